From an optimization exercise on the open Yosys and OpenROAD flow, aimed at small area, a short achievable clock period and few clock cycles per item; shortcuts taken in it are not production practice.
Where RTL was checked, it was by simulation tests only, not by an equivalence proof against the original.
The runs stand in the order in which they began. Some may have run side by side, so a run need not build on the results above it, and the first need not be the original design.
The series may have gaps, and a smaller design here may also do less where the tests do not look.
The RTL of runs 2 to 4, 7 to 12, 15 to 23, 26 and 31 was laid out without a check of its function.
Power is estimated from default activity; no workload was simulated.

==> flow/config.mk <==
export PLATFORM = sky130hd
export DESIGN_NAME = huffman
export DESIGN_NICKNAME = huffman
export VERILOG_FILES = /design/flow/design.v
export SDC_FILE = /design/flow/constraint.sdc
export NUM_CORES = 4
export LEC_CHECK = 0
export CAP_MARGIN = 20
export CORE_MARGIN = 2
export CORE_UTILIZATION = 40
export SLEW_MARGIN = 20
==> flow/constraint.sdc <==
create_clock -name core_clock -period 6.0 [get_ports {clk}]
set_input_delay 1.2000 -clock core_clock [delete_from_list [all_inputs] [get_ports {clk}]]
set_output_delay 1.2000 -clock core_clock [all_outputs]
set_load 0.01 [all_outputs]
==> flow/design.v <==
module huffman(clk, reset, gray_data, gray_valid, CNT_valid, CNT1, CNT2, CNT3, CNT4, CNT5, CNT6,
    code_valid, HC1, HC2, HC3, HC4, HC5, HC6, M1, M2, M3, M4, M5, M6);
input clk;
input reset;
input gray_valid;
input [7:0] gray_data;
output reg CNT_valid;
output [7:0] CNT1, CNT2, CNT3, CNT4, CNT5, CNT6;
output reg code_valid;
output [7:0] HC1, HC2, HC3, HC4, HC5, HC6;
output [7:0] M1, M2, M3, M4, M5, M6;
reg [7:0] cnt[0:5];
reg [6:0] pix_cnt;
reg [7:0] HC[0:5];
reg [7:0] M[0:5];
reg [7:0] weight[0:5];
reg [5:0] member[0:5];    
reg [2:0] len;            
reg [2:0] pos;            
reg [2:0] sort_cnt;
reg [2:0] state;
parameter IDLE    = 0;
parameter INPUT   = 1;
parameter LOAD    = 2;
parameter SORT    = 3;
parameter COMBINE = 4;
parameter REORDER = 5;
parameter OUT     = 6;
integer i;
wire [7:0] sum_w = weight[len - 2] + weight[len - 1];
wire [5:0] up_set = member[len - 2];
wire [5:0] lo_set = member[len - 1];
always @(posedge clk or posedge reset) begin
	if (reset) begin
		state <= IDLE;
	end
	else begin
		case(state)
			IDLE: if (gray_valid) state <= INPUT;
			INPUT: if (gray_valid && pix_cnt == 99) state <= LOAD;
			LOAD: state <= SORT;
			SORT: if (sort_cnt == 5) state <= COMBINE;
			COMBINE: state <= (len == 2) ? OUT : REORDER;
			REORDER: if (pos == 0 || weight[pos - 1] >= weight[pos]) state <= COMBINE;
			OUT: state <= IDLE;
			default: state <= IDLE;
		endcase
	end
end
always @(posedge clk or posedge reset) begin
	if (reset) begin
		pix_cnt <= 0;
		for(i = 0; i < 6; i = i + 1) begin
			cnt[i] <= 0;
		end
	end
	else begin
		case(state)
			IDLE, INPUT: begin
				if (gray_valid) begin
					pix_cnt <= pix_cnt + 1;
					case(gray_data)
						1: cnt[0] <= cnt[0] + 1;
						2: cnt[1] <= cnt[1] + 1;
						3: cnt[2] <= cnt[2] + 1;
						4: cnt[3] <= cnt[3] + 1;
						5: cnt[4] <= cnt[4] + 1;
						6: cnt[5] <= cnt[5] + 1;
						default: ;
					endcase
				end
			end
			OUT: begin
				pix_cnt <= 0;
				for(i = 0; i < 6; i = i + 1) begin
					cnt[i] <= 0;
				end
			end
			default: ;
		endcase
	end
end
always @(posedge clk or posedge reset) begin
	if (reset) begin
		CNT_valid <= 0;
	end
	else begin
		CNT_valid <= (state == IDLE || state == INPUT) && gray_valid && pix_cnt == 99;
	end
end
assign CNT1 = cnt[0];
assign CNT2 = cnt[1];
assign CNT3 = cnt[2];
assign CNT4 = cnt[3];
assign CNT5 = cnt[4];
assign CNT6 = cnt[5];
always @(posedge clk or posedge reset) begin
	if (reset) begin
		sort_cnt <= 0;
	end
	else begin
		case(state)
			SORT: sort_cnt <= (sort_cnt == 5) ? 0 : (sort_cnt + 1);
			default: sort_cnt <= 0;
		endcase
	end
end
always @(posedge clk or posedge reset) begin
	if (reset) begin
		len <= 0;
		pos <= 0;
		for(i = 0; i < 6; i = i + 1) begin
			weight[i] <= 0;
			member[i] <= 0;
		end
	end
	else begin
		case(state)
			LOAD: begin
				len <= 6;
				for(i = 0; i < 6; i = i + 1) begin
					weight[i] <= cnt[i];
					member[i] <= 6'b000001 << i;
				end
			end
			SORT: begin
				for(i = 0; i < 5; i = i + 1) begin
					if (i[0] == sort_cnt[0] && weight[i] < weight[i + 1]) begin
						weight[i] <= weight[i + 1];
						weight[i + 1] <= weight[i];
						member[i] <= member[i + 1];
						member[i + 1] <= member[i];
					end
				end
			end
			COMBINE: begin
				weight[len - 2] <= sum_w;
				member[len - 2] <= up_set | lo_set;
				weight[len - 1] <= 0;
				member[len - 1] <= 0;
				len <= len - 1;
				pos <= len - 2;
			end
			REORDER: begin
				if (pos != 0 && weight[pos - 1] < weight[pos]) begin
					weight[pos - 1] <= weight[pos];
					weight[pos] <= weight[pos - 1];
					member[pos - 1] <= member[pos];
					member[pos] <= member[pos - 1];
					pos <= pos - 1;
				end
			end
			default: ;
		endcase
	end
end
always @(posedge clk or posedge reset) begin
	if (reset) begin
		for(i = 0; i < 6; i = i + 1) begin
			HC[i] <= 0;
			M[i] <= 0;
		end
	end
	else begin
		case(state)
			LOAD: begin
				for(i = 0; i < 6; i = i + 1) begin
					HC[i] <= 0;
					M[i] <= 0;
				end
			end
			COMBINE: begin
				for(i = 0; i < 6; i = i + 1) begin
					if (lo_set[i]) begin
						HC[i] <= HC[i] | (M[i] + 1);
						M[i] <= (M[i] << 1) + 1;
					end
					else if (up_set[i]) begin
						M[i] <= (M[i] << 1) + 1;
					end
				end
			end
			default: ;
		endcase
	end
end
assign HC1 = HC[0];
assign HC2 = HC[1];
assign HC3 = HC[2];
assign HC4 = HC[3];
assign HC5 = HC[4];
assign HC6 = HC[5];
assign M1 = M[0];
assign M2 = M[1];
assign M3 = M[2];
assign M4 = M[3];
assign M5 = M[4];
assign M6 = M[5];
always @(posedge clk or posedge reset) begin
	if (reset) begin
		code_valid <= 0;
	end
	else begin
		code_valid <= (state == COMBINE && len == 2);
	end
end
endmodule
==> flow/run.sh <==
#!/bin/bash
# synth_recipe.tcl (not shown) runs the flow's synth.tcl, then flattens the netlist and writes it again
# the make line also repeats each setting of config.mk as NAME=value (left out here)
make -C /OpenROAD-flow-scripts/flow DESIGN_CONFIG=/design/flow/config.mk WORK_HOME=/design/flow/orfs CLKGATE_MAP_FILE= SYNTH_SCRIPT=/design/flow/synth_recipe.tcl finish
==> results of run 1 <==
## power by group
| group | internal, mW | switching (mW) |
|---|---|---|
| logic | 2.70 | 5.34 |
| clock network | 1.22 | 0.788 |
| registers | 2.01 | 0.791 |
| total | 5.94 | 6.92 |
## kinds of logic after synthesis
logic type	count (synthesis)	synth area share, %
flip-flops	249	35.5
XOR/XNOR	86	4.48
AO/OA/AOI/OAI	692	27.2
AND/OR/NAND/NOR	665	16.4
buffers and inverters	222	5.04
adder cells (fa/ha/maj)	74	5.32
multiplexers	102	6.09
## layout by cell type, fill, tap and decap left out, types with 46 or more instances in the layout
| cell type | instances |
|---|---|
| clkdlybuf4s50_1 | 156 |
| a21oi_1 | 174 |
| nor2_1 | 227 |
| nand3_1 | 51 |
| ha_1 | 73 |
| buf_4 | 68 |
| xor2_1 | 53 |
| a221oi_1 | 46 |
| nand2_1 | 272 |
| dfrtp_1 | 249 |
| inv_1 | 61 |
| o21ai_0 | 144 |
| a222oi_1 | 54 |
| mux2i_1 | 63 |
## worst max-delay path: stages, from the launching register on
cell and delay [ns]:
dfrtp_1 0.43, inv_1 0.15, ha_1 0.48, nor2_1 0.10
mux2_2 0.41, and2_1 0.35, a21oi_1 0.43, inv_1 0.12
ha_1 0.32, and4b_1 0.21, a211oi_1 0.23, o2111ai_1 0.30
nand2_1 0.40, o311a_1 0.54, buf_4 0.36, o21ai_0 0.13
o22a_1 0.19
## sequential cells by signal, indices dropped and copies added (netlist names), 7 cells and up
signal   count
weight      48
member      36
M           48
pix_cnt      7
cnt         48
HC          48
## stage by stage
stage               cell area (µm²)  util [%]
floorplan                     17600         -
global placement              19800      45.9
detailed placement            19800      45.9
CTS                           20900      48.4
global route                  20900      48.4
finish                        20900      48.4
## final cells by class
type	count	share of cell area, %
clock buffers	40	4.11
clock inverters	16	1.10
inverters	62	1.13
multi-input cells	1619	50.3
flip-flops and latches	249	29.8
well taps	585	3.50
repair buffers	226	10.1
## metal layers
layer | GRT usage, % | part of all wire [%] | vias to the layer above
met1 | 43.4 | 40 | 8614
met3 | 5.81 | 10 | 258
met2 | 48.3 | 43 | 1113
met5 | 0 | 0 | -
met4 | 17.5 | 6.6 | 0
li1 | - | - | 7963
## path summary, 6_finish.rpt
check	start	to
worst max-delay path	pos[0]	weight[2][1]
worst min-delay path	HC[4][3]	HC[4][3]
worst max register to register	pos[0]	weight[2][1]
worst min register to register	HC[4][3]	HC[4][3]
max in group asynchronous	reset	weight[0][2]
min in group asynchronous	reset	len[2]
==> impl_metrics.tcl, run 1 <==
set metrics [dict create \
    status "no timing/DRC/antenna violations" \
    fmax_mhz 189 \
    cts_max_path_buffers 3 \
    setup_slack_ns 0.714 \
    start_util_pct 40.7 \
    first_iter_violations 2640 \
    grt_pass1_vias 17029 \
    cts.clk_slew.worst_paths_ns 0.06 \
    synth_warnings 6 \
    synth_edf_count 0 \
    antenna_cells 0 \
    htree_levels 1 \
    p_leak_nw 8.72 \
    drc 0 \
    yosysTopAreaCell "dfrtp_1" \
    min_path_cells 2 \
    synth_most_common_cell "nand2_1" \
    worstRegToRegCells 16 \
    cp.required_ns 6.46 \
    ios 157 \
    grt_antenna_before_repair 0 \
    drive_above_1_share_pct 8.82 \
    dp_hpwl_um 51000 \
    clock_latency_ns 0.58 \
    multiInputGateArea_um2 10500 \
    hp-class "register to register" \
    min_period_over_period_pct 88.1 \
    ant_nets 0 \
    dieArea_um2 45600 \
    grt_pass1_wl_um 110000 \
    ys_types 80 \
    fin_total_pwr_mw 12.9 \
    wl_per_cell_um 26.2 \
    portBuffers 156 \
    grt.total_usage_pct 32.0 \
    final_cell_count_no_fill 2797 \
    die_x_um 214 \
    n_fill_cell 4229 \
    dpl.cell_count 2741 \
    grt_max_degree 158 \
    synth_common_cells "nand2_1 (272), dfrtp_1 (249), nor2_1 (228), a21oi_1 (174), o21ai_0 (144)" \
    yosys-top-cells-area "dfrtp_1 (35%), nand2_1 (5.8%), ha_1 (5.2%), a21oi_1 (5.0%), nor2_1 (4.9%)" \
    worst_clock_skew_ns 0.0140 \
    r2r_slack_ns 0.71 \
    drtPass1Iterations 9 \
    regArea_um2 6230 \
    yosysTopAreaCellShare_pct 35.5 \
    fin_hold_ws_ns 0.493 \
    synth_seq_cells 249 \
    finalSetupViolations 0 \
    endpoint_kind "register" \
    synth-main-ff-cell "dfrtp_1" \
    row_count 76 \
    die_y_um 214 \
    peakVddDrop_mv 0.342 \
    avgSynthCellArea_um2 8.40 \
    cts_made_buffers 30 \
    synth-seq-area-share_pct 35.5 \
    cts_tree "built" \
    post_cts_buffers 0 \
    synth_area_um2 17600 \
    postCtsHoldBufs 0 \
    cts_sinks 249 \
    num_vias 17948 \
    final.min_clock_period_ns 5.29 \
    vias_per_cell 6.42 \
    totalWireLength_um 73200 \
    fin_tns_setup_ns 0 \
    cts_root_buf "clkbuf_16" \
    fin_nets 2273 \
    grt_overflow 0 \
    area_delta_synth_final_pct 19.1 \
    rsz0062_at_grt "false" \
    crit_type "register to register" \
    place_ws_ns 0.963 \
    synthCells 2090 \
    cp_max_fo 18 \
    final-max-slew-violation-count 0 \
    tightest_slew_ns 0.996 \
    cts_resized 0 \
    core_um2 43200 \
    cp-start-kind "register" \
    arrival_ns 5.75 \
    cap_violations 0 \
    power.density_nw_per_um2 615 \
    timing.final.hold_violations 0 \
    slew_headroom_pct 33.4 \
    place_congestion 0.991 \
    async_flop_share_pct 100 \
]
Testbench counts, summed over its fixed seeds: cycles 23,527, frames 192.
==> run 2: changes to the inputs <==
==> flow/design.v (replaced) <==
module huffman(clk, reset, gray_data, gray_valid, CNT_valid, CNT1, CNT2, CNT3, CNT4, CNT5, CNT6,
    code_valid, HC1, HC2, HC3, HC4, HC5, HC6, M1, M2, M3, M4, M5, M6);
input clk;
input reset;
input gray_valid;
input [7:0] gray_data;
output reg CNT_valid;
output [7:0] CNT1, CNT2, CNT3, CNT4, CNT5, CNT6;
output reg code_valid;
output [7:0] HC1, HC2, HC3, HC4, HC5, HC6;
output [7:0] M1, M2, M3, M4, M5, M6;
reg [1:0] st;
reg in_v;
reg [2:0] in_d;
reg [6:0] w[0:5];
reg [2:0] pos[0:5];
reg [4:0] hc[0:5];
reg [4:0] m[0:5];
reg par;         
reg merged;      
reg [2:0] ncomb;
integer i;
wire idle     = (st == 2'd0);
wire counting = (st == 2'd1);
wire build    = (st == 2'd2);
reg [5:0] sel;
reg [6:0] cur;
always @* begin
	cur = 7'd0;
	for (i = 0; i < 6; i = i + 1) begin
		sel[i] = in_v && (in_d == i + 1);
		cur = cur | ({7{sel[i]}} & w[i]);
	end
end
wire [6:0] inc = cur + 7'd1;
reg [4:0] lt, swap;
always @* begin
	for (i = 0; i < 5; i = i + 1) begin
		lt[i] = (w[i] < w[i + 1]);
		swap[i] = build && lt[i] && (merged || (i[0] == par));
	end
end
wire in_order = ~|lt;
wire comb = build && in_order;
wire last = comb && (ncomb == 3'd4);
wire [6:0] sum = w[4] + w[5];
reg [2:0] np[0:5];
always @* begin
	for (i = 0; i < 6; i = i + 1) begin
		if (comb)
			np[i] = (i >= 4) ? 3'd5 : i + 1;
		else if (i < 5 && swap[i])
			np[i] = i + 1;
		else if (i > 0 && swap[i - 1])
			np[i] = i - 1;
		else
			np[i] = i;
	end
end
always @(posedge clk or posedge reset) begin
	if (reset) begin
		st <= 2'd0;
		in_v <= 1'b0;
		CNT_valid <= 1'b0;
		code_valid <= 1'b0;
	end
	else begin
		if (idle)
			st <= gray_valid ? 2'd1 : 2'd0;
		else if (counting)
			st <= gray_valid ? 2'd1 : 2'd2;
		else if (last)
			st <= 2'd0;
		in_v <= gray_valid;
		CNT_valid <= counting && !gray_valid;
		code_valid <= last;
	end
end
always @(posedge clk) begin
	in_d <= gray_data[2:0];
	if (!build) begin
		par <= 1'b0;
		merged <= 1'b0;
		ncomb <= 3'd0;
	end
	else begin
		par <= ~par;
		if (comb) begin
			merged <= 1'b1;
			ncomb <= ncomb + 3'd1;
		end
	end
end
always @(posedge clk) begin
	for (i = 0; i < 6; i = i + 1) begin
		if (idle)
			w[i] <= 7'd0;
		else if (counting) begin
			if (sel[i])
				w[i] <= inc;
		end
		else if (i > 0 && (comb ? i < 5 : swap[i - 1]))
			w[i] <= w[i - 1];
		else if (i < 5 && swap[i])
			w[i] <= w[i + 1];
		else if (comb)
			w[i] <= (i == 0) ? 7'd127 : sum;
	end
end
always @(posedge clk) begin
	for (i = 0; i < 6; i = i + 1) begin
		if (!build) begin
			pos[i] <= i;
			hc[i] <= 5'd0;
			m[i] <= 5'd0;
		end
		else begin
			pos[i] <= np[pos[i]];
			if (comb && pos[i][2]) begin
				m[i] <= {m[i][3:0], 1'b1};
				if (pos[i][0])
					hc[i] <= hc[i] | ({m[i][3:0], 1'b1} & ~m[i]);
			end
		end
	end
end
assign CNT1 = {1'b0, w[0]};
assign CNT2 = {1'b0, w[1]};
assign CNT3 = {1'b0, w[2]};
assign CNT4 = {1'b0, w[3]};
assign CNT5 = {1'b0, w[4]};
assign CNT6 = {1'b0, w[5]};
assign HC1 = {3'b0, hc[0]};
assign HC2 = {3'b0, hc[1]};
assign HC3 = {3'b0, hc[2]};
assign HC4 = {3'b0, hc[3]};
assign HC5 = {3'b0, hc[4]};
assign HC6 = {3'b0, hc[5]};
assign M1 = {3'b0, m[0]};
assign M2 = {3'b0, m[1]};
assign M3 = {3'b0, m[2]};
assign M4 = {3'b0, m[3]};
assign M5 = {3'b0, m[4]};
assign M6 = {3'b0, m[5]};
endmodule
==> impl_metrics.tcl, run 2 <==
set metrics [dict create \
    num_vias 7943 \
    synth_seq_cells 133 \
    synth_warnings 10 \
    yosysTopAreaCellShare_pct 31.5 \
    portBuffers 109 \
    grt_max_degree 69 \
    drtPass1Iterations 5 \
    wl_per_cell_um 17.8 \
    n_fill_cell 1996 \
    power.density_nw_per_um2 548 \
    timing.final.hold_violations 0 \
    fmax_mhz 256 \
    vias_per_cell 5.66 \
    fin_tns_setup_ns 0 \
    final_util_pct 48.9 \
    htree_levels 4 \
    layout_common_cells "dfxtp_1 (128), clkdlybuf4s50_1 (109), nor2_1 (108)" \
    ys_types 79 \
    core_um2 20100 \
    start_util_pct 40.5 \
    place_congestion 0.954 \
    cts.clk_slew.worst_paths_ns 0.06 \
    yosys-top-cells-area "dfxtp_1 (31%), ha_1 (6.1%), a21oi_1 (5.2%), nor2_1 (5.0%), nand2_1 (4.5%)" \
    tightest_slew_ns 0.992 \
    min_period_over_period_pct 65.1 \
    avgSynthCellArea_um2 7.79 \
    cts_max_path_buffers 2 \
    cts_made_buffers 17 \
    grt_pass1_wl_um 39500 \
    synth_area_um2 8140 \
    ant_nets 0 \
    synth_common_cells "dfxtp_1 (128), nor2_1 (108), nand2_1 (97), a21oi_1 (85), inv_1 (67)" \
    hp-class "register to register" \
    ios 157 \
    endpoint_kind "register" \
    cp_max_fo 52 \
    arrival_ns 4.20 \
    final-max-slew-violation-count 0 \
    p_leak_nw 3.93 \
    grt_overflow 0 \
    cap_violations 0 \
    dp_hpwl_um 17900 \
    top_regs "w: 42 flops, hc: 30 flops, m: 30 flops" \
    die_x_um 147 \
    cts_root_buf "clkbuf_16" \
    die_y_um 147 \
    worstRegToRegCells 11 \
    grt.total_usage_pct 22.9 \
    cp.required_ns 6.30 \
    finalSetupViolations 0 \
    synthCells 1045 \
    post_cts_buffers 0 \
    synth-main-ff-cell "dfxtp_1" \
    drive_above_1_share_pct 6.44 \
    totalWireLength_um 25000 \
    cp-start-kind "register" \
    largest_reg_flops 42 \
    dieArea_um2 21500 \
    grt_pass1_vias 7131 \
    rsz0062_at_grt "false" \
    async_flop_share_pct 3.76 \
    fin_nets 1172 \
    grt_antenna_before_repair 0 \
    clock_latency_ns 0.43 \
    first_iter_violations 671 \
    cts_sinks 133 \
    synth-seq-area-share_pct 33.0 \
    synth_most_common_cell "dfxtp_1" \
    cts_tree "built" \
    row_count 52 \
    crit_type "register to register" \
    area_delta_synth_final_pct 20.6 \
    worst_clock_skew_ns 0.0134 \
    postCtsHoldBufs 0 \
    status "no timing/DRC/antenna violations" \
    min_path_cells 1 \
    top_register "w" \
    antenna_cells 0 \
    cts_resized 0 \
    yosysTopAreaCell "dfxtp_1" \
    final_common_cell "dfxtp_1" \
    final.min_clock_period_ns 3.90 \
    peakVddDrop_mv 0.274 \
    slew_headroom_pct 33.9 \
    drc 0 \
    synth_edf_count 0 \
]
[run 2: worst paths after layout]
kind,startpoint,slack [ns],end
worst min-delay path,par,0.46,par
worst min register to register,par,0.46,par
min in group asynchronous,reset,0.97,code_valid
worst max-delay path,w[5][2],2.10,w[2][4]
max in group asynchronous,reset,4.86,in_v
worst max register to register,w[5][2],2.10,w[2][4]
[run 2: critical path, cell delays in order, from the launching register on]
cell and delay (ns):
dfxtp_1 0.51, inv_1 0.11, ha_1 0.40, a21oi_1 0.09, a21oi_1 0.20, o22ai_1 0.26, nor4_4 0.56, and2_2 0.90
nor3_1 0.17, buf_4 0.23, o21ai_0 0.19, a32oi_1 0.13
[run 2: metrics by stage]
stage | worst slack, ns | std cells | total power, mW | area (µm²) | hold WS, ns
after floorplan | 3.22 | 1086 | 3.36 | 8300 | 0.422
after global placement | 2.00 | 1371 | 4.27 | 9250 | 0.437
after detailed placement | 2.00 | 1371 | 4.30 | 9250 | 0.444
after CTS | 1.94 | 1403 | 5.33 | 9820 | 0.458
after global routing | 1.76 | 1403 | 5.79 | 9820 | 0.489
final | 2.10 | 1403 | 5.39 | 9820 | 0.462
[run 2: power breakdown]
part	switching, mW	internal (mW)	total [mW]
combinational	1.68	1.23	2.91
sequential	0.386	1.07	1.46
clock	0.457	0.559	1.02
[run 2: cell type report]
type | count | area [µm²] | area share, %
Clock buffer | 18 | 439 | 4.47
Clock inverter | 14 | 130 | 1.32
Inverter | 69 | 259 | 2.64
Multi-Input combinational cell | 775 | 4770 | 48.5
Sequential cell | 133 | 2690 | 27.4
Tap cell | 270 | 338 | 3.44
Timing Repair Buffer | 124 | 1200 | 12.3
[run 2: cell families (layout without fill, tap and decap cells)]
logic type | after synthesis | count (layout) | synth area share, %
XOR/XNOR | 8 | 8 | 0.860
other | 1 | 42 | 0.0460
flip-flops | 133 | 133 | 33.0
multiplexers | 23 | 23 | 3.09
AO/OA/AOI/OAI | 321 | 321 | 26.2
buffers and inverters | 178 | 225 | 10.5
adder cells (fa/ha/maj) | 41 | 41 | 6.39
AND/OR/NAND/NOR | 340 | 340 | 19.9
[run 2: layer usage]
layer / vias to the layer above / GRT usage, % / share of wire (%) / wire, µm
met2: 363 / 35.2 / 44 / 11000
met4: 0 / 5.97 / 1.6 / 392
met5: - / 0 / 0 / 0
li1: 3828 / - / - / -
met1: 3719 / 32.5 / 46 / 11400
met3: 33 / 5.00 / 8.7 / 2190
==> run 3: changes to the inputs <==
--- a/flow/config.mk
+++ b/flow/config.mk
@@ -7,2 +7,3 @@
 export LEC_CHECK = 0
+export ABC_CLOCK_PERIOD_IN_PS = 2500
 export CAP_MARGIN = 20
@@ -10,2 +11,3 @@
 export CORE_UTILIZATION = 40
+export SETUP_SLACK_MARGIN = 3.5
 export SLEW_MARGIN = 20
==> impl_metrics.tcl, run 3 <==
set metrics [dict create \
    status "no timing/DRC/antenna violations" \
    area_delta_synth_final_pct 59.5 \
    first_iter_violations 1103 \
    arrival_ns 3.33 \
    cpPeakStageDelay_ns 0.47 \
    ys_types 79 \
    n_fill_cell 1583 \
    largest_reg_flops 42 \
    timing.final.hold_violations 0 \
    grt.total_usage_pct 26.6 \
    portBuffers 109 \
    cp-start-kind "register" \
    grt_antenna_before_repair 0 \
    cp.required_ns 6.36 \
    cap_violations 0 \
    yosysTopAreaCell "dfxtp_1" \
    vias_per_cell 5.97 \
    hp-class "register to register" \
    tightest_slew_ns 0.974 \
    yosys-top-cells-area "dfxtp_1 (31%), ha_1 (6.1%), a21oi_1 (5.2%), nor2_1 (5.0%), nand2_1 (4.5%)" \
    dp_hpwl_um 17600 \
    synth_area_um2 8140 \
    drc 0 \
    htree_levels 4 \
    grt_pass1_wl_um 45800 \
    min_period_over_period_pct 49.5 \
    cts_made_buffers 17 \
    cts_tree "built" \
    row_count 52 \
    layout_common_cells "dlygate4sd2_1 (96), nor2_1 (89), buf_4 (88)" \
    antenna_cells 0 \
    top_register "w" \
    cp_max_fo 6 \
    totalWireLength_um 31400 \
    synthCells 1045 \
    synth_warnings 10 \
    rsz0062_at_grt "true" \
    avgSynthCellArea_um2 7.79 \
    async_flop_share_pct 3.76 \
    final_util_pct 64.6 \
    dieArea_um2 21500 \
    fin_tns_setup_ns 0 \
    cts_sinks 133 \
    synth_seq_cells 133 \
    cp_cell_sequence "buf_4 -> ha_4 -> and3_4 -> nand2_1 -> o21a_2 -> nor3_4 -> and2_4 -> buf_6 -> buf_8 -> buf_12 -> nor2_1 -> mux4_2 -> a21oi_2" \
    synth-seq-area-share_pct 33.0 \
    yosysTopAreaCellShare_pct 31.5 \
    peakVddDrop_mv 0.328 \
    core_um2 20100 \
    drtPass1Iterations 6 \
    final.min_clock_period_ns 2.97 \
    ios 157 \
    crit_type "register to register" \
    fin_nets 1312 \
    crit_family "simple AND/OR/NAND/NOR gates" \
    wl_per_cell_um 20.3 \
    final-max-slew-violation-count 0 \
    fmax_mhz 336 \
    synth_most_common_cell "dfxtp_1" \
    start_util_pct 40.5 \
    power.density_nw_per_um2 577 \
    crit_buf_inv 4 \
    place_congestion 0.931 \
    ant_nets 0 \
    endpoint_kind "register" \
    synth-main-ff-cell "dfxtp_1" \
    clock_latency_ns 0.43 \
    finalSetupViolations 0 \
    drive_above_1_share_pct 39.0 \
    die_x_um 147 \
    synth_common_cells "dfxtp_1 (128), nor2_1 (108), nand2_1 (97), a21oi_1 (85), inv_1 (67)" \
    synth_edf_count 0 \
    slowest_stage "mux4_2" \
    top_regs "w: 42 flops, hc: 30 flops, m: 30 flops" \
    grt_pass1_vias 8405 \
    worst_clock_skew_ns 0.00871 \
    slew_headroom_pct 35.0 \
    grt_max_degree 43 \
    p_leak_nw 5.45 \
    cts_max_path_buffers 2 \
    cts.clk_slew.worst_paths_ns 0.07 \
    grt_overflow 0 \
    final_common_cell "dlygate4sd2_1" \
    die_y_um 147 \
    num_vias 9213 \
    cts_root_buf "clkbuf_16" \
]
run 3: what timing repair did:
item / 4_1_cts / 5_1_grt
gates cloned: 7 / 3
gates resized for setup: 416 / 145
hold buffers: 0 / 0
endpoints found under the setup margin: 222 / 133
pin swaps: 133 / 70
setup buffers: 111 / 21
run 3: cell type report:
| type | count | area, µm² | share of cell area (%) |
|---|---|---|---|
| multi-input combinational | 779 | 6410 | 49.4 |
| timing repair buffer | 260 | 2530 | 19.5 |
| inverter | 69 | 264 | 2.03 |
| tap | 270 | 338 | 2.60 |
| clock inverter | 15 | 159 | 1.22 |
| clock buffer | 17 | 425 | 3.28 |
| sequential | 133 | 2850 | 22.0 |
run 3: logic make-up (layout without fill, tap and decap cells):
family	count (synthesis)	in the layout	share of synthesized area, %
muxes	23	23	3.09
and+or+nand+nor	340	343	19.9
AOI/OAI and AO/OA	321	322	26.2
buffers and inverters	178	361	10.5
adders and majority gates	41	41	6.39
DFF	133	133	33.0
other	1	42	0.0460
xor gates and xnor gates	8	8	0.860
run 3: final timing paths:
| kind | cells after the start | end | slack, ns | start |
|---|---|---|---|---|
| max | 13 | pos[1][0] | 3.03 | w[1][6] |
| min | 1 | hc[5][3] | 0.46 | hc[5][3] |
| max reg2reg | 13 | pos[1][0] | 3.03 | w[1][6] |
| min reg2reg | 1 | hc[5][3] | 0.46 | hc[5][3] |
| max in group asynchronous | 2 | in_v | 4.86 | reset |
| min in group asynchronous | 2 | code_valid | 0.96 | reset |
run 3: where the power goes:
group          switching, mW  leakage (nW)  internal [mW]
Sequential             0.408          1.12           1.14
Combinational           2.58          4.05           2.31
Clock                  0.464         0.279          0.589
run 3: routing by layer:
metal,GRT usage [%],wire (µm),vias to the layer above
met5,0,0,-
met4,9.03,1130,0
met3,4.84,3180,111
met2,41.3,14100,573
met1,37.2,12900,4407
li1,-,-,4122
run 3: per-stage QoR:
step | hold WS, ns | area, µm² | power, mW | setup WS [ns] | instances
after floorplan | 0.422 | 8490 | 3.53 | 3.47 | 1086
after global placement | 0.438 | 9390 | 4.39 | 2.34 | 1369
after detailed placement | 0.450 | 9400 | 4.44 | 2.43 | 1369
after CTS | 0.461 | 12100 | 6.81 | 3.19 | 1519
after global routing | 0.474 | 13000 | 7.88 | 3.00 | 1543
final | 0.455 | 13000 | 7.49 | 3.03 | 1543
==> run 4: changes to the inputs <==
--- a/flow/config.mk
+++ b/flow/config.mk
@@ -7,3 +7,3 @@
 export LEC_CHECK = 0
-export ABC_CLOCK_PERIOD_IN_PS = 2500
+export ABC_CLOCK_PERIOD_IN_PS = 2000
 export CAP_MARGIN = 20
@@ -11,3 +11,3 @@
 export CORE_UTILIZATION = 40
-export SETUP_SLACK_MARGIN = 3.5
+export SETUP_SLACK_MARGIN = 4.0
 export SLEW_MARGIN = 20
==> impl_metrics.tcl, run 4 <==
set metrics [dict create \
    htree_levels 4 \
    first_iter_violations 1133 \
    drtPass1Iterations 7 \
    worstRegToRegCells 12 \
    synthCells 1045 \
    top_regs "w: 42 flops, hc: 30 flops, m: 30 flops" \
    vias_per_cell 5.96 \
    grt_use_met2_pct 44.3 \
    async_flop_share_pct 3.76 \
    cp.required_ns 6.31 \
    p_leak_nw 5.91 \
    antenna_cells 0 \
    core_um2 20100 \
    worst_clock_skew_ns 0.0105 \
    peakVddDrop_mv 0.483 \
    cts_tree "built" \
    yosysTopAreaCellShare_pct 31.5 \
    synth-seq-area-share_pct 33.0 \
    cts_sinks 133 \
    r2r_start "w[1][6]" \
    cts_max_path_buffers 2 \
    grt_max_degree 57 \
    hp-class "register to register" \
    totalWireLength_um 34200 \
    ant_nets 0 \
    cts_made_buffers 17 \
    crit_type "register to register" \
    row_count 52 \
    dp_hpwl_um 17900 \
    final_cell_area_um2 14300 \
    grt_overflow 0 \
    clock_latency_ns 0.44 \
    avgSynthCellArea_um2 7.79 \
    n_fill_cell 1437 \
    cp_max_fo 7 \
    layout_common_cells "buf_6 (174), buf_4 (143), nor2_1 (83)" \
    status "no timing/DRC/antenna violations" \
    num_vias 9807 \
    yosysTopAreaCell "dfxtp_1" \
    dieArea_um2 21500 \
    synth-main-ff-cell "dfxtp_1" \
    reg2reg_to "w[3][0]" \
    met3_usage_pct 6.61 \
    arrival_ns 3.23 \
    grt_pass1_vias 8700 \
    synth_most_common_cell "dfxtp_1" \
    synth_edf_count 0 \
    die_y_um 147 \
    start_util_pct 40.5 \
    final_common_cell "buf_6" \
    busiest_layer "met2" \
    top_register "w" \
    min_period_over_period_pct 48.7 \
    cp-start-kind "register" \
    finalSetupViolations 0 \
    tightest_slew_ns 0.664 \
    r2r_slack_ns 3.08 \
    timing.final.hold_violations 0 \
    cap_violations 0 \
    synth_area_um2 8140 \
    grt.total_usage_pct 27.9 \
    min-delay-start "hc[3][0]" \
    min_path_cells 1 \
    postCtsHoldBufs 0 \
    wl_per_cell_um 20.8 \
    endpoint_kind "register" \
    fin_tns_setup_ns 0 \
    ys_types 79 \
    ios 157 \
    placed_area_um2 9650 \
    portBuffers 109 \
    place_congestion 0.934 \
    drc 0 \
    synth_warnings 10 \
    grt_util_met1_pct 36.7 \
    cts_root_buf "clkbuf_16" \
    grt_pass1_wl_um 47800 \
    final-max-slew-violation-count 0 \
    synth_common_cells "dfxtp_1 (128), nor2_1 (108), nand2_1 (97), a21oi_1 (85), inv_1 (67)" \
    area_delta_synth_final_pct 75.6 \
    cts.clk_slew.worst_paths_ns 0.07 \
    fmax_mhz 342 \
    largest_reg_flops 42 \
    synth_seq_cells 133 \
    yosys-top-cells-area "dfxtp_1 (31%), ha_1 (6.1%), a21oi_1 (5.2%), nor2_1 (5.0%), nand2_1 (4.5%)" \
    hold_end "hc[3][0]" \
    power.density_nw_per_um2 589 \
    final.min_clock_period_ns 2.92 \
    rsz0062_at_grt "true" \
    drive_above_1_share_pct 54.5 \
    grt_antenna_before_repair 0 \
    die_x_um 147 \
    fin_nets 1414 \
    slew_headroom_pct 55.6 \
]
-- run 4: worst max path at each step --
stage | start | to | slack, ns | cells after the start
after detailed placement | w[1][3] | w[1][4] | 2.35 | 10
after CTS | w[1][6] | w[3][1] | 3.22 | 12
after global routing | w[1][6] | w[3][6] | 3.02 | 13
after floorplan | w[1][6] | w[3][2] | 3.48 | 11
final | w[1][6] | w[3][0] | 3.08 | 12
after global placement | w[1][3] | w[1][0] | 2.40 | 10
-- run 4: worst max-delay path, stage by stage, from the launching register on --
cell and delay [ns]:
dfxtp_4 0.38, inv_4 0.05, ha_4 0.20, o21a_1 0.19, a221o_1 0.36, a41oi_4 0.21, buf_12 0.16, nor4_4 0.05
buf_4 0.16, a211oi_4 0.27, and2b_4 0.28, o21ai_1 0.10, a2111oi_1 0.38
-- run 4: kinds of logic after synthesis --
group / share of synthesized area [%]
simple gates: 19.9
compound gates: 26.2
buf+inv: 10.5
flops: 33.0
fa+ha+maj: 6.39
mux: 3.09
xor+xnor: 0.860
other cells: 0.0460
-- run 4: report_power, final --
group          internal [mW]  total (mW)  switching, mW
registers               1.14        1.49          0.345
clock network          0.574        1.05          0.477
logic                   2.92        5.88           2.96
-- run 4: through the flow --
step	hold WS [ns]	power (mW)	instances	setup slack, ns	util (%)
finish	0.471	8.42	1645	3.08	71.1
global placement	0.437	4.55	1369	2.40	48.0
global route	0.484	8.76	1645	3.02	71.1
floorplan	0.422	3.70	1086	3.48	-
CTS	0.469	7.32	1582	3.22	64.9
detailed placement	0.444	4.58	1369	2.35	48.0
-- run 4: area by class of cell --
cell class | count | area [µm²] | area share (%)
repair buffers | 358 | 3680 | 25.8
well taps | 270 | 338 | 2.36
clock inverters | 14 | 131 | 0.919
clock buffers | 18 | 450 | 3.15
multi-input cells | 783 | 6460 | 45.2
flip-flops and latches | 133 | 2960 | 20.7
inverters | 69 | 272 | 1.90
-- run 4: routing by layer --
layer | up-vias | share of wire, %
met3 | 172 | 9.2
li1 | 4352 | -
met4 | 0 | 4.6
met1 | 4647 | 40
met5 | - | 0
met2 | 636 | 46
-- run 4: repair_timing --
action | CTS | global route
gates cloned | 11 | 3
pin swaps | 89 | 94
gates resized for setup | 854 | 163
setup endpoints to repair | 230 | 230
setup buffers | 170 | 60
==> run 5: changes to the inputs <==
--- a/flow/design.v
+++ b/flow/design.v
@@ -21,2 +21,4 @@
 reg [2:0] ncomb;
+reg srt;         
+reg [4:1] pend;  
 integer i;
@@ -39,3 +41,6 @@
 		lt[i] = (w[i] < w[i + 1]);
-		swap[i] = build && lt[i] && (merged || (i[0] == par));
+		if (merged)
+			swap[i] = build && (i > 0) && pend[i] && (i == 4 || !pend[i + 1]);
+		else
+			swap[i] = build && lt[i] && (i[0] == par);
 	end
@@ -43,3 +48,3 @@
 wire in_order = ~|lt;
-wire comb = build && in_order;
+wire comb = build && (merged ? ~|pend : srt);
 wire last = comb && (ncomb == 3'd4);
@@ -84,2 +89,3 @@
 		ncomb <= 3'd0;
+		srt <= 1'b0;
 	end
@@ -87,2 +93,8 @@
 		par <= ~par;
+		srt <= in_order;
+		if (comb)
+			for (i = 1; i < 5; i = i + 1)
+				pend[i] <= (w[i - 1] < sum);
+		else
+			pend <= pend & ~swap[4:1];
 		if (comb) begin
--- a/flow/config.mk
+++ b/flow/config.mk
@@ -7,3 +7,2 @@
 export LEC_CHECK = 0
-export ABC_CLOCK_PERIOD_IN_PS = 2000
 export CAP_MARGIN = 20
@@ -11,3 +10,2 @@
 export CORE_UTILIZATION = 40
-export SETUP_SLACK_MARGIN = 4.0
 export SLEW_MARGIN = 20
==> impl_metrics.tcl, run 5 <==
set metrics [dict create \
    slew_headroom_pct 32.7 \
    wl_per_cell_um 17.9 \
    grt_pass1_wl_um 42300 \
    top_regs "w: 42 flops, hc: 30 flops, m: 30 flops" \
    worst_clock_skew_ns 0.0138 \
    drive_above_1_share_pct 5.29 \
    yosysTopAreaCellShare_pct 29.5 \
    ant_nets 0 \
    synth_seq_cells 138 \
    peakVddDrop_mv 0.431 \
    worstSetupEndpoint "w[4][6]" \
    cts_tree "built" \
    status "no timing/DRC/antenna violations" \
    endpoint_kind "register" \
    grt_antenna_before_repair 0 \
    synth-seq-area-share_pct 32.3 \
    synth-main-ff-cell "dfxtp_1" \
    cts_max_path_buffers 2 \
    regArea_um2 2830 \
    dieArea_um2 23100 \
    r2r_slack_ns 1.97 \
    top_register "w" \
    cts_sinks 138 \
    num_vias 8394 \
    grt_pass1_vias 7526 \
    fin_nets 1272 \
    die_y_um 152 \
    cp-start-kind "register" \
    cts.clk_slew.worst_paths_ns 0.06 \
    drtPass1Iterations 6 \
    cap_violations 0 \
    synth_common_cells "dfxtp_1 (129), a21oi_1 (117), nor2_1 (112), nand2_1 (88), inv_1 (82)" \
    portBuffers 109 \
    crit_type "register to register" \
    synthCells 1123 \
    area_delta_synth_final_pct 19.0 \
    largest_reg_flops 42 \
    fin_tns_setup_ns 0 \
    min-delay-start "hc[2][4]" \
    first_iter_violations 811 \
    dp_hpwl_um 19100 \
    totalWireLength_um 26600 \
    final_cell_count_no_fill 1489 \
    tightest_slew_ns 1.00 \
    row_count 54 \
    cp.required_ns 6.32 \
    postCtsHoldBufs 0 \
    ios 157 \
    synth_area_um2 8760 \
    crit_start "in_d[0]" \
    fmax_mhz 248 \
    cp_max_fo 22 \
    power.density_nw_per_um2 566 \
    start_util_pct 40.4 \
    final_common_cell "dfxtp_1" \
    antenna_cells 0 \
    dpl.cell_count 1457 \
    htree_levels 4 \
    n_fill_cell 2133 \
    p_leak_nw 4.23 \
    vias_per_cell 5.64 \
    worstRegToRegCells 10 \
    cts_made_buffers 17 \
    grt.total_usage_pct 22.7 \
    core_um2 21700 \
    reg2reg_to "w[4][6]" \
    post_cts_buffers 0 \
    arrival_ns 4.35 \
    grt_max_degree 41 \
    place_congestion 0.896 \
    yosysTopAreaCell "dfxtp_1" \
    cts_resized 0 \
    final-max-slew-violation-count 0 \
    fin_hold_ws_ns 0.467 \
    grt_overflow 0 \
    timing.final.hold_violations 0 \
    finalSetupViolations 0 \
    synth_edf_count 4 \
    final.min_clock_period_ns 4.03 \
    cts_root_buf "clkbuf_16" \
    clock_latency_ns 0.43 \
    synth_most_common_cell "dfxtp_1" \
    synth_warnings 12 \
    rsz0062_at_grt "false" \
    drc 0 \
    yosys-top-cells-area "dfxtp_1 (29%), ha_1 (9.1%), a21oi_1 (6.7%), nor2_1 (4.8%), buf_4 (3.9%)" \
    r2r_start "in_d[0]" \
    layout_common_cells "dfxtp_1 (129), a21oi_1 (117), nor2_1 (111)" \
    ys_types 75 \
    multiInputGateArea_um2 5170 \
    die_x_um 152 \
    avgSynthCellArea_um2 7.80 \
    hp-class "register to register" \
    min_period_over_period_pct 67.2 \
    async_flop_share_pct 3.62 \
]
run 5: changes by cell type after synthesis, sizes merged, moves of 9 or more:
cell / previous run / this run
inv: 68 / 83
nand3b: 6 / 15
a211oi: 17 / 27
nand2: 97 / 88
nand2b: 11 / 27
ha: 40 / 64
a21oi: 85 / 119
a31oi: 23 / 41
run 5: cells by family after synthesis:
family | share of synthesized area (%)
AO/OA/AOI/OAI | 25.2
AND/OR/NAND/NOR | 19.6
buffers and inverters | 10.5
flip-flops | 32.3
adder cells (fa/ha/maj) | 9.37
multiplexers | 1.97
XOR/XNOR | 1.00
other | 0.0428
run 5: area by class of cell:
cell class,count,share of cell area [%]
Multi-Input combinational cell,835,49.6
Sequential cell,138,27.1
Timing Repair Buffer,121,11.3
Clock buffer,17,4.08
Tap cell,280,3.36
Inverter,83,2.99
Clock inverter,15,1.52
run 5: worst max-delay path: stages, from the launching register on:
cell	delay, ns
dfxtp_1	0.90
nor3b_1	0.51
a32o_1	0.26
or2_2	0.20
ha_1	0.18
o21ai_0	0.17
nor4b_1	0.41
mux2i_1	0.85
nand2_1	0.16
a211oi_1	0.21
nor2_1	0.07
run 5: through the flow:
stage / area [µm²] / util [%] / power, mW / setup slack, ns
floorplan: 8910 / - / 3.68 / 3.39
global placement: 9840 / 45.4 / 4.74 / 2.18
detailed placement: 9840 / 45.4 / 4.81 / 2.18
CTS: 10400 / 48.0 / 5.89 / 2.16
global route: 10400 / 48.1 / 6.42 / 1.68
finish: 10400 / 48.1 / 5.90 / 1.97
run 5: layer usage:
metal / track usage [%] / wire length (µm) / vias up
met5: 0 / 0 / -
met4: 7.88 / 648 / 0
met3: 4.73 / 1940 / 44
met2: 34.1 / 11600 / 333
met1: 32.2 / 12400 / 3939
li1: - / - / 4078
run 5: worst min-delay path by stage:
stage / endpoint / slack, ns / cells after the start
2_1_floorplan: par / 0.45 / 1
3_3_place_gp: hc[1][2] / 0.45 / 2
3_5_place_dp: hc[3][4] / 0.46 / 2
4_1_cts: hc[3][4] / 0.47 / 2
5_1_grt: m[0][4] / 0.49 / 2
6_report: hc[2][4] / 0.47 / 2
run 5: report_power, final:
| part | leakage, nW | switching (mW) | internal, mW |
|---|---|---|---|
| Clock | 0.282 | 0.473 | 0.587 |
| Sequential | 1.16 | 0.453 | 1.12 |
| Combinational | 2.79 | 1.87 | 1.40 |
Testbench counts for the RTL of run 5, summed over its fixed seeds: cycles 22,627, frames 192.
==> run 6: changes to the inputs <==
--- a/flow/config.mk
+++ b/flow/config.mk
@@ -10,2 +10,4 @@
 export CORE_UTILIZATION = 40
+export SETUP_SLACK_MARGIN = 3.4
 export SLEW_MARGIN = 20
+export TNS_END_PERCENT = 10
==> impl_metrics.tcl, run 6 <==
set metrics [dict create \
    fin_total_pwr_mw 6.96 \
    grt_overflow 0 \
    grt_max_degree 41 \
    grt_pass1_vias 7856 \
    synth_warnings 12 \
    hp-class "register to register" \
    drc 0 \
    slowest_stage "clkdlybuf4s50_1" \
    yosysTopAreaCell "dfxtp_1" \
    dp_hpwl_um 19300 \
    cts_made_buffers 17 \
    power.density_nw_per_um2 603 \
    final_common_cell "clkdlybuf4s50_1" \
    peakVddDrop_mv 0.641 \
    antenna_cells 0 \
    synth_common_cells "dfxtp_1 (129), a21oi_1 (117), nor2_1 (112), nand2_1 (88), inv_1 (82)" \
    cp-start-kind "register" \
    ant_nets 0 \
    ios 157 \
    final-max-slew-violation-count 0 \
    p_leak_nw 4.66 \
    portBuffers 109 \
    top_regs "w: 42 flops, hc: 30 flops, m: 30 flops" \
    num_vias 8793 \
    htree_levels 4 \
    fin_tns_setup_ns 0 \
    drtPass1Iterations 5 \
    core_um2 21700 \
    top_register "w" \
    rsz0062_at_grt "true" \
    worst_clock_skew_ns 0.0119 \
    vias_per_cell 5.68 \
    start_util_pct 40.4 \
    layout_common_cells "clkdlybuf4s50_1 (109), a21oi_1 (106), nor2_1 (105)" \
    cp.required_ns 4.80 \
    synth-main-ff-cell "dfxtp_1" \
    slew_headroom_pct 53.4 \
    cp_cell_sequence "clkdlybuf4s50_1" \
    arrival_ns 1.49 \
    die_y_um 152 \
    cts_max_path_buffers 2 \
    avgSynthCellArea_um2 7.80 \
    row_count 54 \
    grt_antenna_before_repair 0 \
    cts_root_buf "clkbuf_16" \
    grt.total_usage_pct 23.9 \
    min_period_over_period_pct 44.8 \
    cp_max_fo 8 \
    synth_area_um2 8760 \
    crit_type "register to output pin" \
    synthCells 1123 \
    wl_per_cell_um 18.6 \
    largest_reg_flops 42 \
    place_ws_ns 2.10 \
    multiInputGateArea_um2 5660 \
    cts_tree "built" \
    tightest_slew_ns 0.699 \
    cap_violations 0 \
    endpoint_kind "output pin" \
    crit_family "buffers and inverters" \
    place_congestion 0.887 \
    n_fill_cell 2059 \
    cpPeakStageDelay_ns 0.59 \
    fin_nets 1332 \
    totalWireLength_um 28800 \
    clock_latency_ns 0.42 \
    first_iter_violations 775 \
    cts_sinks 138 \
    dieArea_um2 23100 \
    die_x_um 152 \
    cts.clk_slew.worst_paths_ns 0.07 \
    status "no timing/DRC/antenna violations" \
    drive_above_1_share_pct 19.0 \
    grt_pass1_wl_um 44400 \
    ys_types 75 \
    finalSetupViolations 0 \
    fmax_mhz 372 \
    regArea_um2 2920 \
    crit_buf_inv 1 \
    timing.final.hold_violations 0 \
    yosys-top-cells-area "dfxtp_1 (29%), ha_1 (9.1%), a21oi_1 (6.7%), nor2_1 (4.8%), buf_4 (3.9%)" \
    final.min_clock_period_ns 2.69 \
    setup_slack_ns 3.31 \
    synth_most_common_cell "dfxtp_1" \
    yosysTopAreaCellShare_pct 29.5 \
    synth_edf_count 4 \
    async_flop_share_pct 3.62 \
    synth_seq_cells 138 \
    synth-seq-area-share_pct 32.3 \
    area_delta_synth_final_pct 31.8 \
]
[run 6: cell types whose count changed in the layout (fill, tap and decap cells not counted), sizes merged]
cell / before / now
inv: 90 / 91
clkinv: 5 / 3
clkinvlp: 2 / 3
nand2b: 27 / 28
buf: 12 / 70
mux2: 2 / 3
[run 6: path summary, 6_finish.rpt]
kind | slack (ns) | start | cells after the start | to
max | 3.31 | w[1][3] | 1 | CNT2[3]
min | 0.47 | hc[1][3] | 2 | hc[1][3]
max reg2reg | 3.33 | w[4][1] | 11 | pos[4][1]
min reg2reg | 0.47 | hc[1][3] | 2 | hc[1][3]
max in group asynchronous | 4.84 | reset | 2 | in_v
min in group asynchronous | 0.97 | reset | 2 | code_valid
[run 6: through the flow]
step	hold WS (ns)	std cells	cell area [µm²]	utilization, %
floorplan	0.450	1164	8910	-
global placement	0.447	1458	9840	45.4
detailed placement	0.455	1458	9840	45.4
CTS	0.475	1520	11100	51.0
global route	0.486	1549	11500	53.2
finish	0.469	1549	11500	53.2
[run 6: cell type report]
| type | instances | share of cell area [%] |
|---|---|---|
| clock inverters | 15 | 1.33 |
| flip-flops and latches | 138 | 25.3 |
| repair buffers | 179 | 14.9 |
| inverters | 83 | 2.73 |
| multi-input cells | 837 | 49.0 |
| well taps | 280 | 3.04 |
| clock buffers | 17 | 3.69 |
[run 6: kinds of logic (layout without fill, tap and decap cells)]
kind of cell	Yosys count	in the layout	share of synthesized area [%]
compound gates	351	351	25.2
fa+ha+maj	65	65	9.37
xor+xnor	10	10	1.00
buf+inv	191	294	10.5
flops	138	138	32.3
other cells	1	42	0.0428
mux	17	18	1.97
simple gates	350	351	19.6
[run 6: power breakdown]
group          switching, mW  total (mW)  internal [mW]
clock                  0.470        1.06          0.588
sequential             0.467        1.63           1.16
combinational           2.23        4.27           2.04
[run 6: repair_timing]
item,4_1_cts,5_1_grt
gates resized for setup,118,66
cloned,2,0
pin swaps,14,20
endpoints found under the setup margin,115,117
buffers inserted,28,29
hold buffers,0,0
hold endpoints to repair,0,0
[run 6: layer usage]
layer	GRT usage (%)	wire length (µm)	vias to the layer above
met5	0	0	-
met3	5.68	2370	53
met4	8.23	702	0
met1	33.4	13000	4164
met2	36.0	12800	376
li1	-	-	4200
==> run 7: changes to the inputs <==
--- a/flow/design.v
+++ b/flow/design.v
@@ -150,8 +150,8 @@
 assign HC6 = {3'b0, hc[5]};
-assign M1 = {3'b0, m[0]};
-assign M2 = {3'b0, m[1]};
-assign M3 = {3'b0, m[2]};
-assign M4 = {3'b0, m[3]};
-assign M5 = {3'b0, m[4]};
-assign M6 = {3'b0, m[5]};
+assign M1 = {3'b0, m[0][4:1], 1'b1};
+assign M2 = {3'b0, m[1][4:1], 1'b1};
+assign M3 = {3'b0, m[2][4:1], 1'b1};
+assign M4 = {3'b0, m[3][4:1], 1'b1};
+assign M5 = {3'b0, m[4][4:1], 1'b1};
+assign M6 = {3'b0, m[5][4:1], 1'b1};
 endmodule
==> flow/flow/run.sh (new file) <==
#!/bin/bash
# Standard layout, with plain buffers (instead of the delay buffers buffer_ports picks by
# default) on the input and output ports.
set -euo pipefail
export BUFFER_PORTS_ARGS="-buffer_cell sky130_fd_sc_hd__buf_2"
bash standard.sh > standard_flow.log 2>&1
==> flow/standard.sh (new file) <==
#!/bin/bash
# synth_recipe.tcl (not shown) runs the flow's synth.tcl, then flattens the netlist and writes it again
# the make line also repeats each setting of config.mk as NAME=value (left out here)
make -C /OpenROAD-flow-scripts/flow DESIGN_CONFIG=/design/flow/config.mk WORK_HOME=/design/flow/orfs CLKGATE_MAP_FILE= SYNTH_SCRIPT=/design/flow/synth_recipe.tcl "${@:-finish}"
--- a/flow/config.mk
+++ b/flow/config.mk
@@ -10,3 +10,3 @@
 export CORE_UTILIZATION = 40
-export SETUP_SLACK_MARGIN = 3.4
+export SETUP_SLACK_MARGIN = 3.6
 export SLEW_MARGIN = 20
removed: flow/run.sh
==> impl_metrics.tcl, run 7 <==
set metrics [dict create \
    finalSetupViolations 0 \
    cts_max_path_buffers 2 \
    cp_max_fo 5 \
    yosysTopAreaCell "dfxtp_1" \
    min-delay-start "hc[3][4]" \
    min_period_over_period_pct 44.3 \
    tightest_slew_ns 0.700 \
    grt_pass1_vias 8194 \
    p_seq_share_pct 21.4 \
    synth_common_cells "dfxtp_1 (129), a21oi_1 (117), nor2_1 (112), nand2_1 (88), inv_1 (82)" \
    first_iter_violations 1048 \
    vias_per_cell 5.83 \
    drive_above_1_share_pct 31.0 \
    ant_nets 0 \
    largest_reg_flops 42 \
    cts_root_buf "clkbuf_16" \
    cap_violations 0 \
    p_sw_mw 3.52 \
    cts_sinks 138 \
    fmax_mhz 376 \
    die_y_um 154 \
    htree_levels 4 \
    top_register "w" \
    core_um2 22000 \
    synth_most_common_cell "dfxtp_1" \
    drtPass1Iterations 5 \
    synth_edf_count 4 \
    highest_layer "met4" \
    rsz0062_at_grt "true" \
    grt_antenna_before_repair 1 \
    async_flop_share_pct 3.62 \
    power.internal_mw 4.07 \
    avgSynthCellArea_um2 7.79 \
    yosys-top-cells-area "dfxtp_1 (29%), ha_1 (8.9%), a21oi_1 (6.5%), buf_4 (6.3%), nor2_1 (4.7%)" \
    cp.required_ns 6.30 \
    crit_start "in_d[1]" \
    peakVddDrop_mv 0.661 \
    synth-main-ff-cell "dfxtp_1" \
    fin_total_pwr_mw 7.59 \
    portBuffers 103 \
    status "no timing/DRC/antenna violations" \
    cts.clk_slew.worst_paths_ns 0.07 \
    synth_warnings 12 \
    crit_type "register to register" \
    comb_power_share_pct 64.6 \
    p_leak_nw 5.06 \
    die_x_um 154 \
    hp-class "register to register" \
    ios 157 \
    place_congestion 0.931 \
    arrival_ns 2.96 \
    top_regs "w: 42 flops, hc: 30 flops, m: 30 flops" \
    pwr-share-clk_pct 14.0 \
    yosysTopAreaCellShare_pct 28.7 \
    wl_met3_um 3120 \
    synth_area_um2 8990 \
    met1_length_um 13000 \
    grt_pass1_wl_um 46800 \
    worstRegToRegCells 11 \
    num_vias 9270 \
    totalWireLength_um 31300 \
    worst_clock_skew_ns 0.0190 \
    area_delta_synth_final_pct 30.7 \
    p_sw_share_pct 46.4 \
    power.density_nw_per_um2 646 \
    cp-start-kind "register" \
    grt_max_degree 36 \
    timing.final.hold_violations 0 \
    route.met2.wl_um 13900 \
    slew_headroom_pct 53.2 \
    synth_seq_cells 138 \
    min_path_cells 2 \
    cts_tree "built" \
    cts_made_buffers 17 \
    final_cell_area_um2 11700 \
    final_common_cell "nor2_1" \
    dp_hpwl_um 19000 \
    dieArea_um2 23700 \
    row_count 54 \
    wl_per_cell_um 19.7 \
    fin_tns_setup_ns 0 \
    synth-seq-area-share_pct 31.5 \
    start_util_pct 40.9 \
    placed_area_um2 9340 \
    fin_nets 1371 \
    clock_latency_ns 0.43 \
    ys_types 75 \
    r2r_start "in_d[1]" \
    grt_overflow 0 \
    layout_common_cells "nor2_1 (105), buf_2 (103), a21oi_1 (101)" \
    endpoint_kind "register" \
    r2r_slack_ns 3.34 \
    final.min_clock_period_ns 2.66 \
    grt.total_usage_pct 25.1 \
    final-max-slew-violation-count 0 \
    synthCells 1154 \
    drc 0 \
]
-- run 7: layer usage --
layer | vias up | track usage, %
met5 | - | 0
li1 | 4283 | -
met4 | 0 | 9.17
met1 | 4324 | 33.8
met3 | 100 | 5.36
met2 | 563 | 39.9
-- run 7: timing repair --
action                                  in CTS  in global routing
hold buffers                                 0                  0
gates resized for setup                    150                 82
pin swaps                                   33                 34
cloned                                       3                  2
setup buffers                               59                 36
endpoints found under the setup margin     111                 70
-- run 7: worst paths after layout --
kind                                  to
worst min register to register  hc[3][4]
min in group asynchronous           in_v
max in group asynchronous          st[1]
worst max register to register   w[2][6]
worst min-delay path            hc[3][4]
worst max-delay path             w[2][6]
-- run 7: power groups by stage --
| stage | logic, mW | registers (mW) | clock network (mW) |
|---|---|---|---|
| 5_1_grt | 5.31 | 1.63 | 1.12 |
| 3_5_place_dp | 3.13 | 1.61 | 0 |
| 6_report | 4.90 | 1.63 | 1.06 |
| 2_1_floorplan | 2.31 | 1.42 | 0 |
| 3_3_place_gp | 3.06 | 1.61 | 0 |
| 4_1_cts | 4.04 | 1.58 | 1.07 |
-- run 7: final cells by class --
cell class	count	area, µm²
fill	1980	10200
multi-input combinational	842	5930
sequential	138	2940
timing repair buffer	213	1630
clock buffer	17	425
tap	280	350
inverter	83	319
clock inverter	15	156
antenna	1	2.50
-- run 7: worst max-delay path: stages, from the launching register on --
cell and delay, ns:
dfxtp_4 0.37, buf_4 0.15, nor2b_1 0.19, a32oi_1 0.12, o211ai_1 0.25, ha_2 0.23
o21ai_2 0.10, nor4b_4 0.33, mux2i_4 0.43, buf_12 0.15, and3_1 0.14, a21oi_1 0.06
-- run 7: cell families after synthesis --
| logic type | after synthesis | synth area share, % |
|---|---|---|
| other | 2 | 0.0836 |
| multiplexers | 17 | 1.92 |
| buffers and inverters | 221 | 12.8 |
| flip-flops | 138 | 31.5 |
| AND/OR/NAND/NOR | 350 | 19.1 |
| adder cells (fa/ha/maj) | 65 | 9.13 |
| XOR/XNOR | 10 | 0.975 |
| AO/OA/AOI/OAI | 351 | 24.5 |
-- run 7: per-stage QoR --
| stage | util, % | worst slack (ns) | instances | hold slack, ns |
|---|---|---|---|---|
| CTS | 50.4 | 3.29 | 1550 | 0.465 |
| floorplan | - | 3.53 | 1200 | 0.450 |
| detailed placement | 42.5 | 2.30 | 1456 | 0.450 |
| finish | 53.5 | 3.34 | 1589 | 0.459 |
| global placement | 42.5 | 2.42 | 1456 | 0.441 |
| global route | 53.5 | 3.28 | 1589 | 0.486 |
==> run 8: changes to the inputs <==
--- a/flow/design.v
+++ b/flow/design.v
@@ -12,4 +12,3 @@
 reg [1:0] st;
-reg in_v;
-reg [2:0] in_d;
+reg [5:0] sel;
 reg [6:0] w[0:5];
@@ -20,6 +19,33 @@
 reg merged;      
+reg srt;         
+reg chk;         
+reg [3:1] pend;  
 reg [2:0] ncomb;
-reg srt;         
-reg [4:1] pend;  
 integer i;
+function lt7(input [6:0] x, input [6:0] z);
+	integer j;
+	reg r;
+	begin
+		r = 1'b0;
+		for (j = 0; j < 7; j = j + 1)
+			r = (~x[j] & z[j]) | (~(x[j] & ~z[j]) & r);
+		lt7 = r;
+	end
+endfunction
+function [6:0] add7(input [6:0] x, input [6:0] z);
+	integer j, k;
+	reg [6:0] g, p, c;
+	reg gg;
+	begin
+		g = x & z;
+		p = x ^ z;
+		for (j = 0; j < 7; j = j + 1) begin
+			gg = 1'b0;
+			for (k = 0; k < j; k = k + 1)
+				gg = g[k] | (p[k] & gg);
+			c[j] = gg;
+		end
+		add7 = p ^ c;
+	end
+endfunction
 wire idle     = (st == 2'd0);
@@ -27,26 +53,32 @@
 wire build    = (st == 2'd2);
-reg [5:0] sel;
-reg [6:0] cur;
+reg [6:0] cur, inc;
 always @* begin
 	cur = 7'd0;
-	for (i = 0; i < 6; i = i + 1) begin
-		sel[i] = in_v && (in_d == i + 1);
+	for (i = 0; i < 6; i = i + 1)
 		cur = cur | ({7{sel[i]}} & w[i]);
+	for (i = 0; i < 7; i = i + 1)
+		inc[i] = cur[i] ^ (&(cur | ~((7'd1 << i) - 7'd1)));
+end
+reg [4:0] lt;
+always @* begin
+	for (i = 0; i < 5; i = i + 1)
+		lt[i] = lt7(w[i], w[i + 1]);
+end
+wire in_order = ~|lt;
+wire comb = build && (merged ? (!chk && pend == 3'd0) : srt);
+wire last = comb && (ncomb == 3'd4);
+wire [6:0] sum = add7(w[4], w[5]);
+reg [4:0] swap;
+always @* begin
+	for (i = 0; i < 5; i = i + 1) begin
+		if (!build)
+			swap[i] = 1'b0;
+		else if (!merged)
+			swap[i] = lt[i] && (i[0] == par);
+		else if (chk)
+			swap[i] = (i == 4) && lt[4];
+		else
+			swap[i] = (i >= 1 && i <= 3) && pend[i] && (i == 3 || !pend[i + 1]);
 	end
 end
-wire [6:0] inc = cur + 7'd1;
-reg [4:0] lt, swap;
-always @* begin
-	for (i = 0; i < 5; i = i + 1) begin
-		lt[i] = (w[i] < w[i + 1]);
-		if (merged)
-			swap[i] = build && (i > 0) && pend[i] && (i == 4 || !pend[i + 1]);
-		else
-			swap[i] = build && lt[i] && (i[0] == par);
-	end
-end
-wire in_order = ~|lt;
-wire comb = build && (merged ? ~|pend : srt);
-wire last = comb && (ncomb == 3'd4);
-wire [6:0] sum = w[4] + w[5];
 reg [2:0] np[0:5];
@@ -67,3 +99,3 @@
 		st <= 2'd0;
-		in_v <= 1'b0;
+		sel <= 6'd0;
 		CNT_valid <= 1'b0;
@@ -78,3 +110,4 @@
 			st <= 2'd0;
-		in_v <= gray_valid;
+		for (i = 0; i < 6; i = i + 1)
+			sel[i] <= gray_valid && (gray_data[2:0] == i + 1);
 		CNT_valid <= counting && !gray_valid;
@@ -84,3 +117,2 @@
 always @(posedge clk) begin
-	in_d <= gray_data[2:0];
 	if (!build) begin
@@ -88,4 +120,5 @@
 		merged <= 1'b0;
+		srt <= 1'b0;
+		chk <= 1'b0;
 		ncomb <= 3'd0;
-		srt <= 1'b0;
 	end
@@ -94,7 +127,3 @@
 		srt <= in_order;
-		if (comb)
-			for (i = 1; i < 5; i = i + 1)
-				pend[i] <= (w[i - 1] < sum);
-		else
-			pend <= pend & ~swap[4:1];
+		chk <= comb;
 		if (comb) begin
@@ -104,2 +133,8 @@
 	end
+	if (chk) begin
+		for (i = 1; i < 4; i = i + 1)
+			pend[i] <= lt7(w[i], w[5]);
+	end
+	else
+		pend <= pend & ~swap[3:1];
 end
--- a/flow/config.mk
+++ b/flow/config.mk
@@ -9,4 +9,6 @@
 export CORE_MARGIN = 2
-export CORE_UTILIZATION = 40
-export SETUP_SLACK_MARGIN = 3.6
+export CORE_UTILIZATION = 55
+export CTS_BUF_LIST = sky130_fd_sc_hd__clkbuf_8
+export CTS_CLUSTER_SIZE = 30
+export SETUP_SLACK_MARGIN = 3.7
 export SLEW_MARGIN = 20
==> impl_metrics.tcl, run 8 <==
set metrics [dict create \
    ios 157 \
    slowest_stage "fa_2" \
    slew_headroom_pct 31.9 \
    cts.clk_slew.worst_paths_ns 0.09 \
    antenna_cells 0 \
    p_leak_nw 4.19 \
    place_congestion 0.892 \
    cp.required_ns 6.34 \
    vias_per_cell 6.09 \
    synth_edf_count 0 \
    row_count 45 \
    cp_cell_sequence "ha_4 -> fa_1 -> fa_2 -> inv_2 -> fa_2 -> fa_2 -> fa_2 -> xor2_4 -> nor4_2 -> a41oi_1 -> a32oi_1 -> a31oi_1" \
    grt_overflow 0 \
    layout_common_cells "nor2_1 (124), dfxtp_1 (111), nand2_1 (103), buf_2 (103), a21oi_1 (98)" \
    synth_area_um2 8480 \
    power.density_nw_per_um2 599 \
    portBuffers 103 \
    cpPeakStageDelay_ns 0.43 \
    start_util_pct 56.0 \
    first_iter_violations 993 \
    drtPass1Iterations 8 \
    async_flop_share_pct 7.14 \
    worst_clock_skew_ns 0.0111 \
    cap_violations 0 \
    synthCells 1126 \
    cts_sinks 140 \
    hp-class "register to register" \
    final_cell_area_um2 10000 \
    drc 0 \
    area_delta_synth_final_pct 18.1 \
    grt_pass1_vias 7291 \
    final-max-slew-violation-count 0 \
    dieArea_um2 16400 \
    crit_path_frequent_cell "fa_2" \
    yosysTopAreaCellShare_pct 30.7 \
    yosysTopAreaCell "dfxtp_1" \
    status "no timing/DRC/antenna violations" \
    cp-start-kind "register" \
    die_y_um 128 \
    tightest_slew_ns 1.02 \
    die_x_um 128 \
    synth_common_cells "dfxtp_1 (130), nor2_1 (130), nand2_1 (108), a21oi_1 (100), inv_1 (76)" \
    placed_area_um2 8800 \
    htree_levels 4 \
    synth_seq_cells 140 \
    endpoint_kind "register" \
    synth-seq-area-share_pct 33.6 \
    timing.final.hold_violations 0 \
    largest_reg_flops 42 \
    crit_type "register to register" \
    fin_tns_setup_ns 0 \
    grt.total_usage_pct 31.1 \
    peakVddDrop_mv 0.285 \
    ant_nets 0 \
    num_vias 8619 \
    wl_per_cell_um 18.7 \
    totalWireLength_um 26400 \
    fin_nets 1250 \
    core_um2 15100 \
    ys_types 66 \
    cts_tree "built" \
    arrival_ns 3.37 \
    min_period_over_period_pct 50.6 \
    top_regs "w: 42 flops, hc: 30 flops, m: 30 flops" \
    fin_hold_ws_ns 0.467 \
    clock_latency_ns 0.46 \
    synth-main-ff-cell "dfxtp_1" \
    final_common_cell "nor2_1" \
    cts_made_buffers 17 \
    postCtsHoldBufs 0 \
    finalSetupViolations 0 \
    dp_hpwl_um 17300 \
    r2r_slack_ns 2.97 \
    rsz0062_at_grt "true" \
    cp_max_fo 4 \
    final.min_clock_period_ns 3.03 \
    cts_max_path_buffers 2 \
    grt_pass1_wl_um 40100 \
    grt_antenna_before_repair 0 \
    fmax_mhz 330 \
    grt_max_degree 65 \
    drive_above_1_share_pct 23.6 \
    synth_warnings 14 \
    cts_root_buf "clkbuf_8" \
    avgSynthCellArea_um2 7.53 \
    top_register "w" \
    yosys-top-cells-area "dfxtp_1 (31%), buf_4 (6.4%), a21oi_1 (5.9%), nor2_1 (5.8%), nand2_1 (4.8%)" \
]
run 8: cell count changes in the layout (fill, tap and decap cells not counted), sizes merged, moves of 13 or more:
cell | before | now
o211ai | 9 | 23
nand2 | 88 | 108
nor2b | 10 | 25
maj3 | 0 | 19
a21oi | 119 | 102
nand3b | 15 | 2
o21ai | 66 | 48
buf | 209 | 158
ha | 64 | 19
a22oi | 2 | 26
nor2 | 112 | 132
run 8: stage by stage:
stage               instances  utilization, %  total power, mW  worst slack (ns)
floorplan                1172               -             3.51              3.13
global placement         1339            58.1             4.37              2.20
detailed placement       1339            58.1             4.39              2.21
CTS                      1397            63.7             5.63              2.95
global route             1416            66.1             6.37              2.90
finish                   1416            66.1             6.00              2.97
run 8: per-layer routing:
layer  global-route usage [%]  part of all wire (%)  vias to the layer above
met5                        0                     0                        -
met4                     10.2                   2.6                        0
met3                     7.43                    11                       65
met2                     44.9                    43                      489
met1                     45.6                    44                     4008
li1                         -                     -                     4057
run 8: cell families (layout without fill, tap and decap cells):
| logic type | after synthesis | in the layout | share of synthesized area, % |
|---|---|---|---|
| muxes | 6 | 6 | 0.752 |
| buffers and inverters | 217 | 269 | 12.8 |
| other | 2 | 48 | 0.0885 |
| xor gates and xnor gates | 7 | 7 | 0.723 |
| and+or+nand+nor | 367 | 370 | 19.4 |
| AOI/OAI and AO/OA | 344 | 345 | 26.4 |
| DFF | 140 | 140 | 33.6 |
| adders and majority gates | 43 | 43 | 6.25 |
run 8: what timing repair did:
item | 4_1_cts | 5_1_grt
setup buffers | 25 | 15
gates resized for setup | 64 | 58
setup endpoints to repair | 130 | 133
cloned | 1 | 4
pin swaps | 22 | 13
run 8: final cells by class:
type	count	area, µm²
Tap cell	188	235
Multi-Input combinational cell	819	5130
Sequential cell	140	2900
Clock inverter	15	186
Fill cell	1363	5130
Clock buffer	17	234
Inverter	78	297
Timing Repair Buffer	159	1030
run 8: critical path: cells and delay by family (launching register included):
kind,cells,cell delay [ns]
and+or+nand+nor,1,0.16
buffers and inverters,1,0.05
DFF,1,0.38
AOI/OAI and AO/OA,3,0.40
xor gates and xnor gates,1,0.20
adders and majority gates,6,1.74
run 8: worst paths after layout:
kind / startpoint / cells after the start / to
hold / removal: srt / 2 / merged
setup / recovery: w[4][0] / 12 / w[1][6]
min in group asynchronous: reset / 2 / sel[4]
hold reg to reg: srt / 2 / merged
setup reg to reg: w[4][0] / 12 / w[1][6]
max in group asynchronous: reset / 2 / st[1]
run 8: power by group:
part           leakage, nW  total (mW)  internal, mW  switching, mW
logic                 2.79        3.56          1.53           2.03
registers             1.19        1.60          1.16          0.440
clock network        0.211       0.837         0.419          0.418
total                 4.19        6.00          3.11           2.89
==> run 9: changes to the inputs <==
--- a/flow/config.mk
+++ b/flow/config.mk
@@ -9,5 +9,3 @@
 export CORE_MARGIN = 2
-export CORE_UTILIZATION = 55
-export CTS_BUF_LIST = sky130_fd_sc_hd__clkbuf_8
-export CTS_CLUSTER_SIZE = 30
+export CORE_UTILIZATION = 40
 export SETUP_SLACK_MARGIN = 3.7
==> impl_metrics.tcl, run 9 <==
set metrics [dict create \
    fmax_mhz 334 \
    cts_max_path_buffers 2 \
    cts_tree "built" \
    antenna_cells 0 \
    min-delay-start "srt" \
    power.density_nw_per_um2 596 \
    timing.final.hold_violations 0 \
    dieArea_um2 22400 \
    place_congestion 0.901 \
    core_um2 20900 \
    arrival_ns 3.30 \
    r2r_slack_ns 3.01 \
    crit_type "register to register" \
    finalSetupViolations 0 \
    worst_clock_skew_ns 0.00667 \
    slowest_stage "maj3_2" \
    cts_sinks 140 \
    die_x_um 150 \
    synth_area_um2 8480 \
    comb_power_share_pct 56.4 \
    htree_levels 4 \
    slew_headroom_pct 51.9 \
    peakVddDrop_mv 0.292 \
    largest_reg_flops 42 \
    status "no timing/DRC/antenna violations" \
    place_ws_ns 2.25 \
    synth-seq-area-share_pct 33.6 \
    cts_made_buffers 17 \
    area_delta_synth_final_pct 21.8 \
    r2r_start "w[2][0]" \
    drc 0 \
    setup_slack_ns 3.01 \
    ant_nets 0 \
    synth_compound_area_share_pct 26.4 \
    row_count 53 \
    vias_per_cell 5.63 \
    p_seq_share_pct 26.0 \
    synth_top_family_by_area "compound AO/OA/AOI/OAI gates" \
    cp.required_ns 6.31 \
    synth_mux_area_share_pct 0.752 \
    hp-class "register to register" \
    cap_violations 0 \
    hold_end "merged" \
    drtPass1Iterations 5 \
    final.min_clock_period_ns 2.99 \
    synth_fa_ha_area_share_pct 6.25 \
    synth_common_cells "dfxtp_1 (130), nor2_1 (130), nand2_1 (108), a21oi_1 (100), inv_1 (76)" \
    num_vias 8510 \
    die_y_um 150 \
    grt_pass1_vias 7667 \
    worstRegToRegCells 10 \
    top_register "w" \
    avgSynthCellArea_um2 7.53 \
    p_sw_mw 2.88 \
    totalWireLength_um 27400 \
    pwr-share-clk_pct 17.6 \
    fin_nets 1258 \
    n_fill_cell 2077 \
    tightest_slew_ns 0.719 \
    clock_latency_ns 0.42 \
    synth_warnings 14 \
    ios 157 \
    crit_path_frequent_cell "maj3_2" \
    wl_per_cell_um 18.1 \
    crit_family "compound AO/OA/AOI/OAI gates" \
    first_iter_violations 810 \
    postCtsHoldBufs 0 \
    rsz0062_at_grt "true" \
    final_util_pct 49.4 \
    yosysTopAreaCellShare_pct 30.7 \
    cpPeakStageDelay_ns 0.40 \
    layout_common_cells "nor2_1 (126), dfxtp_1 (108), nand2_1 (104)" \
    dp_hpwl_um 17800 \
    endpoint_kind "register" \
    min_path_cells 2 \
    placed_area_um2 8910 \
    cp-start-kind "register" \
    final_common_cell "nor2_1" \
    final-max-slew-violation-count 0 \
    cts.clk_slew.worst_paths_ns 0.06 \
    reg2reg_to "w[1][2]" \
    synth-main-ff-cell "dfxtp_1" \
    top_regs "w: 42 flops, hc: 30 flops, m: 30 flops" \
    yosys-top-cells-area "dfxtp_1 (31%), buf_4 (6.4%), a21oi_1 (5.9%), nor2_1 (5.8%), nand2_1 (4.8%)" \
    fin_tns_setup_ns 0 \
    drive_above_1_share_pct 25.0 \
    synthSimpleGateAreaFrac_pct 19.4 \
    grt_pass1_wl_um 42000 \
    grt_max_degree 53 \
    p_leak_nw 4.28 \
    grt_antenna_before_repair 0 \
    min_period_over_period_pct 49.9 \
    portBuffers 103 \
    p_sw_share_pct 46.7 \
    async_flop_share_pct 7.14 \
    cts_root_buf "clkbuf_16" \
    power.internal_mw 3.28 \
    start_util_pct 40.6 \
    grt_overflow 0 \
    grt.total_usage_pct 24.0 \
    synthXorXnorAreaFrac_pct 0.723 \
    crit_buf_inv 1 \
    cp_max_fo 6 \
    cp_cell_sequence "nor2b_4 -> maj3_2 -> o311a_1 -> o31a_1 -> maj3_2 -> o21ai_2 -> buf_6 -> mux2_2 -> a221oi_2 -> a21oi_1" \
    yosysTopAreaCell "dfxtp_1" \
    final_cell_area_um2 10300 \
    synth_edf_count 0 \
    ys_types 66 \
    synthCells 1126 \
    synth_seq_cells 140 \
]
## run 9: power by group through the flow
| stage | sequential (mW) | combinational (mW) | clock (mW) |
|---|---|---|---|
| final | 1.60 | 3.47 | 1.08 |
| after global routing | 1.63 | 3.77 | 1.15 |
| after CTS | 1.57 | 3.22 | 1.10 |
| after detailed placement | 1.60 | 2.79 | 0 |
| after global placement | 1.61 | 2.77 | 0 |
| after floorplan | 1.44 | 2.06 | 0 |
## run 9: worst reg2reg max path, stage by stage, from the launching register on
cell and delay (ns):
dfxtp_4 0.34, nor2b_4 0.12, maj3_2 0.32, o311a_1 0.33
o31a_1 0.33, maj3_2 0.40, o21ai_2 0.16, buf_6 0.16
mux2_2 0.36, a221oi_2 0.25, a21oi_1 0.11
## run 9: cell type report
class                      instances  area, µm²  share of cell area (%)
clock buffer                      20        478                    4.63
clock inverter                    12        121                    1.18
inverter                          78        300                    2.91
multi-input combinational        818       5080                    49.2
sequential                       140       2910                    28.2
tap                              275        344                    3.33
timing repair buffer             168       1090                    10.6
## run 9: worst max-delay path by stage
| stage | start | depth (start not counted) | end | slack (ns) |
|---|---|---|---|---|
| 6_report | w[2][0] | 10 | w[1][2] | 3.01 |
| 5_1_grt | w[5][0] | 12 | w[1][6] | 2.93 |
| 4_1_cts | w[5][0] | 12 | w[1][6] | 3.01 |
| 3_5_place_dp | w[4][2] | 11 | w[4][3] | 2.25 |
| 3_3_place_gp | w[4][2] | 11 | w[4][3] | 2.26 |
| 2_1_floorplan | w[2][0] | 10 | w[2][3] | 3.13 |
## run 9: per-stage QoR
stage               power [mW]  cells  hold WS [ns]
detailed placement        4.39   1426         0.453
floorplan                 3.51   1172         0.427
finish                    6.16   1511         0.459
CTS                       5.89   1492         0.459
global placement          4.38   1426         0.439
global route              6.54   1511         0.488
## run 9: logic make-up (layout without fill, tap and decap cells)
family | Yosys count | count (layout)
muxes | 6 | 6
DFF | 140 | 140
and+or+nand+nor | 367 | 370
adders and majority gates | 43 | 43
AOI/OAI and AO/OA | 344 | 344
buffers and inverters | 217 | 278
other | 2 | 48
xor gates and xnor gates | 7 | 7
## run 9: what timing repair did
action	CTS	global route
cloned	2	2
buffers inserted	32	17
setup endpoints to repair	124	117
resized for setup	77	44
pin swaps	17	13
## run 9: layer usage
layer	vias up	wire length [µm]	GRT usage (%)
li1	4066	-	-
met1	3964	12000	33.1
met2	422	12400	37.0
met3	58	2200	4.60
met4	0	774	9.67
met5	-	0	0
==> run 10: changes to the inputs <==
--- a/flow/design.v
+++ b/flow/design.v
@@ -25,9 +25,17 @@
 function lt7(input [6:0] x, input [6:0] z);
-	integer j;
-	reg r;
+	reg [6:0] l, e;
+	reg l65, e65, l43, e43, l21, e21, l6to3, e6to3, l2to0;
 	begin
-		r = 1'b0;
-		for (j = 0; j < 7; j = j + 1)
-			r = (~x[j] & z[j]) | (~(x[j] & ~z[j]) & r);
-		lt7 = r;
+		l = ~x & z;
+		e = ~(x ^ z);
+		l65 = l[6] | (e[6] & l[5]);
+		e65 = e[6] & e[5];
+		l43 = l[4] | (e[4] & l[3]);
+		e43 = e[4] & e[3];
+		l21 = l[2] | (e[2] & l[1]);
+		e21 = e[2] & e[1];
+		l6to3 = l65 | (e65 & l43);
+		e6to3 = e65 & e43;
+		l2to0 = l21 | (e21 & l[0]);
+		lt7 = l6to3 | (e6to3 & l2to0);
 	end
==> impl_metrics.tcl, run 10 <==
set metrics [dict create \
    postCtsHoldBufs 0 \
    async_flop_share_pct 7.14 \
    grt_use_met2_pct 36.7 \
    ant_nets 0 \
    first_iter_violations 1010 \
    layout_common_cells "buf_2 (104), dfxtp_1 (95), nor2_1 (91), a21oi_1 (91), nand2_1 (78)" \
    n_fill_cell 2078 \
    start_util_pct 41.0 \
    avgSynthCellArea_um2 7.95 \
    synth-seq-area-share_pct 33.0 \
    htree_levels 4 \
    area_delta_synth_final_pct 19.9 \
    dp_hpwl_um 18600 \
    yosysTopAreaCell "dfxtp_1" \
    core_um2 21100 \
    synth_seq_cells 140 \
    ios 157 \
    top_regs "w: 42 flops, hc: 30 flops, m: 30 flops" \
    grt_util_met1_pct 34.3 \
    finalSetupViolations 0 \
    synth_edf_count 0 \
    totalWireLength_um 27600 \
    yosysTopAreaCellShare_pct 30.1 \
    final_common_cell "buf_2" \
    final.min_clock_period_ns 2.99 \
    grt_antenna_before_repair 0 \
    cts_tree "built" \
    slew_headroom_pct 41.1 \
    cp-start-kind "register" \
    worstSetupEndpoint "w[4][5]" \
    wl_per_cell_um 18.8 \
    fin_hold_ws_ns 0.444 \
    endpoint_kind "register" \
    grt_pass1_wl_um 42800 \
    largest_reg_flops 42 \
    vias_per_cell 5.74 \
    grt_pass1_vias 7665 \
    fmax_mhz 335 \
    cts_made_buffers 17 \
    row_count 53 \
    cts_max_path_buffers 2 \
    clock_latency_ns 0.44 \
    dieArea_um2 22800 \
    arrival_ns 3.29 \
    synthCells 1087 \
    busiest_layer "met2" \
    worst_clock_skew_ns 0.0147 \
    peakVddDrop_mv 0.315 \
    status "no timing/DRC/antenna violations" \
    synth_most_common_cell "dfxtp_1" \
    die_x_um 151 \
    cp.required_ns 6.31 \
    cap_violations 0 \
    grt_overflow 0 \
    synth_area_um2 8640 \
    synth_warnings 14 \
    crit_start "w[4][0]" \
    synth-main-ff-cell "dfxtp_1" \
    drtPass1Iterations 6 \
    p_leak_nw 4.41 \
    fin_tns_setup_ns 0 \
    num_vias 8433 \
    rsz0062_at_grt "true" \
    crit_type "register to register" \
    place_congestion 0.901 \
    min_period_over_period_pct 49.8 \
    worstRegToRegCells 13 \
    synth_common_cells "dfxtp_1 (130), a21oi_1 (100), nor2_1 (92), inv_1 (84), nand2_1 (83)" \
    antenna_cells 0 \
    top_register "w" \
    power.density_nw_per_um2 629 \
    fin_nets 1251 \
    cts_sinks 140 \
    ys_types 77 \
    portBuffers 103 \
    die_y_um 151 \
    met3_usage_pct 5.45 \
    cp_max_fo 5 \
    cts_root_buf "clkbuf_16" \
    reg2reg_to "w[4][5]" \
    yosys-top-cells-area "dfxtp_1 (30%), ha_1 (8.0%), buf_4 (6.4%), a21oi_1 (5.8%), nor2_1 (4.0%)" \
    tightest_slew_ns 0.859 \
    hp-class "register to register" \
    grt_max_degree 68 \
    r2r_start "w[4][0]" \
    min-delay-start "par" \
    timing.final.hold_violations 0 \
    r2r_slack_ns 3.01 \
    drc 0 \
    cts.clk_slew.worst_paths_ns 0.07 \
    drive_above_1_share_pct 26.3 \
    final-max-slew-violation-count 0 \
    grt.total_usage_pct 24.4 \
]
## run 10: worst min path at each step
stage / to / slack [ns] / depth (start not counted)
after floorplan: par / 0.41 / 1
after global placement: par / 0.42 / 1
after detailed placement: par / 0.44 / 1
after CTS: par / 0.45 / 1
after global routing: hc[5][1] / 0.48 / 2
final: par / 0.44 / 1
## run 10: routing by layer
layer	routed length [µm]	up-vias
met5	0	-
met4	657	0
met3	2400	48
met2	12100	428
met1	12400	3987
li1	-	3970
## run 10: logic make-up (layout without fill, tap and decap cells)
logic type,after synthesis,in the layout,synth area share (%)
compound gates,323,323,24.2
mux,13,14,1.64
flops,140,140,33.0
buf+inv,214,273,12.9
other cells,2,48,0.0869
fa+ha+maj,60,60,9.12
simple gates,328,328,18.3
xor+xnor,7,7,0.709
## run 10: cell type report
class	instances	area, µm²	share of cell area [%]
clock inverter	13	130	1.26
multi-input combinational	780	5210	50.3
sequential	140	2950	28.5
timing repair buffer	157	946	9.13
clock buffer	19	454	4.38
inverter	84	323	3.12
tap	275	344	3.32
## run 10: report_power, final
| part | switching (mW) | internal, mW | total, mW |
|---|---|---|---|
| Clock | 0.457 | 0.605 | 1.06 |
| Combinational | 2.27 | 1.54 | 3.81 |
| Sequential | 0.440 | 1.20 | 1.64 |
| Total | 3.17 | 3.34 | 6.51 |
## run 10: critical path: stages (launching register included)
cell and delay [ns]:
dfxtp_4 0.38, ha_4 0.13, inv_2 0.03, fa_2 0.32, inv_2 0.06, fa_2 0.18, inv_2 0.04, fa_2 0.33
fa_2 0.34, inv_2 0.06, fa_2 0.47, mux2_4 0.28, o21ai_1 0.14, a31oi_1 0.10
## run 10: per-stage QoR
stage	power, mW	cell area, µm²	utilization [%]	worst slack (ns)	instances
floorplan	3.85	8850	-	3.13	1133
global placement	4.76	8970	42.5	2.41	1388
detailed placement	4.80	8970	42.5	2.36	1388
CTS	6.32	10100	48.0	3.04	1451
global route	6.97	10400	49.1	2.97	1468
finish	6.51	10400	49.1	3.01	1468
## run 10: repair_timing
item	in CTS	in global routing
pin swaps	19	4
endpoints found under the setup margin	118	111
cloned	1	1
gates resized for setup	100	30
setup buffers	30	16
==> run 11: changes to the inputs <==
--- a/flow/design.v
+++ b/flow/design.v
@@ -43,5 +43,4 @@
 function [6:0] add7(input [6:0] x, input [6:0] z);
-	integer j, k;
 	reg [6:0] g, p, c;
-	reg gg;
+	reg g10, g32, p32, g54, p54;
 	begin
@@ -49,8 +48,14 @@
 		p = x ^ z;
-		for (j = 0; j < 7; j = j + 1) begin
-			gg = 1'b0;
-			for (k = 0; k < j; k = k + 1)
-				gg = g[k] | (p[k] & gg);
-			c[j] = gg;
-		end
+		g10 = g[1] | (p[1] & g[0]);
+		g32 = g[3] | (p[3] & g[2]);
+		p32 = p[3] & p[2];
+		g54 = g[5] | (p[5] & g[4]);
+		p54 = p[5] & p[4];
+		c[0] = 1'b0;
+		c[1] = g[0];
+		c[2] = g10;
+		c[3] = g[2] | (p[2] & g10);
+		c[4] = g32 | (p32 & g10);
+		c[5] = g[4] | (p[4] & c[4]);
+		c[6] = g54 | (p54 & c[4]);
 		add7 = p ^ c;
--- a/flow/config.mk
+++ b/flow/config.mk
@@ -9,3 +9,5 @@
 export CORE_MARGIN = 2
-export CORE_UTILIZATION = 40
+export CORE_UTILIZATION = 55
+export CTS_BUF_LIST = sky130_fd_sc_hd__clkbuf_8
+export CTS_CLUSTER_SIZE = 30
 export SETUP_SLACK_MARGIN = 3.7
==> impl_metrics.tcl, run 11 <==
set metrics [dict create \
    postCtsHoldBufs 0 \
    top_regs "w: 42 flops, hc: 30 flops, m: 30 flops" \
    cp-start-kind "register" \
    slowest_stage "dfxtp_4" \
    busiest_layer "met1" \
    reg2reg_to "w[1][5]" \
    die_y_um 132 \
    synth_compound_area_share_pct 26.8 \
    largest_reg_flops 42 \
    cts_tree "built" \
    multiInputGateArea_um2 5810 \
    wl_per_cell_um 22.0 \
    synthXorXnorAreaFrac_pct 0.581 \
    place_congestion 0.973 \
    clock_latency_ns 0.48 \
    finalSetupViolations 0 \
    cts_made_buffers 17 \
    worstRegToRegCells 12 \
    yosysTopAreaCellShare_pct 28.8 \
    setup_slack_ns 3.27 \
    slew_headroom_pct 59.9 \
    regArea_um2 2970 \
    rsz0062_at_grt "true" \
    ios 157 \
    min_period_over_period_pct 45.5 \
    cpPeakStageDelay_ns 0.38 \
    met3_usage_pct 10.5 \
    endpoint_kind "register" \
    avgSynthCellArea_um2 7.94 \
    layout_common_cells "buf_2 (103), a21oi_1 (98), dfxtp_1 (94)" \
    cp_cell_sequence "ha_4 -> inv_2 -> fa_2 -> or2_4 -> a21oi_2 -> nor2_2 -> fa_2 -> xor2_4 -> inv_2 -> mux2i_2 -> a31oi_1 -> a31oi_1" \
    n_fill_cell 1314 \
    power.density_nw_per_um2 696 \
    drc 0 \
    grt_overflow 0 \
    peakVddDrop_mv 0.352 \
    status "no timing/DRC/antenna violations" \
    area_delta_synth_final_pct 25.3 \
    async_flop_share_pct 7.14 \
    synth-main-ff-cell "dfxtp_1" \
    cts_max_path_buffers 2 \
    hold_end "par" \
    drive_above_1_share_pct 31.2 \
    ys_types 80 \
    synth_mux_area_share_pct 2.92 \
    synth_warnings 14 \
    fmax_mhz 366 \
    tightest_slew_ns 0.600 \
    synth_most_common_cell "dfxtp_1" \
    antenna_cells 0 \
    cts_sinks 140 \
    fin_tns_setup_ns 0 \
    min-delay-start "par" \
    num_vias 9688 \
    timing.final.hold_violations 0 \
    row_count 46 \
    r2r_slack_ns 3.27 \
    dp_hpwl_um 19900 \
    die_x_um 132 \
    min_path_cells 1 \
    grt_antenna_before_repair 0 \
    portBuffers 103 \
    htree_levels 4 \
    yosysTopAreaCell "dfxtp_1" \
    synth_edf_count 0 \
    grt_use_met2_pct 49.2 \
    crit_type "register to register" \
    yosys-top-cells-area "dfxtp_1 (29%), ha_1 (8.2%), buf_4 (6.1%), a21oi_1 (5.7%), nor2_1 (4.0%)" \
    cp_max_fo 3 \
    vias_per_cell 6.43 \
    place_ws_ns 2.13 \
    grt.total_usage_pct 34.8 \
    core_um2 16000 \
    start_util_pct 56.5 \
    drtPass1Iterations 8 \
    synthSimpleGateAreaFrac_pct 16.4 \
    totalWireLength_um 33100 \
    synth_seq_cells 140 \
    hp-class "register to register" \
    grt_pass1_wl_um 47800 \
    p_leak_nw 4.81 \
    worst_clock_skew_ns 0.0157 \
    synth_area_um2 9050 \
    arrival_ns 3.12 \
    synth_common_cells "dfxtp_1 (130), a21oi_1 (103), nor2_1 (96), inv_1 (87), nand2_1 (76)" \
    cap_violations 0 \
    grt_max_degree 78 \
    synth-seq-area-share_pct 31.5 \
    synth_top_family_by_area "compound AO/OA/AOI/OAI gates" \
    dieArea_um2 17500 \
    fin_nets 1350 \
    first_iter_violations 1217 \
    r2r_start "w[4][0]" \
    synth_fa_ha_area_share_pct 8.82 \
    cp.required_ns 6.39 \
    ant_nets 0 \
    cts_root_buf "clkbuf_8" \
    final_common_cell "buf_2" \
    final-max-slew-violation-count 0 \
    grt_util_met1_pct 49.6 \
    top_register "w" \
    grt_pass1_vias 8281 \
    final.min_clock_period_ns 2.73 \
    synthCells 1139 \
    cts.clk_slew.worst_paths_ns 0.09 \
]
[run 11: logic make-up after synthesis]
kind of cell / count (synthesis)
compound gates: 373
xor+xnor: 6
fa+ha+maj: 62
buf+inv: 225
flops: 140
mux: 22
other cells: 2
simple gates: 309
[run 11: layout make-up]
cell class                      count  area share, %
Clock buffer                       18           2.19
Clock inverter                     14           1.41
Inverter                           89           3.16
Multi-Input combinational cell    823           51.3
Sequential cell                   140           26.2
Tap cell                          216           2.38
Timing Repair Buffer              206           13.4
[run 11: how the worst max path moves through the flow]
stage            start        to  slack [ns]  cells after the start
2_1_floorplan  w[5][0]   w[2][5]        3.48                     12
3_3_place_gp     st[1]  hc[4][1]        2.19                     10
3_5_place_dp     st[1]  hc[2][1]        2.13                     10
4_1_cts        w[2][6]   w[3][0]        3.35                      9
5_1_grt        w[4][0]   w[2][5]        3.22                     12
6_report       w[4][0]   w[1][5]        3.27                     12
[run 11: timing repair]
item	CTS	global route
hold endpoints to repair	0	0
resized for setup	90	104
gates cloned	2	4
pin swaps	8	21
endpoints found under the setup margin	156	138
buffers inserted	27	58
[run 11: power breakdown]
| part | leakage [nW] | switching (mW) | internal (mW) | total [mW] |
|---|---|---|---|---|
| sequential | 1.19 | 0.466 | 1.22 | 1.69 |
| combinational | 3.42 | 3.06 | 2.32 | 5.38 |
| clock | 0.204 | 0.432 | 0.390 | 0.822 |
[run 11: routing by layer]
| layer | share of wire, % | vias up |
|---|---|---|
| met5 | 0 | - |
| met4 | 4.7 | 0 |
| met3 | 14 | 144 |
| met2 | 42 | 734 |
| met1 | 40 | 4494 |
| li1 | - | 4316 |
[run 11: through the flow]
step / utilization [%] / power [mW] / area [µm²] / instances / hold WS (ns)
finish: 70.8 / 7.89 / 11300 / 1506 / 0.451
detailed placement: 58.6 / 5.45 / 9380 / 1383 / 0.427
global route: 70.8 / 8.25 / 11300 / 1506 / 0.470
CTS: 64.4 / 6.76 / 10300 / 1444 / 0.446
floorplan: - / 4.25 / 9310 / 1185 / 0.408
global placement: 58.6 / 5.42 / 9380 / 1383 / 0.422
[run 11: critical path: cells and delay by family (launching register included)]
family,cells,cell delay [ns]
AO/OA/AOI/OAI,3,0.46
multiplexers,1,0.27
XOR/XNOR,1,0.21
flip-flops,1,0.38
buffers and inverters,2,0.13
adder cells (fa/ha/maj),3,0.86
AND/OR/NAND/NOR,2,0.31
==> run 12: changes to the inputs <==
--- a/flow/config.mk
+++ b/flow/config.mk
@@ -9,5 +9,3 @@
 export CORE_MARGIN = 2
-export CORE_UTILIZATION = 55
-export CTS_BUF_LIST = sky130_fd_sc_hd__clkbuf_8
-export CTS_CLUSTER_SIZE = 30
+export CORE_UTILIZATION = 40
 export SETUP_SLACK_MARGIN = 3.7
==> impl_metrics.tcl, run 12 <==
set metrics [dict create \
    cap_violations 0 \
    cts_made_buffers 17 \
    async_flop_share_pct 7.14 \
    p_seq_share_pct 20.9 \
    start_util_pct 40.3 \
    power.internal_mw 4.10 \
    fin_nets 1348 \
    final-max-slew-violation-count 0 \
    portBuffers 103 \
    pwr-share-clk_pct 13.6 \
    ys_types 80 \
    n_fill_cell 2142 \
    layout_common_cells "buf_2 (104), a21oi_1 (95), dfxtp_1 (91)" \
    finalSetupViolations 0 \
    yosysTopAreaCellShare_pct 28.8 \
    synthXorXnorAreaFrac_pct 0.581 \
    synth_common_cells "dfxtp_1 (130), a21oi_1 (103), nor2_1 (96), inv_1 (87), nand2_1 (76)" \
    power.density_nw_per_um2 694 \
    cts_sinks 140 \
    p_leak_nw 4.85 \
    synthCells 1139 \
    synth-main-ff-cell "dfxtp_1" \
    hp-class "register to register" \
    arrival_ns 3.03 \
    area_delta_synth_final_pct 26.5 \
    fmax_mhz 376 \
    cp.required_ns 6.37 \
    synth_fa_ha_area_share_pct 8.82 \
    core_um2 22400 \
    synth_mux_area_share_pct 2.92 \
    dieArea_um2 23800 \
    cp_max_fo 25 \
    top_regs "w: 42 flops, hc: 30 flops, m: 30 flops" \
    synth_seq_cells 140 \
    drive_above_1_share_pct 31.3 \
    synth-seq-area-share_pct 31.5 \
    grt_max_degree 77 \
    postCtsHoldBufs 0 \
    die_y_um 154 \
    synth_top_family_by_area "compound AO/OA/AOI/OAI gates" \
    comb_power_share_pct 65.5 \
    synth_warnings 14 \
    cts.clk_slew.worst_paths_ns 0.07 \
    setup_slack_ns 3.34 \
    num_vias 9525 \
    cts_root_buf "clkbuf_16" \
    timing.final.hold_violations 0 \
    drc 0 \
    wl_per_cell_um 20.8 \
    avgSynthCellArea_um2 7.94 \
    grt.total_usage_pct 26.1 \
    worst_clock_skew_ns 0.00829 \
    cp-start-kind "register" \
    endpoint_kind "register" \
    cts_max_path_buffers 2 \
    first_iter_violations 953 \
    grt_pass1_wl_um 48300 \
    slew_headroom_pct 30.1 \
    dp_hpwl_um 20300 \
    final.min_clock_period_ns 2.66 \
    die_x_um 154 \
    synthSimpleGateAreaFrac_pct 16.4 \
    place_congestion 0.990 \
    status "no timing/DRC/antenna violations" \
    synth_area_um2 9050 \
    synth_most_common_cell "dfxtp_1" \
    synth_edf_count 0 \
    final_common_cell "buf_2" \
    ant_nets 0 \
    rsz0062_at_grt "true" \
    peakVddDrop_mv 0.314 \
    vias_per_cell 6.06 \
    yosysTopAreaCell "dfxtp_1" \
    grt_overflow 0 \
    yosys-top-cells-area "dfxtp_1 (29%), ha_1 (8.2%), buf_4 (6.1%), a21oi_1 (5.7%), nor2_1 (4.0%)" \
    htree_levels 4 \
    cts_tree "built" \
    p_sw_mw 3.84 \
    tightest_slew_ns 1.02 \
    drtPass1Iterations 5 \
    antenna_cells 0 \
    largest_reg_flops 42 \
    place_ws_ns 2.54 \
    grt_antenna_before_repair 1 \
    fin_tns_setup_ns 0 \
    crit_type "register to register" \
    top_register "w" \
    p_sw_share_pct 48.4 \
    clock_latency_ns 0.45 \
    row_count 55 \
    synth_compound_area_share_pct 26.8 \
    ios 157 \
    min_period_over_period_pct 44.3 \
    grt_pass1_vias 8409 \
    totalWireLength_um 32800 \
]
-- run 12: cell counts after synthesis --
Identical to the previous run, type by type.
-- run 12: kinds of logic (layout without fill, tap and decap cells) --
logic type,after synthesis,after routing
other,2,48
buffers and inverters,225,322
flip-flops,140,140
AND/OR/NAND/NOR,309,312
adder cells (fa/ha/maj),62,62
AO/OA/AOI/OAI,373,376
XOR/XNOR,6,6
multiplexers,22,22
-- run 12: cell type report --
cell class / instances / area [µm²] / share of cell area, %
multi-input cells: 826 / 5790 / 50.6
flip-flops and latches: 140 / 2970 / 25.9
repair buffers: 201 / 1390 / 12.2
clock buffers: 20 / 468 / 4.09
well taps: 285 / 357 / 3.12
inverters: 89 / 352 / 3.07
clock inverters: 12 / 123 / 1.07
-- run 12: worst paths after layout --
check | end | start | depth (start not counted) | slack (ns)
max reg2reg | w[3][0] | st[1] | 6 | 3.34
min | par | par | 1 | 0.46
max | w[3][0] | st[1] | 6 | 3.34
max in group asynchronous | sel[2] | reset | 2 | 5.01
min in group asynchronous | sel[3] | reset | 2 | 0.71
min reg2reg | par | par | 1 | 0.46
-- run 12: stage by stage --
step	cell area [µm²]	util (%)	total power [mW]	hold WS, ns	std cells
after detailed placement	9440	42.1	5.41	0.436	1449
after global routing	11400	51.0	8.36	0.484	1573
after CTS	10800	48.2	7.22	0.454	1529
final	11400	51.0	7.94	0.461	1573
after global placement	9440	42.1	5.37	0.428	1449
after floorplan	9310	-	4.25	0.408	1185
-- run 12: worst max-delay path, stage by stage (launching register included) --
cell        delay [ns]
dfrtp_1           0.37
buf_12            0.20
clkinvlp_4        0.50
and3_1            0.42
or4_4             0.58
mux2_4            0.32
a211oi_2          0.19
-- run 12: what timing repair did --
action	in CTS	in global routing
pin swaps	19	23
setup buffers	43	41
endpoints found under the setup margin	146	128
cloned	5	3
gates resized for setup	120	72
-- run 12: power by group through the flow --
stage / combinational [mW] / sequential [mW] / clock, mW
after floorplan: 2.76 / 1.49 / 0
after global placement: 3.71 / 1.66 / 0
after detailed placement: 3.75 / 1.66 / 0
after CTS: 4.49 / 1.64 / 1.09
after global routing: 5.55 / 1.67 / 1.14
final: 5.20 / 1.66 / 1.08
-- run 12: metal layers --
metal / routed length, µm / up-vias / share of wire [%] / track usage (%)
li1: - / 4327 / - / -
met1: 13200 / 4447 / 40 / 32.9
met2: 14600 / 610 / 45 / 41.1
met3: 3160 / 139 / 9.6 / 6.70
met4: 1770 / 2 / 5.4 / 14.4
met5: 11 / - / 0.034 / 0
==> run 13: changes to the inputs <==
--- a/flow/design.v
+++ b/flow/design.v
@@ -11,3 +11,3 @@
 output [7:0] M1, M2, M3, M4, M5, M6;
-reg [1:0] st;
+reg idle, counting, build;    
 reg [5:0] sel;
@@ -19,4 +19,4 @@
 reg merged;      
-reg srt;         
 reg chk;         
+reg comb;        
 reg [3:1] pend;  
@@ -63,5 +63,2 @@
 endfunction
-wire idle     = (st == 2'd0);
-wire counting = (st == 2'd1);
-wire build    = (st == 2'd2);
 reg [6:0] cur, inc;
@@ -80,3 +77,3 @@
 wire in_order = ~|lt;
-wire comb = build && (merged ? (!chk && pend == 3'd0) : srt);
+wire sorting = build && !merged;
 wire last = comb && (ncomb == 3'd4);
@@ -86,5 +83,3 @@
 	for (i = 0; i < 5; i = i + 1) begin
-		if (!build)
-			swap[i] = 1'b0;
-		else if (!merged)
+		if (sorting)
 			swap[i] = lt[i] && (i[0] == par);
@@ -93,4 +88,64 @@
 		else
-			swap[i] = (i >= 1 && i <= 3) && pend[i] && (i == 3 || !pend[i + 1]);
-	end
+			swap[i] = build && (i >= 1 && i <= 3) && pend[i] && (i == 3 || !pend[i + 1]);
+	end
+end
+reg [3:1] pend_nx;
+always @* begin
+	if (chk) begin
+		for (i = 1; i < 4; i = i + 1)
+			pend_nx[i] = lt7(w[i], w[5]);
+	end
+	else
+		pend_nx = pend & ~swap[3:1];
+end
+wire build_nx  = build ? !last : (counting && !gray_valid);
+wire merged_nx = build && (merged || comb);
+wire chk_nx    = build && comb;
+wire comb_nx   = build_nx && (merged_nx ? (!chk_nx && pend_nx == 3'd0) : (build && in_order));
+always @(posedge clk or posedge reset) begin
+	if (reset) begin
+		idle <= 1'b1;
+		counting <= 1'b0;
+		build <= 1'b0;
+		sel <= 6'd0;
+		CNT_valid <= 1'b0;
+		code_valid <= 1'b0;
+	end
+	else begin
+		idle <= idle ? !gray_valid : last;
+		counting <= idle ? gray_valid : (counting && gray_valid);
+		build <= build_nx;
+		for (i = 0; i < 6; i = i + 1)
+			sel[i] <= gray_valid && (gray_data[2:0] == i + 1);
+		CNT_valid <= counting && !gray_valid;
+		code_valid <= last;
+	end
+end
+always @(posedge clk) begin
+	par <= build && !par;
+	merged <= merged_nx;
+	chk <= chk_nx;
+	comb <= comb_nx;
+	pend <= pend_nx;
+	if (!build)
+		ncomb <= 3'd0;
+	else if (comb)
+		ncomb <= ncomb + 3'd1;
+end
+reg dn[0:5], up[0:5], hold[0:5];
+always @* begin
+	for (i = 0; i < 6; i = i + 1) begin
+		dn[i] = (i > 0) && (comb ? (i < 5) : swap[i - 1]);
+		up[i] = (i < 5) && !comb && swap[i];
+		hold[i] = counting ? !sel[i] : (build && !comb && !(i < 5 && swap[i]) && !(i > 0 && swap[i - 1]));
+	end
+end
+always @(posedge clk) begin
+	for (i = 0; i < 6; i = i + 1)
+		w[i] <= ({7{hold[i]}} & w[i])
+		      | ({7{dn[i]}} & w[(i + 5) % 6])
+		      | ({7{up[i]}} & w[(i + 1) % 6])
+		      | ({7{counting && sel[i]}} & inc)
+		      | ({7{comb && i == 5}} & sum)
+		      | {7{comb && i == 0}};
 end
@@ -107,62 +162,2 @@
 			np[i] = i;
-	end
-end
-always @(posedge clk or posedge reset) begin
-	if (reset) begin
-		st <= 2'd0;
-		sel <= 6'd0;
-		CNT_valid <= 1'b0;
-		code_valid <= 1'b0;
-	end
-	else begin
-		if (idle)
-			st <= gray_valid ? 2'd1 : 2'd0;
-		else if (counting)
-			st <= gray_valid ? 2'd1 : 2'd2;
-		else if (last)
-			st <= 2'd0;
-		for (i = 0; i < 6; i = i + 1)
-			sel[i] <= gray_valid && (gray_data[2:0] == i + 1);
-		CNT_valid <= counting && !gray_valid;
-		code_valid <= last;
-	end
-end
-always @(posedge clk) begin
-	if (!build) begin
-		par <= 1'b0;
-		merged <= 1'b0;
-		srt <= 1'b0;
-		chk <= 1'b0;
-		ncomb <= 3'd0;
-	end
-	else begin
-		par <= ~par;
-		srt <= in_order;
-		chk <= comb;
-		if (comb) begin
-			merged <= 1'b1;
-			ncomb <= ncomb + 3'd1;
-		end
-	end
-	if (chk) begin
-		for (i = 1; i < 4; i = i + 1)
-			pend[i] <= lt7(w[i], w[5]);
-	end
-	else
-		pend <= pend & ~swap[3:1];
-end
-always @(posedge clk) begin
-	for (i = 0; i < 6; i = i + 1) begin
-		if (idle)
-			w[i] <= 7'd0;
-		else if (counting) begin
-			if (sel[i])
-				w[i] <= inc;
-		end
-		else if (i > 0 && (comb ? i < 5 : swap[i - 1]))
-			w[i] <= w[i - 1];
-		else if (i < 5 && swap[i])
-			w[i] <= w[i + 1];
-		else if (comb)
-			w[i] <= (i == 0) ? 7'd127 : sum;
 	end
--- a/flow/config.mk
+++ b/flow/config.mk
@@ -9,3 +9,5 @@
 export CORE_MARGIN = 2
-export CORE_UTILIZATION = 40
+export CORE_UTILIZATION = 55
+export CTS_BUF_LIST = sky130_fd_sc_hd__clkbuf_8
+export CTS_CLUSTER_SIZE = 30
 export SETUP_SLACK_MARGIN = 3.7
==> impl_metrics.tcl, run 13 <==
set metrics [dict create \
    status "no timing/DRC/antenna violations" \
    arrival_ns 2.72 \
    drc 0 \
    totalWireLength_um 22200 \
    tightest_slew_ns 0.815 \
    final.min_clock_period_ns 2.39 \
    die_y_um 128 \
    p_sw_mw 2.34 \
    portBuffers 103 \
    synth_seq_cells 141 \
    rsz0062_at_grt "true" \
    start_util_pct 55.8 \
    synth_mux_area_share_pct 2.00 \
    cp-start-kind "register" \
    crit_path_frequent_cell "nand2b_2" \
    finalSetupViolations 0 \
    cts_root_buf "clkbuf_8" \
    die_x_um 128 \
    cp_cell_sequence "inv_1 -> ha_1 -> a21o_1 -> a21oi_4 -> a31oi_4 -> nand2b_2 -> nand2b_2 -> o311ai_1 -> a31oi_1" \
    grt_pass1_vias 6695 \
    yosysTopAreaCellShare_pct 31.0 \
    final-max-slew-violation-count 0 \
    synth_area_um2 8390 \
    cts_max_path_buffers 2 \
    fin_hold_ws_ns 0.470 \
    dieArea_um2 16300 \
    postCtsHoldBufs 0 \
    place_ws_ns 2.74 \
    grt_pass1_wl_um 34900 \
    first_iter_violations 784 \
    cts_tree "built" \
    num_vias 7652 \
    yosys-top-cells-area "dfxtp_1 (31%), ha_1 (8.8%), buf_4 (6.4%), nand2_1 (5.2%), nor2_1 (5.2%)" \
    timing.final.hold_violations 0 \
    synth_edf_count 0 \
    reg2reg_to "pos[2][0]" \
    crit_family "compound AO/OA/AOI/OAI gates" \
    ys_types 75 \
    vias_per_cell 5.83 \
    p_seq_share_pct 32.6 \
    setup_slack_ns 3.61 \
    min-delay-start "hc[0][1]" \
    final_common_cell "nand2_1" \
    top_register "w" \
    synth_most_common_cell "dfxtp_1" \
    dp_hpwl_um 14700 \
    final_cell_count_no_fill 1312 \
    wl_per_cell_um 17.0 \
    worstRegToRegCells 9 \
    synthCells 1025 \
    synth_top_family_by_area "compound AO/OA/AOI/OAI gates" \
    p_sw_share_pct 45.8 \
    fin_tns_setup_ns 0 \
    htree_levels 4 \
    drtPass1Iterations 7 \
    cts_sinks 141 \
    power.internal_mw 2.77 \
    crit_type "register to register" \
    avgSynthCellArea_um2 8.19 \
    ant_nets 0 \
    min_period_over_period_pct 39.9 \
    synth_warnings 19 \
    crit_start "w[4][4]" \
    area_delta_synth_final_pct 17.3 \
    hp-class "register to register" \
    r2r_slack_ns 3.61 \
    async_flop_share_pct 7.80 \
    synthSimpleGateAreaFrac_pct 20.6 \
    layout_common_cells "nand2_1 (115), nor2_1 (112), buf_2 (103)" \
    slowest_stage "dfxtp_4" \
    slew_headroom_pct 45.6 \
    dpl.cell_count 1232 \
    path_depth 9 \
    cpPeakStageDelay_ns 0.41 \
    pwr-share-clk_pct 14.9 \
    antenna_cells 0 \
    power.density_nw_per_um2 519 \
    drive_above_1_share_pct 27.3 \
    clock_latency_ns 0.44 \
    largest_reg_flops 42 \
    place_congestion 0.881 \
    grt_overflow 0 \
    worstSetupEndpoint "pos[2][0]" \
    n_fill_cell 1327 \
    cp.required_ns 6.32 \
    top_regs "w: 42 flops, hc: 30 flops, m: 30 flops" \
    cts_made_buffers 17 \
    grt.total_usage_pct 26.7 \
    synth_compound_area_share_pct 20.7 \
    r2r_start "w[4][4]" \
    cp_max_fo 8 \
    endpoint_kind "register" \
    final_util_pct 65.5 \
    cts.clk_slew.worst_paths_ns 0.08 \
    synthXorXnorAreaFrac_pct 0.939 \
    fin_nets 1184 \
    grt_antenna_before_repair 0 \
    fmax_mhz 418 \
    synth-main-ff-cell "dfxtp_1" \
    row_count 45 \
    worst_clock_skew_ns 0.0102 \
    crit_buf_inv 1 \
    core_um2 15000 \
    ios 157 \
    synth_fa_ha_area_share_pct 9.51 \
    synth_common_cells "dfxtp_1 (130), nand2_1 (116), nor2_1 (116), buf_4 (72), a21oi_1 (62)" \
    yosysTopAreaCell "dfxtp_1" \
    peakVddDrop_mv 0.281 \
    comb_power_share_pct 52.5 \
    grt_max_degree 74 \
    cap_violations 0 \
    p_leak_nw 4.38 \
    synth-seq-area-share_pct 34.3 \
]
[run 13: cell types whose count changed after synthesis, moves of 17 or more]
cell,before,now
a21oi_1,103,62
a221o_1,1,18
a222oi_1,0,17
a31oi_1,53,9
inv_1,87,51
nand2_1,76,116
nor2_1,96,116
nor3b_1,1,25
o21ai_0,70,30
[run 13: cell type report]
| cell class | count | area, µm² | share of cell area [%] |
|---|---|---|---|
| clock buffer | 18 | 248 | 2.52 |
| multi-input combinational | 745 | 5080 | 51.6 |
| clock inverter | 14 | 144 | 1.46 |
| inverter | 53 | 211 | 2.15 |
| tap | 188 | 235 | 2.39 |
| sequential | 141 | 2990 | 30.3 |
| timing repair buffer | 153 | 937 | 9.52 |
[run 13: timing repair]
action / in CTS / in global routing
endpoints found under the setup margin: 93 / 86
hold endpoints to repair: 0 / 0
resized for setup: 82 / 67
pin swaps: 19 / 23
setup buffers: 27 / 19
cloned: 0 / 2
[run 13: cells by family after synthesis]
logic type / count (synthesis)
AOI/OAI and AO/OA: 238
xor gates and xnor gates: 9
and+or+nand+nor: 371
muxes: 15
DFF: 141
buffers and inverters: 187
adders and majority gates: 62
other: 2
[run 13: metal layers]
metal  up-vias  track usage, %  wire [µm]
li1       3706               -          -
met4         0            6.53        342
met1      3599            39.9      10600
met2       316            39.6       9540
met5         -               0          0
met3        31            5.28       1780
[run 13: power by group through the flow]
stage / sequential (mW) / combinational (mW) / clock (mW)
after global routing: 1.72 / 2.95 / 0.817
after CTS: 1.63 / 2.38 / 0.782
after global placement: 1.65 / 2.12 / 0
after floorplan: 1.47 / 1.72 / 0
after detailed placement: 1.65 / 2.14 / 0
final: 1.67 / 2.68 / 0.764
[run 13: how the worst min path moves through the flow]
stage,endpoint,slack [ns],cells past startpoint
after global placement,hc[1][2],0.45,2
final,hc[0][1],0.47,2
after floorplan,par,0.44,1
after global routing,hc[0][2],0.50,2
after detailed placement,hc[1][4],0.46,2
after CTS,m[0][4],0.48,2
[run 13: worst min-delay path: stages (launching register included)]
cell	delay (ns)
dfxtp_1	0.33
nor2_1	0.04
nor2_1	0.07
[run 13: through the flow]
stage / total power [mW] / cell area, µm²
2_1_floorplan: 3.20 / 8570
6_report: 5.11 / 9840
4_1_cts: 4.79 / 9420
3_5_place_dp: 3.79 / 8560
3_3_place_gp: 3.77 / 8560
5_1_grt: 5.48 / 9840
Testbench counts for the RTL of run 13, summed over its fixed seeds: cycles 22,806, frames 192.
==> run 14: changes to the inputs <==
--- a/flow/config.mk
+++ b/flow/config.mk
@@ -9,5 +9,3 @@
 export CORE_MARGIN = 2
-export CORE_UTILIZATION = 55
-export CTS_BUF_LIST = sky130_fd_sc_hd__clkbuf_8
-export CTS_CLUSTER_SIZE = 30
+export CORE_UTILIZATION = 40
 export SETUP_SLACK_MARGIN = 3.7
==> impl_metrics.tcl, run 14 <==
set metrics [dict create \
    final_cell_count_no_fill 1391 \
    synth_common_cells "dfxtp_1 (130), nand2_1 (116), nor2_1 (116), buf_4 (72), a21oi_1 (62)" \
    ant_nets 0 \
    portBuffers 103 \
    place_congestion 0.883 \
    die_y_um 149 \
    rsz0062_at_grt "true" \
    dp_hpwl_um 15400 \
    status "no timing/DRC/antenna violations" \
    final.min_clock_period_ns 2.44 \
    grt_pass1_vias 6872 \
    first_iter_violations 805 \
    dieArea_um2 22200 \
    arrival_ns 2.73 \
    fmax_mhz 409 \
    drtPass1Iterations 5 \
    grt_antenna_before_repair 0 \
    drc 0 \
    endpoint_kind "register" \
    grt.total_usage_pct 20.3 \
    synth-main-ff-cell "dfxtp_1" \
    cp.required_ns 6.29 \
    yosys-top-cells-area "dfxtp_1 (31%), ha_1 (8.8%), buf_4 (6.4%), nand2_1 (5.2%), nor2_1 (5.2%)" \
    yosysTopAreaCellShare_pct 31.0 \
    cts_tree "built" \
    grt_pass1_wl_um 36000 \
    synth_warnings 19 \
    slew_headroom_pct 49.4 \
    worst_clock_skew_ns 0.0115 \
    totalWireLength_um 23400 \
    num_vias 7639 \
    hp-class "register to register" \
    dpl.cell_count 1313 \
    grt_max_degree 76 \
    top_regs "w: 42 flops, hc: 30 flops, m: 30 flops" \
    cap_violations 0 \
    die_x_um 149 \
    ys_types 75 \
    synth_seq_cells 141 \
    largest_reg_flops 42 \
    yosysTopAreaCell "dfxtp_1" \
    min_period_over_period_pct 40.7 \
    postCtsHoldBufs 0 \
    cts_root_buf "clkbuf_16" \
    tightest_slew_ns 0.760 \
    fin_hold_ws_ns 0.461 \
    ios 157 \
    cts.clk_slew.worst_paths_ns 0.06 \
    clock_latency_ns 0.42 \
    avgSynthCellArea_um2 8.19 \
    p_leak_nw 4.44 \
    cp_max_fo 7 \
    final_cell_area_um2 10100 \
    synthCells 1025 \
    fin_nets 1181 \
    finalSetupViolations 0 \
    synth_most_common_cell "dfxtp_1" \
    core_um2 20400 \
    cts_sinks 141 \
    placed_area_um2 8650 \
    peakVddDrop_mv 0.331 \
    vias_per_cell 5.49 \
    grt_overflow 0 \
    wl_per_cell_um 16.8 \
    layout_common_cells "nand2_1 (115), nor2_1 (113), buf_2 (103)" \
    n_fill_cell 2032 \
    regArea_um2 2970 \
    cp-start-kind "register" \
    synth_area_um2 8390 \
    final_common_cell "nand2_1" \
    crit_type "register to register" \
    async_flop_share_pct 7.80 \
    cts_max_path_buffers 2 \
    top_register "w" \
    synth_edf_count 0 \
    cts_made_buffers 17 \
    start_util_pct 41.1 \
    htree_levels 4 \
    power.density_nw_per_um2 536 \
    fin_tns_setup_ns 0 \
    timing.final.hold_violations 0 \
    drive_above_1_share_pct 26.1 \
    multiInputGateArea_um2 5060 \
    antenna_cells 0 \
    row_count 52 \
    synth-seq-area-share_pct 34.3 \
    area_delta_synth_final_pct 20.2 \
    final-max-slew-violation-count 0 \
]
-- run 14: timing repair --
action | CTS | global route
gates resized for setup | 96 | 35
setup endpoints to repair | 84 | 70
cloned | 1 | 2
pin swaps | 21 | 24
setup buffers | 19 | 24
-- run 14: path summary, 6_finish.rpt --
check                         start   endpoint  slack, ns  depth (start not counted)
min                        hc[1][3]   hc[1][3]       0.46                          2
min in group asynchronous     reset      build       0.75                          2
max in group asynchronous     reset       idle       4.92                          2
min reg2reg                hc[1][3]   hc[1][3]       0.46                          2
max                         w[2][6]  pos[0][0]       3.56                          9
max reg2reg                 w[2][6]  pos[0][0]       3.56                          9
-- run 14: worst max-delay path, stage by stage (launching register included) --
cell       delay [ns]
dfxtp_4          0.35
inv_2            0.07
ha_4             0.20
buf_4            0.14
a2111oi_4        0.45
o41ai_4          0.19
buf_4            0.19
or4_4            0.48
o311ai_2         0.10
a41oi_2          0.13
-- run 14: final cells by class --
type	instances	area share (%)
multi-input combinational	745	50.1
sequential	141	29.4
timing repair buffer	149	8.68
clock buffer	19	4.50
tap	270	3.35
inverter	53	2.10
clock inverter	13	1.74
timing repair inverter	1	0.0744
-- run 14: routing by layer --
metal | up-vias | GRT usage [%] | share of wire, %
li1 | 3709 | - | -
met1 | 3582 | 27.6 | 45
met2 | 300 | 32.0 | 45
met3 | 48 | 4.19 | 6.9
met4 | 0 | 7.24 | 2.5
met5 | - | 0 | 0
-- run 14: cells by family (layout without fill, tap and decap cells) --
logic type	after synthesis	count (layout)	synth area share [%]
AOI/OAI and AO/OA	238	238	20.7
xor gates and xnor gates	9	9	0.939
adders and majority gates	62	62	9.51
buffers and inverters	187	235	11.9
DFF	141	141	34.3
muxes	15	15	2.00
other	2	48	0.0895
and+or+nand+nor	371	373	20.6
-- run 14: metrics by stage --
| stage | power (mW) | setup slack, ns | util, % |
|---|---|---|---|
| final | 5.41 | 3.56 | 49.4 |
| after global routing | 5.78 | 3.46 | 49.4 |
| after CTS | 5.22 | 3.53 | 47.7 |
| after detailed placement | 3.82 | 2.75 | 42.3 |
| after global placement | 3.78 | 2.76 | 42.3 |
| after floorplan | 3.20 | 3.64 | - |
-- run 14: report_power, final --
group / internal [mW] / switching [mW]
clock network: 0.689 / 0.441
logic: 1.12 / 1.48
registers: 1.21 / 0.466
==> run 15: changes to the inputs <==
--- a/flow/design.v
+++ b/flow/design.v
@@ -25,17 +25,17 @@
 function lt7(input [6:0] x, input [6:0] z);
-	reg [6:0] l, e;
-	reg l65, e65, l43, e43, l21, e21, l6to3, e6to3, l2to0;
+	reg [6:0] l, g;
+	reg l65, g65, l43, g43, l21, g21, l6to3, g6to3, l2to0;
 	begin
 		l = ~x & z;
-		e = ~(x ^ z);
-		l65 = l[6] | (e[6] & l[5]);
-		e65 = e[6] & e[5];
-		l43 = l[4] | (e[4] & l[3]);
-		e43 = e[4] & e[3];
-		l21 = l[2] | (e[2] & l[1]);
-		e21 = e[2] & e[1];
-		l6to3 = l65 | (e65 & l43);
-		e6to3 = e65 & e43;
-		l2to0 = l21 | (e21 & l[0]);
-		lt7 = l6to3 | (e6to3 & l2to0);
+		g = x & ~z;
+		l65 = l[6] | (~g[6] & l[5]);
+		g65 = g[6] | (~l[6] & g[5]);
+		l43 = l[4] | (~g[4] & l[3]);
+		g43 = g[4] | (~l[4] & g[3]);
+		l21 = l[2] | (~g[2] & l[1]);
+		g21 = g[2] | (~l[2] & g[1]);
+		l6to3 = l65 | (~g65 & l43);
+		g6to3 = g65 | (~l65 & g43);
+		l2to0 = l21 | (~g21 & l[0]);
+		lt7 = l6to3 | (~g6to3 & l2to0);
 	end
--- a/flow/config.mk
+++ b/flow/config.mk
@@ -9,3 +9,5 @@
 export CORE_MARGIN = 2
-export CORE_UTILIZATION = 40
+export CORE_UTILIZATION = 55
+export CTS_BUF_LIST = sky130_fd_sc_hd__clkbuf_8
+export CTS_CLUSTER_SIZE = 30
 export SETUP_SLACK_MARGIN = 3.7
==> impl_metrics.tcl, run 15 <==
set metrics [dict create \
    cts_made_buffers 17 \
    min_path_cells 1 \
    ys_types 75 \
    cts_tree "built" \
    synthCells 1033 \
    avgSynthCellArea_um2 7.92 \
    p_leak_nw 3.86 \
    synth_area_um2 8180 \
    die_y_um 126 \
    die_x_um 126 \
    slowest_stage "or4_4" \
    portBuffers 103 \
    grt_pass1_vias 6549 \
    arrival_ns 3.04 \
    final_util_pct 63.2 \
    status "no timing/DRC/antenna violations" \
    cap_violations 0 \
    row_count 44 \
    peakVddDrop_mv 0.223 \
    vias_per_cell 5.80 \
    synth-main-ff-cell "dfxtp_1" \
    antenna_cells 0 \
    totalWireLength_um 21600 \
    synth_edf_count 0 \
    top_regs "w: 42 flops, hc: 30 flops, m: 30 flops" \
    start_util_pct 56.3 \
    slew_headroom_pct 47.2 \
    cts_max_path_buffers 2 \
    place_congestion 0.864 \
    n_fill_cell 1343 \
    finalSetupViolations 0 \
    crit_path_frequent_cell "maj3_2" \
    cp-start-kind "register" \
    drc 0 \
    dp_hpwl_um 14700 \
    min_period_over_period_pct 44.5 \
    multiInputGateArea_um2 4700 \
    layout_common_cells "nand2_1 (122), nor2_1 (117), dfxtp_1 (107)" \
    grt_overflow 0 \
    timing.final.hold_violations 0 \
    htree_levels 4 \
    worstRegToRegCells 10 \
    postCtsHoldBufs 0 \
    grt_pass1_wl_um 35000 \
    crit_type "register to register" \
    synth_seq_cells 141 \
    final_common_cell "nand2_1" \
    final.min_clock_period_ns 2.67 \
    cp_cell_sequence "nand2b_4 -> maj3_2 -> maj3_2 -> maj3_2 -> a221oi_4 -> buf_6 -> buf_12 -> o32ai_4 -> or4_4 -> o31ai_1" \
    wl_per_cell_um 16.8 \
    synth_warnings 19 \
    synth_most_common_cell "dfxtp_1" \
    grt.total_usage_pct 27.1 \
    cp.required_ns 6.37 \
    power.density_nw_per_um2 458 \
    synth-seq-area-share_pct 35.2 \
    hp-class "register to register" \
    endpoint_kind "register" \
    tightest_slew_ns 0.792 \
    rsz0062_at_grt "true" \
    drive_above_1_share_pct 21.7 \
    cts_sinks 141 \
    grt_antenna_before_repair 0 \
    largest_reg_flops 42 \
    first_iter_violations 785 \
    regArea_um2 2930 \
    top_register "w" \
    cpPeakStageDelay_ns 0.43 \
    drtPass1Iterations 6 \
    ios 157 \
    num_vias 7436 \
    cp_max_fo 5 \
    fin_tns_setup_ns 0 \
    area_delta_synth_final_pct 12.3 \
    fmax_mhz 375 \
    synth_common_cells "dfxtp_1 (130), nand2_1 (123), nor2_1 (121), buf_4 (75)" \
    cts.clk_slew.worst_paths_ns 0.09 \
    fin_nets 1123 \
    async_flop_share_pct 7.80 \
    ant_nets 0 \
    yosysTopAreaCellShare_pct 31.8 \
    worst_clock_skew_ns 0.0113 \
    yosysTopAreaCell "dfxtp_1" \
    clock_latency_ns 0.45 \
    final-max-slew-violation-count 0 \
    cts_root_buf "clkbuf_8" \
    dieArea_um2 15900 \
    grt_max_degree 73 \
    yosys-top-cells-area "dfxtp_1 (32%), buf_4 (6.9%), nand2_1 (5.6%), nor2_1 (5.6%), ha_1 (3.5%)" \
    core_um2 14500 \
]
==> run 15: cell families (layout without fill, tap and decap cells) <==
logic type	Yosys count	in the layout	synth area share, %
and+or+nand+nor	404	404	23.1
AOI/OAI and AO/OA	237	237	21.3
buffers and inverters	192	212	12.4
DFF	141	141	35.2
adders and majority gates	39	39	5.89
xor gates and xnor gates	11	11	1.18
muxes	7	7	0.872
other	2	48	0.0918
==> run 15: routing by layer <==
| layer | share of wire (%) | GRT usage, % | wire [µm] | vias to the layer above |
|---|---|---|---|---|
| met1 | 48 | 42.7 | 10400 | 3420 |
| met2 | 42 | 37.7 | 9020 | 345 |
| met5 | 0 | 0 | 0 | - |
| met3 | 9.0 | 5.27 | 1940 | 18 |
| li1 | - | - | - | 3653 |
| met4 | 1.0 | 7.11 | 216 | 0 |
==> run 15: metrics by stage <==
step                power, mW  cell area, µm²  std cells  setup WS (ns)  hold WS [ns]
floorplan                2.72            8450       1079           3.52         0.406
global placement         3.17            8380       1230           2.85         0.425
detailed placement       3.18            8380       1230           2.83         0.433
CTS                      4.11            9090       1279           3.34         0.451
global route             4.51            9190       1283           3.24         0.487
finish                   4.21            9190       1283           3.33         0.454
==> run 15: report_power, final <==
part | switching [mW] | leakage (nW) | internal, mW | total [mW]
logic | 1.15 | 2.47 | 0.822 | 1.97
clock network | 0.400 | 0.182 | 0.316 | 0.716
registers | 0.379 | 1.21 | 1.14 | 1.52
total | 1.93 | 3.86 | 2.28 | 4.21
==> run 15: final cells by class <==
class	instances	share of cell area, %
repair buffers	130	8.35
inverters	50	2.04
clock inverters	13	1.16
well taps	184	2.51
flip-flops and latches	141	31.9
multi-input cells	746	51.2
clock buffers	19	2.85
==> run 15: worst max-delay path: cells and delay by family, from the launching register on <==
kind	cells	cell delay (ns)
buf+inv	2	0.28
compound gates	3	0.41
simple gates	2	0.56
fa+ha+maj	3	0.98
flops	1	0.36
==> run 15: path summary, 6_finish.rpt <==
check,from,to,slack (ns)
worst max register to register,w[1][0],comb,3.33
worst min-delay path,par,par,0.45
max in group asynchronous,reset,idle,4.97
min in group asynchronous,reset,build,0.71
worst min register to register,par,par,0.45
worst max-delay path,w[1][0],comb,3.33
==> run 15: repair_timing <==
item / CTS / global route
pin swaps: 9 / 10
gates resized for setup: 53 / 23
setup buffers: 16 / 4
setup endpoints to repair: 99 / 100
gates cloned: 1 / 0
==> run 16: changes to the inputs <==
--- a/flow/design.v
+++ b/flow/design.v
@@ -19,5 +19,5 @@
 reg merged;      
-reg chk;         
 reg comb;        
-reg [3:1] pend;  
+reg fin;         
+reg [4:1] pend;  
 reg [2:0] ncomb;
@@ -78,3 +78,2 @@
 wire sorting = build && !merged;
-wire last = comb && (ncomb == 3'd4);
 wire [6:0] sum = add7(w[4], w[5]);
@@ -85,21 +84,19 @@
 			swap[i] = lt[i] && (i[0] == par);
-		else if (chk)
-			swap[i] = (i == 4) && lt[4];
 		else
-			swap[i] = build && (i >= 1 && i <= 3) && pend[i] && (i == 3 || !pend[i + 1]);
+			swap[i] = build && !comb && !fin && (i >= 1) && pend[i] && (i == 4 || !pend[i + 1]);
 	end
 end
-reg [3:1] pend_nx;
+reg [4:1] pend_nx;
 always @* begin
-	if (chk) begin
-		for (i = 1; i < 4; i = i + 1)
-			pend_nx[i] = lt7(w[i], w[5]);
+	if (comb) begin
+		for (i = 1; i < 5; i = i + 1)
+			pend_nx[i] = lt7(w[i - 1], sum);
 	end
 	else
-		pend_nx = pend & ~swap[3:1];
+		pend_nx = pend & ~swap[4:1];
 end
-wire build_nx  = build ? !last : (counting && !gray_valid);
+wire fin_nx    = build && comb && (ncomb == 3'd3);
+wire build_nx  = build ? !fin : (counting && !gray_valid);
 wire merged_nx = build && (merged || comb);
-wire chk_nx    = build && comb;
-wire comb_nx   = build_nx && (merged_nx ? (!chk_nx && pend_nx == 3'd0) : (build && in_order));
+wire comb_nx   = build_nx && !fin_nx && (merged_nx ? (pend_nx == 4'd0) : (build && in_order));
 always @(posedge clk or posedge reset) begin
@@ -114,3 +111,3 @@
 	else begin
-		idle <= idle ? !gray_valid : last;
+		idle <= idle ? !gray_valid : fin;
 		counting <= idle ? gray_valid : (counting && gray_valid);
@@ -120,3 +117,3 @@
 		CNT_valid <= counting && !gray_valid;
-		code_valid <= last;
+		code_valid <= fin;
 	end
@@ -126,4 +123,4 @@
 	merged <= merged_nx;
-	chk <= chk_nx;
 	comb <= comb_nx;
+	fin <= fin_nx;
 	pend <= pend_nx;
@@ -173,5 +170,5 @@
 			pos[i] <= np[pos[i]];
-			if (comb && pos[i][2]) begin
+			if ((comb && pos[i][2]) || fin) begin
 				m[i] <= {m[i][3:0], 1'b1};
-				if (pos[i][0])
+				if (fin ? pos[i][0] ^ pend[4] : pos[i][0])
 					hc[i] <= hc[i] | ({m[i][3:0], 1'b1} & ~m[i]);
--- a/flow/config.mk
+++ b/flow/config.mk
@@ -14,2 +14,2 @@
 export SLEW_MARGIN = 20
-export TNS_END_PERCENT = 10
+export TNS_END_PERCENT = 100
==> impl_metrics.tcl, run 16 <==
set metrics [dict create \
    cp.required_ns 6.41 \
    final_cell_area_um2 11300 \
    placed_area_um2 8910 \
    grt_antenna_before_repair 0 \
    final_cell_count_no_fill 1455 \
    synth_warnings 17 \
    cts_made_buffers 17 \
    endpoint_kind "register" \
    final-max-slew-violation-count 0 \
    timing.final.hold_violations 0 \
    wl_per_cell_um 18.7 \
    dpl.cell_count 1320 \
    cts_sinks 142 \
    drive_above_1_share_pct 34.7 \
    p_leak_nw 4.81 \
    postCtsHoldBufs 0 \
    synth-seq-area-share_pct 33.0 \
    die_x_um 130 \
    yosys-top-cells-area "dfxtp_1 (30%), buf_4 (6.4%), nand2_1 (6.2%), nor2_1 (5.6%), a21oi_1 (3.6%)" \
    crit_start "w[5][1]" \
    largest_reg_flops 42 \
    drc 0 \
    die_y_um 130 \
    drtPass1Iterations 5 \
    top_register "w" \
    r2r_slack_ns 2.74 \
    htree_levels 4 \
    vias_per_cell 5.94 \
    yosysTopAreaCellShare_pct 29.9 \
    fin_nets 1263 \
    ios 157 \
    portBuffers 103 \
    min_period_over_period_pct 54.3 \
    fin_tns_setup_ns 0 \
    crit_family "simple AND/OR/NAND/NOR gates" \
    setup_slack_ns 2.74 \
    worstRegToRegCells 13 \
    ant_nets 0 \
    ys_types 96 \
    grt.total_usage_pct 30.3 \
    layout_common_cells "nand2_1 (140), nor2_1 (125), buf_2 (100)" \
    core_um2 15800 \
    arrival_ns 3.67 \
    final_common_cell "nand2_1" \
    peakVddDrop_mv 0.229 \
    top_regs "w: 42 flops, hc: 30 flops, m: 30 flops" \
    synthCells 1098 \
    totalWireLength_um 27200 \
    fmax_mhz 307 \
    grt_overflow 0 \
    grt_pass1_wl_um 40100 \
    synth_most_common_cell "nand2_1" \
    avgSynthCellArea_um2 8.00 \
    cp_max_fo 6 \
    place_ws_ns 2.06 \
    dp_hpwl_um 16100 \
    area_delta_synth_final_pct 28.7 \
    start_util_pct 55.7 \
    reg2reg_to "comb" \
    synth-main-ff-cell "dfxtp_1" \
    clock_latency_ns 0.46 \
    row_count 46 \
    synth_area_um2 8780 \
    path_depth 13 \
    status "no timing/DRC/antenna violations" \
    tightest_slew_ns 0.699 \
    grt_pass1_vias 7452 \
    first_iter_violations 1090 \
    r2r_start "w[5][1]" \
    place_congestion 0.898 \
    final.min_clock_period_ns 3.26 \
    cts_max_path_buffers 2 \
    cts_tree "built" \
    yosysTopAreaCell "dfxtp_1" \
    cts_root_buf "clkbuf_8" \
    finalSetupViolations 0 \
    rsz0062_at_grt "true" \
    cap_violations 0 \
    power.density_nw_per_um2 590 \
    crit_path_frequent_cell "fa_2" \
    synth_seq_cells 142 \
    cts.clk_slew.worst_paths_ns 0.09 \
    slowest_stage "or3_4" \
    fin_total_pwr_mw 6.67 \
    crit_type "register to register" \
    worst_clock_skew_ns 0.0159 \
    synth_edf_count 0 \
    grt_max_degree 56 \
    dieArea_um2 17000 \
    synth_common_cells "nand2_1 (145), dfxtp_1 (131), nor2_1 (130), buf_4 (75), a21oi_1 (64)" \
    async_flop_share_pct 7.75 \
    worstSetupEndpoint "comb" \
    slew_headroom_pct 53.4 \
    cpPeakStageDelay_ns 0.41 \
    cp-start-kind "register" \
    hp-class "register to register" \
    cp_cell_sequence "inv_1 -> fa_2 -> or2_4 -> a21oi_2 -> nor2_2 -> fa_2 -> xnor2_4 -> or2_2 -> a211oi_1 -> a31o_2 -> or3_4 -> nor4_4 -> o31a_1" \
    num_vias 8641 \
    crit_buf_inv 1 \
]
[run 16: cell count changes in the layout (fill, tap and decap cells not counted), sizes merged, moves of 9 or more]
cell,previous run,this run
nand2,123,147
a221oi,13,2
a21oi,49,67
a21o,1,10
buf,130,205
nor2,121,131
a221o,9,21
nand3,53,20
[run 16: kinds of logic (layout without fill, tap and decap cells)]
group,after synthesis,count (layout),synth area share [%]
AND/OR/NAND/NOR,418,419,22.2
other,2,49,0.0855
XOR/XNOR,15,15,1.50
flip-flops,142,142,33.0
buffers and inverters,198,290,12.6
adder cells (fa/ha/maj),37,37,5.29
multiplexers,7,7,0.812
AO/OA/AOI/OAI,279,280,24.4
[run 16: worst min-delay path by stage]
| stage | startpoint | end | slack [ns] | cells past startpoint |
|---|---|---|---|---|
| finish | hc[5][2] | hc[5][2] | 0.47 | 2 |
| global placement | par | par | 0.44 | 1 |
| CTS | m[4][4] | m[4][4] | 0.47 | 2 |
| detailed placement | par | par | 0.44 | 1 |
| global route | hc[3][0] | hc[3][0] | 0.49 | 2 |
| floorplan | fin | code_valid | 0.34 | 0 |
[run 16: power by group]
group          switching (mW)  total, mW  internal [mW]
Sequential              0.504       1.77           1.27
Clock                   0.414      0.815          0.401
Combinational            2.15       4.08           1.93
[run 16: cell type report]
class                           instances  area [µm²]
Multi-Input combinational cell        806        5680
Fill cell                            1295        4470
Sequential cell                       142        3040
Timing Repair Buffer                  211        1710
Tap cell                              216         270
Clock buffer                           19         262
Inverter                               48         190
Clock inverter                         12         148
Antenna cell                            1        2.50
[run 16: layer usage]
| metal | routed length (µm) | vias up | track usage [%] |
|---|---|---|---|
| li1 | - | 4037 | - |
| met1 | 12100 | 4072 | 44.0 |
| met2 | 11900 | 481 | 44.6 |
| met3 | 2580 | 51 | 6.60 |
| met4 | 626 | 0 | 10.3 |
| met5 | 0 | - | 0 |
[run 16: worst min-delay path, cell delays in order, from the launching register on]
cell and delay [ns]:
dfxtp_1 0.33, nor2_1 0.04, nor2_1 0.07
[run 16: per-stage QoR]
step	util, %	hold slack (ns)
after floorplan	-	0.345
after CTS	66.5	0.473
final	71.7	0.467
after global routing	71.7	0.493
after detailed placement	56.5	0.443
after global placement	56.5	0.439
[run 16: what timing repair did]
item / 4_1_cts / 5_1_grt
setup buffers: 51 / 43
endpoints found under the setup margin: 99 / 76
cloned: 8 / 1
pin swaps: 54 / 72
gates resized for setup: 161 / 99
==> run 17: changes to the inputs <==
--- a/flow/config.mk
+++ b/flow/config.mk
@@ -14,2 +14,2 @@
 export SLEW_MARGIN = 20
-export TNS_END_PERCENT = 100
+export TNS_END_PERCENT = 10
==> impl_metrics.tcl, run 17 <==
set metrics [dict create \
    timing.final.hold_violations 0 \
    status "no timing/DRC/antenna violations" \
    grt_overflow 0 \
    synth-main-ff-cell "dfxtp_1" \
    layout_common_cells "nand2_1 (143), nor2_1 (128), dfxtp_1 (106)" \
    synth_common_cells "nand2_1 (145), dfxtp_1 (131), nor2_1 (130), buf_4 (75), a21oi_1 (64)" \
    cts.clk_slew.worst_paths_ns 0.09 \
    cts_sinks 142 \
    ys_types 96 \
    crit_start "w[4][0]" \
    dp_hpwl_um 16200 \
    vias_per_cell 5.87 \
    final_common_cell "nand2_1" \
    grt_pass1_vias 7034 \
    rsz0062_at_grt "true" \
    postCtsHoldBufs 0 \
    final-max-slew-violation-count 0 \
    r2r_start "w[4][0]" \
    clock_latency_ns 0.46 \
    fin_nets 1208 \
    arrival_ns 3.54 \
    tightest_slew_ns 0.805 \
    peakVddDrop_mv 0.245 \
    grt_max_degree 55 \
    top_register "w" \
    endpoint_kind "register" \
    ios 157 \
    crit_family "adder cells" \
    wl_per_cell_um 17.5 \
    yosysTopAreaCell "dfxtp_1" \
    final_cell_area_um2 10100 \
    final_util_pct 64.2 \
    drc 0 \
    final.min_clock_period_ns 3.18 \
    dieArea_um2 17000 \
    die_x_um 130 \
    synth_warnings 17 \
    ant_nets 0 \
    crit_type "register to register" \
    fin_total_pwr_mw 5.80 \
    top_regs "w: 42 flops, hc: 30 flops, m: 30 flops" \
    grt.total_usage_pct 28.3 \
    grt_antenna_before_repair 0 \
    fmax_mhz 314 \
    yosysTopAreaCellShare_pct 29.9 \
    place_congestion 0.879 \
    drive_above_1_share_pct 25.8 \
    htree_levels 4 \
    p_leak_nw 4.34 \
    totalWireLength_um 24500 \
    slowest_stage "fa_2" \
    placed_area_um2 8890 \
    min-delay-start "hc[5][0]" \
    power.density_nw_per_um2 573 \
    slew_headroom_pct 45.9 \
    cts_made_buffers 17 \
    finalSetupViolations 0 \
    min_period_over_period_pct 53.0 \
    cp.required_ns 6.36 \
    die_y_um 130 \
    cap_violations 0 \
    async_flop_share_pct 7.75 \
    largest_reg_flops 42 \
    fin_tns_setup_ns 0 \
    dpl.cell_count 1320 \
    yosys-top-cells-area "dfxtp_1 (30%), buf_4 (6.4%), nand2_1 (6.2%), nor2_1 (5.6%), a21oi_1 (3.6%)" \
    area_delta_synth_final_pct 15.3 \
    synth_seq_cells 142 \
    synthCells 1098 \
    synth_area_um2 8780 \
    hp-class "register to register" \
    start_util_pct 55.7 \
    drtPass1Iterations 8 \
    synth_most_common_cell "nand2_1" \
    antenna_cells 0 \
    cts_tree "built" \
    synth-seq-area-share_pct 33.0 \
    cp-start-kind "register" \
    num_vias 8215 \
    cts_root_buf "clkbuf_8" \
    row_count 46 \
    cpPeakStageDelay_ns 0.48 \
    portBuffers 103 \
    crit_buf_inv 1 \
    first_iter_violations 850 \
    final_cell_count_no_fill 1400 \
    core_um2 15800 \
    cts_max_path_buffers 2 \
    cp_max_fo 5 \
    avgSynthCellArea_um2 8.00 \
    synth_edf_count 0 \
    grt_pass1_wl_um 37500 \
    cp_cell_sequence "ha_4 -> inv_2 -> fa_2 -> fa_2 -> o221ai_2 -> o211ai_1 -> maj3_2 -> maj3_2 -> a2111oi_2 -> or3_4 -> nor4_2 -> o31a_1" \
    worst_clock_skew_ns 0.0133 \
]
[run 17: cell counts after synthesis]
No cell type changed its count.
[run 17: what timing repair did]
action / CTS / global route
pin swaps: 24 / 21
setup buffers: 30 / 15
gates resized for setup: 77 / 36
cloned: 2 / 1
setup endpoints to repair: 100 / 97
[run 17: per-layer routing]
layer / routed length [µm] / track usage (%)
met1: 11300 / 41.1
met2: 10500 / 41.7
met3: 2220 / 6.52
met4: 486 / 8.76
met5: 0 / 0
[run 17: power breakdown]
part | switching (mW) | internal [mW] | leakage (nW) | total (mW)
clock network | 0.421 | 0.311 | 0.183 | 0.732
logic | 1.84 | 1.49 | 2.93 | 3.34
registers | 0.496 | 1.24 | 1.22 | 1.74
[run 17: cell families (layout without fill, tap and decap cells)]
family / count (synthesis) / in the layout / synth area share, %
other: 2 / 48 / 0.0855
XOR/XNOR: 15 / 15 / 1.50
AND/OR/NAND/NOR: 418 / 418 / 22.2
AO/OA/AOI/OAI: 279 / 280 / 24.4
multiplexers: 7 / 7 / 0.812
adder cells (fa/ha/maj): 37 / 37 / 5.29
flip-flops: 142 / 142 / 33.0
buffers and inverters: 198 / 237 / 12.6
[run 17: final cells by class]
cell class,instances,area (µm²)
Timing Repair Buffer,157,1050
Tap cell,216,270
Clock buffer,18,248
Fill cell,1468,5640
Multi-Input combinational cell,805,5300
Clock inverter,14,120
Inverter,48,185
Sequential cell,142,2960
[run 17: through the flow]
stage | hold slack [ns] | setup WS (ns)
after floorplan | 0.345 | 2.82
after global placement | 0.430 | 2.08
after detailed placement | 0.439 | 2.03
after CTS | 0.472 | 2.78
after global routing | 0.492 | 2.67
final | 0.464 | 2.82
[run 17: worst paths after layout]
check / endpoint / slack [ns] / cells after the start
setup / recovery: comb / 2.82 / 12
hold / removal: hc[5][0] / 0.46 / 2
setup reg to reg: comb / 2.82 / 12
hold reg to reg: hc[5][0] / 0.46 / 2
max in group asynchronous: idle / 4.97 / 2
min in group asynchronous: CNT_valid / 0.71 / 2
[run 17: worst reg2reg max path: cells and delay by family (launching register included)]
kind	cells	cell delay (ns)
AO/OA/AOI/OAI	4	0.87
AND/OR/NAND/NOR	2	0.23
flip-flops	1	0.37
buffers and inverters	1	0.03
adder cells (fa/ha/maj)	5	1.59
==> run 18: changes to the inputs <==
--- a/flow/design.v
+++ b/flow/design.v
@@ -19,5 +19,5 @@
 reg merged;      
+reg chk;         
 reg comb;        
-reg fin;         
-reg [4:1] pend;  
+reg [3:1] pend;  
 reg [2:0] ncomb;
@@ -78,2 +78,3 @@
 wire sorting = build && !merged;
+wire last = chk && (ncomb == 3'd4);    
 wire [6:0] sum = add7(w[4], w[5]);
@@ -84,19 +85,21 @@
 			swap[i] = lt[i] && (i[0] == par);
+		else if (chk)
+			swap[i] = (i == 4) && lt[4];
 		else
-			swap[i] = build && !comb && !fin && (i >= 1) && pend[i] && (i == 4 || !pend[i + 1]);
-	end
-end
-reg [4:1] pend_nx;
-always @* begin
-	if (comb) begin
-		for (i = 1; i < 5; i = i + 1)
-			pend_nx[i] = lt7(w[i - 1], sum);
+			swap[i] = build && (i >= 1 && i <= 3) && pend[i] && (i == 3 || !pend[i + 1]);
+	end
+end
+reg [3:1] pend_nx;
+always @* begin
+	if (chk) begin
+		for (i = 1; i < 4; i = i + 1)
+			pend_nx[i] = lt7(w[i], w[5]);
 	end
 	else
-		pend_nx = pend & ~swap[4:1];
-end
-wire fin_nx    = build && comb && (ncomb == 3'd3);
-wire build_nx  = build ? !fin : (counting && !gray_valid);
+		pend_nx = pend & ~swap[3:1];
+end
+wire build_nx  = build ? !last : (counting && !gray_valid);
 wire merged_nx = build && (merged || comb);
-wire comb_nx   = build_nx && !fin_nx && (merged_nx ? (pend_nx == 4'd0) : (build && in_order));
+wire chk_nx    = build && comb;
+wire comb_nx   = build_nx && (ncomb != 3'd4) && (merged_nx ? (!chk_nx && pend_nx == 3'd0) : (build && in_order));
 always @(posedge clk or posedge reset) begin
@@ -111,3 +114,3 @@
 	else begin
-		idle <= idle ? !gray_valid : fin;
+		idle <= idle ? !gray_valid : last;
 		counting <= idle ? gray_valid : (counting && gray_valid);
@@ -117,3 +120,3 @@
 		CNT_valid <= counting && !gray_valid;
-		code_valid <= fin;
+		code_valid <= last;
 	end
@@ -123,4 +126,4 @@
 	merged <= merged_nx;
+	chk <= chk_nx;
 	comb <= comb_nx;
-	fin <= fin_nx;
 	pend <= pend_nx;
@@ -170,5 +173,5 @@
 			pos[i] <= np[pos[i]];
-			if ((comb && pos[i][2]) || fin) begin
+			if ((comb && pos[i][2]) || last) begin
 				m[i] <= {m[i][3:0], 1'b1};
-				if (fin ? pos[i][0] ^ pend[4] : pos[i][0])
+				if (last ? pos[i][0] ^ lt[4] : pos[i][0])
 					hc[i] <= hc[i] | ({m[i][3:0], 1'b1} & ~m[i]);
==> impl_metrics.tcl, run 18 <==
set metrics [dict create \
    status "no timing/DRC/antenna violations" \
    cts.clk_slew.worst_paths_ns 0.08 \
    fmax_mhz 390 \
    largest_reg_flops 42 \
    cap_violations 0 \
    grt_pass1_wl_um 37200 \
    clock_latency_ns 0.46 \
    top_regs "w: 42 flops, hc: 30 flops, m: 30 flops" \
    cts_root_buf "clkbuf_8" \
    htree_levels 4 \
    synth_top_family_by_area "compound AO/OA/AOI/OAI gates" \
    synth_common_cells "nand2_1 (155), dfxtp_1 (130), nor2_1 (89), inv_1 (76), buf_4 (74)" \
    cts_tree "built" \
    placed_area_um2 8360 \
    die_x_um 126 \
    place_congestion 0.914 \
    slew_headroom_pct 47.9 \
    rsz0062_at_grt "true" \
    p_leak_nw 4.30 \
    final.min_clock_period_ns 2.56 \
    final_util_pct 69.4 \
    portBuffers 103 \
    crit_type "register to register" \
    first_iter_violations 1063 \
    grt_max_degree 75 \
    drtPass1Iterations 10 \
    synth_edf_count 0 \
    async_flop_share_pct 7.80 \
    cp-start-kind "register" \
    dp_hpwl_um 15100 \
    antenna_cells 0 \
    grt_antenna_before_repair 0 \
    place_ws_ns 2.74 \
    final_cell_area_um2 10100 \
    timing.final.hold_violations 0 \
    totalWireLength_um 24500 \
    die_y_um 126 \
    ant_nets 0 \
    area_delta_synth_final_pct 23.1 \
    ios 157 \
    cts_max_path_buffers 2 \
    n_fill_cell 1204 \
    row_count 44 \
    cp_max_fo 7 \
    start_util_pct 56.4 \
    arrival_ns 2.89 \
    cts_sinks 141 \
    wl_per_cell_um 18.2 \
    cts_made_buffers 17 \
    cp.required_ns 6.33 \
    synthSimpleGateAreaFrac_pct 19.0 \
    r2r_slack_ns 3.44 \
    worst_clock_skew_ns 0.00904 \
    drive_above_1_share_pct 31.0 \
    synth_compound_area_share_pct 23.4 \
    vias_per_cell 5.95 \
    power.density_nw_per_um2 547 \
    tightest_slew_ns 0.782 \
    top_register "w" \
    synthXorXnorAreaFrac_pct 1.38 \
    final-max-slew-violation-count 0 \
    synth-seq-area-share_pct 35.0 \
    regArea_um2 2980 \
    setup_slack_ns 3.44 \
    peakVddDrop_mv 0.299 \
    synth_seq_cells 141 \
    finalSetupViolations 0 \
    multiInputGateArea_um2 4960 \
    core_um2 14600 \
    final_common_cell "nand2_1" \
    synth_most_common_cell "nand2_1" \
    dieArea_um2 16000 \
    grt_pass1_vias 6857 \
    avgSynthCellArea_um2 7.88 \
    drc 0 \
    synth_warnings 19 \
    yosysTopAreaCellShare_pct 31.6 \
    synth_fa_ha_area_share_pct 6.80 \
    fin_nets 1186 \
    min_period_over_period_pct 42.7 \
    synth_area_um2 8230 \
    ys_types 75 \
    hp-class "register to register" \
    synth-main-ff-cell "dfxtp_1" \
    yosysTopAreaCell "dfxtp_1" \
    yosys-top-cells-area "dfxtp_1 (32%), nand2_1 (7.1%), buf_4 (6.8%), a21oi_1 (4.1%), a222oi_1 (4.1%)" \
    postCtsHoldBufs 0 \
    num_vias 8010 \
    synth_mux_area_share_pct 0.502 \
    grt.total_usage_pct 29.1 \
    grt_overflow 0 \
    endpoint_kind "register" \
    synthCells 1044 \
    layout_common_cells "nand2_1 (153), buf_2 (103), dfxtp_1 (92)" \
    fin_tns_setup_ns 0 \
]
-- run 18: changes by cell type in the layout (fill, tap and decap cells not counted), moves of 15 or more --
| cell | before | now |
|---|---|---|
| a221o_1 | 21 | 3 |
| a222oi_1 | 19 | 34 |
| a31oi_1 | 5 | 31 |
| buf_4 | 38 | 62 |
| inv_1 | 44 | 65 |
| nor2_1 | 128 | 83 |
| nor3b_1 | 27 | 0 |
-- run 18: metrics by stage --
stage,hold slack [ns],std cells,total power [mW]
after global routing,0.480,1346,5.86
after floorplan,0.413,1090,3.09
after global placement,0.435,1238,3.64
after CTS,0.468,1308,5.06
final,0.465,1346,5.54
after detailed placement,0.445,1238,3.64
-- run 18: timing repair --
action	in CTS	in global routing
gates resized for setup	116	64
gates cloned	2	1
setup endpoints to repair	134	132
setup buffers	36	37
pin swaps	26	42
-- run 18: per-layer routing --
layer | vias to the layer above | wire length [µm] | GRT usage, % | part of all wire [%]
li1 | 3753 | - | - | -
met1 | 3765 | 10900 | 43.8 | 45
met2 | 454 | 10500 | 41.8 | 43
met3 | 38 | 2730 | 7.42 | 11
met4 | 0 | 399 | 6.85 | 1.6
met5 | - | 0 | 0 | 0
-- run 18: worst paths after layout --
path / from / cells past startpoint / endpoint
hold / removal: hc[1][4] / 2 / hc[1][4]
setup reg to reg: w[4][4] / 11 / w[4][6]
setup / recovery: w[4][4] / 11 / w[4][6]
min in group asynchronous: reset / 2 / sel[3]
max in group asynchronous: reset / 2 / idle
hold reg to reg: hc[1][4] / 2 / hc[1][4]
-- run 18: kinds of logic after synthesis --
group | Yosys count
muxes | 4
DFF | 141
xor gates and xnor gates | 13
AOI/OAI and AO/OA | 271
other | 2
and+or+nand+nor | 349
adders and majority gates | 46
buffers and inverters | 218
-- run 18: power by group --
group	leakage, nW	internal, mW	total [mW]	switching, mW
combinational	2.86	1.40	3.07	1.67
sequential	1.22	1.19	1.63	0.447
clock	0.222	0.448	0.840	0.392
total	4.30	3.04	5.54	2.50
-- run 18: area by class of cell --
cell class	count	share of cell area, %
Multi-Input combinational cell	733	49.0
Timing Repair Buffer	179	12.0
Tap cell	184	2.27
Sequential cell	141	29.4
Inverter	77	3.04
Clock inverter	12	1.57
Clock buffer	20	2.72
-- run 18: critical path: stages, from the launching register on --
cell and delay, ns:
dfxtp_4 0.40, inv_4 0.05, ha_4 0.16, nor2b_4 0.12, or4_4 0.41, o211ai_1 0.24, buf_4 0.21, nor2_4 0.08
buf_6 0.17, buf_16 0.13, a222oi_1 0.36, nand2_1 0.10
==> run 19: changes to the inputs <==
--- a/flow/design.v
+++ b/flow/design.v
@@ -25,17 +25,17 @@
 function lt7(input [6:0] x, input [6:0] z);
-	reg [6:0] l, g;
-	reg l65, g65, l43, g43, l21, g21, l6to3, g6to3, l2to0;
+	reg [6:0] l, e;
+	reg l65, e65, l43, e43, l21, e21, l6to3, e6to3, l2to0;
 	begin
 		l = ~x & z;
-		g = x & ~z;
-		l65 = l[6] | (~g[6] & l[5]);
-		g65 = g[6] | (~l[6] & g[5]);
-		l43 = l[4] | (~g[4] & l[3]);
-		g43 = g[4] | (~l[4] & g[3]);
-		l21 = l[2] | (~g[2] & l[1]);
-		g21 = g[2] | (~l[2] & g[1]);
-		l6to3 = l65 | (~g65 & l43);
-		g6to3 = g65 | (~l65 & g43);
-		l2to0 = l21 | (~g21 & l[0]);
-		lt7 = l6to3 | (~g6to3 & l2to0);
+		e = ~(x ^ z);
+		l65 = l[6] | (e[6] & l[5]);
+		e65 = e[6] & e[5];
+		l43 = l[4] | (e[4] & l[3]);
+		e43 = e[4] & e[3];
+		l21 = l[2] | (e[2] & l[1]);
+		e21 = e[2] & e[1];
+		l6to3 = l65 | (e65 & l43);
+		e6to3 = e65 & e43;
+		l2to0 = l21 | (e21 & l[0]);
+		lt7 = l6to3 | (e6to3 & l2to0);
 	end
==> impl_metrics.tcl, run 19 <==
set metrics [dict create \
    p_sw_share_pct 45.2 \
    cts_max_path_buffers 2 \
    place_congestion 0.882 \
    wl_per_cell_um 17.7 \
    antenna_cells 0 \
    cts_sinks 141 \
    first_iter_violations 786 \
    synthCells 1016 \
    busiest_layer "met2" \
    clock_latency_ns 0.46 \
    cts_tree "built" \
    async_flop_share_pct 7.80 \
    area_delta_synth_final_pct 22.1 \
    met3_usage_pct 5.78 \
    min-delay-start "hc[0][3]" \
    fmax_mhz 409 \
    multiInputGateArea_um2 5140 \
    synth_warnings 19 \
    placed_area_um2 8690 \
    final.min_clock_period_ns 2.44 \
    top_regs "w: 42 flops, hc: 30 flops, m: 30 flops" \
    finalSetupViolations 0 \
    drtPass1Iterations 7 \
    pwr-share-clk_pct 15.5 \
    yosysTopAreaCell "dfxtp_1" \
    grt_overflow 0 \
    status "no timing/DRC/antenna violations" \
    grt_pass1_wl_um 36900 \
    comb_power_share_pct 53.9 \
    synth_common_cells "dfxtp_1 (130), nand2_1 (111), nor2_1 (87), inv_1 (85), a21oi_1 (75)" \
    timing.final.hold_violations 0 \
    worst_clock_skew_ns 0.0116 \
    dieArea_um2 16200 \
    drc 0 \
    cts_root_buf "clkbuf_8" \
    final_cell_area_um2 10200 \
    crit_start "w[2][1]" \
    cp.required_ns 6.36 \
    grt_antenna_before_repair 0 \
    p_leak_nw 4.42 \
    htree_levels 4 \
    rsz0062_at_grt "true" \
    num_vias 7813 \
    cap_violations 0 \
    cp_max_fo 7 \
    die_x_um 127 \
    tightest_slew_ns 0.756 \
    totalWireLength_um 23700 \
    synth-main-ff-cell "dfxtp_1" \
    grt_util_met1_pct 41.9 \
    grt_use_met2_pct 42.7 \
    die_y_um 127 \
    synth_most_common_cell "dfxtp_1" \
    p_sw_mw 2.33 \
    largest_reg_flops 42 \
    crit_buf_inv 2 \
    layout_common_cells "nand2_1 (109), buf_2 (107), dfxtp_1 (95)" \
    core_um2 15000 \
    cpPeakStageDelay_ns 0.38 \
    endpoint_kind "register" \
    arrival_ns 2.80 \
    crit_family "compound AO/OA/AOI/OAI gates" \
    ant_nets 0 \
    power.density_nw_per_um2 505 \
    r2r_start "w[2][1]" \
    cts.clk_slew.worst_paths_ns 0.09 \
    yosys-top-cells-area "dfxtp_1 (31%), ha_1 (8.8%), buf_4 (6.5%), nand2_1 (5.0%), a21oi_1 (4.5%)" \
    avgSynthCellArea_um2 8.22 \
    min_period_over_period_pct 40.7 \
    synth_edf_count 0 \
    final_common_cell "nand2_1" \
    top_register "w" \
    synth_area_um2 8350 \
    cts_made_buffers 17 \
    grt_max_degree 74 \
    crit_type "register to register" \
    fin_nets 1206 \
    fin_tns_setup_ns 0 \
    hp-class "register to register" \
    ios 157 \
    slew_headroom_pct 49.6 \
    cp_cell_sequence "inv_1 -> ha_1 -> nand4b_1 -> a21oi_2 -> a2111oi_4 -> buf_4 -> o21a_1 -> nor2_1 -> a32o_1 -> a221o_1" \
    grt.total_usage_pct 28.6 \
    start_util_pct 55.5 \
    dp_hpwl_um 15800 \
    yosysTopAreaCellShare_pct 31.2 \
    row_count 45 \
    p_seq_share_pct 30.6 \
    slowest_stage "dfxtp_4" \
    ys_types 67 \
    portBuffers 103 \
    regArea_um2 3000 \
    synth_seq_cells 141 \
    final-max-slew-violation-count 0 \
    power.internal_mw 2.82 \
    grt_pass1_vias 6937 \
    peakVddDrop_mv 0.250 \
    n_fill_cell 1333 \
    synth-seq-area-share_pct 34.5 \
    cp-start-kind "register" \
    drive_above_1_share_pct 29.8 \
    vias_per_cell 5.86 \
]
-- run 19: changes by cell type after synthesis, moves of 12 or more --
cell / delta
ha_1: +36
nor2b_1: -12
a222oi_1: -27
a221o_1: +29
nand2_1: -44
nand2b_1: -17
-- run 19: what timing repair did --
action | in CTS | in global routing
gates cloned | 0 | 1
buffers inserted | 37 | 28
setup endpoints to repair | 125 | 113
hold buffers | 0 | 0
pin swaps | 28 | 21
resized for setup | 100 | 52
-- run 19: area by class of cell --
class                      count  area share, %
clock buffer                  20           2.70
sequential                   141           29.4
timing repair buffer         174           10.6
inverter                      87           3.25
tap                          188           2.31
clock inverter                11           1.24
multi-input combinational    712           50.5
-- run 19: cell families (layout without fill, tap and decap cells) --
logic type | count (synthesis) | after routing | share of synthesized area [%]
AOI/OAI and AO/OA | 292 | 292 | 24.8
xor gates and xnor gates | 11 | 11 | 1.15
adders and majority gates | 62 | 62 | 9.56
buffers and inverters | 209 | 292 | 12.7
DFF | 141 | 141 | 34.5
muxes | 16 | 16 | 1.98
other | 2 | 48 | 0.0900
and+or+nand+nor | 283 | 283 | 15.2
-- run 19: worst paths after layout --
kind / to / slack [ns] / depth (start not counted)
max in group asynchronous: idle / 4.94 / 2
max reg2reg: w[2][2] / 3.56 / 10
min in group asynchronous: code_valid / 0.72 / 2
max: w[2][2] / 3.56 / 10
min: hc[0][3] / 0.46 / 2
min reg2reg: hc[0][3] / 0.46 / 2
-- run 19: power by group through the flow --
stage	Sequential [mW]	Clock [mW]	Combinational [mW]
after floorplan	1.43	0	1.63
after global placement	1.58	0	2.09
after detailed placement	1.58	0	2.10
after CTS	1.56	0.810	2.56
after global routing	1.61	0.853	3.03
final	1.57	0.800	2.77
-- run 19: metrics by stage --
step	hold slack (ns)	power (mW)	instances	worst slack (ns)	utilization (%)
6_report	0.465	5.15	1333	3.56	67.8
5_1_grt	0.485	5.49	1333	3.47	67.8
4_1_cts	0.454	4.93	1304	3.59	65.0
3_5_place_dp	0.436	3.69	1236	2.60	57.8
3_3_place_gp	0.419	3.67	1236	2.62	57.8
2_1_floorplan	0.401	3.07	1062	3.65	-
-- run 19: metal layers --
metal  routed length [µm]  part of all wire, %  up-vias
li1                     -                    -     3765
met1                11100                   47     3693
met2                10500                   44      328
met3                 1780                  7.5       27
met4                  284                  1.2        0
met5                    0                    0        -
-- run 19: worst reg2reg max path: cells and delay by family (launching register included) --
| kind | cells | cell delay [ns] |
|---|---|---|
| AOI/OAI and AO/OA | 5 | 1.16 |
| DFF | 1 | 0.38 |
| adders and majority gates | 1 | 0.28 |
| and+or+nand+nor | 2 | 0.28 |
| buffers and inverters | 2 | 0.25 |
==> run 20: changes to the inputs <==
--- a/flow/config.mk
+++ b/flow/config.mk
@@ -10,3 +10,3 @@
 export CORE_UTILIZATION = 55
-export CTS_BUF_LIST = sky130_fd_sc_hd__clkbuf_8
+export CTS_BUF_LIST = sky130_fd_sc_hd__clkbuf_4 sky130_fd_sc_hd__clkbuf_8
 export CTS_CLUSTER_SIZE = 30
==> impl_metrics.tcl, run 20 <==
set metrics [dict create \
    status "no timing/DRC/antenna violations" \
    htree_levels 4 \
    ios 157 \
    synth_warnings 19 \
    p_sw_mw 2.33 \
    hold_end "hc[0][3]" \
    cts.clk_slew.worst_paths_ns 0.09 \
    drtPass1Iterations 7 \
    synth_seq_cells 141 \
    clock_latency_ns 0.46 \
    avgSynthCellArea_um2 8.22 \
    core_um2 15000 \
    finalSetupViolations 0 \
    pwr-share-clk_pct 15.5 \
    p_sw_share_pct 45.2 \
    synthCells 1016 \
    comb_power_share_pct 53.9 \
    r2r_slack_ns 3.56 \
    rsz0062_at_grt "true" \
    power.density_nw_per_um2 505 \
    dieArea_um2 16200 \
    synth_area_um2 8350 \
    synth-main-ff-cell "dfxtp_1" \
    synthSimpleGateAreaFrac_pct 15.2 \
    die_y_um 127 \
    start_util_pct 55.5 \
    n_fill_cell 1333 \
    layout_common_cells "nand2_1 (109), buf_2 (107), dfxtp_1 (95)" \
    reg2reg_to "w[2][2]" \
    synth-seq-area-share_pct 34.5 \
    cap_violations 0 \
    first_iter_violations 786 \
    synth_fa_ha_area_share_pct 9.56 \
    drive_above_1_share_pct 29.8 \
    cts_sinks 141 \
    final.min_clock_period_ns 2.44 \
    power.internal_mw 2.82 \
    top_regs "w: 42 flops, hc: 30 flops, m: 30 flops" \
    top_register "w" \
    grt_max_degree 74 \
    totalWireLength_um 23700 \
    portBuffers 103 \
    ys_types 67 \
    place_congestion 0.882 \
    ant_nets 0 \
    grt_pass1_wl_um 36900 \
    cts_max_path_buffers 2 \
    grt_overflow 0 \
    peakVddDrop_mv 0.250 \
    wl_per_cell_um 17.7 \
    fin_tns_setup_ns 0 \
    yosys-top-cells-area "dfxtp_1 (31%), ha_1 (8.8%), buf_4 (6.5%), nand2_1 (5.0%), a21oi_1 (4.5%)" \
    fmax_mhz 409 \
    yosysTopAreaCell "dfxtp_1" \
    grt.total_usage_pct 28.6 \
    async_flop_share_pct 7.80 \
    cts_made_buffers 17 \
    cts_root_buf "clkbuf_8" \
    dp_hpwl_um 15800 \
    worst_clock_skew_ns 0.0116 \
    hp-class "register to register" \
    arrival_ns 2.80 \
    worstRegToRegCells 10 \
    grt_antenna_before_repair 0 \
    timing.final.hold_violations 0 \
    row_count 45 \
    crit_type "register to register" \
    area_delta_synth_final_pct 22.1 \
    final_common_cell "nand2_1" \
    cpPeakStageDelay_ns 0.38 \
    die_x_um 127 \
    final_util_pct 67.8 \
    p_leak_nw 4.42 \
    min_period_over_period_pct 40.7 \
    synth_common_cells "dfxtp_1 (130), nand2_1 (111), nor2_1 (87), inv_1 (85), a21oi_1 (75)" \
    antenna_cells 0 \
    endpoint_kind "register" \
    synth_mux_area_share_pct 1.98 \
    drc 0 \
    min_path_cells 2 \
    synth_compound_area_share_pct 24.8 \
    largest_reg_flops 42 \
    cp_max_fo 7 \
    slew_headroom_pct 49.6 \
    synth_edf_count 0 \
    p_seq_share_pct 30.6 \
    slowest_stage "dfxtp_4" \
    synthXorXnorAreaFrac_pct 1.15 \
    fin_nets 1206 \
    yosysTopAreaCellShare_pct 31.2 \
    num_vias 7813 \
    vias_per_cell 5.86 \
    cp.required_ns 6.36 \
    r2r_start "w[2][1]" \
    min-delay-start "hc[0][3]" \
    cp-start-kind "register" \
    tightest_slew_ns 0.756 \
    synth_top_family_by_area "compound AO/OA/AOI/OAI gates" \
    cts_tree "built" \
    final-max-slew-violation-count 0 \
    grt_pass1_vias 6937 \
    cp_cell_sequence "inv_1 -> ha_1 -> nand4b_1 -> a21oi_2 -> a2111oi_4 -> buf_4 -> o21a_1 -> nor2_1 -> a32o_1 -> a221o_1" \
    synth_most_common_cell "dfxtp_1" \
]
-- run 20: how the worst max path moves through the flow --
stage,cells past startpoint,to,from,slack [ns]
global placement,9,pos[4][0],w[0][2],2.62
floorplan,9,pos[1][0],w[1][4],3.65
detailed placement,9,pos[4][0],w[0][2],2.60
global route,10,w[2][1],w[2][1],3.47
CTS,11,w[2][5],w[2][2],3.59
finish,10,w[2][2],w[2][1],3.56
-- run 20: power by group through the flow --
stage | Combinational [mW] | Sequential (mW) | Clock (mW)
after global routing | 3.03 | 1.61 | 0.853
after CTS | 2.56 | 1.56 | 0.810
after global placement | 2.09 | 1.58 | 0
final | 2.77 | 1.57 | 0.800
after detailed placement | 2.10 | 1.58 | 0
after floorplan | 1.63 | 1.43 | 0
-- run 20: cell families after synthesis --
logic type      Yosys count
xor+xnor                 11
buf+inv                 209
compound gates          292
other cells               2
fa+ha+maj                62
flops                   141
simple gates            283
mux                      16
-- run 20: final cells by class --
class / count / area, µm² / area share [%]
Multi-Input combinational cell: 712 / 5140 / 50.5
Sequential cell: 141 / 3000 / 29.4
Timing Repair Buffer: 174 / 1080 / 10.6
Inverter: 87 / 332 / 3.25
Clock buffer: 20 / 275 / 2.70
Tap cell: 188 / 235 / 2.31
Clock inverter: 11 / 126 / 1.24
-- run 20: per-layer routing --
layer | GRT usage [%] | part of all wire (%) | vias to the layer above
li1 | - | - | 3765
met1 | 41.9 | 47 | 3693
met2 | 42.7 | 44 | 328
met3 | 5.78 | 7.5 | 27
met4 | 7.95 | 1.2 | 0
met5 | 0 | 0 | -
-- run 20: timing repair --
action                                  CTS  global route
setup buffers                            37            28
cloned                                    0             1
pin swaps                                28            21
hold buffers                              0             0
gates resized for setup                 100            52
endpoints found under the setup margin  125           113
-- run 20: through the flow --
stage	power, mW	hold slack, ns	area, µm²	instances	setup slack (ns)
after floorplan	3.07	0.401	8640	1062	3.65
after global placement	3.67	0.419	8690	1236	2.62
after detailed placement	3.69	0.436	8690	1236	2.60
after CTS	4.93	0.454	9770	1304	3.59
after global routing	5.49	0.485	10200	1333	3.47
final	5.15	0.465	10200	1333	3.56
-- run 20: critical path: cells and delay by family, from the launching register on --
family          cells  cell delay [ns]
flops               1             0.38
compound gates      5             1.15
buf+inv             2             0.25
simple gates        2             0.28
fa+ha+maj           1             0.28
==> run 21: changes to the inputs <==
==> flow/flow/run.sh (replaced) <==
#!/bin/bash
# Standard layout, with two changes: plain buffers (instead of the delay buffers
# buffer_ports picks by default) on the input and output ports, and one tie
# cell per constant value shared by all constant outputs (instead of one per port).
set -euo pipefail
export BUFFER_PORTS_ARGS="-buffer_cell sky130_fd_sc_hd__buf_2"
export SKIP_REPAIR_TIE_FANOUT=1
bash standard.sh > standard_flow.log 2>&1
--- a/flow/config.mk
+++ b/flow/config.mk
@@ -10,3 +10,3 @@
 export CORE_UTILIZATION = 55
-export CTS_BUF_LIST = sky130_fd_sc_hd__clkbuf_4 sky130_fd_sc_hd__clkbuf_8
+export CTS_BUF_LIST = sky130_fd_sc_hd__clkbuf_8
 export CTS_CLUSTER_SIZE = 30
==> impl_metrics.tcl, run 21 <==
set metrics [dict create \
    totalWireLength_um 24300 \
    cts_root_buf "clkbuf_8" \
    cts_tree "built" \
    final_common_cell "nand2_1" \
    r2r_slack_ns 3.49 \
    fin_tns_setup_ns 0 \
    top_register "w" \
    yosys-top-cells-area "dfxtp_1 (31%), ha_1 (8.8%), buf_4 (6.5%), nand2_1 (5.0%), a21oi_1 (4.5%)" \
    synth_warnings 19 \
    reg2reg_to "pos[1][0]" \
    layout_common_cells "nand2_1 (110), buf_2 (103), dfxtp_1 (97)" \
    final.min_clock_period_ns 2.51 \
    setup_slack_ns 3.49 \
    die_y_um 127 \
    arrival_ns 2.86 \
    p_seq_share_pct 29.3 \
    ant_nets 0 \
    antenna_cells 0 \
    synth-seq-area-share_pct 34.5 \
    synth_area_um2 8350 \
    fin_hold_ws_ns 0.446 \
    route.met2.wl_um 11000 \
    worst_clock_skew_ns 0.0138 \
    crit_type "register to register" \
    grt_max_degree 74 \
    largest_reg_flops 42 \
    hold_end "par" \
    fin_nets 1157 \
    met1_length_um 11000 \
    place_ws_ns 2.62 \
    synth-main-ff-cell "dfxtp_1" \
    start_util_pct 55.5 \
    endpoint_kind "register" \
    grt_pass1_vias 7325 \
    grt.total_usage_pct 29.7 \
    synth_edf_count 0 \
    comb_power_share_pct 56.4 \
    p_sw_mw 2.40 \
    cp.required_ns 6.34 \
    peakVddDrop_mv 0.264 \
    cts_made_buffers 17 \
    yosysTopAreaCell "dfxtp_1" \
    async_flop_share_pct 7.80 \
    synthCells 1016 \
    synth_common_cells "dfxtp_1 (130), nand2_1 (111), nor2_1 (87), inv_1 (85), a21oi_1 (75)" \
    grt_util_met1_pct 41.9 \
    postCtsHoldBufs 0 \
    grt_use_met2_pct 47.0 \
    grt_pass1_wl_um 38400 \
    htree_levels 4 \
    synth_seq_cells 141 \
    core_um2 15000 \
    clock_latency_ns 0.46 \
    ys_types 67 \
    tightest_slew_ns 1.06 \
    cp_max_fo 4 \
    power.density_nw_per_um2 530 \
    p_leak_nw 4.25 \
    cap_violations 0 \
    final-max-slew-violation-count 0 \
    area_delta_synth_final_pct 19.0 \
    cts_sinks 141 \
    fmax_mhz 398 \
    busiest_layer "met2" \
    wl_per_cell_um 18.9 \
    first_iter_violations 874 \
    grt_overflow 0 \
    place_congestion 0.971 \
    wl_met3_um 1960 \
    synth_most_common_cell "dfxtp_1" \
    avgSynthCellArea_um2 8.22 \
    ios 157 \
    highest_layer "met4" \
    r2r_start "w[3][4]" \
    min_period_over_period_pct 41.9 \
    cts.clk_slew.worst_paths_ns 0.08 \
    num_vias 7805 \
    grt_antenna_before_repair 0 \
    die_x_um 127 \
    worstRegToRegCells 10 \
    row_count 45 \
    drive_above_1_share_pct 30.1 \
    finalSetupViolations 0 \
    dieArea_um2 16200 \
    hp-class "register to register" \
    drtPass1Iterations 7 \
    vias_per_cell 6.07 \
    timing.final.hold_violations 0 \
    top_regs "w: 42 flops, hc: 30 flops, m: 30 flops" \
    cts_max_path_buffers 2 \
    min_path_cells 1 \
    drc 0 \
    yosysTopAreaCellShare_pct 31.2 \
    slew_headroom_pct 29.0 \
    portBuffers 103 \
    dp_hpwl_um 16500 \
    met3_usage_pct 5.15 \
    p_sw_share_pct 45.6 \
    pwr-share-clk_pct 14.3 \
    min-delay-start "par" \
    rsz0062_at_grt "true" \
    status "no timing/DRC/antenna violations" \
    cp-start-kind "register" \
    power.internal_mw 2.86 \
]
==> run 21: cell types whose count changed in the layout (fill, tap and decap cells not counted), sizes merged <==
cell,previous run,this run
clkinv,2,6
clkinvlp,2,1
clkbuf,20,17
bufinv,2,1
conb,48,2
buf,174,171
inv,92,94
==> run 21: final cells by class <==
| type | count | area (µm²) |
|---|---|---|
| clock buffers | 17 | 234 |
| clock inverters | 15 | 149 |
| fillers | 1286 | 5100 |
| inverters | 87 | 332 |
| multi-input cells | 666 | 4900 |
| flip-flops and latches | 141 | 2980 |
| well taps | 188 | 235 |
| repair buffers | 171 | 1100 |
==> run 21: kinds of logic (layout without fill, tap and decap cells) <==
family                     count (synthesis)  in the layout  share of synthesized area (%)
AOI/OAI and AO/OA                        292            292                           24.8
buffers and inverters                    209            290                           12.7
and+or+nand+nor                          283            283                           15.2
other                                      2              2                         0.0900
DFF                                      141            141                           34.5
xor gates and xnor gates                  11             11                           1.15
adders and majority gates                 62             62                           9.56
muxes                                     16             16                           1.98
==> run 21: critical path, stage by stage (launching register included) <==
cell and delay [ns]:
dfxtp_4 0.36, buf_12 0.12, ha_4 0.24, a21oi_4 0.12, nor2_2 0.06, a2111oi_4 0.36, buf_4 0.18, o21ai_4 0.07
or2_4 0.27, or3_1 0.31, a311o_1 0.32
==> run 21: power by group through the flow <==
stage | registers (mW) | logic [mW] | clock network (mW)
after global routing | 1.57 | 3.22 | 0.811
after global placement | 1.57 | 2.06 | 0
after floorplan | 1.43 | 1.63 | 0
after detailed placement | 1.58 | 2.13 | 0
after CTS | 1.54 | 2.70 | 0.770
final | 1.54 | 2.97 | 0.756
==> run 21: through the flow <==
stage | utilization, % | power, mW | std cells | cell area, µm²
floorplan | - | 3.07 | 1016 | 8460
detailed placement | 56.6 | 3.71 | 1189 | 8510
global route | 66.1 | 5.60 | 1285 | 9930
CTS | 64.4 | 5.00 | 1268 | 9680
global placement | 56.6 | 3.63 | 1189 | 8510
finish | 66.1 | 5.27 | 1285 | 9930
==> run 21: worst max path at each step <==
stage / from / cells after the start / slack [ns] / end
after floorplan: w[1][4] / 9 / 3.65 / pos[1][0]
after global placement: w[0][2] / 9 / 2.66 / pos[1][0]
after detailed placement: w[0][2] / 9 / 2.62 / pos[4][0]
after CTS: w[3][4] / 9 / 3.55 / pos[1][0]
after global routing: w[3][4] / 10 / 3.44 / pos[1][0]
final: w[3][4] / 10 / 3.49 / pos[1][0]
==> run 21: what timing repair did <==
| item | in CTS | in global routing |
|---|---|---|
| resized for setup | 110 | 23 |
| pin swaps | 29 | 17 |
| setup buffers | 47 | 17 |
| setup endpoints to repair | 125 | 107 |
==> run 22: changes to the inputs <==
==> flow/flow/run.sh (replaced) <==
#!/bin/bash
# Standard layout, with plain buffers (instead of the delay buffers buffer_ports picks by
# default) on the input and output ports.
set -euo pipefail
export BUFFER_PORTS_ARGS="-buffer_cell sky130_fd_sc_hd__buf_2"
bash standard.sh > standard_flow.log 2>&1
--- a/flow/config.mk
+++ b/flow/config.mk
@@ -12,4 +12,4 @@
 export CTS_CLUSTER_SIZE = 30
-export SETUP_SLACK_MARGIN = 3.7
+export SETUP_SLACK_MARGIN = 3.9
 export SLEW_MARGIN = 20
-export TNS_END_PERCENT = 10
+export TNS_END_PERCENT = 5
==> impl_metrics.tcl, run 22 <==
set metrics [dict create \
    fin_nets 1226 \
    first_iter_violations 896 \
    cap_violations 0 \
    hp-class "register to register" \
    largest_reg_flops 42 \
    endpoint_kind "register" \
    n_fill_cell 1219 \
    core_um2 15000 \
    min_period_over_period_pct 39.6 \
    cp-start-kind "register" \
    crit_family "compound AO/OA/AOI/OAI gates" \
    layout_common_cells "nand2_1 (108), buf_2 (102), dfxtp_1 (89)" \
    placed_area_um2 8710 \
    final.min_clock_period_ns 2.38 \
    synth_most_common_cell "dfxtp_1" \
    slowest_stage "dfxtp_4" \
    timing.final.hold_violations 0 \
    die_x_um 127 \
    cts_max_path_buffers 2 \
    min_path_cells 1 \
    place_congestion 0.881 \
    synth_edf_count 0 \
    top_register "w" \
    final_cell_count_no_fill 1353 \
    cts_tree "built" \
    reg2reg_to "pos[1][0]" \
    area_delta_synth_final_pct 27.7 \
    final_util_pct 70.9 \
    status "no timing/DRC/antenna violations" \
    rsz0062_at_grt "true" \
    grt.total_usage_pct 29.4 \
    crit_path_frequent_cell "a21oi_2" \
    ys_types 67 \
    async_flop_share_pct 7.80 \
    grt_pass1_vias 6975 \
    final_cell_area_um2 10700 \
    worstRegToRegCells 10 \
    antenna_cells 0 \
    min-delay-start "par" \
    vias_per_cell 5.88 \
    power.density_nw_per_um2 521 \
    wl_per_cell_um 17.9 \
    fin_tns_setup_ns 0 \
    avgSynthCellArea_um2 8.22 \
    top_regs "w: 42 flops, hc: 30 flops, m: 30 flops" \
    p_leak_nw 4.58 \
    die_y_um 127 \
    hold_end "par" \
    row_count 45 \
    totalWireLength_um 24200 \
    clock_latency_ns 0.46 \
    cp.required_ns 6.35 \
    synth_common_cells "dfxtp_1 (130), nand2_1 (111), nor2_1 (87), inv_1 (85), a21oi_1 (75)" \
    synth-seq-area-share_pct 34.5 \
    fin_hold_ws_ns 0.449 \
    cts_root_buf "clkbuf_8" \
    portBuffers 103 \
    start_util_pct 55.5 \
    finalSetupViolations 0 \
    grt_antenna_before_repair 0 \
    drc 0 \
    cp_max_fo 3 \
    peakVddDrop_mv 0.287 \
    ios 157 \
    yosysTopAreaCell "dfxtp_1" \
    r2r_slack_ns 3.62 \
    yosysTopAreaCellShare_pct 31.2 \
    htree_levels 4 \
    synthCells 1016 \
    dp_hpwl_um 15600 \
    cp_cell_sequence "buf_6 -> ha_4 -> a21oi_2 -> a21oi_2 -> a2111oi_4 -> buf_4 -> o21ai_4 -> or2_4 -> or3_1 -> a311o_1" \
    crit_buf_inv 2 \
    final-max-slew-violation-count 0 \
    grt_overflow 0 \
    dpl.cell_count 1234 \
    fmax_mhz 421 \
    r2r_start "w[2][2]" \
    worst_clock_skew_ns 0.0116 \
    drtPass1Iterations 6 \
    cts_made_buffers 17 \
    final_common_cell "nand2_1" \
    synth_warnings 19 \
    synth_seq_cells 141 \
    slew_headroom_pct 49.0 \
    grt_pass1_wl_um 37700 \
    num_vias 7950 \
    arrival_ns 2.73 \
    synth_area_um2 8350 \
    synth-main-ff-cell "dfxtp_1" \
    crit_type "register to register" \
    cts.clk_slew.worst_paths_ns 0.08 \
    tightest_slew_ns 0.765 \
    dieArea_um2 16200 \
    cts_sinks 141 \
    ant_nets 0 \
    cpPeakStageDelay_ns 0.35 \
    postCtsHoldBufs 0 \
    yosys-top-cells-area "dfxtp_1 (31%), ha_1 (8.8%), buf_4 (6.5%), nand2_1 (5.0%), a21oi_1 (4.5%)" \
    drive_above_1_share_pct 33.5 \
    grt_max_degree 74 \
]
-- run 22: changes by cell type in the layout (fill, tap and decap cells not counted), sizes merged --
cell | previous run | this run
bufinv | 1 | 4
clkbuf | 17 | 20
inv | 94 | 86
clkinvlp | 1 | 2
conb | 2 | 48
clkinv | 6 | 7
buf | 171 | 193
-- run 22: cells by family (layout without fill, tap and decap cells) --
kind of cell    count (synthesis)  after routing  share of synthesized area (%)
other cells                     2             48                         0.0900
flops                         141            141                           34.5
buf+inv                       209            312                           12.7
fa+ha+maj                      62             62                           9.56
xor+xnor                       11             11                           1.15
simple gates                  283            283                           15.2
compound gates                292            292                           24.8
mux                            16             16                           1.98
-- run 22: worst max path at each step --
| stage | slack (ns) | start | to | depth (start not counted) |
|---|---|---|---|---|
| floorplan | 3.65 | w[1][4] | pos[1][0] | 9 |
| global placement | 2.67 | w[0][2] | pos[4][0] | 9 |
| detailed placement | 2.69 | w[0][2] | pos[4][0] | 9 |
| CTS | 3.62 | w[2][2] | CNT3[2] | 3 |
| global route | 3.54 | w[2][4] | pos[1][0] | 9 |
| finish | 3.62 | w[2][2] | pos[1][0] | 10 |
-- run 22: cell type report --
type,instances,area [µm²],share of cell area [%]
multi-input combinational,712,5300,49.7
tap,188,235,2.21
inverter,87,345,3.24
timing repair buffer,193,1310,12.3
timing repair inverter,1,5.00,0.0470
clock inverter,11,181,1.70
sequential,141,3010,28.2
clock buffer,20,275,2.58
-- run 22: layer usage --
metal | track usage, % | routed length (µm)
met2 | 44.1 | 10800
met5 | 0 | 0
met3 | 5.49 | 1770
met1 | 43.1 | 11300
met4 | 8.60 | 327
-- run 22: what timing repair did --
item | 4_1_cts | 5_1_grt
pin swaps | 43 | 35
resized for setup | 141 | 50
cloned | 1 | 0
setup buffers | 65 | 22
endpoints found under the setup margin | 221 | 200
-- run 22: power by group --
group          total, mW  switching (mW)  leakage [nW]  internal [mW]
sequential          1.58           0.384          1.22           1.19
combinational       3.09            1.65          3.14           1.44
clock              0.893           0.402         0.230          0.490
-- run 22: worst register-to-register path, cell delays in order (launching register included) --
cell       delay [ns]
dfxtp_4          0.35
buf_6            0.12
ha_4             0.23
a21oi_2          0.15
a21oi_2          0.09
a2111oi_4        0.23
buf_4            0.19
o21ai_4          0.05
or2_4            0.24
or3_1            0.30
a311o_1          0.31
-- run 22: metrics by stage --
stage	worst slack [ns]	total power, mW
after floorplan	3.65	3.08
after global placement	2.67	3.67
after detailed placement	2.69	3.69
after CTS	3.62	5.24
after global routing	3.54	5.90
final	3.62	5.56
==> run 23: changes to the inputs <==
--- a/flow/config.mk
+++ b/flow/config.mk
@@ -12,4 +12,4 @@
 export CTS_CLUSTER_SIZE = 30
-export SETUP_SLACK_MARGIN = 3.9
+export SETUP_SLACK_MARGIN = 3.5
 export SLEW_MARGIN = 20
-export TNS_END_PERCENT = 5
+export TNS_END_PERCENT = 10
==> impl_metrics.tcl, run 23 <==
set metrics [dict create \
    place_congestion 0.878 \
    status "no timing/DRC/antenna violations" \
    vias_per_cell 5.88 \
    tightest_slew_ns 0.775 \
    grt_antenna_before_repair 0 \
    endpoint_kind "register" \
    power.density_nw_per_um2 515 \
    dp_hpwl_um 15800 \
    peakVddDrop_mv 0.316 \
    dieArea_um2 16200 \
    cp.required_ns 6.35 \
    avgSynthCellArea_um2 8.22 \
    setup_slack_ns 3.45 \
    cts_tree "built" \
    layout_common_cells "nand2_1 (111), buf_2 (103), dfxtp_1 (99)" \
    r2r_start "sel[2]" \
    die_y_um 127 \
    finalSetupViolations 0 \
    start_util_pct 55.5 \
    crit_buf_inv 0 \
    slowest_stage "dfrtp_2" \
    final.min_clock_period_ns 2.55 \
    min-delay-start "par" \
    grt_pass1_vias 6881 \
    crit_path_frequent_cell "ha_1" \
    drtPass1Iterations 6 \
    min_period_over_period_pct 42.5 \
    timing.final.hold_violations 0 \
    cts_sinks 141 \
    wl_per_cell_um 17.7 \
    ios 157 \
    p_leak_nw 4.26 \
    cts.clk_slew.worst_paths_ns 0.08 \
    worst_clock_skew_ns 0.0105 \
    num_vias 7662 \
    area_delta_synth_final_pct 17.1 \
    portBuffers 103 \
    crit_type "register to register" \
    grt_pass1_wl_um 36600 \
    final_cell_area_um2 9780 \
    async_flop_share_pct 7.80 \
    grt_max_degree 74 \
    top_register "w" \
    synth_area_um2 8350 \
    crit_family "compound AO/OA/AOI/OAI gates" \
    ys_types 67 \
    drc 0 \
    synth_common_cells "dfxtp_1 (130), nand2_1 (111), nor2_1 (87), inv_1 (85), a21oi_1 (75)" \
    slew_headroom_pct 48.3 \
    cap_violations 0 \
    die_x_um 127 \
    core_um2 15000 \
    fin_nets 1177 \
    antenna_cells 0 \
    cts_root_buf "clkbuf_8" \
    cts_max_path_buffers 2 \
    arrival_ns 2.89 \
    htree_levels 4 \
    ant_nets 0 \
    drive_above_1_share_pct 25.5 \
    yosys-top-cells-area "dfxtp_1 (31%), ha_1 (8.8%), buf_4 (6.5%), nand2_1 (5.0%), a21oi_1 (4.5%)" \
    rsz0062_at_grt "true" \
    fmax_mhz 392 \
    synthCells 1016 \
    synth-seq-area-share_pct 34.5 \
    final-max-slew-violation-count 0 \
    cts_made_buffers 17 \
    cp-start-kind "register" \
    first_iter_violations 817 \
    synth_seq_cells 141 \
    top_regs "w: 42 flops, hc: 30 flops, m: 30 flops" \
    yosysTopAreaCellShare_pct 31.2 \
    cpPeakStageDelay_ns 0.52 \
    synth_most_common_cell "dfxtp_1" \
    placed_area_um2 8570 \
    final_common_cell "nand2_1" \
    synth-main-ff-cell "dfxtp_1" \
    cp_max_fo 12 \
    synth_edf_count 0 \
    n_fill_cell 1337 \
    place_ws_ns 2.54 \
    fin_total_pwr_mw 5.04 \
    crit_start "sel[2]" \
    grt.total_usage_pct 28.2 \
    totalWireLength_um 23100 \
    clock_latency_ns 0.46 \
    cp_cell_sequence "a22oi_1 -> nand3_2 -> ha_1 -> and3_1 -> ha_1 -> xnor2_4 -> o21ai_0 -> a221o_1" \
    grt_overflow 0 \
    hp-class "register to register" \
    row_count 45 \
    yosysTopAreaCell "dfxtp_1" \
    synth_warnings 19 \
    fin_tns_setup_ns 0 \
    largest_reg_flops 42 \
]
[run 23: stage by stage]
stage               hold WS, ns  utilization (%)  cells
floorplan                 0.401                -   1062
global placement          0.438             57.0   1234
detailed placement        0.443             57.0   1234
CTS                       0.459             62.7   1286
global route              0.478             65.0   1304
finish                    0.460             65.0   1304
[run 23: cell type report]
cell class              count  area [µm²]  area share [%]
repair inverters            1        5.00          0.0512
clock buffers              19         262            2.67
clock inverters            12         145            1.48
multi-input cells         712        4970            50.8
inverters                  87         337            3.44
repair buffers            144         856            8.75
flip-flops and latches    141        2970            30.4
well taps                 188         235            2.41
[run 23: where the power goes]
part           leakage, nW  total (mW)  internal, mW  switching [mW]
combinational         2.84        2.65          1.16            1.49
clock                0.205       0.804         0.427           0.377
sequential            1.21        1.58          1.18           0.404
[run 23: timing repair]
action / in CTS / in global routing
resized for setup: 77 / 53
gates cloned: 0 / 1
hold buffers: 0 / 0
pin swaps: 13 / 21
endpoints found under the setup margin: 91 / 88
buffers inserted: 21 / 17
[run 23: final timing paths]
check | endpoint | slack [ns] | cells after the start
max in group asynchronous | idle | 4.96 | 2
max reg2reg | w[0][5] | 3.45 | 8
max | w[0][5] | 3.45 | 8
min | par | 0.46 | 1
min reg2reg | par | 0.46 | 1
min in group asynchronous | sel[5] | 0.71 | 2
[run 23: kinds of logic (layout without fill, tap and decap cells)]
| family | Yosys count | in the layout | synth area share, % |
|---|---|---|---|
| buf+inv | 209 | 263 | 12.7 |
| fa+ha+maj | 62 | 62 | 9.56 |
| simple gates | 283 | 283 | 15.2 |
| compound gates | 292 | 292 | 24.8 |
| other cells | 2 | 48 | 0.0900 |
| xor+xnor | 11 | 11 | 1.15 |
| mux | 16 | 16 | 1.98 |
| flops | 141 | 141 | 34.5 |
[run 23: per-layer routing]
layer  track usage, %  vias to the layer above  part of all wire [%]
li1                 -                     3697                     -
met4             7.30                        0                   1.1
met2             42.5                      294                    44
met3             5.57                       25                   6.8
met1             41.5                     3646                    48
met5                0                        -                     0
==> run 24: changes to the inputs <==
--- a/flow/design.v
+++ b/flow/design.v
@@ -19,5 +19,4 @@
 reg merged;      
-reg chk;         
+reg fin;         
 reg comb;        
-reg [3:1] pend;  
 reg [2:0] ncomb;
@@ -77,4 +76,3 @@
 wire in_order = ~|lt;
-wire sorting = build && !merged;
-wire last = chk && (ncomb == 3'd4);    
+wire last = fin;
 wire [6:0] sum = add7(w[4], w[5]);
@@ -83,18 +81,4 @@
 	for (i = 0; i < 5; i = i + 1) begin
-		if (sorting)
-			swap[i] = lt[i] && (i[0] == par);
-		else if (chk)
-			swap[i] = (i == 4) && lt[4];
-		else
-			swap[i] = build && (i >= 1 && i <= 3) && pend[i] && (i == 3 || !pend[i + 1]);
+		swap[i] = build && !comb && lt[i] && (merged || (i[0] == par));
 	end
-end
-reg [3:1] pend_nx;
-always @* begin
-	if (chk) begin
-		for (i = 1; i < 4; i = i + 1)
-			pend_nx[i] = lt7(w[i], w[5]);
-	end
-	else
-		pend_nx = pend & ~swap[3:1];
 end
@@ -102,4 +86,4 @@
 wire merged_nx = build && (merged || comb);
-wire chk_nx    = build && comb;
-wire comb_nx   = build_nx && (ncomb != 3'd4) && (merged_nx ? (!chk_nx && pend_nx == 3'd0) : (build && in_order));
+wire fin_nx    = build && comb && (ncomb == 3'd3);
+wire comb_nx   = build && !comb && !fin && in_order;
 always @(posedge clk or posedge reset) begin
@@ -126,5 +110,4 @@
 	merged <= merged_nx;
-	chk <= chk_nx;
+	fin <= fin_nx;
 	comb <= comb_nx;
-	pend <= pend_nx;
 	if (!build)
==> flow/flow/run.sh (replaced) <==
#!/bin/bash
# Standard layout, with two changes: plain buffers (instead of the delay buffers
# buffer_ports picks by default) on the input and output ports, and one tie
# cell per constant value shared by all constant outputs (instead of one per port).
set -euo pipefail
export BUFFER_PORTS_ARGS="-buffer_cell sky130_fd_sc_hd__buf_2"
export SKIP_REPAIR_TIE_FANOUT=1
bash standard.sh > standard_flow.log 2>&1
==> impl_metrics.tcl, run 24 <==
set metrics [dict create \
    status "no timing/DRC/antenna violations" \
    synth-seq-area-share_pct 36.1 \
    endpoint_kind "register" \
    yosysTopAreaCellShare_pct 32.6 \
    ant_nets 0 \
    cts_root_buf "clkbuf_8" \
    p_seq_share_pct 32.8 \
    first_iter_violations 531 \
    largest_reg_flops 42 \
    r2r_slack_ns 3.35 \
    ios 157 \
    min-delay-start "hc[1][2]" \
    p_sw_mw 2.17 \
    fmax_mhz 377 \
    hp-class "register to register" \
    final.min_clock_period_ns 2.65 \
    p_sw_share_pct 45.2 \
    async_flop_share_pct 7.97 \
    num_vias 6967 \
    antenna_cells 0 \
    crit_path_frequent_cell "a21oi_1" \
    final_common_cell "nand2_1" \
    arrival_ns 3.03 \
    cpPeakStageDelay_ns 0.56 \
    drtPass1Iterations 6 \
    yosysTopAreaCell "dfxtp_1" \
    min_period_over_period_pct 44.2 \
    wl_per_cell_um 18.3 \
    p_leak_nw 3.69 \
    start_util_pct 56.2 \
    grt_overflow 0 \
    slew_headroom_pct 40.6 \
    crit_buf_inv 2 \
    crit_family "compound AO/OA/AOI/OAI gates" \
    crit_type "register to register" \
    totalWireLength_um 20800 \
    cp_max_fo 22 \
    slowest_stage "a2111oi_0" \
    rsz0062_at_grt "true" \
    cts_sinks 138 \
    avgSynthCellArea_um2 8.51 \
    pwr-share-clk_pct 17.5 \
    grt_max_degree 96 \
    portBuffers 103 \
    cp_cell_sequence "inv_1 -> ha_1 -> a21oi_1 -> a21oi_1 -> o32a_1 -> buf_6 -> a2111oi_0 -> a221oi_1 -> nor2_1" \
    fin_tns_setup_ns 0 \
    cts_tree "built" \
    cp-start-kind "register" \
    place_congestion 0.900 \
    drive_above_1_share_pct 24.1 \
    grt_antenna_before_repair 0 \
    placed_area_um2 7860 \
    drc 0 \
    synth_area_um2 7800 \
    area_delta_synth_final_pct 12.0 \
    synth_common_cells "dfxtp_1 (127), nand2_1 (123), buf_4 (72), o21ai_0 (67), inv_1 (47)" \
    top_regs "w: 42 flops, hc: 30 flops, m: 30 flops" \
    cts_max_path_buffers 2 \
    r2r_start "w[3][2]" \
    synth-main-ff-cell "dfxtp_1" \
    grt_pass1_wl_um 32400 \
    power.internal_mw 2.63 \
    layout_common_cells "nand2_1 (122), dfxtp_1 (104), buf_2 (103)" \
    final_cell_area_um2 8740 \
    clock_latency_ns 0.46 \
    cp.required_ns 6.38 \
    yosys-top-cells-area "dfxtp_1 (33%), buf_4 (6.9%), ha_1 (6.6%), nand2_1 (5.9%), a221o_1 (5.0%)" \
    synthCells 917 \
    htree_levels 4 \
    synth_seq_cells 138 \
    dp_hpwl_um 14200 \
    core_um2 13900 \
    top_register "w" \
    tightest_slew_ns 0.891 \
    cap_violations 0 \
    die_x_um 123 \
    die_y_um 123 \
    timing.final.hold_violations 0 \
    comb_power_share_pct 49.6 \
    peakVddDrop_mv 0.342 \
    synth_edf_count 0 \
    crit_start "w[3][2]" \
    finalSetupViolations 0 \
    grt_pass1_vias 6430 \
    vias_per_cell 6.13 \
    row_count 43 \
    fin_hold_ws_ns 0.452 \
    synth_warnings 15 \
    cts.clk_slew.worst_paths_ns 0.08 \
    final-max-slew-violation-count 0 \
    dieArea_um2 15200 \
    power.density_nw_per_um2 549 \
    worst_clock_skew_ns 0.0139 \
    synth_most_common_cell "dfxtp_1" \
    ys_types 68 \
    fin_nets 999 \
    cts_made_buffers 17 \
    grt.total_usage_pct 27.1 \
]
[run 24: cell count changes after synthesis, moves of 8 or more]
cell / change
a32o_1: +14
nand2_1: +12
nor2b_1: +12
a21boi_0: +30
a21oi_1: -43
nand2b_1: +20
mux2i_1: -8
inv_1: -38
nor2_1: -52
a31oi_1: -30
o21ai_0: +31
ha_1: -18
[run 24: worst reg2reg max path: stages, from the launching register on]
cell and delay (ns):
dfxtp_4 0.40, inv_1 0.05, ha_1 0.31, a21oi_1 0.24
a21oi_1 0.17, o32a_1 0.39, buf_6 0.22, a2111oi_0 0.56
a221oi_1 0.11, nor2_1 0.12
[run 24: area by class of cell]
type	count	area, µm²
clock buffers	17	234
fillers	1222	5140
multi-input cells	614	4320
inverters	48	180
well taps	180	225
flip-flops and latches	138	2880
clock inverters	15	200
repair buffers	125	701
[run 24: cell families after synthesis]
kind of cell / synth area share, %
AO/OA/AOI/OAI: 26.1
AND/OR/NAND/NOR: 17.2
buffers and inverters: 11.5
flip-flops: 36.1
adder cells (fa/ha/maj): 7.34
XOR/XNOR: 0.786
multiplexers: 0.802
other: 0.0963
[run 24: path summary, 6_finish.rpt]
check,cells after the start,endpoint
max in group asynchronous,2,idle
worst max register to register,9,pos[1][1]
worst min-delay path,2,hc[1][2]
worst max-delay path,9,pos[1][1]
worst min register to register,2,hc[1][2]
min in group asynchronous,2,CNT_valid
[run 24: stage by stage]
stage | worst slack [ns] | utilization (%) | total power [mW] | instances
final | 3.35 | 62.9 | 4.79 | 1137
after global routing | 3.32 | 62.9 | 5.10 | 1137
after CTS | 3.32 | 60.6 | 4.53 | 1120
after detailed placement | 2.74 | 56.6 | 3.61 | 1086
after global placement | 2.84 | 56.6 | 3.53 | 1086
after floorplan | 3.54 | - | 3.01 | 917
[run 24: per-layer routing]
metal / track usage (%) / share of wire, % / up-vias
li1: - / - / 3285
met1: 34.8 / 43 / 3321
met5: 0 / 0 / -
met2: 45.0 / 47 / 310
met3: 4.94 / 7.4 / 51
met4: 10.8 / 2.4 / 0
[run 24: power groups by stage]
stage          Clock [mW]  Combinational [mW]  Sequential (mW)
2_1_floorplan           0                1.58             1.44
3_3_place_gp            0                1.99             1.54
3_5_place_dp            0                2.05             1.56
4_1_cts             0.852                2.14             1.54
5_1_grt             0.893                2.60             1.61
6_report            0.841                2.38             1.57
[run 24: what timing repair did]
action                                  in CTS  in global routing
setup buffers                                1                 17
hold buffers                                 0                  0
endpoints found under the setup margin      90                 90
gates resized for setup                     36                 53
cloned                                       1                  0
pin swaps                                    3                 11
Testbench counts for the RTL of run 24, summed over its fixed seeds: cycles 23,029, frames 192.
==> run 25: changes to the inputs <==
--- a/flow/config.mk
+++ b/flow/config.mk
@@ -12,3 +12,3 @@
 export CTS_CLUSTER_SIZE = 30
-export SETUP_SLACK_MARGIN = 3.5
+export SETUP_SLACK_MARGIN = 3.7
 export SLEW_MARGIN = 20
==> impl_metrics.tcl, run 25 <==
set metrics [dict create \
    timing.final.hold_violations 0 \
    synth_edf_count 0 \
    final.min_clock_period_ns 2.42 \
    portBuffers 103 \
    num_vias 7230 \
    row_count 43 \
    synth-main-ff-cell "dfxtp_1" \
    cts.clk_slew.worst_paths_ns 0.08 \
    totalWireLength_um 22300 \
    cts_root_buf "clkbuf_8" \
    peakVddDrop_mv 0.284 \
    synth_most_common_cell "dfxtp_1" \
    first_iter_violations 623 \
    fin_nets 1043 \
    slowest_stage "mux4_2" \
    synth_common_cells "dfxtp_1 (127), nand2_1 (123), buf_4 (72), o21ai_0 (67), inv_1 (47)" \
    grt_max_degree 96 \
    synth_warnings 15 \
    drive_above_1_share_pct 33.1 \
    endpoint_kind "register" \
    dieArea_um2 15200 \
    fin_tns_setup_ns 0 \
    die_y_um 123 \
    dp_hpwl_um 14100 \
    ios 157 \
    drc 0 \
    p_leak_nw 3.95 \
    cts_sinks 138 \
    place_congestion 0.933 \
    arrival_ns 2.81 \
    power.density_nw_per_um2 550 \
    grt_pass1_vias 6533 \
    core_um2 13900 \
    hp-class "register to register" \
    synth_area_um2 7800 \
    fmax_mhz 413 \
    layout_common_cells "nand2_1 (123), buf_2 (103), dfxtp_1 (93)" \
    cp-start-kind "register" \
    ant_nets 0 \
    avgSynthCellArea_um2 8.51 \
    crit_path_frequent_cell "a21oi_2" \
    start_util_pct 56.2 \
    final_common_cell "nand2_1" \
    async_flop_share_pct 7.97 \
    area_delta_synth_final_pct 20.1 \
    synthCells 917 \
    slew_headroom_pct 40.2 \
    cap_violations 0 \
    cts_tree "built" \
    vias_per_cell 6.13 \
    top_register "w" \
    yosysTopAreaCell "dfxtp_1" \
    drtPass1Iterations 7 \
    crit_type "register to register" \
    worst_clock_skew_ns 0.0101 \
    rsz0062_at_grt "true" \
    ys_types 68 \
    cp_max_fo 6 \
    die_x_um 123 \
    htree_levels 4 \
    setup_slack_ns 3.58 \
    cts_made_buffers 17 \
    clock_latency_ns 0.46 \
    place_ws_ns 2.78 \
    synth_seq_cells 138 \
    cp_cell_sequence "inv_1 -> ha_1 -> a21oi_2 -> a21oi_2 -> o32a_4 -> or2_4 -> mux4_2 -> a2bb2oi_1 -> nand3_1" \
    status "no timing/DRC/antenna violations" \
    grt_pass1_wl_um 33000 \
    grt_overflow 0 \
    largest_reg_flops 42 \
    tightest_slew_ns 0.897 \
    cp.required_ns 6.39 \
    yosysTopAreaCellShare_pct 32.6 \
    final-max-slew-violation-count 0 \
    grt.total_usage_pct 27.7 \
    crit_family "compound AO/OA/AOI/OAI gates" \
    cts_max_path_buffers 2 \
    wl_per_cell_um 18.9 \
    finalSetupViolations 0 \
    crit_buf_inv 1 \
    antenna_cells 0 \
    cpPeakStageDelay_ns 0.46 \
    grt_antenna_before_repair 0 \
    yosys-top-cells-area "dfxtp_1 (33%), buf_4 (6.9%), ha_1 (6.6%), nand2_1 (5.9%), a221o_1 (5.0%)" \
    top_regs "w: 42 flops, hc: 30 flops, m: 30 flops" \
    min_period_over_period_pct 40.3 \
    synth-seq-area-share_pct 36.1 \
]
==> run 25: changes by cell type in the layout (fill, tap and decap cells not counted), sizes merged <==
| cell | delta |
|---|---|
| buf | +43 |
| clkbuf | +3 |
| clkinv | -3 |
| clkinvlp | +3 |
| bufinv | -2 |
| inv | -1 |
==> run 25: path summary, 6_finish.rpt <==
kind	startpoint	to	slack, ns	depth (start not counted)
worst min register to register	hc[1][2]	hc[1][2]	0.45	2
max in group asynchronous	reset	idle	4.95	2
worst max register to register	w[1][2]	pos[3][0]	3.58	9
worst max-delay path	w[1][2]	pos[3][0]	3.58	9
worst min-delay path	hc[1][2]	hc[1][2]	0.45	2
min in group asynchronous	reset	counting	0.72	2
==> run 25: repair_timing <==
action	4_1_cts	5_1_grt
setup endpoints to repair	116	108
cloned	1	1
pin swaps	14	33
hold buffers	0	0
gates resized for setup	80	84
setup buffers	25	36
==> run 25: worst min-delay path, stage by stage (launching register included) <==
cell and delay, ns:
dfxtp_1 0.32, nand2_1 0.04, o21ai_0 0.05
==> run 25: per-layer routing <==
metal | global-route usage, % | vias to the layer above | routed length, µm
li1 | - | 3380 | -
met1 | 36.6 | 3448 | 9560
met2 | 44.4 | 341 | 10400
met3 | 5.40 | 61 | 1640
met4 | 11.5 | 0 | 684
met5 | 0 | - | 0
==> run 25: area by class of cell <==
class                   instances  area, µm²
repair buffers                169       1060
clock buffers                  19        262
inverters                      48        186
multi-input cells             614       4580
flip-flops and latches        138       2920
fillers                      1120       4510
clock inverters                12        126
well taps                     180        225
==> run 25: through the flow <==
step,total power [mW],cells,hold WS [ns],util (%),cell area [µm²]
2_1_floorplan,3.03,917,0.400,-,7820
3_3_place_gp,3.55,1086,0.429,56.7,7870
3_5_place_dp,3.63,1086,0.437,56.7,7870
4_1_cts,4.68,1143,0.455,62.9,8730
5_1_grt,5.44,1180,0.481,67.5,9370
6_report,5.15,1180,0.448,67.5,9370
==> run 25: kinds of logic (layout without fill, tap and decap cells) <==
kind of cell             Yosys count  count (layout)  synth area share (%)
AO/OA/AOI/OAI                    278             279                  26.1
AND/OR/NAND/NOR                  277             277                  17.2
buffers and inverters            166             248                  11.5
flip-flops                       138             138                  36.1
adder cells (fa/ha/maj)           44              44                  7.34
XOR/XNOR                           7               7                 0.786
multiplexers                       5               5                 0.802
other                              2               2                0.0963
==> run 25: power breakdown <==
group	internal [mW]	total (mW)	switching [mW]	leakage, nW
clock network	0.387	0.759	0.372	0.199
registers	1.19	1.59	0.395	1.19
logic	1.25	2.80	1.55	2.56
total	2.83	5.15	2.32	3.95
==> run 26: changes to the inputs <==
--- a/flow/design.v
+++ b/flow/design.v
@@ -12,2 +12,3 @@
 reg idle, counting, build;    
+reg [2:0] pix;
 reg [5:0] sel;
@@ -64,2 +65,4 @@
 always @* begin
+	for (i = 0; i < 6; i = i + 1)
+		sel[i] = (pix == i + 1);
 	cur = 7'd0;
@@ -93,3 +96,2 @@
 		build <= 1'b0;
-		sel <= 6'd0;
 		CNT_valid <= 1'b0;
@@ -101,4 +103,2 @@
 		build <= build_nx;
-		for (i = 0; i < 6; i = i + 1)
-			sel[i] <= gray_valid && (gray_data[2:0] == i + 1);
 		CNT_valid <= counting && !gray_valid;
@@ -108,2 +108,3 @@
 always @(posedge clk) begin
+	pix <= gray_data[2:0];
 	par <= build && !par;
==> impl_metrics.tcl, run 26 <==
set metrics [dict create \
    r2r_slack_ns 3.55 \
    worst_clock_skew_ns 0.0128 \
    final_common_cell "nand2_1" \
    top_register "w" \
    synth_area_um2 7830 \
    cts_sinks 135 \
    crit_start "pix[0]" \
    comb_power_share_pct 58.3 \
    cp-start-kind "register" \
    area_delta_synth_final_pct 19.5 \
    r2r_start "pix[0]" \
    grt_overflow 0 \
    final.min_clock_period_ns 2.45 \
    portBuffers 103 \
    place_congestion 0.954 \
    die_x_um 123 \
    yosysTopAreaCell "dfxtp_1" \
    vias_per_cell 6.23 \
    dieArea_um2 15200 \
    finalSetupViolations 0 \
    fin_hold_ws_ns 0.434 \
    grt_antenna_before_repair 0 \
    yosys-top-cells-area "dfxtp_1 (33%), buf_4 (6.9%), ha_1 (6.6%), nand2_1 (6.5%), a21oi_1 (4.2%)" \
    final-max-slew-violation-count 0 \
    cts_tree "built" \
    power.density_nw_per_um2 631 \
    power.internal_mw 3.12 \
    synth_common_cells "nand2_1 (135), dfxtp_1 (130), buf_4 (72), a21oi_1 (66), o21ai_0 (61)" \
    fin_total_pwr_mw 5.90 \
    synthCells 959 \
    top_regs "w: 42 flops, hc: 30 flops, m: 30 flops" \
    reg2reg_to "w[5][5]" \
    worstRegToRegCells 12 \
    p_sw_mw 2.78 \
    ys_types 68 \
    synth-main-ff-cell "dfxtp_1" \
    die_y_um 123 \
    tightest_slew_ns 0.732 \
    grt.total_usage_pct 30.3 \
    status "no timing/DRC/antenna violations" \
    num_vias 7544 \
    cts_root_buf "clkbuf_8" \
    n_fill_cell 1223 \
    grt_max_degree 72 \
    p_leak_nw 3.90 \
    yosysTopAreaCellShare_pct 33.2 \
    final_cell_area_um2 9350 \
    endpoint_kind "register" \
    peakVddDrop_mv 0.350 \
    avgSynthCellArea_um2 8.16 \
    core_um2 13900 \
    layout_common_cells "nand2_1 (134), dfxtp_1 (103), buf_2 (103)" \
    first_iter_violations 926 \
    clock_latency_ns 0.46 \
    min_period_over_period_pct 40.8 \
    synth-seq-area-share_pct 34.9 \
    synth_warnings 15 \
    wl_per_cell_um 19.4 \
    antenna_cells 0 \
    arrival_ns 2.79 \
    fin_tns_setup_ns 0 \
    fin_nets 1073 \
    drc 0 \
    worstSetupEndpoint "w[5][5]" \
    start_util_pct 56.4 \
    ios 157 \
    p_seq_share_pct 27.6 \
    pwr-share-clk_pct 14.1 \
    cap_violations 0 \
    cts_max_path_buffers 2 \
    slew_headroom_pct 51.2 \
    fmax_mhz 409 \
    largest_reg_flops 42 \
    crit_type "register to register" \
    drive_above_1_share_pct 29.1 \
    synth_most_common_cell "nand2_1" \
    totalWireLength_um 23500 \
    hp-class "register to register" \
    rsz0062_at_grt "true" \
    ant_nets 0 \
    p_sw_share_pct 47.1 \
    async_flop_share_pct 3.70 \
    timing.final.hold_violations 0 \
    synth_seq_cells 135 \
    placed_area_um2 7910 \
    cp.required_ns 6.34 \
    cp_max_fo 7 \
    grt_pass1_wl_um 36200 \
    synth_edf_count 0 \
    cts_made_buffers 17 \
    row_count 43 \
    dp_hpwl_um 15100 \
    postCtsHoldBufs 0 \
    drtPass1Iterations 6 \
    grt_pass1_vias 7035 \
    htree_levels 4 \
    cts.clk_slew.worst_paths_ns 0.08 \
]
==> run 26: cell types whose count changed in the layout (fill, tap and decap cells not counted), moves of 16 or more <==
cell and delta:
a21oi_1 +32, nand2b_1 -19, nand3b_1 +34, a22oi_1 -21, nor2_1 +18, a21boi_0 -29
a221o_1 -20, a32o_1 -16, a222oi_1 +16
==> run 26: worst min path at each step <==
stage	startpoint	to	depth (start not counted)
2_1_floorplan	fin	code_valid	0
3_3_place_gp	par	par	1
3_5_place_dp	par	par	1
4_1_cts	par	par	1
5_1_grt	par	par	1
6_report	par	par	1
==> run 26: critical path, stage by stage (launching register included) <==
cell	delay, ns
dfxtp_4	0.41
nor2b_4	0.16
a22oi_2	0.19
o22ai_2	0.09
a21oi_2	0.19
inv_2	0.07
ha_4	0.17
o31ai_4	0.06
nor2_1	0.09
ha_2	0.24
xnor2_4	0.18
a22o_1	0.23
a221o_1	0.25
==> run 26: power by group through the flow <==
stage               combinational (mW)  sequential [mW]  clock [mW]
finish                            3.44             1.63       0.833
global placement                  2.46             1.58           0
floorplan                         1.91             1.49           0
global route                      3.72             1.67       0.880
CTS                               2.99             1.59       0.843
detailed placement                2.54             1.60           0
==> run 26: cell type report <==
type	instances	area, µm²	share of cell area, %
clock buffers	18	248	2.65
multi-input cells	650	4630	49.5
inverters	54	206	2.21
clock inverters	14	186	1.99
repair buffers	160	1060	11.3
well taps	180	225	2.41
flip-flops and latches	135	2800	29.9
==> run 26: metal layers <==
metal / up-vias / GRT usage (%) / wire (µm)
li1: 3506 / - / -
met2: 387 / 47.0 / 10700
met5: - / 0 / 0
met1: 3602 / 41.9 / 10100
met3: 49 / 6.41 / 2200
met4: 0 / 10.3 / 479
==> run 26: per-stage QoR <==
step                util (%)  setup WS (ns)  std cells
finish                  67.4           3.55       1211
global route            67.4           3.50       1211
CTS                     64.7           3.59       1192
detailed placement      57.0           2.50       1127
global placement        57.0           2.52       1127
floorplan                  -           3.51        959
==> run 26: what timing repair did <==
action / in CTS / in global routing
setup buffers: 32 / 17
resized for setup: 100 / 52
gates cloned: 1 / 2
pin swaps: 21 / 18
setup endpoints to repair: 122 / 115
==> run 26: logic make-up after synthesis <==
kind of cell	count (synthesis)	synth area share [%]
XOR/XNOR	6	0.671
AND/OR/NAND/NOR	307	18.9
multiplexers	10	1.33
flip-flops	135	34.9
adder cells (fa/ha/maj)	44	7.32
AO/OA/AOI/OAI	280	24.8
buffers and inverters	175	12.0
other	2	0.0959
==> run 27: changes to the inputs <==
--- a/flow/design.v
+++ b/flow/design.v
@@ -12,3 +12,2 @@
 reg idle, counting, build;    
-reg [2:0] pix;
 reg [5:0] sel;
@@ -65,4 +64,2 @@
 always @* begin
-	for (i = 0; i < 6; i = i + 1)
-		sel[i] = (pix == i + 1);
 	cur = 7'd0;
@@ -96,2 +93,3 @@
 		build <= 1'b0;
+		sel <= 6'd0;
 		CNT_valid <= 1'b0;
@@ -103,2 +101,4 @@
 		build <= build_nx;
+		for (i = 0; i < 6; i = i + 1)
+			sel[i] <= gray_valid && (gray_data[2:0] == i + 1);
 		CNT_valid <= counting && !gray_valid;
@@ -108,3 +108,2 @@
 always @(posedge clk) begin
-	pix <= gray_data[2:0];
 	par <= build && !par;
--- a/flow/config.mk
+++ b/flow/config.mk
@@ -12,3 +12,3 @@
 export CTS_CLUSTER_SIZE = 30
-export SETUP_SLACK_MARGIN = 3.7
+export SETUP_SLACK_MARGIN = 3.8
 export SLEW_MARGIN = 20
==> impl_metrics.tcl, run 27 <==
set metrics [dict create \
    clock_latency_ns 0.46 \
    largest_reg_flops 42 \
    cts_tree "built" \
    grt_pass1_wl_um 34200 \
    htree_levels 4 \
    synth_seq_cells 138 \
    placed_area_um2 8030 \
    start_util_pct 56.2 \
    slew_headroom_pct 36.3 \
    totalWireLength_um 22400 \
    r2r_start "w[3][5]" \
    synth_most_common_cell "dfxtp_1" \
    grt.total_usage_pct 28.8 \
    cts_max_path_buffers 2 \
    async_flop_share_pct 7.97 \
    grt_antenna_before_repair 0 \
    postCtsHoldBufs 0 \
    setup_slack_ns 3.64 \
    top_register "w" \
    yosysTopAreaCellShare_pct 32.6 \
    top_regs "w: 42 flops, hc: 30 flops, m: 30 flops" \
    cts_root_buf "clkbuf_8" \
    cts_made_buffers 17 \
    finalSetupViolations 0 \
    p_leak_nw 4.05 \
    arrival_ns 1.16 \
    cp_max_fo 6 \
    grt_overflow 0 \
    crit_buf_inv 1 \
    final_util_pct 70.0 \
    synth_area_um2 7800 \
    cp.required_ns 4.80 \
    cp-start-kind "register" \
    final-max-slew-violation-count 0 \
    synth-main-ff-cell "dfxtp_1" \
    drive_above_1_share_pct 36.0 \
    crit_type "register to output pin" \
    tightest_slew_ns 0.956 \
    layout_common_cells "nand2_1 (123), buf_2 (103), dfxtp_1 (92)" \
    fin_nets 1061 \
    synth_edf_count 0 \
    place_ws_ns 2.76 \
    synthCells 917 \
    cts_sinks 138 \
    grt_pass1_vias 6824 \
    final_cell_area_um2 9720 \
    row_count 43 \
    r2r_slack_ns 3.65 \
    min_path_cells 2 \
    synth-seq-area-share_pct 36.1 \
    cap_violations 0 \
    ant_nets 0 \
    min_period_over_period_pct 39.3 \
    final.min_clock_period_ns 2.36 \
    drc 0 \
    reg2reg_to "w[3][6]" \
    crit_family "flip-flops" \
    hp-class "register to register" \
    n_fill_cell 1095 \
    die_x_um 123 \
    yosysTopAreaCell "dfxtp_1" \
    timing.final.hold_violations 0 \
    num_vias 7383 \
    cpPeakStageDelay_ns 0.51 \
    yosys-top-cells-area "dfxtp_1 (33%), buf_4 (6.9%), ha_1 (6.6%), nand2_1 (5.9%), a221o_1 (5.0%)" \
    fmax_mhz 424 \
    drtPass1Iterations 6 \
    avgSynthCellArea_um2 8.51 \
    synth_warnings 15 \
    wl_per_cell_um 18.7 \
    synth_common_cells "dfxtp_1 (127), nand2_1 (123), buf_4 (72), o21ai_0 (67), inv_1 (47)" \
    core_um2 13900 \
    first_iter_violations 661 \
    final_common_cell "nand2_1" \
    vias_per_cell 6.16 \
    fin_tns_setup_ns 0 \
    place_congestion 0.918 \
    hold_end "hc[2][4]" \
    dp_hpwl_um 14300 \
    power.density_nw_per_um2 566 \
    ios 157 \
    cts.clk_slew.worst_paths_ns 0.08 \
    die_y_um 123 \
    worst_clock_skew_ns 0.00987 \
    cp_cell_sequence "buf_2" \
    status "no timing/DRC/antenna violations" \
    ys_types 68 \
    endpoint_kind "output pin" \
    rsz0062_at_grt "true" \
    slowest_stage "dfxtp_1" \
    antenna_cells 0 \
    min-delay-start "hc[2][4]" \
    worstRegToRegCells 10 \
    portBuffers 103 \
    area_delta_synth_final_pct 24.6 \
    peakVddDrop_mv 0.375 \
    dieArea_um2 15200 \
    grt_max_degree 96 \
]
## run 27: changes by cell type in the layout (fill, tap and decap cells not counted), moves of 17 or more
cell / change
o21ai_0: -17
buf_4: +31
a221o_1: +20
nand3b_1: -34
a21oi_1: -33
nor2_1: -22
nand2b_1: +20
a21boi_0: +29
a22oi_1: +19
## run 27: tightest hold or removal path, stage by stage (launching register included)
cell and delay [ns]:
dfxtp_1 0.31, nand2_1 0.05, o21ai_1 0.05
## run 27: final cells by class
class                           count  area [µm²]  area share [%]
Clock inverter                     15         171            1.76
Tap cell                          180         225            2.32
Clock buffer                       17         234            2.41
Sequential cell                   138        2940            30.2
Timing Repair Buffer              186        1180            12.1
Inverter                           48         189            1.94
Multi-Input combinational cell    615        4780            49.2
## run 27: worst max-delay path by stage
stage                     cells past startpoint     from  slack, ns        end
after floorplan                              10  w[4][2]       3.77   hc[0][3]
after global placement                        9  w[3][2]       2.85  pos[0][0]
after detailed placement                     10  w[4][2]       2.76   hc[3][4]
after CTS                                     8   sel[4]       3.64    w[1][6]
after global routing                         10  w[2][6]       3.58    w[3][6]
final                                         1  w[5][5]       3.64    CNT6[5]
## run 27: stage by stage
step                      total power [mW]  std cells  hold WS, ns
after detailed placement              3.72       1086        0.442
after CTS                             4.91       1159        0.450
after global placement                3.63       1086        0.429
final                                 5.50       1199        0.443
after global routing                  5.81       1199        0.474
after floorplan                       3.13        917        0.400
## run 27: logic make-up (layout without fill, tap and decap cells)
| logic type | after synthesis | count (layout) | synth area share (%) |
|---|---|---|---|
| AOI/OAI and AO/OA | 278 | 280 | 26.1 |
| xor gates and xnor gates | 7 | 7 | 0.786 |
| adders and majority gates | 44 | 44 | 7.34 |
| buffers and inverters | 166 | 266 | 11.5 |
| DFF | 138 | 138 | 36.1 |
| muxes | 5 | 5 | 0.802 |
| other | 2 | 2 | 0.0963 |
| and+or+nand+nor | 277 | 277 | 17.2 |
## run 27: repair_timing
| action | in CTS | in global routing |
|---|---|---|
| resized for setup | 115 | 62 |
| pin swaps | 37 | 31 |
| setup buffers | 39 | 40 |
| gates cloned | 2 | 0 |
| setup endpoints to repair | 151 | 154 |
## run 27: where the power goes
| part | switching (mW) | internal, mW |
|---|---|---|
| sequential | 0.402 | 1.21 |
| combinational | 1.66 | 1.43 |
| clock | 0.386 | 0.413 |
| total | 2.45 | 3.05 |
## run 27: metal layers
layer  vias to the layer above  track usage [%]  share of wire, %
met1                      3559             35.9                41
met2                       350             47.2                47
met4                         0             13.6               2.7
li1                       3420                -                 -
met3                        54             6.60               8.5
met5                         -                0                 0
Testbench counts for the RTL of run 27, summed over its fixed seeds: cycles 23,029, frames 192.
==> run 28: changes to the inputs <==
--- a/flow/config.mk
+++ b/flow/config.mk
@@ -12,3 +12,3 @@
 export CTS_CLUSTER_SIZE = 30
-export SETUP_SLACK_MARGIN = 3.8
+export SETUP_SLACK_MARGIN = 3.6
 export SLEW_MARGIN = 20
==> impl_metrics.tcl, run 28 <==
set metrics [dict create \
    p_leak_nw 3.79 \
    top_register "w" \
    p_sw_share_pct 44.1 \
    grt_antenna_before_repair 0 \
    htree_levels 4 \
    power.internal_mw 2.76 \
    yosys-top-cells-area "dfxtp_1 (33%), buf_4 (6.9%), ha_1 (6.6%), nand2_1 (5.9%), a221o_1 (5.0%)" \
    first_iter_violations 680 \
    p_sw_mw 2.18 \
    layout_common_cells "nand2_1 (123), buf_2 (103), dfxtp_1 (99)" \
    finalSetupViolations 0 \
    cap_violations 0 \
    place_congestion 0.901 \
    worst_clock_skew_ns 0.0100 \
    cts_max_path_buffers 2 \
    timing.final.hold_violations 0 \
    ant_nets 0 \
    avgSynthCellArea_um2 8.51 \
    dp_hpwl_um 14300 \
    synth_common_cells "dfxtp_1 (127), nand2_1 (123), buf_4 (72), o21ai_0 (67), inv_1 (47)" \
    rsz0062_at_grt "true" \
    final.min_clock_period_ns 2.47 \
    final_common_cell "nand2_1" \
    dieArea_um2 15200 \
    setup_slack_ns 3.53 \
    final-max-slew-violation-count 0 \
    regArea_um2 2890 \
    grt_use_met2_pct 45.3 \
    grt_pass1_wl_um 33100 \
    tightest_slew_ns 0.888 \
    cts.clk_slew.worst_paths_ns 0.08 \
    synth_edf_count 0 \
    die_x_um 123 \
    wl_per_cell_um 18.4 \
    endpoint_kind "register" \
    peakVddDrop_mv 0.228 \
    grt_util_met1_pct 36.2 \
    n_fill_cell 1190 \
    status "no timing/DRC/antenna violations" \
    p_seq_share_pct 31.8 \
    drtPass1Iterations 5 \
    met3_usage_pct 6.37 \
    busiest_layer "met2" \
    cp-start-kind "register" \
    vias_per_cell 6.13 \
    ios 157 \
    grt.total_usage_pct 27.9 \
    async_flop_share_pct 7.97 \
    grt_max_degree 96 \
    comb_power_share_pct 50.7 \
    fmax_mhz 404 \
    crit_type "register to register" \
    top_regs "w: 42 flops, hc: 30 flops, m: 30 flops" \
    num_vias 7066 \
    hp-class "register to register" \
    die_y_um 123 \
    ys_types 68 \
    synth_seq_cells 138 \
    grt_overflow 0 \
    synth_area_um2 7800 \
    start_util_pct 56.2 \
    area_delta_synth_final_pct 14.4 \
    row_count 43 \
    cts_made_buffers 17 \
    place_ws_ns 2.68 \
    drc 0 \
    portBuffers 103 \
    antenna_cells 0 \
    grt_pass1_vias 6488 \
    postCtsHoldBufs 0 \
    totalWireLength_um 21200 \
    synth-seq-area-share_pct 36.1 \
    cts_tree "built" \
    core_um2 13900 \
    min_period_over_period_pct 41.2 \
    arrival_ns 2.86 \
    slew_headroom_pct 40.8 \
    synthCells 917 \
    cts_sinks 138 \
    synth_most_common_cell "dfxtp_1" \
    synth-main-ff-cell "dfxtp_1" \
    fin_tns_setup_ns 0 \
    clock_latency_ns 0.46 \
    cts_root_buf "clkbuf_8" \
    cp_max_fo 10 \
    cp.required_ns 6.39 \
    yosysTopAreaCellShare_pct 32.6 \
    drive_above_1_share_pct 26.5 \
    largest_reg_flops 42 \
    synth_warnings 15 \
    multiInputGateArea_um2 4340 \
    yosysTopAreaCell "dfxtp_1" \
    power.density_nw_per_um2 553 \
    pwr-share-clk_pct 17.5 \
    fin_nets 1015 \
]
run 28: cell types whose count changed in the layout (fill, tap and decap cells not counted), moves of 8 or more:
cell,before,now
buf_4,77,35
dfxtp_4,25,12
o21ai_1,23,7
inv_1,41,49
o21ai_0,35,58
ha_4,14,3
ha_1,25,38
run 28: per-layer routing:
metal,wire [µm],vias up,share of wire (%)
met5,0,-,0
met4,552,0,2.6
met3,1820,50,8.5
met2,10100,324,47
met1,8790,3357,41
li1,-,3335,-
run 28: layout make-up:
class | count | area share, %
Timing Repair Buffer | 141 | 9.43
Clock buffer | 17 | 2.62
Sequential cell | 138 | 32.4
Clock inverter | 15 | 2.35
Multi-Input combinational cell | 614 | 48.6
Tap cell | 180 | 2.52
Inverter | 48 | 2.02
run 28: cells by family (layout without fill, tap and decap cells):
group           after synthesis  in the layout  share of synthesized area [%]
compound gates              278            279                           26.1
fa+ha+maj                    44             44                           7.34
other cells                   2              2                         0.0963
simple gates                277            277                           17.2
flops                       138            138                           36.1
buf+inv                     166            221                           11.5
mux                           5              5                          0.802
xor+xnor                      7              7                          0.786
run 28: worst max-delay path: stages, from the launching register on:
cell,delay (ns)
dfrtp_2,0.40
nand2b_1,0.50
nor2_1,0.24
o32a_4,0.29
or2_4,0.28
mux4_2,0.46
a2bb2oi_1,0.14
nand3_1,0.09
run 28: power by group through the flow:
stage	registers, mW	clock network, mW	logic, mW
4_1_cts	1.55	0.873	2.43
3_3_place_gp	1.54	0	1.98
3_5_place_dp	1.56	0	2.06
5_1_grt	1.61	0.914	2.71
6_report	1.57	0.863	2.50
2_1_floorplan	1.44	0	1.58
run 28: timing repair:
item	CTS	global route
setup endpoints to repair	90	82
gates resized for setup	97	8
hold endpoints to repair	0	0
cloned	2	0
pin swaps	17	3
setup buffers	28	5
run 28: through the flow:
stage                     hold WS, ns  total power [mW]  util [%]  instances  instance area (µm²)
after global placement          0.428              3.53      56.6       1086                 7860
after global routing            0.479              5.24      64.3       1153                 8930
after floorplan                 0.400              3.01         -        917                 7800
after detailed placement        0.438              3.63      56.6       1086                 7860
final                           0.448              4.94      64.3       1153                 8930
after CTS                       0.456              4.85      63.9       1148                 8860
run 28: path summary, 6_finish.rpt:
path,from,endpoint,slack [ns],cells past startpoint
min in group asynchronous,reset,CNT_valid,0.70,2
hold / removal,hc[2][4],hc[2][4],0.45,2
hold reg to reg,hc[2][4],hc[2][4],0.45,2
setup reg to reg,build,pos[3][0],3.53,7
setup / recovery,build,pos[3][0],3.53,7
max in group asynchronous,reset,idle,4.98,2
==> run 29: changes to the inputs <==
==> flow/flow/run.sh (replaced) <==
#!/bin/bash
# Standard layout, with three changes: plain buffers (instead of the delay
# buffers buffer_ports picks by default) on the input and output ports, one tie
# cell per constant value shared by all constant outputs (instead of one per
# port), and a clock tree without dummy loads.
set -euo pipefail
export BUFFER_PORTS_ARGS="-buffer_cell sky130_fd_sc_hd__buf_2"
export SKIP_REPAIR_TIE_FANOUT=1
export CTS_ARGS="-sink_clustering_enable -repair_clock_nets -sink_clustering_size 30 -buf_list sky130_fd_sc_hd__clkbuf_8 -dont_use_dummy_load"
bash standard.sh > standard_flow.log 2>&1
==> impl_metrics.tcl, run 29 <==
set metrics [dict create \
    status "no timing/DRC/antenna violations" \
    cts_root_buf "clkbuf_8" \
    fin_hold_ws_ns 0.437 \
    area_delta_synth_final_pct 17.0 \
    cp.required_ns 6.34 \
    tightest_slew_ns 0.940 \
    ios 157 \
    ant_nets 0 \
    cp_max_fo 8 \
    cts_made_buffers 17 \
    start_util_pct 56.2 \
    fin_total_pwr_mw 4.87 \
    largest_reg_flops 42 \
    grt_overflow 0 \
    core_um2 13900 \
    r2r_slack_ns 3.56 \
    htree_levels 4 \
    cts_tree "built" \
    grt_pass1_vias 6357 \
    row_count 43 \
    final-max-slew-violation-count 0 \
    avgSynthCellArea_um2 8.51 \
    cts_sinks 138 \
    synth_seq_cells 138 \
    slowest_stage "dfxtp_4" \
    ys_types 68 \
    synth_warnings 15 \
    vias_per_cell 6.17 \
    clock_latency_ns 0.46 \
    cts_max_path_buffers 2 \
    synth_common_cells "dfxtp_1 (127), nand2_1 (123), buf_4 (72), o21ai_0 (67), inv_1 (47)" \
    layout_common_cells "nand2_1 (122), buf_2 (105), dfxtp_1 (98)" \
    synth-seq-area-share_pct 36.1 \
    wl_per_cell_um 18.8 \
    timing.final.hold_violations 0 \
    portBuffers 103 \
    arrival_ns 2.78 \
    worst_clock_skew_ns 0.0260 \
    synth_most_common_cell "dfxtp_1" \
    synthCells 917 \
    endpoint_kind "register" \
    die_y_um 123 \
    drtPass1Iterations 6 \
    min_period_over_period_pct 40.6 \
    cp_cell_sequence "inv_1 -> ha_1 -> nand3_1 -> a21oi_4 -> o31a_1 -> o21ai_4 -> buf_6 -> mux2i_4 -> and2_1 -> a32o_1" \
    postCtsHoldBufs 0 \
    yosysTopAreaCell "dfxtp_1" \
    yosys-top-cells-area "dfxtp_1 (33%), buf_4 (6.9%), ha_1 (6.6%), nand2_1 (5.9%), a221o_1 (5.0%)" \
    dp_hpwl_um 14300 \
    fin_nets 1038 \
    final_cell_area_um2 9130 \
    rsz0062_at_grt "true" \
    synth_edf_count 0 \
    grt_antenna_before_repair 0 \
    dieArea_um2 15200 \
    power.density_nw_per_um2 533 \
    grt.total_usage_pct 27.2 \
    first_iter_violations 737 \
    highest_layer "met4" \
    cpPeakStageDelay_ns 0.41 \
    cp-start-kind "register" \
    place_congestion 0.901 \
    drive_above_1_share_pct 30.2 \
    top_regs "w: 42 flops, hc: 30 flops, m: 30 flops" \
    totalWireLength_um 21800 \
    synth-main-ff-cell "dfxtp_1" \
    antenna_cells 0 \
    slew_headroom_pct 37.4 \
    num_vias 7167 \
    grt_pass1_wl_um 32100 \
    final_common_cell "nand2_1" \
    drc 0 \
    grt_max_degree 96 \
    cts.clk_slew.worst_paths_ns 0.07 \
    top_register "w" \
    die_x_um 123 \
    hp-class "register to register" \
    fin_tns_setup_ns 0 \
    synth_area_um2 7800 \
    finalSetupViolations 0 \
    route.met2.wl_um 10500 \
    peakVddDrop_mv 0.253 \
    async_flop_share_pct 7.97 \
    cap_violations 0 \
    fmax_mhz 410 \
    placed_area_um2 7860 \
    met1_length_um 8870 \
    final.min_clock_period_ns 2.44 \
    p_leak_nw 3.83 \
    yosysTopAreaCellShare_pct 32.6 \
    dpl.cell_count 1086 \
    wl_met3_um 1840 \
    crit_type "register to register" \
    final_cell_count_no_fill 1161 \
]
run 29: timing repair:
| action | CTS | global route |
|---|---|---|
| gates cloned | 1 | 1 |
| setup endpoints to repair | 90 | 91 |
| resized for setup | 59 | 97 |
| pin swaps | 8 | 26 |
| setup buffers | 10 | 46 |
| endpoints found under the hold margin | 0 | 0 |
run 29: final timing paths:
path | startpoint | end | cells after the start
worst max-delay path | w[4][5] | hc[0][1] | 10
worst min-delay path | hc[2][4] | hc[2][4] | 2
worst max register to register | w[4][5] | hc[0][1] | 10
worst min register to register | hc[2][4] | hc[2][4] | 2
max in group asynchronous | reset | sel[1] | 2
min in group asynchronous | reset | CNT_valid | 2
run 29: critical path: cells and delay by family (launching register included):
kind	cells	cell delay, ns
AO/OA/AOI/OAI	4	0.81
buffers and inverters	2	0.25
multiplexers	1	0.18
adder cells (fa/ha/maj)	1	0.34
flip-flops	1	0.41
AND/OR/NAND/NOR	2	0.33
run 29: logic make-up (layout without fill, tap and decap cells):
| family | Yosys count | count (layout) | synth area share [%] |
|---|---|---|---|
| flops | 138 | 138 | 36.1 |
| compound gates | 278 | 279 | 26.1 |
| xor+xnor | 7 | 7 | 0.786 |
| simple gates | 277 | 277 | 17.2 |
| buf+inv | 166 | 229 | 11.5 |
| mux | 5 | 5 | 0.802 |
| fa+ha+maj | 44 | 44 | 7.34 |
| other cells | 2 | 2 | 0.0963 |
run 29: final cells by class:
class                      count  area, µm²
fill                        1165       4750
multi-input combinational    614       4540
sequential                   138       2920
timing repair buffer         164       1030
clock buffer                  17        234
tap                          180        225
inverter                      48        184
run 29: layer usage:
| metal | global-route usage (%) | vias up |
|---|---|---|
| met1 | 35.5 | 3379 |
| met3 | 5.67 | 61 |
| met4 | 9.09 | 0 |
| li1 | - | 3368 |
| met5 | 0 | - |
| met2 | 45.0 | 359 |
run 29: per-stage QoR:
step / worst slack [ns] / utilization (%)
after floorplan: 3.62 / -
after detailed placement: 2.68 / 56.6
final: 3.56 / 65.8
after global placement: 2.82 / 56.6
after global routing: 3.51 / 65.8
after CTS: 3.45 / 60.1
run 29: where the power goes:
group	total [mW]	internal (mW)	switching [mW]	leakage [nW]
Sequential	1.59	1.19	0.396	1.19
Clock	0.558	0.249	0.309	0.122
Combinational	2.72	1.21	1.52	2.52
Total	4.87	2.65	2.22	3.83
==> run 30: changes to the inputs <==
--- a/flow/design.v
+++ b/flow/design.v
@@ -134,15 +134,2 @@
 end
-reg [2:0] np[0:5];
-always @* begin
-	for (i = 0; i < 6; i = i + 1) begin
-		if (comb)
-			np[i] = (i >= 4) ? 3'd5 : i + 1;
-		else if (i < 5 && swap[i])
-			np[i] = i + 1;
-		else if (i > 0 && swap[i - 1])
-			np[i] = i - 1;
-		else
-			np[i] = i;
-	end
-end
 always @(posedge clk) begin
@@ -150,3 +137,3 @@
 		if (!build) begin
-			pos[i] <= i;
+			pos[i] <= i ^ (i >> 1);
 			hc[i] <= 5'd0;
@@ -155,3 +142,7 @@
 		else begin
-			pos[i] <= np[pos[i]];
+			pos[i][0] <= pos[i][0] ^ (comb ? !(^pos[i]) :
+			             ((pos[i][2:1] == 2'b00 && swap[0]) || (pos[i][2:1] == 2'b01 && swap[2]) ||
+			              (pos[i][2:1] == 2'b11 && swap[4])));
+			pos[i][1] <= pos[i][1] ^ (!pos[i][2] && pos[i][0] && (comb ? !pos[i][1] : swap[1]));
+			pos[i][2] <= pos[i][2] ^ (!pos[i][0] && pos[i][1] && (comb ? !pos[i][2] : swap[3]));
 			if ((comb && pos[i][2]) || last) begin
==> flow/flow/run.sh (replaced) <==
#!/bin/bash
# Standard layout, with two changes: plain buffers (instead of the delay buffers
# buffer_ports picks by default) on the input and output ports, and one tie
# cell per constant value shared by all constant outputs (instead of one per port).
set -euo pipefail
export BUFFER_PORTS_ARGS="-buffer_cell sky130_fd_sc_hd__buf_2"
export SKIP_REPAIR_TIE_FANOUT=1
bash standard.sh > standard_flow.log 2>&1
==> impl_metrics.tcl, run 30 <==
set metrics [dict create \
    crit_buf_inv 3 \
    dieArea_um2 15800 \
    first_iter_violations 762 \
    cp_cell_sequence "buf_4 -> buf_4 -> a22oi_1 -> nand3_1 -> ha_4 -> inv_2 -> a31oi_2 -> and2_4 -> ha_4 -> xnor2_4 -> o21ai_1 -> a221o_1" \
    htree_levels 4 \
    wl_per_cell_um 19.1 \
    timing.final.hold_violations 0 \
    vias_per_cell 6.36 \
    yosysTopAreaCellShare_pct 31.3 \
    peakVddDrop_mv 0.304 \
    tightest_slew_ns 0.976 \
    grt_antenna_before_repair 0 \
    cts_max_path_buffers 2 \
    crit_family "compound AO/OA/AOI/OAI gates" \
    seq_share_pct 32.0 \
    grt_util_met1_pct 38.9 \
    cts_sinks 138 \
    synth_area_um2 8130 \
    layout_common_cells "dfxtp_1 (112), buf_2 (103), nand2_1 (82)" \
    nFlopsAndLatches 138 \
    ant_nets 0 \
    grt_overflow 0 \
    fin_tns_setup_ns 0 \
    cp_max_fo 2 \
    grt_pass1_vias 6712 \
    cts_made_buffers 17 \
    regArea_um2 2850 \
    n_fill_cell 1307 \
    synth_edf_count 0 \
    finalSetupViolations 0 \
    final.min_clock_period_ns 2.48 \
    async_flop_share_pct 7.97 \
    synthCells 950 \
    busiest_layer "met2" \
    fin_nets 1025 \
    cap_violations 0 \
    multi_input_area_share_pct 50.9 \
    multiInputGateArea_um2 4540 \
    nWellTaps 184 \
    clock_latency_ns 0.46 \
    start_util_pct 56.1 \
    status "no timing/DRC/antenna violations" \
    met3_usage_pct 6.12 \
    grt_use_met2_pct 41.4 \
    p_leak_nw 3.90 \
    final-max-slew-violation-count 0 \
    grt.total_usage_pct 27.2 \
    comb.multi_input.count 625 \
    worst_clock_skew_ns 0.0119 \
    largest_reg_flops 42 \
    cts_tree "built" \
    slowest_stage "dfrtp_2" \
    cpPeakStageDelay_ns 0.45 \
    grt_max_degree 48 \
    synth-seq-area-share_pct 34.7 \
    place_congestion 0.940 \
    ys_types 61 \
    avgSynthCellArea_um2 8.56 \
    portBuffers 103 \
    crit_type "register to register" \
    grt_pass1_wl_um 35100 \
    nNonClkInverters 58 \
    endpoint_kind "register" \
    top_register "w" \
    fmax_mhz 403 \
    synth_seq_cells 138 \
    power.density_nw_per_um2 563 \
    drc 0 \
    top_regs "w: 42 flops, hc: 30 flops, m: 30 flops" \
    drive_above_1_share_pct 23.0 \
    yosysTopAreaCell "dfxtp_1" \
    nClkBuffers 17 \
    dp_hpwl_um 14700 \
    synth_most_common_cell "dfxtp_1" \
    rsz0062_at_grt "true" \
    top_area_cell_class "multi-input gates" \
    clk_share_pct 4.35 \
    cts_root_buf "clkbuf_8" \
    core_um2 14500 \
    slew_headroom_pct 35.0 \
    row_count 44 \
    die_y_um 126 \
    buffers_excl_clock 124 \
    synth_warnings 12 \
    totalWireLength_um 22200 \
    cp.required_ns 6.35 \
    cts.clk_slew.worst_paths_ns 0.08 \
    arrival_ns 2.83 \
    final_cell_area_um2 8920 \
    cp-start-kind "register" \
    antenna_cells 0 \
    ios 157 \
    hp-class "register to register" \
    num_vias 7382 \
    die_x_um 126 \
    area_delta_synth_final_pct 9.76 \
    yosys-top-cells-area "dfxtp_1 (31%), ha_1 (7.2%), buf_4 (6.7%), nand4b_1 (5.0%), nand2_1 (3.9%)" \
    final-nonclk-buf-share_pct 7.73 \
    final_common_cell "dfxtp_1" \
    drtPass1Iterations 9 \
    synth_common_cells "dfxtp_1 (127), nand2_1 (84), buf_4 (73), nor2_1 (72), inv_1 (58)" \
    placed_area_um2 8120 \
    synth-main-ff-cell "dfxtp_1" \
    min_period_over_period_pct 41.3 \
]
[run 30: cell types whose count changed in the layout (fill, tap and decap cells not counted), moves of 18 or more]
cell / previous run / this run
o311ai_1: 0 / 25
nand3_1: 17 / 35
nand4b_1: 6 / 46
nand2b_1: 28 / 5
a222oi_1: 2 / 24
mux2i_1: 2 / 21
a21oi_1: 23 / 43
nor2_1: 32 / 70
o21ai_0: 52 / 26
a221o_1: 39 / 17
dfxtp_4: 21 / 2
nand2_1: 122 / 82
buf_4: 52 / 19
a21boi_0: 29 / 0
[run 30: repair_timing]
item                       4_1_cts  5_1_grt
buffers inserted                11        6
gates cloned                     2        0
setup endpoints to repair       92       96
hold buffers                     0        0
gates resized for setup         39       36
pin swaps                        7       17
[run 30: final timing paths]
check / startpoint / to / slack [ns] / cells after the start
min reg2reg: par / par / 0.43 / 1
max reg2reg: sel[0] / w[0][5] / 3.52 / 12
max in group asynchronous: reset / idle / 4.97 / 2
max: sel[0] / w[0][5] / 3.52 / 12
min: par / par / 0.43 / 1
min in group asynchronous: reset / build / 0.70 / 2
[run 30: worst register-to-register path: cells and delay by family, from the launching register on]
| family | cells | cell delay (ns) |
|---|---|---|
| flops | 1 | 0.45 |
| buf+inv | 3 | 0.33 |
| simple gates | 2 | 0.35 |
| xor+xnor | 1 | 0.24 |
| compound gates | 4 | 0.61 |
| fa+ha+maj | 2 | 0.39 |
[run 30: where the power goes]
part	total, mW	leakage, nW	internal (mW)	switching, mW
combinational	2.63	2.53	1.02	1.62
clock	0.757	0.194	0.369	0.387
sequential	1.63	1.18	1.20	0.431
total	5.02	3.90	2.59	2.44
[run 30: kinds of logic (layout without fill, tap and decap cells)]
kind of cell | Yosys count | in the layout | synth area share (%)
adders and majority gates | 50 | 50 | 7.97
xor gates and xnor gates | 14 | 14 | 1.51
muxes | 21 | 21 | 2.59
other | 2 | 2 | 0.0924
AOI/OAI and AO/OA | 225 | 227 | 20.4
buffers and inverters | 189 | 214 | 12.5
DFF | 138 | 138 | 34.7
and+or+nand+nor | 311 | 311 | 20.3
[run 30: metrics by stage]
step	utilization [%]	total power, mW	cells	setup WS, ns	hold WS [ns]
floorplan	-	3.34	950	3.56	0.331
global placement	56.1	3.90	1110	2.88	0.407
detailed placement	56.1	3.97	1110	2.87	0.408
CTS	60.5	4.91	1155	3.53	0.429
global route	61.6	5.39	1161	3.42	0.483
finish	61.6	5.02	1161	3.52	0.429
[run 30: per-layer routing]
metal / share of wire (%) / up-vias
met5: 0 / -
met4: 1.8 / 0
met3: 8.1 / 42
met2: 45 / 322
met1: 45 / 3534
li1: - / 3484
Testbench counts for the RTL of run 30, summed over its fixed seeds: cycles 23,029, frames 192.
==> run 31: changes to the inputs <==
--- a/flow/design.v
+++ b/flow/design.v
@@ -20,2 +20,3 @@
 reg fin;         
+reg fo;          
 reg comb;        
@@ -111,2 +112,4 @@
 	fin <= fin_nx;
+	if (comb)
+		fo <= lt7(w[3], sum);
 	comb <= comb_nx;
@@ -149,3 +152,3 @@
 				m[i] <= {m[i][3:0], 1'b1};
-				if (last ? pos[i][0] ^ lt[4] : pos[i][0])
+				if (last ? pos[i][0] ^ fo : pos[i][0])
 					hc[i] <= hc[i] | ({m[i][3:0], 1'b1} & ~m[i]);
==> impl_metrics.tcl, run 31 <==
set metrics [dict create \
    power.density_nw_per_um2 538 \
    finalSetupViolations 0 \
    rsz0062_at_grt "true" \
    peakVddDrop_mv 0.254 \
    hp-class "register to register" \
    arrival_ns 2.74 \
    place_congestion 0.938 \
    top_register "w" \
    worst_clock_skew_ns 0.0139 \
    tightest_slew_ns 0.720 \
    final_cell_count_no_fill 1150 \
    synth_edf_count 1 \
    first_iter_violations 587 \
    synth_warnings 12 \
    grt_pass1_wl_um 33200 \
    top_regs "w: 42 flops, hc: 30 flops, m: 30 flops" \
    min_path_cells 1 \
    yosysTopAreaCell "dfxtp_1" \
    synth_most_common_cell "nand2_1" \
    final_util_pct 62.4 \
    vias_per_cell 6.05 \
    slowest_stage "fa_1" \
    synth_area_um2 8050 \
    layout_common_cells "nand2_1 (129), dfxtp_1 (110), buf_2 (103)" \
    clock_latency_ns 0.46 \
    status "no timing/DRC/antenna violations" \
    cp_cell_sequence "ha_4 -> inv_1 -> fa_2 -> o21bai_1 -> a21oi_2 -> fa_1 -> inv_2 -> ha_4 -> a21oi_2 -> o21ai_1 -> nand3_1 -> nand2_1" \
    ys_types 69 \
    cts_max_path_buffers 2 \
    async_flop_share_pct 7.91 \
    largest_reg_flops 42 \
    antenna_cells 0 \
    synth_common_cells "nand2_1 (129), dfxtp_1 (127), buf_4 (73), ha_1 (53), inv_1 (52)" \
    grt_antenna_before_repair 0 \
    area_delta_synth_final_pct 11.7 \
    drc 0 \
    placed_area_um2 8110 \
    final-max-slew-violation-count 0 \
    endpoint_kind "register" \
    cp_max_fo 2 \
    dp_hpwl_um 13900 \
    cts_tree "built" \
    r2r_start "w[4][0]" \
    drtPass1Iterations 6 \
    wl_per_cell_um 17.8 \
    min_period_over_period_pct 42.2 \
    cts_sinks 139 \
    p_leak_nw 4.01 \
    synth-main-ff-cell "dfxtp_1" \
    dpl.cell_count 1087 \
    fin_nets 1020 \
    grt_overflow 0 \
    cap_violations 0 \
    yosysTopAreaCellShare_pct 31.6 \
    crit_type "register to register" \
    min-delay-start "hc[5][0]" \
    die_y_um 125 \
    fmax_mhz 395 \
    final.min_clock_period_ns 2.53 \
    yosys-top-cells-area "dfxtp_1 (32%), ha_1 (8.2%), buf_4 (6.8%), nand2_1 (6.0%), o21a_1 (3.7%)" \
    ant_nets 0 \
    final_common_cell "nand2_1" \
    num_vias 6956 \
    synth-seq-area-share_pct 35.4 \
    cp.required_ns 6.20 \
    die_x_um 125 \
    timing.final.hold_violations 0 \
    fin_tns_setup_ns 0 \
    portBuffers 103 \
    crit_start "w[4][0]" \
    synth_seq_cells 139 \
    cpPeakStageDelay_ns 0.52 \
    synthCells 913 \
    avgSynthCellArea_um2 8.82 \
    drive_above_1_share_pct 24.6 \
    worstRegToRegCells 12 \
    cts_made_buffers 17 \
    slew_headroom_pct 51.9 \
    final_cell_area_um2 9000 \
    cts.clk_slew.worst_paths_ns 0.08 \
    row_count 44 \
    grt_pass1_vias 6677 \
    core_um2 14400 \
    dieArea_um2 15600 \
    cp-start-kind "register" \
    start_util_pct 55.8 \
    grt_max_degree 103 \
    totalWireLength_um 20500 \
    cts_root_buf "clkbuf_8" \
    postCtsHoldBufs 0 \
    grt.total_usage_pct 25.8 \
    htree_levels 4 \
    ios 157 \
]
run 31: changes by cell type after synthesis, moves of 14 or more:
cell,before,now
o21a_1,3,40
nand3_1,36,22
o21ai_0,30,15
nand4b_1,46,4
nand2_1,84,129
nor3b_1,0,30
a21boi_0,0,24
nor2_1,72,29
o311ai_1,25,0
run 31: per-stage QoR:
step	power (mW)	hold slack (ns)	setup slack, ns
6_report	4.84	0.461	3.47
3_5_place_dp	3.69	0.447	2.67
5_1_grt	5.18	0.479	3.36
3_3_place_gp	3.59	0.440	2.69
2_1_floorplan	3.10	0.331	3.55
4_1_cts	4.68	0.466	3.40
run 31: area by class of cell:
type	count	area [µm²]
tap	184	230
timing repair buffer	136	796
multi-input combinational	605	4430
clock buffer	18	248
clock inverter	14	185
sequential	139	2900
inverter	54	208
fill	1257	5430
run 31: cells by family (layout without fill, tap and decap cells):
kind of cell	Yosys count	count (layout)	share of synthesized area [%]
other	2	2	0.0933
buffers and inverters	170	222	11.5
adders and majority gates	56	56	8.98
DFF	139	139	35.4
xor gates and xnor gates	19	19	2.07
and+or+nand+nor	268	268	16.4
muxes	13	13	1.74
AOI/OAI and AO/OA	246	247	23.8
run 31: path summary, 6_finish.rpt:
kind,slack (ns),end
setup / recovery,3.47,fo
hold / removal,0.46,hc[5][0]
setup reg to reg,3.47,fo
max in group asynchronous,4.94,sel[1]
hold reg to reg,0.46,hc[5][0]
min in group asynchronous,0.73,sel[1]
run 31: worst max-delay path, delay by kind of cell, from the launching register on:
| kind | cells | cell delay (ns) |
|---|---|---|
| AND/OR/NAND/NOR | 2 | 0.14 |
| AO/OA/AOI/OAI | 4 | 0.46 |
| buffers and inverters | 2 | 0.10 |
| flip-flops | 1 | 0.36 |
| adder cells (fa/ha/maj) | 4 | 1.21 |
run 31: power by group:
part / internal (mW) / leakage, nW / switching, mW / total (mW)
registers: 1.18 / 1.19 / 0.332 / 1.51
clock network: 0.432 / 0.214 / 0.398 / 0.829
logic: 1.06 / 2.61 / 1.43 / 2.50
run 31: timing repair:
item | 4_1_cts | 5_1_grt
pin swaps | 7 | 9
resized for setup | 28 | 34
setup buffers | 20 | 10
endpoints found under the setup margin | 60 | 61
cloned | 1 | 0
endpoints found under the hold margin | 0 | 0
run 31: per-layer routing:
| layer | track usage (%) | share of wire [%] | wire length, µm | vias to the layer above |
|---|---|---|---|---|
| li1 | - | - | - | 3289 |
| met1 | 32.1 | 42 | 8680 | 3308 |
| met2 | 43.6 | 48 | 9880 | 296 |
| met3 | 5.22 | 6.7 | 1370 | 63 |
| met4 | 11.4 | 2.9 | 594 | 0 |
| met5 | 0 | 0 | 0 | - |
==> run 32: changes to the inputs <==
--- a/flow/design.v
+++ b/flow/design.v
@@ -20,3 +20,2 @@
 reg fin;         
-reg fo;          
 reg comb;        
@@ -112,4 +111,2 @@
 	fin <= fin_nx;
-	if (comb)
-		fo <= lt7(w[3], sum);
 	comb <= comb_nx;
@@ -152,3 +149,3 @@
 				m[i] <= {m[i][3:0], 1'b1};
-				if (last ? pos[i][0] ^ fo : pos[i][0])
+				if (last ? pos[i][0] ^ lt[4] : pos[i][0])
 					hc[i] <= hc[i] | ({m[i][3:0], 1'b1} & ~m[i]);
--- a/flow/config.mk
+++ b/flow/config.mk
@@ -12,3 +12,3 @@
 export CTS_CLUSTER_SIZE = 30
-export SETUP_SLACK_MARGIN = 3.6
+export SETUP_SLACK_MARGIN = 3.5
 export SLEW_MARGIN = 20
==> impl_metrics.tcl, run 32 <==
set metrics [dict create \
    synthCells 950 \
    arrival_ns 2.77 \
    grt_overflow 0 \
    largest_reg_flops 42 \
    cts.clk_slew.worst_paths_ns 0.08 \
    grt.total_usage_pct 26.6 \
    hold_end "par" \
    synth_edf_count 0 \
    yosysTopAreaCell "dfxtp_1" \
    row_count 44 \
    place_congestion 0.947 \
    p_leak_nw 3.88 \
    dieArea_um2 15800 \
    vias_per_cell 6.31 \
    synth-main-ff-cell "dfxtp_1" \
    synth_seq_cells 138 \
    yosysTopAreaCellShare_pct 31.3 \
    cts_root_buf "clkbuf_8" \
    min_period_over_period_pct 41.1 \
    fin_hold_ws_ns 0.435 \
    final_util_pct 61.3 \
    ant_nets 0 \
    drc 0 \
    cap_violations 0 \
    final-max-slew-violation-count 0 \
    synth-seq-area-share_pct 34.7 \
    final.min_clock_period_ns 2.47 \
    clock_latency_ns 0.44 \
    met3_usage_pct 6.25 \
    min_path_cells 1 \
    grt_use_met2_pct 40.2 \
    cp-start-kind "register" \
    area_delta_synth_final_pct 9.11 \
    dp_hpwl_um 14800 \
    num_vias 7295 \
    yosys-top-cells-area "dfxtp_1 (31%), ha_1 (7.2%), buf_4 (6.7%), nand4b_1 (5.0%), nand2_1 (3.9%)" \
    worst_clock_skew_ns 0.0103 \
    p_seq_share_pct 32.4 \
    core_um2 14500 \
    fmax_mhz 405 \
    grt_antenna_before_repair 0 \
    status "no timing/DRC/antenna violations" \
    min-delay-start "par" \
    top_regs "w: 42 flops, hc: 30 flops, m: 30 flops" \
    start_util_pct 56.1 \
    async_flop_share_pct 7.97 \
    wl_per_cell_um 18.6 \
    placed_area_um2 8110 \
    cp.required_ns 6.31 \
    slew_headroom_pct 34.8 \
    final_cell_count_no_fill 1156 \
    setup_slack_ns 3.53 \
    tightest_slew_ns 0.977 \
    final_common_cell "dfxtp_1" \
    dpl.cell_count 1110 \
    r2r_slack_ns 3.53 \
    layout_common_cells "dfxtp_1 (114), buf_2 (103), nand2_1 (81)" \
    antenna_cells 0 \
    die_x_um 126 \
    avgSynthCellArea_um2 8.56 \
    pwr-share-clk_pct 16.7 \
    htree_levels 4 \
    p_sw_share_pct 48.1 \
    synth_common_cells "dfxtp_1 (127), nand2_1 (84), buf_4 (73), nor2_1 (72), inv_1 (58)" \
    cts_sinks 138 \
    drtPass1Iterations 8 \
    die_y_um 126 \
    comb_power_share_pct 50.9 \
    endpoint_kind "register" \
    n_fill_cell 1315 \
    portBuffers 103 \
    timing.final.hold_violations 0 \
    totalWireLength_um 21500 \
    synth_warnings 12 \
    first_iter_violations 700 \
    peakVddDrop_mv 0.261 \
    place_ws_ns 2.72 \
    rsz0062_at_grt "true" \
    r2r_start "sel[1]" \
    drive_above_1_share_pct 21.7 \
    power.internal_mw 2.62 \
    hp-class "register to register" \
    fin_tns_setup_ns 0 \
    cts_tree "built" \
    cp_max_fo 4 \
    synth_area_um2 8130 \
    crit_type "register to register" \
    finalSetupViolations 0 \
    busiest_layer "met2" \
    ys_types 61 \
    ios 157 \
    grt_pass1_wl_um 34700 \
    top_register "w" \
    reg2reg_to "w[3][5]" \
    cts_max_path_buffers 2 \
    grt_pass1_vias 6784 \
    fin_nets 1020 \
    final_cell_area_um2 8870 \
    p_sw_mw 2.43 \
    fin_total_pwr_mw 5.04 \
    power.density_nw_per_um2 568 \
    grt_util_met1_pct 38.5 \
    synth_most_common_cell "dfxtp_1" \
    grt_max_degree 64 \
    cts_made_buffers 17 \
    worstRegToRegCells 12 \
    postCtsHoldBufs 0 \
]
## run 32: changes by cell type after synthesis, sizes merged, moves of 19 or more
| cell | previous run | this run |
|---|---|---|
| nand2 | 131 | 84 |
| buf | 82 | 103 |
| a21boi | 25 | 0 |
| nand4b | 4 | 46 |
| o21a | 41 | 3 |
| o311ai | 0 | 25 |
| nor2 | 29 | 73 |
| o21ai | 19 | 38 |
| nor3b | 30 | 0 |
## run 32: cell families after synthesis
logic type               count (synthesis)  share of synthesized area [%]
buffers and inverters                  189                           12.5
XOR/XNOR                                14                           1.51
AO/OA/AOI/OAI                          225                           20.4
multiplexers                            21                           2.59
AND/OR/NAND/NOR                        311                           20.3
other                                    2                         0.0924
adder cells (fa/ha/maj)                 50                           7.97
flip-flops                             138                           34.7
## run 32: timing repair
action,4_1_cts,5_1_grt
pin swaps,2,12
endpoints found under the setup margin,88,72
resized for setup,27,36
buffers inserted,9,5
hold endpoints to repair,0,0
## run 32: area by class of cell
cell class	count	area [µm²]	share of cell area, %
Clock buffer	17	234	2.64
Clock inverter	15	201	2.27
Inverter	58	218	2.45
Multi-Input combinational cell	623	4460	50.3
Sequential cell	138	2850	32.1
Tap cell	184	230	2.60
Timing Repair Buffer	121	679	7.66
## run 32: layer usage
layer	share of wire [%]	wire length (µm)
met1	46	9890
met3	7.7	1660
met2	45	9690
met4	1.2	256
met5	0	0
## run 32: worst max-delay path by stage
stage                        from        end  slack, ns
after detailed placement    build  pos[5][0]       2.72
final                      sel[1]    w[3][5]       3.53
after CTS                 w[2][6]    w[2][0]       3.48
after floorplan            sel[0]    w[2][5]       3.50
after global placement      build  pos[4][0]       2.76
after global routing       sel[1]    w[2][5]       3.38
## run 32: power groups by stage
stage,combinational [mW],sequential (mW),clock (mW)
after floorplan,1.83,1.51,0
after global placement,2.26,1.63,0
after detailed placement,2.33,1.65,0
after CTS,2.44,1.62,0.857
after global routing,2.86,1.67,0.901
final,2.56,1.63,0.843
## run 32: critical path, cell delays in order (launching register included)
cell	delay (ns)
dfrtp_2	0.45
a22oi_2	0.20
nand2_2	0.09
a221oi_4	0.23
inv_2	0.10
ha_4	0.18
inv_2	0.04
a31oi_2	0.04
and2_4	0.17
ha_4	0.19
xor2_4	0.21
a222oi_1	0.31
o21ai_0	0.14
Testbench counts for the RTL of run 32, summed over its fixed seeds: cycles 23,029, frames 192.
==> run 33: changes to the inputs <==
--- a/flow/config.mk
+++ b/flow/config.mk
@@ -12,3 +12,3 @@
 export CTS_CLUSTER_SIZE = 30
-export SETUP_SLACK_MARGIN = 3.5
+export SETUP_SLACK_MARGIN = 3.7
 export SLEW_MARGIN = 20
==> impl_metrics.tcl, run 33 <==
set metrics [dict create \
    final_cell_area_um2 9170 \
    ys_types 61 \
    grt.total_usage_pct 27.3 \
    min_period_over_period_pct 40.2 \
    grt_antenna_before_repair 0 \
    fin_nets 1040 \
    final-max-slew-violation-count 0 \
    grt_pass1_vias 6778 \
    peakVddDrop_mv 0.260 \
    crit_type "register to output pin" \
    dp_hpwl_um 14700 \
    layout_common_cells "dfxtp_1 (107), buf_2 (103), nand2_1 (81)" \
    clock_latency_ns 0.45 \
    totalWireLength_um 22300 \
    slew_headroom_pct 35.7 \
    core_um2 14500 \
    die_x_um 126 \
    cpPeakStageDelay_ns 0.56 \
    first_iter_violations 826 \
    ant_nets 0 \
    synthCells 950 \
    synth_area_um2 8130 \
    power.density_nw_per_um2 563 \
    dieArea_um2 15800 \
    cts_max_path_buffers 2 \
    synth_most_common_cell "dfxtp_1" \
    cts_sinks 138 \
    final.min_clock_period_ns 2.41 \
    r2r_start "sel[1]" \
    cts_root_buf "clkbuf_8" \
    drive_above_1_share_pct 25.4 \
    hp-class "register to register" \
    final_common_cell "dfxtp_1" \
    synth_seq_cells 138 \
    avgSynthCellArea_um2 8.56 \
    num_vias 7469 \
    start_util_pct 56.1 \
    worstSetupEndpoint "CNT5[1]" \
    crit_family "flip-flops" \
    synth_warnings 12 \
    place_congestion 0.954 \
    cts_tree "built" \
    yosysTopAreaCellShare_pct 31.3 \
    n_fill_cell 1261 \
    yosys-top-cells-area "dfxtp_1 (31%), ha_1 (7.2%), buf_4 (6.7%), nand4b_1 (5.0%), nand2_1 (3.9%)" \
    grt_overflow 0 \
    reg2reg_to "w[1][5]" \
    row_count 44 \
    rsz0062_at_grt "true" \
    dpl.cell_count 1110 \
    wl_per_cell_um 19.0 \
    antenna_cells 0 \
    placed_area_um2 8130 \
    timing.final.hold_violations 0 \
    fin_tns_setup_ns 0 \
    grt_pass1_wl_um 35500 \
    htree_levels 4 \
    cap_violations 0 \
    cts_made_buffers 17 \
    die_y_um 126 \
    drtPass1Iterations 10 \
    synth-seq-area-share_pct 34.7 \
    area_delta_synth_final_pct 12.9 \
    grt_max_degree 56 \
    status "no timing/DRC/antenna violations" \
    largest_reg_flops 42 \
    cp-start-kind "register" \
    cts.clk_slew.worst_paths_ns 0.08 \
    portBuffers 103 \
    synth-main-ff-cell "dfxtp_1" \
    top_regs "w: 42 flops, hc: 30 flops, m: 30 flops" \
    worst_clock_skew_ns 0.0170 \
    drc 0 \
    synth_edf_count 0 \
    worstRegToRegCells 12 \
    tightest_slew_ns 0.965 \
    path_depth 1 \
    r2r_slack_ns 3.61 \
    async_flop_share_pct 7.97 \
    postCtsHoldBufs 0 \
    finalSetupViolations 0 \
    final_cell_count_no_fill 1176 \
    top_register "w" \
    ios 157 \
    cp_max_fo 8 \
    crit_buf_inv 1 \
    arrival_ns 1.21 \
    vias_per_cell 6.35 \
    crit_start "w[4][1]" \
    fmax_mhz 415 \
    fin_total_pwr_mw 5.16 \
    cp_cell_sequence "buf_2" \
    slowest_stage "dfxtp_1" \
    endpoint_kind "output pin" \
    p_leak_nw 4.01 \
    final_util_pct 63.4 \
    cp.required_ns 4.80 \
    yosysTopAreaCell "dfxtp_1" \
    synth_common_cells "dfxtp_1 (127), nand2_1 (84), buf_4 (73), nor2_1 (72), inv_1 (58)" \
]
## run 33: cell counts after synthesis
No cell type changed its count.
## run 33: how the worst min path moves through the flow
| stage | cells after the start | to | slack (ns) | from |
|---|---|---|---|---|
| 4_1_cts | 1 | par | 0.44 | par |
| 2_1_floorplan | 0 | code_valid | 0.33 | fin |
| 6_report | 1 | par | 0.44 | par |
| 3_3_place_gp | 1 | par | 0.41 | par |
| 3_5_place_dp | 1 | par | 0.42 | par |
| 5_1_grt | 1 | par | 0.46 | par |
## run 33: cell families (layout without fill, tap and decap cells)
| family | count (synthesis) | in the layout | synth area share (%) |
|---|---|---|---|
| buf+inv | 189 | 229 | 12.5 |
| mux | 21 | 21 | 2.59 |
| simple gates | 311 | 311 | 20.3 |
| xor+xnor | 14 | 14 | 1.51 |
| fa+ha+maj | 50 | 50 | 7.97 |
| compound gates | 225 | 227 | 20.4 |
| other cells | 2 | 2 | 0.0924 |
| flops | 138 | 138 | 34.7 |
## run 33: metal layers
metal / GRT usage [%] / wire length [µm] / up-vias
met5: 0 / 0 / -
met4: 6.21 / 260 / 0
met3: 4.92 / 1770 / 32
met2: 43.2 / 10300 / 307
met1: 39.0 / 9960 / 3605
li1: - / - / 3525
## run 33: cell type report
type                            instances  area (µm²)  share of cell area [%]
Multi-Input combinational cell        625        4600                    50.2
Sequential cell                       138        2860                    31.2
Timing Repair Buffer                  139         872                    9.51
Clock buffer                           17         234                    2.55
Tap cell                              184         230                    2.51
Inverter                               58         218                    2.37
Clock inverter                         15         154                    1.68
## run 33: through the flow
| step | setup slack [ns] | hold slack (ns) |
|---|---|---|
| after floorplan | 3.62 | 0.331 |
| after CTS | 3.55 | 0.436 |
| after global routing | 3.48 | 0.462 |
| final | 3.59 | 0.439 |
| after global placement | 2.87 | 0.407 |
| after detailed placement | 2.81 | 0.422 |
## run 33: repair_timing
item,4_1_cts,5_1_grt
setup endpoints to repair,123,137
gates resized for setup,44,58
cloned,3,0
setup buffers,16,15
pin swaps,10,24
## run 33: where the power goes
part	total [mW]	switching, mW	leakage, nW	internal [mW]
sequential	1.62	0.419	1.18	1.20
clock	0.759	0.416	0.187	0.343
combinational	2.78	1.67	2.64	1.11
total	5.16	2.51	4.01	2.66
==> run 34: changes to the inputs <==
--- a/flow/design.v
+++ b/flow/design.v
@@ -12,2 +12,3 @@
 reg idle, counting, build;    
+reg [2:0] pix;
 reg [5:0] sel;
@@ -64,2 +65,4 @@
 always @* begin
+	for (i = 0; i < 6; i = i + 1)
+		sel[i] = (pix == i + 1);
 	cur = 7'd0;
@@ -93,3 +96,2 @@
 		build <= 1'b0;
-		sel <= 6'd0;
 		CNT_valid <= 1'b0;
@@ -101,4 +103,2 @@
 		build <= build_nx;
-		for (i = 0; i < 6; i = i + 1)
-			sel[i] <= gray_valid && (gray_data[2:0] == i + 1);
 		CNT_valid <= counting && !gray_valid;
@@ -108,2 +108,3 @@
 always @(posedge clk) begin
+	pix <= gray_data[2:0];
 	par <= build && !par;
==> impl_metrics.tcl, run 34 <==
set metrics [dict create \
    status "no timing/DRC/antenna violations" \
    tightest_slew_ns 0.779 \
    multiInputGateArea_um2 4490 \
    first_iter_violations 787 \
    arrival_ns 2.72 \
    synth_common_cells "nand2_1 (181), dfxtp_1 (130), buf_4 (76), o21ai_0 (71), ha_1 (47)" \
    fin_hold_ws_ns 0.447 \
    path_depth 13 \
    antenna_cells 0 \
    wl_per_cell_um 18.1 \
    grt.total_usage_pct 27.6 \
    crit_type "register to register" \
    crit_start "pix[1]" \
    hp-class "register to register" \
    r2r_start "pix[1]" \
    synth-seq-area-share_pct 34.9 \
    crit_path_frequent_cell "buf_6" \
    vias_per_cell 5.97 \
    worst_clock_skew_ns 0.00657 \
    die_x_um 123 \
    cp_max_fo 6 \
    cts_root_buf "clkbuf_8" \
    cp-start-kind "register" \
    min-delay-start "hc[1][0]" \
    htree_levels 4 \
    r2r_slack_ns 3.62 \
    core_um2 13900 \
    finalSetupViolations 0 \
    drc 0 \
    n_fill_cell 1181 \
    fmax_mhz 421 \
    synth_most_common_cell "nand2_1" \
    ios 157 \
    peakVddDrop_mv 0.264 \
    grt_antenna_before_repair 0 \
    row_count 43 \
    timing.final.hold_violations 0 \
    cts.clk_slew.worst_paths_ns 0.07 \
    highest_layer "met4" \
    reg2reg_to "w[5][5]" \
    wl_met3_um 1580 \
    regArea_um2 2810 \
    cp.required_ns 6.34 \
    fin_tns_setup_ns 0 \
    grt_max_degree 83 \
    place_congestion 0.921 \
    synth_edf_count 0 \
    dieArea_um2 15200 \
    synth_area_um2 7830 \
    synth_warnings 12 \
    yosysTopAreaCellShare_pct 33.2 \
    fin_nets 1050 \
    async_flop_share_pct 3.70 \
    final_util_pct 65.0 \
    portBuffers 103 \
    cts_tree "built" \
    synth-main-ff-cell "dfxtp_1" \
    yosys-top-cells-area "dfxtp_1 (33%), nand2_1 (8.7%), ha_1 (7.5%), buf_4 (7.3%), o21ai_0 (4.5%)" \
    grt_overflow 0 \
    num_vias 7056 \
    final_cell_area_um2 9020 \
    drive_above_1_share_pct 27.3 \
    drtPass1Iterations 6 \
    cts_max_path_buffers 2 \
    area_delta_synth_final_pct 15.2 \
    cp_cell_sequence "buf_6 -> buf_6 -> nand3b_1 -> a21oi_2 -> a21oi_1 -> o21ai_1 -> ha_2 -> o21ai_4 -> nor2_2 -> ha_4 -> xnor2_4 -> a222oi_1 -> nand2_1" \
    crit_family "compound AO/OA/AOI/OAI gates" \
    ys_types 62 \
    rsz0062_at_grt "true" \
    layout_common_cells "nand2_1 (180), buf_2 (103), dfxtp_1 (98)" \
    met1_length_um 8810 \
    synth_seq_cells 135 \
    avgSynthCellArea_um2 8.25 \
    worstSetupEndpoint "w[5][5]" \
    endpoint_kind "register" \
    final.min_clock_period_ns 2.38 \
    slowest_stage "a222oi_1" \
    top_regs "w: 42 flops, hc: 30 flops, m: 30 flops" \
    grt_pass1_wl_um 32600 \
    route.met2.wl_um 10400 \
    cap_violations 0 \
    worstRegToRegCells 13 \
    yosysTopAreaCell "dfxtp_1" \
    totalWireLength_um 21300 \
    dp_hpwl_um 14000 \
    final-max-slew-violation-count 0 \
    die_y_um 123 \
    cts_made_buffers 17 \
    cts_sinks 135 \
    clock_latency_ns 0.46 \
    slew_headroom_pct 48.1 \
    grt_pass1_vias 6352 \
    crit_buf_inv 2 \
    largest_reg_flops 42 \
    start_util_pct 56.4 \
    cpPeakStageDelay_ns 0.37 \
    fin_total_pwr_mw 5.00 \
    final_common_cell "nand2_1" \
    placed_area_um2 7850 \
    synthCells 949 \
    power.density_nw_per_um2 554 \
    postCtsHoldBufs 0 \
    top_register "w" \
    ant_nets 0 \
    p_leak_nw 3.90 \
    min_period_over_period_pct 39.6 \
]
[run 34: how the worst min path moves through the flow]
stage | end | slack, ns | depth (start not counted)
2_1_floorplan | code_valid | 0.39 | 0
3_3_place_gp | par | 0.42 | 1
3_5_place_dp | par | 0.43 | 1
4_1_cts | par | 0.45 | 1
5_1_grt | hc[1][4] | 0.47 | 2
6_report | hc[1][0] | 0.45 | 2
[run 34: cells by family (layout without fill, tap and decap cells)]
logic type / count (synthesis) / in the layout / share of synthesized area (%)
fa+ha+maj: 50 / 50 / 8.28
mux: 26 / 26 / 3.40
simple gates: 319 / 319 / 18.9
flops: 135 / 135 / 34.9
xor+xnor: 12 / 12 / 1.44
other cells: 2 / 2 / 0.0959
buf+inv: 166 / 217 / 12.0
compound gates: 239 / 241 / 21.0
[run 34: per-layer routing]
metal	GRT usage (%)	vias up
li1	-	3363
met1	34.3	3289
met2	46.9	344
met3	4.80	60
met4	11.6	0
met5	0	-
[run 34: timing repair]
item                                   in CTS  in global routing
buffers inserted                           13                 19
pin swaps                                   9                 26
gates resized for setup                    66                 73
cloned                                      2                  1
setup endpoints to repair                 124                 99
endpoints found under the hold margin       0                  0
[run 34: stage by stage]
stage	worst slack, ns	std cells
floorplan	3.72	949
global placement	2.90	1115
detailed placement	2.75	1115
CTS	3.60	1162
global route	3.53	1182
finish	3.62	1182
[run 34: final cells by class]
| type | instances | area share (%) |
|---|---|---|
| Sequential cell | 135 | 31.1 |
| Timing Repair Buffer | 140 | 9.47 |
| Inverter | 45 | 1.87 |
| Tap cell | 180 | 2.50 |
| Multi-Input combinational cell | 650 | 49.7 |
| Clock buffer | 18 | 2.75 |
| Clock inverter | 14 | 2.55 |
[run 34: report_power, final]
group / internal, mW / switching [mW]
Sequential: 1.18 / 0.376
Clock: 0.545 / 0.364
Combinational: 1.07 / 1.47
Total: 2.79 / 2.21
[run 34: worst min-delay path, cell delays in order, from the launching register on]
cell	delay [ns]
dfxtp_1	0.32
nand2_1	0.04
o21ai_0	0.05
Testbench counts for the RTL of run 34, summed over its fixed seeds: cycles 23,029, frames 192.
==> run 35: changes to the inputs <==
--- a/flow/flow/run.sh
+++ b/flow/flow/run.sh
@@ -5,3 +5,3 @@
 set -euo pipefail
-export BUFFER_PORTS_ARGS="-buffer_cell sky130_fd_sc_hd__buf_2"
+export BUFFER_PORTS_ARGS="-buffer_cell sky130_fd_sc_hd__buf_1"
 export SKIP_REPAIR_TIE_FANOUT=1
==> impl_metrics.tcl, run 35 <==
set metrics [dict create \
    fin_nets 1052 \
    tightest_slew_ns 0.875 \
    place_ws_ns 3.02 \
    drc 0 \
    avgSynthCellArea_um2 8.25 \
    first_iter_violations 689 \
    final_common_cell "nand2_1" \
    ys_types 62 \
    final_cell_area_um2 8910 \
    synth_common_cells "nand2_1 (181), dfxtp_1 (130), buf_4 (76), o21ai_0 (71), ha_1 (47)" \
    setup_slack_ns 3.64 \
    placed_area_um2 7720 \
    fin_tns_setup_ns 0 \
    die_x_um 123 \
    final-max-slew-violation-count 0 \
    portBuffers 103 \
    cts_max_path_buffers 2 \
    min_period_over_period_pct 39.3 \
    start_util_pct 56.4 \
    synth_warnings 12 \
    yosysTopAreaCell "dfxtp_1" \
    crit_buf_inv 1 \
    cts_root_buf "clkbuf_8" \
    synth-seq-area-share_pct 34.9 \
    cp_max_fo 7 \
    cap_violations 0 \
    fmax_mhz 424 \
    drtPass1Iterations 8 \
    crit_family "flip-flops" \
    worst_clock_skew_ns 0.0115 \
    slowest_stage "dfxtp_1" \
    synth_edf_count 0 \
    grt_use_met2_pct 48.0 \
    synth-main-ff-cell "dfxtp_1" \
    final.min_clock_period_ns 2.36 \
    htree_levels 4 \
    async_flop_share_pct 3.70 \
    hp-class "register to register" \
    core_um2 13900 \
    cpPeakStageDelay_ns 0.51 \
    grt.total_usage_pct 28.7 \
    top_regs "w: 42 flops, hc: 30 flops, m: 30 flops" \
    status "no timing/DRC/antenna violations" \
    drive_above_1_share_pct 17.8 \
    ant_nets 0 \
    arrival_ns 1.16 \
    cp.required_ns 4.80 \
    rsz0062_at_grt "true" \
    n_fill_cell 1202 \
    cp_cell_sequence "buf_1" \
    die_y_um 123 \
    num_vias 6963 \
    r2r_start "w[1][4]" \
    cts_sinks 135 \
    place_congestion 0.899 \
    endpoint_kind "output pin" \
    clock_latency_ns 0.46 \
    slew_headroom_pct 41.6 \
    ios 157 \
    busiest_layer "met2" \
    row_count 43 \
    yosys-top-cells-area "dfxtp_1 (33%), nand2_1 (8.7%), ha_1 (7.5%), buf_4 (7.3%), o21ai_0 (4.5%)" \
    dp_hpwl_um 14000 \
    layout_common_cells "nand2_1 (180), buf_1 (103), dfxtp_1 (96)" \
    crit_type "register to output pin" \
    power.density_nw_per_um2 554 \
    grt_antenna_before_repair 0 \
    crit_start "w[3][0]" \
    dieArea_um2 15200 \
    cts_tree "built" \
    antenna_cells 0 \
    top_register "w" \
    postCtsHoldBufs 0 \
    synth_most_common_cell "nand2_1" \
    p_leak_nw 3.49 \
    cts.clk_slew.worst_paths_ns 0.08 \
    cp-start-kind "register" \
    finalSetupViolations 0 \
    vias_per_cell 5.88 \
    cts_made_buffers 17 \
    yosysTopAreaCellShare_pct 33.2 \
    timing.final.hold_violations 0 \
    peakVddDrop_mv 0.261 \
    synth_seq_cells 135 \
    totalWireLength_um 21300 \
    grt_overflow 0 \
    grt_pass1_vias 6540 \
    synthCells 949 \
    grt_pass1_wl_um 33800 \
    min-delay-start "hc[1][2]" \
    met3_usage_pct 6.32 \
    largest_reg_flops 42 \
    grt_max_degree 95 \
    wl_per_cell_um 18.0 \
    fin_hold_ws_ns 0.445 \
    synth_area_um2 7830 \
    grt_util_met1_pct 34.8 \
    area_delta_synth_final_pct 13.9 \
]
[run 35: cell types whose count changed in the layout (fill, tap and decap cells not counted), moves of 3 or more]
| cell | change |
|---|---|
| buf_6 | -3 |
| buf_4 | +3 |
| buf_2 | -103 |
| buf_1 | +103 |
| o21ai_0 | +6 |
| o21ai_1 | -4 |
[run 35: per-stage QoR]
step | power (mW) | cells | util [%]
floorplan | 3.05 | 949 | -
global placement | 3.53 | 1115 | 55.6
detailed placement | 3.63 | 1115 | 55.6
CTS | 4.77 | 1175 | 62.6
global route | 5.28 | 1184 | 64.2
finish | 4.94 | 1184 | 64.2
[run 35: what timing repair did]
action / CTS / global route
cloned: 4 / 0
setup endpoints to repair: 127 / 102
gates resized for setup: 84 / 52
pin swaps: 19 / 14
buffers inserted: 24 / 9
[run 35: power breakdown]
part / internal [mW] / switching [mW]
sequential: 1.18 / 0.371
clock: 0.497 / 0.373
combinational: 1.03 / 1.48
total: 2.71 / 2.22
[run 35: worst paths after layout]
check / endpoint / slack (ns) / cells after the start
hold / removal: hc[1][2] / 0.45 / 2
setup reg to reg: w[2][6] / 3.66 / 8
setup / recovery: CNT4[0] / 3.64 / 1
hold reg to reg: hc[1][2] / 0.45 / 2
max in group asynchronous: idle / 5.16 / 2
min in group asynchronous: code_valid / 0.61 / 2
[run 35: layout make-up]
class,instances,area (µm²),area share [%]
clock inverters,15,225,2.53
flip-flops and latches,135,2810,31.6
well taps,180,225,2.53
inverters,45,169,1.90
clock buffers,17,234,2.62
multi-input cells,650,4490,50.3
repair buffers,142,762,8.55
[run 35: kinds of logic after synthesis]
family          count (synthesis)  synth area share, %
compound gates                239                 21.0
xor+xnor                       12                 1.44
fa+ha+maj                      50                 8.28
buf+inv                       166                 12.0
flops                         135                 34.9
mux                            26                 3.40
other cells                     2               0.0959
simple gates                  319                 18.9
[run 35: layer usage]
metal / vias up / part of all wire [%]
met2: 272 / 48
li1: 3351 / -
met3: 73 / 6.3
met1: 3267 / 42
met5: - / 0
met4: 0 / 3.8
==> run 36: changes to the inputs <==
--- a/flow/config.mk
+++ b/flow/config.mk
@@ -9,3 +9,3 @@
 export CORE_MARGIN = 2
-export CORE_UTILIZATION = 55
+export CORE_UTILIZATION = 65
 export CTS_BUF_LIST = sky130_fd_sc_hd__clkbuf_8
==> impl_metrics.tcl, run 36 <==
set metrics [dict create \
    vias_per_cell 6.20 \
    yosysTopAreaCellShare_pct 33.2 \
    async_flop_share_pct 3.70 \
    yosysTopAreaCell "dfxtp_1" \
    busiest_layer "met2" \
    reg2reg_to "w[1][6]" \
    finalSetupViolations 0 \
    met3_usage_pct 6.16 \
    synth_seq_cells 135 \
    wl_per_cell_um 17.8 \
    min-delay-start "par" \
    regArea_um2 2790 \
    clock_latency_ns 0.45 \
    largest_reg_flops 42 \
    cts_max_path_buffers 2 \
    num_vias 7085 \
    arrival_ns 2.68 \
    cts.clk_slew.worst_paths_ns 0.08 \
    slew_headroom_pct 41.7 \
    grt_use_met2_pct 53.9 \
    totalWireLength_um 20400 \
    synth_edf_count 0 \
    place_ws_ns 2.85 \
    worstRegToRegCells 8 \
    dieArea_um2 12900 \
    synth_common_cells "nand2_1 (181), dfxtp_1 (130), buf_4 (76), o21ai_0 (71), ha_1 (47)" \
    dpl.cell_count 1082 \
    fin_tns_setup_ns 0 \
    cp.required_ns 6.31 \
    cp-start-kind "register" \
    min_path_cells 1 \
    final_cell_area_um2 8670 \
    die_x_um 114 \
    cts_made_buffers 17 \
    crit_buf_inv 1 \
    grt_max_degree 98 \
    synthCells 949 \
    final_cell_count_no_fill 1143 \
    setup_slack_ns 3.63 \
    cts_tree "built" \
    grt_pass1_wl_um 32400 \
    cts_root_buf "clkbuf_8" \
    avgSynthCellArea_um2 8.25 \
    synth-main-ff-cell "dfxtp_1" \
    multiInputGateArea_um2 4490 \
    cap_violations 0 \
    min_period_over_period_pct 39.5 \
    r2r_start "w[0][4]" \
    dp_hpwl_um 13500 \
    top_register "w" \
    grt_antenna_before_repair 0 \
    cts_sinks 135 \
    ant_nets 0 \
    cp_cell_sequence "inv_1 -> ha_1 -> a211oi_2 -> nor2_1 -> o31a_1 -> or2_4 -> a222oi_1 -> o21ai_1" \
    hp-class "register to register" \
    crit_family "compound AO/OA/AOI/OAI gates" \
    p_leak_nw 3.40 \
    first_iter_violations 693 \
    r2r_slack_ns 3.63 \
    grt.total_usage_pct 31.2 \
    hold_end "par" \
    peakVddDrop_mv 0.295 \
    endpoint_kind "register" \
    area_delta_synth_final_pct 10.7 \
    grt_util_met1_pct 36.5 \
    synth_warnings 12 \
    worst_clock_skew_ns 0.00948 \
    grt_overflow 0 \
    power.density_nw_per_um2 551 \
    antenna_cells 0 \
    final_common_cell "nand2_1" \
    postCtsHoldBufs 0 \
    rsz0062_at_grt "true" \
    ios 157 \
    drc 0 \
    ys_types 62 \
    row_count 40 \
    synth_area_um2 7830 \
    place_congestion 0.957 \
    cpPeakStageDelay_ns 0.39 \
    drive_above_1_share_pct 16.6 \
    n_fill_cell 913 \
    slowest_stage "dfxtp_2" \
    cp_max_fo 7 \
    placed_area_um2 7680 \
    final.min_clock_period_ns 2.37 \
    fin_nets 1044 \
    timing.final.hold_violations 0 \
    drtPass1Iterations 9 \
    top_regs "w: 42 flops, hc: 30 flops, m: 30 flops" \
    start_util_pct 66.0 \
    tightest_slew_ns 0.874 \
    final-max-slew-violation-count 0 \
    fmax_mhz 422 \
    htree_levels 4 \
    core_um2 11900 \
    status "no timing/DRC/antenna violations" \
    layout_common_cells "nand2_1 (180), buf_1 (103), dfxtp_1 (99)" \
    synth_most_common_cell "nand2_1" \
    synth-seq-area-share_pct 34.9 \
    portBuffers 103 \
    die_y_um 114 \
    grt_pass1_vias 6736 \
    yosys-top-cells-area "dfxtp_1 (33%), nand2_1 (8.7%), ha_1 (7.5%), buf_4 (7.3%), o21ai_0 (4.5%)" \
    crit_type "register to register" \
]
-- run 36: cell count changes in the layout (fill, tap and decap cells not counted), sizes merged --
cell | before | now
bufinv | 5 | 2
clkinv | 6 | 8
clkbuf | 17 | 19
buf | 141 | 131
clkinvlp | 2 | 3
-- run 36: cell type report --
class                      instances  share of cell area (%)
tap                              147                    2.12
clock buffer                      17                    2.70
multi-input combinational        650                    51.8
inverter                          45                    1.95
sequential                       135                    32.2
timing repair buffer             134                    7.62
clock inverter                    15                    1.60
-- run 36: worst max-delay path by stage --
| stage | slack [ns] | startpoint | cells after the start | end |
|---|---|---|---|---|
| final | 3.63 | w[0][4] | 8 | w[1][6] |
| after global routing | 3.53 | w[0][4] | 8 | w[1][6] |
| after CTS | 3.62 | w[4][6] | 9 | hc[0][2] |
| after detailed placement | 2.85 | pix[1] | 12 | w[2][5] |
| after global placement | 2.91 | pix[1] | 12 | w[5][4] |
| after floorplan | 3.72 | w[0][4] | 9 | w[1][6] |
-- run 36: cell families after synthesis --
logic type | after synthesis | share of synthesized area (%)
fa+ha+maj | 50 | 8.28
flops | 135 | 34.9
mux | 26 | 3.40
buf+inv | 166 | 12.0
simple gates | 319 | 18.9
xor+xnor | 12 | 1.44
other cells | 2 | 0.0959
compound gates | 239 | 21.0
-- run 36: through the flow --
stage | hold slack [ns] | total power [mW] | util (%)
after detailed placement | 0.426 | 3.60 | 64.7
after floorplan | 0.390 | 3.05 | -
after CTS | 0.434 | 4.56 | 71.1
after global placement | 0.419 | 3.50 | 64.7
final | 0.437 | 4.77 | 73.1
after global routing | 0.463 | 5.08 | 73.1
-- run 36: metal layers --
layer | up-vias | part of all wire (%)
li1 | 3335 | -
met2 | 394 | 50
met1 | 3273 | 38
met5 | - | 0
met3 | 83 | 7.7
met4 | 0 | 4.5
-- run 36: worst reg2reg max path, stage by stage (launching register included) --
cell and delay (ns):
dfxtp_2 0.39, inv_1 0.06, ha_1 0.32, a211oi_2 0.23
nor2_1 0.12, o31a_1 0.38, or2_4 0.30, a222oi_1 0.32
o21ai_1 0.13
-- run 36: where the power goes --
group / leakage [nW] / total [mW] / switching, mW / internal, mW
registers: 1.14 / 1.53 / 0.358 / 1.18
clock network: 0.194 / 0.724 / 0.362 / 0.362
logic: 2.07 / 2.52 / 1.48 / 1.03
-- run 36: timing repair --
action / CTS / global route
endpoints found under the setup margin: 123 / 100
pin swaps: 14 / 15
gates cloned: 3 / 1
buffers inserted: 15 / 10
gates resized for setup: 79 / 52
==> run 37: changes to the inputs <==
--- a/flow/config.mk
+++ b/flow/config.mk
@@ -10,3 +10,3 @@
 export CORE_UTILIZATION = 65
-export CTS_BUF_LIST = sky130_fd_sc_hd__clkbuf_8
+export CTS_BUF_LIST = sky130_fd_sc_hd__clkbuf_4
 export CTS_CLUSTER_SIZE = 30
==> impl_metrics.tcl, run 37 <==
set metrics [dict create \
    hp-class "register to register" \
    grt_pass1_wl_um 32600 \
    first_iter_violations 932 \
    final_cell_count_no_fill 1149 \
    async_flop_share_pct 3.70 \
    totalWireLength_um 20800 \
    setup_slack_ns 3.55 \
    grt_pass1_vias 6796 \
    synth-main-ff-cell "dfxtp_1" \
    cts_root_buf "clkbuf_4" \
    timing.final.hold_violations 0 \
    status "no timing/DRC/antenna violations" \
    worstRegToRegCells 10 \
    grt_antenna_before_repair 0 \
    drtPass1Iterations 9 \
    core_um2 11900 \
    cts_max_path_buffers 2 \
    final-max-slew-violation-count 0 \
    fin_hold_ws_ns 0.445 \
    path_depth 10 \
    synth_seq_cells 135 \
    slew_headroom_pct 42.5 \
    grt_max_degree 98 \
    largest_reg_flops 42 \
    drc 0 \
    tightest_slew_ns 0.863 \
    grt_overflow 0 \
    crit_path_frequent_cell "o21ai_1" \
    grt_util_met1_pct 36.8 \
    area_delta_synth_final_pct 11.6 \
    power.density_nw_per_um2 540 \
    synth_area_um2 7830 \
    fmax_mhz 409 \
    avgSynthCellArea_um2 8.25 \
    drive_above_1_share_pct 19.3 \
    p_leak_nw 3.41 \
    dieArea_um2 12900 \
    die_y_um 114 \
    grt_use_met2_pct 54.7 \
    cts_made_buffers 17 \
    rsz0062_at_grt "true" \
    layout_common_cells "nand2_1 (180), buf_1 (98), dfxtp_1 (82)" \
    cts.clk_slew.worst_paths_ns 0.12 \
    finalSetupViolations 0 \
    die_x_um 114 \
    postCtsHoldBufs 0 \
    antenna_cells 0 \
    arrival_ns 2.88 \
    endpoint_kind "register" \
    synth_edf_count 0 \
    synth_most_common_cell "nand2_1" \
    peakVddDrop_mv 0.314 \
    portBuffers 103 \
    min_path_cells 1 \
    final.min_clock_period_ns 2.45 \
    worst_clock_skew_ns 0.0169 \
    grt.total_usage_pct 31.5 \
    slowest_stage "xor2_2" \
    place_congestion 0.957 \
    cp-start-kind "register" \
    top_register "w" \
    start_util_pct 66.0 \
    yosysTopAreaCellShare_pct 33.2 \
    htree_levels 4 \
    top_regs "w: 42 flops, hc: 30 flops, m: 30 flops" \
    synth_common_cells "nand2_1 (181), dfxtp_1 (130), buf_4 (76), o21ai_0 (71), ha_1 (47)" \
    ios 157 \
    ys_types 62 \
    fin_nets 1050 \
    crit_family "compound AO/OA/AOI/OAI gates" \
    met3_usage_pct 6.48 \
    num_vias 7129 \
    cp.required_ns 6.43 \
    min_period_over_period_pct 40.8 \
    cpPeakStageDelay_ns 0.40 \
    wl_per_cell_um 18.1 \
    yosysTopAreaCell "dfxtp_1" \
    crit_buf_inv 1 \
    synth-seq-area-share_pct 34.9 \
    yosys-top-cells-area "dfxtp_1 (33%), nand2_1 (8.7%), ha_1 (7.5%), buf_4 (7.3%), o21ai_0 (4.5%)" \
    cts_tree "built" \
    cap_violations 0 \
    dpl.cell_count 1082 \
    final_common_cell "nand2_1" \
    crit_type "register to register" \
    busiest_layer "met2" \
    row_count 40 \
    synth_warnings 12 \
    ant_nets 0 \
    cts_sinks 135 \
    synthCells 949 \
    cp_max_fo 13 \
    vias_per_cell 6.20 \
    clock_latency_ns 0.55 \
    cp_cell_sequence "buf_12 -> nand2b_1 -> o21ai_0 -> a21oi_1 -> o21ai_1 -> ha_4 -> o21ai_4 -> nor4b_4 -> xor2_2 -> o21ai_1" \
    dp_hpwl_um 13500 \
    place_ws_ns 2.85 \
    fin_tns_setup_ns 0 \
]
-- run 37: stage by stage --
| step | area (µm²) | utilization (%) | total power, mW |
|---|---|---|---|
| 2_1_floorplan | 7850 | - | 3.05 |
| 3_3_place_gp | 7680 | 64.7 | 3.50 |
| 3_5_place_dp | 7680 | 64.7 | 3.60 |
| 4_1_cts | 8440 | 71.1 | 4.46 |
| 5_1_grt | 8740 | 73.7 | 5.02 |
| 6_report | 8740 | 73.7 | 4.71 |
-- run 37: repair_timing --
action | 4_1_cts | 5_1_grt
setup buffers | 20 | 12
endpoints found under the setup margin | 157 | 166
endpoints found under the hold margin | 0 | 0
resized for setup | 121 | 57
pin swaps | 14 | 27
gates cloned | 3 | 0
-- run 37: metal layers --
metal | vias up | wire length, µm
li1 | 3357 | -
met1 | 3326 | 8170
met2 | 357 | 10200
met3 | 89 | 1530
met4 | 0 | 909
met5 | - | 0
-- run 37: path summary, 6_finish.rpt --
| kind | slack [ns] | to | start |
|---|---|---|---|
| worst min-delay path | 0.45 | par | par |
| min in group asynchronous | 0.49 | CNT_valid | reset |
| max in group asynchronous | 5.28 | idle | reset |
| worst min register to register | 0.45 | par | par |
| worst max register to register | 3.55 | w[3][6] | pix[0] |
| worst max-delay path | 3.55 | w[3][6] | pix[0] |
-- run 37: final cells by class --
class | instances | area, µm²
fill | 907 | 3120
clock buffer | 19 | 143
inverter | 45 | 169
multi-input combinational | 650 | 4520
tap | 147 | 184
clock inverter | 13 | 131
timing repair buffer | 140 | 719
sequential | 135 | 2870
-- run 37: cell families (layout without fill, tap and decap cells) --
group                    Yosys count  after routing  synth area share, %
AND/OR/NAND/NOR                  319            319                 18.9
AO/OA/AOI/OAI                    239            241                 21.0
buffers and inverters            166            217                 12.0
flip-flops                       135            135                 34.9
adder cells (fa/ha/maj)           50             50                 8.28
multiplexers                      26             26                 3.40
XOR/XNOR                          12             12                 1.44
other                              2              2               0.0959
-- run 37: power breakdown --
group | total, mW | switching [mW] | leakage (nW) | internal (mW)
sequential | 1.55 | 0.350 | 1.15 | 1.20
combinational | 2.56 | 1.51 | 2.11 | 1.05
clock | 0.602 | 0.349 | 0.148 | 0.253
total | 4.71 | 2.21 | 3.41 | 2.50
==> run 38: changes to the inputs <==
--- a/flow/config.mk
+++ b/flow/config.mk
@@ -9,6 +9,6 @@
 export CORE_MARGIN = 2
-export CORE_UTILIZATION = 65
-export CTS_BUF_LIST = sky130_fd_sc_hd__clkbuf_4
+export CORE_UTILIZATION = 55
+export CTS_BUF_LIST = sky130_fd_sc_hd__clkbuf_8
 export CTS_CLUSTER_SIZE = 30
-export SETUP_SLACK_MARGIN = 3.7
+export SETUP_SLACK_MARGIN = 3.6
 export SLEW_MARGIN = 20
==> impl_metrics.tcl, run 38 <==
set metrics [dict create \
    status "no timing/DRC/antenna violations" \
    cts.clk_slew.worst_paths_ns 0.08 \
    cts_max_path_buffers 2 \
    die_y_um 123 \
    peakVddDrop_mv 0.279 \
    cts_made_buffers 17 \
    async_flop_share_pct 3.70 \
    worst_clock_skew_ns 0.0110 \
    cap_violations 0 \
    dieArea_um2 15200 \
    grt_pass1_vias 6513 \
    final.min_clock_period_ns 2.42 \
    yosysTopAreaCellShare_pct 33.2 \
    fin_nets 1040 \
    clock_latency_ns 0.46 \
    yosys-top-cells-area "dfxtp_1 (33%), nand2_1 (8.7%), ha_1 (7.5%), buf_4 (7.3%), o21ai_0 (4.5%)" \
    largest_reg_flops 42 \
    layout_common_cells "nand2_1 (180), dfxtp_1 (104), buf_1 (103)" \
    synth_seq_cells 135 \
    crit_family "compound AO/OA/AOI/OAI gates" \
    fin_total_pwr_mw 4.74 \
    fmax_mhz 412 \
    synth_area_um2 7830 \
    grt_antenna_before_repair 0 \
    endpoint_kind "register" \
    min_period_over_period_pct 40.4 \
    yosysTopAreaCell "dfxtp_1" \
    cp_max_fo 7 \
    totalWireLength_um 20900 \
    antenna_cells 0 \
    synth_edf_count 0 \
    synth-seq-area-share_pct 34.9 \
    final_util_pct 62.5 \
    synth_common_cells "nand2_1 (181), dfxtp_1 (130), buf_4 (76), o21ai_0 (71), ha_1 (47)" \
    top_register "w" \
    die_x_um 123 \
    drtPass1Iterations 6 \
    htree_levels 4 \
    grt_pass1_wl_um 32700 \
    ant_nets 0 \
    fin_tns_setup_ns 0 \
    cts_sinks 135 \
    cp_cell_sequence "inv_1 -> ha_1 -> a211oi_1 -> nor2_1 -> o31a_4 -> or2_4 -> a222oi_1 -> o21ai_1" \
    synth-main-ff-cell "dfxtp_1" \
    drc 0 \
    cp-start-kind "register" \
    grt.total_usage_pct 27.8 \
    cp.required_ns 6.33 \
    tightest_slew_ns 0.887 \
    vias_per_cell 6.00 \
    final-max-slew-violation-count 0 \
    grt_overflow 0 \
    avgSynthCellArea_um2 8.25 \
    slew_headroom_pct 40.9 \
    portBuffers 103 \
    dp_hpwl_um 14000 \
    first_iter_violations 669 \
    synth_most_common_cell "nand2_1" \
    cts_root_buf "clkbuf_8" \
    cpPeakStageDelay_ns 0.51 \
    p_leak_nw 3.40 \
    place_congestion 0.900 \
    grt_max_degree 96 \
    hp-class "register to register" \
    finalSetupViolations 0 \
    row_count 43 \
    r2r_slack_ns 3.58 \
    power.density_nw_per_um2 546 \
    wl_per_cell_um 17.8 \
    synthCells 949 \
    start_util_pct 56.4 \
    final_common_cell "nand2_1" \
    synth_warnings 12 \
    top_regs "w: 42 flops, hc: 30 flops, m: 30 flops" \
    core_um2 13900 \
    ys_types 62 \
    fin_hold_ws_ns 0.443 \
    timing.final.hold_violations 0 \
    area_delta_synth_final_pct 10.9 \
    ios 157 \
    slowest_stage "dfxtp_1" \
    cts_tree "built" \
    rsz0062_at_grt "true" \
    num_vias 7037 \
    crit_buf_inv 1 \
    drive_above_1_share_pct 14.8 \
    arrival_ns 2.75 \
    crit_type "register to register" \
]
## run 38: cell type report
type	count	area (µm²)
Timing Repair Buffer	130	661
Clock buffer	22	303
Clock inverter	10	116
Sequential cell	135	2790
Tap cell	180	225
Multi-Input combinational cell	650	4420
Fill cell	1249	5200
Inverter	45	169
## run 38: path summary, 6_finish.rpt
check | startpoint | endpoint | cells after the start
max | w[1][3] | w[2][6] | 8
min | par | par | 1
max reg2reg | w[1][3] | w[2][6] | 8
min reg2reg | par | par | 1
max in group asynchronous | reset | idle | 2
min in group asynchronous | reset | code_valid | 2
## run 38: stage by stage
stage / setup slack, ns / instance area [µm²] / cells
global route: 3.51 / 8680 / 1172
finish: 3.58 / 8680 / 1172
CTS: 3.55 / 8360 / 1156
detailed placement: 2.93 / 7710 / 1116
floorplan: 3.62 / 7840 / 949
global placement: 2.96 / 7710 / 1116
## run 38: kinds of logic (layout without fill, tap and decap cells)
family	after synthesis	in the layout	synth area share [%]
other cells	2	2	0.0959
mux	26	26	3.40
xor+xnor	12	12	1.44
fa+ha+maj	50	50	8.28
flops	135	135	34.9
buf+inv	166	207	12.0
simple gates	319	319	18.9
compound gates	239	241	21.0
## run 38: what timing repair did
action / CTS / global route
pin swaps: 9 / 14
gates cloned: 3 / 1
hold endpoints to repair: 0 / 0
buffers inserted: 5 / 15
gates resized for setup: 50 / 52
hold buffers: 0 / 0
endpoints found under the setup margin: 96 / 87
## run 38: per-layer routing
layer / vias up / routed length (µm) / GRT usage, %
li1: 3335 / - / -
met1: 3354 / 8530 / 33.3
met2: 290 / 10400 / 48.0
met3: 58 / 1350 / 5.44
met4: 0 / 601 / 12.6
met5: - / 0 / 0
## run 38: report_power, final
group	internal [mW]	leakage (nW)	total [mW]	switching [mW]
combinational	0.966	2.05	2.40	1.43
sequential	1.17	1.14	1.55	0.371
clock	0.425	0.212	0.790	0.365
total	2.57	3.40	4.74	2.17
==> run 39: changes to the inputs <==
--- a/flow/config.mk
+++ b/flow/config.mk
@@ -12,3 +12,3 @@
 export CTS_CLUSTER_SIZE = 30
-export SETUP_SLACK_MARGIN = 3.6
+export SETUP_SLACK_MARGIN = 3.8
 export SLEW_MARGIN = 20
==> impl_metrics.tcl, run 39 <==
set metrics [dict create \
    grt.total_usage_pct 28.5 \
    fin_tns_setup_ns 0 \
    cp_max_fo 6 \
    final_cell_area_um2 9400 \
    synth_warnings 12 \
    met3_usage_pct 4.98 \
    ys_types 62 \
    multiInputGateArea_um2 4730 \
    avgSynthCellArea_um2 8.25 \
    core_um2 13900 \
    synth_edf_count 0 \
    slew_headroom_pct 55.6 \
    cpPeakStageDelay_ns 0.44 \
    vias_per_cell 6.01 \
    crit_family "simple AND/OR/NAND/NOR gates" \
    top_register "w" \
    placed_area_um2 7750 \
    yosysTopAreaCell "dfxtp_1" \
    cts_made_buffers 17 \
    cts_tree "built" \
    cp_cell_sequence "buf_6 -> buf_4 -> mux2i_1 -> nor2_1 -> or2_2 -> ha_1 -> xnor2_2 -> a222oi_1 -> nand2_1" \
    endpoint_kind "register" \
    grt_pass1_vias 6570 \
    final_cell_count_no_fill 1200 \
    final.min_clock_period_ns 2.29 \
    area_delta_synth_final_pct 20.1 \
    portBuffers 103 \
    grt_antenna_before_repair 0 \
    rsz0062_at_grt "true" \
    synth_area_um2 7830 \
    fin_nets 1068 \
    slowest_stage "dfxtp_4" \
    async_flop_share_pct 3.70 \
    final_common_cell "nand2_1" \
    reg2reg_to "w[2][3]" \
    yosys-top-cells-area "dfxtp_1 (33%), nand2_1 (8.7%), ha_1 (7.5%), buf_4 (7.3%), o21ai_0 (4.5%)" \
    timing.final.hold_violations 0 \
    first_iter_violations 622 \
    largest_reg_flops 42 \
    crit_buf_inv 2 \
    clock_latency_ns 0.46 \
    die_y_um 123 \
    status "no timing/DRC/antenna violations" \
    crit_type "register to register" \
    busiest_layer "met2" \
    cp.required_ns 6.34 \
    synth_seq_cells 135 \
    hold_end "par" \
    r2r_start "pix[1]" \
    final-max-slew-violation-count 0 \
    cp-start-kind "register" \
    fmax_mhz 437 \
    layout_common_cells "nand2_1 (180), buf_1 (86), dfxtp_1 (79)" \
    antenna_cells 0 \
    drc 0 \
    final_util_pct 67.7 \
    finalSetupViolations 0 \
    synth_common_cells "nand2_1 (181), dfxtp_1 (130), buf_4 (76), o21ai_0 (71), ha_1 (47)" \
    cts_root_buf "clkbuf_8" \
    arrival_ns 2.63 \
    worstRegToRegCells 9 \
    place_congestion 0.921 \
    totalWireLength_um 22200 \
    worst_clock_skew_ns 0.0105 \
    n_fill_cell 1132 \
    dieArea_um2 15200 \
    power.density_nw_per_um2 556 \
    cts.clk_slew.worst_paths_ns 0.08 \
    grt_pass1_wl_um 33500 \
    cap_violations 0 \
    hp-class "register to register" \
    drive_above_1_share_pct 25.1 \
    top_regs "w: 42 flops, hc: 30 flops, m: 30 flops" \
    min_path_cells 1 \
    grt_use_met2_pct 48.9 \
    row_count 43 \
    drtPass1Iterations 7 \
    tightest_slew_ns 0.664 \
    dp_hpwl_um 13800 \
    wl_per_cell_um 18.5 \
    ios 157 \
    synth-main-ff-cell "dfxtp_1" \
    setup_slack_ns 3.71 \
    postCtsHoldBufs 0 \
    regArea_um2 2880 \
    yosysTopAreaCellShare_pct 33.2 \
    cts_max_path_buffers 2 \
    p_leak_nw 3.70 \
    grt_overflow 0 \
    dpl.cell_count 1115 \
    num_vias 7216 \
    fin_total_pwr_mw 5.23 \
    die_x_um 123 \
    min_period_over_period_pct 38.2 \
    place_ws_ns 2.84 \
    synth-seq-area-share_pct 34.9 \
    peakVddDrop_mv 0.292 \
    synthCells 949 \
    r2r_slack_ns 3.71 \
    start_util_pct 56.4 \
    grt_max_degree 100 \
    cts_sinks 135 \
    min-delay-start "par" \
    htree_levels 4 \
    fin_hold_ws_ns 0.439 \
    synth_most_common_cell "nand2_1" \
    grt_util_met1_pct 33.9 \
    ant_nets 0 \
]
-- run 39: cell counts after synthesis --
No cell type changed its count.
-- run 39: area by class of cell --
class / instances / share of cell area, %
sequential: 135 / 30.6
multi-input combinational: 650 / 50.3
timing repair buffer: 158 / 9.94
inverter: 45 / 1.80
clock buffer: 17 / 2.49
clock inverter: 15 / 2.41
tap: 180 / 2.39
-- run 39: kinds of logic (layout without fill, tap and decap cells) --
kind of cell	after synthesis	count (layout)	synth area share (%)
other cells	2	2	0.0959
simple gates	319	319	18.9
fa+ha+maj	50	50	8.28
buf+inv	166	235	12.0
xor+xnor	12	12	1.44
mux	26	26	3.40
flops	135	135	34.9
compound gates	239	241	21.0
-- run 39: worst max-delay path by stage --
stage / from / to / slack, ns / cells past startpoint
after floorplan: pix[1] / w[5][5] / 3.79 / 13
after global placement: pix[1] / w[5][5] / 2.87 / 12
after detailed placement: pix[1] / w[5][5] / 2.84 / 12
after CTS: w[3][0] / CNT4[0] / 3.76 / 1
after global routing: w[2][6] / w[3][5] / 3.62 / 8
final: pix[1] / w[2][3] / 3.71 / 9
-- run 39: metal layers --
metal	up-vias	routed length, µm
li1	3398	-
met1	3408	8720
met2	323	10800
met3	87	1600
met4	0	1050
met5	-	0
-- run 39: what timing repair did --
item                       4_1_cts  5_1_grt
pin swaps                       28       31
cloned                           4        1
hold endpoints to repair         0        0
setup endpoints to repair      151      167
setup buffers                   32       16
resized for setup              166       63
-- run 39: power by group --
| part | switching, mW | internal [mW] |
|---|---|---|
| clock | 0.382 | 0.498 |
| combinational | 1.59 | 1.19 |
| sequential | 0.368 | 1.20 |
==> run 40: changes to the inputs <==
--- a/flow/config.mk
+++ b/flow/config.mk
@@ -12,4 +12,4 @@
 export CTS_CLUSTER_SIZE = 30
-export SETUP_SLACK_MARGIN = 3.8
+export SETUP_SLACK_MARGIN = 3.7
 export SLEW_MARGIN = 20
-export TNS_END_PERCENT = 10
+export TNS_END_PERCENT = 25
==> impl_metrics.tcl, run 40 <==
set metrics [dict create \
    status "no timing/DRC/antenna violations" \
    slowest_stage "dfxtp_1" \
    grt.total_usage_pct 28.6 \
    grt_pass1_vias 6551 \
    cts_sinks 135 \
    slew_headroom_pct 41.7 \
    power.density_nw_per_um2 558 \
    synth-seq-area-share_pct 34.9 \
    rsz0062_at_grt "true" \
    finalSetupViolations 0 \
    crit_type "register to output pin" \
    min_period_over_period_pct 39.4 \
    multiInputGateArea_um2 4510 \
    peakVddDrop_mv 0.263 \
    clock_latency_ns 0.46 \
    synth_edf_count 0 \
    first_iter_violations 715 \
    synth_common_cells "nand2_1 (181), dfxtp_1 (130), buf_4 (76), o21ai_0 (71), ha_1 (47)" \
    timing.final.hold_violations 0 \
    totalWireLength_um 21400 \
    regArea_um2 2800 \
    cp_max_fo 6 \
    yosysTopAreaCell "dfxtp_1" \
    top_register "w" \
    num_vias 7037 \
    grt_antenna_before_repair 0 \
    fin_tns_setup_ns 0 \
    tightest_slew_ns 0.875 \
    cts_root_buf "clkbuf_8" \
    antenna_cells 0 \
    cpPeakStageDelay_ns 0.50 \
    ios 157 \
    worst_clock_skew_ns 0.0128 \
    drtPass1Iterations 6 \
    cp-start-kind "register" \
    yosys-top-cells-area "dfxtp_1 (33%), nand2_1 (8.7%), ha_1 (7.5%), buf_4 (7.3%), o21ai_0 (4.5%)" \
    synth_seq_cells 135 \
    crit_family "flip-flops" \
    synth_most_common_cell "nand2_1" \
    cp_cell_sequence "buf_1" \
    cts.clk_slew.worst_paths_ns 0.08 \
    final.min_clock_period_ns 2.37 \
    die_x_um 123 \
    cts_tree "built" \
    async_flop_share_pct 3.70 \
    synth_warnings 12 \
    crit_buf_inv 1 \
    fmax_mhz 422 \
    synth_area_um2 7830 \
    place_congestion 0.899 \
    drive_above_1_share_pct 18.1 \
    endpoint_kind "output pin" \
    area_delta_synth_final_pct 14.7 \
    cts_made_buffers 17 \
    htree_levels 4 \
    cp.required_ns 4.80 \
    ant_nets 0 \
    start_util_pct 56.4 \
    grt_overflow 0 \
    hp-class "register to register" \
    grt_pass1_wl_um 33800 \
    fin_nets 1057 \
    die_y_um 123 \
    layout_common_cells "nand2_1 (180), buf_1 (103), dfxtp_1 (99)" \
    drc 0 \
    final-max-slew-violation-count 0 \
    row_count 43 \
    setup_slack_ns 3.63 \
    largest_reg_flops 42 \
    postCtsHoldBufs 0 \
    cap_violations 0 \
    dieArea_um2 15200 \
    cts_max_path_buffers 2 \
    dp_hpwl_um 14000 \
    avgSynthCellArea_um2 8.25 \
    p_leak_nw 3.52 \
    grt_max_degree 95 \
    yosysTopAreaCellShare_pct 33.2 \
    portBuffers 103 \
    vias_per_cell 5.92 \
    place_ws_ns 3.02 \
    synthCells 949 \
    arrival_ns 1.17 \
    n_fill_cell 1192 \
    core_um2 13900 \
    synth-main-ff-cell "dfxtp_1" \
    wl_per_cell_um 18.0 \
    top_regs "w: 42 flops, hc: 30 flops, m: 30 flops" \
    final_common_cell "nand2_1" \
    ys_types 62 \
]
==> run 40: cell counts after synthesis <==
No cell type changed its count.
==> run 40: logic make-up (layout without fill, tap and decap cells) <==
family          Yosys count  in the layout  share of synthesized area (%)
xor+xnor                 12             12                           1.44
buf+inv                 166            224                           12.0
other cells               2              2                         0.0959
flops                   135            135                           34.9
mux                      26             26                           3.40
simple gates            319            319                           18.9
fa+ha+maj                50             50                           8.28
compound gates          239            241                           21.0
==> run 40: worst register-to-register path, stage by stage, from the launching register on <==
cell and delay, ns:
dfxtp_4 0.37, buf_12 0.13, buf_16 0.12, buf_4 0.13
mux2i_1 0.17, nor2_1 0.11, or2_2 0.29, ha_2 0.23
xnor2_4 0.20, a222oi_1 0.37, nand2_1 0.10
==> run 40: per-stage QoR <==
stage / area (µm²) / hold slack, ns / cells / power [mW] / util, %
2_1_floorplan: 7850 / 0.390 / 949 / 3.05 / -
3_3_place_gp: 7720 / 0.420 / 1115 / 3.53 / 55.6
3_5_place_dp: 7720 / 0.442 / 1115 / 3.63 / 55.6
4_1_cts: 8710 / 0.455 / 1176 / 4.79 / 62.7
5_1_grt: 8980 / 0.483 / 1189 / 5.35 / 64.7
6_report: 8980 / 0.446 / 1189 / 5.01 / 64.7
==> run 40: report_power, final <==
group	internal, mW	total (mW)	switching [mW]	leakage [nW]
registers	1.18	1.55	0.369	1.14
logic	1.09	2.59	1.50	2.15
clock network	0.497	0.871	0.374	0.227
==> run 40: cell type report <==
type                            count  share of cell area [%]
Clock buffer                       17                    2.61
Tap cell                          180                    2.51
Multi-Input combinational cell    650                    50.3
Sequential cell                   135                    31.2
Timing Repair Buffer              147                    9.04
Clock inverter                     15                    2.51
Inverter                           45                    1.88
==> run 40: layer usage <==
layer / global-route usage (%) / part of all wire [%]
met4: 14.0 / 3.7
met3: 6.32 / 7.3
met1: 34.7 / 41
met2: 47.8 / 48
met5: 0 / 0
==> run 40: path summary, 6_finish.rpt <==
check | from | to | slack, ns | cells after the start
max in group asynchronous | reset | idle | 5.16 | 2
min in group asynchronous | reset | code_valid | 0.61 | 2
worst min register to register | hc[1][2] | hc[1][2] | 0.45 | 2
worst min-delay path | hc[1][2] | hc[1][2] | 0.45 | 2
worst max-delay path | w[2][1] | CNT3[1] | 3.63 | 1
worst max register to register | pix[1] | w[4][3] | 3.67 | 10
==> run 40: timing repair <==
item | 4_1_cts | 5_1_grt
pin swaps | 20 | 18
setup endpoints to repair | 127 | 101
cloned | 4 | 0
gates resized for setup | 88 | 49
buffers inserted | 25 | 13
==> run 41: changes to the inputs <==
--- a/flow/config.mk
+++ b/flow/config.mk
@@ -7,2 +7,3 @@
 export LEC_CHECK = 0
+export ABC_CLOCK_PERIOD_IN_PS = 2400
 export CAP_MARGIN = 20
@@ -14,2 +15,2 @@
 export SLEW_MARGIN = 20
-export TNS_END_PERCENT = 25
+export TNS_END_PERCENT = 10
==> impl_metrics.tcl, run 41 <==
set metrics [dict create \
    portBuffers 103 \
    ant_nets 0 \
    cts_root_buf "clkbuf_8" \
    grt_overflow 0 \
    p_leak_nw 3.49 \
    yosys-top-cells-area "dfxtp_1 (33%), nand2_1 (8.7%), ha_1 (7.5%), buf_4 (7.3%), o21ai_0 (4.5%)" \
    final_common_cell "nand2_1" \
    num_vias 6963 \
    comb_power_share_pct 50.9 \
    synth_area_um2 7830 \
    r2r_slack_ns 3.66 \
    n_fill_cell 1202 \
    tightest_slew_ns 0.875 \
    multiInputGateArea_um2 4490 \
    htree_levels 4 \
    synth-main-ff-cell "dfxtp_1" \
    layout_common_cells "nand2_1 (180), buf_1 (103), dfxtp_1 (96)" \
    drtPass1Iterations 8 \
    cts.clk_slew.worst_paths_ns 0.08 \
    pwr-share-clk_pct 17.6 \
    synth_warnings 12 \
    cap_violations 0 \
    grt_max_degree 95 \
    synth-seq-area-share_pct 34.9 \
    crit_family "flip-flops" \
    cts_tree "built" \
    top_regs "w: 42 flops, hc: 30 flops, m: 30 flops" \
    totalWireLength_um 21300 \
    cp_cell_sequence "buf_1" \
    p_sw_mw 2.22 \
    final.min_clock_period_ns 2.36 \
    synth_seq_cells 135 \
    fmax_mhz 424 \
    worst_clock_skew_ns 0.0115 \
    dieArea_um2 15200 \
    slew_headroom_pct 41.6 \
    rsz0062_at_grt "true" \
    timing.final.hold_violations 0 \
    p_sw_share_pct 45.1 \
    cpPeakStageDelay_ns 0.51 \
    cp-start-kind "register" \
    min-delay-start "hc[1][2]" \
    place_congestion 0.899 \
    largest_reg_flops 42 \
    synthCells 949 \
    synth_edf_count 0 \
    final-max-slew-violation-count 0 \
    async_flop_share_pct 3.70 \
    grt_antenna_before_repair 0 \
    antenna_cells 0 \
    status "no timing/DRC/antenna violations" \
    start_util_pct 56.4 \
    clock_latency_ns 0.46 \
    synth_most_common_cell "nand2_1" \
    synth_common_cells "nand2_1 (181), dfxtp_1 (130), buf_4 (76), o21ai_0 (71), ha_1 (47)" \
    hp-class "register to register" \
    fin_total_pwr_mw 4.94 \
    regArea_um2 2810 \
    drive_above_1_share_pct 17.8 \
    avgSynthCellArea_um2 8.25 \
    crit_type "register to output pin" \
    peakVddDrop_mv 0.261 \
    crit_start "w[3][0]" \
    vias_per_cell 5.88 \
    postCtsHoldBufs 0 \
    top_register "w" \
    die_x_um 123 \
    cts_sinks 135 \
    cp.required_ns 4.80 \
    arrival_ns 1.16 \
    p_seq_share_pct 31.5 \
    first_iter_violations 689 \
    slowest_stage "dfxtp_1" \
    dp_hpwl_um 14000 \
    cts_made_buffers 17 \
    die_y_um 123 \
    yosysTopAreaCellShare_pct 33.2 \
    power.density_nw_per_um2 554 \
    cts_max_path_buffers 2 \
    fin_nets 1052 \
    drc 0 \
    fin_tns_setup_ns 0 \
    crit_buf_inv 1 \
    ys_types 62 \
    fin_hold_ws_ns 0.445 \
    min_period_over_period_pct 39.3 \
    grt.total_usage_pct 28.7 \
    cp_max_fo 7 \
    row_count 43 \
    wl_per_cell_um 18.0 \
    grt_pass1_wl_um 33800 \
    power.internal_mw 2.71 \
    area_delta_synth_final_pct 13.9 \
    r2r_start "w[1][4]" \
    finalSetupViolations 0 \
    core_um2 13900 \
    ios 157 \
    endpoint_kind "output pin" \
    grt_pass1_vias 6540 \
    yosysTopAreaCell "dfxtp_1" \
]
==> run 41: metal layers <==
metal	vias up	GRT usage, %	routed length [µm]
met1	3267	34.8	9030
met2	272	48.0	10100
met3	73	6.32	1350
met5	-	0	0
met4	0	14.0	803
li1	3351	-	-
==> run 41: cell type report <==
cell class	count	share of cell area [%]
inverter	45	1.90
multi-input combinational	650	50.3
sequential	135	31.6
tap	180	2.53
clock inverter	15	2.53
timing repair buffer	142	8.55
clock buffer	17	2.62
==> run 41: logic make-up (layout without fill, tap and decap cells) <==
family | count (synthesis) | in the layout | synth area share [%]
adder cells (fa/ha/maj) | 50 | 50 | 8.28
multiplexers | 26 | 26 | 3.40
buffers and inverters | 166 | 219 | 12.0
other | 2 | 2 | 0.0959
AND/OR/NAND/NOR | 319 | 319 | 18.9
flip-flops | 135 | 135 | 34.9
AO/OA/AOI/OAI | 239 | 241 | 21.0
XOR/XNOR | 12 | 12 | 1.44
==> run 41: power by group through the flow <==
stage / combinational, mW / sequential (mW) / clock, mW
2_1_floorplan: 1.61 / 1.44 / 0
3_3_place_gp: 2.00 / 1.53 / 0
3_5_place_dp: 2.09 / 1.54 / 0
4_1_cts: 2.36 / 1.53 / 0.885
5_1_grt: 2.77 / 1.59 / 0.925
6_report: 2.51 / 1.55 / 0.870
==> run 41: repair_timing <==
action | CTS | global route
resized for setup | 84 | 52
endpoints found under the setup margin | 127 | 102
gates cloned | 4 | 0
buffers inserted | 24 | 9
pin swaps | 19 | 14
==> run 41: per-stage QoR <==
step                instance area [µm²]  instances  util (%)  setup WS, ns
floorplan                          7850        949         -          3.72
global placement                   7720       1115      55.6          3.04
detailed placement                 7720       1115      55.6          3.02
CTS                                8690       1175      62.6          3.61
global route                       8910       1184      64.2          3.55
finish                             8910       1184      64.2          3.64
==> run 41: path summary, 6_finish.rpt <==
| path | endpoint | cells past startpoint |
|---|---|---|
| max | CNT4[0] | 1 |
| min | hc[1][2] | 2 |
| max reg2reg | w[2][6] | 8 |
| min reg2reg | hc[1][2] | 2 |
| max in group asynchronous | idle | 2 |
| min in group asynchronous | code_valid | 2 |
==> run 42: changes to the inputs <==
--- a/flow/config.mk
+++ b/flow/config.mk
@@ -7,3 +7,3 @@
 export LEC_CHECK = 0
-export ABC_CLOCK_PERIOD_IN_PS = 2400
+export ABC_AREA = 1
 export CAP_MARGIN = 20
==> impl_metrics.tcl, run 42 <==
set metrics [dict create \
    synth-main-ff-cell "dfxtp_1" \
    synth_most_common_cell "nand2_1" \
    cp-start-kind "register" \
    htree_levels 4 \
    grt_antenna_before_repair 0 \
    power.density_nw_per_um2 510 \
    final.min_clock_period_ns 2.34 \
    grt_pass1_wl_um 33700 \
    cp.required_ns 4.80 \
    crit_family "flip-flops" \
    ios 157 \
    antenna_cells 0 \
    first_iter_violations 492 \
    min_period_over_period_pct 39.1 \
    die_x_um 125 \
    fin_tns_setup_ns 0 \
    clock_latency_ns 0.46 \
    num_vias 7437 \
    postCtsHoldBufs 0 \
    synthCells 1176 \
    top_regs "w: 42 flops, hc: 30 flops, m: 30 flops" \
    cp_max_fo 5 \
    layout_common_cells "nand2_1 (262), inv_1 (181), dfxtp_1 (115)" \
    cts_made_buffers 17 \
    peakVddDrop_mv 0.290 \
    yosysTopAreaCell "dfxtp_1" \
    synth_top_family_by_area "simple AND/OR/NAND/NOR gates" \
    grt_overflow 0 \
    synth_common_cells "nand2_1 (273), inv_1 (183), dfxtp_1 (130), a21oi_1 (91), nor2_1 (86)" \
    yosysTopAreaCellShare_pct 32.3 \
    cp_cell_sequence "buf_1" \
    crit_type "register to output pin" \
    drive_above_1_share_pct 9.63 \
    row_count 44 \
    largest_reg_flops 42 \
    fin_nets 1273 \
    multiInputGateArea_um2 4080 \
    final-max-slew-violation-count 0 \
    slowest_stage "dfxtp_1" \
    cts.clk_slew.worst_paths_ns 0.08 \
    synth_edf_count 0 \
    endpoint_kind "output pin" \
    synth_area_um2 8070 \
    fin_total_pwr_mw 4.43 \
    vias_per_cell 5.28 \
    synth_compound_area_share_pct 12.8 \
    rsz0062_at_grt "true" \
    die_y_um 125 \
    fmax_mhz 427 \
    crit_buf_inv 1 \
    start_util_pct 55.9 \
    status "no timing/DRC/antenna violations" \
    slew_headroom_pct 52.1 \
    dieArea_um2 15700 \
    synth_seq_cells 135 \
    drc 0 \
    finalSetupViolations 0 \
    area_delta_synth_final_pct 7.63 \
    cap_violations 0 \
    grt_pass1_vias 6856 \
    cts_root_buf "clkbuf_8" \
    fin_hold_ws_ns 0.452 \
    cts_sinks 135 \
    grt_max_degree 52 \
    synth_mux_area_share_pct 0 \
    place_congestion 0.923 \
    n_fill_cell 1421 \
    async_flop_share_pct 3.70 \
    ys_types 46 \
    core_um2 14400 \
    dp_hpwl_um 14700 \
    timing.final.hold_violations 0 \
    hp-class "register to register" \
    avgSynthCellArea_um2 6.86 \
    synthXorXnorAreaFrac_pct 0.217 \
    cpPeakStageDelay_ns 0.44 \
    cts_tree "built" \
    synth_warnings 12 \
    arrival_ns 1.14 \
    wl_per_cell_um 14.6 \
    drtPass1Iterations 5 \
    totalWireLength_um 20600 \
    top_register "w" \
    tightest_slew_ns 0.716 \
    ant_nets 0 \
    cts_max_path_buffers 2 \
    yosys-top-cells-area "dfxtp_1 (32%), nand2_1 (13%), inv_1 (8.5%), ha_1 (7.3%), buf_4 (7.1%)" \
    p_leak_nw 4.00 \
    synthSimpleGateAreaFrac_pct 27.6 \
    synth-seq-area-share_pct 33.8 \
    portBuffers 103 \
    worst_clock_skew_ns 0.0144 \
    grt.total_usage_pct 26.7 \
    final_common_cell "nand2_1" \
    synth_fa_ha_area_share_pct 8.03 \
    regArea_um2 2760 \
]
## run 42: cell types whose count changed after synthesis, moves of 17 or more
cell,change
a21boi_0,-24
nand2_1,+92
nand4_1,+26
mux2i_1,-21
nand3_1,+67
inv_1,+139
a21oi_1,+56
a222oi_1,-27
nand2b_1,-33
clkbuf_1,-17
o21ai_0,-24
nor2_1,+57
## run 42: routing by layer
| metal | global-route usage [%] | up-vias | part of all wire [%] |
|---|---|---|---|
| li1 | - | 3795 | - |
| met1 | 32.0 | 3391 | 43 |
| met2 | 46.6 | 204 | 49 |
| met3 | 5.39 | 47 | 4.6 |
| met4 | 10.9 | 0 | 3.4 |
| met5 | 0 | - | 0 |
## run 42: logic make-up (layout without fill, tap and decap cells)
| group | Yosys count | in the layout |
|---|---|---|
| and+or+nand+nor | 510 | 510 |
| buffers and inverters | 291 | 339 |
| xor gates and xnor gates | 2 | 2 |
| AOI/OAI and AO/OA | 186 | 187 |
| adders and majority gates | 50 | 50 |
| other | 2 | 2 |
| DFF | 135 | 135 |
## run 42: power breakdown
group	total [mW]	internal, mW	switching (mW)
Combinational	2.12	0.689	1.43
Sequential	1.52	1.19	0.335
Clock	0.789	0.391	0.398
## run 42: layout make-up
| cell class | count | area share, % |
|---|---|---|
| multi-input combinational | 751 | 47.0 |
| sequential | 135 | 31.8 |
| clock inverter | 14 | 1.84 |
| tap | 184 | 2.65 |
| timing repair buffer | 113 | 5.36 |
| inverter | 194 | 8.51 |
| clock buffer | 18 | 2.85 |
## run 42: what timing repair did
| item | 4_1_cts | 5_1_grt |
|---|---|---|
| resized for setup | 34 | 27 |
| cloned | 1 | 0 |
| buffers inserted | 5 | 3 |
| pin swaps | 1 | 4 |
| setup endpoints to repair | 121 | 115 |
## run 42: final timing paths
check / from / to / slack, ns / cells past startpoint
worst max-delay path: w[3][6] / CNT4[6] / 3.66 / 1
worst min-delay path: hc[3][2] / hc[3][2] / 0.45 / 2
worst max register to register: pix[2] / w[0][5] / 3.74 / 14
worst min register to register: hc[3][2] / hc[3][2] / 0.45 / 2
max in group asynchronous: reset / idle / 5.18 / 2
min in group asynchronous: reset / CNT_valid / 0.59 / 2
## run 42: per-stage QoR
step	std cells	util, %	instance area (µm²)	setup WS [ns]
3_5_place_dp	1368	55.6	8020	2.98
6_report	1409	60.2	8680	3.66
2_1_floorplan	1176	-	8070	3.78
3_3_place_gp	1368	55.6	8020	2.97
4_1_cts	1406	59.5	8580	3.60
5_1_grt	1409	60.2	8680	3.59
==> run 43: changes to the inputs <==
--- a/flow/config.mk
+++ b/flow/config.mk
@@ -13,3 +13,3 @@
 export CTS_CLUSTER_SIZE = 30
-export SETUP_SLACK_MARGIN = 3.7
+export SETUP_SLACK_MARGIN = 3.9
 export SLEW_MARGIN = 20
==> impl_metrics.tcl, run 43 <==
set metrics [dict create \
    peakVddDrop_mv 0.227 \
    antenna_cells 0 \
    wl_per_cell_um 14.9 \
    hp-class "register to register" \
    arrival_ns 0.98 \
    final_cell_area_um2 9460 \
    ios 157 \
    portBuffers 103 \
    area_delta_synth_final_pct 17.2 \
    cts_sinks 135 \
    cap_violations 0 \
    avgSynthCellArea_um2 6.86 \
    cp-start-kind "register" \
    cp_cell_sequence "clkbuf_2" \
    grt_antenna_before_repair 0 \
    synth_warnings 12 \
    final-max-slew-violation-count 0 \
    power.density_nw_per_um2 494 \
    yosys-top-cells-area "dfxtp_1 (32%), nand2_1 (13%), inv_1 (8.5%), ha_1 (7.3%), buf_4 (7.1%)" \
    cp.required_ns 4.80 \
    grt.total_usage_pct 27.3 \
    place_congestion 0.901 \
    final.min_clock_period_ns 2.18 \
    endpoint_kind "output pin" \
    cp_max_fo 5 \
    cts_root_buf "clkbuf_8" \
    slowest_stage "dfxtp_4" \
    crit_type "register to output pin" \
    die_y_um 125 \
    p_leak_nw 4.51 \
    htree_levels 4 \
    yosysTopAreaCell "dfxtp_1" \
    top_regs "w: 42 flops, hc: 30 flops, m: 30 flops" \
    placed_area_um2 8040 \
    drtPass1Iterations 5 \
    synth_common_cells "nand2_1 (273), inv_1 (183), dfxtp_1 (130), a21oi_1 (91), nor2_1 (86)" \
    ys_types 46 \
    worst_clock_skew_ns 0.00993 \
    synth_most_common_cell "nand2_1" \
    synth-main-ff-cell "dfxtp_1" \
    cts_made_buffers 17 \
    synth_edf_count 0 \
    die_x_um 125 \
    yosysTopAreaCellShare_pct 32.3 \
    start_util_pct 55.9 \
    grt_overflow 0 \
    ant_nets 0 \
    num_vias 7698 \
    grt_pass1_vias 7100 \
    synth-seq-area-share_pct 33.8 \
    top_register "w" \
    largest_reg_flops 42 \
    synthCells 1176 \
    cts_max_path_buffers 2 \
    tightest_slew_ns 0.732 \
    grt_max_degree 52 \
    clock_latency_ns 0.45 \
    timing.final.hold_violations 0 \
    cts.clk_slew.worst_paths_ns 0.08 \
    dp_hpwl_um 14800 \
    crit_buf_inv 1 \
    totalWireLength_um 21600 \
    fin_tns_setup_ns 0 \
    layout_common_cells "nand2_1 (255), inv_1 (177), a21oi_1 (86)" \
    drive_above_1_share_pct 23.2 \
    final_common_cell "nand2_1" \
    fin_total_pwr_mw 4.67 \
    synth_area_um2 8070 \
    fin_nets 1315 \
    row_count 44 \
    first_iter_violations 424 \
    dieArea_um2 15700 \
    rsz0062_at_grt "true" \
    fmax_mhz 458 \
    min_period_over_period_pct 36.4 \
    n_fill_cell 1336 \
    grt_pass1_wl_um 34600 \
    crit_family "flip-flops" \
    core_um2 14400 \
    synth_seq_cells 135 \
    finalSetupViolations 0 \
    cts_tree "built" \
    vias_per_cell 5.31 \
    slew_headroom_pct 51.0 \
    status "no timing/DRC/antenna violations" \
    cpPeakStageDelay_ns 0.39 \
    drc 0 \
    async_flop_share_pct 3.70 \
]
==> run 43: cell counts after synthesis <==
Identical to the previous run, type by type.
==> run 43: cell families after synthesis <==
group,synth area share (%)
xor+xnor,0.217
other cells,0.0931
buf+inv,17.5
simple gates,27.6
fa+ha+maj,8.03
flops,33.8
compound gates,12.8
==> run 43: path summary, 6_finish.rpt <==
check | depth (start not counted) | startpoint | slack [ns] | endpoint
max | 1 | w[3][5] | 3.82 | CNT4[5]
min | 2 | hc[1][3] | 0.45 | hc[1][3]
max reg2reg | 14 | pix[1] | 3.87 | w[0][5]
min reg2reg | 2 | hc[1][3] | 0.45 | hc[1][3]
max in group asynchronous | 2 | reset | 5.17 | idle
min in group asynchronous | 2 | reset | 0.59 | CNT_valid
==> run 43: worst reg2reg max path: cells and delay by family, from the launching register on <==
kind            cells  cell delay, ns
compound gates      3            0.41
fa+ha+maj           2            0.38
buf+inv             2            0.20
flops               1            0.38
simple gates        7            0.63
==> run 43: stage by stage <==
stage	worst slack, ns	instances	hold slack, ns	util, %
floorplan	3.91	1176	0.377	-
global placement	3.02	1368	0.429	55.7
detailed placement	2.98	1368	0.427	55.7
CTS	3.75	1413	0.451	60.9
global route	3.77	1451	0.473	65.6
finish	3.82	1451	0.450	65.6
==> run 43: power breakdown <==
group          total (mW)  internal [mW]  switching, mW
clock               0.717          0.329          0.388
sequential           1.54           1.23          0.313
combinational        2.42          0.870           1.55
total                4.67           2.43           2.25
==> run 43: final cells by class <==
class / instances / area, µm² / area share [%]
repair buffers: 154 / 907 / 9.59
clock buffers: 17 / 234 / 2.47
well taps: 184 / 230 / 2.43
flip-flops and latches: 135 / 2900 / 30.7
inverters: 194 / 754 / 7.98
repair inverters: 1 / 6.26 / 0.0662
multi-input cells: 751 / 4290 / 45.4
clock inverters: 15 / 126 / 1.34
==> run 43: metal layers <==
metal | share of wire [%] | wire [µm] | GRT usage [%] | vias up
li1 | - | - | - | 3874
met4 | 4.0 | 866 | 12.0 | 0
met3 | 5.0 | 1070 | 5.48 | 63
met5 | 0 | 0 | 0 | -
met1 | 42 | 9130 | 32.8 | 3537
met2 | 49 | 10500 | 47.3 | 224
==> run 43: timing repair <==
action	CTS	global route
setup buffers	11	38
resized for setup	110	153
gates cloned	2	0
pin swaps	10	12
hold buffers	0	0
endpoints found under the setup margin	188	187
==> run 44: changes to the inputs <==
--- a/flow/design.v
+++ b/flow/design.v
@@ -12,3 +12,2 @@
 reg idle, counting, build;    
-reg [2:0] pix;
 reg [5:0] sel;
@@ -65,4 +64,2 @@
 always @* begin
-	for (i = 0; i < 6; i = i + 1)
-		sel[i] = (pix == i + 1);
 	cur = 7'd0;
@@ -96,2 +93,3 @@
 		build <= 1'b0;
+		sel <= 6'd0;
 		CNT_valid <= 1'b0;
@@ -103,2 +101,4 @@
 		build <= build_nx;
+		for (i = 0; i < 6; i = i + 1)
+			sel[i] <= gray_valid && (gray_data[2:0] == i + 1);
 		CNT_valid <= counting && !gray_valid;
@@ -108,3 +108,2 @@
 always @(posedge clk) begin
-	pix <= gray_data[2:0];
 	par <= build && !par;
--- a/flow/config.mk
+++ b/flow/config.mk
@@ -13,3 +13,3 @@
 export CTS_CLUSTER_SIZE = 30
-export SETUP_SLACK_MARGIN = 3.9
+export SETUP_SLACK_MARGIN = 3.8
 export SLEW_MARGIN = 20
==> impl_metrics.tcl, run 44 <==
set metrics [dict create \
    status "no timing/DRC/antenna violations" \
    synth_most_common_cell "nand2_1" \
    min-delay-start "hc[0][1]" \
    fmax_mhz 449 \
    hold_end "hc[0][1]" \
    portBuffers 103 \
    synth_common_cells "nand2_1 (253), inv_1 (178), dfxtp_1 (127), nor2_1 (96), nand3_1 (92)" \
    cts_tree "built" \
    dieArea_um2 15700 \
    start_util_pct 56.0 \
    synth_area_um2 8110 \
    row_count 44 \
    drive_above_1_share_pct 14.5 \
    synth-seq-area-share_pct 34.7 \
    cap_violations 0 \
    cp_cell_sequence "buf_1" \
    cts.clk_slew.worst_paths_ns 0.09 \
    place_congestion 0.941 \
    slowest_stage "dfxtp_4" \
    yosysTopAreaCellShare_pct 31.3 \
    arrival_ns 1.03 \
    grt.total_usage_pct 28.0 \
    antenna_cells 0 \
    reg2reg_to "w[2][2]" \
    totalWireLength_um 22300 \
    r2r_slack_ns 3.83 \
    largest_reg_flops 42 \
    dpl.cell_count 1361 \
    ant_nets 0 \
    avgSynthCellArea_um2 6.94 \
    synth_edf_count 0 \
    slew_headroom_pct 29.4 \
    grt_overflow 0 \
    postCtsHoldBufs 0 \
    fin_tns_setup_ns 0 \
    grt_pass1_vias 6861 \
    p_leak_nw 4.20 \
    crit_type "register to output pin" \
    tightest_slew_ns 1.06 \
    layout_common_cells "nand2_1 (244), inv_1 (177), nor2_1 (93)" \
    final_cell_count_no_fill 1415 \
    grt_antenna_before_repair 0 \
    htree_levels 4 \
    crit_buf_inv 1 \
    route.met2.wl_um 9560 \
    peakVddDrop_mv 0.297 \
    cpPeakStageDelay_ns 0.41 \
    die_y_um 125 \
    final-max-slew-violation-count 0 \
    final_common_cell "nand2_1" \
    r2r_start "sel[4]" \
    cts_root_buf "clkbuf_8" \
    drc 0 \
    synth-main-ff-cell "dfxtp_1" \
    clock_latency_ns 0.46 \
    area_delta_synth_final_pct 11.8 \
    ys_types 41 \
    power.density_nw_per_um2 463 \
    worst_clock_skew_ns 0.0165 \
    min_period_over_period_pct 37.1 \
    cts_max_path_buffers 2 \
    cp-start-kind "register" \
    fin_nets 1279 \
    dp_hpwl_um 15900 \
    timing.final.hold_violations 0 \
    synthCells 1170 \
    rsz0062_at_grt "true" \
    cts_sinks 138 \
    die_x_um 125 \
    num_vias 7503 \
    hp-class "register to register" \
    top_register "w" \
    top_regs "w: 42 flops, hc: 30 flops, m: 30 flops" \
    finalSetupViolations 0 \
    first_iter_violations 566 \
    worstRegToRegCells 10 \
    min_path_cells 2 \
    cp.required_ns 4.80 \
    grt_max_degree 58 \
    yosys-top-cells-area "dfxtp_1 (31%), nand2_1 (12%), inv_1 (8.2%), ha_1 (7.2%), buf_4 (6.8%)" \
    synth_warnings 12 \
    async_flop_share_pct 7.97 \
    yosysTopAreaCell "dfxtp_1" \
    final.min_clock_period_ns 2.23 \
    core_um2 14500 \
    ios 157 \
    cp_max_fo 7 \
    wl_met3_um 1780 \
    synth_seq_cells 138 \
    vias_per_cell 5.30 \
    highest_layer "met4" \
    cts_made_buffers 17 \
    fin_total_pwr_mw 4.20 \
    endpoint_kind "output pin" \
    drtPass1Iterations 5 \
    wl_per_cell_um 15.8 \
    grt_pass1_wl_um 35400 \
    met1_length_um 10400 \
    crit_family "flip-flops" \
]
## run 44: changes by cell type after synthesis, moves of 7 or more
cell | before | now
nand2_1 | 273 | 253
nand3_1 | 82 | 92
nor2_1 | 86 | 96
o22ai_1 | 14 | 24
nand4_1 | 37 | 28
o21ai_1 | 7 | 0
## run 44: worst max path at each step
stage                       start  endpoint  slack [ns]  depth (start not counted)
after floorplan            sel[4]   w[2][5]        3.81                         13
after global placement     sel[4]   w[0][5]        3.24                         12
after detailed placement   sel[4]   w[0][5]        3.26                         12
after CTS                 w[0][5]   CNT1[5]        3.71                          1
after global routing      w[4][2]   w[4][4]        3.73                         12
final                     w[1][5]   CNT2[5]        3.77                          1
## run 44: final cells by class
class	instances	area [µm²]
fill	1362	5410
multi-input combinational	746	4160
sequential	138	2920
inverter	187	702
timing repair buffer	128	637
clock buffer	18	248
tap	184	230
clock inverter	14	173
## run 44: metal layers
metal | global-route usage (%) | up-vias
li1 | - | 3800
met1 | 38.3 | 3379
met2 | 42.7 | 283
met3 | 7.40 | 41
met4 | 9.80 | 0
met5 | 0 | -
## run 44: tightest hold or removal path, cell delays in order (launching register included)
cell and delay [ns]:
dfxtp_1 0.31, inv_1 0.05, a21oi_1 0.05
## run 44: where the power goes
part / internal, mW / total, mW / leakage [nW] / switching, mW
Clock: 0.425 / 0.812 / 0.214 / 0.387
Sequential: 1.20 / 1.48 / 1.20 / 0.282
Combinational: 0.627 / 1.90 / 2.79 / 1.28
Total: 2.25 / 4.20 / 4.20 / 1.95
## run 44: timing repair
item	4_1_cts	5_1_grt
resized for setup	66	61
pin swaps	7	5
setup buffers	12	9
cloned	0	1
setup endpoints to repair	134	162
## run 44: metrics by stage
stage | util, % | hold slack [ns] | instance area, µm² | setup slack (ns)
2_1_floorplan | - | 0.409 | 8120 | 3.81
3_3_place_gp | 55.9 | 0.437 | 8090 | 3.24
3_5_place_dp | 55.9 | 0.442 | 8090 | 3.26
4_1_cts | 60.5 | 0.454 | 8750 | 3.71
5_1_grt | 62.6 | 0.473 | 9070 | 3.73
6_report | 62.6 | 0.453 | 9070 | 3.77
## run 44: cell families (layout without fill, tap and decap cells)
group                    Yosys count  after routing  share of synthesized area, %
AO/OA/AOI/OAI                    191            191                          13.3
XOR/XNOR                           3              3                         0.324
adder cells (fa/ha/maj)           50             50                          7.99
buffers and inverters            287            347                          17.0
flip-flops                       138            138                          34.7
other                              2              2                        0.0926
AND/OR/NAND/NOR                  499            500                          26.6
Testbench counts for the RTL of run 44, summed over its fixed seeds: cycles 23,029, frames 192.
==> run 45: changes to the inputs <==
--- a/flow/design.v
+++ b/flow/design.v
@@ -12,2 +12,3 @@
 reg idle, counting, build;    
+reg [2:0] pix;
 reg [5:0] sel;
@@ -64,2 +65,4 @@
 always @* begin
+	for (i = 0; i < 6; i = i + 1)
+		sel[i] = (pix == i + 1);
 	cur = 7'd0;
@@ -93,3 +96,2 @@
 		build <= 1'b0;
-		sel <= 6'd0;
 		CNT_valid <= 1'b0;
@@ -101,4 +103,2 @@
 		build <= build_nx;
-		for (i = 0; i < 6; i = i + 1)
-			sel[i] <= gray_valid && (gray_data[2:0] == i + 1);
 		CNT_valid <= counting && !gray_valid;
@@ -108,2 +108,3 @@
 always @(posedge clk) begin
+	pix <= gray_data[2:0];
 	par <= build && !par;
==> impl_metrics.tcl, run 45 <==
set metrics [dict create \
    status "no timing/DRC/antenna violations" \
    synth_seq_cells 135 \
    grt_pass1_vias 6941 \
    cts_made_buffers 17 \
    met3_usage_pct 4.96 \
    p_sw_mw 2.20 \
    final-max-slew-violation-count 0 \
    dpl.cell_count 1368 \
    busiest_layer "met2" \
    hold_end "hc[5][4]" \
    cts_tree "built" \
    fin_total_pwr_mw 4.56 \
    crit_buf_inv 1 \
    antenna_cells 0 \
    endpoint_kind "output pin" \
    htree_levels 4 \
    final_common_cell "nand2_1" \
    num_vias 7427 \
    final_cell_area_um2 8970 \
    crit_type "register to output pin" \
    cp.required_ns 4.80 \
    vias_per_cell 5.23 \
    power.internal_mw 2.36 \
    cts.clk_slew.worst_paths_ns 0.09 \
    postCtsHoldBufs 0 \
    die_x_um 125 \
    ant_nets 0 \
    grt_pass1_wl_um 33700 \
    cp_max_fo 5 \
    synth-main-ff-cell "dfxtp_1" \
    cp_cell_sequence "buf_1" \
    top_register "w" \
    avgSynthCellArea_um2 6.86 \
    cts_max_path_buffers 2 \
    finalSetupViolations 0 \
    place_congestion 0.923 \
    fmax_mhz 444 \
    yosysTopAreaCellShare_pct 32.3 \
    cts_sinks 135 \
    synth_common_cells "nand2_1 (273), inv_1 (183), dfxtp_1 (130), a21oi_1 (91), nor2_1 (86)" \
    rsz0062_at_grt "true" \
    grt_overflow 0 \
    reg2reg_to "w[5][4]" \
    grt_antenna_before_repair 0 \
    grt_util_met1_pct 32.2 \
    fin_nets 1283 \
    synth-seq-area-share_pct 33.8 \
    ys_types 46 \
    synth_area_um2 8070 \
    slew_headroom_pct 52.9 \
    area_delta_synth_final_pct 11.1 \
    clock_latency_ns 0.45 \
    cpPeakStageDelay_ns 0.40 \
    final_cell_count_no_fill 1419 \
    p_leak_nw 4.10 \
    dp_hpwl_um 14800 \
    dieArea_um2 15700 \
    crit_family "flip-flops" \
    async_flop_share_pct 3.70 \
    drive_above_1_share_pct 13.6 \
    die_y_um 125 \
    first_iter_violations 478 \
    grt_use_met2_pct 46.6 \
    slowest_stage "dfxtp_2" \
    arrival_ns 1.05 \
    grt_max_degree 52 \
    tightest_slew_ns 0.705 \
    peakVddDrop_mv 0.254 \
    hp-class "register to register" \
    placed_area_um2 8030 \
    drc 0 \
    r2r_start "w[4][0]" \
    cp-start-kind "register" \
    synth_most_common_cell "nand2_1" \
    start_util_pct 55.9 \
    r2r_slack_ns 3.85 \
    final.min_clock_period_ns 2.25 \
    synth_edf_count 0 \
    totalWireLength_um 20800 \
    min_path_cells 2 \
    drtPass1Iterations 7 \
    cts_root_buf "clkbuf_8" \
    synth_warnings 12 \
    top_regs "w: 42 flops, hc: 30 flops, m: 30 flops" \
    wl_per_cell_um 14.6 \
    worstRegToRegCells 10 \
    min_period_over_period_pct 37.5 \
    yosys-top-cells-area "dfxtp_1 (32%), nand2_1 (13%), inv_1 (8.5%), ha_1 (7.3%), buf_4 (7.1%)" \
    synthCells 1176 \
    core_um2 14400 \
    power.density_nw_per_um2 508 \
    comb_power_share_pct 49.0 \
    timing.final.hold_violations 0 \
    portBuffers 103 \
    grt.total_usage_pct 26.6 \
    yosysTopAreaCell "dfxtp_1" \
    p_seq_share_pct 33.9 \
    largest_reg_flops 42 \
    min-delay-start "hc[5][4]" \
    worst_clock_skew_ns 0.0130 \
    pwr-share-clk_pct 17.1 \
    p_sw_share_pct 48.2 \
    row_count 44 \
    ios 157 \
    cap_violations 0 \
    fin_tns_setup_ns 0 \
    layout_common_cells "nand2_1 (259), inv_1 (177), buf_1 (103)" \
]
==> run 45: final cells by class <==
cell class | count | area (µm²)
inverters | 194 | 752
well taps | 184 | 230
multi-input cells | 751 | 4210
fillers | 1434 | 5460
repair buffers | 123 | 566
clock inverters | 15 | 168
flip-flops and latches | 135 | 2810
clock buffers | 17 | 234
==> run 45: worst max path at each step <==
stage,from,cells past startpoint,slack (ns),end
global placement,comb,9,3.03,w[2][6]
CTS,w[5][1],1,3.72,CNT6[1]
global route,w[2][5],1,3.70,CNT3[5]
detailed placement,comb,9,3.04,w[2][6]
finish,w[3][6],1,3.75,CNT4[6]
floorplan,pix[2],17,3.83,w[0][5]
==> run 45: timing repair <==
action	4_1_cts	5_1_grt
gates cloned	1	0
resized for setup	79	45
pin swaps	1	11
setup buffers	3	15
endpoints found under the setup margin	147	169
==> run 45: metal layers <==
layer / up-vias / share of wire (%)
met5: - / 0
met4: 0 / 3.1
met3: 40 / 4.8
met2: 206 / 49
met1: 3375 / 43
li1: 3806 / -
==> run 45: worst reg2reg max path, stage by stage, from the launching register on <==
cell and delay, ns:
dfxtp_4 0.39, ha_1 0.21, fa_1 0.36, inv_1 0.10, o21bai_1 0.06, nand2_1 0.06
nand2_1 0.07, inv_1 0.07, fa_1 0.39, or2_2 0.29, nand4_1 0.09
==> run 45: cells by family (layout without fill, tap and decap cells) <==
| family | count (synthesis) | count (layout) | synth area share, % |
|---|---|---|---|
| XOR/XNOR | 2 | 2 | 0.217 |
| flip-flops | 135 | 135 | 33.8 |
| AO/OA/AOI/OAI | 186 | 187 | 12.8 |
| adder cells (fa/ha/maj) | 50 | 50 | 8.03 |
| buffers and inverters | 291 | 349 | 17.5 |
| other | 2 | 2 | 0.0931 |
| AND/OR/NAND/NOR | 510 | 510 | 27.6 |
==> run 45: power groups by stage <==
stage,clock [mW],combinational [mW],sequential (mW)
after global placement,0,1.96,1.53
after global routing,0.840,2.53,1.59
final,0.779,2.23,1.54
after detailed placement,0,1.98,1.53
after floorplan,0,1.56,1.48
after CTS,0.797,2.06,1.53
==> run 45: per-stage QoR <==
stage	hold slack, ns	setup WS, ns	util [%]
final	0.451	3.75	62.2
after global routing	0.474	3.70	62.2
after floorplan	0.377	3.83	-
after detailed placement	0.423	3.04	55.7
after global placement	0.434	3.03	55.7
after CTS	0.454	3.72	60.1
Testbench counts for the RTL of run 45, summed over its fixed seeds: cycles 23,029, frames 192.
==> run 46: changes to the inputs <==
--- a/flow/design.v
+++ b/flow/design.v
@@ -25,17 +25,17 @@
 function lt7(input [6:0] x, input [6:0] z);
-	reg [6:0] l, e;
-	reg l65, e65, l43, e43, l21, e21, l6to3, e6to3, l2to0;
+	reg [6:0] l, g;
+	reg l65, g65, l43, g43, l21, g21, l6to3, g6to3, l2to0;
 	begin
 		l = ~x & z;
-		e = ~(x ^ z);
-		l65 = l[6] | (e[6] & l[5]);
-		e65 = e[6] & e[5];
-		l43 = l[4] | (e[4] & l[3]);
-		e43 = e[4] & e[3];
-		l21 = l[2] | (e[2] & l[1]);
-		e21 = e[2] & e[1];
-		l6to3 = l65 | (e65 & l43);
-		e6to3 = e65 & e43;
-		l2to0 = l21 | (e21 & l[0]);
-		lt7 = l6to3 | (e6to3 & l2to0);
+		g = x & ~z;
+		l65 = l[6] | (~g[6] & l[5]);
+		g65 = g[6] | (~l[6] & g[5]);
+		l43 = l[4] | (~g[4] & l[3]);
+		g43 = g[4] | (~l[4] & g[3]);
+		l21 = l[2] | (~g[2] & l[1]);
+		g21 = g[2] | (~l[2] & g[1]);
+		l6to3 = l65 | (~g65 & l43);
+		g6to3 = g65 | (~l65 & g43);
+		l2to0 = l21 | (~g21 & l[0]);
+		lt7 = l6to3 | (~g6to3 & l2to0);
 	end
==> impl_metrics.tcl, run 46 <==
set metrics [dict create \
    reg2reg_to "w[1][5]" \
    crit_type "register to output pin" \
    r2r_start "pix[1]" \
    core_um2 14000 \
    ant_nets 0 \
    vias_per_cell 5.34 \
    cts_max_path_buffers 2 \
    cts_root_buf "clkbuf_8" \
    place_congestion 0.969 \
    worst_clock_skew_ns 0.00816 \
    drtPass1Iterations 5 \
    timing.final.hold_violations 0 \
    rsz0062_at_grt "true" \
    synth_common_cells "nand2_1 (276), inv_1 (160), dfxtp_1 (130), a21oi_1 (92), nor2_1 (87)" \
    fin_nets 1248 \
    cp.required_ns 4.80 \
    final_cell_count_no_fill 1398 \
    clock_latency_ns 0.45 \
    min-delay-start "fin" \
    cts_tree "built" \
    cts_made_buffers 17 \
    cts.clk_slew.worst_paths_ns 0.08 \
    top_register "w" \
    crit_start "w[1][3]" \
    die_y_um 124 \
    wl_per_cell_um 14.6 \
    grt_pass1_wl_um 33000 \
    min_path_cells 0 \
    antenna_cells 0 \
    htree_levels 4 \
    grt_pass1_vias 6474 \
    synth-seq-area-share_pct 34.3 \
    synth_edf_count 0 \
    cp_max_fo 8 \
    dieArea_um2 15500 \
    top_regs "w: 42 flops, hc: 30 flops, m: 30 flops" \
    slew_headroom_pct 48.0 \
    avgSynthCellArea_um2 6.81 \
    worstRegToRegCells 16 \
    hp-class "register to register" \
    dpl.cell_count 1359 \
    drive_above_1_share_pct 13.5 \
    yosysTopAreaCellShare_pct 32.7 \
    synth_most_common_cell "nand2_1" \
    grt.total_usage_pct 26.0 \
    cp_cell_sequence "buf_1" \
    crit_family "flip-flops" \
    yosysTopAreaCell "dfxtp_1" \
    final-max-slew-violation-count 0 \
    row_count 43 \
    cp-start-kind "register" \
    drc 0 \
    dp_hpwl_um 14600 \
    first_iter_violations 629 \
    synth_area_um2 7960 \
    async_flop_share_pct 3.70 \
    cap_violations 0 \
    grt_overflow 0 \
    final.min_clock_period_ns 2.22 \
    power.density_nw_per_um2 689 \
    grt_max_degree 49 \
    num_vias 7469 \
    synth_seq_cells 135 \
    grt_antenna_before_repair 0 \
    hold_end "code_valid" \
    die_x_um 124 \
    fmax_mhz 449 \
    yosys-top-cells-area "dfxtp_1 (33%), nand2_1 (13%), inv_1 (7.5%), buf_4 (7.1%), a21oi_1 (5.8%)" \
    endpoint_kind "output pin" \
    largest_reg_flops 42 \
    fin_total_pwr_mw 6.02 \
    synth-main-ff-cell "dfxtp_1" \
    peakVddDrop_mv 0.408 \
    arrival_ns 1.02 \
    slowest_stage "dfxtp_4" \
    area_delta_synth_final_pct 9.63 \
    ys_types 45 \
    tightest_slew_ns 0.778 \
    final_common_cell "nand2_1" \
    ios 157 \
    totalWireLength_um 20400 \
    cpPeakStageDelay_ns 0.41 \
    start_util_pct 56.9 \
    synthCells 1169 \
    status "no timing/DRC/antenna violations" \
    p_leak_nw 4.11 \
    finalSetupViolations 0 \
    cts_sinks 135 \
    fin_tns_setup_ns 0 \
    synth_warnings 12 \
    r2r_slack_ns 3.81 \
    portBuffers 103 \
    layout_common_cells "nand2_1 (267), inv_1 (160), buf_1 (95)" \
    min_period_over_period_pct 37.1 \
    crit_buf_inv 1 \
]
## run 46: cell count changes after synthesis, sizes merged, moves of 3 or more
cell	delta
o21ai	+31
nand2	+6
nor2	+5
ha	-18
inv	-14
o2111ai	+4
or2	-3
o22ai	-10
a31oi	+4
clkinv	-3
and3	-3
nand4	-4
## run 46: worst max path at each step
stage	to	slack, ns	cells past startpoint
2_1_floorplan	w[1][4]	3.82	15
3_3_place_gp	hc[5][3]	3.39	14
3_5_place_dp	w[1][5]	3.39	16
4_1_cts	CNT4[0]	3.74	1
5_1_grt	w[1][5]	3.72	16
6_report	CNT2[3]	3.78	1
## run 46: report_power, final
| group | internal (mW) | switching, mW | total (mW) |
|---|---|---|---|
| Clock | 0.439 | 0.378 | 0.817 |
| Sequential | 1.39 | 0.476 | 1.86 |
| Combinational | 1.10 | 2.23 | 3.34 |
## run 46: cell type report
class | instances | area (µm²)
clock buffer | 19 | 262
clock inverter | 13 | 168
fill | 1370 | 5260
inverter | 177 | 668
multi-input combinational | 762 | 4080
sequential | 135 | 2850
tap | 180 | 225
timing repair buffer | 112 | 477
## run 46: cell families after synthesis
logic type	count (synthesis)	synth area share (%)
other cells	2	0.0943
simple gates	507	27.9
buf+inv	272	16.4
fa+ha+maj	32	5.31
flops	135	34.3
compound gates	217	15.4
xor+xnor	4	0.534
## run 46: repair_timing
action,4_1_cts,5_1_grt
pin swaps,2,5
gates resized for setup,79,40
hold buffers,0,0
setup buffers,3,4
setup endpoints to repair,147,160
## run 46: layer usage
layer  vias to the layer above  share of wire [%]  global-route usage [%]  wire (µm)
met2                       277                 42                    37.7       8490
met1                      3381                 49                    39.3      10000
met3                        23                8.3                    5.50       1690
met5                         -                  0                       0          0
met4                         0                1.0                    6.35        206
li1                       3788                  -                       -          -
## run 46: metrics by stage
stage	util, %	worst slack, ns	hold slack [ns]	cell area, µm²
6_report	62.4	3.78	0.444	8730
5_1_grt	62.4	3.72	0.471	8730
4_1_cts	61.3	3.74	0.424	8570
3_5_place_dp	56.8	3.39	0.402	7950
3_3_place_gp	56.8	3.39	0.410	7950
2_1_floorplan	-	3.82	0.377	7960
Testbench counts for the RTL of run 46, summed over its fixed seeds: cycles 23,029, frames 192.
==> run 47: changes to the inputs <==
--- a/flow/config.mk
+++ b/flow/config.mk
@@ -13,3 +13,3 @@
 export CTS_CLUSTER_SIZE = 30
-export SETUP_SLACK_MARGIN = 3.8
+export SETUP_SLACK_MARGIN = 3.7
 export SLEW_MARGIN = 20
==> impl_metrics.tcl, run 47 <==
set metrics [dict create \
    synth_edf_count 0 \
    ant_nets 0 \
    cts_made_buffers 17 \
    peakVddDrop_mv 0.365 \
    cts_root_buf "clkbuf_8" \
    crit_family "flip-flops" \
    place_ws_ns 3.39 \
    synth_most_common_cell "nand2_1" \
    power.density_nw_per_um2 688 \
    final_cell_area_um2 8560 \
    tightest_slew_ns 0.711 \
    status "no timing/DRC/antenna violations" \
    cpPeakStageDelay_ns 0.51 \
    cts_tree "built" \
    cts_sinks 135 \
    synth_fa_ha_area_share_pct 5.31 \
    p_leak_nw 4.06 \
    placed_area_um2 7950 \
    ys_types 45 \
    synth_area_um2 7960 \
    core_um2 14000 \
    fin_total_pwr_mw 5.89 \
    yosys-top-cells-area "dfxtp_1 (33%), nand2_1 (13%), inv_1 (7.5%), buf_4 (7.1%), a21oi_1 (5.8%)" \
    synth_common_cells "nand2_1 (276), inv_1 (160), dfxtp_1 (130), a21oi_1 (92), nor2_1 (87)" \
    totalWireLength_um 20000 \
    cts.clk_slew.worst_paths_ns 0.08 \
    ios 157 \
    multiInputGateArea_um2 4020 \
    dp_hpwl_um 14600 \
    worstRegToRegCells 8 \
    area_delta_synth_final_pct 7.49 \
    min_path_cells 0 \
    yosysTopAreaCellShare_pct 32.7 \
    setup_slack_ns 3.66 \
    synth_seq_cells 135 \
    finalSetupViolations 0 \
    path_depth 1 \
    avgSynthCellArea_um2 6.81 \
    synthCells 1169 \
    grt_pass1_vias 6396 \
    fin_tns_setup_ns 0 \
    num_vias 7402 \
    synthXorXnorAreaFrac_pct 0.534 \
    top_regs "w: 42 flops, hc: 30 flops, m: 30 flops" \
    drive_above_1_share_pct 9.70 \
    final.min_clock_period_ns 2.34 \
    cp-start-kind "register" \
    synthSimpleGateAreaFrac_pct 27.9 \
    grt_overflow 0 \
    cp_max_fo 7 \
    place_congestion 0.969 \
    worst_clock_skew_ns 0.00899 \
    grt.total_usage_pct 25.7 \
    cp.required_ns 4.80 \
    antenna_cells 0 \
    synth_mux_area_share_pct 0 \
    first_iter_violations 653 \
    portBuffers 103 \
    synth-seq-area-share_pct 34.3 \
    htree_levels 4 \
    fin_nets 1247 \
    synth_compound_area_share_pct 15.4 \
    fmax_mhz 427 \
    start_util_pct 56.9 \
    vias_per_cell 5.30 \
    cts_max_path_buffers 2 \
    cap_violations 0 \
    regArea_um2 2760 \
    wl_per_cell_um 14.3 \
    final_common_cell "nand2_1" \
    timing.final.hold_violations 0 \
    die_y_um 124 \
    top_register "w" \
    final-max-slew-violation-count 0 \
    cp_cell_sequence "buf_1" \
    arrival_ns 1.14 \
    clock_latency_ns 0.45 \
    hp-class "register to register" \
    slowest_stage "dfxtp_1" \
    crit_type "register to output pin" \
    drtPass1Iterations 5 \
    endpoint_kind "output pin" \
    synth_warnings 12 \
    grt_pass1_wl_um 32700 \
    row_count 43 \
    grt_max_degree 49 \
    layout_common_cells "nand2_1 (272), inv_1 (161), dfxtp_1 (113)" \
    async_flop_share_pct 3.70 \
    die_x_um 124 \
    n_fill_cell 1383 \
    synth_top_family_by_area "simple AND/OR/NAND/NOR gates" \
    crit_buf_inv 1 \
    largest_reg_flops 42 \
    min_period_over_period_pct 39.0 \
    rsz0062_at_grt "true" \
    drc 0 \
    yosysTopAreaCell "dfxtp_1" \
    grt_antenna_before_repair 0 \
    slew_headroom_pct 52.5 \
    dieArea_um2 15500 \
    fin_hold_ws_ns 0.443 \
    synth-main-ff-cell "dfxtp_1" \
]
run 47: per-stage QoR:
stage / util, % / cells
after global placement: 56.8 / 1359
final: 61.2 / 1397
after detailed placement: 56.8 / 1359
after global routing: 61.2 / 1397
after CTS: 60.4 / 1393
after floorplan: - / 1169
run 47: where the power goes:
group | total (mW) | leakage (nW) | switching [mW] | internal, mW
registers | 1.83 | 1.15 | 0.479 | 1.35
clock network | 0.816 | 0.219 | 0.377 | 0.439
logic | 3.24 | 2.68 | 2.18 | 1.06
run 47: repair_timing:
action                                  CTS  global route
endpoints found under the hold margin     0             0
buffers inserted                          2             4
hold buffers                              0             0
cloned                                    0             0
gates resized for setup                  17            29
pin swaps                                 2             6
endpoints found under the setup margin  106           113
run 47: area by class of cell:
| type | count | share of cell area (%) |
|---|---|---|
| multi-input cells | 762 | 47.0 |
| flip-flops and latches | 135 | 32.3 |
| inverters | 177 | 7.85 |
| repair buffers | 111 | 5.23 |
| clock buffers | 19 | 3.05 |
| well taps | 180 | 2.63 |
| clock inverters | 13 | 1.96 |
run 47: metal layers:
| metal | part of all wire, % | up-vias | track usage, % |
|---|---|---|---|
| met1 | 50 | 3358 | 39.2 |
| met4 | 0.79 | 0 | 6.35 |
| met3 | 7.5 | 14 | 5.41 |
| li1 | - | 3784 | - |
| met2 | 42 | 246 | 36.9 |
| met5 | 0 | - | 0 |
run 47: kinds of logic after synthesis:
family                   after synthesis
buffers and inverters                272
AO/OA/AOI/OAI                        217
XOR/XNOR                               4
flip-flops                           135
other                                  2
AND/OR/NAND/NOR                      507
adder cells (fa/ha/maj)               32
run 47: final timing paths:
| check | startpoint | end | slack, ns |
|---|---|---|---|
| worst max-delay path | w[2][4] | CNT3[4] | 3.66 |
| worst min-delay path | fin | code_valid | 0.44 |
| worst max register to register | comb | w[0][3] | 3.73 |
| worst min register to register | fin | code_valid | 0.44 |
| max in group asynchronous | reset | idle | 5.16 |
| min in group asynchronous | reset | code_valid | 0.60 |
==> run 48: changes to the inputs <==
--- a/flow/config.mk
+++ b/flow/config.mk
@@ -13,3 +13,3 @@
 export CTS_CLUSTER_SIZE = 30
-export SETUP_SLACK_MARGIN = 3.7
+export SETUP_SLACK_MARGIN = 3.9
 export SLEW_MARGIN = 20
==> impl_metrics.tcl, run 48 <==
set metrics [dict create \
    status "no timing/DRC/antenna violations" \
    antenna_cells 0 \
    grt_overflow 0 \
    yosysTopAreaCellShare_pct 32.7 \
    vias_per_cell 5.33 \
    synth_warnings 12 \
    worst_clock_skew_ns 0.0103 \
    cap_violations 0 \
    cts_sinks 135 \
    timing.final.hold_violations 0 \
    endpoint_kind "register" \
    synth_top_family_by_area "simple AND/OR/NAND/NOR gates" \
    core_um2 14000 \
    final.min_clock_period_ns 2.20 \
    min_period_over_period_pct 36.7 \
    cts_made_buffers 17 \
    avgSynthCellArea_um2 6.81 \
    postCtsHoldBufs 0 \
    cts_root_buf "clkbuf_8" \
    top_regs "w: 42 flops, hc: 30 flops, m: 30 flops" \
    grt_pass1_wl_um 35000 \
    final_util_pct 66.9 \
    totalWireLength_um 21800 \
    synth_area_um2 7960 \
    grt.total_usage_pct 27.5 \
    cp_max_fo 5 \
    ys_types 45 \
    area_delta_synth_final_pct 17.6 \
    yosysTopAreaCell "dfxtp_1" \
    grt_antenna_before_repair 0 \
    dieArea_um2 15500 \
    drtPass1Iterations 5 \
    dp_hpwl_um 14600 \
    fin_nets 1306 \
    num_vias 7759 \
    synth_edf_count 0 \
    largest_reg_flops 42 \
    synthCells 1169 \
    layout_common_cells "nand2_1 (267), inv_1 (159), a21oi_1 (88)" \
    fin_tns_setup_ns 0 \
    synth-seq-area-share_pct 34.3 \
    hp-class "register to register" \
    final_common_cell "nand2_1" \
    wl_per_cell_um 14.9 \
    fin_total_pwr_mw 6.38 \
    final-max-slew-violation-count 0 \
    htree_levels 4 \
    row_count 43 \
    top_register "w" \
    slew_headroom_pct 47.7 \
    r2r_slack_ns 3.80 \
    place_congestion 0.947 \
    die_x_um 124 \
    p_leak_nw 4.63 \
    fmax_mhz 454 \
    async_flop_share_pct 3.70 \
    synthSimpleGateAreaFrac_pct 27.9 \
    grt_pass1_vias 6814 \
    arrival_ns 2.60 \
    start_util_pct 56.9 \
    power.density_nw_per_um2 681 \
    cts.clk_slew.worst_paths_ns 0.08 \
    cp.required_ns 6.40 \
    cpPeakStageDelay_ns 0.40 \
    synthXorXnorAreaFrac_pct 0.534 \
    rsz0062_at_grt "true" \
    cts_tree "built" \
    synth_common_cells "nand2_1 (276), inv_1 (160), dfxtp_1 (130), a21oi_1 (92), nor2_1 (87)" \
    yosys-top-cells-area "dfxtp_1 (33%), nand2_1 (13%), inv_1 (7.5%), buf_4 (7.1%), a21oi_1 (5.8%)" \
    synth_compound_area_share_pct 15.4 \
    synth_fa_ha_area_share_pct 5.31 \
    synth-main-ff-cell "dfxtp_1" \
    drc 0 \
    synth_seq_cells 135 \
    peakVddDrop_mv 0.374 \
    cp-start-kind "register" \
    cts_max_path_buffers 2 \
    finalSetupViolations 0 \
    portBuffers 103 \
    crit_type "register to register" \
    grt_max_degree 50 \
    cp_cell_sequence "inv_4 -> nand3_4 -> inv_4 -> nand2_2 -> o221ai_2 -> a21oi_2 -> o221ai_2 -> ha_4 -> nand2_4 -> nor2_4 -> ha_4 -> xnor2_4 -> nand2_1 -> nand2_1 -> inv_1 -> nand3_1" \
    synth_mux_area_share_pct 0 \
    ant_nets 0 \
    synth_most_common_cell "nand2_1" \
    slowest_stage "dfxtp_4" \
    first_iter_violations 731 \
    ios 157 \
    clock_latency_ns 0.46 \
    tightest_slew_ns 0.783 \
    die_y_um 124 \
    drive_above_1_share_pct 24.5 \
]
[run 48: cell counts after synthesis]
No cell type changed its count.
[run 48: final cells by class]
cell class	instances	area (µm²)
fillers	1296	4620
multi-input cells	762	4150
flip-flops and latches	135	2900
repair buffers	170	1020
inverters	177	687
clock buffers	17	234
well taps	180	225
clock inverters	15	143
[run 48: repair_timing]
item                       4_1_cts  5_1_grt
setup endpoints to repair      188      185
setup buffers                   51       14
resized for setup              208       30
pin swaps                        4        8
[run 48: report_power, final]
part,leakage (nW),internal (mW),switching (mW)
Sequential,1.17,1.41,0.347
Combinational,3.26,1.39,2.50
Clock,0.193,0.337,0.394
Total,4.63,3.14,3.24
[run 48: metal layers]
| metal | share of wire [%] | GRT usage [%] | up-vias |
|---|---|---|---|
| li1 | - | - | 3895 |
| met1 | 48 | 41.0 | 3523 |
| met2 | 42 | 39.8 | 312 |
| met3 | 8.5 | 5.84 | 29 |
| met4 | 1.3 | 8.13 | 0 |
| met5 | 0 | 0 | - |
[run 48: cells by family (layout without fill, tap and decap cells)]
family / Yosys count / after routing
xor+xnor: 4 / 4
buf+inv: 272 / 379
fa+ha+maj: 32 / 32
simple gates: 507 / 507
flops: 135 / 135
compound gates: 217 / 217
other cells: 2 / 2
[run 48: path summary, 6_finish.rpt]
kind | from | to | depth (start not counted)
setup / recovery | pix[1] | w[1][5] | 16
hold / removal | hc[2][1] | hc[2][1] | 2
setup reg to reg | pix[1] | w[1][5] | 16
hold reg to reg | hc[2][1] | hc[2][1] | 2
max in group asynchronous | reset | idle | 2
min in group asynchronous | reset | counting | 2
[run 48: worst max-delay path, delay by kind of cell, from the launching register on]
kind,cells,cell delay [ns]
fa+ha+maj,2,0.40
buf+inv,3,0.16
xor+xnor,1,0.28
compound gates,3,0.39
simple gates,7,0.53
flops,1,0.40
[run 48: per-stage QoR]
stage / instances / area (µm²) / setup slack [ns] / hold WS [ns]
finish: 1456 / 9360 / 3.80 / 0.449
global route: 1456 / 9360 / 3.68 / 0.468
CTS: 1442 / 9140 / 3.82 / 0.420
detailed placement: 1359 / 7950 / 3.36 / 0.399
global placement: 1359 / 7950 / 3.36 / 0.404
floorplan: 1169 / 7970 / 3.92 / 0.377
==> run 49: changes to the inputs <==
--- a/flow/config.mk
+++ b/flow/config.mk
@@ -13,4 +13,4 @@
 export CTS_CLUSTER_SIZE = 30
-export SETUP_SLACK_MARGIN = 3.9
+export SETUP_SLACK_MARGIN = 3.8
 export SLEW_MARGIN = 20
-export TNS_END_PERCENT = 10
+export TNS_END_PERCENT = 25
==> impl_metrics.tcl, run 49 <==
set metrics [dict create \
    grt_overflow 0 \
    synth-seq-area-share_pct 34.3 \
    fmax_mhz 448 \
    synth_edf_count 0 \
    htree_levels 4 \
    portBuffers 103 \
    fin_tns_setup_ns 0 \
    wl_per_cell_um 14.5 \
    crit_start "w[0][1]" \
    vias_per_cell 5.32 \
    cts.clk_slew.worst_paths_ns 0.08 \
    status "no timing/DRC/antenna violations" \
    hp-class "register to register" \
    die_x_um 124 \
    drtPass1Iterations 8 \
    place_congestion 0.969 \
    yosysTopAreaCell "dfxtp_1" \
    cts_made_buffers 17 \
    first_iter_violations 654 \
    totalWireLength_um 20400 \
    drc 0 \
    slowest_stage "dfxtp_2" \
    crit_type "register to output pin" \
    avgSynthCellArea_um2 6.81 \
    row_count 43 \
    largest_reg_flops 42 \
    grt_antenna_before_repair 0 \
    p_leak_nw 4.18 \
    synth_common_cells "nand2_1 (276), inv_1 (160), dfxtp_1 (130), a21oi_1 (92), nor2_1 (87)" \
    fin_total_pwr_mw 6.06 \
    final_common_cell "nand2_1" \
    crit_family "flip-flops" \
    dp_hpwl_um 14600 \
    yosys-top-cells-area "dfxtp_1 (33%), nand2_1 (13%), inv_1 (7.5%), buf_4 (7.1%), a21oi_1 (5.8%)" \
    timing.final.hold_violations 0 \
    synth_seq_cells 135 \
    final-max-slew-violation-count 0 \
    grt_pass1_wl_um 33100 \
    finalSetupViolations 0 \
    postCtsHoldBufs 0 \
    grt_max_degree 49 \
    grt.total_usage_pct 26.1 \
    ios 157 \
    tightest_slew_ns 0.769 \
    final.min_clock_period_ns 2.23 \
    synthCells 1169 \
    cpPeakStageDelay_ns 0.41 \
    antenna_cells 0 \
    core_um2 14000 \
    r2r_start "pix[2]" \
    cap_violations 0 \
    cp_max_fo 5 \
    rsz0062_at_grt "true" \
    crit_buf_inv 1 \
    fin_nets 1256 \
    yosysTopAreaCellShare_pct 32.7 \
    slew_headroom_pct 48.7 \
    area_delta_synth_final_pct 11.1 \
    cts_sinks 135 \
    num_vias 7486 \
    synth_warnings 12 \
    cts_root_buf "clkbuf_8" \
    cts_max_path_buffers 2 \
    power.density_nw_per_um2 684 \
    die_y_um 124 \
    worst_clock_skew_ns 0.00861 \
    n_fill_cell 1344 \
    cts_tree "built" \
    synth_area_um2 7960 \
    peakVddDrop_mv 0.422 \
    fin_hold_ws_ns 0.444 \
    clock_latency_ns 0.46 \
    top_register "w" \
    grt_pass1_vias 6505 \
    ys_types 45 \
    top_regs "w: 42 flops, hc: 30 flops, m: 30 flops" \
    async_flop_share_pct 3.70 \
    ant_nets 0 \
    start_util_pct 56.9 \
    layout_common_cells "nand2_1 (266), inv_1 (159), buf_1 (95)" \
    min_period_over_period_pct 37.2 \
    cp-start-kind "register" \
    min-delay-start "fin" \
    arrival_ns 1.03 \
    endpoint_kind "output pin" \
    cp_cell_sequence "buf_1" \
    synth-main-ff-cell "dfxtp_1" \
    synth_most_common_cell "nand2_1" \
    cp.required_ns 4.80 \
    dieArea_um2 15500 \
    drive_above_1_share_pct 14.3 \
]
## run 49: cell counts after synthesis
No cell type changed its count.
## run 49: final timing paths
| kind | to | slack [ns] | cells after the start |
|---|---|---|---|
| max in group asynchronous | idle | 5.16 | 2 |
| min | code_valid | 0.44 | 0 |
| max reg2reg | w[1][5] | 3.86 | 16 |
| min reg2reg | code_valid | 0.44 | 0 |
| max | CNT1[1] | 3.77 | 1 |
| min in group asynchronous | CNT_valid | 0.60 | 2 |
## run 49: worst register-to-register path, delay by kind of cell, from the launching register on
family	cells	cell delay, ns
AND/OR/NAND/NOR	7	0.49
flip-flops	1	0.41
adder cells (fa/ha/maj)	2	0.39
AO/OA/AOI/OAI	3	0.37
XOR/XNOR	1	0.26
buffers and inverters	3	0.17
## run 49: layout make-up
class / instances / area [µm²] / area share [%]
multi-input cells: 762 / 4150 / 46.9
flip-flops and latches: 135 / 2850 / 32.2
inverters: 177 / 676 / 7.63
repair buffers: 120 / 524 / 5.92
clock buffers: 19 / 262 / 2.95
well taps: 180 / 225 / 2.54
clock inverters: 13 / 168 / 1.89
## run 49: cell families (layout without fill, tap and decap cells)
logic type,count (synthesis),after routing,share of synthesized area (%)
AND/OR/NAND/NOR,507,507,27.9
adder cells (fa/ha/maj),32,32,5.31
flip-flops,135,135,34.3
AO/OA/AOI/OAI,217,217,15.4
other,2,2,0.0943
buffers and inverters,272,329,16.4
XOR/XNOR,4,4,0.534
## run 49: repair_timing
action                     4_1_cts  5_1_grt
resized for setup               79       55
setup endpoints to repair      147      160
buffers inserted                 5       10
pin swaps                        2       11
## run 49: through the flow
| stage | instance area (µm²) | utilization, % | instances | setup WS, ns |
|---|---|---|---|---|
| floorplan | 7960 | - | 1169 | 3.82 |
| global placement | 7950 | 56.8 | 1359 | 3.39 |
| detailed placement | 7950 | 56.8 | 1359 | 3.39 |
| CTS | 8580 | 61.4 | 1396 | 3.74 |
| global route | 8850 | 63.3 | 1406 | 3.73 |
| finish | 8850 | 63.3 | 1406 | 3.77 |
## run 49: per-layer routing
metal  global-route usage, %  vias up  part of all wire (%)
met5                       0        -                     0
met4                    6.35        0                   1.3
met3                    5.50       25                   8.0
met1                    39.3     3394                    49
met2                    37.9      263                    41
li1                        -     3804                     -
## run 49: power breakdown
group          internal, mW  switching [mW]
clock                 0.439           0.379
combinational          1.12            2.25
sequential             1.39           0.475
total                  2.95            3.11

-- separate check: timing with driven ports --
How much do the figures lean on ideal ports? The routed layouts below were timed once more, with nothing changed but the port constraints. Step 1 (the two cells are an assumption about what drives the block):
set clk [get_ports {clk}]
set_driving_cell -lib_cell sky130_fd_sc_hd__clkbuf_16 $clk
set_driving_cell -lib_cell sky130_fd_sc_hd__buf_2 [delete_from_list [all_inputs] $clk]
Step 2 times the ports against the registers' clock, not the clock port: input delays grow and output delays shrink by t, the midpoint of the rising clock arrivals with the driver on. Three values: ideal, step 1, step 2; two values: the first two.
| run | t, ns | setup WS [ns] | worst register clock-pin slew, ns | worst data-port slew with drivers (ns) |
|---|---|---|---|---|
| run 1 | 0.629 | 0.714 / 0.714 / 0.714 | 0.07 / 0.07 | 0.03 |
| run 2 | 0.467 | 2.097 / 2.097 / 2.097 | 0.07 / 0.07 | 0.03 |
| run 3 | 0.468 | 3.028 / 3.028 / 3.028 | 0.07 / 0.07 | 0.03 |
| run 4 | 0.478 | 3.080 / 3.080 / 3.080 | 0.07 / 0.07 | 0.03 |
| run 5 | 0.473 | 1.971 / 1.971 / 1.971 | 0.07 / 0.07 | 0.03 |
| run 6 | 0.464 | 3.310 / 3.265 / 3.329 | 0.07 / 0.07 | 0.03 |
| run 7 | 0.463 | 3.342 / 3.342 / 3.342 | 0.07 / 0.07 | 0.03 |
| run 8 | 0.493 | 2.966 / 2.966 / 2.966 | 0.09 / 0.09 | 0.03 |
| run 9 | 0.472 | 3.006 / 3.006 / 3.006 | 0.07 / 0.07 | 0.03 |
| run 10 | 0.479 | 3.014 / 3.014 / 3.014 | 0.07 / 0.07 | 0.03 |
| run 11 | 0.509 | 3.271 / 3.271 / 3.271 | 0.10 / 0.10 | 0.03 |
| run 12 | 0.487 | 3.340 / 3.340 / 3.340 | 0.07 / 0.07 | 0.03 |
| run 13 | 0.477 | 3.608 / 3.579 / 3.608 | 0.08 / 0.08 | 0.03 |
| run 14 | 0.462 | 3.558 / 3.526 / 3.558 | 0.06 / 0.06 | 0.03 |
| run 15 | 0.484 | 3.332 / 3.332 / 3.332 | 0.09 / 0.09 | 0.03 |
| run 16 | 0.500 | 2.744 / 2.744 / 2.744 | 0.09 / 0.09 | 0.03 |
| run 17 | 0.493 | 2.818 / 2.818 / 2.818 | 0.10 / 0.10 | 0.03 |
| run 18 | 0.492 | 3.438 / 3.438 / 3.438 | 0.09 / 0.09 | 0.03 |
| run 19 | 0.494 | 3.556 / 3.542 / 3.556 | 0.09 / 0.09 | 0.03 |
| run 20 | 0.494 | 3.556 / 3.542 / 3.556 | 0.09 / 0.09 | 0.03 |
| run 21 | 0.493 | 3.487 / 3.487 / 3.487 | 0.09 / 0.09 | 0.03 |
| run 22 | 0.493 | 3.623 / 3.594 / 3.623 | 0.09 / 0.09 | 0.03 |
| run 23 | 0.495 | 3.452 / 3.452 / 3.452 | 0.08 / 0.08 | 0.03 |
| run 24 | 0.478 | 3.348 / 3.348 / 3.348 | 0.09 / 0.09 | 0.03 |
| run 25 | 0.480 | 3.580 / 3.580 / 3.580 | 0.08 / 0.08 | 0.03 |
| run 26 | 0.484 | 3.554 / 3.542 / 3.554 | 0.09 / 0.09 | 0.03 |
| run 27 | 0.481 | 3.639 / 3.610 / 3.645 | 0.09 / 0.09 | 0.03 |
| run 28 | 0.484 | 3.527 / 3.527 / 3.527 | 0.08 / 0.08 | 0.03 |
| run 29 | 0.472 | 3.563 / 3.563 / 3.563 | 0.08 / 0.08 | 0.03 |
| run 30 | 0.482 | 3.520 / 3.520 / 3.520 | 0.09 / 0.09 | 0.03 |
| run 31 | 0.486 | 3.466 / 3.466 / 3.466 | 0.09 / 0.09 | 0.03 |
| run 32 | 0.464 | 3.534 / 3.534 / 3.534 | 0.09 / 0.09 | 0.03 |
| run 33 | 0.474 | 3.591 / 3.563 / 3.611 | 0.09 / 0.09 | 0.03 |
| run 34 | 0.490 | 3.624 / 3.614 / 3.624 | 0.08 / 0.08 | 0.03 |
| run 35 | 0.488 | 3.640 / 3.602 / 3.662 | 0.08 / 0.08 | 0.03 |
| run 36 | 0.480 | 3.629 / 3.608 / 3.629 | 0.08 / 0.08 | 0.03 |
| run 37 | 0.577 | 3.553 / 3.553 / 3.553 | 0.12 / 0.12 | 0.03 |
| run 38 | 0.496 | 3.575 / 3.570 / 3.575 | 0.08 / 0.08 | 0.03 |
| run 39 | 0.494 | 3.710 / 3.710 / 3.710 | 0.08 / 0.08 | 0.03 |
| run 40 | 0.493 | 3.633 / 3.595 / 3.668 | 0.08 / 0.08 | 0.03 |
| run 41 | 0.488 | 3.640 / 3.602 / 3.662 | 0.08 / 0.08 | 0.03 |
| run 42 | 0.496 | 3.656 / 3.616 / 3.738 | 0.09 / 0.09 | 0.03 |
| run 43 | 0.487 | 3.818 / 3.778 / 3.870 | 0.09 / 0.09 | 0.03 |
| run 44 | 0.485 | 3.771 / 3.734 / 3.826 | 0.09 / 0.09 | 0.03 |
| run 45 | 0.486 | 3.747 / 3.709 / 3.852 | 0.09 / 0.09 | 0.03 |
| run 46 | 0.481 | 3.775 / 3.738 / 3.810 | 0.08 / 0.08 | 0.03 |
| run 47 | 0.482 | 3.660 / 3.623 / 3.734 | 0.08 / 0.08 | 0.03 |
| run 48 | 0.489 | 3.796 / 3.796 / 3.796 | 0.09 / 0.09 | 0.04 |
| run 49 | 0.487 | 3.768 / 3.732 / 3.862 | 0.08 / 0.08 | 0.03 |
After both steps setup and hold are still met in every run listed.
